Context: an optimization exercise on an open-source flow, tuned for small area and a short achievable clock period. The choices shown serve that exercise and are no tape-out recipe.
The RTL was checked by simulation tests, not by an equivalence proof against the original design.
The runs stand in the order in which they began. Some may have run side by side, so a run need not build on the results above it, and the first need not be the original design.
The series may have gaps, and a smaller design here may also do less where the tests do not look.

--- design/flow/config.mk ---
export PLATFORM = sky130hd
export DESIGN_NAME = fpu
export DESIGN_NICKNAME = fpu
export VERILOG_FILES = /design/flow/design.v
export SDC_FILE = /design/flow/constraint.sdc
export NUM_CORES = 4
export LEC_CHECK = 0
export CAP_MARGIN = 20
export CORE_MARGIN = 2
export CORE_UTILIZATION = 40
export SLEW_MARGIN = 20
--- design/flow/run.sh ---
#!/bin/bash
# synth_recipe.tcl (not shown) runs the flow's synth.tcl, then flattens the netlist and writes it again
# the make line also repeats each setting of config.mk as NAME=value (left out here)
make -C /OpenROAD-flow-scripts/flow DESIGN_CONFIG=/design/flow/config.mk WORK_HOME=/design/flow/orfs CLKGATE_MAP_FILE= SYNTH_SCRIPT=/design/flow/synth_recipe.tcl finish
--- design/flow/constraint.sdc ---
create_clock -name core_clock -period 30.0 [get_ports {clk}]
set_input_delay 6.0000 -clock core_clock [delete_from_list [all_inputs] [get_ports {clk}]]
set_output_delay 6.0000 -clock core_clock [all_outputs]
set_load 0.01 [all_outputs]
--- design/flow/design.v ---
module fp32flo (
    input  [31:0] X,
    output [33:0] R
);
   wire [7:0]  expX = X[30:23];
   wire [22:0] fracX = X[22:0];
   wire        sX = X[31];
   wire expZero = (expX == 8'h00);
   wire expInfty = (expX == 8'hFF);
   wire fracZero = (fracX == 23'd0);
   wire reprSubNormal = fracX[22];
   wire [22:0] sfracX = (expZero && reprSubNormal) ? {fracX[21:0], 1'b0} : fracX;
   wire [22:0] fracR = sfracX;
   wire [7:0]  expR = expX;
   wire infinity = expInfty & fracZero;
   wire zero = expZero & ~reprSubNormal;
   wire NaN = expInfty & ~fracZero;
   wire [1:0] exnR = zero ? 2'b00 : infinity ? 2'b10 : NaN ? 2'b11 : 2'b01;
   assign R = {exnR, sX, expR, fracR};
endmodule
module flo2fp32 (
    input  [33:0] X,
    output [31:0] R
);
   wire [22:0] fracX = X[22:0];
   wire [1:0]  exnX = X[33:32];
   wire [7:0]  expX = X[30:23];
   wire sX = (exnX == 2'b01 || exnX == 2'b10 || exnX == 2'b00) ? X[31] : 1'b0;
   wire expZero = (expX == 8'h00);
   wire [22:0] fracR = (exnX == 2'b00) ? 23'd0 :
                       (expZero && exnX == 2'b01) ? {1'b1, fracX[22:1]} :
                       (exnX == 2'b01) ? fracX :
                       {22'd0, exnX[0]};
   wire [7:0] expR = (exnX == 2'b00) ? 8'h00 :
                     (exnX == 2'b01) ? expX : 8'hFF;
   assign R = {sX, expR, fracR};
endmodule
module fp32_add #(
	parameter SIZE = 32,
	parameter EXP_SIZE = 8,
	parameter MANT_SIZE = 23
) (
	input      [SIZE-1:0] A, B,
    output reg [SIZE-1:0] out
);
	reg                 sign_A, sign_B, sign_res;
	reg [EXP_SIZE-1:0]  exp_A, exp_B, exp_res;
	reg [MANT_SIZE:0]   mant_A, mant_B, mant_res;
	reg [EXP_SIZE-1:0] exp_diff;
	reg [MANT_SIZE+1:0] mant_sum;
	reg [MANT_SIZE:0] temp;
	wire [4:0] shift_amount;
	integer i;
    leading_zeros_counter lzc_0 (temp, shift_amount);
    always @(*) begin
        { sign_A, exp_A, mant_A } = { A[SIZE-1], A[SIZE-2:MANT_SIZE], {1'b1, A[MANT_SIZE-1:0]} };
        { sign_B, exp_B, mant_B } = { B[SIZE-1], B[SIZE-2:MANT_SIZE], {1'b1, B[MANT_SIZE-1:0]} };
        if (exp_A > exp_B) begin
            exp_diff = exp_A - exp_B;
            exp_res = exp_A;
            mant_B = mant_B >> exp_diff;
        end else begin
            exp_diff = exp_B - exp_A;
            exp_res = exp_B;
            mant_A = mant_A >> exp_diff;
        end
        if (sign_A == sign_B) begin
            mant_sum = mant_A + mant_B;
            sign_res = sign_A;
        end else begin
            if (mant_A > mant_B) begin
                mant_sum = mant_A - mant_B;
                sign_res = sign_A;
            end else begin
                mant_sum = mant_B - mant_A;
                sign_res = sign_B;
            end
        end
        if (mant_sum[MANT_SIZE+1]) begin
            mant_sum = mant_sum >> 1;
            exp_res = exp_res + 1;
        end
        temp = mant_sum[MANT_SIZE:0];
        mant_res = temp << shift_amount;
        exp_res = exp_res - shift_amount;
        if (mant_res == 0 || exp_res == 'b1 && mant_res == 'h800000) begin
            out = 0;
        end else begin
            out = {sign_res, exp_res, mant_res[MANT_SIZE-1:0]};
        end
    end
endmodule
module leading_zeros_counter (
    input  [23:0] in,
    output [4:0]  lz
);
    wire [5:0] A;
    wire [5:0] Q1;
    wire [5:0] Q0;
    wire [2:0] Q_msb;
    wire [1:0] Q_lsb;
    lzc_4 lzc_4_0 (in[3:0],   A[0], Q1[0], Q0[0]);
    lzc_4 lzc_4_1 (in[7:4],   A[1], Q1[1], Q0[1]);
    lzc_4 lzc_4_2 (in[11:8],  A[2], Q1[2], Q0[2]);
    lzc_4 lzc_4_3 (in[15:12], A[3], Q1[3], Q0[3]);
    lzc_4 lzc_4_4 (in[19:16], A[4], Q1[4], Q0[4]);
    lzc_4 lzc_4_5 (in[23:20], A[5], Q1[5], Q0[5]);
    lze lze_0 (A, Q_msb);
    assign Q_lsb = (Q_msb == 6) ? 2'b0 : { Q1[5-Q_msb], Q0[5-Q_msb] };
    assign lz = { Q_msb, Q_lsb };
endmodule
module lzc_4 (
    input      [3:0] in,
    output           A,
    output reg       Q1, Q0
);
    assign A = ~(|in);
    always @(in) begin
        casez (in)
            4'b1???: { Q1, Q0 } = 0;
            4'b01??: { Q1, Q0 } = 1;
            4'b001?: { Q1, Q0 } = 2;
            4'b0001: { Q1, Q0 } = 3;
            4'b0000: { Q1, Q0 } = 4;
            default: { Q1, Q0 } = 0; 
        endcase
    end
endmodule
module lze (
    input      [5:0] A,
    output reg [2:0] Q_msb
);
    always @(A) begin
        casez (A)
            6'b0?????: Q_msb = 0;
            6'b10????: Q_msb = 1;
            6'b110???: Q_msb = 2;
            6'b1110??: Q_msb = 3;
            6'b11110?: Q_msb = 4;
            6'b111110: Q_msb = 5;
            default:   Q_msb = 6;
        endcase
    end
endmodule
module IntMultiplier_24x24_48_Freq50_uid5 (
    input  [23:0] X,
    input  [23:0] Y,
    output [47:0] R
);
   assign R = X * Y;
endmodule
module IntAdder_33_Freq50_uid9 (
    input  [32:0] X,
    input  [32:0] Y,
    input         Cin,
    output [32:0] R
);
   assign R = X + Y + {32'd0, Cin};
endmodule
module fp32_mult (
    input  [33:0] X,
    input  [33:0] Y,
    output [33:0] R
);
   wire sign = X[31] ^ Y[31];
   wire [7:0] expX = X[30:23];
   wire [7:0] expY = Y[30:23];
   wire [9:0] expSumPreSub = {2'b00, expX} + {2'b00, expY};
   wire [9:0] bias = 10'd127;
   wire [9:0] expSum = expSumPreSub - bias;
   wire [23:0] sigX = {1'b1, X[22:0]};
   wire [23:0] sigY = {1'b1, Y[22:0]};
   wire [47:0] sigProd;
   IntMultiplier_24x24_48_Freq50_uid5 SignificandMultiplication (.X(sigX), .Y(sigY), .R(sigProd));
   wire [3:0] excSel = {X[33:32], Y[33:32]};
   reg  [1:0] exc;
   always @(*) begin
      case (excSel)
         4'b0000, 4'b0001, 4'b0100: exc = 2'b00;
         4'b0101: exc = 2'b01;
         4'b0110, 4'b1001, 4'b1010: exc = 2'b10;
         default: exc = 2'b11;
      endcase
   end
   wire norm = sigProd[47];
   wire [9:0] expPostNorm = expSum + {9'd0, norm};
   wire [47:0] sigProdExt = norm ? {sigProd[46:0], 1'b0} : {sigProd[45:0], 2'b00};
   wire [32:0] expSig = {expPostNorm, sigProdExt[47:25]};
   wire sticky = sigProdExt[24];
   wire guard = (sigProdExt[23:0] != 24'd0);
   wire round = sticky & ((guard & ~sigProdExt[25]) | sigProdExt[25]);
   wire [32:0] expSigPostRound;
   IntAdder_33_Freq50_uid9 RoundingAdder (.X(expSig), .Y(33'd0), .Cin(round), .R(expSigPostRound));
   reg [1:0] excPostNorm;
   always @(*) begin
      case (expSigPostRound[32:31])
         2'b00: excPostNorm = 2'b01;
         2'b01: excPostNorm = 2'b10;
         default: excPostNorm = 2'b00;
      endcase
   end
   wire [1:0] finalExc = (exc == 2'b11 || exc == 2'b10 || exc == 2'b00) ? exc : excPostNorm;
   assign R = {finalExc, sign, expSigPostRound[30:0]};
endmodule
module selFunction7_4_Freq50_uid4 (
    input  [6:0] X,
    output reg [3:0] Y
);
   always @(*) begin
      case (X)
         7'b0000000: Y = 4'b0000;
         7'b0000001: Y = 4'b0000;
         7'b0000010: Y = 4'b0000;
         7'b0000011: Y = 4'b0000;
         7'b0000100: Y = 4'b0001;
         7'b0000101: Y = 4'b0001;
         7'b0000110: Y = 4'b0001;
         7'b0000111: Y = 4'b0001;
         7'b0001000: Y = 4'b0001;
         7'b0001001: Y = 4'b0001;
         7'b0001010: Y = 4'b0001;
         7'b0001011: Y = 4'b0001;
         7'b0001100: Y = 4'b0010;
         7'b0001101: Y = 4'b0010;
         7'b0001110: Y = 4'b0010;
         7'b0001111: Y = 4'b0010;
         7'b0010000: Y = 4'b0011;
         7'b0010001: Y = 4'b0011;
         7'b0010010: Y = 4'b0010;
         7'b0010011: Y = 4'b0010;
         7'b0010100: Y = 4'b0011;
         7'b0010101: Y = 4'b0011;
         7'b0010110: Y = 4'b0011;
         7'b0010111: Y = 4'b0011;
         7'b0011000: Y = 4'b0100;
         7'b0011001: Y = 4'b0100;
         7'b0011010: Y = 4'b0011;
         7'b0011011: Y = 4'b0011;
         7'b0011100: Y = 4'b0101;
         7'b0011101: Y = 4'b0100;
         7'b0011110: Y = 4'b0100;
         7'b0011111: Y = 4'b0100;
         7'b0100000: Y = 4'b0101;
         7'b0100001: Y = 4'b0101;
         7'b0100010: Y = 4'b0101;
         7'b0100011: Y = 4'b0100;
         7'b0100100: Y = 4'b0110;
         7'b0100101: Y = 4'b0110;
         7'b0100110: Y = 4'b0101;
         7'b0100111: Y = 4'b0101;
         7'b0101000: Y = 4'b0111;
         7'b0101001: Y = 4'b0110;
         7'b0101010: Y = 4'b0110;
         7'b0101011: Y = 4'b0101;
         7'b0101100: Y = 4'b0111;
         7'b0101101: Y = 4'b0111;
         7'b0101110: Y = 4'b0110;
         7'b0101111: Y = 4'b0110;
         7'b0110000: Y = 4'b0111;
         7'b0110001: Y = 4'b0111;
         7'b0110010: Y = 4'b0111;
         7'b0110011: Y = 4'b0110;
         7'b0110100: Y = 4'b0111;
         7'b0110101: Y = 4'b0111;
         7'b0110110: Y = 4'b0111;
         7'b0110111: Y = 4'b0111;
         7'b0111000: Y = 4'b0111;
         7'b0111001: Y = 4'b0111;
         7'b0111010: Y = 4'b0111;
         7'b0111011: Y = 4'b0111;
         7'b0111100: Y = 4'b0111;
         7'b0111101: Y = 4'b0111;
         7'b0111110: Y = 4'b0111;
         7'b0111111: Y = 4'b0111;
         7'b1000000: Y = 4'b1001;
         7'b1000001: Y = 4'b1001;
         7'b1000010: Y = 4'b1001;
         7'b1000011: Y = 4'b1001;
         7'b1000100: Y = 4'b1001;
         7'b1000101: Y = 4'b1001;
         7'b1000110: Y = 4'b1001;
         7'b1000111: Y = 4'b1001;
         7'b1001000: Y = 4'b1001;
         7'b1001001: Y = 4'b1001;
         7'b1001010: Y = 4'b1001;
         7'b1001011: Y = 4'b1001;
         7'b1001100: Y = 4'b1001;
         7'b1001101: Y = 4'b1001;
         7'b1001110: Y = 4'b1001;
         7'b1001111: Y = 4'b1001;
         7'b1010000: Y = 4'b1001;
         7'b1010001: Y = 4'b1001;
         7'b1010010: Y = 4'b1010;
         7'b1010011: Y = 4'b1010;
         7'b1010100: Y = 4'b1001;
         7'b1010101: Y = 4'b1010;
         7'b1010110: Y = 4'b1010;
         7'b1010111: Y = 4'b1010;
         7'b1011000: Y = 4'b1010;
         7'b1011001: Y = 4'b1010;
         7'b1011010: Y = 4'b1011;
         7'b1011011: Y = 4'b1011;
         7'b1011100: Y = 4'b1011;
         7'b1011101: Y = 4'b1011;
         7'b1011110: Y = 4'b1011;
         7'b1011111: Y = 4'b1011;
         7'b1100000: Y = 4'b1011;
         7'b1100001: Y = 4'b1011;
         7'b1100010: Y = 4'b1100;
         7'b1100011: Y = 4'b1100;
         7'b1100100: Y = 4'b1100;
         7'b1100101: Y = 4'b1100;
         7'b1100110: Y = 4'b1100;
         7'b1100111: Y = 4'b1100;
         7'b1101000: Y = 4'b1100;
         7'b1101001: Y = 4'b1101;
         7'b1101010: Y = 4'b1101;
         7'b1101011: Y = 4'b1101;
         7'b1101100: Y = 4'b1101;
         7'b1101101: Y = 4'b1101;
         7'b1101110: Y = 4'b1101;
         7'b1101111: Y = 4'b1101;
         7'b1110000: Y = 4'b1110;
         7'b1110001: Y = 4'b1110;
         7'b1110010: Y = 4'b1110;
         7'b1110011: Y = 4'b1110;
         7'b1110100: Y = 4'b1110;
         7'b1110101: Y = 4'b1110;
         7'b1110110: Y = 4'b1110;
         7'b1110111: Y = 4'b1110;
         7'b1111000: Y = 4'b1111;
         7'b1111001: Y = 4'b1111;
         7'b1111010: Y = 4'b1111;
         7'b1111011: Y = 4'b1111;
         7'b1111100: Y = 4'b1111;
         7'b1111101: Y = 4'b1111;
         7'b1111110: Y = 4'b1111;
         7'b1111111: Y = 4'b1111;
         default: Y = 4'b0000;
      endcase
   end
endmodule
module fp32_div (
    input         clk,
    input  [33:0] X,
    input  [33:0] Y,
    output [33:0] R
);
   wire [23:0] fX = {1'b1, X[22:0]};
   wire [23:0] fY = {1'b1, Y[22:0]};
   wire [9:0] expR0 = {2'b00, X[30:23]} - {2'b00, Y[30:23]};
   wire sR = X[31] ^ Y[31];
   wire [3:0] exnXY = {X[33:32], Y[33:32]};
   reg  [1:0] exnR0;
   always @(*) begin
      case (exnXY)
         4'b0101: exnR0 = 2'b01;
         4'b0001, 4'b0010, 4'b0110: exnR0 = 2'b00;
         4'b0100, 4'b1000, 4'b1001: exnR0 = 2'b10;
         default: exnR0 = 2'b11;
      endcase
   end
   reg [25:0] prescaledfY;
   reg [26:0] prescaledfX;
   always @(*) begin
      case (fY[22:21])
         2'b00: prescaledfY = {1'b0, fY, 1'b0} + {fY, 2'b00};
         2'b01: prescaledfY = {2'b00, fY} + {fY, 2'b00};
         default: prescaledfY = {fY, 2'b00};
      endcase
      case (fY[22:21])
         2'b00: prescaledfX = {2'b00, fX, 1'b0} + {1'b0, fX, 2'b00};
         2'b01: prescaledfX = {3'b000, fX} + {1'b0, fX, 2'b00};
         default: prescaledfX = {1'b0, fX, 2'b00};
      endcase
   end
   reg [9:0]  expR0_d1, expR0_d2;
   reg        sR_d1, sR_d2;
   reg [1:0]  exnR0_d1, exnR0_d2;
   reg [25:0] prescaledfY_d1, prescaledfY_d2;
   reg [3:0]  q6_copy8_d1, q3_d1;
   reg [29:0] w6pad_d1, w3pad_d1, fYdec2_d1;
   reg [2:0]  qP9_d1, qP9_d2, qM9_d1, qM9_d2, qP8_d1, qP8_d2, qM8_d1, qM8_d2;
   reg [2:0]  qP7_d1, qP7_d2, qM7_d1, qM7_d2;
   reg [2:0]  qP6_d1, qM6_d1, qP5_d1, qM5_d1, qP4_d1, qM4_d1, qP3_d1, qM3_d1;
   wire [28:0] w9 = {2'b00, prescaledfX};
   wire [6:0] sel9 = {w9[28:24], prescaledfY[23:22]};
   wire [3:0] q9_copy; 
   selFunction7_4_Freq50_uid4 SelFunctionTable9 (.X(sel9), .Y(q9_copy));
   wire [3:0] q9 = q9_copy;
   wire [29:0] w9pad = {w9, 1'b0};
   reg [29:0] w8fulla, fYdec8;
   always @(*) begin
      case (q9[1:0])
         2'b01: w8fulla = w9pad - {4'b0000, prescaledfY};
         2'b11: w8fulla = w9pad + {4'b0000, prescaledfY};
         2'b10: w8fulla = w9pad + {3'b000, prescaledfY, 1'b0};
         default: w8fulla = w9pad;
      endcase
      case (q9[3:1])
         3'b001, 3'b010, 3'b110, 3'b101: fYdec8 = {2'b00, prescaledfY, 2'b00};
         3'b011, 3'b100: fYdec8 = {1'b0, prescaledfY, 3'b000};
         default: fYdec8 = 30'd0;
      endcase
   end
   wire [29:0] w8full = (q9[3] == 1'b0) ? (w8fulla - fYdec8) : (w8fulla + fYdec8);
   wire [28:0] w8 = {w8full[26:0], 2'b00};
   wire [6:0] sel8 = {w8[28:24], prescaledfY[23:22]};
   wire [3:0] q8_copy; 
   selFunction7_4_Freq50_uid4 SelFunctionTable8 (.X(sel8), .Y(q8_copy));
   wire [3:0] q8 = q8_copy;
   wire [29:0] w8pad = {w8, 1'b0};
   reg [29:0] w7fulla, fYdec7;
   always @(*) begin
      case (q8[1:0])
         2'b01: w7fulla = w8pad - {4'b0000, prescaledfY};
         2'b11: w7fulla = w8pad + {4'b0000, prescaledfY};
         2'b10: w7fulla = w8pad + {3'b000, prescaledfY, 1'b0};
         default: w7fulla = w8pad;
      endcase
      case (q8[3:1])
         3'b001, 3'b010, 3'b110, 3'b101: fYdec7 = {2'b00, prescaledfY, 2'b00};
         3'b011, 3'b100: fYdec7 = {1'b0, prescaledfY, 3'b000};
         default: fYdec7 = 30'd0;
      endcase
   end
   wire [29:0] w7full = (q8[3] == 1'b0) ? (w7fulla - fYdec7) : (w7fulla + fYdec7);
   wire [28:0] w7 = {w7full[26:0], 2'b00};
   wire [6:0] sel7 = {w7[28:24], prescaledfY[23:22]};
   wire [3:0] q7_copy; 
   selFunction7_4_Freq50_uid4 SelFunctionTable7 (.X(sel7), .Y(q7_copy));
   wire [3:0] q7 = q7_copy;
   wire [29:0] w7pad = {w7, 1'b0};
   reg [29:0] w6fulla, fYdec6;
   always @(*) begin
      case (q7[1:0])
         2'b01: w6fulla = w7pad - {4'b0000, prescaledfY};
         2'b11: w6fulla = w7pad + {4'b0000, prescaledfY};
         2'b10: w6fulla = w7pad + {3'b000, prescaledfY, 1'b0};
         default: w6fulla = w7pad;
      endcase
      case (q7[3:1])
         3'b001, 3'b010, 3'b110, 3'b101: fYdec6 = {2'b00, prescaledfY, 2'b00};
         3'b011, 3'b100: fYdec6 = {1'b0, prescaledfY, 3'b000};
         default: fYdec6 = 30'd0;
      endcase
   end
   wire [29:0] w6full = (q7[3] == 1'b0) ? (w6fulla - fYdec6) : (w6fulla + fYdec6);
   wire [28:0] w6 = {w6full[26:0], 2'b00};
   wire [6:0] sel6 = {w6[28:24], prescaledfY[23:22]};
   wire [3:0] q6_copy; 
   selFunction7_4_Freq50_uid4 SelFunctionTable6 (.X(sel6), .Y(q6_copy));
   wire [3:0] q6 = q6_copy8_d1;
   wire [29:0] w6pad = {w6, 1'b0};
   reg [29:0] w5fulla, fYdec5;
   always @(*) begin
      case (q6[1:0])
         2'b01: w5fulla = w6pad_d1 - {4'b0000, prescaledfY_d1};
         2'b11: w5fulla = w6pad_d1 + {4'b0000, prescaledfY_d1};
         2'b10: w5fulla = w6pad_d1 + {3'b000, prescaledfY_d1, 1'b0};
         default: w5fulla = w6pad_d1;
      endcase
      case (q6[3:1])
         3'b001, 3'b010, 3'b110, 3'b101: fYdec5 = {2'b00, prescaledfY_d1, 2'b00};
         3'b011, 3'b100: fYdec5 = {1'b0, prescaledfY_d1, 3'b000};
         default: fYdec5 = 30'd0;
      endcase
   end
   wire [29:0] w5full = (q6[3] == 1'b0) ? (w5fulla - fYdec5) : (w5fulla + fYdec5);
   wire [28:0] w5 = {w5full[26:0], 2'b00};
   wire [6:0] sel5 = {w5[28:24], prescaledfY_d1[23:22]};
   wire [3:0] q5_copy; 
   selFunction7_4_Freq50_uid4 SelFunctionTable5 (.X(sel5), .Y(q5_copy));
   wire [3:0] q5 = q5_copy;
   wire [29:0] w5pad = {w5, 1'b0};
   reg [29:0] w4fulla, fYdec4;
   always @(*) begin
      case (q5[1:0])
         2'b01: w4fulla = w5pad - {4'b0000, prescaledfY_d1};
         2'b11: w4fulla = w5pad + {4'b0000, prescaledfY_d1};
         2'b10: w4fulla = w5pad + {3'b000, prescaledfY_d1, 1'b0};
         default: w4fulla = w5pad;
      endcase
      case (q5[3:1])
         3'b001, 3'b010, 3'b110, 3'b101: fYdec4 = {2'b00, prescaledfY_d1, 2'b00};
         3'b011, 3'b100: fYdec4 = {1'b0, prescaledfY_d1, 3'b000};
         default: fYdec4 = 30'd0;
      endcase
   end
   wire [29:0] w4full = (q5[3] == 1'b0) ? (w4fulla - fYdec4) : (w4fulla + fYdec4);
   wire [28:0] w4 = {w4full[26:0], 2'b00};
   wire [6:0] sel4 = {w4[28:24], prescaledfY_d1[23:22]};
   wire [3:0] q4_copy; 
   selFunction7_4_Freq50_uid4 SelFunctionTable4 (.X(sel4), .Y(q4_copy));
   wire [3:0] q4 = q4_copy;
   wire [29:0] w4pad = {w4, 1'b0};
   reg [29:0] w3fulla, fYdec3;
   always @(*) begin
      case (q4[1:0])
         2'b01: w3fulla = w4pad - {4'b0000, prescaledfY_d1};
         2'b11: w3fulla = w4pad + {4'b0000, prescaledfY_d1};
         2'b10: w3fulla = w4pad + {3'b000, prescaledfY_d1, 1'b0};
         default: w3fulla = w4pad;
      endcase
      case (q4[3:1])
         3'b001, 3'b010, 3'b110, 3'b101: fYdec3 = {2'b00, prescaledfY_d1, 2'b00};
         3'b011, 3'b100: fYdec3 = {1'b0, prescaledfY_d1, 3'b000};
         default: fYdec3 = 30'd0;
      endcase
   end
   wire [29:0] w3full = (q4[3] == 1'b0) ? (w3fulla - fYdec3) : (w3fulla + fYdec3);
   wire [28:0] w3 = {w3full[26:0], 2'b00};
   wire [6:0] sel3 = {w3[28:24], prescaledfY_d1[23:22]};
   wire [3:0] q3_copy; 
   selFunction7_4_Freq50_uid4 SelFunctionTable3 (.X(sel3), .Y(q3_copy));
   wire [3:0] q3 = q3_copy;
   wire [29:0] w3pad = {w3, 1'b0};
   reg [29:0] w2fulla, fYdec2;
   always @(*) begin
      case (q3_d1[1:0])
         2'b01: w2fulla = w3pad_d1 - {4'b0000, prescaledfY_d2};
         2'b11: w2fulla = w3pad_d1 + {4'b0000, prescaledfY_d2};
         2'b10: w2fulla = w3pad_d1 + {3'b000, prescaledfY_d2, 1'b0};
         default: w2fulla = w3pad_d1;
      endcase
      case (q3[3:1])
         3'b001, 3'b010, 3'b110, 3'b101: fYdec2 = {2'b00, prescaledfY_d1, 2'b00};
         3'b011, 3'b100: fYdec2 = {1'b0, prescaledfY_d1, 3'b000};
         default: fYdec2 = 30'd0;
      endcase
   end
   wire [29:0] w2full = (q3_d1[3] == 1'b0) ? (w2fulla - fYdec2_d1) : (w2fulla + fYdec2_d1);
   wire [28:0] w2 = {w2full[26:0], 2'b00};
   wire [6:0] sel2 = {w2[28:24], prescaledfY_d2[23:22]};
   wire [3:0] q2_copy; 
   selFunction7_4_Freq50_uid4 SelFunctionTable2 (.X(sel2), .Y(q2_copy));
   wire [3:0] q2 = q2_copy;
   wire [29:0] w2pad = {w2, 1'b0};
   reg [29:0] w1fulla, fYdec1;
   always @(*) begin
      case (q2[1:0])
         2'b01: w1fulla = w2pad - {4'b0000, prescaledfY_d2};
         2'b11: w1fulla = w2pad + {4'b0000, prescaledfY_d2};
         2'b10: w1fulla = w2pad + {3'b000, prescaledfY_d2, 1'b0};
         default: w1fulla = w2pad;
      endcase
      case (q2[3:1])
         3'b001, 3'b010, 3'b110, 3'b101: fYdec1 = {2'b00, prescaledfY_d2, 2'b00};
         3'b011, 3'b100: fYdec1 = {1'b0, prescaledfY_d2, 3'b000};
         default: fYdec1 = 30'd0;
      endcase
   end
   wire [29:0] w1full = (q2[3] == 1'b0) ? (w1fulla - fYdec1) : (w1fulla + fYdec1);
   wire [28:0] w1 = {w1full[26:0], 2'b00};
   wire [6:0] sel1 = {w1[28:24], prescaledfY_d2[23:22]};
   wire [3:0] q1_copy; 
   selFunction7_4_Freq50_uid4 SelFunctionTable1 (.X(sel1), .Y(q1_copy));
   wire [3:0] q1 = q1_copy;
   wire [29:0] w1pad = {w1, 1'b0};
   reg [29:0] w0fulla, fYdec0;
   always @(*) begin
      case (q1[1:0])
         2'b01: w0fulla = w1pad - {4'b0000, prescaledfY_d2};
         2'b11: w0fulla = w1pad + {4'b0000, prescaledfY_d2};
         2'b10: w0fulla = w1pad + {3'b000, prescaledfY_d2, 1'b0};
         default: w0fulla = w1pad;
      endcase
      case (q1[3:1])
         3'b001, 3'b010, 3'b110, 3'b101: fYdec0 = {2'b00, prescaledfY_d2, 2'b00};
         3'b011, 3'b100: fYdec0 = {1'b0, prescaledfY_d2, 3'b000};
         default: fYdec0 = 30'd0;
      endcase
   end
   wire [29:0] w0full = (q1[3] == 1'b0) ? (w0fulla - fYdec0) : (w0fulla + fYdec0);
   wire [28:0] w0 = {w0full[26:0], 2'b00};
   wire [3:0] q0 = (w0 == 29'd0) ? 4'b0000 : {w0[28], 3'b010};
   wire [2:0] qP9 = q9[2:0];
   wire [2:0] qM9 = {q9[3], 2'b00};
   wire [2:0] qP8 = q8[2:0];
   wire [2:0] qM8 = {q8[3], 2'b00};
   wire [2:0] qP7 = q7[2:0];
   wire [2:0] qM7 = {q7[3], 2'b00};
   wire [2:0] qP6 = q6[2:0];
   wire [2:0] qM6 = {q6[3], 2'b00};
   wire [2:0] qP5 = q5[2:0];
   wire [2:0] qM5 = {q5[3], 2'b00};
   wire [2:0] qP4 = q4[2:0];
   wire [2:0] qM4 = {q4[3], 2'b00};
   wire [2:0] qP3 = q3[2:0];
   wire [2:0] qM3 = {q3[3], 2'b00};
   wire [2:0] qP2 = q2[2:0];
   wire [2:0] qM2 = {q2[3], 2'b00};
   wire [2:0] qP1 = q1[2:0];
   wire [2:0] qM1 = {q1[3], 2'b00};
   wire [2:0] qP0 = q0[2:0];
   wire [2:0] qM0 = {q0[3], 2'b00};
   always @(posedge clk) begin
      expR0_d1 <= expR0;
      expR0_d2 <= expR0_d1;
      sR_d1 <= sR;
      sR_d2 <= sR_d1;
      exnR0_d1 <= exnR0;
      exnR0_d2 <= exnR0_d1;
      prescaledfY_d1 <= prescaledfY;
      prescaledfY_d2 <= prescaledfY_d1;
      q6_copy8_d1 <= q6_copy;
      w6pad_d1 <= w6pad;
      q3_d1 <= q3;
      w3pad_d1 <= w3pad;
      fYdec2_d1 <= fYdec2;
      qP9_d1 <= qP9;
      qP9_d2 <= qP9_d1;
      qM9_d1 <= qM9;
      qM9_d2 <= qM9_d1;
      qP8_d1 <= qP8;
      qP8_d2 <= qP8_d1;
      qM8_d1 <= qM8;
      qM8_d2 <= qM8_d1;
      qP7_d1 <= qP7;
      qP7_d2 <= qP7_d1;
      qM7_d1 <= qM7;
      qM7_d2 <= qM7_d1;
      qP6_d1 <= qP6;
      qM6_d1 <= qM6;
      qP5_d1 <= qP5;
      qM5_d1 <= qM5;
      qP4_d1 <= qP4;
      qM4_d1 <= qM4;
      qP3_d1 <= qP3;
      qM3_d1 <= qM3;
   end
   wire [29:0] qP = {qP9_d2, qP8_d2, qP7_d2, qP6_d1, qP5_d1, qP4_d1, qP3_d1, qP2, qP1, qP0};
   wire [29:0] qM = {qM9_d2[1:0], qM8_d2, qM7_d2, qM6_d1, qM5_d1, qM4_d1, qM3_d1, qM2, qM1, qM0, 1'b0};
   wire [29:0] quotient = qP - qM;
   wire [25:0] mR = quotient[28:3];
   wire [23:0] fRnorm = mR[25] ? mR[24:1] : mR[23:0];
   wire round = fRnorm[0];
   wire [9:0] expR1 = expR0_d2 + {3'b000, 6'b111111, mR[25]};
   wire [32:0] expfrac = {expR1, fRnorm[23:1]};
   wire [32:0] expfracR = expfrac + {32'd0, round};
   wire [1:0] exnR = expfracR[32] ? 2'b00 : (expfracR[32:31] == 2'b01) ? 2'b10 : 2'b01;
   wire [1:0] exnRfinal = (exnR0_d2 == 2'b01) ? exnR : exnR0_d2;
   assign R = {exnRfinal, sR_d2, expfracR[30:0]};
endmodule
module fp32_sqrt (
    input         clk,
    input  [33:0] X,
    output [33:0] R
);
   wire [22:0] fracX = X[22:0];
   wire [7:0]  eRn0 = {1'b0, X[30:24]};
   wire [2:0]  xsX = X[33:31];
   wire [7:0]  eRn1 = eRn0 + {2'b00, 6'b111111} + {7'd0, X[23]};
   wire [26:0] fracXnorm = (X[23] == 1'b0) ? {1'b1, fracX, 3'b000} : {2'b01, fracX, 2'b00};
   wire [1:0]  S0 = 2'b01;
   wire [3:0]  T1_top = 4'b0111 + fracXnorm[26:23];
   wire [26:0] T1 = {T1_top, fracXnorm[22:0]};
   reg [7:0]  eRn1_d1;
   reg        d14_d1;
   reg [18:0] T14s_h_d1;
   reg [8:0]  T14s_l_d1;
   reg [18:0] U14_d1;
   reg [15:0] S14_d1;
   reg [2:0]  xsR_d1;
   wire d1 = ~T1[26];
   wire [27:0] T1s = {T1, 1'b0};
   wire [5:0] T1s_h = T1s[27:22];
   wire [21:0] T1s_l = T1s[21:0];
   wire [5:0] U1 = {1'b0, S0, d1, ~d1, 1'b1};
   wire [5:0] T3_h = d1 ? (T1s_h - U1) : (T1s_h + U1);
   wire [26:0] T2 = {T3_h[4:0], T1s_l};
   wire [2:0] S1 = {S0, d1};
   wire d2 = ~T2[26];
   wire [27:0] T2s = {T2, 1'b0};
   wire [6:0] T2s_h = T2s[27:21];
   wire [20:0] T2s_l = T2s[20:0];
   wire [6:0] U2 = {1'b0, S1, d2, ~d2, 1'b1};
   wire [6:0] T4_h = d2 ? (T2s_h - U2) : (T2s_h + U2);
   wire [26:0] T3 = {T4_h[5:0], T2s_l};
   wire [3:0] S2 = {S1, d2};
   wire d3 = ~T3[26];
   wire [27:0] T3s = {T3, 1'b0};
   wire [7:0] T3s_h = T3s[27:20];
   wire [19:0] T3s_l = T3s[19:0];
   wire [7:0] U3 = {1'b0, S2, d3, ~d3, 1'b1};
   wire [7:0] T5_h = d3 ? (T3s_h - U3) : (T3s_h + U3);
   wire [26:0] T4 = {T5_h[6:0], T3s_l};
   wire [4:0] S3 = {S2, d3};
   wire d4 = ~T4[26];
   wire [27:0] T4s = {T4, 1'b0};
   wire [8:0] T4s_h = T4s[27:19];
   wire [18:0] T4s_l = T4s[18:0];
   wire [8:0] U4 = {1'b0, S3, d4, ~d4, 1'b1};
   wire [8:0] T6_h = d4 ? (T4s_h - U4) : (T4s_h + U4);
   wire [26:0] T5 = {T6_h[7:0], T4s_l};
   wire [5:0] S4 = {S3, d4};
   wire d5 = ~T5[26];
   wire [27:0] T5s = {T5, 1'b0};
   wire [9:0] T5s_h = T5s[27:18];
   wire [17:0] T5s_l = T5s[17:0];
   wire [9:0] U5 = {1'b0, S4, d5, ~d5, 1'b1};
   wire [9:0] T7_h = d5 ? (T5s_h - U5) : (T5s_h + U5);
   wire [26:0] T6 = {T7_h[8:0], T5s_l};
   wire [6:0] S5 = {S4, d5};
   wire d6 = ~T6[26];
   wire [27:0] T6s = {T6, 1'b0};
   wire [10:0] T6s_h = T6s[27:17];
   wire [16:0] T6s_l = T6s[16:0];
   wire [10:0] U6 = {1'b0, S5, d6, ~d6, 1'b1};
   wire [10:0] T8_h = d6 ? (T6s_h - U6) : (T6s_h + U6);
   wire [26:0] T7 = {T8_h[9:0], T6s_l};
   wire [7:0] S6 = {S5, d6};
   wire d7 = ~T7[26];
   wire [27:0] T7s = {T7, 1'b0};
   wire [11:0] T7s_h = T7s[27:16];
   wire [15:0] T7s_l = T7s[15:0];
   wire [11:0] U7 = {1'b0, S6, d7, ~d7, 1'b1};
   wire [11:0] T9_h = d7 ? (T7s_h - U7) : (T7s_h + U7);
   wire [26:0] T8 = {T9_h[10:0], T7s_l};
   wire [8:0] S7 = {S6, d7};
   wire d8 = ~T8[26];
   wire [27:0] T8s = {T8, 1'b0};
   wire [12:0] T8s_h = T8s[27:15];
   wire [14:0] T8s_l = T8s[14:0];
   wire [12:0] U8 = {1'b0, S7, d8, ~d8, 1'b1};
   wire [12:0] T10_h = d8 ? (T8s_h - U8) : (T8s_h + U8);
   wire [26:0] T9 = {T10_h[11:0], T8s_l};
   wire [9:0] S8 = {S7, d8};
   wire d9 = ~T9[26];
   wire [27:0] T9s = {T9, 1'b0};
   wire [13:0] T9s_h = T9s[27:14];
   wire [13:0] T9s_l = T9s[13:0];
   wire [13:0] U9 = {1'b0, S8, d9, ~d9, 1'b1};
   wire [13:0] T11_h = d9 ? (T9s_h - U9) : (T9s_h + U9);
   wire [26:0] T10 = {T11_h[12:0], T9s_l};
   wire [10:0] S9 = {S8, d9};
   wire d10 = ~T10[26];
   wire [27:0] T10s = {T10, 1'b0};
   wire [14:0] T10s_h = T10s[27:13];
   wire [12:0] T10s_l = T10s[12:0];
   wire [14:0] U10 = {1'b0, S9, d10, ~d10, 1'b1};
   wire [14:0] T12_h = d10 ? (T10s_h - U10) : (T10s_h + U10);
   wire [26:0] T11 = {T12_h[13:0], T10s_l};
   wire [11:0] S10 = {S9, d10};
   wire d11 = ~T11[26];
   wire [27:0] T11s = {T11, 1'b0};
   wire [15:0] T11s_h = T11s[27:12];
   wire [11:0] T11s_l = T11s[11:0];
   wire [15:0] U11 = {1'b0, S10, d11, ~d11, 1'b1};
   wire [15:0] T13_h = d11 ? (T11s_h - U11) : (T11s_h + U11);
   wire [26:0] T12 = {T13_h[14:0], T11s_l};
   wire [12:0] S11 = {S10, d11};
   wire d12 = ~T12[26];
   wire [27:0] T12s = {T12, 1'b0};
   wire [16:0] T12s_h = T12s[27:11];
   wire [10:0] T12s_l = T12s[10:0];
   wire [16:0] U12 = {1'b0, S11, d12, ~d12, 1'b1};
   wire [16:0] T14_h = d12 ? (T12s_h - U12) : (T12s_h + U12);
   wire [26:0] T13 = {T14_h[15:0], T12s_l};
   wire [13:0] S12 = {S11, d12};
   wire d13 = ~T13[26];
   wire [27:0] T13s = {T13, 1'b0};
   wire [17:0] T13s_h = T13s[27:10];
   wire [9:0] T13s_l = T13s[9:0];
   wire [17:0] U13 = {1'b0, S12, d13, ~d13, 1'b1};
   wire [17:0] T15_h = d13 ? (T13s_h - U13) : (T13s_h + U13);
   wire [26:0] T14 = {T15_h[16:0], T13s_l};
   wire [14:0] S13 = {S12, d13};
   wire d14 = ~T14[26];
   wire [27:0] T14s = {T14, 1'b0};
   wire [18:0] T14s_h = T14s[27:9];
   wire [8:0] T14s_l = T14s[8:0];
   wire [18:0] U14 = {1'b0, S13, d14, ~d14, 1'b1};
   wire [18:0] T16_h = d14_d1 ? (T14s_h_d1 - U14_d1) : (T14s_h_d1 + U14_d1);
   wire [26:0] T15 = {T16_h[17:0], T14s_l_d1};
   wire [15:0] S14 = {S13, d14};
   wire d15 = ~T15[26];
   wire [27:0] T15s = {T15, 1'b0};
   wire [19:0] T15s_h = T15s[27:8];
   wire [7:0] T15s_l = T15s[7:0];
   wire [19:0] U15 = {1'b0, S14_d1, d15, ~d15, 1'b1};
   wire [19:0] T17_h = d15 ? (T15s_h - U15) : (T15s_h + U15);
   wire [26:0] T16 = {T17_h[18:0], T15s_l};
   wire [16:0] S15 = {S14_d1, d15};
   wire d16 = ~T16[26];
   wire [27:0] T16s = {T16, 1'b0};
   wire [20:0] T16s_h = T16s[27:7];
   wire [6:0] T16s_l = T16s[6:0];
   wire [20:0] U16 = {1'b0, S15, d16, ~d16, 1'b1};
   wire [20:0] T18_h = d16 ? (T16s_h - U16) : (T16s_h + U16);
   wire [26:0] T17 = {T18_h[19:0], T16s_l};
   wire [17:0] S16 = {S15, d16};
   wire d17 = ~T17[26];
   wire [27:0] T17s = {T17, 1'b0};
   wire [21:0] T17s_h = T17s[27:6];
   wire [5:0] T17s_l = T17s[5:0];
   wire [21:0] U17 = {1'b0, S16, d17, ~d17, 1'b1};
   wire [21:0] T19_h = d17 ? (T17s_h - U17) : (T17s_h + U17);
   wire [26:0] T18 = {T19_h[20:0], T17s_l};
   wire [18:0] S17 = {S16, d17};
   wire d18 = ~T18[26];
   wire [27:0] T18s = {T18, 1'b0};
   wire [22:0] T18s_h = T18s[27:5];
   wire [4:0] T18s_l = T18s[4:0];
   wire [22:0] U18 = {1'b0, S17, d18, ~d18, 1'b1};
   wire [22:0] T20_h = d18 ? (T18s_h - U18) : (T18s_h + U18);
   wire [26:0] T19 = {T20_h[21:0], T18s_l};
   wire [19:0] S18 = {S17, d18};
   wire d19 = ~T19[26];
   wire [27:0] T19s = {T19, 1'b0};
   wire [23:0] T19s_h = T19s[27:4];
   wire [3:0] T19s_l = T19s[3:0];
   wire [23:0] U19 = {1'b0, S18, d19, ~d19, 1'b1};
   wire [23:0] T21_h = d19 ? (T19s_h - U19) : (T19s_h + U19);
   wire [26:0] T20 = {T21_h[22:0], T19s_l};
   wire [20:0] S19 = {S18, d19};
   wire d20 = ~T20[26];
   wire [27:0] T20s = {T20, 1'b0};
   wire [24:0] T20s_h = T20s[27:3];
   wire [2:0] T20s_l = T20s[2:0];
   wire [24:0] U20 = {1'b0, S19, d20, ~d20, 1'b1};
   wire [24:0] T22_h = d20 ? (T20s_h - U20) : (T20s_h + U20);
   wire [26:0] T21 = {T22_h[23:0], T20s_l};
   wire [21:0] S20 = {S19, d20};
   wire d21 = ~T21[26];
   wire [27:0] T21s = {T21, 1'b0};
   wire [25:0] T21s_h = T21s[27:2];
   wire [1:0] T21s_l = T21s[1:0];
   wire [25:0] U21 = {1'b0, S20, d21, ~d21, 1'b1};
   wire [25:0] T23_h = d21 ? (T21s_h - U21) : (T21s_h + U21);
   wire [26:0] T22 = {T23_h[24:0], T21s_l};
   wire [22:0] S21 = {S20, d21};
   wire d22 = ~T22[26];
   wire [27:0] T22s = {T22, 1'b0};
   wire [26:0] T22s_h = T22s[27:1];
   wire [0:0] T22s_l = T22s[0:0];
   wire [26:0] U22 = {1'b0, S21, d22, ~d22, 1'b1};
   wire [26:0] T24_h = d22 ? (T22s_h - U22) : (T22s_h + U22);
   wire [26:0] T23 = {T24_h[25:0], T22s_l};
   wire [23:0] S22 = {S21, d22};
   wire d23 = ~T23[26];
   wire [27:0] T23s = {T23, 1'b0};
   wire [27:0] T23s_h = T23s[27:0];
   wire [27:0] U23 = {1'b0, S22, d23, ~d23, 1'b1};
   wire [27:0] T25_h = d23 ? (T23s_h - U23) : (T23s_h + U23);
   wire [26:0] T24 = T25_h[26:0];
   wire [24:0] S23 = {S22, d23};
   wire d25 = ~T24[26];
   wire [25:0] mR = {S23, d25};
   wire [22:0] fR = mR[23:1];
   wire round = mR[0];
   wire [22:0] fRrnd = fR + {22'd0, round};
   wire [30:0] Rn2 = {eRn1_d1, fRrnd};
   reg  [2:0] xsR;
   always @(*) begin
      case (xsX)
         3'b010: xsR = 3'b010;
         3'b100: xsR = 3'b100;
         3'b000: xsR = 3'b000;
         3'b001: xsR = 3'b001;
         default: xsR = 3'b110;
      endcase
   end
   always @(posedge clk) begin
      eRn1_d1 <= eRn1;
      d14_d1 <= d14;
      T14s_h_d1 <= T14s_h;
      T14s_l_d1 <= T14s_l;
      U14_d1 <= U14;
      S14_d1 <= S14;
      xsR_d1 <= xsR;
   end
   assign R = {xsR_d1, Rn2};
endmodule
module fp32_comp (
    input  [31:0] a,
    input  [31:0] b,
    output        is_eq,
    output        is_lt,
    output	      is_ne,
    output	      is_le,
    output	      is_gt,
    output	      is_ge,
    output        is_nan
);
	wire sign_a     = a[31];
	wire sign_b     = b[31];
	wire [7:0] exp_a = a[30:23];
	wire [7:0] exp_b = b[30:23];
	wire [22:0] frac_a = a[22:0];
	wire [22:0] frac_b = b[22:0];
	wire a_is_nan = (exp_a == 8'hFF) && (frac_a != 0);
	wire b_is_nan = (exp_b == 8'hFF) && (frac_b != 0);
	assign is_nan = a_is_nan | b_is_nan;
	wire a_is_zero = (exp_a == 0) && (frac_a == 0);
	wire b_is_zero = (exp_b == 0) && (frac_b == 0);
	assign is_eq = (~is_nan) && (
		      (a_is_zero && b_is_zero) ||
		      (a == b)
		  );
	reg lt;
	always @(*) begin
		if (is_nan) begin
			lt = 1'b0;  
		end else if (a_is_zero && b_is_zero) begin
			lt = 1'b0;
		end else if (sign_a != sign_b) begin
			lt = sign_a;  
		end else if (sign_a == 0) begin
			if (exp_a < exp_b)
				lt = 1'b1;
			else if (exp_a > exp_b)
				lt = 1'b0;
			else  
				lt = frac_a < frac_b;
			end else begin
				if (exp_a > exp_b)
					lt = 1'b1;
				else if (exp_a < exp_b)
					lt = 1'b0;
				else
					lt = frac_a > frac_b;
		end
	end
	assign is_lt = lt;
	assign is_ne  = ~is_eq || is_nan;
	assign is_le  = is_lt || is_eq;
	assign is_gt  = ~is_lt & ~is_eq & ~is_nan;
	assign is_ge  = ~is_lt || is_eq;
endmodule
module i2fp (
    input [31:0] in_num,
    output reg [31:0] out_num
);
    reg [7:0] exponent;
    reg [22:0] mantissa;
    reg [31:0] input_adj, mantissa_temp, out_temp;
    integer j;
    reg [4:0] leading_zeros;
    reg first_bit;
    reg [4:0] count;
    always @(*) begin
        out_temp = 32'b0;
        mantissa_temp = 0;
        exponent = 0;
        mantissa = 0;
        input_adj = 0;
        leading_zeros = 5'd31;
        count = 0;
        if (in_num == 32'hFF800000)
            out_temp = 32'hFF800000;
        else if (in_num == 32'h7F800000)
            out_temp = 32'h7F800000;
        else if (in_num == 32'h7FC00000)
            out_temp = 32'h7FC00000;
        else if (in_num == 32'h00000000)
            out_temp = 32'h00000000;
        else begin
            input_adj = in_num[31] ? (~in_num + 1'b1) : in_num;
            first_bit = 0;
            for (j = 31; j >= 0; j = j - 1) begin
                if (input_adj[j] == 1'b1 && !first_bit) begin
                    leading_zeros = 5'd31 - j;
                    first_bit = 1'b1;
                end
            end
            count = leading_zeros + 1;
            mantissa_temp = input_adj << count;
            mantissa = (mantissa_temp[8] == 1'b1) ? mantissa_temp[31:9] + 1 : mantissa_temp[31:9];
            exponent = 159 - count;
            out_temp = {in_num[31], exponent, mantissa};
        end
        out_num = out_temp;
    end
endmodule
module fp2i (
    input wire [31:0] in_num,
    output reg [31:0] out_num
);
	localparam BIAS = 127;
	reg [7:0] exponent;
	reg [22:0] mantissa;
	reg [7:0] adjusted_exponent;
	reg [22:0] shifted_mantissa;
	reg [31:0] out_temp;
	reg sign;
	always @(*) begin
		sign = in_num [31];
		exponent = in_num[30:23];
		mantissa = in_num[22:0];
		shifted_mantissa = 'd0;
		adjusted_exponent = exponent - BIAS;
        if (in_num == 32'hFF800000)   
            out_temp = 32'hFF800000;		
		else if (in_num == 32'h7F800000)   
            out_temp = 32'h7F800000;
    	else if (in_num[30:23] == 8'hFF)   
			out_temp = 32'hFFC00000;
		else if (in_num == 32'h00000000)   
			out_temp = 32'h00000000;
		else if ( exponent <='d 125)   
			out_temp = 32'h00000000;
		else if (exponent == 'd 126 ) begin 
    			out_temp = 'd1;
			if (sign)
				out_temp=~out_temp+1'b1;
			else
				out_temp=out_temp+1'b0;
		    end else begin
                if (adjusted_exponent > 'd22 ) begin 
				    if (sign) 
					   out_temp = 32'hFF800000;
				    else 
					   out_temp = 32'h7F800000;
				    end else begin
					   out_temp = {8'd0, 1'b1, mantissa} >> (5'd23 - adjusted_exponent[4:0]);
					   shifted_mantissa = mantissa << adjusted_exponent;
					   if (sign)
						  out_temp=~out_temp+1'b1;
					   else
					       out_temp=out_temp+1'b0;
                end
          end
		  out_num=out_temp;
	end
endmodule
module fpu (clk, rst, in_valid, op_sel, rsA, rsB, out_valid, rd, exc2fsr);
	input clk, rst;
	input in_valid;
	input [3:0] op_sel;
	input [31:0] rsA, rsB;
	output reg out_valid;
	output reg [4:0] exc2fsr;
	output reg [31:0] rd;
	reg        v1, v2;
	reg [3:0]  op1, op2;
	reg [31:0] a1, b1, a2, b2;
	always @(posedge clk) begin
		if (rst) begin
			v1 <= 1'b0;
			v2 <= 1'b0;
		end else begin
			v1 <= in_valid;
			v2 <= v1;
		end
		op1 <= op_sel;
		a1  <= rsA;
		b1  <= rsB;
		op2 <= op1;
		a2  <= a1;
		b2  <= b1;
	end
	wire [33:0] a_flo, b_flo, a1_flo, a2_flo, b2_flo, r_mul, r_div, r_sqrt;
	wire [31:0] i2f_float_out, f2i_result, tmp, r_add;
	wire [33:0] selected_result;
	wire is_zero, is_subnorm, is_inf, is_nan,
	     is_snan, sign, is_eq, is_lt, is_ne, is_le, is_gt, is_ge, is_nan_cmp;
	wire [7:0] exponent;
	wire [22:0] fraction;
	wire [31:0] rd_n;
	wire [4:0] exc_n;
	fp32flo conv_a  (.X(rsA), .R(a_flo));
	fp32flo conv_b  (.X(rsB), .R(b_flo));
	fp32flo conv_a1 (.X(a1),  .R(a1_flo));
	fp32flo conv_a2 (.X(a2),  .R(a2_flo));
	fp32flo conv_b2 (.X(b2),  .R(b2_flo));
	fp32_add u_add (.A(a2), .B((op2 == 4'b0001) ? {~b2[31], b2[30:0]} : b2), .out(r_add));
	fp32_mult u_mul (.X(a2_flo), .Y(b2_flo), .R(r_mul));
	fp32_div u_div (.clk(clk), .X(a_flo), .Y(b_flo), .R(r_div));
	fp32_sqrt u_sqrt (.clk(clk), .X(a1_flo), .R(r_sqrt));
	fp32_comp u_comp (.a(a2), .b(b2), .is_eq(is_eq), .is_lt(is_lt),
	        .is_ne(is_ne), .is_le(is_le), .is_gt(is_gt), .is_ge(is_ge), .is_nan(is_nan_cmp));
	i2fp i2f (.in_num(a2), .out_num(i2f_float_out));
	fp2i f2i (.in_num(a2), .out_num(f2i_result));
	flo2fp32 conv_out (.X(selected_result), .R(tmp));
	assign selected_result = (op2 == 4'b0010) ? r_mul :
	                         (op2 == 4'b0011) ? r_div : r_sqrt;
	assign rd_n = (op2 == 4'b0000 || op2 == 4'b0001) ? r_add :
	              (op2 == 4'b0110) ?  i2f_float_out :
	              (op2 == 4'b0101) ? f2i_result :
	              (op2 == 4'b0111) ? {31'd0, is_eq} :
	              (op2 == 4'b1000) ? {31'd0, is_ne} :
	              (op2 == 4'b1001) ? {31'd0, is_lt} :
	              (op2 == 4'b1010) ? {31'd0, is_le} :
	              (op2 == 4'b1011) ? {31'd0, is_gt} :
	              (op2 == 4'b1100) ? {31'd0, is_ge} :
	              tmp;
	assign sign     = rd_n[31];
	assign exponent = rd_n[30:23];
	assign fraction = rd_n[22:0];
	assign is_zero     = (exponent == 8'b00000000) && (fraction == 0);
	assign is_subnorm  = (exponent == 8'b00000000) && (fraction != 0);
	assign is_inf      = (exponent == 8'b11111111) && (fraction == 0);
	assign is_nan      = is_nan_cmp || (exponent == 8'b11111111) && (fraction != 0);
	assign is_snan     = is_nan_cmp || is_nan && (fraction[22] == 0);
	assign exc_n[4] = is_snan || ((op2 == 4'b0100) && a2[31]) || ((op2 == 4'b0011) && (b2 == 0)); 	 
	assign exc_n[3] = (op2 == 4'b0011) && (b2 == 0);		 												 
	assign exc_n[2] = is_inf;				 								                                 
	assign exc_n[1] = is_subnorm;	 																		 
	assign exc_n[0] = is_subnorm || is_snan; 																 
	always @(posedge clk) begin
		if (rst)
			out_valid <= 1'b0;
		else
			out_valid <= v2;
		rd      <= rd_n;
		exc2fsr <= exc_n;
	end
endmodule
==> results.cfg, run 1 <==
[drt]
detail-route-antenna-nets = 0
drt_iter0_drc = 12311
first_pass_iters = 7
drc = 0
vias = 124473
wire_per_inst_um = 21.9
drt-total-wl_um = 458000
vias_per_cell = 5.95

[clock_tree]
cts_buffer_depth = 3
h-tree-depth = 2
cts_sinks = 405
tritoncts = built
path_clk_slew_ns = 0.07
root_buffer = clkbuf_16
cts_inserted_buffers = 47
insertion_delay_ns = 0.71

[sta]
relSlewSlack = 0.0951
fmax_mhz = 35.3
tns_ns = 0
setup_viol = 0
rsz0062_at_grt = true
skew_ns = 0.0785
fin_crit_sh = 0.944
tightest_slew_ns = 1.34
min_period_ns = 28.32
hold_viol = 0
drv_slew = 0

[min_path]
hold_path_end = b2[30]
hold_path.class = flop to flop
min_from = b1[30]
whs_path_depth = 0

[placement]
dp_hpwl_um = 362000
io_buffers = 108
place.gp.congestion = 1.01
place_inst = 20776

[final_layout]
fillers = 30773
area_growth_pct = 9.23
stdcell_count = 20919
drive_gt1_frac = 0.0805
utilization = 0.440
nNetsFinal = 18987
final_cell_mix = nand2_1 (1640), nor2_1 (1607), a21oi_1 (1488)
mostFrequentLayoutCell = nand2_1

[run_status]
status = complete, no violations

[critical_path]
crit_top_cell = o21bai_1
cp_max_fo = 15
worstSetupPathType = primary input to flop
rrSetupSlack_ns = 1.93
path_delay_family = compound AO/OA/AOI/OAI gates
cp.required_ns = 30.59
reg2reg_to = u_sqrt.S14_d1[0]
worstPathArrival_ns = 28.91
path_buf_inv = 11
end_kind = flop
critPathSlowestCell = or4_1
r2r_cells = 144
slowest_delay_ns = 0.49
worstSetupStartpointType = primary input
reg2reg_from = a1[24]

[global_route]
antenna_found_initial = 15
grt_pass1_vias = 116471
busiest_layer = met2
grt_overflow = 0
gr-usage-met1 = 0.400
grt_max_degree = 73
use_met3 = 0.0517
track_usage = 0.291
grt_util_met2 = 0.450
grt_pass1_wl_um = 699000

[floorplan]
die_h_um = 551
pin_count = 109
core_area_um2 = 297000
start_util = 0.403
fp.dieW_um = 551
dieArea_um2 = 304000
num_rows = 200

[logic_synthesis]
syn_inst = 16908
syn_area_um2 = 120000
synth_edf_count = 0
async_flop_share = 0
avgSynthCellArea_um2 = 7.08
yosysWarnings = 11
synth_top_flop_cell = dfxtp_1
ys_ff_latch = 405
seq_area_frac_synth = 0.0677
synth_cell_types = 145

[job]
drv_cap = 0
==> metrics by stage <==
stage | instance area, µm² | hold WS [ns] | setup WS (ns)
finish | 131000 | 0.320 | 1.68
global route | 131000 | 0.330 | -0.139
CTS | 130000 | 0.322 | 0.297
detailed placement | 128000 | 0.312 | -0.319
global placement | 128000 | 0.310 | -0.332
floorplan | 120000 | 0.310 | 0.000881
==> registers in the layout, summed over array words and instances (netlist names), 5 cells and up <==
signal                count
b2                       32
u_sqrt.S14_d1            14
u_div.prescaledfY_d1     26
b1                       32
a2                       32
u_div.expR0_d2            9
a1                       32
rd                       32
u_div.w6pad_d1           24
u_div.fYdec2_d1          25
u_div.prescaledfY_d2     26
u_sqrt.T14s_h_d1         14
exc2fsr                   5
u_div.w3pad_d1           24
u_sqrt.eRn1_d1            8
u_div.expR0_d1            9
==> worst max path at each step <==
| stage | depth (start not counted) | start | endpoint |
|---|---|---|---|
| floorplan | 153 | rsB[27] | u_div.q6_copy8_d1[1] |
| global placement | 134 | rsA[24] | u_div.q6_copy8_d1[1] |
| detailed placement | 134 | rsA[24] | u_div.q6_copy8_d1[1] |
| CTS | 134 | rsA[24] | u_div.q6_copy8_d1[1] |
| global route | 141 | rsB[28] | u_div.q6_copy8_d1[1] |
| finish | 133 | rsA[30] | u_div.q6_copy8_d1[1] |
==> metal layers <==
| metal | part of all wire | vias up |
|---|---|---|
| met2 | 0.43 | 5161 |
| met4 | 0.043 | 14 |
| met5 | 0.00020 | - |
| met1 | 0.44 | 58722 |
| li1 | - | 59792 |
| met3 | 0.088 | 784 |
==> synth_stat cells (all sizes together), types with 374 or more instances <==
cell,instances,area [µm²]
a21o,378,2840
a21oi,1567,7900
clkbuf,722,2710
dfxtp,405,8110
fa,510,10200
ha,1478,18500
inv,1513,5690
mux2i,374,3750
nand2,1646,6190
nor2,1621,6090
o21ai,1198,6010
xnor2,936,8370
==> cells by family after synthesis <==
logic type,share of synthesized area
fa+ha+maj,0.240
other cells,0.0000627
flops,0.0677
xor+xnor,0.0941
simple gates,0.196
mux,0.0437
compound gates,0.283
buf+inv,0.0758
==> timing repair <==
action	in CTS	in global routing
hold buffers	0	0
setup endpoints to repair	0	50
hold endpoints to repair	0	0
gates resized for setup	0	160
buffers inserted	0	41
==> area by class of cell <==
| cell class | instances | area [µm²] | share of cell area |
|---|---|---|---|
| well taps | 3939 | 4930 | 0.0377 |
| multi-input cells | 14116 | 104000 | 0.793 |
| diodes | 14 | 35.0 | 0.000268 |
| clock buffers | 53 | 1210 | 0.00924 |
| inverters | 1535 | 5770 | 0.0441 |
| flip-flops and latches | 405 | 8120 | 0.0620 |
| clock inverters | 34 | 434 | 0.00332 |
| repair buffers | 823 | 6530 | 0.0499 |
Power of run 1 is not shown: default switching activity piles up to over one toggle a cycle in this logic, so the estimate is an artifact.
==> inputs of run 2 (changes only) <==
==> design/flow/design.v (replaced) <==
module fpu (clk, rst, in_valid, op_sel, rsA, rsB, out_valid, rd, exc2fsr);
	input clk, rst;
	input in_valid;
	input [3:0] op_sel;
	input [31:0] rsA, rsB;
	output reg out_valid;
	output reg [4:0] exc2fsr;
	output reg [31:0] rd;
	function [3:0] srtsel(input [6:0] x);
		begin
			srtsel[0] = (x == 7'd4) | (x == 7'd5) | (x == 7'd6) | (x == 7'd7) | (x == 7'd8) | (x == 7'd9) | (x == 7'd10) | (x == 7'd11) | (x == 7'd16) | (x == 7'd17) | (x == 7'd20) | (x == 7'd21) | (x == 7'd22) | (x == 7'd23) | (x == 7'd26) | (x == 7'd27) | (x == 7'd28) | (x == 7'd32) | (x == 7'd33) | (x == 7'd34) | (x == 7'd38) | (x == 7'd39) | (x == 7'd40) | (x == 7'd43) | (x == 7'd44) | (x == 7'd45) | (x == 7'd48) | (x == 7'd49) | (x == 7'd50) | (x == 7'd52) | (x == 7'd53) | (x == 7'd54) | (x == 7'd55) | (x == 7'd56) | (x == 7'd57) | (x == 7'd58) | (x == 7'd59) | (x == 7'd60) | (x == 7'd61) | (x == 7'd62) | (x == 7'd63) | (x == 7'd64) | (x == 7'd65) | (x == 7'd66) | (x == 7'd67) | (x == 7'd68) | (x == 7'd69) | (x == 7'd70) | (x == 7'd71) | (x == 7'd72) | (x == 7'd73) | (x == 7'd74) | (x == 7'd75) | (x == 7'd76) | (x == 7'd77) | (x == 7'd78) | (x == 7'd79) | (x == 7'd80) | (x == 7'd81) | (x == 7'd84) | (x == 7'd90) | (x == 7'd91) | (x == 7'd92) | (x == 7'd93) | (x == 7'd94) | (x == 7'd95) | (x == 7'd96) | (x == 7'd97) | (x == 7'd105) | (x == 7'd106) | (x == 7'd107) | (x == 7'd108) | (x == 7'd109) | (x == 7'd110) | (x == 7'd111) | (x == 7'd120) | (x == 7'd121) | (x == 7'd122) | (x == 7'd123) | (x == 7'd124) | (x == 7'd125) | (x == 7'd126) | (x == 7'd127);
			srtsel[1] = (x == 7'd12) | (x == 7'd13) | (x == 7'd14) | (x == 7'd15) | (x == 7'd16) | (x == 7'd17) | (x == 7'd18) | (x == 7'd19) | (x == 7'd20) | (x == 7'd21) | (x == 7'd22) | (x == 7'd23) | (x == 7'd26) | (x == 7'd27) | (x == 7'd36) | (x == 7'd37) | (x == 7'd40) | (x == 7'd41) | (x == 7'd42) | (x == 7'd44) | (x == 7'd45) | (x == 7'd46) | (x == 7'd47) | (x == 7'd48) | (x == 7'd49) | (x == 7'd50) | (x == 7'd51) | (x == 7'd52) | (x == 7'd53) | (x == 7'd54) | (x == 7'd55) | (x == 7'd56) | (x == 7'd57) | (x == 7'd58) | (x == 7'd59) | (x == 7'd60) | (x == 7'd61) | (x == 7'd62) | (x == 7'd63) | (x == 7'd82) | (x == 7'd83) | (x == 7'd85) | (x == 7'd86) | (x == 7'd87) | (x == 7'd88) | (x == 7'd89) | (x == 7'd90) | (x == 7'd91) | (x == 7'd92) | (x == 7'd93) | (x == 7'd94) | (x == 7'd95) | (x == 7'd96) | (x == 7'd97) | (x == 7'd112) | (x == 7'd113) | (x == 7'd114) | (x == 7'd115) | (x == 7'd116) | (x == 7'd117) | (x == 7'd118) | (x == 7'd119) | (x == 7'd120) | (x == 7'd121) | (x == 7'd122) | (x == 7'd123) | (x == 7'd124) | (x == 7'd125) | (x == 7'd126) | (x == 7'd127);
			srtsel[2] = (x == 7'd24) | (x == 7'd25) | (x == 7'd28) | (x == 7'd29) | (x == 7'd30) | (x == 7'd31) | (x == 7'd32) | (x == 7'd33) | (x == 7'd34) | (x == 7'd35) | (x == 7'd36) | (x == 7'd37) | (x == 7'd38) | (x == 7'd39) | (x == 7'd40) | (x == 7'd41) | (x == 7'd42) | (x == 7'd43) | (x == 7'd44) | (x == 7'd45) | (x == 7'd46) | (x == 7'd47) | (x == 7'd48) | (x == 7'd49) | (x == 7'd50) | (x == 7'd51) | (x == 7'd52) | (x == 7'd53) | (x == 7'd54) | (x == 7'd55) | (x == 7'd56) | (x == 7'd57) | (x == 7'd58) | (x == 7'd59) | (x == 7'd60) | (x == 7'd61) | (x == 7'd62) | (x == 7'd63) | (x == 7'd98) | (x == 7'd99) | (x == 7'd100) | (x == 7'd101) | (x == 7'd102) | (x == 7'd103) | (x == 7'd104) | (x == 7'd105) | (x == 7'd106) | (x == 7'd107) | (x == 7'd108) | (x == 7'd109) | (x == 7'd110) | (x == 7'd111) | (x == 7'd112) | (x == 7'd113) | (x == 7'd114) | (x == 7'd115) | (x == 7'd116) | (x == 7'd117) | (x == 7'd118) | (x == 7'd119) | (x == 7'd120) | (x == 7'd121) | (x == 7'd122) | (x == 7'd123) | (x == 7'd124) | (x == 7'd125) | (x == 7'd126) | (x == 7'd127);
			srtsel[3] = (x == 7'd64) | (x == 7'd65) | (x == 7'd66) | (x == 7'd67) | (x == 7'd68) | (x == 7'd69) | (x == 7'd70) | (x == 7'd71) | (x == 7'd72) | (x == 7'd73) | (x == 7'd74) | (x == 7'd75) | (x == 7'd76) | (x == 7'd77) | (x == 7'd78) | (x == 7'd79) | (x == 7'd80) | (x == 7'd81) | (x == 7'd82) | (x == 7'd83) | (x == 7'd84) | (x == 7'd85) | (x == 7'd86) | (x == 7'd87) | (x == 7'd88) | (x == 7'd89) | (x == 7'd90) | (x == 7'd91) | (x == 7'd92) | (x == 7'd93) | (x == 7'd94) | (x == 7'd95) | (x == 7'd96) | (x == 7'd97) | (x == 7'd98) | (x == 7'd99) | (x == 7'd100) | (x == 7'd101) | (x == 7'd102) | (x == 7'd103) | (x == 7'd104) | (x == 7'd105) | (x == 7'd106) | (x == 7'd107) | (x == 7'd108) | (x == 7'd109) | (x == 7'd110) | (x == 7'd111) | (x == 7'd112) | (x == 7'd113) | (x == 7'd114) | (x == 7'd115) | (x == 7'd116) | (x == 7'd117) | (x == 7'd118) | (x == 7'd119) | (x == 7'd120) | (x == 7'd121) | (x == 7'd122) | (x == 7'd123) | (x == 7'd124) | (x == 7'd125) | (x == 7'd126) | (x == 7'd127);
		end
	endfunction
	function [33:0] fp32flo(input [31:0] X);
		reg expZero, expInfty, fracZero;
		reg [1:0] exnR;
		begin
			expZero = (X[30:23] == 8'h00);
			expInfty = (X[30:23] == 8'hFF);
			fracZero = (X[22:0] == 23'd0);
			exnR = (expZero & ~X[22]) ? 2'b00 : (expInfty & fracZero) ? 2'b10 :
			       (expInfty & ~fracZero) ? 2'b11 : 2'b01;
			fp32flo = {exnR, X[31], X[30:23], (expZero & X[22]) ? {X[21:0], 1'b0} : X[22:0]};
		end
	endfunction
	function [31:0] flo2fp32(input [33:0] X);
		reg sX;
		reg [22:0] fracR;
		reg [7:0] expR;
		begin
			sX = (X[33:32] != 2'b11) ? X[31] : 1'b0;
			fracR = (X[33:32] == 2'b00) ? 23'd0 :
			        ((X[30:23] == 8'h00) && X[33:32] == 2'b01) ? {1'b1, X[22:1]} :
			        (X[33:32] == 2'b01) ? X[22:0] : {22'd0, X[32]};
			expR = (X[33:32] == 2'b00) ? 8'h00 : (X[33:32] == 2'b01) ? X[30:23] : 8'hFF;
			flo2fp32 = {sX, expR, fracR};
		end
	endfunction
	function [1:0] mulexc(input [3:0] s);
		begin
			mulexc = (s == 4'b0000 || s == 4'b0001 || s == 4'b0100) ? 2'b00 :
			         (s == 4'b0101) ? 2'b01 :
			         (s == 4'b0110 || s == 4'b1001 || s == 4'b1010) ? 2'b10 : 2'b11;
		end
	endfunction
	function [1:0] divexn(input [3:0] s);
		begin
			divexn = (s == 4'b0101) ? 2'b01 :
			         (s == 4'b0001 || s == 4'b0010 || s == 4'b0110) ? 2'b00 :
			         (s == 4'b0100 || s == 4'b1000 || s == 4'b1001) ? 2'b10 : 2'b11;
		end
	endfunction
	function [4:0] lzc32(input [31:0] x);
		integer j;
		reg found;
		begin
			lzc32 = 5'd31;
			found = 1'b0;
			for (j = 31; j >= 0; j = j - 1)
				if (x[j] && !found) begin
					lzc32 = 31 - j;
					found = 1'b1;
				end
		end
	endfunction
	function [4:0] lzc24(input [23:0] x);
		integer j;
		reg found;
		begin
			lzc24 = 5'd24;
			found = 1'b0;
			for (j = 23; j >= 0; j = j - 1)
				if (x[j] && !found) begin
					lzc24 = 23 - j;
					found = 1'b1;
				end
		end
	endfunction
	reg [31:0] a0, b0;
	reg [3:0] op0;
	reg [10:0] vp;
	wire [0:0] isdiv;
	wire [0:0] issqrt;
	wire [0:0] ismul;
	wire [0:0] isadd;
	wire [0:0] isi2f;
	wire [0:0] bzero;
	wire [0:0] a_nan;
	wire [0:0] b_nan;
	wire [0:0] nancmp;
	wire [0:0] nvx;
	wire [0:0] dvx;
	wire [33:0] xa;
	wire [33:0] xb;
	wire [0:0] a_zero;
	wire [0:0] b_zero;
	wire [0:0] c_eq;
	wire [0:0] mag_lt;
	wire [0:0] mag_gt;
	wire [0:0] c_lt;
	wire [0:0] cmpbit;
	wire [7:0] f2i_adj;
	wire [31:0] f2i_sh;
	wire [31:0] f2i_shs;
	wire [31:0] f2i_res;
	wire [31:0] i2f_abs;
	wire [4:0] i2f_lz;
	wire [4:0] i2f_cnt;
	wire [31:0] i2f_mt;
	wire [2:0] i2f_spc;
	wire [31:0] ad_b;
	wire [0:0] ad_agtb;
	wire [7:0] ad_dab;
	wire [7:0] ad_dba;
	wire [7:0] ad_sh;
	wire [7:0] ad_er;
	wire [23:0] ad_big;
	wire [23:0] ad_sml;
	wire [23:0] ad_smls;
	wire [0:0] ad_same;
	wire [0:0] ad_sgnb;
	wire [9:0] m_esum;
	wire [1:0] m_exc;
	wire [0:0] m_sgn;
	wire [58:0] misc1;
	wire [23:0] ad2_big;
	wire [23:0] ad2_sml;
	wire [24:0] ad2_d;
	wire [23:0] ad2_mag;
	wire [24:0] ad2_sum;
	wire [0:0] ad2_sgn;
	wire [23:0] m_fX;
	wire [23:0] m_fY;
	wire [35:0] m_lo;
	wire [35:0] m_hi;
	wire [23:0] i2_mt;
	wire [22:0] i2_man;
	wire [7:0] i2_exp;
	wire [31:0] i2_res;
	wire [73:0] misc2;
	wire [24:0] ad3_ms;
	wire [7:0] ad3_er;
	wire [4:0] ad3_lz;
	wire [23:0] ad3_mr;
	wire [7:0] ad3_e2;
	wire [31:0] ad3_res;
	wire [35:0] mu3_ps;
	wire [0:0] mu3_or21;
	wire [39:0] misc3;
	wire [25:0] mu_p;
	wire [0:0] mu_or21;
	wire [9:0] mu_es;
	wire [0:0] mu_norm;
	wire [9:0] mu_epn;
	wire [22:0] mu_f;
	wire [0:0] mu_stk;
	wire [0:0] mu_grd;
	wire [0:0] mu_b25;
	wire [0:0] mu_rnd;
	wire [32:0] mu_esr;
	wire [1:0] mu_epx;
	wire [1:0] mu_fx;
	wire [31:0] mu_res;
	wire [31:0] rdp4;
	wire [23:0] dv_fX;
	wire [23:0] dv_fY;
	wire [9:0] dv_exp;
	wire [0:0] dv_sR;
	wire [1:0] dv_exn;
	wire [25:0] dv_d;
	wire [26:0] dv_pX;
	wire [3:0] dv_q9;
	wire [28:0] dv_w9x;
	wire [26:0] dv_A9;
	wire [26:0] dv_Bm9;
	wire [26:0] dv_B9;
	wire [26:0] dv_P9;
	wire [26:0] dv_cs9;
	wire [26:0] dv_cc9;
	wire [26:0] dv_wf9;
	wire [3:0] dv_q8;
	wire [28:0] dv_w8x;
	wire [26:0] dv_A8;
	wire [26:0] dv_Bm8;
	wire [26:0] dv_B8;
	wire [26:0] dv_P8;
	wire [26:0] dv_cs8;
	wire [26:0] dv_cc8;
	wire [26:0] dv_wf8;
	wire [3:0] dv_q7;
	wire [28:0] dv_w7x;
	wire [26:0] dv_A7;
	wire [26:0] dv_Bm7;
	wire [26:0] dv_B7;
	wire [26:0] dv_P7;
	wire [26:0] dv_cs7;
	wire [26:0] dv_cc7;
	wire [26:0] dv_wf7;
	wire [3:0] dv_q6;
	wire [28:0] dv_w6x;
	wire [26:0] dv_A6;
	wire [26:0] dv_Bm6;
	wire [26:0] dv_B6;
	wire [26:0] dv_P6;
	wire [26:0] dv_cs6;
	wire [26:0] dv_cc6;
	wire [26:0] dv_wf6;
	wire [3:0] dv_q5;
	wire [28:0] dv_w5x;
	wire [26:0] dv_A5;
	wire [26:0] dv_Bm5;
	wire [26:0] dv_B5;
	wire [26:0] dv_P5;
	wire [26:0] dv_cs5;
	wire [26:0] dv_cc5;
	wire [26:0] dv_wf5;
	wire [3:0] dv_q4;
	wire [28:0] dv_w4x;
	wire [26:0] dv_A4;
	wire [26:0] dv_Bm4;
	wire [26:0] dv_B4;
	wire [26:0] dv_P4;
	wire [26:0] dv_cs4;
	wire [26:0] dv_cc4;
	wire [26:0] dv_wf4;
	wire [3:0] dv_q3;
	wire [28:0] dv_w3x;
	wire [26:0] dv_A3;
	wire [26:0] dv_Bm3;
	wire [26:0] dv_B3;
	wire [26:0] dv_P3;
	wire [26:0] dv_cs3;
	wire [26:0] dv_cc3;
	wire [26:0] dv_wf3;
	wire [3:0] dv_q2;
	wire [28:0] dv_w2x;
	wire [26:0] dv_A2;
	wire [26:0] dv_Bm2;
	wire [26:0] dv_B2;
	wire [26:0] dv_P2;
	wire [26:0] dv_cs2;
	wire [26:0] dv_cc2;
	wire [26:0] dv_wf2;
	wire [3:0] dv_q1;
	wire [28:0] dv_w1x;
	wire [26:0] dv_A1;
	wire [26:0] dv_Bm1;
	wire [26:0] dv_B1;
	wire [26:0] dv_P1;
	wire [26:0] dv_cs1;
	wire [26:0] dv_cc1;
	wire [26:0] dv_wf1;
	wire [29:0] dv_qP;
	wire [29:0] dv_qM;
	wire [29:0] dv_quo;
	wire [25:0] dv_qa;
	wire [25:0] dv_qb;
	wire [0:0] dv_neg;
	wire [25:0] dv_mR;
	wire [23:0] dv_fRn;
	wire [0:0] dv_mR25;
	wire [9:0] dv_expR1;
	wire [32:0] dv_efR;
	wire [1:0] dv_exnR;
	wire [1:0] dv_exnF;
	wire [33:0] dv_R;
	wire [7:0] sq_eRn1;
	wire [26:0] sq_fxn;
	wire [26:0] sq_T1;
	wire [2:0] sq_xsR;
	wire [0:0] sq_d1;
	wire [27:0] sq_Ts1;
	wire [5:0] sq_U1;
	wire [5:0] sq_R1;
	wire [26:0] sq_T2;
	wire [0:0] sq_Sd1;
	wire [0:0] sq_d2;
	wire [27:0] sq_Ts2;
	wire [6:0] sq_U2;
	wire [6:0] sq_R2;
	wire [26:0] sq_T3;
	wire [1:0] sq_Sd2;
	wire [0:0] sq_d3;
	wire [27:0] sq_Ts3;
	wire [7:0] sq_U3;
	wire [7:0] sq_R3;
	wire [26:0] sq_T4;
	wire [2:0] sq_Sd3;
	wire [0:0] sq_d4;
	wire [27:0] sq_Ts4;
	wire [8:0] sq_U4;
	wire [8:0] sq_R4;
	wire [26:0] sq_T5;
	wire [3:0] sq_Sd4;
	wire [0:0] sq_d5;
	wire [27:0] sq_Ts5;
	wire [9:0] sq_U5;
	wire [9:0] sq_R5;
	wire [26:0] sq_T6;
	wire [4:0] sq_Sd5;
	wire [0:0] sq_d6;
	wire [27:0] sq_Ts6;
	wire [10:0] sq_U6;
	wire [10:0] sq_R6;
	wire [26:0] sq_T7;
	wire [5:0] sq_Sd6;
	wire [0:0] sq_d7;
	wire [27:0] sq_Ts7;
	wire [11:0] sq_U7;
	wire [11:0] sq_R7;
	wire [26:0] sq_T8;
	wire [6:0] sq_Sd7;
	wire [0:0] sq_d8;
	wire [27:0] sq_Ts8;
	wire [12:0] sq_U8;
	wire [12:0] sq_R8;
	wire [26:0] sq_T9;
	wire [7:0] sq_Sd8;
	wire [0:0] sq_d9;
	wire [27:0] sq_Ts9;
	wire [13:0] sq_U9;
	wire [13:0] sq_R9;
	wire [26:0] sq_T10;
	wire [8:0] sq_Sd9;
	wire [0:0] sq_d10;
	wire [27:0] sq_Ts10;
	wire [14:0] sq_U10;
	wire [14:0] sq_R10;
	wire [26:0] sq_T11;
	wire [9:0] sq_Sd10;
	wire [0:0] sq_d11;
	wire [27:0] sq_Ts11;
	wire [15:0] sq_U11;
	wire [15:0] sq_R11;
	wire [26:0] sq_T12;
	wire [10:0] sq_Sd11;
	wire [0:0] sq_d12;
	wire [27:0] sq_Ts12;
	wire [16:0] sq_U12;
	wire [16:0] sq_R12;
	wire [26:0] sq_T13;
	wire [11:0] sq_Sd12;
	wire [0:0] sq_d13;
	wire [27:0] sq_Ts13;
	wire [17:0] sq_U13;
	wire [17:0] sq_R13;
	wire [26:0] sq_T14;
	wire [12:0] sq_Sd13;
	wire [0:0] sq_d14;
	wire [27:0] sq_Ts14;
	wire [18:0] sq_U14;
	wire [18:0] sq_R14;
	wire [26:0] sq_T15;
	wire [13:0] sq_Sd14;
	wire [0:0] sq_d15;
	wire [27:0] sq_Ts15;
	wire [19:0] sq_U15;
	wire [19:0] sq_R15;
	wire [26:0] sq_T16;
	wire [14:0] sq_Sd15;
	wire [0:0] sq_d16;
	wire [27:0] sq_Ts16;
	wire [20:0] sq_U16;
	wire [20:0] sq_R16;
	wire [26:0] sq_T17;
	wire [15:0] sq_Sd16;
	wire [0:0] sq_d17;
	wire [27:0] sq_Ts17;
	wire [21:0] sq_U17;
	wire [21:0] sq_R17;
	wire [26:0] sq_T18;
	wire [16:0] sq_Sd17;
	wire [0:0] sq_d18;
	wire [27:0] sq_Ts18;
	wire [22:0] sq_U18;
	wire [22:0] sq_R18;
	wire [26:0] sq_T19;
	wire [17:0] sq_Sd18;
	wire [0:0] sq_d19;
	wire [27:0] sq_Ts19;
	wire [23:0] sq_U19;
	wire [23:0] sq_R19;
	wire [26:0] sq_T20;
	wire [18:0] sq_Sd19;
	wire [0:0] sq_d20;
	wire [27:0] sq_Ts20;
	wire [24:0] sq_U20;
	wire [24:0] sq_R20;
	wire [26:0] sq_T21;
	wire [19:0] sq_Sd20;
	wire [0:0] sq_d21;
	wire [27:0] sq_Ts21;
	wire [25:0] sq_U21;
	wire [25:0] sq_R21;
	wire [26:0] sq_T22;
	wire [20:0] sq_Sd21;
	wire [0:0] sq_d22;
	wire [27:0] sq_Ts22;
	wire [26:0] sq_U22;
	wire [26:0] sq_R22;
	wire [26:0] sq_T23;
	wire [21:0] sq_Sd22;
	wire [0:0] sq_d23;
	wire [27:0] sq_Ts23;
	wire [27:0] sq_U23;
	wire [27:0] sq_R23;
	wire [26:0] sq_T24;
	wire [22:0] sq_Sd23;
	wire [0:0] sq_d25;
	wire [21:0] sq_inc;
	wire [22:0] sq_fR;
	wire [33:0] sq_R;
	wire [33:0] fl_in;
	wire [31:0] fl_out;
	wire [31:0] rd_n;
	wire [7:0] f_e;
	wire [0:0] f_fz;
	wire [0:0] f_snan;
	wire [0:0] f_sub;
	wire [4:0] exc_n;
	reg [0:0] isadd_r1;
	reg [0:0] ismul_r1;
	reg [0:0] isi2f_r1;
	reg [0:0] ismul_r2;
	reg [0:0] isadd_r2;
	reg [0:0] ismul_r3;
	reg [0:0] isdiv_r1;
	reg [0:0] isdiv_r2;
	reg [0:0] isdiv_r3;
	reg [0:0] isdiv_r4;
	reg [0:0] isdiv_r5;
	reg [0:0] isdiv_r6;
	reg [0:0] isdiv_r7;
	reg [0:0] isdiv_r8;
	reg [0:0] isdiv_r9;
	reg [0:0] isdiv_r10;
	reg [0:0] issqrt_r1;
	reg [0:0] issqrt_r2;
	reg [0:0] issqrt_r3;
	reg [0:0] issqrt_r4;
	reg [0:0] issqrt_r5;
	reg [0:0] issqrt_r6;
	reg [0:0] issqrt_r7;
	reg [0:0] issqrt_r8;
	reg [0:0] issqrt_r9;
	reg [0:0] issqrt_r10;
	reg [0:0] nancmp_r1;
	reg [0:0] nancmp_r2;
	reg [0:0] nancmp_r3;
	reg [0:0] nancmp_r4;
	reg [0:0] nancmp_r5;
	reg [0:0] nancmp_r6;
	reg [0:0] nancmp_r7;
	reg [0:0] nancmp_r8;
	reg [0:0] nancmp_r9;
	reg [0:0] nancmp_r10;
	reg [0:0] nvx_r1;
	reg [0:0] nvx_r2;
	reg [0:0] nvx_r3;
	reg [0:0] nvx_r4;
	reg [0:0] nvx_r5;
	reg [0:0] nvx_r6;
	reg [0:0] nvx_r7;
	reg [0:0] nvx_r8;
	reg [0:0] nvx_r9;
	reg [0:0] nvx_r10;
	reg [0:0] dvx_r1;
	reg [0:0] dvx_r2;
	reg [0:0] dvx_r3;
	reg [0:0] dvx_r4;
	reg [0:0] dvx_r5;
	reg [0:0] dvx_r6;
	reg [0:0] dvx_r7;
	reg [0:0] dvx_r8;
	reg [0:0] dvx_r9;
	reg [0:0] dvx_r10;
	reg [69:0] st1;
	wire [58:0] misc1_r1 = st1[58:0];
	wire [26:0] dv_pX_r1 = st1[26:0];
	wire [25:0] dv_d_r1 = st1[52:27];
	wire [3:0] dv_q9_r1 = st1[56:53];
	wire [9:0] dv_exp_r1 = st1[66:57];
	wire [1:0] dv_exn_r1 = st1[68:67];
	wire [0:0] dv_sR_r1 = st1[69:69];
	wire [26:0] sq_T4_r1 = st1[26:0];
	wire [2:0] sq_Sd3_r1 = st1[29:27];
	wire [2:0] sq_xsR_r1 = st1[32:30];
	wire [7:0] sq_eRn1_r1 = st1[40:33];
	reg [73:0] st2;
	wire [73:0] misc2_r2 = st2[73:0];
	wire [26:0] dv_wf9_r2 = st2[26:0];
	wire [25:0] dv_d_r2 = st2[52:27];
	wire [3:0] dv_q8_r2 = st2[56:53];
	wire [3:0] dv_q9_r2 = st2[60:57];
	wire [9:0] dv_exp_r2 = st2[70:61];
	wire [1:0] dv_exn_r2 = st2[72:71];
	wire [0:0] dv_sR_r2 = st2[73:73];
	wire [26:0] sq_T7_r2 = st2[26:0];
	wire [5:0] sq_Sd6_r2 = st2[32:27];
	wire [2:0] sq_xsR_r2 = st2[35:33];
	wire [7:0] sq_eRn1_r2 = st2[43:36];
	reg [77:0] st3;
	wire [39:0] misc3_r3 = st3[39:0];
	wire [26:0] dv_wf8_r3 = st3[26:0];
	wire [25:0] dv_d_r3 = st3[52:27];
	wire [3:0] dv_q7_r3 = st3[56:53];
	wire [3:0] dv_q9_r3 = st3[60:57];
	wire [3:0] dv_q8_r3 = st3[64:61];
	wire [9:0] dv_exp_r3 = st3[74:65];
	wire [1:0] dv_exn_r3 = st3[76:75];
	wire [0:0] dv_sR_r3 = st3[77:77];
	wire [26:0] sq_T10_r3 = st3[26:0];
	wire [8:0] sq_Sd9_r3 = st3[35:27];
	wire [2:0] sq_xsR_r3 = st3[38:36];
	wire [7:0] sq_eRn1_r3 = st3[46:39];
	reg [81:0] st4;
	wire [26:0] dv_wf7_r4 = st4[26:0];
	wire [25:0] dv_d_r4 = st4[52:27];
	wire [3:0] dv_q6_r4 = st4[56:53];
	wire [3:0] dv_q9_r4 = st4[60:57];
	wire [3:0] dv_q8_r4 = st4[64:61];
	wire [3:0] dv_q7_r4 = st4[68:65];
	wire [9:0] dv_exp_r4 = st4[78:69];
	wire [1:0] dv_exn_r4 = st4[80:79];
	wire [0:0] dv_sR_r4 = st4[81:81];
	wire [26:0] sq_T12_r4 = st4[26:0];
	wire [10:0] sq_Sd11_r4 = st4[37:27];
	wire [2:0] sq_xsR_r4 = st4[40:38];
	wire [7:0] sq_eRn1_r4 = st4[48:41];
	wire [31:0] rdp4_r4 = st4[31:0];
	reg [85:0] st5;
	wire [26:0] dv_wf6_r5 = st5[26:0];
	wire [25:0] dv_d_r5 = st5[52:27];
	wire [3:0] dv_q5_r5 = st5[56:53];
	wire [3:0] dv_q9_r5 = st5[60:57];
	wire [3:0] dv_q8_r5 = st5[64:61];
	wire [3:0] dv_q7_r5 = st5[68:65];
	wire [3:0] dv_q6_r5 = st5[72:69];
	wire [9:0] dv_exp_r5 = st5[82:73];
	wire [1:0] dv_exn_r5 = st5[84:83];
	wire [0:0] dv_sR_r5 = st5[85:85];
	wire [26:0] sq_T14_r5 = st5[26:0];
	wire [12:0] sq_Sd13_r5 = st5[39:27];
	wire [2:0] sq_xsR_r5 = st5[42:40];
	wire [7:0] sq_eRn1_r5 = st5[50:43];
	wire [31:0] rdp4_r5 = st5[31:0];
	reg [89:0] st6;
	wire [26:0] dv_wf5_r6 = st6[26:0];
	wire [25:0] dv_d_r6 = st6[52:27];
	wire [3:0] dv_q4_r6 = st6[56:53];
	wire [3:0] dv_q9_r6 = st6[60:57];
	wire [3:0] dv_q8_r6 = st6[64:61];
	wire [3:0] dv_q7_r6 = st6[68:65];
	wire [3:0] dv_q6_r6 = st6[72:69];
	wire [3:0] dv_q5_r6 = st6[76:73];
	wire [9:0] dv_exp_r6 = st6[86:77];
	wire [1:0] dv_exn_r6 = st6[88:87];
	wire [0:0] dv_sR_r6 = st6[89:89];
	wire [26:0] sq_T16_r6 = st6[26:0];
	wire [14:0] sq_Sd15_r6 = st6[41:27];
	wire [2:0] sq_xsR_r6 = st6[44:42];
	wire [7:0] sq_eRn1_r6 = st6[52:45];
	wire [31:0] rdp4_r6 = st6[31:0];
	reg [93:0] st7;
	wire [26:0] dv_wf4_r7 = st7[26:0];
	wire [25:0] dv_d_r7 = st7[52:27];
	wire [3:0] dv_q3_r7 = st7[56:53];
	wire [3:0] dv_q9_r7 = st7[60:57];
	wire [3:0] dv_q8_r7 = st7[64:61];
	wire [3:0] dv_q7_r7 = st7[68:65];
	wire [3:0] dv_q6_r7 = st7[72:69];
	wire [3:0] dv_q5_r7 = st7[76:73];
	wire [3:0] dv_q4_r7 = st7[80:77];
	wire [9:0] dv_exp_r7 = st7[90:81];
	wire [1:0] dv_exn_r7 = st7[92:91];
	wire [0:0] dv_sR_r7 = st7[93:93];
	wire [26:0] sq_T18_r7 = st7[26:0];
	wire [16:0] sq_Sd17_r7 = st7[43:27];
	wire [2:0] sq_xsR_r7 = st7[46:44];
	wire [7:0] sq_eRn1_r7 = st7[54:47];
	wire [31:0] rdp4_r7 = st7[31:0];
	reg [97:0] st8;
	wire [26:0] dv_wf3_r8 = st8[26:0];
	wire [25:0] dv_d_r8 = st8[52:27];
	wire [3:0] dv_q2_r8 = st8[56:53];
	wire [3:0] dv_q9_r8 = st8[60:57];
	wire [3:0] dv_q8_r8 = st8[64:61];
	wire [3:0] dv_q7_r8 = st8[68:65];
	wire [3:0] dv_q6_r8 = st8[72:69];
	wire [3:0] dv_q5_r8 = st8[76:73];
	wire [3:0] dv_q4_r8 = st8[80:77];
	wire [3:0] dv_q3_r8 = st8[84:81];
	wire [9:0] dv_exp_r8 = st8[94:85];
	wire [1:0] dv_exn_r8 = st8[96:95];
	wire [0:0] dv_sR_r8 = st8[97:97];
	wire [26:0] sq_T20_r8 = st8[26:0];
	wire [18:0] sq_Sd19_r8 = st8[45:27];
	wire [2:0] sq_xsR_r8 = st8[48:46];
	wire [7:0] sq_eRn1_r8 = st8[56:49];
	wire [31:0] rdp4_r8 = st8[31:0];
	reg [101:0] st9;
	wire [26:0] dv_wf2_r9 = st9[26:0];
	wire [25:0] dv_d_r9 = st9[52:27];
	wire [3:0] dv_q1_r9 = st9[56:53];
	wire [3:0] dv_q9_r9 = st9[60:57];
	wire [3:0] dv_q8_r9 = st9[64:61];
	wire [3:0] dv_q7_r9 = st9[68:65];
	wire [3:0] dv_q6_r9 = st9[72:69];
	wire [3:0] dv_q5_r9 = st9[76:73];
	wire [3:0] dv_q4_r9 = st9[80:77];
	wire [3:0] dv_q3_r9 = st9[84:81];
	wire [3:0] dv_q2_r9 = st9[88:85];
	wire [9:0] dv_exp_r9 = st9[98:89];
	wire [1:0] dv_exn_r9 = st9[100:99];
	wire [0:0] dv_sR_r9 = st9[101:101];
	wire [26:0] sq_T22_r9 = st9[26:0];
	wire [20:0] sq_Sd21_r9 = st9[47:27];
	wire [2:0] sq_xsR_r9 = st9[50:48];
	wire [7:0] sq_eRn1_r9 = st9[58:51];
	wire [31:0] rdp4_r9 = st9[31:0];
	reg [59:0] st10;
	wire [9:0] dv_exp_r10 = st10[9:0];
	wire [0:0] dv_mR25_r10 = st10[10:10];
	wire [23:0] dv_fRn_r10 = st10[34:11];
	wire [1:0] dv_exn_r10 = st10[36:35];
	wire [0:0] dv_sR_r10 = st10[37:37];
	wire [26:0] sq_T23_r10 = st10[26:0];
	wire [21:0] sq_Sd22_r10 = st10[48:27];
	wire [2:0] sq_xsR_r10 = st10[51:49];
	wire [7:0] sq_eRn1_r10 = st10[59:52];
	wire [31:0] rdp4_r10 = st10[31:0];
	assign isdiv = op0 == 4'd3;
	assign issqrt = op0 == 4'd4 || op0 >= 4'd13;
	assign ismul = op0 == 4'd2;
	assign isadd = op0 == 4'd0 || op0 == 4'd1;
	assign isi2f = op0 == 4'd6;
	assign bzero = b0 == 32'd0;
	assign a_nan = (a0[30:23] == 8'hFF) && (a0[22:0] != 23'd0);
	assign b_nan = (b0[30:23] == 8'hFF) && (b0[22:0] != 23'd0);
	assign nancmp = a_nan | b_nan;
	assign nvx = ((op0 == 4'd4) & a0[31]) | (isdiv & bzero);
	assign dvx = isdiv & bzero;
	assign xa = fp32flo(a0);
	assign xb = fp32flo(b0);
	assign a_zero = a0[30:0] == 31'd0;
	assign b_zero = b0[30:0] == 31'd0;
	assign c_eq = ~nancmp & ((a_zero & b_zero) | (a0 == b0));
	assign mag_lt = a0[30:0] < b0[30:0];
	assign mag_gt = a0[30:0] > b0[30:0];
	assign c_lt = nancmp ? 1'b0 : (a_zero & b_zero) ? 1'b0 : (a0[31] != b0[31]) ? a0[31] : (~a0[31]) ? mag_lt : mag_gt;
	assign cmpbit = (op0 == 4'd7) ? c_eq : (op0 == 4'd8) ? (~c_eq | nancmp) : (op0 == 4'd9) ? c_lt : (op0 == 4'd10) ? (c_lt | c_eq) : (op0 == 4'd11) ? (~c_lt & ~c_eq & ~nancmp) : (~c_lt | c_eq);
	assign f2i_adj = a0[30:23] - 8'd127;
	assign f2i_sh = {8'd0, 1'b1, a0[22:0]} >> (5'd23 - f2i_adj[4:0]);
	assign f2i_shs = a0[31] ? (~f2i_sh + 32'd1) : f2i_sh;
	assign f2i_res = (a0 == 32'hFF800000) ? 32'hFF800000 : (a0 == 32'h7F800000) ? 32'h7F800000 : (a0[30:23] == 8'hFF) ? 32'hFFC00000 : (a0 == 32'd0) ? 32'd0 : (a0[30:23] <= 8'd125) ? 32'd0 : (a0[30:23] == 8'd126) ? (a0[31] ? 32'hFFFFFFFF : 32'd1) : (f2i_adj > 8'd22) ? (a0[31] ? 32'hFF800000 : 32'h7F800000) : f2i_shs;
	assign i2f_abs = a0[31] ? (~a0 + 32'd1) : a0;
	assign i2f_lz = lzc32(i2f_abs);
	assign i2f_cnt = i2f_lz + 5'd1;
	assign i2f_mt = i2f_abs << i2f_cnt;
	assign i2f_spc = (a0 == 32'hFF800000) ? 3'd1 : (a0 == 32'h7F800000) ? 3'd2 : (a0 == 32'h7FC00000) ? 3'd3 : (a0 == 32'd0) ? 3'd4 : 3'd0;
	assign ad_b = (op0 == 4'd1) ? {~b0[31], b0[30:0]} : b0;
	assign ad_agtb = a0[30:23] > ad_b[30:23];
	assign ad_dab = a0[30:23] - ad_b[30:23];
	assign ad_dba = ad_b[30:23] - a0[30:23];
	assign ad_sh = ad_agtb ? ad_dab : ad_dba;
	assign ad_er = ad_agtb ? a0[30:23] : ad_b[30:23];
	assign ad_big = ad_agtb ? {1'b1, a0[22:0]} : {1'b1, ad_b[22:0]};
	assign ad_sml = ad_agtb ? {1'b1, ad_b[22:0]} : {1'b1, a0[22:0]};
	assign ad_smls = ad_sml >> ad_sh;
	assign ad_same = a0[31] == ad_b[31];
	assign ad_sgnb = ad_agtb ? a0[31] : ad_b[31];
	assign m_esum = {2'b00, xa[30:23]} + {2'b00, xb[30:23]} - 10'd127;
	assign m_exc = mulexc({xa[33:32], xb[33:32]});
	assign m_sgn = xa[31] ^ xb[31];
	assign misc1 = isadd ? {2'd0, a0[31], ad_sgnb, ad_same, ad_er, ad_big, ad_smls} : ismul ? {xa[22:0], xb[22:0], m_esum, m_sgn, m_exc} : isi2f ? {19'd0, i2f_spc, a0[31], i2f_cnt, i2f_mt[31:8]} : {27'd0, (op0 == 4'd5) ? f2i_res : {31'd0, cmpbit}};
	assign ad2_big = misc1_r1[47:24];
	assign ad2_sml = misc1_r1[23:0];
	assign ad2_d = {1'b0, ad2_big} - {1'b0, ad2_sml};
	assign ad2_mag = ad2_d[24] ? (~ad2_d[23:0] + 24'd1) : ad2_d[23:0];
	assign ad2_sum = misc1_r1[56] ? ({1'b0, ad2_big} + {1'b0, ad2_sml}) : {1'b0, ad2_mag};
	assign ad2_sgn = (misc1_r1[56] | ad2_d[24]) ? misc1_r1[58] : misc1_r1[57];
	assign m_fX = {1'b1, misc1_r1[58:36]};
	assign m_fY = {1'b1, misc1_r1[35:13]};
	assign m_lo = m_fX * m_fY[11:0];
	assign m_hi = m_fX * m_fY[23:12];
	assign i2_mt = misc1_r1[23:0];
	assign i2_man = i2_mt[23:1] + {22'd0, i2_mt[0]};
	assign i2_exp = 8'd159 - {3'd0, misc1_r1[28:24]};
	assign i2_res = (misc1_r1[32:30] == 3'd1) ? 32'hFF800000 : (misc1_r1[32:30] == 3'd2) ? 32'h7F800000 : (misc1_r1[32:30] == 3'd3) ? 32'h7FC00000 : (misc1_r1[32:30] == 3'd4) ? 32'd0 : {misc1_r1[29], i2_exp, i2_man};
	assign misc2 = isadd_r1 ? {40'd0, ad2_sgn, misc1_r1[55:48], ad2_sum} : ismul_r1 ? {m_hi, m_lo[35:12], m_lo[11:0] != 12'd0, misc1_r1[12:0]} : {42'd0, isi2f_r1 ? i2_res : misc1_r1[31:0]};
	assign ad3_ms = misc2_r2[24] ? {1'b0, misc2_r2[24:1]} : misc2_r2[24:0];
	assign ad3_er = misc2_r2[24] ? (misc2_r2[32:25] + 8'd1) : misc2_r2[32:25];
	assign ad3_lz = lzc24(ad3_ms[23:0]);
	assign ad3_mr = ad3_ms[23:0] << ad3_lz;
	assign ad3_e2 = ad3_er - {3'd0, ad3_lz};
	assign ad3_res = ((ad3_ms[23:0] == 24'd0) || (ad3_e2 == 8'd1 && ad3_mr == 24'h800000)) ? 32'd0 : {misc2_r2[33], ad3_e2, ad3_mr[22:0]};
	assign mu3_ps = {12'd0, misc2_r2[37:14]} + misc2_r2[73:38];
	assign mu3_or21 = misc2_r2[13] | (mu3_ps[9:0] != 10'd0);
	assign misc3 = ismul_r2 ? {mu3_ps[35:10], mu3_or21, misc2_r2[12:0]} : {8'd0, isadd_r2 ? ad3_res : misc2_r2[31:0]};
	assign mu_p = misc3_r3[39:14];
	assign mu_or21 = misc3_r3[13];
	assign mu_es = misc3_r3[12:3];
	assign mu_norm = mu_p[25];
	assign mu_epn = mu_es + {9'd0, mu_norm};
	assign mu_f = mu_norm ? mu_p[24:2] : mu_p[23:1];
	assign mu_stk = mu_norm ? mu_p[1] : mu_p[0];
	assign mu_grd = mu_norm ? (mu_p[0] | mu_or21) : mu_or21;
	assign mu_b25 = mu_norm ? mu_p[2] : mu_p[1];
	assign mu_rnd = mu_stk & (mu_grd | mu_b25);
	assign mu_esr = {mu_epn, mu_f} + {32'd0, mu_rnd};
	assign mu_epx = (mu_esr[32:31] == 2'b00) ? 2'b01 : (mu_esr[32:31] == 2'b01) ? 2'b10 : 2'b00;
	assign mu_fx = (misc3_r3[1:0] == 2'b11 || misc3_r3[1:0] == 2'b10 || misc3_r3[1:0] == 2'b00) ? misc3_r3[1:0] : mu_epx;
	assign mu_res = flo2fp32({mu_fx, misc3_r3[2], mu_esr[30:0]});
	assign rdp4 = ismul_r3 ? mu_res : misc3_r3[31:0];
	assign dv_fX = {1'b1, xa[22:0]};
	assign dv_fY = {1'b1, xb[22:0]};
	assign dv_exp = {2'b00, xa[30:23]} - {2'b00, xb[30:23]};
	assign dv_sR = xa[31] ^ xb[31];
	assign dv_exn = divexn({xa[33:32], xb[33:32]});
	assign dv_d = (dv_fY[22:21] == 2'b00) ? ({1'b0, dv_fY, 1'b0} + {dv_fY, 2'b00}) : (dv_fY[22:21] == 2'b01) ? ({2'b00, dv_fY} + {dv_fY, 2'b00}) : {dv_fY, 2'b00};
	assign dv_pX = (dv_fY[22:21] == 2'b00) ? ({2'b00, dv_fX, 1'b0} + {1'b0, dv_fX, 2'b00}) : (dv_fY[22:21] == 2'b01) ? ({3'b000, dv_fX} + {1'b0, dv_fX, 2'b00}) : {1'b0, dv_fX, 2'b00};
	assign dv_q9 = srtsel({2'b00, dv_pX[26:24], dv_d[23:22]});
	assign dv_w9x = {2'b00, dv_pX_r1};
	assign dv_A9 = (dv_q9_r1[1:0] == 2'b01) ? ~{1'b0, dv_d_r1} : (dv_q9_r1[1:0] == 2'b11) ? {1'b0, dv_d_r1} : (dv_q9_r1[1:0] == 2'b10) ? {dv_d_r1, 1'b0} : 27'd0;
	assign dv_Bm9 = (dv_q9_r1[3:1] == 3'b001 || dv_q9_r1[3:1] == 3'b010 || dv_q9_r1[3:1] == 3'b110 || dv_q9_r1[3:1] == 3'b101) ? {dv_d_r1[24:0], 2'b00} : (dv_q9_r1[3:1] == 3'b011 || dv_q9_r1[3:1] == 3'b100) ? {dv_d_r1[23:0], 3'b000} : 27'd0;
	assign dv_B9 = dv_q9_r1[3] ? dv_Bm9 : ~dv_Bm9;
	assign dv_P9 = {dv_w9x[25:0], 1'b0};
	assign dv_cs9 = dv_P9 ^ dv_A9 ^ dv_B9;
	assign dv_cc9 = {(dv_P9[25:0] & dv_A9[25:0]) | (dv_P9[25:0] & dv_B9[25:0]) | (dv_A9[25:0] & dv_B9[25:0]), (dv_q9_r1[1:0] == 2'b01)};
	assign dv_wf9 = dv_cs9 + dv_cc9 + {26'd0, ~dv_q9_r1[3]};
	assign dv_q8 = srtsel({dv_wf9[26:22], dv_d_r1[23:22]});
	assign dv_w8x = {dv_wf9_r2, 2'b00};
	assign dv_A8 = (dv_q8_r2[1:0] == 2'b01) ? ~{1'b0, dv_d_r2} : (dv_q8_r2[1:0] == 2'b11) ? {1'b0, dv_d_r2} : (dv_q8_r2[1:0] == 2'b10) ? {dv_d_r2, 1'b0} : 27'd0;
	assign dv_Bm8 = (dv_q8_r2[3:1] == 3'b001 || dv_q8_r2[3:1] == 3'b010 || dv_q8_r2[3:1] == 3'b110 || dv_q8_r2[3:1] == 3'b101) ? {dv_d_r2[24:0], 2'b00} : (dv_q8_r2[3:1] == 3'b011 || dv_q8_r2[3:1] == 3'b100) ? {dv_d_r2[23:0], 3'b000} : 27'd0;
	assign dv_B8 = dv_q8_r2[3] ? dv_Bm8 : ~dv_Bm8;
	assign dv_P8 = {dv_w8x[25:0], 1'b0};
	assign dv_cs8 = dv_P8 ^ dv_A8 ^ dv_B8;
	assign dv_cc8 = {(dv_P8[25:0] & dv_A8[25:0]) | (dv_P8[25:0] & dv_B8[25:0]) | (dv_A8[25:0] & dv_B8[25:0]), (dv_q8_r2[1:0] == 2'b01)};
	assign dv_wf8 = dv_cs8 + dv_cc8 + {26'd0, ~dv_q8_r2[3]};
	assign dv_q7 = srtsel({dv_wf8[26:22], dv_d_r2[23:22]});
	assign dv_w7x = {dv_wf8_r3, 2'b00};
	assign dv_A7 = (dv_q7_r3[1:0] == 2'b01) ? ~{1'b0, dv_d_r3} : (dv_q7_r3[1:0] == 2'b11) ? {1'b0, dv_d_r3} : (dv_q7_r3[1:0] == 2'b10) ? {dv_d_r3, 1'b0} : 27'd0;
	assign dv_Bm7 = (dv_q7_r3[3:1] == 3'b001 || dv_q7_r3[3:1] == 3'b010 || dv_q7_r3[3:1] == 3'b110 || dv_q7_r3[3:1] == 3'b101) ? {dv_d_r3[24:0], 2'b00} : (dv_q7_r3[3:1] == 3'b011 || dv_q7_r3[3:1] == 3'b100) ? {dv_d_r3[23:0], 3'b000} : 27'd0;
	assign dv_B7 = dv_q7_r3[3] ? dv_Bm7 : ~dv_Bm7;
	assign dv_P7 = {dv_w7x[25:0], 1'b0};
	assign dv_cs7 = dv_P7 ^ dv_A7 ^ dv_B7;
	assign dv_cc7 = {(dv_P7[25:0] & dv_A7[25:0]) | (dv_P7[25:0] & dv_B7[25:0]) | (dv_A7[25:0] & dv_B7[25:0]), (dv_q7_r3[1:0] == 2'b01)};
	assign dv_wf7 = dv_cs7 + dv_cc7 + {26'd0, ~dv_q7_r3[3]};
	assign dv_q6 = srtsel({dv_wf7[26:22], dv_d_r3[23:22]});
	assign dv_w6x = {dv_wf7_r4, 2'b00};
	assign dv_A6 = (dv_q6_r4[1:0] == 2'b01) ? ~{1'b0, dv_d_r4} : (dv_q6_r4[1:0] == 2'b11) ? {1'b0, dv_d_r4} : (dv_q6_r4[1:0] == 2'b10) ? {dv_d_r4, 1'b0} : 27'd0;
	assign dv_Bm6 = (dv_q6_r4[3:1] == 3'b001 || dv_q6_r4[3:1] == 3'b010 || dv_q6_r4[3:1] == 3'b110 || dv_q6_r4[3:1] == 3'b101) ? {dv_d_r4[24:0], 2'b00} : (dv_q6_r4[3:1] == 3'b011 || dv_q6_r4[3:1] == 3'b100) ? {dv_d_r4[23:0], 3'b000} : 27'd0;
	assign dv_B6 = dv_q6_r4[3] ? dv_Bm6 : ~dv_Bm6;
	assign dv_P6 = {dv_w6x[25:0], 1'b0};
	assign dv_cs6 = dv_P6 ^ dv_A6 ^ dv_B6;
	assign dv_cc6 = {(dv_P6[25:0] & dv_A6[25:0]) | (dv_P6[25:0] & dv_B6[25:0]) | (dv_A6[25:0] & dv_B6[25:0]), (dv_q6_r4[1:0] == 2'b01)};
	assign dv_wf6 = dv_cs6 + dv_cc6 + {26'd0, ~dv_q6_r4[3]};
	assign dv_q5 = srtsel({dv_wf6[26:22], dv_d_r4[23:22]});
	assign dv_w5x = {dv_wf6_r5, 2'b00};
	assign dv_A5 = (dv_q5_r5[1:0] == 2'b01) ? ~{1'b0, dv_d_r5} : (dv_q5_r5[1:0] == 2'b11) ? {1'b0, dv_d_r5} : (dv_q5_r5[1:0] == 2'b10) ? {dv_d_r5, 1'b0} : 27'd0;
	assign dv_Bm5 = (dv_q5_r5[3:1] == 3'b001 || dv_q5_r5[3:1] == 3'b010 || dv_q5_r5[3:1] == 3'b110 || dv_q5_r5[3:1] == 3'b101) ? {dv_d_r5[24:0], 2'b00} : (dv_q5_r5[3:1] == 3'b011 || dv_q5_r5[3:1] == 3'b100) ? {dv_d_r5[23:0], 3'b000} : 27'd0;
	assign dv_B5 = dv_q5_r5[3] ? dv_Bm5 : ~dv_Bm5;
	assign dv_P5 = {dv_w5x[25:0], 1'b0};
	assign dv_cs5 = dv_P5 ^ dv_A5 ^ dv_B5;
	assign dv_cc5 = {(dv_P5[25:0] & dv_A5[25:0]) | (dv_P5[25:0] & dv_B5[25:0]) | (dv_A5[25:0] & dv_B5[25:0]), (dv_q5_r5[1:0] == 2'b01)};
	assign dv_wf5 = dv_cs5 + dv_cc5 + {26'd0, ~dv_q5_r5[3]};
	assign dv_q4 = srtsel({dv_wf5[26:22], dv_d_r5[23:22]});
	assign dv_w4x = {dv_wf5_r6, 2'b00};
	assign dv_A4 = (dv_q4_r6[1:0] == 2'b01) ? ~{1'b0, dv_d_r6} : (dv_q4_r6[1:0] == 2'b11) ? {1'b0, dv_d_r6} : (dv_q4_r6[1:0] == 2'b10) ? {dv_d_r6, 1'b0} : 27'd0;
	assign dv_Bm4 = (dv_q4_r6[3:1] == 3'b001 || dv_q4_r6[3:1] == 3'b010 || dv_q4_r6[3:1] == 3'b110 || dv_q4_r6[3:1] == 3'b101) ? {dv_d_r6[24:0], 2'b00} : (dv_q4_r6[3:1] == 3'b011 || dv_q4_r6[3:1] == 3'b100) ? {dv_d_r6[23:0], 3'b000} : 27'd0;
	assign dv_B4 = dv_q4_r6[3] ? dv_Bm4 : ~dv_Bm4;
	assign dv_P4 = {dv_w4x[25:0], 1'b0};
	assign dv_cs4 = dv_P4 ^ dv_A4 ^ dv_B4;
	assign dv_cc4 = {(dv_P4[25:0] & dv_A4[25:0]) | (dv_P4[25:0] & dv_B4[25:0]) | (dv_A4[25:0] & dv_B4[25:0]), (dv_q4_r6[1:0] == 2'b01)};
	assign dv_wf4 = dv_cs4 + dv_cc4 + {26'd0, ~dv_q4_r6[3]};
	assign dv_q3 = srtsel({dv_wf4[26:22], dv_d_r6[23:22]});
	assign dv_w3x = {dv_wf4_r7, 2'b00};
	assign dv_A3 = (dv_q3_r7[1:0] == 2'b01) ? ~{1'b0, dv_d_r7} : (dv_q3_r7[1:0] == 2'b11) ? {1'b0, dv_d_r7} : (dv_q3_r7[1:0] == 2'b10) ? {dv_d_r7, 1'b0} : 27'd0;
	assign dv_Bm3 = (dv_q3_r7[3:1] == 3'b001 || dv_q3_r7[3:1] == 3'b010 || dv_q3_r7[3:1] == 3'b110 || dv_q3_r7[3:1] == 3'b101) ? {dv_d_r7[24:0], 2'b00} : (dv_q3_r7[3:1] == 3'b011 || dv_q3_r7[3:1] == 3'b100) ? {dv_d_r7[23:0], 3'b000} : 27'd0;
	assign dv_B3 = dv_q3_r7[3] ? dv_Bm3 : ~dv_Bm3;
	assign dv_P3 = {dv_w3x[25:0], 1'b0};
	assign dv_cs3 = dv_P3 ^ dv_A3 ^ dv_B3;
	assign dv_cc3 = {(dv_P3[25:0] & dv_A3[25:0]) | (dv_P3[25:0] & dv_B3[25:0]) | (dv_A3[25:0] & dv_B3[25:0]), (dv_q3_r7[1:0] == 2'b01)};
	assign dv_wf3 = dv_cs3 + dv_cc3 + {26'd0, ~dv_q3_r7[3]};
	assign dv_q2 = srtsel({dv_wf3[26:22], dv_d_r7[23:22]});
	assign dv_w2x = {dv_wf3_r8, 2'b00};
	assign dv_A2 = (dv_q2_r8[1:0] == 2'b01) ? ~{1'b0, dv_d_r8} : (dv_q2_r8[1:0] == 2'b11) ? {1'b0, dv_d_r8} : (dv_q2_r8[1:0] == 2'b10) ? {dv_d_r8, 1'b0} : 27'd0;
	assign dv_Bm2 = (dv_q2_r8[3:1] == 3'b001 || dv_q2_r8[3:1] == 3'b010 || dv_q2_r8[3:1] == 3'b110 || dv_q2_r8[3:1] == 3'b101) ? {dv_d_r8[24:0], 2'b00} : (dv_q2_r8[3:1] == 3'b011 || dv_q2_r8[3:1] == 3'b100) ? {dv_d_r8[23:0], 3'b000} : 27'd0;
	assign dv_B2 = dv_q2_r8[3] ? dv_Bm2 : ~dv_Bm2;
	assign dv_P2 = {dv_w2x[25:0], 1'b0};
	assign dv_cs2 = dv_P2 ^ dv_A2 ^ dv_B2;
	assign dv_cc2 = {(dv_P2[25:0] & dv_A2[25:0]) | (dv_P2[25:0] & dv_B2[25:0]) | (dv_A2[25:0] & dv_B2[25:0]), (dv_q2_r8[1:0] == 2'b01)};
	assign dv_wf2 = dv_cs2 + dv_cc2 + {26'd0, ~dv_q2_r8[3]};
	assign dv_q1 = srtsel({dv_wf2[26:22], dv_d_r8[23:22]});
	assign dv_w1x = {dv_wf2_r9, 2'b00};
	assign dv_A1 = (dv_q1_r9[1:0] == 2'b01) ? ~{1'b0, dv_d_r9} : (dv_q1_r9[1:0] == 2'b11) ? {1'b0, dv_d_r9} : (dv_q1_r9[1:0] == 2'b10) ? {dv_d_r9, 1'b0} : 27'd0;
	assign dv_Bm1 = (dv_q1_r9[3:1] == 3'b001 || dv_q1_r9[3:1] == 3'b010 || dv_q1_r9[3:1] == 3'b110 || dv_q1_r9[3:1] == 3'b101) ? {dv_d_r9[24:0], 2'b00} : (dv_q1_r9[3:1] == 3'b011 || dv_q1_r9[3:1] == 3'b100) ? {dv_d_r9[23:0], 3'b000} : 27'd0;
	assign dv_B1 = dv_q1_r9[3] ? dv_Bm1 : ~dv_Bm1;
	assign dv_P1 = {dv_w1x[25:0], 1'b0};
	assign dv_cs1 = dv_P1 ^ dv_A1 ^ dv_B1;
	assign dv_cc1 = {(dv_P1[25:0] & dv_A1[25:0]) | (dv_P1[25:0] & dv_B1[25:0]) | (dv_A1[25:0] & dv_B1[25:0]), (dv_q1_r9[1:0] == 2'b01)};
	assign dv_wf1 = dv_cs1 + dv_cc1 + {26'd0, ~dv_q1_r9[3]};
	assign dv_qP = {dv_q9_r9[2:0], dv_q8_r9[2:0], dv_q7_r9[2:0], dv_q6_r9[2:0], dv_q5_r9[2:0], dv_q4_r9[2:0], dv_q3_r9[2:0], dv_q2_r9[2:0], dv_q1_r9[2:0], 3'b000};
	assign dv_qM = {2'b00, dv_q8_r9[3], 2'b00, dv_q7_r9[3], 2'b00, dv_q6_r9[3], 2'b00, dv_q5_r9[3], 2'b00, dv_q4_r9[3], 2'b00, dv_q3_r9[3], 2'b00, dv_q2_r9[3], 2'b00, dv_q1_r9[3], 2'b00, 4'b0000};
	assign dv_quo = dv_qP - dv_qM;
	assign dv_qa = dv_quo[28:3];
	assign dv_qb = dv_quo[28:3] - 26'd1;
	assign dv_neg = dv_wf1[26];
	assign dv_mR = dv_neg ? dv_qb : dv_qa;
	assign dv_fRn = dv_mR[25] ? dv_mR[24:1] : dv_mR[23:0];
	assign dv_mR25 = dv_mR[25];
	assign dv_expR1 = dv_exp_r10 + {3'b000, 6'b111111, dv_mR25_r10};
	assign dv_efR = {dv_expR1, dv_fRn_r10[23:1]} + {32'd0, dv_fRn_r10[0]};
	assign dv_exnR = dv_efR[32] ? 2'b00 : (dv_efR[32:31] == 2'b01) ? 2'b10 : 2'b01;
	assign dv_exnF = (dv_exn_r10 == 2'b01) ? dv_exnR : dv_exn_r10;
	assign dv_R = {dv_exnF, dv_sR_r10, dv_efR[30:0]};
	assign sq_eRn1 = {1'b0, xa[30:24]} + 8'd63 + {7'd0, xa[23]};
	assign sq_fxn = (xa[23] == 1'b0) ? {1'b1, xa[22:0], 3'b000} : {2'b01, xa[22:0], 2'b00};
	assign sq_T1 = {4'b0111 + sq_fxn[26:23], sq_fxn[22:0]};
	assign sq_xsR = (xa[33:31] == 3'b010) ? 3'b010 : (xa[33:31] == 3'b100) ? 3'b100 : (xa[33:31] == 3'b000) ? 3'b000 : (xa[33:31] == 3'b001) ? 3'b001 : 3'b110;
	assign sq_d1 = ~sq_T1[26];
	assign sq_Ts1 = {sq_T1, 1'b0};
	assign sq_U1 = {1'b0, 2'b01, sq_d1, ~sq_d1, 1'b1};
	assign sq_R1 = sq_Ts1[27:22] + (sq_U1 ^ {6{sq_d1}}) + {5'd0, sq_d1};
	assign sq_T2 = {sq_R1[4:0], sq_Ts1[21:0]};
	assign sq_Sd1 = sq_d1;
	assign sq_d2 = ~sq_T2[26];
	assign sq_Ts2 = {sq_T2, 1'b0};
	assign sq_U2 = {1'b0, {2'b01, sq_Sd1}, sq_d2, ~sq_d2, 1'b1};
	assign sq_R2 = sq_Ts2[27:21] + (sq_U2 ^ {7{sq_d2}}) + {6'd0, sq_d2};
	assign sq_T3 = {sq_R2[5:0], sq_Ts2[20:0]};
	assign sq_Sd2 = {sq_Sd1, sq_d2};
	assign sq_d3 = ~sq_T3[26];
	assign sq_Ts3 = {sq_T3, 1'b0};
	assign sq_U3 = {1'b0, {2'b01, sq_Sd2}, sq_d3, ~sq_d3, 1'b1};
	assign sq_R3 = sq_Ts3[27:20] + (sq_U3 ^ {8{sq_d3}}) + {7'd0, sq_d3};
	assign sq_T4 = {sq_R3[6:0], sq_Ts3[19:0]};
	assign sq_Sd3 = {sq_Sd2, sq_d3};
	assign sq_d4 = ~sq_T4_r1[26];
	assign sq_Ts4 = {sq_T4_r1, 1'b0};
	assign sq_U4 = {1'b0, {2'b01, sq_Sd3_r1}, sq_d4, ~sq_d4, 1'b1};
	assign sq_R4 = sq_Ts4[27:19] + (sq_U4 ^ {9{sq_d4}}) + {8'd0, sq_d4};
	assign sq_T5 = {sq_R4[7:0], sq_Ts4[18:0]};
	assign sq_Sd4 = {sq_Sd3_r1, sq_d4};
	assign sq_d5 = ~sq_T5[26];
	assign sq_Ts5 = {sq_T5, 1'b0};
	assign sq_U5 = {1'b0, {2'b01, sq_Sd4}, sq_d5, ~sq_d5, 1'b1};
	assign sq_R5 = sq_Ts5[27:18] + (sq_U5 ^ {10{sq_d5}}) + {9'd0, sq_d5};
	assign sq_T6 = {sq_R5[8:0], sq_Ts5[17:0]};
	assign sq_Sd5 = {sq_Sd4, sq_d5};
	assign sq_d6 = ~sq_T6[26];
	assign sq_Ts6 = {sq_T6, 1'b0};
	assign sq_U6 = {1'b0, {2'b01, sq_Sd5}, sq_d6, ~sq_d6, 1'b1};
	assign sq_R6 = sq_Ts6[27:17] + (sq_U6 ^ {11{sq_d6}}) + {10'd0, sq_d6};
	assign sq_T7 = {sq_R6[9:0], sq_Ts6[16:0]};
	assign sq_Sd6 = {sq_Sd5, sq_d6};
	assign sq_d7 = ~sq_T7_r2[26];
	assign sq_Ts7 = {sq_T7_r2, 1'b0};
	assign sq_U7 = {1'b0, {2'b01, sq_Sd6_r2}, sq_d7, ~sq_d7, 1'b1};
	assign sq_R7 = sq_Ts7[27:16] + (sq_U7 ^ {12{sq_d7}}) + {11'd0, sq_d7};
	assign sq_T8 = {sq_R7[10:0], sq_Ts7[15:0]};
	assign sq_Sd7 = {sq_Sd6_r2, sq_d7};
	assign sq_d8 = ~sq_T8[26];
	assign sq_Ts8 = {sq_T8, 1'b0};
	assign sq_U8 = {1'b0, {2'b01, sq_Sd7}, sq_d8, ~sq_d8, 1'b1};
	assign sq_R8 = sq_Ts8[27:15] + (sq_U8 ^ {13{sq_d8}}) + {12'd0, sq_d8};
	assign sq_T9 = {sq_R8[11:0], sq_Ts8[14:0]};
	assign sq_Sd8 = {sq_Sd7, sq_d8};
	assign sq_d9 = ~sq_T9[26];
	assign sq_Ts9 = {sq_T9, 1'b0};
	assign sq_U9 = {1'b0, {2'b01, sq_Sd8}, sq_d9, ~sq_d9, 1'b1};
	assign sq_R9 = sq_Ts9[27:14] + (sq_U9 ^ {14{sq_d9}}) + {13'd0, sq_d9};
	assign sq_T10 = {sq_R9[12:0], sq_Ts9[13:0]};
	assign sq_Sd9 = {sq_Sd8, sq_d9};
	assign sq_d10 = ~sq_T10_r3[26];
	assign sq_Ts10 = {sq_T10_r3, 1'b0};
	assign sq_U10 = {1'b0, {2'b01, sq_Sd9_r3}, sq_d10, ~sq_d10, 1'b1};
	assign sq_R10 = sq_Ts10[27:13] + (sq_U10 ^ {15{sq_d10}}) + {14'd0, sq_d10};
	assign sq_T11 = {sq_R10[13:0], sq_Ts10[12:0]};
	assign sq_Sd10 = {sq_Sd9_r3, sq_d10};
	assign sq_d11 = ~sq_T11[26];
	assign sq_Ts11 = {sq_T11, 1'b0};
	assign sq_U11 = {1'b0, {2'b01, sq_Sd10}, sq_d11, ~sq_d11, 1'b1};
	assign sq_R11 = sq_Ts11[27:12] + (sq_U11 ^ {16{sq_d11}}) + {15'd0, sq_d11};
	assign sq_T12 = {sq_R11[14:0], sq_Ts11[11:0]};
	assign sq_Sd11 = {sq_Sd10, sq_d11};
	assign sq_d12 = ~sq_T12_r4[26];
	assign sq_Ts12 = {sq_T12_r4, 1'b0};
	assign sq_U12 = {1'b0, {2'b01, sq_Sd11_r4}, sq_d12, ~sq_d12, 1'b1};
	assign sq_R12 = sq_Ts12[27:11] + (sq_U12 ^ {17{sq_d12}}) + {16'd0, sq_d12};
	assign sq_T13 = {sq_R12[15:0], sq_Ts12[10:0]};
	assign sq_Sd12 = {sq_Sd11_r4, sq_d12};
	assign sq_d13 = ~sq_T13[26];
	assign sq_Ts13 = {sq_T13, 1'b0};
	assign sq_U13 = {1'b0, {2'b01, sq_Sd12}, sq_d13, ~sq_d13, 1'b1};
	assign sq_R13 = sq_Ts13[27:10] + (sq_U13 ^ {18{sq_d13}}) + {17'd0, sq_d13};
	assign sq_T14 = {sq_R13[16:0], sq_Ts13[9:0]};
	assign sq_Sd13 = {sq_Sd12, sq_d13};
	assign sq_d14 = ~sq_T14_r5[26];
	assign sq_Ts14 = {sq_T14_r5, 1'b0};
	assign sq_U14 = {1'b0, {2'b01, sq_Sd13_r5}, sq_d14, ~sq_d14, 1'b1};
	assign sq_R14 = sq_Ts14[27:9] + (sq_U14 ^ {19{sq_d14}}) + {18'd0, sq_d14};
	assign sq_T15 = {sq_R14[17:0], sq_Ts14[8:0]};
	assign sq_Sd14 = {sq_Sd13_r5, sq_d14};
	assign sq_d15 = ~sq_T15[26];
	assign sq_Ts15 = {sq_T15, 1'b0};
	assign sq_U15 = {1'b0, {2'b01, sq_Sd14}, sq_d15, ~sq_d15, 1'b1};
	assign sq_R15 = sq_Ts15[27:8] + (sq_U15 ^ {20{sq_d15}}) + {19'd0, sq_d15};
	assign sq_T16 = {sq_R15[18:0], sq_Ts15[7:0]};
	assign sq_Sd15 = {sq_Sd14, sq_d15};
	assign sq_d16 = ~sq_T16_r6[26];
	assign sq_Ts16 = {sq_T16_r6, 1'b0};
	assign sq_U16 = {1'b0, {2'b01, sq_Sd15_r6}, sq_d16, ~sq_d16, 1'b1};
	assign sq_R16 = sq_Ts16[27:7] + (sq_U16 ^ {21{sq_d16}}) + {20'd0, sq_d16};
	assign sq_T17 = {sq_R16[19:0], sq_Ts16[6:0]};
	assign sq_Sd16 = {sq_Sd15_r6, sq_d16};
	assign sq_d17 = ~sq_T17[26];
	assign sq_Ts17 = {sq_T17, 1'b0};
	assign sq_U17 = {1'b0, {2'b01, sq_Sd16}, sq_d17, ~sq_d17, 1'b1};
	assign sq_R17 = sq_Ts17[27:6] + (sq_U17 ^ {22{sq_d17}}) + {21'd0, sq_d17};
	assign sq_T18 = {sq_R17[20:0], sq_Ts17[5:0]};
	assign sq_Sd17 = {sq_Sd16, sq_d17};
	assign sq_d18 = ~sq_T18_r7[26];
	assign sq_Ts18 = {sq_T18_r7, 1'b0};
	assign sq_U18 = {1'b0, {2'b01, sq_Sd17_r7}, sq_d18, ~sq_d18, 1'b1};
	assign sq_R18 = sq_Ts18[27:5] + (sq_U18 ^ {23{sq_d18}}) + {22'd0, sq_d18};
	assign sq_T19 = {sq_R18[21:0], sq_Ts18[4:0]};
	assign sq_Sd18 = {sq_Sd17_r7, sq_d18};
	assign sq_d19 = ~sq_T19[26];
	assign sq_Ts19 = {sq_T19, 1'b0};
	assign sq_U19 = {1'b0, {2'b01, sq_Sd18}, sq_d19, ~sq_d19, 1'b1};
	assign sq_R19 = sq_Ts19[27:4] + (sq_U19 ^ {24{sq_d19}}) + {23'd0, sq_d19};
	assign sq_T20 = {sq_R19[22:0], sq_Ts19[3:0]};
	assign sq_Sd19 = {sq_Sd18, sq_d19};
	assign sq_d20 = ~sq_T20_r8[26];
	assign sq_Ts20 = {sq_T20_r8, 1'b0};
	assign sq_U20 = {1'b0, {2'b01, sq_Sd19_r8}, sq_d20, ~sq_d20, 1'b1};
	assign sq_R20 = sq_Ts20[27:3] + (sq_U20 ^ {25{sq_d20}}) + {24'd0, sq_d20};
	assign sq_T21 = {sq_R20[23:0], sq_Ts20[2:0]};
	assign sq_Sd20 = {sq_Sd19_r8, sq_d20};
	assign sq_d21 = ~sq_T21[26];
	assign sq_Ts21 = {sq_T21, 1'b0};
	assign sq_U21 = {1'b0, {2'b01, sq_Sd20}, sq_d21, ~sq_d21, 1'b1};
	assign sq_R21 = sq_Ts21[27:2] + (sq_U21 ^ {26{sq_d21}}) + {25'd0, sq_d21};
	assign sq_T22 = {sq_R21[24:0], sq_Ts21[1:0]};
	assign sq_Sd21 = {sq_Sd20, sq_d21};
	assign sq_d22 = ~sq_T22_r9[26];
	assign sq_Ts22 = {sq_T22_r9, 1'b0};
	assign sq_U22 = {1'b0, {2'b01, sq_Sd21_r9}, sq_d22, ~sq_d22, 1'b1};
	assign sq_R22 = sq_Ts22[27:1] + (sq_U22 ^ {27{sq_d22}}) + {26'd0, sq_d22};
	assign sq_T23 = {sq_R22[25:0], sq_Ts22[0:0]};
	assign sq_Sd22 = {sq_Sd21_r9, sq_d22};
	assign sq_d23 = ~sq_T23_r10[26];
	assign sq_Ts23 = {sq_T23_r10, 1'b0};
	assign sq_U23 = {1'b0, {2'b01, sq_Sd22_r10}, sq_d23, ~sq_d23, 1'b1};
	assign sq_R23 = sq_Ts23[27:0] + (sq_U23 ^ {28{sq_d23}}) + {27'd0, sq_d23};
	assign sq_T24 = sq_R23[26:0];
	assign sq_Sd23 = {sq_Sd22_r10, sq_d23};
	assign sq_d25 = ~sq_T24[26];
	assign sq_inc = sq_Sd22_r10 + 22'd1;
	assign sq_fR = ~sq_d25 ? sq_Sd23 : sq_d23 ? {sq_inc, 1'b0} : {sq_Sd22_r10, 1'b1};
	assign sq_R = {sq_xsR_r10, sq_eRn1_r10, sq_fR};
	assign fl_in = isdiv_r10 ? dv_R : sq_R;
	assign fl_out = flo2fp32(fl_in);
	assign rd_n = (isdiv_r10 | issqrt_r10) ? fl_out : rdp4_r10;
	assign f_e = rd_n[30:23];
	assign f_fz = rd_n[22:0] == 23'd0;
	assign f_snan = nancmp_r10 | ((f_e == 8'hFF) & ~f_fz & ~rd_n[22]);
	assign f_sub = (f_e == 8'h00) & ~f_fz;
	assign exc_n = {f_snan | nvx_r10, dvx_r10, (f_e == 8'hFF) & f_fz, f_sub, f_sub | f_snan};
	always @(posedge clk) begin
		a0 <= rsA;
		b0 <= rsB;
		op0 <= op_sel;
		if (rst) begin
			vp <= 11'd0;
			out_valid <= 1'b0;
		end else begin
			vp <= {vp[9:0], in_valid};
			out_valid <= vp[10];
		end
		rd <= rd_n;
		exc2fsr <= exc_n;
	end
	always @(posedge clk) begin
		isadd_r1 <= isadd;
		ismul_r1 <= ismul;
		isi2f_r1 <= isi2f;
		ismul_r2 <= ismul_r1;
		isadd_r2 <= isadd_r1;
		ismul_r3 <= ismul_r2;
		isdiv_r1 <= isdiv;
		isdiv_r2 <= isdiv_r1;
		isdiv_r3 <= isdiv_r2;
		isdiv_r4 <= isdiv_r3;
		isdiv_r5 <= isdiv_r4;
		isdiv_r6 <= isdiv_r5;
		isdiv_r7 <= isdiv_r6;
		isdiv_r8 <= isdiv_r7;
		isdiv_r9 <= isdiv_r8;
		isdiv_r10 <= isdiv_r9;
		issqrt_r1 <= issqrt;
		issqrt_r2 <= issqrt_r1;
		issqrt_r3 <= issqrt_r2;
		issqrt_r4 <= issqrt_r3;
		issqrt_r5 <= issqrt_r4;
		issqrt_r6 <= issqrt_r5;
		issqrt_r7 <= issqrt_r6;
		issqrt_r8 <= issqrt_r7;
		issqrt_r9 <= issqrt_r8;
		issqrt_r10 <= issqrt_r9;
		nancmp_r1 <= nancmp;
		nancmp_r2 <= nancmp_r1;
		nancmp_r3 <= nancmp_r2;
		nancmp_r4 <= nancmp_r3;
		nancmp_r5 <= nancmp_r4;
		nancmp_r6 <= nancmp_r5;
		nancmp_r7 <= nancmp_r6;
		nancmp_r8 <= nancmp_r7;
		nancmp_r9 <= nancmp_r8;
		nancmp_r10 <= nancmp_r9;
		nvx_r1 <= nvx;
		nvx_r2 <= nvx_r1;
		nvx_r3 <= nvx_r2;
		nvx_r4 <= nvx_r3;
		nvx_r5 <= nvx_r4;
		nvx_r6 <= nvx_r5;
		nvx_r7 <= nvx_r6;
		nvx_r8 <= nvx_r7;
		nvx_r9 <= nvx_r8;
		nvx_r10 <= nvx_r9;
		dvx_r1 <= dvx;
		dvx_r2 <= dvx_r1;
		dvx_r3 <= dvx_r2;
		dvx_r4 <= dvx_r3;
		dvx_r5 <= dvx_r4;
		dvx_r6 <= dvx_r5;
		dvx_r7 <= dvx_r6;
		dvx_r8 <= dvx_r7;
		dvx_r9 <= dvx_r8;
		dvx_r10 <= dvx_r9;
		st1 <= isdiv ? {dv_sR, dv_exn, dv_exp, dv_q9, dv_d, dv_pX} : issqrt ? {29'd0, sq_eRn1, sq_xsR, sq_Sd3, sq_T4} : {11'd0, misc1};
		st2 <= isdiv_r1 ? {dv_sR_r1, dv_exn_r1, dv_exp_r1, dv_q9_r1, dv_q8, dv_d_r1, dv_wf9} : issqrt_r1 ? {30'd0, sq_eRn1_r1, sq_xsR_r1, sq_Sd6, sq_T7} : {misc2};
		st3 <= isdiv_r2 ? {dv_sR_r2, dv_exn_r2, dv_exp_r2, dv_q8_r2, dv_q9_r2, dv_q7, dv_d_r2, dv_wf8} : issqrt_r2 ? {31'd0, sq_eRn1_r2, sq_xsR_r2, sq_Sd9, sq_T10} : {38'd0, misc3};
		st4 <= isdiv_r3 ? {dv_sR_r3, dv_exn_r3, dv_exp_r3, dv_q7_r3, dv_q8_r3, dv_q9_r3, dv_q6, dv_d_r3, dv_wf7} : issqrt_r3 ? {33'd0, sq_eRn1_r3, sq_xsR_r3, sq_Sd11, sq_T12} : {50'd0, rdp4};
		st5 <= isdiv_r4 ? {dv_sR_r4, dv_exn_r4, dv_exp_r4, dv_q6_r4, dv_q7_r4, dv_q8_r4, dv_q9_r4, dv_q5, dv_d_r4, dv_wf6} : issqrt_r4 ? {35'd0, sq_eRn1_r4, sq_xsR_r4, sq_Sd13, sq_T14} : {54'd0, rdp4_r4};
		st6 <= isdiv_r5 ? {dv_sR_r5, dv_exn_r5, dv_exp_r5, dv_q5_r5, dv_q6_r5, dv_q7_r5, dv_q8_r5, dv_q9_r5, dv_q4, dv_d_r5, dv_wf5} : issqrt_r5 ? {37'd0, sq_eRn1_r5, sq_xsR_r5, sq_Sd15, sq_T16} : {58'd0, rdp4_r5};
		st7 <= isdiv_r6 ? {dv_sR_r6, dv_exn_r6, dv_exp_r6, dv_q4_r6, dv_q5_r6, dv_q6_r6, dv_q7_r6, dv_q8_r6, dv_q9_r6, dv_q3, dv_d_r6, dv_wf4} : issqrt_r6 ? {39'd0, sq_eRn1_r6, sq_xsR_r6, sq_Sd17, sq_T18} : {62'd0, rdp4_r6};
		st8 <= isdiv_r7 ? {dv_sR_r7, dv_exn_r7, dv_exp_r7, dv_q3_r7, dv_q4_r7, dv_q5_r7, dv_q6_r7, dv_q7_r7, dv_q8_r7, dv_q9_r7, dv_q2, dv_d_r7, dv_wf3} : issqrt_r7 ? {41'd0, sq_eRn1_r7, sq_xsR_r7, sq_Sd19, sq_T20} : {66'd0, rdp4_r7};
		st9 <= isdiv_r8 ? {dv_sR_r8, dv_exn_r8, dv_exp_r8, dv_q2_r8, dv_q3_r8, dv_q4_r8, dv_q5_r8, dv_q6_r8, dv_q7_r8, dv_q8_r8, dv_q9_r8, dv_q1, dv_d_r8, dv_wf2} : issqrt_r8 ? {43'd0, sq_eRn1_r8, sq_xsR_r8, sq_Sd21, sq_T22} : {70'd0, rdp4_r8};
		st10 <= isdiv_r9 ? {22'd0, dv_sR_r9, dv_exn_r9, dv_fRn, dv_mR25, dv_exp_r9} : issqrt_r9 ? {sq_eRn1_r9, sq_xsR_r9, sq_Sd22, sq_T23} : {28'd0, rdp4_r9};
	end
endmodule
==> results.cfg, run 2 <==
[run_status]
status = complete, no violations

[drt]
drc = 0
wire_per_inst_um = 22.7
drt-total-wl_um = 453000
drt_iter0_drc = 11601
first_pass_iters = 8
detail-route-antenna-nets = 0
vias = 116960
vias_per_cell = 5.87

[clock_tree]
cts_buffer_depth = 4
post_cts_buffers = 0
cts_sinks = 992
cts_inserted_buffers = 119
tritoncts = built
h-tree-depth = 3
insertion_delay_ns = 0.92
root_buffer = clkbuf_16
postCtsHoldBufs = 0
path_clk_slew_ns = 0.07
cts_resized = 0

[critical_path]
path_delay_family = compound AO/OA/AOI/OAI gates
slowest_delay_ns = 0.62
worstSetupStartpointType = flop
cp_max_fo = 27
end_kind = flop
critPathSlowestCell = o41ai_1
worstPathArrival_ns = 9.21
path_buf_inv = 3
cp.required_ns = 30.77
worstSetupPathType = flop to flop

[logic_synthesis]
synth_edf_count = 0
synth_cell_types = 116
syn_area_um2 = 124000
synth_top_area_frac = 0.160
avgSynthCellArea_um2 = 7.59
synth_top_flop_cell = dfxtp_1
yosysTopAreaCell = dfxtp_1
seq_area_frac_synth = 0.160
ys_ff_latch = 992
yosysMostFrequentCell = nand2_1
yosysWarnings = 1
async_flop_share = 0
syn_inst = 16294
synthTopCellsByArea = dfxtp_1 (16%), fa_1 (11%), ha_1 (9.9%)
yosys-top-cells-count = nand2_1 (1793), inv_1 (1302), nor2_1 (1228), a21oi_1 (1155), o21ai_0 (1056)

[sta]
skew_ns = 0.127
fin_crit_sh = 0.281
tightest_slew_ns = 1.16
drv_slew = 0
tns_ns = 0
min_period_ns = 8.44
hold_viol = 0
relSlewSlack = 0.209
setup_viol = 0
fmax_mhz = 118
rsz0062_at_grt = false

[placement]
dp_hpwl_um = 347000
place.gp.congestion = 1.01
io_buffers = 108

[final_layout]
top_register = st9
largest_reg_flops = 100
top_regs = st9: 100 flops, st8: 96 flops, st7: 92 flops
mostFrequentLayoutCell = nand2_1
drive_gt1_frac = 0.0538
nNetsFinal = 17417
final_cell_mix = nand2_1 (1792), inv_1 (1302), nor2_1 (1222)
area_growth_pct = 6.94
fillers = 31795

[global_route]
antenna_found_initial = 13
use_met3 = 0.0427
grt_overflow = 0
grt_max_degree = 97
gr-usage-met1 = 0.380
grt_pass1_vias = 109926
busiest_layer = met2
track_usage = 0.278
grt_pass1_wl_um = 686000
grt_util_met2 = 0.429

[floorplan]
pin_count = 109
core_area_um2 = 308000
num_rows = 204
die_h_um = 560
dieArea_um2 = 314000
start_util = 0.401
fp.dieW_um = 560

[job]
drv_cap = 0

[min_path]
hold_path.class = flop to flop
-- run 2: cell count changes after synthesis, sizes merged, moves of 150 or more --
cell    delta
dfxtp    +587
ha       -498
a21oi    -410
nor2     -391
and2     +335
clkbuf   +223
o21bai   -213
inv      -205
a21o     -164
fa       +158
nand2    +150
-- run 2: path summary, 6_finish.rpt --
path / startpoint / endpoint / slack (ns) / depth (start not counted)
setup reg to reg: st8[26] / st9[25] / 21.56 / 33
hold / removal: st8[82] / st9[82] / 0.32 / 1
hold reg to reg: st8[82] / st9[82] / 0.32 / 1
setup / recovery: st8[26] / st9[25] / 21.56 / 33
-- run 2: worst register-to-register path, delay by kind of cell, from the launching register on --
kind / cells / cell delay (ns)
AOI/OAI and AO/OA: 18 / 4.74
adders and majority gates: 2 / 0.53
buffers and inverters: 3 / 0.88
DFF: 1 / 0.31
and+or+nand+nor: 7 / 1.36
xor gates and xnor gates: 3 / 0.48
-- run 2: metrics by stage --
stage	instance area, µm²	cells	hold slack, ns	worst slack [ns]	utilization
finish	132000	19918	0.320	21.56	0.429
global route	132000	19915	0.331	20.76	0.429
CTS	132000	19914	0.314	21.59	0.429
detailed placement	128000	19697	0.312	21.60	0.416
global placement	128000	19697	0.313	21.57	0.416
floorplan	124000	16294	0.310	22.36	-
-- run 2: cell type report --
| type | count | area [µm²] | area share |
|---|---|---|---|
| sequential | 992 | 19900 | 0.151 |
| timing repair buffer | 414 | 3380 | 0.0255 |
| multi-input combinational | 12844 | 94700 | 0.716 |
| tap | 4120 | 5150 | 0.0390 |
| clock buffer | 149 | 3250 | 0.0246 |
| clock inverter | 68 | 866 | 0.00654 |
| antenna | 4 | 10.0 | 0.0000757 |
| inverter | 1327 | 4980 | 0.0377 |
-- run 2: layer usage --
metal | share of wire | wire (µm)
met1 | 0.44 | 197000
met2 | 0.43 | 196000
met3 | 0.082 | 37000
met4 | 0.051 | 23300
met5 | 0.000084 | 38
-- run 2: logic make-up (layout without fill, tap and decap cells) --
group           count (synthesis)  in the layout  share of synthesized area
fa+ha+maj                    1697           1697                      0.211
flops                         992            992                      0.160
compound gates               4416           4416                      0.231
other cells                     0              4                          0
mux                           438            438                     0.0392
simple gates                 4888           4888                      0.184
buf+inv                      2458           1958                     0.0750
xor+xnor                     1405           1405                     0.0996
Power of run 2 is left out for the same reason.
==> inputs of run 3 (changes only) <==
--- a/design/flow/design.v
+++ b/design/flow/design.v
@@ -274,151 +274,220 @@
 	wire [0:0] sq_d1;
 	wire [27:0] sq_Ts1;
+	wire [5:0] sq_Tw1;
 	wire [5:0] sq_U1;
+	wire [5:0] sq_X1;
 	wire [5:0] sq_R1;
-	wire [26:0] sq_T2;
 	wire [0:0] sq_Sd1;
+	wire [26:0] sq_T2;
 	wire [0:0] sq_d2;
 	wire [27:0] sq_Ts2;
+	wire [6:0] sq_Tw2;
 	wire [6:0] sq_U2;
+	wire [6:0] sq_X2;
 	wire [6:0] sq_R2;
-	wire [26:0] sq_T3;
 	wire [1:0] sq_Sd2;
+	wire [26:0] sq_T3;
 	wire [0:0] sq_d3;
 	wire [27:0] sq_Ts3;
+	wire [7:0] sq_Tw3;
 	wire [7:0] sq_U3;
+	wire [7:0] sq_X3;
 	wire [7:0] sq_R3;
-	wire [26:0] sq_T4;
 	wire [2:0] sq_Sd3;
+	wire [26:0] sq_T4;
 	wire [0:0] sq_d4;
 	wire [27:0] sq_Ts4;
+	wire [8:0] sq_Tw4;
 	wire [8:0] sq_U4;
+	wire [8:0] sq_X4;
 	wire [8:0] sq_R4;
-	wire [26:0] sq_T5;
 	wire [3:0] sq_Sd4;
+	wire [26:0] sq_T5;
 	wire [0:0] sq_d5;
 	wire [27:0] sq_Ts5;
+	wire [9:0] sq_Tw5;
 	wire [9:0] sq_U5;
+	wire [9:0] sq_X5;
 	wire [9:0] sq_R5;
-	wire [26:0] sq_T6;
 	wire [4:0] sq_Sd5;
+	wire [26:0] sq_T6;
 	wire [0:0] sq_d6;
 	wire [27:0] sq_Ts6;
+	wire [10:0] sq_Tw6;
 	wire [10:0] sq_U6;
+	wire [10:0] sq_X6;
 	wire [10:0] sq_R6;
-	wire [26:0] sq_T7;
 	wire [5:0] sq_Sd6;
+	wire [26:0] sq_T7;
 	wire [0:0] sq_d7;
 	wire [27:0] sq_Ts7;
+	wire [11:0] sq_Tw7;
 	wire [11:0] sq_U7;
+	wire [11:0] sq_X7;
 	wire [11:0] sq_R7;
-	wire [26:0] sq_T8;
 	wire [6:0] sq_Sd7;
+	wire [26:0] sq_T8;
 	wire [0:0] sq_d8;
 	wire [27:0] sq_Ts8;
+	wire [12:0] sq_Tw8;
 	wire [12:0] sq_U8;
+	wire [12:0] sq_X8;
 	wire [12:0] sq_R8;
-	wire [26:0] sq_T9;
 	wire [7:0] sq_Sd8;
+	wire [26:0] sq_T9;
 	wire [0:0] sq_d9;
 	wire [27:0] sq_Ts9;
+	wire [13:0] sq_Tw9;
 	wire [13:0] sq_U9;
+	wire [13:0] sq_X9;
+	wire [10:0] sq_Rl9;
+	wire [3:0] sq_Th9;
+	wire [3:0] sq_Xh9;
+	wire [13:0] sq_Tl9;
+	wire [8:0] sq_Sd9;
+	wire [3:0] sq_Rh9;
 	wire [13:0] sq_R9;
 	wire [26:0] sq_T10;
-	wire [8:0] sq_Sd9;
 	wire [0:0] sq_d10;
 	wire [27:0] sq_Ts10;
+	wire [14:0] sq_Tw10;
 	wire [14:0] sq_U10;
+	wire [14:0] sq_X10;
 	wire [14:0] sq_R10;
-	wire [26:0] sq_T11;
 	wire [9:0] sq_Sd10;
+	wire [26:0] sq_T11;
 	wire [0:0] sq_d11;
 	wire [27:0] sq_Ts11;
+	wire [15:0] sq_Tw11;
 	wire [15:0] sq_U11;
+	wire [15:0] sq_X11;
 	wire [15:0] sq_R11;
-	wire [26:0] sq_T12;
 	wire [10:0] sq_Sd11;
+	wire [26:0] sq_T12;
 	wire [0:0] sq_d12;
 	wire [27:0] sq_Ts12;
+	wire [16:0] sq_Tw12;
 	wire [16:0] sq_U12;
+	wire [16:0] sq_X12;
 	wire [16:0] sq_R12;
-	wire [26:0] sq_T13;
 	wire [11:0] sq_Sd12;
+	wire [26:0] sq_T13;
 	wire [0:0] sq_d13;
 	wire [27:0] sq_Ts13;
+	wire [17:0] sq_Tw13;
 	wire [17:0] sq_U13;
+	wire [17:0] sq_X13;
 	wire [17:0] sq_R13;
-	wire [26:0] sq_T14;
 	wire [12:0] sq_Sd13;
+	wire [26:0] sq_T14;
 	wire [0:0] sq_d14;
 	wire [27:0] sq_Ts14;
+	wire [18:0] sq_Tw14;
 	wire [18:0] sq_U14;
+	wire [18:0] sq_X14;
 	wire [18:0] sq_R14;
-	wire [26:0] sq_T15;
 	wire [13:0] sq_Sd14;
+	wire [26:0] sq_T15;
 	wire [0:0] sq_d15;
 	wire [27:0] sq_Ts15;
+	wire [19:0] sq_Tw15;
 	wire [19:0] sq_U15;
+	wire [19:0] sq_X15;
 	wire [19:0] sq_R15;
-	wire [26:0] sq_T16;
 	wire [14:0] sq_Sd15;
+	wire [26:0] sq_T16;
 	wire [0:0] sq_d16;
 	wire [27:0] sq_Ts16;
+	wire [20:0] sq_Tw16;
 	wire [20:0] sq_U16;
+	wire [20:0] sq_X16;
 	wire [20:0] sq_R16;
-	wire [26:0] sq_T17;
 	wire [15:0] sq_Sd16;
+	wire [26:0] sq_T17;
 	wire [0:0] sq_d17;
 	wire [27:0] sq_Ts17;
+	wire [21:0] sq_Tw17;
 	wire [21:0] sq_U17;
+	wire [21:0] sq_X17;
+	wire [17:0] sq_Rl17;
+	wire [4:0] sq_Th17;
+	wire [4:0] sq_Xh17;
+	wire [5:0] sq_Tl17;
+	wire [16:0] sq_Sd17;
+	wire [4:0] sq_Rh17;
 	wire [21:0] sq_R17;
 	wire [26:0] sq_T18;
-	wire [16:0] sq_Sd17;
 	wire [0:0] sq_d18;
 	wire [27:0] sq_Ts18;
+	wire [22:0] sq_Tw18;
 	wire [22:0] sq_U18;
+	wire [22:0] sq_X18;
 	wire [22:0] sq_R18;
-	wire [26:0] sq_T19;
 	wire [17:0] sq_Sd18;
+	wire [26:0] sq_T19;
 	wire [0:0] sq_d19;
 	wire [27:0] sq_Ts19;
+	wire [23:0] sq_Tw19;
 	wire [23:0] sq_U19;
+	wire [23:0] sq_X19;
+	wire [9:0] sq_Rl19;
+	wire [14:0] sq_Th19;
+	wire [14:0] sq_Xh19;
+	wire [3:0] sq_Tl19;
+	wire [18:0] sq_Sd19;
+	wire [14:0] sq_Rh19;
 	wire [23:0] sq_R19;
 	wire [26:0] sq_T20;
-	wire [18:0] sq_Sd19;
 	wire [0:0] sq_d20;
 	wire [27:0] sq_Ts20;
+	wire [24:0] sq_Tw20;
 	wire [24:0] sq_U20;
+	wire [24:0] sq_X20;
 	wire [24:0] sq_R20;
-	wire [26:0] sq_T21;
 	wire [19:0] sq_Sd20;
+	wire [26:0] sq_T21;
 	wire [0:0] sq_d21;
 	wire [27:0] sq_Ts21;
+	wire [25:0] sq_Tw21;
 	wire [25:0] sq_U21;
+	wire [25:0] sq_X21;
 	wire [25:0] sq_R21;
-	wire [26:0] sq_T22;
 	wire [20:0] sq_Sd21;
+	wire [26:0] sq_T22;
 	wire [0:0] sq_d22;
 	wire [27:0] sq_Ts22;
+	wire [26:0] sq_Tw22;
 	wire [26:0] sq_U22;
+	wire [26:0] sq_X22;
+	wire [11:0] sq_Rl22;
+	wire [15:0] sq_Th22;
+	wire [15:0] sq_Xh22;
+	wire [0:0] sq_Tl22;
+	wire [21:0] sq_Sd22;
+	wire [15:0] sq_Rh22;
 	wire [26:0] sq_R22;
 	wire [26:0] sq_T23;
-	wire [21:0] sq_Sd22;
 	wire [0:0] sq_d23;
 	wire [27:0] sq_Ts23;
+	wire [27:0] sq_Tw23;
 	wire [27:0] sq_U23;
+	wire [27:0] sq_X23;
 	wire [27:0] sq_R23;
-	wire [26:0] sq_T24;
 	wire [22:0] sq_Sd23;
+	wire [26:0] sq_T24;
 	wire [0:0] sq_d25;
 	wire [21:0] sq_inc;
 	wire [22:0] sq_fR;
-	wire [33:0] sq_R;
-	wire [33:0] fl_in;
-	wire [31:0] fl_out;
-	wire [31:0] rd_n;
+	wire [1:0] sq_exn;
+	wire [31:0] sq_rd;
+	wire [0:0] sq_snan;
+	wire [4:0] sq_exc;
+	wire [31:0] dv_rd;
+	wire [31:0] rdx;
 	wire [7:0] f_e;
 	wire [0:0] f_fz;
 	wire [0:0] f_snan;
 	wire [0:0] f_sub;
+	wire [31:0] rd_n;
 	wire [4:0] exc_n;
 	reg [0:0] isadd_r1;
@@ -428,24 +497,4 @@
 	reg [0:0] isadd_r2;
 	reg [0:0] ismul_r3;
-	reg [0:0] isdiv_r1;
-	reg [0:0] isdiv_r2;
-	reg [0:0] isdiv_r3;
-	reg [0:0] isdiv_r4;
-	reg [0:0] isdiv_r5;
-	reg [0:0] isdiv_r6;
-	reg [0:0] isdiv_r7;
-	reg [0:0] isdiv_r8;
-	reg [0:0] isdiv_r9;
-	reg [0:0] isdiv_r10;
-	reg [0:0] issqrt_r1;
-	reg [0:0] issqrt_r2;
-	reg [0:0] issqrt_r3;
-	reg [0:0] issqrt_r4;
-	reg [0:0] issqrt_r5;
-	reg [0:0] issqrt_r6;
-	reg [0:0] issqrt_r7;
-	reg [0:0] issqrt_r8;
-	reg [0:0] issqrt_r9;
-	reg [0:0] issqrt_r10;
 	reg [0:0] nancmp_r1;
 	reg [0:0] nancmp_r2;
@@ -478,6 +527,27 @@
 	reg [0:0] dvx_r9;
 	reg [0:0] dvx_r10;
+	reg [0:0] isdiv_r1;
+	reg [0:0] isdiv_r2;
+	reg [0:0] isdiv_r3;
+	reg [0:0] isdiv_r4;
+	reg [0:0] isdiv_r5;
+	reg [0:0] isdiv_r6;
+	reg [0:0] isdiv_r7;
+	reg [0:0] isdiv_r8;
+	reg [0:0] isdiv_r9;
+	reg [0:0] isdiv_r10;
+	reg [0:0] issqrt_r1;
+	reg [0:0] issqrt_r2;
+	reg [0:0] issqrt_r3;
+	reg [0:0] issqrt_r4;
+	reg [0:0] issqrt_r5;
+	reg [0:0] issqrt_r6;
+	reg [0:0] issqrt_r7;
+	reg [0:0] issqrt_r8;
+	reg [0:0] issqrt_r9;
+	reg [0:0] issqrt_r10;
 	reg [69:0] st1;
-	wire [58:0] misc1_r1 = st1[58:0];
+	wire [58:0] misc1_r1 = st1[69:11];
+	wire [58:0] st1_misc = {misc1};
 	wire [26:0] dv_pX_r1 = st1[26:0];
 	wire [25:0] dv_d_r1 = st1[52:27];
@@ -486,10 +556,13 @@
 	wire [1:0] dv_exn_r1 = st1[68:67];
 	wire [0:0] dv_sR_r1 = st1[69:69];
+	wire [69:0] st1_div = {dv_sR, dv_exn, dv_exp, dv_q9, dv_d, dv_pX};
 	wire [26:0] sq_T4_r1 = st1[26:0];
 	wire [2:0] sq_Sd3_r1 = st1[29:27];
 	wire [2:0] sq_xsR_r1 = st1[32:30];
 	wire [7:0] sq_eRn1_r1 = st1[40:33];
+	wire [40:0] st1_sqrt = {sq_eRn1, sq_xsR, sq_Sd3, sq_T4};
 	reg [73:0] st2;
 	wire [73:0] misc2_r2 = st2[73:0];
+	wire [73:0] st2_misc = {misc2};
 	wire [26:0] dv_wf9_r2 = st2[26:0];
 	wire [25:0] dv_d_r2 = st2[52:27];
@@ -499,10 +572,13 @@
 	wire [1:0] dv_exn_r2 = st2[72:71];
 	wire [0:0] dv_sR_r2 = st2[73:73];
+	wire [73:0] st2_div = {dv_sR_r1, dv_exn_r1, dv_exp_r1, dv_q9_r1, dv_q8, dv_d_r1, dv_wf9};
 	wire [26:0] sq_T7_r2 = st2[26:0];
 	wire [5:0] sq_Sd6_r2 = st2[32:27];
 	wire [2:0] sq_xsR_r2 = st2[35:33];
 	wire [7:0] sq_eRn1_r2 = st2[43:36];
+	wire [43:0] st2_sqrt = {sq_eRn1_r1, sq_xsR_r1, sq_Sd6, sq_T7};
 	reg [77:0] st3;
-	wire [39:0] misc3_r3 = st3[39:0];
+	wire [39:0] misc3_r3 = st3[77:38];
+	wire [39:0] st3_misc = {misc3};
 	wire [26:0] dv_wf8_r3 = st3[26:0];
 	wire [25:0] dv_d_r3 = st3[52:27];
@@ -513,8 +589,13 @@
 	wire [1:0] dv_exn_r3 = st3[76:75];
 	wire [0:0] dv_sR_r3 = st3[77:77];
-	wire [26:0] sq_T10_r3 = st3[26:0];
-	wire [8:0] sq_Sd9_r3 = st3[35:27];
-	wire [2:0] sq_xsR_r3 = st3[38:36];
-	wire [7:0] sq_eRn1_r3 = st3[46:39];
+	wire [77:0] st3_div = {dv_sR_r2, dv_exn_r2, dv_exp_r2, dv_q8_r2, dv_q9_r2, dv_q7, dv_d_r2, dv_wf8};
+	wire [10:0] sq_Rl9_r3 = st3[10:0];
+	wire [3:0] sq_Th9_r3 = st3[14:11];
+	wire [3:0] sq_Xh9_r3 = st3[18:15];
+	wire [13:0] sq_Tl9_r3 = st3[32:19];
+	wire [8:0] sq_Sd9_r3 = st3[41:33];
+	wire [2:0] sq_xsR_r3 = st3[44:42];
+	wire [7:0] sq_eRn1_r3 = st3[52:45];
+	wire [52:0] st3_sqrt = {sq_eRn1_r2, sq_xsR_r2, sq_Sd9, sq_Tl9, sq_Xh9, sq_Th9, sq_Rl9};
 	reg [81:0] st4;
 	wire [26:0] dv_wf7_r4 = st4[26:0];
@@ -527,9 +608,12 @@
 	wire [1:0] dv_exn_r4 = st4[80:79];
 	wire [0:0] dv_sR_r4 = st4[81:81];
+	wire [81:0] st4_div = {dv_sR_r3, dv_exn_r3, dv_exp_r3, dv_q7_r3, dv_q8_r3, dv_q9_r3, dv_q6, dv_d_r3, dv_wf7};
 	wire [26:0] sq_T12_r4 = st4[26:0];
 	wire [10:0] sq_Sd11_r4 = st4[37:27];
 	wire [2:0] sq_xsR_r4 = st4[40:38];
 	wire [7:0] sq_eRn1_r4 = st4[48:41];
-	wire [31:0] rdp4_r4 = st4[31:0];
+	wire [48:0] st4_sqrt = {sq_eRn1_r3, sq_xsR_r3, sq_Sd11, sq_T12};
+	wire [31:0] rdp4_r4 = st4[81:50];
+	wire [31:0] st4_misc = {rdp4};
 	reg [85:0] st5;
 	wire [26:0] dv_wf6_r5 = st5[26:0];
@@ -543,9 +627,12 @@
 	wire [1:0] dv_exn_r5 = st5[84:83];
 	wire [0:0] dv_sR_r5 = st5[85:85];
+	wire [85:0] st5_div = {dv_sR_r4, dv_exn_r4, dv_exp_r4, dv_q6_r4, dv_q7_r4, dv_q8_r4, dv_q9_r4, dv_q5, dv_d_r4, dv_wf6};
 	wire [26:0] sq_T14_r5 = st5[26:0];
 	wire [12:0] sq_Sd13_r5 = st5[39:27];
 	wire [2:0] sq_xsR_r5 = st5[42:40];
 	wire [7:0] sq_eRn1_r5 = st5[50:43];
-	wire [31:0] rdp4_r5 = st5[31:0];
+	wire [50:0] st5_sqrt = {sq_eRn1_r4, sq_xsR_r4, sq_Sd13, sq_T14};
+	wire [31:0] rdp4_r5 = st5[85:54];
+	wire [31:0] st5_misc = {rdp4_r4};
 	reg [89:0] st6;
 	wire [26:0] dv_wf5_r6 = st6[26:0];
@@ -560,9 +647,12 @@
 	wire [1:0] dv_exn_r6 = st6[88:87];
 	wire [0:0] dv_sR_r6 = st6[89:89];
+	wire [89:0] st6_div = {dv_sR_r5, dv_exn_r5, dv_exp_r5, dv_q5_r5, dv_q6_r5, dv_q7_r5, dv_q8_r5, dv_q9_r5, dv_q4, dv_d_r5, dv_wf5};
 	wire [26:0] sq_T16_r6 = st6[26:0];
 	wire [14:0] sq_Sd15_r6 = st6[41:27];
 	wire [2:0] sq_xsR_r6 = st6[44:42];
 	wire [7:0] sq_eRn1_r6 = st6[52:45];
-	wire [31:0] rdp4_r6 = st6[31:0];
+	wire [52:0] st6_sqrt = {sq_eRn1_r5, sq_xsR_r5, sq_Sd15, sq_T16};
+	wire [31:0] rdp4_r6 = st6[89:58];
+	wire [31:0] st6_misc = {rdp4_r5};
 	reg [93:0] st7;
 	wire [26:0] dv_wf4_r7 = st7[26:0];
@@ -578,9 +668,15 @@
 	wire [1:0] dv_exn_r7 = st7[92:91];
 	wire [0:0] dv_sR_r7 = st7[93:93];
-	wire [26:0] sq_T18_r7 = st7[26:0];
-	wire [16:0] sq_Sd17_r7 = st7[43:27];
-	wire [2:0] sq_xsR_r7 = st7[46:44];
-	wire [7:0] sq_eRn1_r7 = st7[54:47];
-	wire [31:0] rdp4_r7 = st7[31:0];
+	wire [93:0] st7_div = {dv_sR_r6, dv_exn_r6, dv_exp_r6, dv_q4_r6, dv_q5_r6, dv_q6_r6, dv_q7_r6, dv_q8_r6, dv_q9_r6, dv_q3, dv_d_r6, dv_wf4};
+	wire [17:0] sq_Rl17_r7 = st7[17:0];
+	wire [4:0] sq_Th17_r7 = st7[22:18];
+	wire [4:0] sq_Xh17_r7 = st7[27:23];
+	wire [5:0] sq_Tl17_r7 = st7[33:28];
+	wire [16:0] sq_Sd17_r7 = st7[50:34];
+	wire [2:0] sq_xsR_r7 = st7[53:51];
+	wire [7:0] sq_eRn1_r7 = st7[61:54];
+	wire [61:0] st7_sqrt = {sq_eRn1_r6, sq_xsR_r6, sq_Sd17, sq_Tl17, sq_Xh17, sq_Th17, sq_Rl17};
+	wire [31:0] rdp4_r7 = st7[93:62];
+	wire [31:0] st7_misc = {rdp4_r6};
 	reg [97:0] st8;
 	wire [26:0] dv_wf3_r8 = st8[26:0];
@@ -597,9 +693,15 @@
 	wire [1:0] dv_exn_r8 = st8[96:95];
 	wire [0:0] dv_sR_r8 = st8[97:97];
-	wire [26:0] sq_T20_r8 = st8[26:0];
-	wire [18:0] sq_Sd19_r8 = st8[45:27];
-	wire [2:0] sq_xsR_r8 = st8[48:46];
-	wire [7:0] sq_eRn1_r8 = st8[56:49];
-	wire [31:0] rdp4_r8 = st8[31:0];
+	wire [97:0] st8_div = {dv_sR_r7, dv_exn_r7, dv_exp_r7, dv_q3_r7, dv_q4_r7, dv_q5_r7, dv_q6_r7, dv_q7_r7, dv_q8_r7, dv_q9_r7, dv_q2, dv_d_r7, dv_wf3};
+	wire [9:0] sq_Rl19_r8 = st8[9:0];
+	wire [14:0] sq_Th19_r8 = st8[24:10];
+	wire [14:0] sq_Xh19_r8 = st8[39:25];
+	wire [3:0] sq_Tl19_r8 = st8[43:40];
+	wire [18:0] sq_Sd19_r8 = st8[62:44];
+	wire [2:0] sq_xsR_r8 = st8[65:63];
+	wire [7:0] sq_eRn1_r8 = st8[73:66];
+	wire [73:0] st8_sqrt = {sq_eRn1_r7, sq_xsR_r7, sq_Sd19, sq_Tl19, sq_Xh19, sq_Th19, sq_Rl19};
+	wire [31:0] rdp4_r8 = st8[97:66];
+	wire [31:0] st8_misc = {rdp4_r7};
 	reg [101:0] st9;
 	wire [26:0] dv_wf2_r9 = st9[26:0];
@@ -617,10 +719,13 @@
 	wire [1:0] dv_exn_r9 = st9[100:99];
 	wire [0:0] dv_sR_r9 = st9[101:101];
-	wire [26:0] sq_T22_r9 = st9[26:0];
-	wire [20:0] sq_Sd21_r9 = st9[47:27];
-	wire [2:0] sq_xsR_r9 = st9[50:48];
-	wire [7:0] sq_eRn1_r9 = st9[58:51];
-	wire [31:0] rdp4_r9 = st9[31:0];
-	reg [59:0] st10;
+	wire [101:0] st9_div = {dv_sR_r8, dv_exn_r8, dv_exp_r8, dv_q2_r8, dv_q3_r8, dv_q4_r8, dv_q5_r8, dv_q6_r8, dv_q7_r8, dv_q8_r8, dv_q9_r8, dv_q1, dv_d_r8, dv_wf2};
+	wire [26:0] sq_T21_r9 = st9[26:0];
+	wire [19:0] sq_Sd20_r9 = st9[46:27];
+	wire [2:0] sq_xsR_r9 = st9[49:47];
+	wire [7:0] sq_eRn1_r9 = st9[57:50];
+	wire [57:0] st9_sqrt = {sq_eRn1_r8, sq_xsR_r8, sq_Sd20, sq_T21};
+	wire [31:0] rdp4_r9 = st9[101:70];
+	wire [31:0] st9_misc = {rdp4_r8};
+	reg [77:0] st10;
 	wire [9:0] dv_exp_r10 = st10[9:0];
 	wire [0:0] dv_mR25_r10 = st10[10:10];
@@ -628,9 +733,15 @@
 	wire [1:0] dv_exn_r10 = st10[36:35];
 	wire [0:0] dv_sR_r10 = st10[37:37];
-	wire [26:0] sq_T23_r10 = st10[26:0];
-	wire [21:0] sq_Sd22_r10 = st10[48:27];
-	wire [2:0] sq_xsR_r10 = st10[51:49];
-	wire [7:0] sq_eRn1_r10 = st10[59:52];
-	wire [31:0] rdp4_r10 = st10[31:0];
+	wire [37:0] st10_div = {dv_sR_r9, dv_exn_r9, dv_fRn, dv_mR25, dv_exp_r9};
+	wire [11:0] sq_Rl22_r10 = st10[11:0];
+	wire [15:0] sq_Th22_r10 = st10[27:12];
+	wire [15:0] sq_Xh22_r10 = st10[43:28];
+	wire [0:0] sq_Tl22_r10 = st10[44:44];
+	wire [21:0] sq_Sd22_r10 = st10[66:45];
+	wire [2:0] sq_xsR_r10 = st10[69:67];
+	wire [7:0] sq_eRn1_r10 = st10[77:70];
+	wire [77:0] st10_sqrt = {sq_eRn1_r9, sq_xsR_r9, sq_Sd22, sq_Tl22, sq_Xh22, sq_Th22, sq_Rl22};
+	wire [31:0] rdp4_r10 = st10[77:46];
+	wire [31:0] st10_misc = {rdp4_r9};
 	assign isdiv = op0 == 4'd3;
 	assign issqrt = op0 == 4'd4 || op0 >= 4'd13;
@@ -824,152 +935,221 @@
 	assign sq_d1 = ~sq_T1[26];
 	assign sq_Ts1 = {sq_T1, 1'b0};
+	assign sq_Tw1 = sq_Ts1[27:22];
 	assign sq_U1 = {1'b0, 2'b01, sq_d1, ~sq_d1, 1'b1};
-	assign sq_R1 = sq_Ts1[27:22] + (sq_U1 ^ {6{sq_d1}}) + {5'd0, sq_d1};
-	assign sq_T2 = {sq_R1[4:0], sq_Ts1[21:0]};
+	assign sq_X1 = sq_U1 ^ {6{sq_d1}};
+	assign sq_R1 = sq_Tw1 + sq_X1 + {5'd0, sq_d1};
 	assign sq_Sd1 = sq_d1;
+	assign sq_T2 = {sq_R1[4:0], sq_Ts1[21:0]};
 	assign sq_d2 = ~sq_T2[26];
 	assign sq_Ts2 = {sq_T2, 1'b0};
+	assign sq_Tw2 = sq_Ts2[27:21];
 	assign sq_U2 = {1'b0, {2'b01, sq_Sd1}, sq_d2, ~sq_d2, 1'b1};
-	assign sq_R2 = sq_Ts2[27:21] + (sq_U2 ^ {7{sq_d2}}) + {6'd0, sq_d2};
-	assign sq_T3 = {sq_R2[5:0], sq_Ts2[20:0]};
+	assign sq_X2 = sq_U2 ^ {7{sq_d2}};
+	assign sq_R2 = sq_Tw2 + sq_X2 + {6'd0, sq_d2};
 	assign sq_Sd2 = {sq_Sd1, sq_d2};
+	assign sq_T3 = {sq_R2[5:0], sq_Ts2[20:0]};
 	assign sq_d3 = ~sq_T3[26];
 	assign sq_Ts3 = {sq_T3, 1'b0};
+	assign sq_Tw3 = sq_Ts3[27:20];
 	assign sq_U3 = {1'b0, {2'b01, sq_Sd2}, sq_d3, ~sq_d3, 1'b1};
-	assign sq_R3 = sq_Ts3[27:20] + (sq_U3 ^ {8{sq_d3}}) + {7'd0, sq_d3};
-	assign sq_T4 = {sq_R3[6:0], sq_Ts3[19:0]};
+	assign sq_X3 = sq_U3 ^ {8{sq_d3}};
+	assign sq_R3 = sq_Tw3 + sq_X3 + {7'd0, sq_d3};
 	assign sq_Sd3 = {sq_Sd2, sq_d3};
+	assign sq_T4 = {sq_R3[6:0], sq_Ts3[19:0]};
 	assign sq_d4 = ~sq_T4_r1[26];
 	assign sq_Ts4 = {sq_T4_r1, 1'b0};
+	assign sq_Tw4 = sq_Ts4[27:19];
 	assign sq_U4 = {1'b0, {2'b01, sq_Sd3_r1}, sq_d4, ~sq_d4, 1'b1};
-	assign sq_R4 = sq_Ts4[27:19] + (sq_U4 ^ {9{sq_d4}}) + {8'd0, sq_d4};
-	assign sq_T5 = {sq_R4[7:0], sq_Ts4[18:0]};
+	assign sq_X4 = sq_U4 ^ {9{sq_d4}};
+	assign sq_R4 = sq_Tw4 + sq_X4 + {8'd0, sq_d4};
 	assign sq_Sd4 = {sq_Sd3_r1, sq_d4};
+	assign sq_T5 = {sq_R4[7:0], sq_Ts4[18:0]};
 	assign sq_d5 = ~sq_T5[26];
 	assign sq_Ts5 = {sq_T5, 1'b0};
+	assign sq_Tw5 = sq_Ts5[27:18];
 	assign sq_U5 = {1'b0, {2'b01, sq_Sd4}, sq_d5, ~sq_d5, 1'b1};
-	assign sq_R5 = sq_Ts5[27:18] + (sq_U5 ^ {10{sq_d5}}) + {9'd0, sq_d5};
-	assign sq_T6 = {sq_R5[8:0], sq_Ts5[17:0]};
+	assign sq_X5 = sq_U5 ^ {10{sq_d5}};
+	assign sq_R5 = sq_Tw5 + sq_X5 + {9'd0, sq_d5};
 	assign sq_Sd5 = {sq_Sd4, sq_d5};
+	assign sq_T6 = {sq_R5[8:0], sq_Ts5[17:0]};
 	assign sq_d6 = ~sq_T6[26];
 	assign sq_Ts6 = {sq_T6, 1'b0};
+	assign sq_Tw6 = sq_Ts6[27:17];
 	assign sq_U6 = {1'b0, {2'b01, sq_Sd5}, sq_d6, ~sq_d6, 1'b1};
-	assign sq_R6 = sq_Ts6[27:17] + (sq_U6 ^ {11{sq_d6}}) + {10'd0, sq_d6};
-	assign sq_T7 = {sq_R6[9:0], sq_Ts6[16:0]};
+	assign sq_X6 = sq_U6 ^ {11{sq_d6}};
+	assign sq_R6 = sq_Tw6 + sq_X6 + {10'd0, sq_d6};
 	assign sq_Sd6 = {sq_Sd5, sq_d6};
+	assign sq_T7 = {sq_R6[9:0], sq_Ts6[16:0]};
 	assign sq_d7 = ~sq_T7_r2[26];
 	assign sq_Ts7 = {sq_T7_r2, 1'b0};
+	assign sq_Tw7 = sq_Ts7[27:16];
 	assign sq_U7 = {1'b0, {2'b01, sq_Sd6_r2}, sq_d7, ~sq_d7, 1'b1};
-	assign sq_R7 = sq_Ts7[27:16] + (sq_U7 ^ {12{sq_d7}}) + {11'd0, sq_d7};
-	assign sq_T8 = {sq_R7[10:0], sq_Ts7[15:0]};
+	assign sq_X7 = sq_U7 ^ {12{sq_d7}};
+	assign sq_R7 = sq_Tw7 + sq_X7 + {11'd0, sq_d7};
 	assign sq_Sd7 = {sq_Sd6_r2, sq_d7};
+	assign sq_T8 = {sq_R7[10:0], sq_Ts7[15:0]};
 	assign sq_d8 = ~sq_T8[26];
 	assign sq_Ts8 = {sq_T8, 1'b0};
+	assign sq_Tw8 = sq_Ts8[27:15];
 	assign sq_U8 = {1'b0, {2'b01, sq_Sd7}, sq_d8, ~sq_d8, 1'b1};
-	assign sq_R8 = sq_Ts8[27:15] + (sq_U8 ^ {13{sq_d8}}) + {12'd0, sq_d8};
-	assign sq_T9 = {sq_R8[11:0], sq_Ts8[14:0]};
+	assign sq_X8 = sq_U8 ^ {13{sq_d8}};
+	assign sq_R8 = sq_Tw8 + sq_X8 + {12'd0, sq_d8};
 	assign sq_Sd8 = {sq_Sd7, sq_d8};
+	assign sq_T9 = {sq_R8[11:0], sq_Ts8[14:0]};
 	assign sq_d9 = ~sq_T9[26];
 	assign sq_Ts9 = {sq_T9, 1'b0};
+	assign sq_Tw9 = sq_Ts9[27:14];
 	assign sq_U9 = {1'b0, {2'b01, sq_Sd8}, sq_d9, ~sq_d9, 1'b1};
-	assign sq_R9 = sq_Ts9[27:14] + (sq_U9 ^ {14{sq_d9}}) + {13'd0, sq_d9};
-	assign sq_T10 = {sq_R9[12:0], sq_Ts9[13:0]};
+	assign sq_X9 = sq_U9 ^ {14{sq_d9}};
+	assign sq_Rl9 = {1'b0, sq_Tw9[9:0]} + {1'b0, sq_X9[9:0]} + {10'd0, sq_d9};
+	assign sq_Th9 = sq_Tw9[13:10];
+	assign sq_Xh9 = sq_X9[13:10];
+	assign sq_Tl9 = sq_Ts9[13:0];
 	assign sq_Sd9 = {sq_Sd8, sq_d9};
-	assign sq_d10 = ~sq_T10_r3[26];
-	assign sq_Ts10 = {sq_T10_r3, 1'b0};
+	assign sq_Rh9 = sq_Th9_r3 + sq_Xh9_r3 + {3'd0, sq_Rl9_r3[10]};
+	assign sq_R9 = {sq_Rh9, sq_Rl9_r3[9:0]};
+	assign sq_T10 = {sq_R9[12:0], sq_Tl9_r3};
+	assign sq_d10 = ~sq_T10[26];
+	assign sq_Ts10 = {sq_T10, 1'b0};
+	assign sq_Tw10 = sq_Ts10[27:13];
 	assign sq_U10 = {1'b0, {2'b01, sq_Sd9_r3}, sq_d10, ~sq_d10, 1'b1};
-	assign sq_R10 = sq_Ts10[27:13] + (sq_U10 ^ {15{sq_d10}}) + {14'd0, sq_d10};
-	assign sq_T11 = {sq_R10[13:0], sq_Ts10[12:0]};
+	assign sq_X10 = sq_U10 ^ {15{sq_d10}};
+	assign sq_R10 = sq_Tw10 + sq_X10 + {14'd0, sq_d10};
 	assign sq_Sd10 = {sq_Sd9_r3, sq_d10};
+	assign sq_T11 = {sq_R10[13:0], sq_Ts10[12:0]};
 	assign sq_d11 = ~sq_T11[26];
 	assign sq_Ts11 = {sq_T11, 1'b0};
+	assign sq_Tw11 = sq_Ts11[27:12];
 	assign sq_U11 = {1'b0, {2'b01, sq_Sd10}, sq_d11, ~sq_d11, 1'b1};
-	assign sq_R11 = sq_Ts11[27:12] + (sq_U11 ^ {16{sq_d11}}) + {15'd0, sq_d11};
-	assign sq_T12 = {sq_R11[14:0], sq_Ts11[11:0]};
+	assign sq_X11 = sq_U11 ^ {16{sq_d11}};
+	assign sq_R11 = sq_Tw11 + sq_X11 + {15'd0, sq_d11};
 	assign sq_Sd11 = {sq_Sd10, sq_d11};
+	assign sq_T12 = {sq_R11[14:0], sq_Ts11[11:0]};
 	assign sq_d12 = ~sq_T12_r4[26];
 	assign sq_Ts12 = {sq_T12_r4, 1'b0};
+	assign sq_Tw12 = sq_Ts12[27:11];
 	assign sq_U12 = {1'b0, {2'b01, sq_Sd11_r4}, sq_d12, ~sq_d12, 1'b1};
-	assign sq_R12 = sq_Ts12[27:11] + (sq_U12 ^ {17{sq_d12}}) + {16'd0, sq_d12};
-	assign sq_T13 = {sq_R12[15:0], sq_Ts12[10:0]};
+	assign sq_X12 = sq_U12 ^ {17{sq_d12}};
+	assign sq_R12 = sq_Tw12 + sq_X12 + {16'd0, sq_d12};
 	assign sq_Sd12 = {sq_Sd11_r4, sq_d12};
+	assign sq_T13 = {sq_R12[15:0], sq_Ts12[10:0]};
 	assign sq_d13 = ~sq_T13[26];
 	assign sq_Ts13 = {sq_T13, 1'b0};
+	assign sq_Tw13 = sq_Ts13[27:10];
 	assign sq_U13 = {1'b0, {2'b01, sq_Sd12}, sq_d13, ~sq_d13, 1'b1};
-	assign sq_R13 = sq_Ts13[27:10] + (sq_U13 ^ {18{sq_d13}}) + {17'd0, sq_d13};
-	assign sq_T14 = {sq_R13[16:0], sq_Ts13[9:0]};
+	assign sq_X13 = sq_U13 ^ {18{sq_d13}};
+	assign sq_R13 = sq_Tw13 + sq_X13 + {17'd0, sq_d13};
 	assign sq_Sd13 = {sq_Sd12, sq_d13};
+	assign sq_T14 = {sq_R13[16:0], sq_Ts13[9:0]};
 	assign sq_d14 = ~sq_T14_r5[26];
 	assign sq_Ts14 = {sq_T14_r5, 1'b0};
+	assign sq_Tw14 = sq_Ts14[27:9];
 	assign sq_U14 = {1'b0, {2'b01, sq_Sd13_r5}, sq_d14, ~sq_d14, 1'b1};
-	assign sq_R14 = sq_Ts14[27:9] + (sq_U14 ^ {19{sq_d14}}) + {18'd0, sq_d14};
-	assign sq_T15 = {sq_R14[17:0], sq_Ts14[8:0]};
+	assign sq_X14 = sq_U14 ^ {19{sq_d14}};
+	assign sq_R14 = sq_Tw14 + sq_X14 + {18'd0, sq_d14};
 	assign sq_Sd14 = {sq_Sd13_r5, sq_d14};
+	assign sq_T15 = {sq_R14[17:0], sq_Ts14[8:0]};
 	assign sq_d15 = ~sq_T15[26];
 	assign sq_Ts15 = {sq_T15, 1'b0};
+	assign sq_Tw15 = sq_Ts15[27:8];
 	assign sq_U15 = {1'b0, {2'b01, sq_Sd14}, sq_d15, ~sq_d15, 1'b1};
-	assign sq_R15 = sq_Ts15[27:8] + (sq_U15 ^ {20{sq_d15}}) + {19'd0, sq_d15};
-	assign sq_T16 = {sq_R15[18:0], sq_Ts15[7:0]};
+	assign sq_X15 = sq_U15 ^ {20{sq_d15}};
+	assign sq_R15 = sq_Tw15 + sq_X15 + {19'd0, sq_d15};
 	assign sq_Sd15 = {sq_Sd14, sq_d15};
+	assign sq_T16 = {sq_R15[18:0], sq_Ts15[7:0]};
 	assign sq_d16 = ~sq_T16_r6[26];
 	assign sq_Ts16 = {sq_T16_r6, 1'b0};
+	assign sq_Tw16 = sq_Ts16[27:7];
 	assign sq_U16 = {1'b0, {2'b01, sq_Sd15_r6}, sq_d16, ~sq_d16, 1'b1};
-	assign sq_R16 = sq_Ts16[27:7] + (sq_U16 ^ {21{sq_d16}}) + {20'd0, sq_d16};
-	assign sq_T17 = {sq_R16[19:0], sq_Ts16[6:0]};
+	assign sq_X16 = sq_U16 ^ {21{sq_d16}};
+	assign sq_R16 = sq_Tw16 + sq_X16 + {20'd0, sq_d16};
 	assign sq_Sd16 = {sq_Sd15_r6, sq_d16};
+	assign sq_T17 = {sq_R16[19:0], sq_Ts16[6:0]};
 	assign sq_d17 = ~sq_T17[26];
 	assign sq_Ts17 = {sq_T17, 1'b0};
+	assign sq_Tw17 = sq_Ts17[27:6];
 	assign sq_U17 = {1'b0, {2'b01, sq_Sd16}, sq_d17, ~sq_d17, 1'b1};
-	assign sq_R17 = sq_Ts17[27:6] + (sq_U17 ^ {22{sq_d17}}) + {21'd0, sq_d17};
-	assign sq_T18 = {sq_R17[20:0], sq_Ts17[5:0]};
+	assign sq_X17 = sq_U17 ^ {22{sq_d17}};
+	assign sq_Rl17 = {1'b0, sq_Tw17[16:0]} + {1'b0, sq_X17[16:0]} + {17'd0, sq_d17};
+	assign sq_Th17 = sq_Tw17[21:17];
+	assign sq_Xh17 = sq_X17[21:17];
+	assign sq_Tl17 = sq_Ts17[5:0];
 	assign sq_Sd17 = {sq_Sd16, sq_d17};
-	assign sq_d18 = ~sq_T18_r7[26];
-	assign sq_Ts18 = {sq_T18_r7, 1'b0};
+	assign sq_Rh17 = sq_Th17_r7 + sq_Xh17_r7 + {4'd0, sq_Rl17_r7[17]};
+	assign sq_R17 = {sq_Rh17, sq_Rl17_r7[16:0]};
+	assign sq_T18 = {sq_R17[20:0], sq_Tl17_r7};
+	assign sq_d18 = ~sq_T18[26];
+	assign sq_Ts18 = {sq_T18, 1'b0};
+	assign sq_Tw18 = sq_Ts18[27:5];
 	assign sq_U18 = {1'b0, {2'b01, sq_Sd17_r7}, sq_d18, ~sq_d18, 1'b1};
-	assign sq_R18 = sq_Ts18[27:5] + (sq_U18 ^ {23{sq_d18}}) + {22'd0, sq_d18};
-	assign sq_T19 = {sq_R18[21:0], sq_Ts18[4:0]};
+	assign sq_X18 = sq_U18 ^ {23{sq_d18}};
+	assign sq_R18 = sq_Tw18 + sq_X18 + {22'd0, sq_d18};
 	assign sq_Sd18 = {sq_Sd17_r7, sq_d18};
+	assign sq_T19 = {sq_R18[21:0], sq_Ts18[4:0]};
 	assign sq_d19 = ~sq_T19[26];
 	assign sq_Ts19 = {sq_T19, 1'b0};
+	assign sq_Tw19 = sq_Ts19[27:4];
 	assign sq_U19 = {1'b0, {2'b01, sq_Sd18}, sq_d19, ~sq_d19, 1'b1};
-	assign sq_R19 = sq_Ts19[27:4] + (sq_U19 ^ {24{sq_d19}}) + {23'd0, sq_d19};
-	assign sq_T20 = {sq_R19[22:0], sq_Ts19[3:0]};
+	assign sq_X19 = sq_U19 ^ {24{sq_d19}};
+	assign sq_Rl19 = {1'b0, sq_Tw19[8:0]} + {1'b0, sq_X19[8:0]} + {9'd0, sq_d19};
+	assign sq_Th19 = sq_Tw19[23:9];
+	assign sq_Xh19 = sq_X19[23:9];
+	assign sq_Tl19 = sq_Ts19[3:0];
 	assign sq_Sd19 = {sq_Sd18, sq_d19};
-	assign sq_d20 = ~sq_T20_r8[26];
-	assign sq_Ts20 = {sq_T20_r8, 1'b0};
+	assign sq_Rh19 = sq_Th19_r8 + sq_Xh19_r8 + {14'd0, sq_Rl19_r8[9]};
+	assign sq_R19 = {sq_Rh19, sq_Rl19_r8[8:0]};
+	assign sq_T20 = {sq_R19[22:0], sq_Tl19_r8};
+	assign sq_d20 = ~sq_T20[26];
+	assign sq_Ts20 = {sq_T20, 1'b0};
+	assign sq_Tw20 = sq_Ts20[27:3];
 	assign sq_U20 = {1'b0, {2'b01, sq_Sd19_r8}, sq_d20, ~sq_d20, 1'b1};
-	assign sq_R20 = sq_Ts20[27:3] + (sq_U20 ^ {25{sq_d20}}) + {24'd0, sq_d20};
-	assign sq_T21 = {sq_R20[23:0], sq_Ts20[2:0]};
+	assign sq_X20 = sq_U20 ^ {25{sq_d20}};
+	assign sq_R20 = sq_Tw20 + sq_X20 + {24'd0, sq_d20};
 	assign sq_Sd20 = {sq_Sd19_r8, sq_d20};
-	assign sq_d21 = ~sq_T21[26];
-	assign sq_Ts21 = {sq_T21, 1'b0};
-	assign sq_U21 = {1'b0, {2'b01, sq_Sd20}, sq_d21, ~sq_d21, 1'b1};
-	assign sq_R21 = sq_Ts21[27:2] + (sq_U21 ^ {26{sq_d21}}) + {25'd0, sq_d21};
+	assign sq_T21 = {sq_R20[23:0], sq_Ts20[2:0]};
+	assign sq_d21 = ~sq_T21_r9[26];
+	assign sq_Ts21 = {sq_T21_r9, 1'b0};
+	assign sq_Tw21 = sq_Ts21[27:2];
+	assign sq_U21 = {1'b0, {2'b01, sq_Sd20_r9}, sq_d21, ~sq_d21, 1'b1};
+	assign sq_X21 = sq_U21 ^ {26{sq_d21}};
+	assign sq_R21 = sq_Tw21 + sq_X21 + {25'd0, sq_d21};
+	assign sq_Sd21 = {sq_Sd20_r9, sq_d21};
 	assign sq_T22 = {sq_R21[24:0], sq_Ts21[1:0]};
-	assign sq_Sd21 = {sq_Sd20, sq_d21};
-	assign sq_d22 = ~sq_T22_r9[26];
-	assign sq_Ts22 = {sq_T22_r9, 1'b0};
-	assign sq_U22 = {1'b0, {2'b01, sq_Sd21_r9}, sq_d22, ~sq_d22, 1'b1};
-	assign sq_R22 = sq_Ts22[27:1] + (sq_U22 ^ {27{sq_d22}}) + {26'd0, sq_d22};
-	assign sq_T23 = {sq_R22[25:0], sq_Ts22[0:0]};
-	assign sq_Sd22 = {sq_Sd21_r9, sq_d22};
-	assign sq_d23 = ~sq_T23_r10[26];
-	assign sq_Ts23 = {sq_T23_r10, 1'b0};
+	assign sq_d22 = ~sq_T22[26];
+	assign sq_Ts22 = {sq_T22, 1'b0};
+	assign sq_Tw22 = sq_Ts22[27:1];
+	assign sq_U22 = {1'b0, {2'b01, sq_Sd21}, sq_d22, ~sq_d22, 1'b1};
+	assign sq_X22 = sq_U22 ^ {27{sq_d22}};
+	assign sq_Rl22 = {1'b0, sq_Tw22[10:0]} + {1'b0, sq_X22[10:0]} + {11'd0, sq_d22};
+	assign sq_Th22 = sq_Tw22[26:11];
+	assign sq_Xh22 = sq_X22[26:11];
+	assign sq_Tl22 = sq_Ts22[0:0];
+	assign sq_Sd22 = {sq_Sd21, sq_d22};
+	assign sq_Rh22 = sq_Th22_r10 + sq_Xh22_r10 + {15'd0, sq_Rl22_r10[11]};
+	assign sq_R22 = {sq_Rh22, sq_Rl22_r10[10:0]};
+	assign sq_T23 = {sq_R22[25:0], sq_Tl22_r10};
+	assign sq_d23 = ~sq_T23[26];
+	assign sq_Ts23 = {sq_T23, 1'b0};
+	assign sq_Tw23 = sq_Ts23[27:0];
 	assign sq_U23 = {1'b0, {2'b01, sq_Sd22_r10}, sq_d23, ~sq_d23, 1'b1};
-	assign sq_R23 = sq_Ts23[27:0] + (sq_U23 ^ {28{sq_d23}}) + {27'd0, sq_d23};
-	assign sq_T24 = sq_R23[26:0];
+	assign sq_X23 = sq_U23 ^ {28{sq_d23}};
+	assign sq_R23 = sq_Tw23 + sq_X23 + {27'd0, sq_d23};
 	assign sq_Sd23 = {sq_Sd22_r10, sq_d23};
+	assign sq_T24 = sq_R23[26:0];
 	assign sq_d25 = ~sq_T24[26];
 	assign sq_inc = sq_Sd22_r10 + 22'd1;
 	assign sq_fR = ~sq_d25 ? sq_Sd23 : sq_d23 ? {sq_inc, 1'b0} : {sq_Sd22_r10, 1'b1};
-	assign sq_R = {sq_xsR_r10, sq_eRn1_r10, sq_fR};
-	assign fl_in = isdiv_r10 ? dv_R : sq_R;
-	assign fl_out = flo2fp32(fl_in);
-	assign rd_n = (isdiv_r10 | issqrt_r10) ? fl_out : rdp4_r10;
-	assign f_e = rd_n[30:23];
-	assign f_fz = rd_n[22:0] == 23'd0;
-	assign f_snan = nancmp_r10 | ((f_e == 8'hFF) & ~f_fz & ~rd_n[22]);
+	assign sq_exn = sq_xsR_r10[2:1];
+	assign sq_rd = (sq_exn == 2'b01) ? {sq_xsR_r10[0], sq_eRn1_r10, sq_fR} : (sq_exn == 2'b00) ? {sq_xsR_r10[0], 31'd0} : (sq_exn == 2'b10) ? {sq_xsR_r10[0], 8'hFF, 23'd0} : 32'h7F800001;
+	assign sq_snan = nancmp_r10 | (sq_exn == 2'b11);
+	assign sq_exc = {sq_snan | nvx_r10, dvx_r10, sq_exn == 2'b10, 1'b0, sq_snan};
+	assign dv_rd = flo2fp32(dv_R);
+	assign rdx = isdiv_r10 ? dv_rd : rdp4_r10;
+	assign f_e = rdx[30:23];
+	assign f_fz = rdx[22:0] == 23'd0;
+	assign f_snan = nancmp_r10 | ((f_e == 8'hFF) & ~f_fz & ~rdx[22]);
 	assign f_sub = (f_e == 8'h00) & ~f_fz;
-	assign exc_n = {f_snan | nvx_r10, dvx_r10, (f_e == 8'hFF) & f_fz, f_sub, f_sub | f_snan};
+	assign rd_n = issqrt_r10 ? sq_rd : rdx;
+	assign exc_n = issqrt_r10 ? sq_exc : {f_snan | nvx_r10, dvx_r10, (f_e == 8'hFF) & f_fz, f_sub, f_sub | f_snan};
 	always @(posedge clk) begin
 		a0 <= rsA;
@@ -993,24 +1173,4 @@
 		isadd_r2 <= isadd_r1;
 		ismul_r3 <= ismul_r2;
-		isdiv_r1 <= isdiv;
-		isdiv_r2 <= isdiv_r1;
-		isdiv_r3 <= isdiv_r2;
-		isdiv_r4 <= isdiv_r3;
-		isdiv_r5 <= isdiv_r4;
-		isdiv_r6 <= isdiv_r5;
-		isdiv_r7 <= isdiv_r6;
-		isdiv_r8 <= isdiv_r7;
-		isdiv_r9 <= isdiv_r8;
-		isdiv_r10 <= isdiv_r9;
-		issqrt_r1 <= issqrt;
-		issqrt_r2 <= issqrt_r1;
-		issqrt_r3 <= issqrt_r2;
-		issqrt_r4 <= issqrt_r3;
-		issqrt_r5 <= issqrt_r4;
-		issqrt_r6 <= issqrt_r5;
-		issqrt_r7 <= issqrt_r6;
-		issqrt_r8 <= issqrt_r7;
-		issqrt_r9 <= issqrt_r8;
-		issqrt_r10 <= issqrt_r9;
 		nancmp_r1 <= nancmp;
 		nancmp_r2 <= nancmp_r1;
@@ -1043,14 +1203,52 @@
 		dvx_r9 <= dvx_r8;
 		dvx_r10 <= dvx_r9;
-		st1 <= isdiv ? {dv_sR, dv_exn, dv_exp, dv_q9, dv_d, dv_pX} : issqrt ? {29'd0, sq_eRn1, sq_xsR, sq_Sd3, sq_T4} : {11'd0, misc1};
-		st2 <= isdiv_r1 ? {dv_sR_r1, dv_exn_r1, dv_exp_r1, dv_q9_r1, dv_q8, dv_d_r1, dv_wf9} : issqrt_r1 ? {30'd0, sq_eRn1_r1, sq_xsR_r1, sq_Sd6, sq_T7} : {misc2};
-		st3 <= isdiv_r2 ? {dv_sR_r2, dv_exn_r2, dv_exp_r2, dv_q8_r2, dv_q9_r2, dv_q7, dv_d_r2, dv_wf8} : issqrt_r2 ? {31'd0, sq_eRn1_r2, sq_xsR_r2, sq_Sd9, sq_T10} : {38'd0, misc3};
-		st4 <= isdiv_r3 ? {dv_sR_r3, dv_exn_r3, dv_exp_r3, dv_q7_r3, dv_q8_r3, dv_q9_r3, dv_q6, dv_d_r3, dv_wf7} : issqrt_r3 ? {33'd0, sq_eRn1_r3, sq_xsR_r3, sq_Sd11, sq_T12} : {50'd0, rdp4};
-		st5 <= isdiv_r4 ? {dv_sR_r4, dv_exn_r4, dv_exp_r4, dv_q6_r4, dv_q7_r4, dv_q8_r4, dv_q9_r4, dv_q5, dv_d_r4, dv_wf6} : issqrt_r4 ? {35'd0, sq_eRn1_r4, sq_xsR_r4, sq_Sd13, sq_T14} : {54'd0, rdp4_r4};
-		st6 <= isdiv_r5 ? {dv_sR_r5, dv_exn_r5, dv_exp_r5, dv_q5_r5, dv_q6_r5, dv_q7_r5, dv_q8_r5, dv_q9_r5, dv_q4, dv_d_r5, dv_wf5} : issqrt_r5 ? {37'd0, sq_eRn1_r5, sq_xsR_r5, sq_Sd15, sq_T16} : {58'd0, rdp4_r5};
-		st7 <= isdiv_r6 ? {dv_sR_r6, dv_exn_r6, dv_exp_r6, dv_q4_r6, dv_q5_r6, dv_q6_r6, dv_q7_r6, dv_q8_r6, dv_q9_r6, dv_q3, dv_d_r6, dv_wf4} : issqrt_r6 ? {39'd0, sq_eRn1_r6, sq_xsR_r6, sq_Sd17, sq_T18} : {62'd0, rdp4_r6};
-		st8 <= isdiv_r7 ? {dv_sR_r7, dv_exn_r7, dv_exp_r7, dv_q3_r7, dv_q4_r7, dv_q5_r7, dv_q6_r7, dv_q7_r7, dv_q8_r7, dv_q9_r7, dv_q2, dv_d_r7, dv_wf3} : issqrt_r7 ? {41'd0, sq_eRn1_r7, sq_xsR_r7, sq_Sd19, sq_T20} : {66'd0, rdp4_r7};
-		st9 <= isdiv_r8 ? {dv_sR_r8, dv_exn_r8, dv_exp_r8, dv_q2_r8, dv_q3_r8, dv_q4_r8, dv_q5_r8, dv_q6_r8, dv_q7_r8, dv_q8_r8, dv_q9_r8, dv_q1, dv_d_r8, dv_wf2} : issqrt_r8 ? {43'd0, sq_eRn1_r8, sq_xsR_r8, sq_Sd21, sq_T22} : {70'd0, rdp4_r8};
-		st10 <= isdiv_r9 ? {22'd0, dv_sR_r9, dv_exn_r9, dv_fRn, dv_mR25, dv_exp_r9} : issqrt_r9 ? {sq_eRn1_r9, sq_xsR_r9, sq_Sd22, sq_T23} : {28'd0, rdp4_r9};
+		isdiv_r1 <= isdiv;
+		isdiv_r2 <= isdiv_r1;
+		isdiv_r3 <= isdiv_r2;
+		isdiv_r4 <= isdiv_r3;
+		isdiv_r5 <= isdiv_r4;
+		isdiv_r6 <= isdiv_r5;
+		isdiv_r7 <= isdiv_r6;
+		isdiv_r8 <= isdiv_r7;
+		isdiv_r9 <= isdiv_r8;
+		isdiv_r10 <= isdiv_r9;
+		issqrt_r1 <= issqrt;
+		issqrt_r2 <= issqrt_r1;
+		issqrt_r3 <= issqrt_r2;
+		issqrt_r4 <= issqrt_r3;
+		issqrt_r5 <= issqrt_r4;
+		issqrt_r6 <= issqrt_r5;
+		issqrt_r7 <= issqrt_r6;
+		issqrt_r8 <= issqrt_r7;
+		issqrt_r9 <= issqrt_r8;
+		issqrt_r10 <= issqrt_r9;
+		st1[10:0] <= isdiv ? st1_div[10:0] : st1_sqrt[10:0];
+		st1[40:11] <= isdiv ? st1_div[40:11] : issqrt ? st1_sqrt[40:11] : st1_misc[29:0];
+		st1[69:41] <= isdiv ? st1_div[69:41] : st1_misc[58:30];
+		st2[43:0] <= isdiv_r1 ? st2_div[43:0] : issqrt_r1 ? st2_sqrt[43:0] : st2_misc[43:0];
+		st2[73:44] <= isdiv_r1 ? st2_div[73:44] : st2_misc[73:44];
+		st3[37:0] <= isdiv_r2 ? st3_div[37:0] : st3_sqrt[37:0];
+		st3[52:38] <= isdiv_r2 ? st3_div[52:38] : issqrt_r2 ? st3_sqrt[52:38] : st3_misc[14:0];
+		st3[77:53] <= isdiv_r2 ? st3_div[77:53] : st3_misc[39:15];
+		st4[48:0] <= isdiv_r3 ? st4_div[48:0] : st4_sqrt[48:0];
+		st4[49:49] <= st4_div[49:49];
+		st4[81:50] <= isdiv_r3 ? st4_div[81:50] : st4_misc[31:0];
+		st5[50:0] <= isdiv_r4 ? st5_div[50:0] : st5_sqrt[50:0];
+		st5[53:51] <= st5_div[53:51];
+		st5[85:54] <= isdiv_r4 ? st5_div[85:54] : st5_misc[31:0];
+		st6[52:0] <= isdiv_r5 ? st6_div[52:0] : st6_sqrt[52:0];
+		st6[57:53] <= st6_div[57:53];
+		st6[89:58] <= isdiv_r5 ? st6_div[89:58] : st6_misc[31:0];
+		st7[61:0] <= isdiv_r6 ? st7_div[61:0] : st7_sqrt[61:0];
+		st7[93:62] <= isdiv_r6 ? st7_div[93:62] : st7_misc[31:0];
+		st8[65:0] <= isdiv_r7 ? st8_div[65:0] : st8_sqrt[65:0];
+		st8[73:66] <= isdiv_r7 ? st8_div[73:66] : issqrt_r7 ? st8_sqrt[73:66] : st8_misc[7:0];
+		st8[97:74] <= isdiv_r7 ? st8_div[97:74] : st8_misc[31:8];
+		st9[57:0] <= isdiv_r8 ? st9_div[57:0] : st9_sqrt[57:0];
+		st9[69:58] <= st9_div[69:58];
+		st9[101:70] <= isdiv_r8 ? st9_div[101:70] : st9_misc[31:0];
+		st10[37:0] <= isdiv_r9 ? st10_div[37:0] : st10_sqrt[37:0];
+		st10[45:38] <= st10_sqrt[45:38];
+		st10[77:46] <= issqrt_r9 ? st10_sqrt[77:46] : st10_misc[31:0];
 	end
 endmodule
==> results.cfg, run 3 <==
[run_status]
status = complete, no violations

[clock_tree]
insertion_delay_ns = 0.92
cts_resized = 0
tritoncts = built
post_cts_buffers = 0
postCtsHoldBufs = 0
cts_inserted_buffers = 125
h-tree-depth = 3
path_clk_slew_ns = 0.06
cts_buffer_depth = 4
cts_sinks = 1019
root_buffer = clkbuf_16

[drt]
first_pass_iters = 7
detail-route-antenna-nets = 0
vias = 110180
wire_per_inst_um = 23.6
drc = 0
drt-total-wl_um = 440000
vias_per_cell = 5.91
drt_iter0_drc = 11533

[global_route]
antenna_found_initial = 27
grt_pass1_vias = 104517
track_usage = 0.283
grt_overflow = 0
grt_pass1_wl_um = 661000
grt_max_degree = 93

[floorplan]
pin_count = 109
num_rows = 200
die_h_um = 550
dieArea_um2 = 303000
start_util = 0.402
core_area_um2 = 297000
fp.dieW_um = 550

[sta]
tns_ns = 0
fin_crit_sh = 0.273
relSlewSlack = 0.127
drv_slew = 0
setup_viol = 0
hold_viol = 0
skew_ns = 0.109
min_period_ns = 8.19
tightest_slew_ns = 1.30
fmax_mhz = 122
rsz0062_at_grt = false
whs_ns = 0.256

[critical_path]
worstSetupStartpointType = flop
cp_max_fo = 13
critPathSlowestCell = dfxtp_1
end_kind = flop
reg2reg_to = st3[9]
r2r_cells = 37
worstSetupPathType = flop to flop
crit_top_cell = o21ai_0
reg2reg_from = st2[26]
worstPathArrival_ns = 8.91
rrSetupSlack_ns = 21.81
cp.required_ns = 30.72
slowest_delay_ns = 0.77

[min_path]
hold_path_end = st8[94]
hold_path.class = flop to flop
whs_path_depth = 0
min_from = st7[90]

[job]
drv_cap = 0

[logic_synthesis]
yosysWarnings = 1
yosys-top-cells-count = nand2_1 (1477), inv_1 (1317), dfxtp_1 (1019), xnor2_1 (1015), ha_1 (980)
seq_area_frac_synth = 0.171
synth_cell_types = 109
synth_xor_area_frac = 0.104
synth_edf_count = 0
yosysTopAreaCell = dfxtp_1
syn_inst = 15005
syn_area_um2 = 119000
synthTopCellsByArea = dfxtp_1 (17%), fa_1 (11%), ha_1 (10%)
yosysMostFrequentCell = nand2_1
synth_top_area_frac = 0.171
muxShareOfSynthArea = 0.0648
synth_top_flop_cell = dfxtp_1
yosys.area_share.simple = 0.160
avgSynthCellArea_um2 = 7.95
synth_top_family_by_area = adder cells
ys_ff_latch = 1019
synth_compound_area_frac = 0.211
synth_fa_ha_area_frac = 0.218
async_flop_share = 0

[final_layout]
top_register = st9
utilization = 0.432
top_regs = st9: 100 flops, st8: 97 flops, st7: 94 flops
largest_reg_flops = 100
mostFrequentLayoutCell = nand2_1
area_growth_pct = 7.55
nNetsFinal = 16300
final_cell_mix = nand2_1 (1476), inv_1 (1317), xnor2_1 (1005)
final_area_um2 = 128000
drive_gt1_frac = 0.0716

[placement]
place.gp.congestion = 1.02
dp_hpwl_um = 336000
dpl_cell_area_um2 = 124000
io_buffers = 108
[run 3: cell types whose count changed in the layout (fill, tap and decap cells not counted), moves of 109 or more]
cell and delta:
a21oi_1 -182, a22o_1 -109, and2_1 -191, mux2_2 +214, nand2_1 -316, nor2_1 -257
o21ai_0 -158
[run 3: per-layer routing]
layer	share of wire	wire, µm	global-route usage
met5	0.000073	32	0
met4	0.056	24700	0.139
met3	0.082	36300	0.0419
met2	0.44	196000	0.450
met1	0.42	184000	0.373
[run 3: through the flow]
step	setup slack [ns]	std cells
floorplan	22.79	15005
global placement	21.81	18384
detailed placement	21.88	18384
CTS	21.83	18611
global route	20.87	18633
finish	21.81	18643
[run 3: worst max-delay path by stage]
| stage | depth (start not counted) | from | to |
|---|---|---|---|
| 2_1_floorplan | 38 | st2[26] | st3[9] |
| 3_3_place_gp | 37 | st2[26] | st3[9] |
| 3_5_place_dp | 37 | st2[26] | st3[9] |
| 4_1_cts | 37 | st2[26] | st3[9] |
| 5_1_grt | 37 | st2[26] | st3[9] |
| 6_report | 37 | st2[26] | st3[9] |
[run 3: cell type report]
| cell class | count | area [µm²] |
|---|---|---|
| Multi-Input combinational cell | 11701 | 90500 |
| Sequential cell | 1019 | 20500 |
| Clock buffer | 164 | 3480 |
| Antenna cell | 31 | 77.6 |
| Timing Repair Buffer | 379 | 3120 |
| Clock inverter | 63 | 728 |
| Fill cell | 30166 | 168000 |
| Tap cell | 3939 | 4930 |
| Inverter | 1347 | 5060 |
[run 3: logic make-up (layout without fill, tap and decap cells)]
kind of cell | count (synthesis) | in the layout
buffers and inverters | 2285 | 1953
adders and majority gates | 1675 | 1675
AOI/OAI and AO/OA | 3892 | 3892
and+or+nand+nor | 4080 | 4080
other | 0 | 31
xor gates and xnor gates | 1406 | 1406
DFF | 1019 | 1019
muxes | 648 | 648
[run 3: worst max-delay path: cells and delay by family, from the launching register on]
kind	cells	cell delay (ns)
fa+ha+maj	4	1.08
buf+inv	2	0.49
flops	1	0.77
simple gates	9	1.00
compound gates	18	3.17
xor+xnor	4	1.50
Power of run 3 is left out for the same reason.
==> inputs of run 4 (changes only) <==
--- a/design/flow/config.mk
+++ b/design/flow/config.mk
@@ -6,4 +6,5 @@
 export NUM_CORES = 4
 export LEC_CHECK = 0
+export ABC_AREA = 1
 export CAP_MARGIN = 20
 export CORE_MARGIN = 2
==> results.cfg, run 4 <==
[min_path]
min_from = dvx_r9
whs_path_depth = 0
hold_path.class = flop to flop
hold_path_end = dvx_r10

[placement]
dpl_cell_area_um2 = 119000
io_buffers = 108
dp_hpwl_um = 355000
place.gp.congestion = 1.04

[global_route]
use_met3 = 0.0464
grt_max_degree = 96
grt_overflow = 0
grt_pass1_vias = 106352
antenna_found_initial = 26
grt_util_met2 = 0.477
gr-usage-met1 = 0.384
track_usage = 0.299
grt_pass1_wl_um = 669000
busiest_layer = met2

[logic_synthesis]
syn_inst = 16690
avgSynthCellArea_um2 = 6.85
yosys-top-cells-count = nand2_1 (3048), inv_1 (2833), o21ai_0 (1704), a21oi_1 (1268), dfxtp_1 (1019)
synth_edf_count = 0
syn_area_um2 = 114000
synth_top_area_frac = 0.178
seq_area_frac_synth = 0.178
yosysTopAreaCell = dfxtp_1
synth_top_flop_cell = dfxtp_1
ys_ff_latch = 1019
yosysWarnings = 1
synth_cell_types = 79
synthTopCellsByArea = dfxtp_1 (18%), fa_1 (12%), ha_1 (11%)
yosysMostFrequentCell = nand2_1
async_flop_share = 0

[floorplan]
fp.dieW_um = 539
dieArea_um2 = 290000
start_util = 0.401
num_rows = 196
pin_count = 109
die_h_um = 539
core_area_um2 = 285000

[sta]
min_period_ns = 8.45
skew_ns = 0.0822
fmax_mhz = 118
tightest_slew_ns = 1.32
drv_slew = 0
tns_ns = 0
fin_crit_sh = 0.282
whs_ns = 0.311
relSlewSlack = 0.113
setup_viol = 0
rsz0062_at_grt = false
hold_viol = 0

[drt]
drc = 0
vias = 112910
vias_per_cell = 5.56
detail-route-antenna-nets = 0
drt-total-wl_um = 447000
drt_iter0_drc = 11997
first_pass_iters = 8
wire_per_inst_um = 22.0

[critical_path]
worstPathArrival_ns = 9.12
critPathSlowestCell = o21ai_0
slowest_delay_ns = 0.71
reg2reg_from = a0[23]
rrSetupSlack_ns = 21.55
reg2reg_to = st1[53]
worstSetupStartpointType = flop
r2r_cells = 43
worstSetupPathType = flop to flop
cp.required_ns = 30.66
cp_max_fo = 73
end_kind = flop

[job]
drv_cap = 0

[run_status]
status = complete, no violations

[clock_tree]
root_buffer = clkbuf_16
cts_inserted_buffers = 135
cts_sinks = 1019
insertion_delay_ns = 0.87
path_clk_slew_ns = 0.06
post_cts_buffers = 0
tritoncts = built
cts_resized = 0
postCtsHoldBufs = 0
h-tree-depth = 4
cts_buffer_depth = 4

[final_layout]
nNetsFinal = 18149
top_regs = st9: 100 flops, st8: 97 flops, st7: 94 flops
mostFrequentLayoutCell = nand2_1
area_growth_pct = 7.95
largest_reg_flops = 100
top_register = st9
drive_gt1_frac = 0.0367
final_cell_mix = nand2_1 (3047), inv_1 (2831), o21ai_0 (1699)
final_area_um2 = 123000
==> run 4: cell count changes after synthesis, moves of 186 or more <==
cell      change
inv_1      +1516
a21oi_1     +295
nand3_1     +369
mux2i_1     -244
xnor2_1     -759
xor2_1      +396
nand2_1    +1571
and2_1      -251
o21ai_0     +815
clkbuf_1    -195
a21o_1      -186
a22oi_1     -188
mux2_2      -317
==> run 4: through the flow <==
| step | std cells | setup slack, ns | util |
|---|---|---|---|
| after floorplan | 16690 | 22.66 | - |
| after global placement | 20046 | 21.74 | 0.417 |
| after detailed placement | 20046 | 21.69 | 0.417 |
| after CTS | 20284 | 21.66 | 0.433 |
| after global routing | 20287 | 20.70 | 0.433 |
| final | 20300 | 21.55 | 0.433 |
==> run 4: final cells by class <==
cell class | count | area [µm²]
fillers | 29801 | 161000
multi-input cells | 12048 | 80200
flip-flops and latches | 1019 | 20400
inverters | 2911 | 10900
well taps | 3762 | 4710
clock buffers | 164 | 3700
repair buffers | 307 | 2590
clock inverters | 74 | 785
diodes | 15 | 37.5
==> run 4: cell families (layout without fill, tap and decap cells) <==
family                     Yosys count  count (layout)  synth area share
AOI/OAI and AO/OA                 4191            4191             0.207
buffers and inverters             3623            3456             0.120
muxes                               21              21           0.00187
adders and majority gates         1656            1656             0.226
DFF                               1019            1019             0.178
and+or+nand+nor                   5138            5138             0.187
xor gates and xnor gates          1042            1042            0.0800
other                                0              15                 0
==> run 4: metal layers <==
layer / share of wire / routed length (µm) / vias to the layer above
li1: - / - / 54058
met1: 0.41 / 184000 / 52717
met2: 0.44 / 198000 / 4958
met3: 0.081 / 36200 / 1161
met4: 0.065 / 29200 / 16
met5: 0.00020 / 91 / -
==> run 4: worst max path at each step <==
| stage | start | endpoint | cells after the start | slack, ns |
|---|---|---|---|---|
| 3_3_place_gp | a0[23] | st1[53] | 43 | 21.74 |
| 4_1_cts | a0[24] | st1[53] | 42 | 21.66 |
| 3_5_place_dp | a0[23] | st1[53] | 43 | 21.69 |
| 5_1_grt | a0[23] | st1[53] | 43 | 20.70 |
| 2_1_floorplan | a0[23] | st1[53] | 45 | 22.66 |
| 6_report | a0[23] | st1[53] | 43 | 21.55 |
==> run 4: critical path: cells and delay by family (launching register included) <==
family	cells	cell delay, ns
xor gates and xnor gates	1	0.33
DFF	1	0.30
buffers and inverters	10	1.48
AOI/OAI and AO/OA	13	3.11
and+or+nand+nor	17	2.34
adders and majority gates	2	0.72
Power of run 4 is left out for the same reason.
--- run 5: outline of the changes from run 4 ---
design/flow/design.v: 1254 -> 2609 lines; modules unchanged: 0
  fpu: edited, 1254 -> 2609 lines, shown in part
==> module fpu, changes in run 5, first 101 of 2029 lines <==
@@ -80,7 +80,9 @@
 		end
 	endfunction
-	reg [31:0] a0, b0;
+	reg [33:0] xa0, xb0;
 	reg [3:0] op0;
 	reg [10:0] vp;
+	wire [31:0] a0;
+	wire [31:0] b0;
 	wire [0:0] isdiv;
 	wire [0:0] issqrt;
@@ -129,5 +131,5 @@
 	wire [23:0] ad2_big;
 	wire [23:0] ad2_sml;
-	wire [24:0] ad2_d;
+	wire [24:0] ad2_T;
 	wire [23:0] ad2_mag;
 	wire [24:0] ad2_sum;
@@ -135,11 +137,676 @@
 	wire [23:0] m_fX;
 	wire [23:0] m_fY;
-	wire [35:0] m_lo;
-	wire [35:0] m_hi;
+	wire [26:0] bm_y;
+	wire [25:0] bm_x;
+	wire bm_s1_0;
+	wire bm_s2_0;
+	wire bm_ng_0;
+	wire [24:0] bm_pp0;
+	wire bm_nsg_0;
+	wire bm_s1_1;
+	wire bm_s2_1;
+	wire bm_ng_1;
+	wire [24:0] bm_pp1;
+	wire bm_nsg_1;
+	wire bm_s1_2;
+	wire bm_s2_2;
+	wire bm_ng_2;
+	wire [24:0] bm_pp2;
+	wire bm_nsg_2;
+	wire bm_s1_3;
+	wire bm_s2_3;
+	wire bm_ng_3;
+	wire [24:0] bm_pp3;
+	wire bm_nsg_3;
+	wire bm_s1_4;
+	wire bm_s2_4;
+	wire bm_ng_4;
+	wire [24:0] bm_pp4;
+	wire bm_nsg_4;
+	wire bm_s1_5;
+	wire bm_s2_5;
+	wire bm_ng_5;
+	wire [24:0] bm_pp5;
+	wire bm_nsg_5;
+	wire bm_s1_6;
+	wire bm_s2_6;
+	wire bm_ng_6;
+	wire [24:0] bm_pp6;
+	wire bm_nsg_6;
+	wire bm_s1_7;
+	wire bm_s2_7;
+	wire bm_ng_7;
+	wire [24:0] bm_pp7;
+	wire bm_nsg_7;
+	wire bm_s1_8;
+	wire bm_s2_8;
+	wire bm_ng_8;
+	wire [24:0] bm_pp8;
+	wire bm_nsg_8;
+	wire bm_s1_9;
+	wire bm_s2_9;
+	wire bm_ng_9;
+	wire [24:0] bm_pp9;
+	wire bm_nsg_9;
+	wire bm_s1_10;
+	wire bm_s2_10;
+	wire bm_ng_10;
+	wire [24:0] bm_pp10;
+	wire bm_nsg_10;
+	wire bm_s1_11;
+	wire bm_s2_11;
+	wire bm_ng_11;
+	wire [24:0] bm_pp11;
+	wire bm_nsg_11;
+	wire bm_s1_12;
+	wire bm_s2_12;
+	wire bm_ng_12;
+	wire [24:0] bm_pp12;
+	wire bm_hs0;
+	wire bm_hc0;
+	wire bm_fs1;
+	wire bm_fc1;
+	wire bm_hs2;
+	wire bm_hc2;
+	wire bm_hs3;
+	wire bm_hc3;
+	wire bm_hs4;
+	wire bm_hc4;
+	wire bm_fs5;
+	wire bm_fc5;
==> results.cfg, run 5 <==
[run_status]
status = complete, no violations

[critical_path]
worstPathArrival_ns = 9.89
slowest_delay_ns = 0.69
cp_max_fo = 41
crit_top_cell = nor2_2
cp.required_ns = 30.68
worstSetupStartpointType = flop
end_kind = flop
worstSetupPathType = flop to flop
critPathSlowestCell = inv_2

[drt]
drt-total-wl_um = 445000
wire_per_inst_um = 22.7
detail-route-antenna-nets = 0
first_pass_iters = 10
drc = 0
vias_per_cell = 5.63
drt_iter0_drc = 11614
vias = 110377

[global_route]
grt_pass1_vias = 102722
track_usage = 0.307
antenna_found_initial = 15
grt_pass1_wl_um = 657000
grt_overflow = 0
grt_max_degree = 103

[placement]
place.gp.congestion = 1.02
dp_hpwl_um = 350000
dpl_cell_area_um2 = 115000
io_buffers = 108

[floorplan]
pin_count = 109
fp.dieW_um = 530
core_area_um2 = 276000
start_util = 0.402
dieArea_um2 = 281000
die_h_um = 530
num_rows = 193

[logic_synthesis]
seq_area_frac_synth = 0.194
synth_cell_types = 89
synth_fa_ha_area_frac = 0.186
avgSynthCellArea_um2 = 6.88
synth_edf_count = 0
syn_area_um2 = 111000
synth_top_area_frac = 0.194
yosys-top-cells-count = nand2_1 (2855), inv_1 (2308), o21ai_0 (1593), a21oi_1 (1158), dfxtp_1 (1075)
synth_top_family_by_area = compound AO/OA/AOI/OAI gates
muxShareOfSynthArea = 0.00157
yosys.area_share.simple = 0.188
async_flop_share = 0
yosysMostFrequentCell = nand2_1
syn_inst = 16114
ys_ff_latch = 1075
synth_xor_area_frac = 0.106
yosysWarnings = 1
yosysTopAreaCell = dfxtp_1
synth_compound_area_frac = 0.216
synthTopCellsByArea = dfxtp_1 (19%), ha_1 (9.9%), nand2_1 (9.7%)
synth_top_flop_cell = dfxtp_1

[job]
drv_cap = 0

[sta]
tightest_slew_ns = 1.19
fmax_mhz = 108
rsz0062_at_grt = false
fin_crit_sh = 0.307
skew_ns = 0.0807
tns_ns = 0
relSlewSlack = 0.204
min_period_ns = 9.22
hold_viol = 0
setup_viol = 0
drv_slew = 0

[final_layout]
multi_input_area_um2 = 77300
largest_reg_flops = 106
drive_gt1_frac = 0.0407
mostFrequentLayoutCell = nand2_1
final_area_um2 = 120000
nNetsFinal = 17216
regArea_um2 = 21500
final_cell_mix = nand2_1 (2854), inv_1 (2306), o21ai_0 (1588)
fillers = 28861
area_growth_pct = 7.87
top_register = st9
top_regs = st9: 106 flops, st8: 103 flops, st7: 100 flops

[clock_tree]
path_clk_slew_ns = 0.06
post_cts_buffers = 0
h-tree-depth = 4
cts_inserted_buffers = 135
root_buffer = clkbuf_16
cts_resized = 0
cts_sinks = 1075
tritoncts = built
insertion_delay_ns = 0.86
postCtsHoldBufs = 0
cts_buffer_depth = 4

[min_path]
hold_path.class = flop to flop
-- run 5: cell types whose count changed after synthesis, moves of 26 or more --
cell / delta
a21oi_1: -110
a31oi_1: -27
buf_1: +30
dfxtp_1: +56
fa_1: -198
ha_1: -100
inv_1: -525
nand2_1: -193
nor3_1: +26
o21ai_0: -111
o22ai_1: +273
xnor2_1: +42
xor2_1: +259
-- run 5: final cells by class --
type                            instances  share of cell area
Tap cell                             3705              0.0388
Sequential cell                      1075               0.180
Clock inverter                         69             0.00643
Multi-Input combinational cell      11871               0.647
Timing Repair Buffer                  304              0.0214
Antenna cell                           10            0.000209
Inverter                             2400              0.0754
Clock buffer                          167              0.0309
-- run 5: worst paths after layout --
| kind | slack (ns) | from | cells past startpoint | endpoint |
|---|---|---|---|---|
| max | 20.78 | xa0[23] | 42 | st1[18] |
| min | 0.30 | st5[91] | 0 | st6[95] |
| max reg2reg | 20.78 | xa0[23] | 42 | st1[18] |
| min reg2reg | 0.30 | st5[91] | 0 | st6[95] |
-- run 5: stage by stage --
step	setup WS (ns)	util	hold slack [ns]	instances
floorplan	22.86	-	0.310	16114
global placement	21.04	0.417	0.311	19354
detailed placement	20.99	0.417	0.312	19354
CTS	20.99	0.433	0.306	19590
global route	20.08	0.433	0.307	19597
finish	20.78	0.433	0.302	19601
-- run 5: cells by family after synthesis --
family,after synthesis
fa+ha+maj,1358
compound gates,4186
buf+inv,3168
flops,1075
mux,17
xor+xnor,1342
simple gates,4968
-- run 5: worst max-delay path, delay by kind of cell, from the launching register on --
family          cells  cell delay, ns
simple gates       29            5.12
buf+inv             6            1.57
compound gates      3            0.87
fa+ha+maj           3            0.77
flops               1            0.33
xor+xnor            1            0.31
-- run 5: layer usage --
layer  up-vias  track usage  share of wire
met1     51252        0.399           0.41
met2      5188        0.484           0.44
met4        12        0.160          0.061
li1      52796            -              -
met5         -            0        0.00013
met3      1129       0.0540          0.088
Power of run 5 is left out for the same reason.
==> inputs of run 6 (changes only) <==
--- a/design/flow/design.v
+++ b/design/flow/design.v
@@ -110,7 +110,4 @@
 	wire [31:0] f2i_res;
 	wire [31:0] i2f_abs;
-	wire [4:0] i2f_lz;
-	wire [4:0] i2f_cnt;
-	wire [31:0] i2f_mt;
 	wire [2:0] i2f_spc;
 	wire [31:0] ad_b;
@@ -120,7 +117,6 @@
 	wire [7:0] ad_sh;
 	wire [7:0] ad_er;
-	wire [23:0] ad_big;
-	wire [23:0] ad_sml;
-	wire [23:0] ad_smls;
+	wire [22:0] ad_big;
+	wire [22:0] ad_sml;
 	wire [0:0] ad_same;
 	wire [0:0] ad_sgnb;
@@ -128,11 +124,8 @@
 	wire [1:0] m_exc;
 	wire [0:0] m_sgn;
-	wire [58:0] misc1;
+	wire [72:0] misc1;
 	wire [23:0] ad2_big;
 	wire [23:0] ad2_sml;
 	wire [24:0] ad2_T;
-	wire [23:0] ad2_mag;
-	wire [24:0] ad2_sum;
-	wire [0:0] ad2_sgn;
 	wire [23:0] m_fX;
 	wire [23:0] m_fY;
@@ -804,15 +797,12 @@
 	wire [47:0] bm_rb;
 	wire [22:0] m_low;
-	wire [23:0] i2_mt;
-	wire [22:0] i2_man;
-	wire [7:0] i2_exp;
-	wire [31:0] i2_res;
+	wire [4:0] i2_lz;
+	wire [4:0] i2_cnt;
+	wire [31:0] i2_mt;
 	wire [66:0] misc2;
-	wire [24:0] ad3_ms;
-	wire [7:0] ad3_er;
-	wire [4:0] ad3_lz;
-	wire [23:0] ad3_mr;
-	wire [7:0] ad3_e2;
-	wire [31:0] ad3_res;
+	wire [24:0] ad3_T;
+	wire [23:0] ad3_mag;
+	wire [24:0] ad3_sum;
+	wire [0:0] ad3_sgn;
 	wire [25:0] mu_p;
 	wire [0:0] mu_or21;
@@ -829,4 +819,15 @@
 	wire [1:0] mu_fx;
 	wire [31:0] mu_res;
+	wire [23:0] i2_mt3;
+	wire [22:0] i2_man;
+	wire [7:0] i2_exp;
+	wire [31:0] i2_res;
+	wire [33:0] misc3;
+	wire [24:0] ad4_ms;
+	wire [7:0] ad4_er;
+	wire [4:0] ad4_lz;
+	wire [23:0] ad4_mr;
+	wire [7:0] ad4_e2;
+	wire [31:0] ad4_res;
 	wire [31:0] rdp4;
 	wire [23:0] dv_fX;
@@ -1169,4 +1170,6 @@
 	reg [0:0] isadd_r2;
 	reg [0:0] ismul_r2;
+	reg [0:0] isi2f_r2;
+	reg [0:0] isadd_r3;
 	reg [0:0] nancmp_r1;
 	reg [0:0] nancmp_r2;
@@ -1220,6 +1223,6 @@
 	reg [0:0] issqrt_r10;
 	reg [75:0] st1;
-	wire [58:0] misc1_r1 = st1[75:17];
-	wire [58:0] st1_misc = {misc1};
+	wire [72:0] misc1_r1 = st1[75:3];
+	wire [72:0] st1_misc = {misc1};
 	wire [26:0] dv_pX_r1 = st1[26:0];
 	wire [25:0] dv_d_r1 = st1[52:27];
@@ -1253,4 +1256,6 @@
 	wire [43:0] st2_sqrt = {sq_eRn1_r1, sq_xsR_r1, sq_Sd6, sq_T7};
 	reg [83:0] st3;
+	wire [33:0] misc3_r3 = st3[83:50];
+	wire [33:0] st3_misc = {misc3};
 	wire [26:0] dv_wf8_r3 = st3[26:0];
 	wire [25:0] dv_d_r3 = st3[52:27];
@@ -1271,6 +1276,4 @@
 	wire [7:0] sq_eRn1_r3 = st3[57:50];
 	wire [57:0] st3_sqrt = {sq_eRn1_r2, sq_xsR_r2, sq_Sd9, sq_Tl9, sq_Xh9, sq_Th9, sq_Rl9};
-	wire [31:0] rdp4_r3 = st3[83:52];
-	wire [31:0] st3_misc = {rdp4};
 	reg [87:0] st4;
 	wire [26:0] dv_wf7_r4 = st4[26:0];
@@ -1291,5 +1294,5 @@
 	wire [48:0] st4_sqrt = {sq_eRn1_r3, sq_xsR_r3, sq_Sd11, sq_T12};
 	wire [31:0] rdp4_r4 = st4[87:56];
-	wire [31:0] st4_misc = {rdp4_r3};
+	wire [31:0] st4_misc = {rdp4};
 	reg [91:0] st5;
 	wire [26:0] dv_wf6_r5 = st5[26:0];
@@ -1452,7 +1455,4 @@
 	assign f2i_res = (a0 == 32'hFF800000) ? 32'hFF800000 : (a0 == 32'h7F800000) ? 32'h7F800000 : (a0[30:23] == 8'hFF) ? 32'hFFC00000 : (a0 == 32'd0) ? 32'd0 : (a0[30:23] <= 8'd125) ? 32'd0 : (a0[30:23] == 8'd126) ? (a0[31] ? 32'hFFFFFFFF : 32'd1) : (f2i_adj > 8'd22) ? (a0[31] ? 32'hFF800000 : 32'h7F800000) : f2i_shs;
 	assign i2f_abs = a0[31] ? (~a0 + 32'd1) : a0;
-	assign i2f_lz = lzc32(i2f_abs);
-	assign i2f_cnt = i2f_lz + 5'd1;
-	assign i2f_mt = i2f_abs << i2f_cnt;
 	assign i2f_spc = (a0 == 32'hFF800000) ? 3'd1 : (a0 == 32'h7F800000) ? 3'd2 : (a0 == 32'h7FC00000) ? 3'd3 : (a0 == 32'd0) ? 3'd4 : 3'd0;
 	assign ad_b = (op0 == 4'd1) ? {~b0[31], b0[30:0]} : b0;
@@ -1462,7 +1462,6 @@
 	assign ad_sh = ad_agtb ? ad_dab : ad_dba;
 	assign ad_er = ad_agtb ? a0[30:23] : ad_b[30:23];
-	assign ad_big = ad_agtb ? {1'b1, a0[22:0]} : {1'b1, ad_b[22:0]};
-	assign ad_sml = ad_agtb ? {1'b1, ad_b[22:0]} : {1'b1, a0[22:0]};
-	assign ad_smls = ad_sml >> ad_sh;
+	assign ad_big = ad_agtb ? a0[22:0] : ad_b[22:0];
+	assign ad_sml = ad_agtb ? ad_b[22:0] : a0[22:0];
 	assign ad_same = a0[31] == ad_b[31];
 	assign ad_sgnb = ad_agtb ? a0[31] : ad_b[31];
@@ -1470,11 +1469,8 @@
 	assign m_exc = mulexc({xa[33:32], xb[33:32]});
 	assign m_sgn = xa[31] ^ xb[31];
-	assign misc1 = isadd ? {2'd0, a0[31], ad_sgnb, ad_same, ad_er, ad_big, ad_smls} : ismul ? {xa[22:0], xb[22:0], m_esum, m_sgn, m_exc} : isi2f ? {19'd0, i2f_spc, a0[31], i2f_cnt, i2f_mt[31:8]} : {27'd0, (op0 == 4'd5) ? f2i_res : {31'd0, cmpbit}};
-	assign ad2_big = misc1_r1[47:24];
-	assign ad2_sml = misc1_r1[23:0];
-	assign ad2_T = {1'b0, ad2_big} + ({1'b0, ad2_sml} ^ {25{~misc1_r1[56]}}) + {24'd0, ~misc1_r1[56]};
-	assign ad2_mag = ad2_T[24] ? (~ad2_T[23:0] + 24'd1) : ad2_T[23:0];
-	assign ad2_sum = misc1_r1[56] ? ad2_T : {1'b0, ad2_mag};
-	assign ad2_sgn = (misc1_r1[56] | ad2_T[24]) ? misc1_r1[58] : misc1_r1[57];
+	assign misc1 = isadd ? {8'd0, a0[31], ad_sgnb, ad_same, ad_er, ad_sh, ad_big, ad_sml} : ismul ? {14'd0, xa[22:0], xb[22:0], m_esum, m_sgn, m_exc} : isi2f ? {37'd0, i2f_spc, a0[31], i2f_abs} : {41'd0, (op0 == 4'd5) ? f2i_res : {31'd0, cmpbit}};
+	assign ad2_big = {1'b1, misc1_r1[45:23]};
+	assign ad2_sml = {1'b1, misc1_r1[22:0]} >> misc1_r1[53:46];
+	assign ad2_T = {1'b0, ad2_big} + ({1'b0, ad2_sml} ^ {25{~misc1_r1[62]}}) + {24'd0, ~misc1_r1[62]};
 	assign m_fX = {1'b1, misc1_r1[58:36]};
 	assign m_fY = {1'b1, misc1_r1[35:13]};
@@ -2146,15 +2142,12 @@
 	assign bm_rb = {bm_fs298, bm_fs297, bm_fs296, bm_fs295, bm_fs294, bm_fs293, bm_fs292, bm_fs291, bm_fs290, bm_fs289, bm_fs288, bm_fs287, bm_fs286, bm_fs285, bm_fs284, bm_fs283, bm_fs282, bm_fs281, bm_fs280, bm_fs279, bm_fs278, bm_fs277, bm_fs276, bm_fs275, bm_fs274, bm_fs273, bm_fs272, bm_fs271, bm_fs270, bm_fs269, bm_fs268, bm_fs267, bm_fs266, bm_fs265, bm_fs264, bm_fs263, bm_fs262, bm_fs261, bm_fs260, bm_fs259, bm_fs258, bm_fs257, bm_fs256, bm_fs255, bm_hs254, bm_ng_1, 1'b0, bm_ng_0};
 	assign m_low = {1'b0, bm_ra[21:0]} + {1'b0, bm_rb[21:0]};
-	assign i2_mt = misc1_r1[23:0];
-	assign i2_man = i2_mt[23:1] + {22'd0, i2_mt[0]};
-	assign i2_exp = 8'd159 - {3'd0, misc1_r1[28:24]};
-	assign i2_res = (misc1_r1[32:30] == 3'd1) ? 32'hFF800000 : (misc1_r1[32:30] == 3'd2) ? 32'h7F800000 : (misc1_r1[32:30] == 3'd3) ? 32'h7FC00000 : (misc1_r1[32:30] == 3'd4) ? 32'd0 : {misc1_r1[29], i2_exp, i2_man};
-	assign misc2 = isadd_r1 ? {33'd0, ad2_sgn, misc1_r1[55:48], ad2_sum} : ismul_r1 ? {bm_ra[47:22], bm_rb[47:22], m_low[22], m_low[21:0] != 22'd0, misc1_r1[12:0]} : {35'd0, isi2f_r1 ? i2_res : misc1_r1[31:0]};
-	assign ad3_ms = misc2_r2[24] ? {1'b0, misc2_r2[24:1]} : misc2_r2[24:0];
-	assign ad3_er = misc2_r2[24] ? (misc2_r2[32:25] + 8'd1) : misc2_r2[32:25];
-	assign ad3_lz = lzc24(ad3_ms[23:0]);
-	assign ad3_mr = ad3_ms[23:0] << ad3_lz;
-	assign ad3_e2 = ad3_er - {3'd0, ad3_lz};
-	assign ad3_res = ((ad3_ms[23:0] == 24'd0) || (ad3_e2 == 8'd1 && ad3_mr == 24'h800000)) ? 32'd0 : {misc2_r2[33], ad3_e2, ad3_mr[22:0]};
+	assign i2_lz = lzc32(misc1_r1[31:0]);
+	assign i2_cnt = i2_lz + 5'd1;
+	assign i2_mt = misc1_r1[31:0] << i2_cnt;
+	assign misc2 = isadd_r1 ? {31'd0, misc1_r1[64:62], misc1_r1[61:54], ad2_T} : ismul_r1 ? {bm_ra[47:22], bm_rb[47:22], m_low[22], m_low[21:0] != 22'd0, misc1_r1[12:0]} : isi2f_r1 ? {34'd0, misc1_r1[35:32], i2_cnt, i2_mt[31:8]} : {35'd0, misc1_r1[31:0]};
+	assign ad3_T = misc2_r2[24:0];
+	assign ad3_mag = ad3_T[24] ? (~ad3_T[23:0] + 24'd1) : ad3_T[23:0];
+	assign ad3_sum = misc2_r2[33] ? ad3_T : {1'b0, ad3_mag};
+	assign ad3_sgn = (misc2_r2[33] | ad3_T[24]) ? misc2_r2[35] : misc2_r2[34];
 	assign mu_p = misc2_r2[66:41] + misc2_r2[40:15] + {25'd0, misc2_r2[14]};
 	assign mu_or21 = misc2_r2[13];
@@ -2171,5 +2164,16 @@
 	assign mu_fx = (misc2_r2[1:0] == 2'b11 || misc2_r2[1:0] == 2'b10 || misc2_r2[1:0] == 2'b00) ? misc2_r2[1:0] : mu_epx;
 	assign mu_res = flo2fp32({mu_fx, misc2_r2[2], mu_esr[30:0]});
-	assign rdp4 = isadd_r2 ? ad3_res : ismul_r2 ? mu_res : misc2_r2[31:0];
+	assign i2_mt3 = misc2_r2[23:0];
+	assign i2_man = i2_mt3[23:1] + {22'd0, i2_mt3[0]};
+	assign i2_exp = 8'd159 - {3'd0, misc2_r2[28:24]};
+	assign i2_res = (misc2_r2[32:30] == 3'd1) ? 32'hFF800000 : (misc2_r2[32:30] == 3'd2) ? 32'h7F800000 : (misc2_r2[32:30] == 3'd3) ? 32'h7FC00000 : (misc2_r2[32:30] == 3'd4) ? 32'd0 : {misc2_r2[29], i2_exp, i2_man};
+	assign misc3 = isadd_r2 ? {ad3_sgn, misc2_r2[32:25], ad3_sum} : {2'd0, ismul_r2 ? mu_res : isi2f_r2 ? i2_res : misc2_r2[31:0]};
+	assign ad4_ms = misc3_r3[24] ? {1'b0, misc3_r3[24:1]} : misc3_r3[24:0];
+	assign ad4_er = misc3_r3[24] ? (misc3_r3[32:25] + 8'd1) : misc3_r3[32:25];
+	assign ad4_lz = lzc24(ad4_ms[23:0]);
+	assign ad4_mr = ad4_ms[23:0] << ad4_lz;
+	assign ad4_e2 = ad4_er - {3'd0, ad4_lz};
+	assign ad4_res = ((ad4_ms[23:0] == 24'd0) || (ad4_e2 == 8'd1 && ad4_mr == 24'h800000)) ? 32'd0 : {misc3_r3[33], ad4_e2, ad4_mr[22:0]};
+	assign rdp4 = isadd_r3 ? ad4_res : misc3_r3[31:0];
 	assign dv_fX = {1'b1, xa[22:0]};
 	assign dv_fY = {1'b1, xb[22:0]};
@@ -2526,4 +2530,6 @@
 		isadd_r2 <= isadd_r1;
 		ismul_r2 <= ismul_r1;
+		isi2f_r2 <= isi2f_r1;
+		isadd_r3 <= isadd_r2;
 		nancmp_r1 <= nancmp;
 		nancmp_r2 <= nancmp_r1;
@@ -2576,13 +2582,13 @@
 		issqrt_r9 <= issqrt_r8;
 		issqrt_r10 <= issqrt_r9;
-		st1[16:0] <= isdiv ? st1_div[16:0] : st1_sqrt[16:0];
-		st1[40:17] <= isdiv ? st1_div[40:17] : issqrt ? st1_sqrt[40:17] : st1_misc[23:0];
-		st1[75:41] <= isdiv ? st1_div[75:41] : st1_misc[58:24];
+		st1[2:0] <= isdiv ? st1_div[2:0] : st1_sqrt[2:0];
+		st1[40:3] <= isdiv ? st1_div[40:3] : issqrt ? st1_sqrt[40:3] : st1_misc[37:0];
+		st1[75:41] <= isdiv ? st1_div[75:41] : st1_misc[72:38];
 		st2[12:0] <= isdiv_r1 ? st2_div[12:0] : st2_sqrt[12:0];
 		st2[43:13] <= isdiv_r1 ? st2_div[43:13] : issqrt_r1 ? st2_sqrt[43:13] : st2_misc[30:0];
 		st2[79:44] <= isdiv_r1 ? st2_div[79:44] : st2_misc[66:31];
-		st3[51:0] <= isdiv_r2 ? st3_div[51:0] : st3_sqrt[51:0];
-		st3[57:52] <= isdiv_r2 ? st3_div[57:52] : issqrt_r2 ? st3_sqrt[57:52] : st3_misc[5:0];
-		st3[83:58] <= isdiv_r2 ? st3_div[83:58] : st3_misc[31:6];
+		st3[49:0] <= isdiv_r2 ? st3_div[49:0] : st3_sqrt[49:0];
+		st3[57:50] <= isdiv_r2 ? st3_div[57:50] : issqrt_r2 ? st3_sqrt[57:50] : st3_misc[7:0];
+		st3[83:58] <= isdiv_r2 ? st3_div[83:58] : st3_misc[33:8];
 		st4[48:0] <= isdiv_r3 ? st4_div[48:0] : st4_sqrt[48:0];
 		st4[55:49] <= st4_div[55:49];
==> results.cfg, run 6 <==
[run_status]
status = complete, no violations

[global_route]
grt_overflow = 0
grt_pass1_wl_um = 711000
antenna_found_initial = 26
grt_max_degree = 102
track_usage = 0.316
grt_pass1_vias = 110437

[logic_synthesis]
synth_cell_types = 86
synth_top_flop_cell = dfxtp_1
ys_ff_latch = 1076
async_flop_share = 0
avgSynthCellArea_um2 = 6.69
seq_area_frac_synth = 0.186
yosysWarnings = 1
yosysTopAreaCell = dfxtp_1
synth_top_area_frac = 0.186
synth_edf_count = 0
synthTopCellsByArea = dfxtp_1 (19%), nand2_1 (12%), ha_1 (9.5%)
yosys-top-cells-count = nand2_1 (3616), inv_1 (2178), o21ai_0 (1506), a21oi_1 (1284), dfxtp_1 (1076)
yosysMostFrequentCell = nand2_1
syn_inst = 17335
syn_area_um2 = 116000

[sta]
relSlewSlack = 0.232
setup_viol = 0
hold_viol = 0
rsz0062_at_grt = false
tns_ns = 0
fin_crit_sh = 0.271
fmax_mhz = 123
skew_ns = 0.162
whs_ns = 0.252
min_period_ns = 8.13
drv_slew = 0
tightest_slew_ns = 1.15

[floorplan]
dieArea_um2 = 294000
start_util = 0.402
pin_count = 109
core_area_um2 = 288000
num_rows = 197
die_h_um = 543
fp.dieW_um = 543

[placement]
io_buffers = 108
dpl_cell_area_um2 = 120000
dp_hpwl_um = 373000
place.gp.congestion = 1.03

[drt]
routed.top_layer = met5
vias_per_cell = 5.75
wl_met1_um = 207000
wl_met2_um = 205000
drt-total-wl_um = 481000
detail-route-antenna-nets = 0
drc = 0
wire_per_inst_um = 23.1
route.met3.wl_um = 46400
vias = 119859
first_pass_iters = 7
drt_iter0_drc = 13528

[critical_path]
worstSetupStartpointType = primary input
worstSetupPathType = primary input to flop
cp.required_ns = 30.67
end_kind = flop
path_delay_family = simple AND/OR/NAND/NOR gates
path_buf_inv = 2
slowest_delay_ns = 0.67
critPathSlowestCell = inv_1
worstPathArrival_ns = 8.80
cp_max_fo = 23
crit_top_cell = nand2_1
crit_chain = clkdlybuf4s50_1 > nor4_1 > nand2_1 > nor3_1 > nand2_1 > inv_1 > o21ai_0

[final_layout]
drive_gt1_frac = 0.0415
top_register = st9
final_area_um2 = 125000
area_growth_pct = 7.40
largest_reg_flops = 106
mostFrequentLayoutCell = nand2_1
nNetsFinal = 18394
top_regs = st9: 106 flops, st8: 103 flops, st7: 100 flops
final_cell_mix = nand2_1 (3614), inv_1 (2170), o21ai_0 (1505)

[clock_tree]
cts_sinks = 1076
cts_inserted_buffers = 124
root_buffer = clkbuf_16
cts_resized = 0
h-tree-depth = 3
post_cts_buffers = 0
insertion_delay_ns = 0.98
tritoncts = built
postCtsHoldBufs = 0
cts_buffer_depth = 4
path_clk_slew_ns = 0.06

[min_path]
hold_path.class = flop to flop

[job]
drv_cap = 0
## run 6: cell count changes after synthesis, sizes merged, moves of 39 or more
cell,previous run,this run
nor2,981,1100
nand3,613,859
a21oi,1161,1286
o21ai,1672,1633
nand2,2886,3659
nand4,140,195
buf,166,208
inv,2349,2220
## run 6: per-layer routing
layer | vias up | global-route usage
met5 | - | 0
met2 | 5806 | 0.482
met1 | 56104 | 0.432
met3 | 1062 | 0.0627
li1 | 56871 | -
met4 | 16 | 0.129
## run 6: cell type report
class / count / area [µm²]
Sequential cell: 1076 / 21600
Clock buffer: 147 / 3340
Tap cell: 3781 / 4730
Clock inverter: 82 / 988
Multi-Input combinational cell: 13156 / 82700
Timing Repair Buffer: 332 / 2760
Antenna cell: 10 / 25.0
Inverter: 2278 / 8550
Fill cell: 30542 / 164000
## run 6: stage by stage
step / setup slack [ns] / util / instances
final: 21.87 / 0.432 / 20862
after global routing: 21.51 / 0.432 / 20856
after CTS: 21.84 / 0.432 / 20852
after detailed placement: 20.96 / 0.417 / 20623
after global placement: 20.92 / 0.417 / 20623
after floorplan: 22.77 / - / 17335
## run 6: final timing paths
path / cells after the start / startpoint / to / slack, ns
worst max-delay path: 7 / rsA[28] / xa0[2] / 21.87
worst min register to register: 0 / st5[80] / st6[84] / 0.25
worst min-delay path: 0 / st5[80] / st6[84] / 0.25
worst max register to register: 28 / st1[17] / st2[26] / 21.98
## run 6: cell families (layout without fill, tap and decap cells)
kind of cell    after synthesis  count (layout)  synth area share
fa+ha+maj                  1356            1356             0.177
simple gates               6199            6199             0.224
mux                           8               8          0.000712
flops                      1076            1076             0.186
other cells                   0              10                 0
buf+inv                    3103            2839             0.102
xor+xnor                   1342            1342             0.101
compound gates             4251            4251             0.209
Power of run 6 is left out for the same reason.
==> inputs of run 7 (changes only) <==
--- a/design/flow/design.v
+++ b/design/flow/design.v
@@ -54,4 +54,30 @@
 		end
 	endfunction
+	function [4:0] lzct(input [31:0] x);
+		reg [15:0] v1; reg [15:0] c1;
+		reg [7:0] v2; reg [15:0] c2;
+		reg [3:0] v3; reg [11:0] c3;
+		reg [1:0] v4; reg [7:0] c4;
+		integer i;
+		begin
+			for (i = 0; i < 16; i = i + 1) begin
+				v1[i] = x[2*i+1] | x[2*i];
+				c1[i] = ~x[2*i+1];
+			end
+			for (i = 0; i < 8; i = i + 1) begin
+				v2[i] = v1[2*i+1] | v1[2*i];
+				c2[2*i+1 -: 2] = v1[2*i+1] ? {1'b0, c1[2*i+1]} : {1'b1, c1[2*i]};
+			end
+			for (i = 0; i < 4; i = i + 1) begin
+				v3[i] = v2[2*i+1] | v2[2*i];
+				c3[3*i+2 -: 3] = v2[2*i+1] ? {1'b0, c2[4*i+3 -: 2]} : {1'b1, c2[4*i+1 -: 2]};
+			end
+			for (i = 0; i < 2; i = i + 1) begin
+				v4[i] = v3[2*i+1] | v3[2*i];
+				c4[4*i+3 -: 4] = v3[2*i+1] ? {1'b0, c3[6*i+5 -: 3]} : {1'b1, c3[6*i+2 -: 3]};
+			end
+			lzct = v4[1] ? {1'b0, c4[7:4]} : {1'b1, c4[3:0]};
+		end
+	endfunction
 	function [4:0] lzc32(input [31:0] x);
 		integer j;
@@ -121,14 +147,15 @@
 	wire [0:0] ad_same;
 	wire [0:0] ad_sgnb;
+	wire [23:0] m_fYe;
 	wire [9:0] m_esum;
 	wire [1:0] m_exc;
 	wire [0:0] m_sgn;
-	wire [72:0] misc1;
+	wire [38:0] m_bsel;
+	wire [74:0] misc1;
 	wire [23:0] ad2_big;
 	wire [23:0] ad2_sml;
 	wire [24:0] ad2_T;
 	wire [23:0] m_fX;
-	wire [23:0] m_fY;
-	wire [26:0] bm_y;
+	wire [38:0] m_bs;
 	wire [25:0] bm_x;
 	wire bm_s1_0;
@@ -797,7 +824,5 @@
 	wire [47:0] bm_rb;
 	wire [22:0] m_low;
-	wire [4:0] i2_lz;
 	wire [4:0] i2_cnt;
-	wire [31:0] i2_mt;
 	wire [66:0] misc2;
 	wire [24:0] ad3_T;
@@ -819,5 +844,5 @@
 	wire [1:0] mu_fx;
 	wire [31:0] mu_res;
-	wire [23:0] i2_mt3;
+	wire [31:0] i2_mt;
 	wire [22:0] i2_man;
 	wire [7:0] i2_exp;
@@ -841,4 +866,5 @@
 	wire [5:0] dv_sl9;
 	wire [28:0] dv_w9x;
+	wire [3:0] dv_qr9;
 	wire [26:0] dv_A9;
 	wire [26:0] dv_Bm9;
@@ -851,4 +877,5 @@
 	wire [5:0] dv_sl8;
 	wire [28:0] dv_w8x;
+	wire [3:0] dv_qr8;
 	wire [26:0] dv_A8;
 	wire [26:0] dv_Bm8;
@@ -861,4 +888,5 @@
 	wire [5:0] dv_sl7;
 	wire [28:0] dv_w7x;
+	wire [3:0] dv_qr7;
 	wire [26:0] dv_A7;
 	wire [26:0] dv_Bm7;
@@ -871,4 +899,5 @@
 	wire [5:0] dv_sl6;
 	wire [28:0] dv_w6x;
+	wire [3:0] dv_qr6;
 	wire [26:0] dv_A6;
 	wire [26:0] dv_Bm6;
@@ -881,4 +910,5 @@
 	wire [5:0] dv_sl5;
 	wire [28:0] dv_w5x;
+	wire [3:0] dv_qr5;
 	wire [26:0] dv_A5;
 	wire [26:0] dv_Bm5;
@@ -891,4 +921,5 @@
 	wire [5:0] dv_sl4;
 	wire [28:0] dv_w4x;
+	wire [3:0] dv_qr4;
 	wire [26:0] dv_A4;
 	wire [26:0] dv_Bm4;
@@ -901,4 +932,5 @@
 	wire [5:0] dv_sl3;
 	wire [28:0] dv_w3x;
+	wire [3:0] dv_qr3;
 	wire [26:0] dv_A3;
 	wire [26:0] dv_Bm3;
@@ -911,4 +943,5 @@
 	wire [5:0] dv_sl2;
 	wire [28:0] dv_w2x;
+	wire [3:0] dv_qr2;
 	wire [26:0] dv_A2;
 	wire [26:0] dv_Bm2;
@@ -921,4 +954,5 @@
 	wire [5:0] dv_sl1;
 	wire [28:0] dv_w1x;
+	wire [3:0] dv_qr1;
 	wire [26:0] dv_A1;
 	wire [26:0] dv_Bm1;
@@ -1222,15 +1256,14 @@
 	reg [0:0] issqrt_r9;
 	reg [0:0] issqrt_r10;
-	reg [75:0] st1;
-	wire [72:0] misc1_r1 = st1[75:3];
-	wire [72:0] st1_misc = {misc1};
+	reg [74:0] st1;
+	wire [74:0] misc1_r1 = st1[74:0];
+	wire [74:0] st1_misc = {misc1};
 	wire [26:0] dv_pX_r1 = st1[26:0];
 	wire [25:0] dv_d_r1 = st1[52:27];
-	wire [3:0] dv_q9_r1 = st1[56:53];
-	wire [5:0] dv_sl9_r1 = st1[62:57];
-	wire [9:0] dv_exp_r1 = st1[72:63];
-	wire [1:0] dv_exn_r1 = st1[74:73];
-	wire [0:0] dv_sR_r1 = st1[75:75];
-	wire [75:0] st1_div = {dv_sR, dv_exn, dv_exp, dv_sl9, dv_q9, dv_d, dv_pX};
+	wire [5:0] dv_sl9_r1 = st1[58:53];
+	wire [9:0] dv_exp_r1 = st1[68:59];
+	wire [1:0] dv_exn_r1 = st1[70:69];
+	wire [0:0] dv_sR_r1 = st1[71:71];
+	wire [71:0] st1_div = {dv_sR, dv_exn, dv_exp, dv_sl9, dv_d, dv_pX};
 	wire [26:0] sq_T4_r1 = st1[26:0];
 	wire [2:0] sq_Sd3_r1 = st1[29:27];
@@ -1238,16 +1271,15 @@
 	wire [7:0] sq_eRn1_r1 = st1[40:33];
 	wire [40:0] st1_sqrt = {sq_eRn1, sq_xsR, sq_Sd3, sq_T4};
-	reg [79:0] st2;
-	wire [66:0] misc2_r2 = st2[79:13];
+	reg [75:0] st2;
+	wire [66:0] misc2_r2 = st2[75:9];
 	wire [66:0] st2_misc = {misc2};
 	wire [26:0] dv_wf9_r2 = st2[26:0];
 	wire [25:0] dv_d_r2 = st2[52:27];
-	wire [3:0] dv_q8_r2 = st2[56:53];
-	wire [5:0] dv_sl8_r2 = st2[62:57];
-	wire [3:0] dv_q9_r2 = st2[66:63];
-	wire [9:0] dv_exp_r2 = st2[76:67];
-	wire [1:0] dv_exn_r2 = st2[78:77];
-	wire [0:0] dv_sR_r2 = st2[79:79];
-	wire [79:0] st2_div = {dv_sR_r1, dv_exn_r1, dv_exp_r1, dv_q9_r1, dv_sl8, dv_q8, dv_d_r1, dv_wf9};
+	wire [5:0] dv_sl8_r2 = st2[58:53];
+	wire [3:0] dv_qr9_r2 = st2[62:59];
+	wire [9:0] dv_exp_r2 = st2[72:63];
+	wire [1:0] dv_exn_r2 = st2[74:73];
+	wire [0:0] dv_sR_r2 = st2[75:75];
+	wire [75:0] st2_div = {dv_sR_r1, dv_exn_r1, dv_exp_r1, dv_qr9, dv_sl8, dv_d_r1, dv_wf9};
 	wire [26:0] sq_T7_r2 = st2[26:0];
 	wire [5:0] sq_Sd6_r2 = st2[32:27];
@@ -1255,17 +1287,16 @@
 	wire [7:0] sq_eRn1_r2 = st2[43:36];
 	wire [43:0] st2_sqrt = {sq_eRn1_r1, sq_xsR_r1, sq_Sd6, sq_T7};
-	reg [83:0] st3;
-	wire [33:0] misc3_r3 = st3[83:50];
+	reg [79:0] st3;
+	wire [33:0] misc3_r3 = st3[79:46];
 	wire [33:0] st3_misc = {misc3};
 	wire [26:0] dv_wf8_r3 = st3[26:0];
 	wire [25:0] dv_d_r3 = st3[52:27];
-	wire [3:0] dv_q7_r3 = st3[56:53];
-	wire [5:0] dv_sl7_r3 = st3[62:57];
-	wire [3:0] dv_q9_r3 = st3[66:63];
-	wire [3:0] dv_q8_r3 = st3[70:67];
-	wire [9:0] dv_exp_r3 = st3[80:71];
-	wire [1:0] dv_exn_r3 = st3[82:81];
-	wire [0:0] dv_sR_r3 = st3[83:83];
-	wire [83:0] st3_div = {dv_sR_r2, dv_exn_r2, dv_exp_r2, dv_q8_r2, dv_q9_r2, dv_sl7, dv_q7, dv_d_r2, dv_wf8};
+	wire [5:0] dv_sl7_r3 = st3[58:53];
+	wire [3:0] dv_qr9_r3 = st3[62:59];
+	wire [3:0] dv_qr8_r3 = st3[66:63];
+	wire [9:0] dv_exp_r3 = st3[76:67];
+	wire [1:0] dv_exn_r3 = st3[78:77];
+	wire [0:0] dv_sR_r3 = st3[79:79];
+	wire [79:0] st3_div = {dv_sR_r2, dv_exn_r2, dv_exp_r2, dv_qr8, dv_qr9_r2, dv_sl7, dv_d_r2, dv_wf8};
 	wire [5:0] sq_Rl9_r3 = st3[5:0];
 	wire [8:0] sq_Th9_r3 = st3[14:6];
@@ -1276,16 +1307,15 @@
 	wire [7:0] sq_eRn1_r3 = st3[57:50];
 	wire [57:0] st3_sqrt = {sq_eRn1_r2, sq_xsR_r2, sq_Sd9, sq_Tl9, sq_Xh9, sq_Th9, sq_Rl9};
-	reg [87:0] st4;
+	reg [83:0] st4;
 	wire [26:0] dv_wf7_r4 = st4[26:0];
 	wire [25:0] dv_d_r4 = st4[52:27];
-	wire [3:0] dv_q6_r4 = st4[56:53];
-	wire [5:0] dv_sl6_r4 = st4[62:57];
-	wire [3:0] dv_q9_r4 = st4[66:63];
-	wire [3:0] dv_q8_r4 = st4[70:67];
-	wire [3:0] dv_q7_r4 = st4[74:71];
-	wire [9:0] dv_exp_r4 = st4[84:75];
-	wire [1:0] dv_exn_r4 = st4[86:85];
-	wire [0:0] dv_sR_r4 = st4[87:87];
-	wire [87:0] st4_div = {dv_sR_r3, dv_exn_r3, dv_exp_r3, dv_q7_r3, dv_q8_r3, dv_q9_r3, dv_sl6, dv_q6, dv_d_r3, dv_wf7};
+	wire [5:0] dv_sl6_r4 = st4[58:53];
+	wire [3:0] dv_qr9_r4 = st4[62:59];
+	wire [3:0] dv_qr8_r4 = st4[66:63];
+	wire [3:0] dv_qr7_r4 = st4[70:67];
+	wire [9:0] dv_exp_r4 = st4[80:71];
+	wire [1:0] dv_exn_r4 = st4[82:81];
+	wire [0:0] dv_sR_r4 = st4[83:83];
+	wire [83:0] st4_div = {dv_sR_r3, dv_exn_r3, dv_exp_r3, dv_qr7, dv_qr8_r3, dv_qr9_r3, dv_sl6, dv_d_r3, dv_wf7};
 	wire [26:0] sq_T12_r4 = st4[26:0];
 	wire [10:0] sq_Sd11_r4 = st4[37:27];
@@ -1293,19 +1323,18 @@
 	wire [7:0] sq_eRn1_r4 = st4[48:41];
 	wire [48:0] st4_sqrt = {sq_eRn1_r3, sq_xsR_r3, sq_Sd11, sq_T12};
-	wire [31:0] rdp4_r4 = st4[87:56];
+	wire [31:0] rdp4_r4 = st4[83:52];
 	wire [31:0] st4_misc = {rdp4};
-	reg [91:0] st5;
+	reg [87:0] st5;
 	wire [26:0] dv_wf6_r5 = st5[26:0];
 	wire [25:0] dv_d_r5 = st5[52:27];
-	wire [3:0] dv_q5_r5 = st5[56:53];
-	wire [5:0] dv_sl5_r5 = st5[62:57];
-	wire [3:0] dv_q9_r5 = st5[66:63];
-	wire [3:0] dv_q8_r5 = st5[70:67];
-	wire [3:0] dv_q7_r5 = st5[74:71];
-	wire [3:0] dv_q6_r5 = st5[78:75];
-	wire [9:0] dv_exp_r5 = st5[88:79];
-	wire [1:0] dv_exn_r5 = st5[90:89];
-	wire [0:0] dv_sR_r5 = st5[91:91];
-	wire [91:0] st5_div = {dv_sR_r4, dv_exn_r4, dv_exp_r4, dv_q6_r4, dv_q7_r4, dv_q8_r4, dv_q9_r4, dv_sl5, dv_q5, dv_d_r4, dv_wf6};
+	wire [5:0] dv_sl5_r5 = st5[58:53];
+	wire [3:0] dv_qr9_r5 = st5[62:59];
+	wire [3:0] dv_qr8_r5 = st5[66:63];
+	wire [3:0] dv_qr7_r5 = st5[70:67];
+	wire [3:0] dv_qr6_r5 = st5[74:71];
+	wire [9:0] dv_exp_r5 = st5[84:75];
+	wire [1:0] dv_exn_r5 = st5[86:85];
+	wire [0:0] dv_sR_r5 = st5[87:87];
+	wire [87:0] st5_div = {dv_sR_r4, dv_exn_r4, dv_exp_r4, dv_qr6, dv_qr7_r4, dv_qr8_r4, dv_qr9_r4, dv_sl5, dv_d_r4, dv_wf6};
 	wire [26:0] sq_T14_r5 = st5[26:0];
 	wire [12:0] sq_Sd13_r5 = st5[39:27];
@@ -1313,20 +1342,19 @@
 	wire [7:0] sq_eRn1_r5 = st5[50:43];
 	wire [50:0] st5_sqrt = {sq_eRn1_r4, sq_xsR_r4, sq_Sd13, sq_T14};
-	wire [31:0] rdp4_r5 = st5[91:60];
+	wire [31:0] rdp4_r5 = st5[87:56];
 	wire [31:0] st5_misc = {rdp4_r4};
-	reg [95:0] st6;
+	reg [91:0] st6;
 	wire [26:0] dv_wf5_r6 = st6[26:0];
 	wire [25:0] dv_d_r6 = st6[52:27];
-	wire [3:0] dv_q4_r6 = st6[56:53];
-	wire [5:0] dv_sl4_r6 = st6[62:57];
-	wire [3:0] dv_q9_r6 = st6[66:63];
-	wire [3:0] dv_q8_r6 = st6[70:67];
-	wire [3:0] dv_q7_r6 = st6[74:71];
-	wire [3:0] dv_q6_r6 = st6[78:75];
-	wire [3:0] dv_q5_r6 = st6[82:79];
-	wire [9:0] dv_exp_r6 = st6[92:83];
-	wire [1:0] dv_exn_r6 = st6[94:93];
-	wire [0:0] dv_sR_r6 = st6[95:95];
-	wire [95:0] st6_div = {dv_sR_r5, dv_exn_r5, dv_exp_r5, dv_q5_r5, dv_q6_r5, dv_q7_r5, dv_q8_r5, dv_q9_r5, dv_sl4, dv_q4, dv_d_r5, dv_wf5};
+	wire [5:0] dv_sl4_r6 = st6[58:53];
+	wire [3:0] dv_qr9_r6 = st6[62:59];
+	wire [3:0] dv_qr8_r6 = st6[66:63];
+	wire [3:0] dv_qr7_r6 = st6[70:67];
+	wire [3:0] dv_qr6_r6 = st6[74:71];
+	wire [3:0] dv_qr5_r6 = st6[78:75];
+	wire [9:0] dv_exp_r6 = st6[88:79];
+	wire [1:0] dv_exn_r6 = st6[90:89];
+	wire [0:0] dv_sR_r6 = st6[91:91];
+	wire [91:0] st6_div = {dv_sR_r5, dv_exn_r5, dv_exp_r5, dv_qr5, dv_qr6_r5, dv_qr7_r5, dv_qr8_r5, dv_qr9_r5, dv_sl4, dv_d_r5, dv_wf5};
 	wire [26:0] sq_T16_r6 = st6[26:0];
 	wire [14:0] sq_Sd15_r6 = st6[41:27];
@@ -1334,21 +1362,20 @@
 	wire [7:0] sq_eRn1_r6 = st6[52:45];
 	wire [52:0] st6_sqrt = {sq_eRn1_r5, sq_xsR_r5, sq_Sd15, sq_T16};
-	wire [31:0] rdp4_r6 = st6[95:64];
+	wire [31:0] rdp4_r6 = st6[91:60];
 	wire [31:0] st6_misc = {rdp4_r5};
-	reg [99:0] st7;
+	reg [95:0] st7;
 	wire [26:0] dv_wf4_r7 = st7[26:0];
 	wire [25:0] dv_d_r7 = st7[52:27];
-	wire [3:0] dv_q3_r7 = st7[56:53];
-	wire [5:0] dv_sl3_r7 = st7[62:57];
-	wire [3:0] dv_q9_r7 = st7[66:63];
-	wire [3:0] dv_q8_r7 = st7[70:67];
-	wire [3:0] dv_q7_r7 = st7[74:71];
-	wire [3:0] dv_q6_r7 = st7[78:75];
-	wire [3:0] dv_q5_r7 = st7[82:79];
-	wire [3:0] dv_q4_r7 = st7[86:83];
-	wire [9:0] dv_exp_r7 = st7[96:87];
-	wire [1:0] dv_exn_r7 = st7[98:97];
-	wire [0:0] dv_sR_r7 = st7[99:99];
-	wire [99:0] st7_div = {dv_sR_r6, dv_exn_r6, dv_exp_r6, dv_q4_r6, dv_q5_r6, dv_q6_r6, dv_q7_r6, dv_q8_r6, dv_q9_r6, dv_sl3, dv_q3, dv_d_r6, dv_wf4};
+	wire [5:0] dv_sl3_r7 = st7[58:53];
+	wire [3:0] dv_qr9_r7 = st7[62:59];
+	wire [3:0] dv_qr8_r7 = st7[66:63];
+	wire [3:0] dv_qr7_r7 = st7[70:67];
+	wire [3:0] dv_qr6_r7 = st7[74:71];
+	wire [3:0] dv_qr5_r7 = st7[78:75];
+	wire [3:0] dv_qr4_r7 = st7[82:79];
+	wire [9:0] dv_exp_r7 = st7[92:83];
+	wire [1:0] dv_exn_r7 = st7[94:93];
+	wire [0:0] dv_sR_r7 = st7[95:95];
+	wire [95:0] st7_div = {dv_sR_r6, dv_exn_r6, dv_exp_r6, dv_qr4, dv_qr5_r6, dv_qr6_r6, dv_qr7_r6, dv_qr8_r6, dv_qr9_r6, dv_sl3, dv_d_r6, dv_wf4};
 	wire [17:0] sq_Rl17_r7 = st7[17:0];
 	wire [4:0] sq_Th17_r7 = st7[22:18];
@@ -1359,22 +1386,21 @@
 	wire [7:0] sq_eRn1_r7 = st7[61:54];
 	wire [61:0] st7_sqrt = {sq_eRn1_r6, sq_xsR_r6, sq_Sd17, sq_Tl17, sq_Xh17, sq_Th17, sq_Rl17};
-	wire [31:0] rdp4_r7 = st7[99:68];
+	wire [31:0] rdp4_r7 = st7[95:64];
 	wire [31:0] st7_misc = {rdp4_r6};
-	reg [103:0] st8;
+	reg [99:0] st8;
 	wire [26:0] dv_wf3_r8 = st8[26:0];
 	wire [25:0] dv_d_r8 = st8[52:27];
-	wire [3:0] dv_q2_r8 = st8[56:53];
-	wire [5:0] dv_sl2_r8 = st8[62:57];
-	wire [3:0] dv_q9_r8 = st8[66:63];
-	wire [3:0] dv_q8_r8 = st8[70:67];
-	wire [3:0] dv_q7_r8 = st8[74:71];
-	wire [3:0] dv_q6_r8 = st8[78:75];
-	wire [3:0] dv_q5_r8 = st8[82:79];
-	wire [3:0] dv_q4_r8 = st8[86:83];
-	wire [3:0] dv_q3_r8 = st8[90:87];
-	wire [9:0] dv_exp_r8 = st8[100:91];
-	wire [1:0] dv_exn_r8 = st8[102:101];
-	wire [0:0] dv_sR_r8 = st8[103:103];
-	wire [103:0] st8_div = {dv_sR_r7, dv_exn_r7, dv_exp_r7, dv_q3_r7, dv_q4_r7, dv_q5_r7, dv_q6_r7, dv_q7_r7, dv_q8_r7, dv_q9_r7, dv_sl2, dv_q2, dv_d_r7, dv_wf3};
+	wire [5:0] dv_sl2_r8 = st8[58:53];
+	wire [3:0] dv_qr9_r8 = st8[62:59];
+	wire [3:0] dv_qr8_r8 = st8[66:63];
+	wire [3:0] dv_qr7_r8 = st8[70:67];
+	wire [3:0] dv_qr6_r8 = st8[74:71];
+	wire [3:0] dv_qr5_r8 = st8[78:75];
+	wire [3:0] dv_qr4_r8 = st8[82:79];
+	wire [3:0] dv_qr3_r8 = st8[86:83];
+	wire [9:0] dv_exp_r8 = st8[96:87];
+	wire [1:0] dv_exn_r8 = st8[98:97];
+	wire [0:0] dv_sR_r8 = st8[99:99];
+	wire [99:0] st8_div = {dv_sR_r7, dv_exn_r7, dv_exp_r7, dv_qr3, dv_qr4_r7, dv_qr5_r7, dv_qr6_r7, dv_qr7_r7, dv_qr8_r7, dv_qr9_r7, dv_sl2, dv_d_r7, dv_wf3};
 	wire [9:0] sq_Rl19_r8 = st8[9:0];
 	wire [14:0] sq_Th19_r8 = st8[24:10];
@@ -1385,23 +1411,22 @@
 	wire [7:0] sq_eRn1_r8 = st8[73:66];
 	wire [73:0] st8_sqrt = {sq_eRn1_r7, sq_xsR_r7, sq_Sd19, sq_Tl19, sq_Xh19, sq_Th19, sq_Rl19};
-	wire [31:0] rdp4_r8 = st8[103:72];
+	wire [31:0] rdp4_r8 = st8[99:68];
 	wire [31:0] st8_misc = {rdp4_r7};
-	reg [107:0] st9;
+	reg [103:0] st9;
 	wire [26:0] dv_wf2_r9 = st9[26:0];
 	wire [25:0] dv_d_r9 = st9[52:27];
-	wire [3:0] dv_q1_r9 = st9[56:53];
-	wire [5:0] dv_sl1_r9 = st9[62:57];
-	wire [3:0] dv_q9_r9 = st9[66:63];
-	wire [3:0] dv_q8_r9 = st9[70:67];
-	wire [3:0] dv_q7_r9 = st9[74:71];
-	wire [3:0] dv_q6_r9 = st9[78:75];
-	wire [3:0] dv_q5_r9 = st9[82:79];
-	wire [3:0] dv_q4_r9 = st9[86:83];
-	wire [3:0] dv_q3_r9 = st9[90:87];
-	wire [3:0] dv_q2_r9 = st9[94:91];
-	wire [9:0] dv_exp_r9 = st9[104:95];
-	wire [1:0] dv_exn_r9 = st9[106:105];
-	wire [0:0] dv_sR_r9 = st9[107:107];
-	wire [107:0] st9_div = {dv_sR_r8, dv_exn_r8, dv_exp_r8, dv_q2_r8, dv_q3_r8, dv_q4_r8, dv_q5_r8, dv_q6_r8, dv_q7_r8, dv_q8_r8, dv_q9_r8, dv_sl1, dv_q1, dv_d_r8, dv_wf2};
+	wire [5:0] dv_sl1_r9 = st9[58:53];
+	wire [3:0] dv_qr9_r9 = st9[62:59];
+	wire [3:0] dv_qr8_r9 = st9[66:63];
+	wire [3:0] dv_qr7_r9 = st9[70:67];
+	wire [3:0] dv_qr6_r9 = st9[74:71];
+	wire [3:0] dv_qr5_r9 = st9[78:75];
+	wire [3:0] dv_qr4_r9 = st9[82:79];
+	wire [3:0] dv_qr3_r9 = st9[86:83];
+	wire [3:0] dv_qr2_r9 = st9[90:87];
+	wire [9:0] dv_exp_r9 = st9[100:91];
+	wire [1:0] dv_exn_r9 = st9[102:101];
+	wire [0:0] dv_sR_r9 = st9[103:103];
+	wire [103:0] st9_div = {dv_sR_r8, dv_exn_r8, dv_exp_r8, dv_qr2, dv_qr3_r8, dv_qr4_r8, dv_qr5_r8, dv_qr6_r8, dv_qr7_r8, dv_qr8_r8, dv_qr9_r8, dv_sl1, dv_d_r8, dv_wf2};
 	wire [26:0] sq_T21_r9 = st9[26:0];
 	wire [19:0] sq_Sd20_r9 = st9[46:27];
@@ -1409,5 +1434,5 @@
 	wire [7:0] sq_eRn1_r9 = st9[57:50];
 	wire [57:0] st9_sqrt = {sq_eRn1_r8, sq_xsR_r8, sq_Sd20, sq_T21};
-	wire [31:0] rdp4_r9 = st9[107:76];
+	wire [31:0] rdp4_r9 = st9[103:72];
 	wire [31:0] st9_misc = {rdp4_r8};
 	reg [77:0] st10;
@@ -1447,5 +1472,5 @@
 	assign c_eq = ~nancmp & ((a_zero & b_zero) | (a0 == b0));
 	assign mag_lt = a0[30:0] < b0[30:0];
-	assign mag_gt = a0[30:0] > b0[30:0];
+	assign mag_gt = ~mag_lt & (a0[30:0] != b0[30:0]);
 	assign c_lt = nancmp ? 1'b0 : (a_zero & b_zero) ? 1'b0 : (a0[31] != b0[31]) ? a0[31] : (~a0[31]) ? mag_lt : mag_gt;
 	assign cmpbit = (op0 == 4'd7) ? c_eq : (op0 == 4'd8) ? (~c_eq | nancmp) : (op0 == 4'd9) ? c_lt : (op0 == 4'd10) ? (c_lt | c_eq) : (op0 == 4'd11) ? (~c_lt & ~c_eq & ~nancmp) : (~c_lt | c_eq);
@@ -1466,78 +1491,79 @@
 	assign ad_same = a0[31] == ad_b[31];
 	assign ad_sgnb = ad_agtb ? a0[31] : ad_b[31];
+	assign m_fYe = {1'b1, xb[22:0]};
 	assign m_esum = {2'b00, xa[30:23]} + {2'b00, xb[30:23]} - 10'd127;
 	assign m_exc = mulexc({xa[33:32], xb[33:32]});
 	assign m_sgn = xa[31] ^ xb[31];
-	assign misc1 = isadd ? {8'd0, a0[31], ad_sgnb, ad_same, ad_er, ad_sh, ad_big, ad_sml} : ismul ? {14'd0, xa[22:0], xb[22:0], m_esum, m_sgn, m_exc} : isi2f ? {37'd0, i2f_spc, a0[31], i2f_abs} : {41'd0, (op0 == 4'd5) ? f2i_res : {31'd0, cmpbit}};
+	assign m_bsel = {1'b0, (1'b0 & ~1'b0 & ~m_fYe[23]) | (~1'b0 & 1'b0 & m_fYe[23]), 1'b0 ^ m_fYe[23], m_fYe[23], (m_fYe[23] & ~m_fYe[22] & ~m_fYe[21]) | (~m_fYe[23] & m_fYe[22] & m_fYe[21]), m_fYe[22] ^ m_fYe[21], m_fYe[21], (m_fYe[21] & ~m_fYe[20] & ~m_fYe[19]) | (~m_fYe[21] & m_fYe[20] & m_fYe[19]), m_fYe[20] ^ m_fYe[19], m_fYe[19], (m_fYe[19] & ~m_fYe[18] & ~m_fYe[17]) | (~m_fYe[19] & m_fYe[18] & m_fYe[17]), m_fYe[18] ^ m_fYe[17], m_fYe[17], (m_fYe[17] & ~m_fYe[16] & ~m_fYe[15]) | (~m_fYe[17] & m_fYe[16] & m_fYe[15]), m_fYe[16] ^ m_fYe[15], m_fYe[15], (m_fYe[15] & ~m_fYe[14] & ~m_fYe[13]) | (~m_fYe[15] & m_fYe[14] & m_fYe[13]), m_fYe[14] ^ m_fYe[13], m_fYe[13], (m_fYe[13] & ~m_fYe[12] & ~m_fYe[11]) | (~m_fYe[13] & m_fYe[12] & m_fYe[11]), m_fYe[12] ^ m_fYe[11], m_fYe[11], (m_fYe[11] & ~m_fYe[10] & ~m_fYe[9]) | (~m_fYe[11] & m_fYe[10] & m_fYe[9]), m_fYe[10] ^ m_fYe[9], m_fYe[9], (m_fYe[9] & ~m_fYe[8] & ~m_fYe[7]) | (~m_fYe[9] & m_fYe[8] & m_fYe[7]), m_fYe[8] ^ m_fYe[7], m_fYe[7], (m_fYe[7] & ~m_fYe[6] & ~m_fYe[5]) | (~m_fYe[7] & m_fYe[6] & m_fYe[5]), m_fYe[6] ^ m_fYe[5], m_fYe[5], (m_fYe[5] & ~m_fYe[4] & ~m_fYe[3]) | (~m_fYe[5] & m_fYe[4] & m_fYe[3]), m_fYe[4] ^ m_fYe[3], m_fYe[3], (m_fYe[3] & ~m_fYe[2] & ~m_fYe[1]) | (~m_fYe[3] & m_fYe[2] & m_fYe[1]), m_fYe[2] ^ m_fYe[1], m_fYe[1], (m_fYe[1] & ~m_fYe[0] & ~1'b0) | (~m_fYe[1] & m_fYe[0] & 1'b0), m_fYe[0] ^ 1'b0};
+	assign misc1 = isadd ? {10'd0, a0[31], ad_sgnb, ad_same, ad_er, ad_sh, ad_big, ad_sml} : ismul ? {xa[22:0], m_bsel, m_esum, m_sgn, m_exc} : isi2f ? {39'd0, i2f_spc, a0[31], i2f_abs} : {43'd0, (op0 == 4'd5) ? f2i_res : {31'd0, cmpbit}};
 	assign ad2_big = {1'b1, misc1_r1[45:23]};
 	assign ad2_sml = {1'b1, misc1_r1[22:0]} >> misc1_r1[53:46];
 	assign ad2_T = {1'b0, ad2_big} + ({1'b0, ad2_sml} ^ {25{~misc1_r1[62]}}) + {24'd0, ~misc1_r1[62]};
-	assign m_fX = {1'b1, misc1_r1[58:36]};
-	assign m_fY = {1'b1, misc1_r1[35:13]};
-	assign bm_y = {2'b00, m_fY, 1'b0};
+	assign m_fX = {1'b1, misc1_r1[74:52]};
+	assign m_bs = misc1_r1[51:13];
 	assign bm_x = {1'b0, m_fX, 1'b0};
-	assign bm_s1_0 = bm_y[1] ^ bm_y[0];
-	assign bm_s2_0 = (bm_y[2] & ~bm_y[1] & ~bm_y[0]) | (~bm_y[2] & bm_y[1] & bm_y[0]);
-	assign bm_ng_0 = bm_y[2];
+	assign bm_s1_0 = m_bs[0];
+	assign bm_s2_0 = m_bs[1];
+	assign bm_ng_0 = m_bs[2];
 	assign bm_pp0 = ({25{bm_s1_0}} & bm_x[25:1] | {25{bm_s2_0}} & bm_x[24:0]) ^ {25{bm_ng_0}};
 	assign bm_nsg_0 = ~bm_ng_0;
-	assign bm_s1_1 = bm_y[3] ^ bm_y[2];
-	assign bm_s2_1 = (bm_y[4] & ~bm_y[3] & ~bm_y[2]) | (~bm_y[4] & bm_y[3] & bm_y[2]);
-	assign bm_ng_1 = bm_y[4];
+	assign bm_s1_1 = m_bs[3];
+	assign bm_s2_1 = m_bs[4];
+	assign bm_ng_1 = m_bs[5];
 	assign bm_pp1 = ({25{bm_s1_1}} & bm_x[25:1] | {25{bm_s2_1}} & bm_x[24:0]) ^ {25{bm_ng_1}};
 	assign bm_nsg_1 = ~bm_ng_1;
-	assign bm_s1_2 = bm_y[5] ^ bm_y[4];
-	assign bm_s2_2 = (bm_y[6] & ~bm_y[5] & ~bm_y[4]) | (~bm_y[6] & bm_y[5] & bm_y[4]);
-	assign bm_ng_2 = bm_y[6];
+	assign bm_s1_2 = m_bs[6];
+	assign bm_s2_2 = m_bs[7];
+	assign bm_ng_2 = m_bs[8];
 	assign bm_pp2 = ({25{bm_s1_2}} & bm_x[25:1] | {25{bm_s2_2}} & bm_x[24:0]) ^ {25{bm_ng_2}};
 	assign bm_nsg_2 = ~bm_ng_2;
-	assign bm_s1_3 = bm_y[7] ^ bm_y[6];
-	assign bm_s2_3 = (bm_y[8] & ~bm_y[7] & ~bm_y[6]) | (~bm_y[8] & bm_y[7] & bm_y[6]);
-	assign bm_ng_3 = bm_y[8];
+	assign bm_s1_3 = m_bs[9];
+	assign bm_s2_3 = m_bs[10];
+	assign bm_ng_3 = m_bs[11];
 	assign bm_pp3 = ({25{bm_s1_3}} & bm_x[25:1] | {25{bm_s2_3}} & bm_x[24:0]) ^ {25{bm_ng_3}};
 	assign bm_nsg_3 = ~bm_ng_3;
-	assign bm_s1_4 = bm_y[9] ^ bm_y[8];
-	assign bm_s2_4 = (bm_y[10] & ~bm_y[9] & ~bm_y[8]) | (~bm_y[10] & bm_y[9] & bm_y[8]);
-	assign bm_ng_4 = bm_y[10];
+	assign bm_s1_4 = m_bs[12];
+	assign bm_s2_4 = m_bs[13];
+	assign bm_ng_4 = m_bs[14];
 	assign bm_pp4 = ({25{bm_s1_4}} & bm_x[25:1] | {25{bm_s2_4}} & bm_x[24:0]) ^ {25{bm_ng_4}};
 	assign bm_nsg_4 = ~bm_ng_4;
-	assign bm_s1_5 = bm_y[11] ^ bm_y[10];
-	assign bm_s2_5 = (bm_y[12] & ~bm_y[11] & ~bm_y[10]) | (~bm_y[12] & bm_y[11] & bm_y[10]);
-	assign bm_ng_5 = bm_y[12];
+	assign bm_s1_5 = m_bs[15];
+	assign bm_s2_5 = m_bs[16];
+	assign bm_ng_5 = m_bs[17];
 	assign bm_pp5 = ({25{bm_s1_5}} & bm_x[25:1] | {25{bm_s2_5}} & bm_x[24:0]) ^ {25{bm_ng_5}};
 	assign bm_nsg_5 = ~bm_ng_5;
-	assign bm_s1_6 = bm_y[13] ^ bm_y[12];
-	assign bm_s2_6 = (bm_y[14] & ~bm_y[13] & ~bm_y[12]) | (~bm_y[14] & bm_y[13] & bm_y[12]);
-	assign bm_ng_6 = bm_y[14];
+	assign bm_s1_6 = m_bs[18];
+	assign bm_s2_6 = m_bs[19];
+	assign bm_ng_6 = m_bs[20];
 	assign bm_pp6 = ({25{bm_s1_6}} & bm_x[25:1] | {25{bm_s2_6}} & bm_x[24:0]) ^ {25{bm_ng_6}};
 	assign bm_nsg_6 = ~bm_ng_6;
-	assign bm_s1_7 = bm_y[15] ^ bm_y[14];
-	assign bm_s2_7 = (bm_y[16] & ~bm_y[15] & ~bm_y[14]) | (~bm_y[16] & bm_y[15] & bm_y[14]);
-	assign bm_ng_7 = bm_y[16];
+	assign bm_s1_7 = m_bs[21];
+	assign bm_s2_7 = m_bs[22];
+	assign bm_ng_7 = m_bs[23];
 	assign bm_pp7 = ({25{bm_s1_7}} & bm_x[25:1] | {25{bm_s2_7}} & bm_x[24:0]) ^ {25{bm_ng_7}};
 	assign bm_nsg_7 = ~bm_ng_7;
-	assign bm_s1_8 = bm_y[17] ^ bm_y[16];
-	assign bm_s2_8 = (bm_y[18] & ~bm_y[17] & ~bm_y[16]) | (~bm_y[18] & bm_y[17] & bm_y[16]);
-	assign bm_ng_8 = bm_y[18];
+	assign bm_s1_8 = m_bs[24];
+	assign bm_s2_8 = m_bs[25];
+	assign bm_ng_8 = m_bs[26];
 	assign bm_pp8 = ({25{bm_s1_8}} & bm_x[25:1] | {25{bm_s2_8}} & bm_x[24:0]) ^ {25{bm_ng_8}};
 	assign bm_nsg_8 = ~bm_ng_8;
-	assign bm_s1_9 = bm_y[19] ^ bm_y[18];
-	assign bm_s2_9 = (bm_y[20] & ~bm_y[19] & ~bm_y[18]) | (~bm_y[20] & bm_y[19] & bm_y[18]);
-	assign bm_ng_9 = bm_y[20];
+	assign bm_s1_9 = m_bs[27];
+	assign bm_s2_9 = m_bs[28];
+	assign bm_ng_9 = m_bs[29];
 	assign bm_pp9 = ({25{bm_s1_9}} & bm_x[25:1] | {25{bm_s2_9}} & bm_x[24:0]) ^ {25{bm_ng_9}};
 	assign bm_nsg_9 = ~bm_ng_9;
-	assign bm_s1_10 = bm_y[21] ^ bm_y[20];
-	assign bm_s2_10 = (bm_y[22] & ~bm_y[21] & ~bm_y[20]) | (~bm_y[22] & bm_y[21] & bm_y[20]);
-	assign bm_ng_10 = bm_y[22];
+	assign bm_s1_10 = m_bs[30];
+	assign bm_s2_10 = m_bs[31];
+	assign bm_ng_10 = m_bs[32];
 	assign bm_pp10 = ({25{bm_s1_10}} & bm_x[25:1] | {25{bm_s2_10}} & bm_x[24:0]) ^ {25{bm_ng_10}};
 	assign bm_nsg_10 = ~bm_ng_10;
-	assign bm_s1_11 = bm_y[23] ^ bm_y[22];
-	assign bm_s2_11 = (bm_y[24] & ~bm_y[23] & ~bm_y[22]) | (~bm_y[24] & bm_y[23] & bm_y[22]);
-	assign bm_ng_11 = bm_y[24];
+	assign bm_s1_11 = m_bs[33];
+	assign bm_s2_11 = m_bs[34];
+	assign bm_ng_11 = m_bs[35];
 	assign bm_pp11 = ({25{bm_s1_11}} & bm_x[25:1] | {25{bm_s2_11}} & bm_x[24:0]) ^ {25{bm_ng_11}};
 	assign bm_nsg_11 = ~bm_ng_11;
-	assign bm_s1_12 = bm_y[25] ^ bm_y[24];
-	assign bm_s2_12 = (bm_y[26] & ~bm_y[25] & ~bm_y[24]) | (~bm_y[26] & bm_y[25] & bm_y[24]);
-	assign bm_ng_12 = bm_y[26];
+	assign bm_s1_12 = m_bs[36];
+	assign bm_s2_12 = m_bs[37];
+	assign bm_ng_12 = m_bs[38];
 	assign bm_pp12 = ({25{bm_s1_12}} & bm_x[25:1] | {25{bm_s2_12}} & bm_x[24:0]) ^ {25{bm_ng_12}};
 	assign bm_hs0 = bm_pp0[24] ^ bm_pp1[22];
@@ -2142,8 +2168,6 @@
 	assign bm_rb = {bm_fs298, bm_fs297, bm_fs296, bm_fs295, bm_fs294, bm_fs293, bm_fs292, bm_fs291, bm_fs290, bm_fs289, bm_fs288, bm_fs287, bm_fs286, bm_fs285, bm_fs284, bm_fs283, bm_fs282, bm_fs281, bm_fs280, bm_fs279, bm_fs278, bm_fs277, bm_fs276, bm_fs275, bm_fs274, bm_fs273, bm_fs272, bm_fs271, bm_fs270, bm_fs269, bm_fs268, bm_fs267, bm_fs266, bm_fs265, bm_fs264, bm_fs263, bm_fs262, bm_fs261, bm_fs260, bm_fs259, bm_fs258, bm_fs257, bm_fs256, bm_fs255, bm_hs254, bm_ng_1, 1'b0, bm_ng_0};
 	assign m_low = {1'b0, bm_ra[21:0]} + {1'b0, bm_rb[21:0]};
-	assign i2_lz = lzc32(misc1_r1[31:0]);
-	assign i2_cnt = i2_lz + 5'd1;
-	assign i2_mt = misc1_r1[31:0] << i2_cnt;
-	assign misc2 = isadd_r1 ? {31'd0, misc1_r1[64:62], misc1_r1[61:54], ad2_T} : ismul_r1 ? {bm_ra[47:22], bm_rb[47:22], m_low[22], m_low[21:0] != 22'd0, misc1_r1[12:0]} : isi2f_r1 ? {34'd0, misc1_r1[35:32], i2_cnt, i2_mt[31:8]} : {35'd0, misc1_r1[31:0]};
+	assign i2_cnt = lzct(misc1_r1[31:0]) + 5'd1;
+	assign misc2 = isadd_r1 ? {31'd0, misc1_r1[64:62], misc1_r1[61:54], ad2_T} : ismul_r1 ? {bm_ra[47:22], bm_rb[47:22], m_low[22], m_low[21:0] != 22'd0, misc1_r1[12:0]} : isi2f_r1 ? {26'd0, misc1_r1[35:32], i2_cnt, misc1_r1[31:0]} : {35'd0, misc1_r1[31:0]};
 	assign ad3_T = misc2_r2[24:0];
 	assign ad3_mag = ad3_T[24] ? (~ad3_T[23:0] + 24'd1) : ad3_T[23:0];
@@ -2164,12 +2188,12 @@
 	assign mu_fx = (misc2_r2[1:0] == 2'b11 || misc2_r2[1:0] == 2'b10 || misc2_r2[1:0] == 2'b00) ? misc2_r2[1:0] : mu_epx;
 	assign mu_res = flo2fp32({mu_fx, misc2_r2[2], mu_esr[30:0]});
-	assign i2_mt3 = misc2_r2[23:0];
-	assign i2_man = i2_mt3[23:1] + {22'd0, i2_mt3[0]};
-	assign i2_exp = 8'd159 - {3'd0, misc2_r2[28:24]};
-	assign i2_res = (misc2_r2[32:30] == 3'd1) ? 32'hFF800000 : (misc2_r2[32:30] == 3'd2) ? 32'h7F800000 : (misc2_r2[32:30] == 3'd3) ? 32'h7FC00000 : (misc2_r2[32:30] == 3'd4) ? 32'd0 : {misc2_r2[29], i2_exp, i2_man};
+	assign i2_mt = misc2_r2[31:0] << misc2_r2[36:32];
+	assign i2_man = i2_mt[31:9] + {22'd0, i2_mt[8]};
+	assign i2_exp = 8'd159 - {3'd0, misc2_r2[36:32]};
+	assign i2_res = (misc2_r2[40:38] == 3'd1) ? 32'hFF800000 : (misc2_r2[40:38] == 3'd2) ? 32'h7F800000 : (misc2_r2[40:38] == 3'd3) ? 32'h7FC00000 : (misc2_r2[40:38] == 3'd4) ? 32'd0 : {misc2_r2[37], i2_exp, i2_man};
 	assign misc3 = isadd_r2 ? {ad3_sgn, misc2_r2[32:25], ad3_sum} : {2'd0, ismul_r2 ? mu_res : isi2f_r2 ? i2_res : misc2_r2[31:0]};
 	assign ad4_ms = misc3_r3[24] ? {1'b0, misc3_r3[24:1]} : misc3_r3[24:0];
 	assign ad4_er = misc3_r3[24] ? (misc3_r3[32:25] + 8'd1) : misc3_r3[32:25];
-	assign ad4_lz = lzc24(ad4_ms[23:0]);
+	assign ad4_lz = lzct({ad4_ms[23:0], 8'hFF});
 	assign ad4_mr = ad4_ms[23:0] << ad4_lz;
 	assign ad4_e2 = ad4_er - {3'd0, ad4_lz};
@@ -2186,4 +2210,5 @@
 	assign dv_sl9 = {dv_q9[3], dv_q9[3:1] == 3'b011 || dv_q9[3:1] == 3'b100, dv_q9[3:1] == 3'b001 || dv_q9[3:1] == 3'b010 || dv_q9[3:1] == 3'b110 || dv_q9[3:1] == 3'b101, dv_q9[1:0] == 2'b10, dv_q9[1:0] == 2'b11, dv_q9[1:0] == 2'b01};
 	assign dv_w9x = {2'b00, dv_pX_r1};
+	assign dv_qr9 = {dv_sl9_r1[5], (dv_sl9_r1[2] | dv_sl9_r1[1]) ? (dv_sl9_r1[5] ? ~dv_sl9_r1[3] : dv_sl9_r1[4]) : dv_sl9_r1[3], dv_sl9_r1[2] | dv_sl9_r1[1], dv_sl9_r1[0] | dv_sl9_r1[1]};
 	assign dv_A9 = ({27{dv_sl9_r1[0]}} & ~{1'b0, dv_d_r1}) | ({27{dv_sl9_r1[1]}} & {1'b0, dv_d_r1}) | ({27{dv_sl9_r1[2]}} & {dv_d_r1, 1'b0});
 	assign dv_Bm9 = ({27{dv_sl9_r1[3]}} & {dv_d_r1[24:0], 2'b00}) | ({27{dv_sl9_r1[4]}} & {dv_d_r1[23:0], 3'b000});
@@ -2196,4 +2221,5 @@
 	assign dv_sl8 = {dv_q8[3], dv_q8[3:1] == 3'b011 || dv_q8[3:1] == 3'b100, dv_q8[3:1] == 3'b001 || dv_q8[3:1] == 3'b010 || dv_q8[3:1] == 3'b110 || dv_q8[3:1] == 3'b101, dv_q8[1:0] == 2'b10, dv_q8[1:0] == 2'b11, dv_q8[1:0] == 2'b01};
 	assign dv_w8x = {dv_wf9_r2, 2'b00};
+	assign dv_qr8 = {dv_sl8_r2[5], (dv_sl8_r2[2] | dv_sl8_r2[1]) ? (dv_sl8_r2[5] ? ~dv_sl8_r2[3] : dv_sl8_r2[4]) : dv_sl8_r2[3], dv_sl8_r2[2] | dv_sl8_r2[1], dv_sl8_r2[0] | dv_sl8_r2[1]};
 	assign dv_A8 = ({27{dv_sl8_r2[0]}} & ~{1'b0, dv_d_r2}) | ({27{dv_sl8_r2[1]}} & {1'b0, dv_d_r2}) | ({27{dv_sl8_r2[2]}} & {dv_d_r2, 1'b0});
 	assign dv_Bm8 = ({27{dv_sl8_r2[3]}} & {dv_d_r2[24:0], 2'b00}) | ({27{dv_sl8_r2[4]}} & {dv_d_r2[23:0], 3'b000});
@@ -2206,4 +2232,5 @@
 	assign dv_sl7 = {dv_q7[3], dv_q7[3:1] == 3'b011 || dv_q7[3:1] == 3'b100, dv_q7[3:1] == 3'b001 || dv_q7[3:1] == 3'b010 || dv_q7[3:1] == 3'b110 || dv_q7[3:1] == 3'b101, dv_q7[1:0] == 2'b10, dv_q7[1:0] == 2'b11, dv_q7[1:0] == 2'b01};
 	assign dv_w7x = {dv_wf8_r3, 2'b00};
+	assign dv_qr7 = {dv_sl7_r3[5], (dv_sl7_r3[2] | dv_sl7_r3[1]) ? (dv_sl7_r3[5] ? ~dv_sl7_r3[3] : dv_sl7_r3[4]) : dv_sl7_r3[3], dv_sl7_r3[2] | dv_sl7_r3[1], dv_sl7_r3[0] | dv_sl7_r3[1]};
 	assign dv_A7 = ({27{dv_sl7_r3[0]}} & ~{1'b0, dv_d_r3}) | ({27{dv_sl7_r3[1]}} & {1'b0, dv_d_r3}) | ({27{dv_sl7_r3[2]}} & {dv_d_r3, 1'b0});
 	assign dv_Bm7 = ({27{dv_sl7_r3[3]}} & {dv_d_r3[24:0], 2'b00}) | ({27{dv_sl7_r3[4]}} & {dv_d_r3[23:0], 3'b000});
@@ -2216,4 +2243,5 @@
 	assign dv_sl6 = {dv_q6[3], dv_q6[3:1] == 3'b011 || dv_q6[3:1] == 3'b100, dv_q6[3:1] == 3'b001 || dv_q6[3:1] == 3'b010 || dv_q6[3:1] == 3'b110 || dv_q6[3:1] == 3'b101, dv_q6[1:0] == 2'b10, dv_q6[1:0] == 2'b11, dv_q6[1:0] == 2'b01};
 	assign dv_w6x = {dv_wf7_r4, 2'b00};
+	assign dv_qr6 = {dv_sl6_r4[5], (dv_sl6_r4[2] | dv_sl6_r4[1]) ? (dv_sl6_r4[5] ? ~dv_sl6_r4[3] : dv_sl6_r4[4]) : dv_sl6_r4[3], dv_sl6_r4[2] | dv_sl6_r4[1], dv_sl6_r4[0] | dv_sl6_r4[1]};
 	assign dv_A6 = ({27{dv_sl6_r4[0]}} & ~{1'b0, dv_d_r4}) | ({27{dv_sl6_r4[1]}} & {1'b0, dv_d_r4}) | ({27{dv_sl6_r4[2]}} & {dv_d_r4, 1'b0});
 	assign dv_Bm6 = ({27{dv_sl6_r4[3]}} & {dv_d_r4[24:0], 2'b00}) | ({27{dv_sl6_r4[4]}} & {dv_d_r4[23:0], 3'b000});
@@ -2226,4 +2254,5 @@
 	assign dv_sl5 = {dv_q5[3], dv_q5[3:1] == 3'b011 || dv_q5[3:1] == 3'b100, dv_q5[3:1] == 3'b001 || dv_q5[3:1] == 3'b010 || dv_q5[3:1] == 3'b110 || dv_q5[3:1] == 3'b101, dv_q5[1:0] == 2'b10, dv_q5[1:0] == 2'b11, dv_q5[1:0] == 2'b01};
 	assign dv_w5x = {dv_wf6_r5, 2'b00};
+	assign dv_qr5 = {dv_sl5_r5[5], (dv_sl5_r5[2] | dv_sl5_r5[1]) ? (dv_sl5_r5[5] ? ~dv_sl5_r5[3] : dv_sl5_r5[4]) : dv_sl5_r5[3], dv_sl5_r5[2] | dv_sl5_r5[1], dv_sl5_r5[0] | dv_sl5_r5[1]};
 	assign dv_A5 = ({27{dv_sl5_r5[0]}} & ~{1'b0, dv_d_r5}) | ({27{dv_sl5_r5[1]}} & {1'b0, dv_d_r5}) | ({27{dv_sl5_r5[2]}} & {dv_d_r5, 1'b0});
 	assign dv_Bm5 = ({27{dv_sl5_r5[3]}} & {dv_d_r5[24:0], 2'b00}) | ({27{dv_sl5_r5[4]}} & {dv_d_r5[23:0], 3'b000});
@@ -2236,4 +2265,5 @@
 	assign dv_sl4 = {dv_q4[3], dv_q4[3:1] == 3'b011 || dv_q4[3:1] == 3'b100, dv_q4[3:1] == 3'b001 || dv_q4[3:1] == 3'b010 || dv_q4[3:1] == 3'b110 || dv_q4[3:1] == 3'b101, dv_q4[1:0] == 2'b10, dv_q4[1:0] == 2'b11, dv_q4[1:0] == 2'b01};
 	assign dv_w4x = {dv_wf5_r6, 2'b00};
+	assign dv_qr4 = {dv_sl4_r6[5], (dv_sl4_r6[2] | dv_sl4_r6[1]) ? (dv_sl4_r6[5] ? ~dv_sl4_r6[3] : dv_sl4_r6[4]) : dv_sl4_r6[3], dv_sl4_r6[2] | dv_sl4_r6[1], dv_sl4_r6[0] | dv_sl4_r6[1]};
 	assign dv_A4 = ({27{dv_sl4_r6[0]}} & ~{1'b0, dv_d_r6}) | ({27{dv_sl4_r6[1]}} & {1'b0, dv_d_r6}) | ({27{dv_sl4_r6[2]}} & {dv_d_r6, 1'b0});
 	assign dv_Bm4 = ({27{dv_sl4_r6[3]}} & {dv_d_r6[24:0], 2'b00}) | ({27{dv_sl4_r6[4]}} & {dv_d_r6[23:0], 3'b000});
@@ -2246,4 +2276,5 @@
 	assign dv_sl3 = {dv_q3[3], dv_q3[3:1] == 3'b011 || dv_q3[3:1] == 3'b100, dv_q3[3:1] == 3'b001 || dv_q3[3:1] == 3'b010 || dv_q3[3:1] == 3'b110 || dv_q3[3:1] == 3'b101, dv_q3[1:0] == 2'b10, dv_q3[1:0] == 2'b11, dv_q3[1:0] == 2'b01};
 	assign dv_w3x = {dv_wf4_r7, 2'b00};
+	assign dv_qr3 = {dv_sl3_r7[5], (dv_sl3_r7[2] | dv_sl3_r7[1]) ? (dv_sl3_r7[5] ? ~dv_sl3_r7[3] : dv_sl3_r7[4]) : dv_sl3_r7[3], dv_sl3_r7[2] | dv_sl3_r7[1], dv_sl3_r7[0] | dv_sl3_r7[1]};
 	assign dv_A3 = ({27{dv_sl3_r7[0]}} & ~{1'b0, dv_d_r7}) | ({27{dv_sl3_r7[1]}} & {1'b0, dv_d_r7}) | ({27{dv_sl3_r7[2]}} & {dv_d_r7, 1'b0});
 	assign dv_Bm3 = ({27{dv_sl3_r7[3]}} & {dv_d_r7[24:0], 2'b00}) | ({27{dv_sl3_r7[4]}} & {dv_d_r7[23:0], 3'b000});
@@ -2256,4 +2287,5 @@
 	assign dv_sl2 = {dv_q2[3], dv_q2[3:1] == 3'b011 || dv_q2[3:1] == 3'b100, dv_q2[3:1] == 3'b001 || dv_q2[3:1] == 3'b010 || dv_q2[3:1] == 3'b110 || dv_q2[3:1] == 3'b101, dv_q2[1:0] == 2'b10, dv_q2[1:0] == 2'b11, dv_q2[1:0] == 2'b01};
 	assign dv_w2x = {dv_wf3_r8, 2'b00};
+	assign dv_qr2 = {dv_sl2_r8[5], (dv_sl2_r8[2] | dv_sl2_r8[1]) ? (dv_sl2_r8[5] ? ~dv_sl2_r8[3] : dv_sl2_r8[4]) : dv_sl2_r8[3], dv_sl2_r8[2] | dv_sl2_r8[1], dv_sl2_r8[0] | dv_sl2_r8[1]};
 	assign dv_A2 = ({27{dv_sl2_r8[0]}} & ~{1'b0, dv_d_r8}) | ({27{dv_sl2_r8[1]}} & {1'b0, dv_d_r8}) | ({27{dv_sl2_r8[2]}} & {dv_d_r8, 1'b0});
 	assign dv_Bm2 = ({27{dv_sl2_r8[3]}} & {dv_d_r8[24:0], 2'b00}) | ({27{dv_sl2_r8[4]}} & {dv_d_r8[23:0], 3'b000});
@@ -2266,4 +2298,5 @@
 	assign dv_sl1 = {dv_q1[3], dv_q1[3:1] == 3'b011 || dv_q1[3:1] == 3'b100, dv_q1[3:1] == 3'b001 || dv_q1[3:1] == 3'b010 || dv_q1[3:1] == 3'b110 || dv_q1[3:1] == 3'b101, dv_q1[1:0] == 2'b10, dv_q1[1:0] == 2'b11, dv_q1[1:0] == 2'b01};
 	assign dv_w1x = {dv_wf2_r9, 2'b00};
+	assign dv_qr1 = {dv_sl1_r9[5], (dv_sl1_r9[2] | dv_sl1_r9[1]) ? (dv_sl1_r9[5] ? ~dv_sl1_r9[3] : dv_sl1_r9[4]) : dv_sl1_r9[3], dv_sl1_r9[2] | dv_sl1_r9[1], dv_sl1_r9[0] | dv_sl1_r9[1]};
 	assign dv_A1 = ({27{dv_sl1_r9[0]}} & ~{1'b0, dv_d_r9}) | ({27{dv_sl1_r9[1]}} & {1'b0, dv_d_r9}) | ({27{dv_sl1_r9[2]}} & {dv_d_r9, 1'b0});
 	assign dv_Bm1 = ({27{dv_sl1_r9[3]}} & {dv_d_r9[24:0], 2'b00}) | ({27{dv_sl1_r9[4]}} & {dv_d_r9[23:0], 3'b000});
@@ -2273,6 +2306,6 @@
 	assign dv_cc1 = {(dv_P1[25:0] & dv_A1[25:0]) | (dv_P1[25:0] & dv_B1[25:0]) | (dv_A1[25:0] & dv_B1[25:0]), dv_sl1_r9[0]};
 	assign dv_wf1 = dv_cs1 + dv_cc1 + {26'd0, ~dv_sl1_r9[5]};
-	assign dv_qP = {dv_q9_r9[2:0], dv_q8_r9[2:0], dv_q7_r9[2:0], dv_q6_r9[2:0], dv_q5_r9[2:0], dv_q4_r9[2:0], dv_q3_r9[2:0], dv_q2_r9[2:0], dv_q1_r9[2:0], 3'b000};
-	assign dv_qM = {2'b00, dv_q8_r9[3], 2'b00, dv_q7_r9[3], 2'b00, dv_q6_r9[3], 2'b00, dv_q5_r9[3], 2'b00, dv_q4_r9[3], 2'b00, dv_q3_r9[3], 2'b00, dv_q2_r9[3], 2'b00, dv_q1_r9[3], 2'b00, 4'b0000};
+	assign dv_qP = {dv_qr9_r9[2:0], dv_qr8_r9[2:0], dv_qr7_r9[2:0], dv_qr6_r9[2:0], dv_qr5_r9[2:0], dv_qr4_r9[2:0], dv_qr3_r9[2:0], dv_qr2_r9[2:0], dv_qr1[2:0], 3'b000};
+	assign dv_qM = {2'b00, dv_qr8_r9[3], 2'b00, dv_qr7_r9[3], 2'b00, dv_qr6_r9[3], 2'b00, dv_qr5_r9[3], 2'b00, dv_qr4_r9[3], 2'b00, dv_qr3_r9[3], 2'b00, dv_qr2_r9[3], 2'b00, dv_qr1[3], 2'b00, 4'b0000};
 	assign dv_quo = dv_qP - dv_qM;
 	assign dv_qa = dv_quo[28:3];
@@ -2582,31 +2615,31 @@
 		issqrt_r9 <= issqrt_r8;
 		issqrt_r10 <= issqrt_r9;
-		st1[2:0] <= isdiv ? st1_div[2:0] : st1_sqrt[2:0];
-		st1[40:3] <= isdiv ? st1_div[40:3] : issqrt ? st1_sqrt[40:3] : st1_misc[37:0];
-		st1[75:41] <= isdiv ? st1_div[75:41] : st1_misc[72:38];
-		st2[12:0] <= isdiv_r1 ? st2_div[12:0] : st2_sqrt[12:0];
-		st2[43:13] <= isdiv_r1 ? st2_div[43:13] : issqrt_r1 ? st2_sqrt[43:13] : st2_misc[30:0];
-		st2[79:44] <= isdiv_r1 ? st2_div[79:44] : st2_misc[66:31];
-		st3[49:0] <= isdiv_r2 ? st3_div[49:0] : st3_sqrt[49:0];
-		st3[57:50] <= isdiv_r2 ? st3_div[57:50] : issqrt_r2 ? st3_sqrt[57:50] : st3_misc[7:0];
-		st3[83:58] <= isdiv_r2 ? st3_div[83:58] : st3_misc[33:8];
+		st1[40:0] <= isdiv ? st1_div[40:0] : issqrt ? st1_sqrt[40:0] : st1_misc[40:0];
+		st1[71:41] <= isdiv ? st1_div[71:41] : st1_misc[71:41];
+		st1[74:72] <= st1_misc[74:72];
+		st2[8:0] <= isdiv_r1 ? st2_div[8:0] : st2_sqrt[8:0];
+		st2[43:9] <= isdiv_r1 ? st2_div[43:9] : issqrt_r1 ? st2_sqrt[43:9] : st2_misc[34:0];
+		st2[75:44] <= isdiv_r1 ? st2_div[75:44] : st2_misc[66:35];
+		st3[45:0] <= isdiv_r2 ? st3_div[45:0] : st3_sqrt[45:0];
+		st3[57:46] <= isdiv_r2 ? st3_div[57:46] : issqrt_r2 ? st3_sqrt[57:46] : st3_misc[11:0];
+		st3[79:58] <= isdiv_r2 ? st3_div[79:58] : st3_misc[33:12];
 		st4[48:0] <= isdiv_r3 ? st4_div[48:0] : st4_sqrt[48:0];
-		st4[55:49] <= st4_div[55:49];
-		st4[87:56] <= isdiv_r3 ? st4_div[87:56] : st4_misc[31:0];
+		st4[51:49] <= st4_div[51:49];
+		st4[83:52] <= isdiv_r3 ? st4_div[83:52] : st4_misc[31:0];
 		st5[50:0] <= isdiv_r4 ? st5_div[50:0] : st5_sqrt[50:0];
-		st5[59:51] <= st5_div[59:51];
-		st5[91:60] <= isdiv_r4 ? st5_div[91:60] : st5_misc[31:0];
+		st5[55:51] <= st5_div[55:51];
+		st5[87:56] <= isdiv_r4 ? st5_div[87:56] : st5_misc[31:0];
 		st6[52:0] <= isdiv_r5 ? st6_div[52:0] : st6_sqrt[52:0];
-		st6[63:53] <= st6_div[63:53];
-		st6[95:64] <= isdiv_r5 ? st6_div[95:64] : st6_misc[31:0];
+		st6[59:53] <= st6_div[59:53];
+		st6[91:60] <= isdiv_r5 ? st6_div[91:60] : st6_misc[31:0];
 		st7[61:0] <= isdiv_r6 ? st7_div[61:0] : st7_sqrt[61:0];
-		st7[67:62] <= st7_div[67:62];
-		st7[99:68] <= isdiv_r6 ? st7_div[99:68] : st7_misc[31:0];
-		st8[71:0] <= isdiv_r7 ? st8_div[71:0] : st8_sqrt[71:0];
-		st8[73:72] <= isdiv_r7 ? st8_div[73:72] : issqrt_r7 ? st8_sqrt[73:72] : st8_misc[1:0];
-		st8[103:74] <= isdiv_r7 ? st8_div[103:74] : st8_misc[31:2];
+		st7[63:62] <= st7_div[63:62];
+		st7[95:64] <= isdiv_r6 ? st7_div[95:64] : st7_misc[31:0];
+		st8[67:0] <= isdiv_r7 ? st8_div[67:0] : st8_sqrt[67:0];
+		st8[73:68] <= isdiv_r7 ? st8_div[73:68] : issqrt_r7 ? st8_sqrt[73:68] : st8_misc[5:0];
+		st8[99:74] <= isdiv_r7 ? st8_div[99:74] : st8_misc[31:6];
 		st9[57:0] <= isdiv_r8 ? st9_div[57:0] : st9_sqrt[57:0];
-		st9[75:58] <= st9_div[75:58];
-		st9[107:76] <= isdiv_r8 ? st9_div[107:76] : st9_misc[31:0];
+		st9[71:58] <= st9_div[71:58];
+		st9[103:72] <= isdiv_r8 ? st9_div[103:72] : st9_misc[31:0];
 		st10[37:0] <= isdiv_r9 ? st10_div[37:0] : st10_sqrt[37:0];
 		st10[45:38] <= st10_sqrt[45:38];
==> design/flow/flow/run.sh (new file) <==
#!/bin/bash
# The standard layout, with one change: the buffers that global placement
# puts on every input and output port get a buf_2 cell instead of the
# clkdlybuf4s50_1 delay cell the resizer picks. Every port still has its buffer.
set -euo pipefail
export POST_GLOBAL_PLACE_TCL="$PWD/flow/port_buffers.tcl"
bash standard.sh > standard.log 2>&1
==> design/flow/flow/port_buffers.tcl (new file) <==
# Sourced by ORFS after global placement (POST_GLOBAL_PLACE_TCL): give the port
# buffers inserted by buffer_ports a buf_2 cell.
set n 0
foreach inst [[ord::get_db_block] getInsts] {
  if {[regexp {^(input|output)[0-9]+$} [$inst getName]] &&
      [[$inst getMaster] getName] eq "sky130_fd_sc_hd__clkdlybuf4s50_1"} {
    replace_cell [$inst getName] sky130_fd_sc_hd__buf_2
    incr n
  }
}
puts "port_buffers.tcl: $n port buffers now sky130_fd_sc_hd__buf_2"
==> design/flow/standard.sh (new file) <==
#!/bin/bash
# synth_recipe.tcl (not shown) runs the flow's synth.tcl, then flattens the netlist and writes it again
# the make line also repeats each setting of config.mk as NAME=value (left out here)
make -C /OpenROAD-flow-scripts/flow DESIGN_CONFIG=/design/flow/config.mk WORK_HOME=/design/flow/orfs CLKGATE_MAP_FILE= SYNTH_SCRIPT=/design/flow/synth_recipe.tcl "${@:-finish}"
removed: design/flow/run.sh
==> results.cfg, run 7 <==
[logic_synthesis]
yosysTopAreaCell = dfxtp_1
syn_area_um2 = 118000
yosys.area_share.simple = 0.229
yosys-top-cells-count = nand2_1 (3890), inv_1 (2248), o21ai_0 (1620), a21oi_1 (1316), nor2_1 (1127)
synth_fa_ha_area_frac = 0.176
yosysWarnings = 1
seq_area_frac_synth = 0.178
synth_cell_types = 80
synth_top_area_frac = 0.178
yosysMostFrequentCell = nand2_1
synth_compound_area_frac = 0.210
synthTopCellsByArea = dfxtp_1 (18%), nand2_1 (12%), ha_1 (9.4%)
synth_top_flop_cell = dfxtp_1
ys_ff_latch = 1045
syn_inst = 17829
async_flop_share = 0
muxShareOfSynthArea = 0.00237
synth_top_family_by_area = simple AND/OR/NAND/NOR gates
synth_edf_count = 0
avgSynthCellArea_um2 = 6.60
synth_xor_area_frac = 0.103

[global_route]
grt_pass1_wl_um = 731000
grt_max_degree = 97
grt_pass1_vias = 112859
track_usage = 0.319
grt_overflow = 0
antenna_found_initial = 21

[critical_path]
cp.required_ns = 30.63
end_kind = flop
rrSetupSlack_ns = 23.06
worstSetupStartpointType = primary input
worstSetupPathType = primary input to flop
worstPathArrival_ns = 8.10
cp_max_fo = 24

[sta]
min_period_ns = 7.47
setup_viol = 0
hold_viol = 0
rsz0062_at_grt = false
fin_crit_sh = 0.249
fmax_mhz = 134
relSlewSlack = 0.193
drv_slew = 0
skew_ns = 0.141
tns_ns = 0
tightest_slew_ns = 1.20

[clock_tree]
path_clk_slew_ns = 0.06
insertion_delay_ns = 0.90
cts_inserted_buffers = 122
cts_buffer_depth = 4
postCtsHoldBufs = 0
cts_resized = 0
root_buffer = clkbuf_16
tritoncts = built
cts_sinks = 1045
h-tree-depth = 3
post_cts_buffers = 0

[drt]
drc = 0
vias = 123254
vias_per_cell = 5.73
drt-total-wl_um = 496000
first_pass_iters = 8
drt_iter0_drc = 15655
wire_per_inst_um = 23.1
detail-route-antenna-nets = 0

[floorplan]
fp.dieW_um = 546
dieArea_um2 = 298000
die_h_um = 546
start_util = 0.401
num_rows = 199
pin_count = 109
core_area_um2 = 293000

[final_layout]
top_regs = st9: 102 flops, st8: 99 flops, st7: 96 flops
top_register = st9
nNetsFinal = 18914
drive_gt1_frac = 0.0423
area_growth_pct = 7.20
largest_reg_flops = 102
mostFrequentLayoutCell = nand2_1
final_cell_mix = nand2_1 (3888), inv_1 (2244), o21ai_0 (1620)

[run_status]
status = complete, no violations

[job]
drv_cap = 0

[placement]
dp_hpwl_um = 388000
io_buffers = 108

[min_path]
hold_path.class = flop to flop
-- run 7: path summary, 6_finish.rpt --
check               start  endpoint  cells past startpoint
hold reg to reg    nvx_r1    nvx_r2                      0
setup reg to reg  st1[62]   st2[23]                     24
hold / removal     nvx_r1    nvx_r2                      0
setup / recovery  rsB[27]   xb0[20]                      7
-- run 7: critical path, cell delays in order --
cell and delay [ns]:
buf_2 0.11, nor4_1 0.29, nand2_1 0.09, nor3_1 0.27, nand2_1 0.51, inv_1 0.61
o21ai_0 0.19
-- run 7: metrics by stage --
stage	worst slack [ns]	instance area, µm²	hold slack (ns)	util	cells
after global placement	20.90	122000	0.310	0.417	21275
final	22.53	126000	0.236	0.430	21509
after detailed placement	21.37	122000	0.312	0.415	21275
after CTS	22.31	126000	0.238	0.430	21496
after floorplan	22.76	118000	0.310	-	17829
after global routing	22.13	126000	0.238	0.430	21499
-- run 7: logic make-up after synthesis --
logic type | Yosys count
simple gates | 6494
compound gates | 4352
buf+inv | 3163
flops | 1045
xor+xnor | 1384
mux | 27
fa+ha+maj | 1364
-- run 7: cell type report --
| type | count | area, µm² |
|---|---|---|
| Antenna cell | 12 | 30.0 |
| Clock buffer | 145 | 3320 |
| Clock inverter | 76 | 1050 |
| Fill cell | 31625 | 167000 |
| Inverter | 2356 | 8840 |
| Multi-Input combinational cell | 13621 | 84700 |
| Sequential cell | 1045 | 20900 |
| Tap cell | 3919 | 4900 |
| Timing Repair Buffer | 335 | 2260 |
-- run 7: layer usage --
metal  routed length, µm  track usage
met1              217000        0.448
met2              210000        0.484
met3               47500       0.0543
met4               21800        0.122
met5                 158            0
Power of run 7 is left out for the same reason.
==> inputs of run 8 (changes only) <==
--- a/design/flow/config.mk
+++ b/design/flow/config.mk
@@ -10,3 +10,5 @@
 export CORE_MARGIN = 2
 export CORE_UTILIZATION = 40
+export CTS_CLUSTER_DIAMETER = 100
+export CTS_CLUSTER_SIZE = 20
 export SLEW_MARGIN = 20
==> results.cfg, run 8 <==
[run_status]
status = complete, no violations

[logic_synthesis]
yosysTopAreaCell = dfxtp_1
async_flop_share = 0
synth_top_area_frac = 0.178
yosysWarnings = 1
avgSynthCellArea_um2 = 6.60
synth_top_flop_cell = dfxtp_1
synth_edf_count = 0
synthTopCellsByArea = dfxtp_1 (18%), nand2_1 (12%), ha_1 (9.4%)
syn_area_um2 = 118000
ys_ff_latch = 1045
yosys-top-cells-count = nand2_1 (3890), inv_1 (2248), o21ai_0 (1620), a21oi_1 (1316), nor2_1 (1127)
seq_area_frac_synth = 0.178
yosysMostFrequentCell = nand2_1
syn_inst = 17829
synth_cell_types = 80

[global_route]
grt_max_degree = 97
antenna_found_initial = 16
grt_pass1_vias = 112210
track_usage = 0.318
grt_overflow = 0
grt_pass1_wl_um = 729000

[final_layout]
stdcell_count = 21407
largest_reg_flops = 102
area_growth_pct = 5.61
mostFrequentLayoutCell = nand2_1
top_register = st9
final_cell_mix = nand2_1 (3888), inv_1 (2244), o21ai_0 (1620)
fillers = 31793
utilization = 0.423
nNetsFinal = 18872
drive_gt1_frac = 0.0370
top_regs = st9: 102 flops, st8: 99 flops, st7: 96 flops

[clock_tree]
root_buffer = clkbuf_16
post_cts_buffers = 0
tritoncts = built
insertion_delay_ns = 0.85
cts_sinks = 1045
cts_inserted_buffers = 80
path_clk_slew_ns = 0.08
cts_buffer_depth = 4
h-tree-depth = 3
postCtsHoldBufs = 0
cts_resized = 0

[critical_path]
cp.required_ns = 30.62
crit_chain = buf_2 > nor4_1 > nand2_1 > nor3_1 > nand2_1 > inv_1 > o21ai_0
end_kind = flop
slowest_delay_ns = 0.61
path_delay_family = simple AND/OR/NAND/NOR gates
cp_max_fo = 24
critPathSlowestCell = inv_1
worstPathArrival_ns = 8.12
worstSetupStartpointType = primary input
path_buf_inv = 2
crit_top_cell = nand2_1
worstSetupPathType = primary input to flop

[sta]
hold_viol = 0
drv_slew = 0
relSlewSlack = 0.0902
skew_ns = 0.0858
fin_crit_sh = 0.250
min_period_ns = 7.50
fmax_mhz = 133
rsz0062_at_grt = false
setup_viol = 0
tns_ns = 0
tightest_slew_ns = 1.35

[floorplan]
fp.dieW_um = 546
pin_count = 109
core_area_um2 = 293000
die_h_um = 546
num_rows = 199
start_util = 0.401
dieArea_um2 = 298000

[drt]
drc = 0
first_pass_iters = 23
detail-route-antenna-nets = 0
vias_per_cell = 5.74
drt-total-wl_um = 494000
vias = 122894
wire_per_inst_um = 23.1
drt_iter0_drc = 15181

[min_path]
hold_path.class = flop to flop

[placement]
place_inst = 21275
dp_hpwl_um = 388000
io_buffers = 108

[job]
drv_cap = 0
## run 8: cell counts after synthesis
No cell type changed its count.
## run 8: worst reg2reg max path, delay by kind of cell, from the launching register on
kind	cells	cell delay [ns]
buf+inv	6	1.71
compound gates	6	1.42
flops	1	0.34
xor+xnor	2	1.31
fa+ha+maj	2	0.80
simple gates	12	1.40
## run 8: final timing paths
kind / start / endpoint / slack (ns) / cells after the start
setup / recovery: rsB[27] / xb0[20] / 22.50 / 7
hold / removal: st6[88] / st7[92] / 0.27 / 0
hold reg to reg: st6[88] / st7[92] / 0.27 / 0
setup reg to reg: st1[29] / st2[56] / 22.93 / 28
## run 8: logic make-up (layout without fill, tap and decap cells)
logic type	count (synthesis)	after routing	share of synthesized area
other cells	0	9	0
buf+inv	3163	2813	0.102
xor+xnor	1384	1384	0.103
compound gates	4352	4352	0.210
flops	1045	1045	0.178
mux	27	27	0.00237
fa+ha+maj	1364	1364	0.176
simple gates	6494	6494	0.229
## run 8: area by class of cell
| cell class | instances | area [µm²] | share of cell area |
|---|---|---|---|
| Multi-Input combinational cell | 13621 | 84700 | 0.682 |
| Sequential cell | 1045 | 20900 | 0.169 |
| Inverter | 2356 | 8840 | 0.0712 |
| Tap cell | 3919 | 4900 | 0.0395 |
| Timing Repair Buffer | 335 | 2250 | 0.0181 |
| Clock buffer | 88 | 2060 | 0.0166 |
| Clock inverter | 34 | 457 | 0.00368 |
| Antenna cell | 9 | 22.5 | 0.000181 |
## run 8: through the flow
| step | setup slack (ns) | hold WS, ns | area, µm² |
|---|---|---|---|
| floorplan | 22.76 | 0.310 | 118000 |
| global placement | 20.90 | 0.310 | 122000 |
| detailed placement | 21.37 | 0.312 | 122000 |
| CTS | 22.23 | 0.268 | 124000 |
| global route | 22.23 | 0.292 | 124000 |
| finish | 22.50 | 0.273 | 124000 |
## run 8: per-layer routing
| layer | track usage | wire length [µm] | part of all wire |
|---|---|---|---|
| met5 | 0 | 64 | 0.00013 |
| met4 | 0.119 | 21500 | 0.043 |
| met3 | 0.0493 | 47200 | 0.095 |
| met2 | 0.483 | 210000 | 0.42 |
| met1 | 0.450 | 216000 | 0.44 |
Power of run 8 is left out for the same reason.
==> inputs of run 9 (changes only) <==
--- a/design/flow/design.v
+++ b/design/flow/design.v
@@ -27,4 +27,11 @@
 		end
 	endfunction
+	function [2:0] floflags(input [31:0] X);
+		reg [33:0] r;
+		begin
+			r = fp32flo(X);
+			floflags = {r[33:32], (X[30:23] == 8'h00) & X[22]};
+		end
+	endfunction
 	function [31:0] flo2fp32(input [33:0] X);
 		reg sX;
@@ -106,9 +113,8 @@
 		end
 	endfunction
-	reg [33:0] xa0, xb0;
+	reg [31:0] a0, b0;
+	reg [2:0] fa0, fb0;
 	reg [3:0] op0;
 	reg [10:0] vp;
-	wire [31:0] a0;
-	wire [31:0] b0;
 	wire [0:0] isdiv;
 	wire [0:0] issqrt;
@@ -825,4 +831,5 @@
 	wire [22:0] m_low;
 	wire [4:0] i2_cnt;
+	wire [31:0] i2_mt;
 	wire [66:0] misc2;
 	wire [24:0] ad3_T;
@@ -844,5 +851,5 @@
 	wire [1:0] mu_fx;
 	wire [31:0] mu_res;
-	wire [31:0] i2_mt;
+	wire [23:0] i2_mt3;
 	wire [22:0] i2_man;
 	wire [7:0] i2_exp;
@@ -1453,6 +1460,4 @@
 	wire [31:0] rdp4_r10 = st10[77:46];
 	wire [31:0] st10_misc = {rdp4_r9};
-	assign a0 = {xa0[31:23], (xa0[30:23] == 8'd0 && xa0[33:32] == 2'b01) ? {1'b1, xa0[22:1]} : xa0[22:0]};
-	assign b0 = {xb0[31:23], (xb0[30:23] == 8'd0 && xb0[33:32] == 2'b01) ? {1'b1, xb0[22:1]} : xb0[22:0]};
 	assign isdiv = op0 == 4'd3;
 	assign issqrt = op0 == 4'd4 || op0 >= 4'd13;
@@ -1466,6 +1471,6 @@
 	assign nvx = ((op0 == 4'd4) & a0[31]) | (isdiv & bzero);
 	assign dvx = isdiv & bzero;
-	assign xa = xa0;
-	assign xb = xb0;
+	assign xa = {fa0[2:1], a0[31:23], fa0[0] ? {a0[21:0], 1'b0} : a0[22:0]};
+	assign xb = {fb0[2:1], b0[31:23], fb0[0] ? {b0[21:0], 1'b0} : b0[22:0]};
 	assign a_zero = a0[30:0] == 31'd0;
 	assign b_zero = b0[30:0] == 31'd0;
@@ -2169,5 +2174,6 @@
 	assign m_low = {1'b0, bm_ra[21:0]} + {1'b0, bm_rb[21:0]};
 	assign i2_cnt = lzct(misc1_r1[31:0]) + 5'd1;
-	assign misc2 = isadd_r1 ? {31'd0, misc1_r1[64:62], misc1_r1[61:54], ad2_T} : ismul_r1 ? {bm_ra[47:22], bm_rb[47:22], m_low[22], m_low[21:0] != 22'd0, misc1_r1[12:0]} : isi2f_r1 ? {26'd0, misc1_r1[35:32], i2_cnt, misc1_r1[31:0]} : {35'd0, misc1_r1[31:0]};
+	assign i2_mt = misc1_r1[31:0] << i2_cnt;
+	assign misc2 = isadd_r1 ? {31'd0, misc1_r1[64:62], misc1_r1[61:54], ad2_T} : ismul_r1 ? {bm_ra[47:22], bm_rb[47:22], m_low[22], m_low[21:0] != 22'd0, misc1_r1[12:0]} : isi2f_r1 ? {34'd0, misc1_r1[35:32], i2_cnt, i2_mt[31:8]} : {35'd0, misc1_r1[31:0]};
 	assign ad3_T = misc2_r2[24:0];
 	assign ad3_mag = ad3_T[24] ? (~ad3_T[23:0] + 24'd1) : ad3_T[23:0];
@@ -2188,8 +2194,8 @@
 	assign mu_fx = (misc2_r2[1:0] == 2'b11 || misc2_r2[1:0] == 2'b10 || misc2_r2[1:0] == 2'b00) ? misc2_r2[1:0] : mu_epx;
 	assign mu_res = flo2fp32({mu_fx, misc2_r2[2], mu_esr[30:0]});
-	assign i2_mt = misc2_r2[31:0] << misc2_r2[36:32];
-	assign i2_man = i2_mt[31:9] + {22'd0, i2_mt[8]};
-	assign i2_exp = 8'd159 - {3'd0, misc2_r2[36:32]};
-	assign i2_res = (misc2_r2[40:38] == 3'd1) ? 32'hFF800000 : (misc2_r2[40:38] == 3'd2) ? 32'h7F800000 : (misc2_r2[40:38] == 3'd3) ? 32'h7FC00000 : (misc2_r2[40:38] == 3'd4) ? 32'd0 : {misc2_r2[37], i2_exp, i2_man};
+	assign i2_mt3 = misc2_r2[23:0];
+	assign i2_man = i2_mt3[23:1] + {22'd0, i2_mt3[0]};
+	assign i2_exp = 8'd159 - {3'd0, misc2_r2[28:24]};
+	assign i2_res = (misc2_r2[32:30] == 3'd1) ? 32'hFF800000 : (misc2_r2[32:30] == 3'd2) ? 32'h7F800000 : (misc2_r2[32:30] == 3'd3) ? 32'h7FC00000 : (misc2_r2[32:30] == 3'd4) ? 32'd0 : {misc2_r2[29], i2_exp, i2_man};
 	assign misc3 = isadd_r2 ? {ad3_sgn, misc2_r2[32:25], ad3_sum} : {2'd0, ismul_r2 ? mu_res : isi2f_r2 ? i2_res : misc2_r2[31:0]};
 	assign ad4_ms = misc3_r3[24] ? {1'b0, misc3_r3[24:1]} : misc3_r3[24:0];
@@ -2544,6 +2550,8 @@
 	assign exc_n = issqrt_r10 ? sq_exc : {f_snan | nvx_r10, dvx_r10, (f_e == 8'hFF) & f_fz, f_sub, f_sub | f_snan};
 	always @(posedge clk) begin
-		xa0 <= fp32flo(rsA);
-		xb0 <= fp32flo(rsB);
+		a0 <= rsA;
+		b0 <= rsB;
+		fa0 <= floflags(rsA);
+		fb0 <= floflags(rsB);
 		op0 <= op_sel;
 		if (rst) begin
==> results.cfg, run 9 <==
[run_status]
status = complete, no violations

[sta]
hold_viol = 0
min_period_ns = 7.75
fin_crit_sh = 0.258
fmax_mhz = 129
drv_slew = 0
tightest_slew_ns = 1.21
relSlewSlack = 0.170
setup_viol = 0
tns_ns = 0
rsz0062_at_grt = false
skew_ns = 0.110

[critical_path]
worstSetupPathType = flop to flop
path_delay_family = compound AO/OA/AOI/OAI gates
critPathSlowestCell = dfxtp_1
cp.required_ns = 30.73
end_kind = flop
slowest_delay_ns = 0.74
worstPathArrival_ns = 8.48
path_buf_inv = 6
worstSetupStartpointType = flop
cp_max_fo = 16
crit_top_cell = a21oi_1

[logic_synthesis]
synth_top_flop_cell = dfxtp_1
yosys-top-cells-count = nand2_1 (3427), inv_1 (2256), o21ai_0 (1684), a21oi_1 (1327), xor2_1 (1088)
seq_area_frac_synth = 0.181
syn_inst = 17270
yosysTopAreaCell = dfxtp_1
yosysWarnings = 1
synth_edf_count = 0
synthTopCellsByArea = dfxtp_1 (18%), nand2_1 (11%), ha_1 (9.6%)
synth_cell_types = 83
avgSynthCellArea_um2 = 6.70
async_flop_share = 0
synth_top_area_frac = 0.181
yosysMostFrequentCell = nand2_1
ys_ff_latch = 1047
syn_area_um2 = 116000

[clock_tree]
cts_resized = 0
post_cts_buffers = 0
cts_buffer_depth = 4
cts_inserted_buffers = 88
root_buffer = clkbuf_16
tritoncts = built
h-tree-depth = 3
cts_sinks = 1047
insertion_delay_ns = 0.88
path_clk_slew_ns = 0.08
postCtsHoldBufs = 0

[drt]
detail-route-antenna-nets = 0
vias_per_cell = 5.81
wire_per_inst_um = 24.4
drc = 0
drt-total-wl_um = 506000
first_pass_iters = 7
vias = 120639
drt_iter0_drc = 14381

[final_layout]
top_register = st9
mostFrequentLayoutCell = nand2_1
largest_reg_flops = 102
final_cell_mix = nand2_1 (3426), inv_1 (2251), o21ai_0 (1684)
top_regs = st9: 102 flops, st8: 99 flops, st7: 96 flops
area_growth_pct = 6.03
nNetsFinal = 18376
drive_gt1_frac = 0.0392
stdcell_count = 20772

[floorplan]
pin_count = 109
num_rows = 197
die_h_um = 542
start_util = 0.402
core_area_um2 = 288000
fp.dieW_um = 542
dieArea_um2 = 293000

[job]
drv_cap = 0

[placement]
io_buffers = 108
dp_hpwl_um = 401000
place_inst = 20626

[min_path]
hold_path.class = flop to flop

[global_route]
antenna_found_initial = 24
grt_max_degree = 102
track_usage = 0.333
grt_overflow = 0
grt_pass1_vias = 111930
grt_pass1_wl_um = 740000
==> run 9: logic make-up after synthesis <==
logic type | share of synthesized area
AOI/OAI and AO/OA | 0.222
xor gates and xnor gates | 0.103
adders and majority gates | 0.180
buffers and inverters | 0.103
DFF | 0.181
muxes | 0.00273
and+or+nand+nor | 0.208
==> run 9: area by class of cell <==
type                       instances  area [µm²]
fill                           30717      165000
tap                             3781        4730
timing repair buffer             353        2380
clock inverter                    36         552
antenna                           14        35.0
sequential                      1047       21000
multi-input combinational      13083       82800
clock buffer                      96        2280
inverter                        2362        8870
==> run 9: per-stage QoR <==
step	hold WS (ns)	setup slack, ns	cell area [µm²]	util
floorplan	0.310	23.02	116000	-
global placement	0.310	22.42	120000	0.418
detailed placement	0.312	22.32	120000	0.416
CTS	0.292	22.30	123000	0.426
global route	0.296	21.49	123000	0.426
finish	0.281	22.25	123000	0.426
==> run 9: per-layer routing <==
metal,part of all wire,track usage
met1,0.41,0.429
met2,0.43,0.517
met3,0.093,0.0623
met4,0.070,0.195
met5,0.00017,0
==> run 9: worst reg2reg max path: cells and delay by family (launching register included) <==
family | cells | cell delay (ns)
buf+inv | 6 | 1.25
simple gates | 7 | 1.17
fa+ha+maj | 4 | 1.34
flops | 1 | 0.74
compound gates | 15 | 2.46
xor+xnor | 4 | 0.67
==> run 9: worst paths after layout <==
kind           start       to  slack, ns  cells past startpoint
max          st1[26]  st2[26]      22.25                     36
min          st4[80]  st5[84]       0.28                      0
max reg2reg  st1[26]  st2[26]      22.25                     36
min reg2reg  st4[80]  st5[84]       0.28                      0
Power of run 9 is left out for the same reason.
==> inputs of run 10 (changes only) <==
--- a/design/flow/config.mk
+++ b/design/flow/config.mk
@@ -9,5 +9,5 @@
 export CAP_MARGIN = 20
 export CORE_MARGIN = 2
-export CORE_UTILIZATION = 40
+export CORE_UTILIZATION = 55
 export CTS_CLUSTER_DIAMETER = 100
 export CTS_CLUSTER_SIZE = 20
==> results.cfg, run 10 <==
[sta]
tightest_slew_ns = 1.22
min_period_ns = 7.23
whs_ns = 0.307
fmax_mhz = 138
skew_ns = 0.0826
fin_crit_sh = 0.241
drv_slew = 0
rsz0062_at_grt = false
relSlewSlack = 0.177
setup_viol = 0
hold_viol = 0
tns_ns = 0

[placement]
dpl_cell_area_um2 = 118000
io_buffers = 108
dp_hpwl_um = 374000

[logic_synthesis]
seq_area_frac_synth = 0.181
async_flop_share = 0
synth_top_area_frac = 0.181
synth_edf_count = 0
ys_ff_latch = 1047
syn_area_um2 = 116000
synthTopCellsByArea = dfxtp_1 (18%), nand2_1 (11%), ha_1 (9.6%)
avgSynthCellArea_um2 = 6.70
yosys-top-cells-count = nand2_1 (3427), inv_1 (2256), o21ai_0 (1684), a21oi_1 (1327), xor2_1 (1088)
yosysTopAreaCell = dfxtp_1
synth_top_flop_cell = dfxtp_1
syn_inst = 17270
yosysWarnings = 1
synth_cell_types = 83
yosysMostFrequentCell = nand2_1

[global_route]
antenna_found_initial = 28
gr-usage-met1 = 0.545
use_met3 = 0.0980
grt_util_met2 = 0.655
grt_max_degree = 102
busiest_layer = met2
track_usage = 0.428
grt_pass1_wl_um = 706000
grt_pass1_vias = 111880
grt_overflow = 0

[floorplan]
start_util = 0.552
core_area_um2 = 209000
pin_count = 109
fp.dieW_um = 463
die_h_um = 463
dieArea_um2 = 214000
num_rows = 168

[critical_path]
r2r_cells = 34
path_buf_inv = 1
critPathSlowestCell = dfxtp_1
end_kind = primary output
worstSetupStartpointType = flop
cp.required_ns = 24.00
path_delay_family = flip-flops
crit_chain = buf_2
worstPathArrival_ns = 1.23
path_depth = 1
cp_max_fo = 1
slowest_delay_ns = 0.32
worstSetupPathType = flop to primary output

[min_path]
hold_path.class = flop to flop
whs_path_depth = 0

[final_layout]
utilization = 0.578
top_regs = st9: 102 flops, st8: 99 flops, st7: 96 flops
top_register = st9
nNetsFinal = 18356
drive_gt1_frac = 0.0378
area_growth_pct = 4.60
mostFrequentLayoutCell = nand2_1
largest_reg_flops = 102
final_area_um2 = 121000
final_cell_mix = nand2_1 (3426), inv_1 (2251), o21ai_0 (1684)

[drt]
drt_iter0_drc = 14904
drc = 0
drt-total-wl_um = 477000
vias_per_cell = 6.13
wire_per_inst_um = 24.1
detail-route-antenna-nets = 0
first_pass_iters = 9
vias = 121166

[clock_tree]
path_clk_slew_ns = 0.09
cts_sinks = 1047
h-tree-depth = 3
cts_buffer_depth = 3
postCtsHoldBufs = 0
post_cts_buffers = 0
tritoncts = built
cts_inserted_buffers = 76
insertion_delay_ns = 0.79
cts_resized = 0
root_buffer = clkbuf_16

[job]
drv_cap = 0

[run_status]
status = complete, no violations
-- run 10: area by class of cell --
class | instances | area (µm²)
tap | 2805 | 3510
inverter | 2362 | 8870
clock inverter | 33 | 503
sequential | 1047 | 21000
multi-input combinational | 13083 | 82800
antenna | 14 | 35.0
clock buffer | 83 | 1940
timing repair buffer | 345 | 2340
fill | 21085 | 88400
-- run 10: stage by stage --
stage | setup WS (ns) | cells
2_1_floorplan | 23.02 | 17270
3_3_place_gp | 22.23 | 19641
3_5_place_dp | 22.57 | 19641
4_1_cts | 22.72 | 19757
5_1_grt | 22.09 | 19759
6_report | 22.77 | 19772
-- run 10: cells by family (layout without fill, tap and decap cells) --
family / Yosys count / in the layout / synth area share
XOR/XNOR: 1363 / 1363 / 0.103
flip-flops: 1047 / 1047 / 0.181
AO/OA/AOI/OAI: 4519 / 4519 / 0.222
AND/OR/NAND/NOR: 5798 / 5798 / 0.208
multiplexers: 31 / 31 / 0.00273
adder cells (fa/ha/maj): 1372 / 1372 / 0.180
buffers and inverters: 3140 / 2823 / 0.103
other: 0 / 14 / 0
-- run 10: metal layers --
metal  part of all wire  vias up
li1                   -    56766
met1               0.39    55713
met2               0.42     7069
met3               0.11     1598
met4              0.075       20
met5            0.00028        -
-- run 10: worst register-to-register path: cells and delay by family (launching register included) --
| kind | cells | cell delay [ns] |
|---|---|---|
| compound gates | 12 | 1.93 |
| xor+xnor | 3 | 0.86 |
| flops | 1 | 0.65 |
| simple gates | 13 | 1.66 |
| fa+ha+maj | 4 | 1.45 |
| buf+inv | 2 | 0.51 |
-- run 10: path summary, 6_finish.rpt --
check | from | endpoint | slack, ns
worst max register to register | st2[27] | st3[4] | 22.84
worst min-delay path | dvx_r5 | dvx_r6 | 0.31
worst min register to register | dvx_r5 | dvx_r6 | 0.31
worst max-delay path | rd[30] | rd[30] | 22.77
Power of run 10 is left out for the same reason.
==> inputs of run 11 (changes only) <==
--- a/design/flow/config.mk
+++ b/design/flow/config.mk
@@ -9,5 +9,5 @@
 export CAP_MARGIN = 20
 export CORE_MARGIN = 2
-export CORE_UTILIZATION = 55
+export CORE_UTILIZATION = 65
 export CTS_CLUSTER_DIAMETER = 100
 export CTS_CLUSTER_SIZE = 20
==> results.cfg, run 11 <==
[critical_path]
reg2reg_to = st3[4]
r2r_cells = 36
cp.required_ns = 30.65
slowest_delay_ns = 0.70
critPathSlowestCell = dfxtp_1
end_kind = flop
worstPathArrival_ns = 7.89
crit_top_cell = nand2_1
cp_max_fo = 13
reg2reg_from = st2[27]
rrSetupSlack_ns = 22.76
worstSetupStartpointType = flop
worstSetupPathType = flop to flop

[drt]
drt_iter0_drc = 18502
drt-total-wl_um = 478000
vias = 125941
vias_per_cell = 6.54
drc = 0
first_pass_iters = 10
detail-route-antenna-nets = 0
wire_per_inst_um = 24.8

[logic_synthesis]
avgSynthCellArea_um2 = 6.70
synth_fa_ha_area_frac = 0.180
async_flop_share = 0
syn_area_um2 = 116000
synth_xor_area_frac = 0.103
yosys-top-cells-count = nand2_1 (3427), inv_1 (2256), o21ai_0 (1684), a21oi_1 (1327), xor2_1 (1088)
syn_inst = 17270
synth_edf_count = 0
synth_top_flop_cell = dfxtp_1
yosysTopAreaCell = dfxtp_1
yosysMostFrequentCell = nand2_1
muxShareOfSynthArea = 0.00273
seq_area_frac_synth = 0.181
ys_ff_latch = 1047
synth_compound_area_frac = 0.222
yosysWarnings = 1
synthTopCellsByArea = dfxtp_1 (18%), nand2_1 (11%), ha_1 (9.6%)
synth_top_family_by_area = compound AO/OA/AOI/OAI gates
yosys.area_share.simple = 0.208
synth_cell_types = 83
synth_top_area_frac = 0.181

[final_layout]
fillers = 15723
final_cell_mix = nand2_1 (3426), inv_1 (2251), o21ai_0 (1682)
largest_reg_flops = 102
final_area_um2 = 120000
mostFrequentLayoutCell = nand2_1
drive_gt1_frac = 0.0359
area_growth_pct = 3.76
top_regs = st9: 102 flops, st8: 99 flops, st7: 96 flops
nNetsFinal = 18327
stdcell_count = 19267
top_register = st9

[sta]
relSlewSlack = 0.141
tns_ns = 0
hold_viol = 0
drv_slew = 0
tightest_slew_ns = 1.29
worst_slack_ns = 22.76
fmax_mhz = 138
min_period_ns = 7.24
fin_crit_sh = 0.241
skew_ns = 0.0591
rsz0062_at_grt = false
setup_viol = 0

[min_path]
min_from = nvx_r6
whs_path_depth = 0
hold_path.class = flop to flop
hold_path_end = nvx_r7

[clock_tree]
root_buffer = clkbuf_16
cts_inserted_buffers = 72
tritoncts = built
path_clk_slew_ns = 0.09
post_cts_buffers = 0
h-tree-depth = 3
cts_buffer_depth = 3
postCtsHoldBufs = 0
cts_sinks = 1047
cts_resized = 0
insertion_delay_ns = 0.78

[job]
drv_cap = 0

[run_status]
status = complete, no violations

[global_route]
grt_pass1_vias = 115181
track_usage = 0.508
grt_overflow = 0
antenna_found_initial = 32
grt_max_degree = 90
grt_pass1_wl_um = 706000

[floorplan]
num_rows = 154
dieArea_um2 = 181000
die_h_um = 426
fp.dieW_um = 426
start_util = 0.655
core_area_um2 = 176000
pin_count = 109

[placement]
dpl_cell_area_um2 = 118000
io_buffers = 108
dp_hpwl_um = 370000
dp_slack_ns = 22.85
place_inst = 19151
run 11: cell counts after synthesis:
Identical to the previous run, type by type.
run 11: how the worst max path moves through the flow:
stage                 start      to  slack [ns]  cells past startpoint
floorplan           rsA[28]  fa0[1]       23.02                      2
global placement    rsB[28]  fb0[1]       22.52                      3
detailed placement  rsB[28]  fb0[1]       22.85                      3
CTS                  rd[13]  rd[13]       22.76                      1
global route        st2[27]  st3[5]       22.08                     35
finish              st2[27]  st3[4]       22.76                     36
run 11: kinds of logic (layout without fill, tap and decap cells):
group | after synthesis | count (layout)
AND/OR/NAND/NOR | 5798 | 5798
AO/OA/AOI/OAI | 4519 | 4519
buffers and inverters | 3140 | 2784
adder cells (fa/ha/maj) | 1372 | 1372
XOR/XNOR | 1363 | 1363
flip-flops | 1047 | 1047
multiplexers | 31 | 31
other | 0 | 13
run 11: routing by layer:
| metal | part of all wire | vias up | GRT usage |
|---|---|---|---|
| li1 | - | 56712 | - |
| met1 | 0.35 | 56908 | 0.610 |
| met2 | 0.41 | 9660 | 0.749 |
| met3 | 0.14 | 2635 | 0.149 |
| met4 | 0.11 | 26 | 0.421 |
| met5 | 0.00036 | - | 0 |
run 11: worst max-delay path: cells and delay by family, from the launching register on:
family	cells	cell delay (ns)
AOI/OAI and AO/OA	13	2.09
and+or+nand+nor	14	1.68
adders and majority gates	4	1.24
buffers and inverters	3	0.71
xor gates and xnor gates	2	0.70
DFF	1	0.70
run 11: cell type report:
cell class | instances | area (µm²) | share of cell area
clock buffers | 76 | 1850 | 0.0154
inverters | 2362 | 8870 | 0.0739
clock inverters | 26 | 408 | 0.00340
multi-input cells | 13083 | 82800 | 0.690
flip-flops and latches | 1047 | 21000 | 0.175
repair buffers | 320 | 2140 | 0.0178
diodes | 13 | 32.5 | 0.000271
well taps | 2340 | 2930 | 0.0244
run 11: metrics by stage:
stage                     hold slack, ns   util
after floorplan                    0.310      -
after global placement             0.310  0.670
after detailed placement           0.312  0.667
after CTS                          0.329  0.680
after global routing               0.331  0.680
final                              0.324  0.680
Power of run 11 is left out for the same reason.

what the ideal ports hide:
The results above use ideal ports. As a check the final layouts listed here were re-extracted and re-timed, cells and wires unchanged.
Step 1 (the two cells are an assumption about what drives the block):
set clk [get_ports {clk}]
set_driving_cell -lib_cell sky130_fd_sc_hd__clkbuf_16 $clk
set_driving_cell -lib_cell sky130_fd_sc_hd__buf_2 [delete_from_list [all_inputs] $clk]
Step 2 times the ports against the registers' clock, not the clock port: input delays grow and output delays shrink by t, the midpoint of the rising clock arrivals with the driver on.
a / b / c = ideal / step 1 / step 2; a / b = the first two.
run	t (ns)	setup WS [ns]	worst hold slack (ns)	worst setup path at the end
run 1	0.756	1.680 / 1.751 / 0.994	0.320 / 0.320 / 0.320	input to register
run 2	0.955	21.557 / 21.557 / 21.557	0.320 / 0.320 / 0.320	register to register
run 3	0.969	21.808 / 21.808 / 21.808	0.256 / 0.256 / 0.256	register to register
run 4	0.916	21.545 / 21.545 / 21.545	0.311 / 0.311 / 0.311	register to register
run 5	0.924	20.781 / 20.781 / 20.781	0.302 / 0.302 / 0.302	register to register
run 6	0.997	21.871 / 21.953 / 20.956	0.252 / 0.252 / 0.252	input to register
run 7	0.949	22.533 / 22.533 / 21.668	0.236 / 0.236 / 0.236	input to register
run 8	0.909	22.500 / 22.584 / 21.675	0.273 / 0.273 / 0.273	input to register
run 9	0.947	22.249 / 22.249 / 22.249	0.281 / 0.281 / 0.281	register to register
run 10	0.841	22.773 / 22.684 / 22.525	0.307 / 0.307 / 0.307	input to register
run 11	0.833	22.758 / 22.697 / 22.758	0.324 / 0.324 / 0.324	register to register
After both steps every run listed still meets setup and hold. For run 6, which loses most, drivers alone change the setup slack by +0.082 ns; drivers and shift together by -0.915 ns.
